This design comes from an exercise in tuning for a short achievable clock period and few clock cycles on the open sky130 flow, not from production work.
At most, simulation tests tie the RTL to the original design; equivalence was not proved.
Order is by start time. A run may have started before the one above it ended, and the first run may already hold edits.
Not every run is shown, and edits may drop behaviour that the tests do not exercise.
Function not checked in runs 1 to 7, 9 and 10: the RTL went through the layout flow alone.

==> flow/design.v <==
`timescale 1ns / 1ps
module TinyMIPS(clk, rst, data_fromRAM, wrEn, addr_toRAM, data_toRAM);
	input clk, rst;
	output reg wrEn;
	input [15:0] data_fromRAM;
	output reg [15:0] data_toRAM;
	output reg [7:0] addr_toRAM;
	reg [2:0] st, stN;
	reg [7:0] PC, PCN;
	reg [15:0] IW, IWN;
	reg [15:0] T1, T1N, T2, T2N;
	reg [15:0] RF [7:0];
	reg        rfWe;
	reg [2:0]  rfAddr;
	reg [15:0] rfData;
	always @(posedge clk) begin
		st <= stN;
		PC <= PCN;
		IW <= IWN;
		T1 <= T1N;
		T2 <= T2N;
		if (rfWe)
			RF[rfAddr] <= rfData;
	end
	always @ * begin
		wrEn = 1'b0;
		PCN = PC;
		IWN = IW;
		stN = 3'd0;
		addr_toRAM = PC;
		data_toRAM = 16'd0;
		T1N = T1;
		T2N = T2;
		rfWe = 1'b0;
		rfAddr = IW[11:9];
		rfData = 16'd0;
		if (rst) begin
			stN = 3'd0;
			PCN = 8'd0;
		end
		else begin
			case (st)
				3'd0: begin  
					addr_toRAM = PC;
					stN = 3'd1;
				end
				3'd1: begin  
					IWN = data_fromRAM;
					if(data_fromRAM[15:12] == 4'b0000) begin  
						T1N = RF[data_fromRAM[8:6]];
						stN = 3'd2;
					end
					else if(data_fromRAM[15:12] == 4'b0001) begin  
						T1N = RF[data_fromRAM[8:6]];
						stN = 3'd2;
					end
					else if(data_fromRAM[15:12] == 4'b0111) begin  
						rfWe = 1'b1;
						rfAddr = data_fromRAM[11:9];
						rfData = {7'd0,data_fromRAM[8:0]};
						PCN = PC + 8'd1;
						stN = 3'd0;
					end
					else if(data_fromRAM[15:12] == 4'b1001) begin  
						T1N = RF[data_fromRAM[11:9]];
						stN = 3'd2;
					end
					else if(data_fromRAM[15:12] == 4'b0010) begin  
						T1N = RF[data_fromRAM[8:6]];
						stN = 3'd2;
					end
					else if(data_fromRAM[15:12] == 4'b0011) begin  
						T1N = RF[data_fromRAM[8:6]];
						stN = 3'd2;
					end
					else if (data_fromRAM[15:12] == 4'b0100) begin  
						T1N = RF[data_fromRAM[8:6]];
						stN = 3'd2;
					end
					else if (data_fromRAM[15:12] == 4'b0101) begin  
						T1N = RF[data_fromRAM[8:6]];
						stN = 3'd2;
					end
					else if (data_fromRAM[15:12] == 4'b0110) begin  
						T1N = RF[data_fromRAM[8:6]];
						stN = 3'd2;
					end
					else if (data_fromRAM[15:12] == 4'b1000) begin  
						T1N = RF[data_fromRAM[11:9]];
						stN = 3'd2;
					end
					else if (data_fromRAM[15:12] == 4'b1010) begin  
						T1N = RF[data_fromRAM[11:9]];
						stN = 3'd2;
					end
					else begin  
						PCN = PC + 8'd1;
						stN = 3'd0;
					end
				end
				3'd2: begin  
					if (IW[15:12]==4'b0000) begin  
						T2N = RF[IW[5:3]];
						stN = 3'd3;
					end
					else if (IW[15:12]==4'b0001) begin  
						rfWe = 1'b1;
						rfData = T1 + {{10{IW[5]}}, IW[5:0]};
						PCN = PC + 8'd1;
						stN = 3'd0;
					end
					else if(IW[15:12] == 4'b1001) begin  
						T2N = RF[IW[8:6]];
						stN = 3'd3;
					end
					else if (IW[15:12] == 4'b0010) begin  
						T2N = RF[IW[5:3]];
						stN = 3'd3;
					end
					else if (IW[15:12] == 4'b0011) begin  
						T2N = RF[IW[5:3]];
						stN = 3'd3;
					end
					else if (IW[15:12] == 4'b0100) begin  
						T2N = T1 + IW[5:0];
						stN = 3'd3;
					end
					else if (IW[15:12] == 4'b0101) begin  
						T2N = T1 + IW[5:0];
						stN = 3'd3;
					end
					else if (IW[15:12] == 4'b0110) begin  
						rfWe = 1'b1;
						rfData = T1;
						PCN = PC + 8'd1;
						stN = 3'd0;
					end
					else if (IW[15:12] == 4'b1000) begin  
						T2N = RF[IW[8:6]];
						stN = 3'd3;
					end
					else if (IW[15:12] == 4'b1010) begin  
						T2N = RF[IW[8:6]];
						stN = 3'd3;
					end
				end
				3'd3: begin  
					if (IW[15:12]==4'b0000) begin  
						rfWe = 1'b1;
						rfData = T1 + T2;
						PCN = PC + 8'd1;
						stN = 3'd0;
					end
					else if (IW[15:12]==4'b1001) begin  
						PCN = (T1 < T2) ? (PC + {{2{IW[5]}}, IW[5:0]}) : (PC + 8'd1);
						stN = 3'd0;
					end
					else if(IW[15:12] == 4'b0010) begin  
						rfWe = 1'b1;
						rfData = T1 * T2;
						PCN = PC + 8'd1;
						stN = 3'd0;
					end
					else if(IW[15:12] == 4'b0011) begin  
						rfWe = 1'b1;
						rfData = ( T2 < 32 ) ? (T1 >> T2) : (T1 << (T2-32));
						PCN = PC + 8'd1;
						stN = 3'd0;
					end
					else if(IW[15:12] == 4'b0100) begin  
						addr_toRAM = T2[7:0];
						stN = 3'd4;
					end
					else if(IW[15:12] == 4'b0101) begin  
						wrEn = 1'b1;
						data_toRAM = RF[IW[11:9]];
						addr_toRAM = T2[7:0];
						PCN = PC + 8'd1;
						stN = 3'd0;
					end
					else if(IW[15:12] == 4'b1000) begin  
						PCN = (T1 == T2) ? (PC + {{2{IW[5]}}, IW[5:0]}): (PC + 8'd1);
						stN = 3'd0;
					end
					else if(IW[15:12] == 4'b1010) begin  
						PCN = (T1 > T2) ? (PC + {{2{IW[5]}}, IW[5:0]}): (PC + 8'd1);
						stN = 3'd0;
					end
				end
				3'd4: begin  
					rfWe = 1'b1;
					rfData = data_fromRAM;
					PCN = PC + 8'd1;
					stN = 3'd0;
				end
				default: stN = 3'd0;
			endcase
		end
	end
endmodule
==> flow/run.sh <==
#!/bin/bash
# synth_recipe.tcl (not shown) runs the flow's synth.tcl, then flattens the netlist and writes it again
# the make line also repeats each setting of config.mk as NAME=value (left out here)
make -C /OpenROAD-flow-scripts/flow DESIGN_CONFIG=/design/flow/config.mk WORK_HOME=/design/flow/orfs CLKGATE_MAP_FILE= SYNTH_SCRIPT=/design/flow/synth_recipe.tcl finish
==> flow/config.mk <==
export PLATFORM = sky130hd
export DESIGN_NAME = TinyMIPS
export DESIGN_NICKNAME = TinyMIPS
export VERILOG_FILES = /design/flow/design.v
export SDC_FILE = /design/flow/constraint.sdc
export NUM_CORES = 4
export LEC_CHECK = 0
export CAP_MARGIN = 20
export CORE_MARGIN = 2
export CORE_UTILIZATION = 40
export SLEW_MARGIN = 20
==> flow/constraint.sdc <==
create_clock -name core_clock -period 7.0 [get_ports {clk}]
set_input_delay 1.4000 -clock core_clock [delete_from_list [all_inputs] [get_ports {clk}]]
set_output_delay 1.4000 -clock core_clock [all_outputs]
set_load 0.01 [all_outputs]
==> qor.log, run 1 <==
INFO  timing         finalWorstPathRequiredPeriod=6.472ns
INFO  detailed_routing postRouteWirelength=64330µm
INFO  timing         fmax=154.5MHz
INFO  detailed_routing antenna_violating_nets_post_route=0
INFO  logic_synthesis ys_dominant_reg_cell=edfxtp_1
INFO  clock_network  cts.sinks=196
INFO  placed_design  place_area=21190µm²
INFO  worst_hold_path worstHoldPathType=reg2reg
INFO  final_layout   fin_area=21840µm²
INFO  floorplan      die-area=51700µm²
INFO  logic_synthesis synth-edff-count=176
INFO  floorplan      core-area=49050µm²
INFO  run            number_of_maximum_capacitance_violations=0
INFO  placed_design  dpl.hpwl=45720µm
INFO  floorplan      io-pin-count=43
INFO  clock_network  depth_of_the_cts_h_tree=4
INFO  logic_synthesis synth.distinct_cells=85
INFO  final_layout   synthToLayoutAreaGrowth=9.403%
INFO  setup_path     setup.worst_path.end_class=flip-flop
INFO  detailed_routing routed-via-count=15630
INFO  setup_path     crit_path_end=RF[1][15]
INFO  detailed_routing 1st_iter_drt_viols=1706
INFO  clock_network  insertion_delay=0.46ns
INFO  final_layout   final_layout_size_suffix_gt1_frac=0.1738
INFO  timing         clock-skew-final=0.01854ns
INFO  setup_path     critical_path.cell_chain=and2_1 -> fa_1 -> inv_1 -> fa_1 -> fa_1 -> fa_1 -> inv_1 -> fa_1 -> inv_1 -> fa_1 -> inv_1 -> ha_1 -> a21oi_1 -> o21bai_1 -> a41o_1 -> a31oi_1 -> xnor2_1 -> a221oi_1 -> o32ai_1
INFO  logic_synthesis synth.cell_area=19960µm²
INFO  logic_synthesis ys_seq_area_frac=0.2848
INFO  setup_path     reg2reg_to=RF[1][15]
INFO  logic_synthesis synth_nets=2062
INFO  floorplan      fp-row-count=81
INFO  clock_network  cts_max_path_buffers=2
INFO  logic_synthesis ys_ff_latch=196
INFO  timing         drv_slew=0
INFO  timing         setup_repair_after_global_routing_missed_its_margin=no
INFO  final_layout   final_net_count=2061
INFO  setup_path     critical-path-slowest-cell=edfxtp_1
INFO  logic_synthesis cells_after_synth=1858
INFO  timing         final.hold.worst_slack=0.4780ns
INFO  final_layout   layout.filler_cells=4625
INFO  global_route   grt_max_degree=43
INFO  final_layout   highest_count_cells_in_the_layout_ignoring_fill_and_taps=176 x edfxtp_1, 164 x mux4_2, 160 x inv_1
INFO  floorplan      chipHeight=227.4µm
INFO  timing         final_count_of_negative_setup_slack_endpoints=0
INFO  logic_synthesis postSynthAreaPerCell=10.74µm²
INFO  clock_network  cts_made_buffers=17
INFO  detailed_routing drc=0
INFO  setup_path     worst-r2r-cell-count=19
INFO  final_layout   layout_commonest_cell=edfxtp_1
INFO  clock_network  post_cts.repair.setup_buffers=0
INFO  final_layout   final_util=0.4452
INFO  setup_path     crit_top_cell=fa_1
INFO  clock_network  tritoncts=yes
INFO  global_route   grt_pass1_vias=15660
INFO  detailed_routing dr.pass1.iters=7
INFO  timing         min_period_over_period=0.9246
INFO  placed_design  place.gp.congestion=0.9503
INFO  clock_network  cts-root-buf=clkbuf_16
INFO  logic_synthesis ys_async_rst_share=0
INFO  detailed_routing wl_per_cell=25.38µm
INFO  clock_network  holdBufCountCts=0
INFO  setup_path     worst-path-max-fanout=13
INFO  setup_path     critPathKind=reg2reg
INFO  timing         max_slew_margin=0.2459
INFO  detailed_routing routed_via_density=6.164
INFO  timing         tightest_slew=1.123ns
INFO  setup_path     cp_data_arrival_time=6.59ns
INFO  timing         fin_tns_setup=0ns
INFO  setup_path     worst_setup_path_start_kind=flip-flop
INFO  setup_path     worst-r2r-setup-slack=0.53ns
INFO  status         outcome=finished clean
INFO  setup_path     critPathMaxStageDelay=0.62ns
INFO  placed_design  io_buffers=42
INFO  logic_synthesis synth_warnings=1
INFO  global_route   grt_pass1_wl=97550µm
INFO  timing         finalHoldViolCount=0
INFO  global_route   grt.total_usage=0.2543
INFO  setup_path     rr_startpoint=T1[7]
INFO  setup_path     worst_ep_required_time=7.12ns
INFO  clock_network  clk_pin_slew=0.07ns
INFO  global_route   initial_antenna_violation_count=3
INFO  clock_network  post_cts.resized_instances=0
INFO  floorplan      initial_core_util=0.4069
INFO  floorplan      chipWidth=227.4µm
INFO  setup_path     critPathLaunch=T1[7]
INFO  global_route   grt_overflow_total=0
flip-flops by register name (all words and copies together), names as in the netlist, named ones only:
register and flops:
RF 128, IW 16, T1 16, T2 16, st 3, PC 8
metrics by stage:
stage          setup slack [ns]  std cells
2_1_floorplan            0.7626       1858
3_3_place_gp             0.7406       2501
3_5_place_dp             0.5909       2501
4_1_cts                  0.5827       2533
5_1_grt                  0.2248       2534
6_report                 0.5278       2535
per-layer routing:
metal,track usage,part of all wire,vias up
met3,0.04582,0.083,144
met4,0.09129,0.034,2
met1,0.3378,0.41,7822
met5,0,0.00020,-
li1,-,-,6874
met2,0.4178,0.47,783
critical path: cells and delay by family, from the launching register on:
| family | cells | cell delay [ns] |
|---|---|---|
| fa+ha+maj | 7 | 3.38 |
| compound gates | 6 | 1.48 |
| flops | 1 | 0.62 |
| simple gates | 1 | 0.29 |
| buf+inv | 4 | 0.20 |
| xor+xnor | 1 | 0.17 |
final cells by class:
class | instances | area, µm² | share of cell area
Antenna cell | 1 | 2.502 | 0.0001146
Clock buffer | 19 | 432.9 | 0.01982
Clock inverter | 13 | 192.7 | 0.008824
Inverter | 162 | 608.1 | 0.02785
Multi-Input combinational cell | 1375 | 13200 | 0.6043
Sequential cell | 196 | 5689 | 0.2605
Tap cell | 664 | 830.8 | 0.03805
Timing Repair Buffer | 105 | 885.9 | 0.04057
how the worst min path moves through the flow:
stage | endpoint | startpoint | depth (start not counted) | slack (ns)
global placement | flip-flop | IW[6] | 1 | 0.46
detailed placement | flip-flop | IW[6] | 1 | 0.47
CTS | flip-flop | IW[6] | 1 | 0.48
global route | flip-flop | IW[7] | 1 | 0.50
finish | flip-flop | IW[6] | 1 | 0.48
floorplan | flip-flop | IW[8] | 1 | 0.45
synthesized netlist by cell type (all sizes together), types with 11 or more instances:
cell type,number,share of area
mux2,27,0.015
nor2,123,0.023
a22oi,16,0.0060
buf,39,0.010
nand2,151,0.029
mux2i,82,0.041
fa,83,0.083
xor2,25,0.011
a211oi,31,0.012
a21o,18,0.0068
ha,103,0.065
and2,71,0.022
o211ai,11,0.0041
dfxtp,20,0.020
o22ai,16,0.0050
clkbuf,86,0.016
edfxtp,176,0.26
a21oi,109,0.028
inv,162,0.030
mux4,164,0.19
nand2b,17,0.0053
a31oi,15,0.0050
nor2b,11,0.0034
nand3,20,0.0050
nor3,26,0.0065
xnor2,55,0.024
o21ai,74,0.019
cell families after synthesis:
group                    Yosys count  synth area share
AO/OA/AOI/OAI                    359            0.1168
XOR/XNOR                          80           0.03510
adder cells (fa/ha/maj)          186            0.1478
buffers and inverters            287           0.05673
flip-flops                       196            0.2848
multiplexers                     273            0.2416
AND/OR/NAND/NOR                  477            0.1172
Power of run 1 is not shown: the default activity estimate is doubtful for this run.
==> run 2: changes to the inputs <==
==> flow/design.v (replaced) <==
`timescale 1ns / 1ps
module TinyMIPS(clk, rst, data_fromRAM, wrEn, addr_toRAM, data_toRAM);
	input clk, rst;
	output reg wrEn;
	input [15:0] data_fromRAM;
	output reg [15:0] data_toRAM;
	output reg [7:0] addr_toRAM;
	reg [15:0] RF [7:0];
	reg [7:0] fpc;           
	reg       fv;            
	reg [7:0] fa;            
	reg       dv;            
	reg [15:0] dir;
	reg [7:0] dpc;
	reg       ev, eph;
	reg       e_wr, e_mul, e_ld, e_st, e_sh, e_beq, e_blt, e_bgt;
	reg [2:0] ed;
	reg [15:0] eA, eB, eC;
	reg [7:0] e_tgt, e_tgt1;
	wire [15:0] sum = eB + eC;
	wire sh_zero = (|eC[15:6]) | eC[4];
	wire [15:0] sh = sh_zero ? 16'd0 : (eC[5] ? (eB << eC[3:0]) : (eB >> eC[3:0]));
	wire lt = eA < eB;
	wire eq = eA == eB;
	wire gt = eB < eA;
	wire taken = ev & ((e_beq & eq) | (e_blt & lt) | (e_bgt & gt));
	wire e_ph0 = ev & ~eph & (e_mul | e_ld);
	wire e_fin = ~e_ph0;
	wire port_busy = ev & ((e_ld & ~eph) | e_st);
	wire e_wnow = ev & e_wr & e_fin;
	wire [15:0] e_res = e_sh ? sh : ((e_ld & eph) ? data_fromRAM : sum);
	wire [7:0] maddr = sum[7:0];
	reg [15:0] ms, mc;
	integer i;
	reg [15:0] r0, r1, r2, t0, t1;
	always @* begin
		r0 = eC[0] ? eB : 16'd0;
		r1 = eC[1] ? (eB << 1) : 16'd0;
		ms = 16'd0; mc = 16'd0;
		ms = r0 ^ r1;
		mc = (r0 & r1) << 1;
		for (i = 2; i < 16; i = i + 1) begin
			r2 = eC[i] ? (eB << i) : 16'd0;
			t0 = ms ^ mc ^ r2;
			t1 = ((ms & mc) | (ms & r2) | (mc & r2)) << 1;
			ms = t0; mc = t1;
		end
	end
	wire d_has = dv | fv;
	wire [15:0] di = dv ? dir : data_fromRAM;
	wire [7:0] dp = dv ? dpc : fa;
	wire [3:0] op = di[15:12];
	wire [2:0] sA = di[11:9], sB = di[8:6], sC = di[5:3];
	wire [15:0] rA = (e_wnow && ed == sA) ? e_res : RF[sA];
	wire [15:0] rB = (e_wnow && ed == sB) ? e_res : RF[sB];
	wire [15:0] rC = (e_wnow && ed == sC) ? e_res : RF[sC];
	wire st_kill = ev & e_st & d_has & (maddr == dp);
	wire squash = taken | st_kill;
	wire d_adv = d_has & e_fin & ~squash;
	wire fetch = ~port_busy & (~d_has | e_fin);
	wire [7:0] tgt = dp + {{2{di[5]}}, di[5:0]};
	always @* begin
		wrEn = ev & e_st;
		data_toRAM = eA;
		addr_toRAM = port_busy ? maddr : (taken ? e_tgt : fpc);
	end
	always @(posedge clk) begin
		if (e_wnow)
			RF[ed] <= e_res;
		if (rst) begin
			fpc <= 8'd0;
			fv <= 1'b0;
			dv <= 1'b0;
			ev <= 1'b0;
		end
		else begin
			fv <= fetch;
			fa <= taken ? e_tgt : fpc;
			if (st_kill)
				fpc <= dp;
			else if (fetch)
				fpc <= taken ? e_tgt1 : fpc + 8'd1;
			dv <= d_has & ~e_fin;
			if (d_has & ~e_fin) begin
				dir <= di;
				dpc <= dp;
			end
			if (d_adv) begin
				ev <= 1'b1;
				eph <= 1'b0;
				ed <= sA;
				e_wr <= (op <= 4'd4) | (op == 4'd6) | (op == 4'd7);
				e_mul <= op == 4'd2;
				e_ld <= op == 4'd4;
				e_st <= op == 4'd5;
				e_sh <= op == 4'd3;
				e_beq <= op == 4'd8;
				e_blt <= op == 4'd9;
				e_bgt <= op == 4'd10;
				eA <= rA;
				eB <= (op == 4'd7) ? {7'd0, di[8:0]} : rB;
				eC <= (op == 4'd0 || op == 4'd2 || op == 4'd3) ? rC :
				      (op == 4'd1) ? {{10{di[5]}}, di[5:0]} :
				      (op == 4'd4 || op == 4'd5) ? {10'd0, di[5:0]} : 16'd0;
				e_tgt <= tgt;
				e_tgt1 <= tgt + 8'd1;
			end
			else if (e_fin)
				ev <= 1'b0;
			else begin
				eph <= 1'b1;
				if (e_mul) begin
					eB <= ms;
					eC <= mc;
				end
			end
		end
	end
endmodule
==> qor.log, run 2 <==
INFO  placed_design  place.gp.congestion=0.9191 [-3.3%]
INFO  timing         drv_slew=0 [unchanged]
INFO  final_layout   final_layout_size_suffix_gt1_frac=0.1272 [-0.04659]
INFO  final_layout   layout.filler_cells=4451 [-3.8%]
INFO  clock_network  insertion_delay=0.62ns [+0.16 ns]
INFO  logic_synthesis synth.most_common_cell=nand2_1
INFO  detailed_routing wl_per_cell=24.02µm [-5.3%]
INFO  timing         final_count_of_negative_setup_slack_endpoints=3 [+3]
INFO  clock_network  cts-root-buf=clkbuf_16
INFO  detailed_routing drc=0 [unchanged]
INFO  logic_synthesis ys_seq_area_frac=0.3764 [+0.09152]
INFO  detailed_routing dr.pass1.iters=5 [-2]
INFO  final_layout   highest_count_cells_in_the_layout_ignoring_fill_and_taps=565 x nand2_1, 236 x edfxtp_1, 141 x nand3_1
INFO  placed_design  io_buffers=42 [unchanged]
INFO  global_route   initial_antenna_violation_count=0 [-3]
INFO  logic_synthesis synth.distinct_cells=76 [-11%]
INFO  setup_path     timing.critical_path.max_delay_family=adder cells
INFO  final_layout   final_util=0.4588 [+0.01360]
INFO  final_layout   final_cells=2769 [+9.2%]
INFO  logic_synthesis synth_area_leaders=edfxtp_1 37%, nand2_1 11%, fa_1 9.6%
INFO  global_route   grt_max_degree=67 [+56%]
INFO  logic_synthesis ys_ff_latch=247 [+26%]
INFO  setup_path     worst_setup_path_start_kind=flip-flop
INFO  logic_synthesis synth-edff-count=236 [+34%]
INFO  timing         fmax=119.7MHz [-23%]
INFO  final_layout   largest_register_ffs=128 [unchanged]
INFO  setup_path     worst-path-max-fanout=7 [-6]
INFO  timing         setup_repair_after_global_routing_missed_its_margin=yes
INFO  placed_design  dpl.hpwl=46430µm [+1.6%]
INFO  setup_path     worst-r2r-setup-slack=-1.35ns [-1.88 ns]
INFO  placed_design  minimum_setup_slack_after_placement=-1.347ns [-1.937 ns]
INFO  timing         fin_tns_setup=-2.395ns [-2.395 ns]
INFO  clock_network  tritoncts=yes
INFO  floorplan      io-pin-count=43 [unchanged]
INFO  clock_network  clk_pin_slew=0.06ns [about the same]
INFO  floorplan      initial_core_util=0.4058 [-0.001143]
INFO  setup_path     cp_num_buf_inv=5 [+1]
INFO  logic_synthesis ys_dominant_reg_cell=edfxtp_1
INFO  placed_design  dpl.cell_count=2708 [+8.3%]
INFO  final_layout   final_net_count=2298 [+11%]
INFO  timing         finalHoldViolCount=0 [unchanged]
INFO  logic_synthesis synth_top_area_frac=0.3650 [+0.1002]
INFO  floorplan      die-area=50320µm² [-2.7%]
INFO  clock_network  cts.sinks=247 [+26%]
INFO  logic_synthesis synth_warnings=1 [unchanged]
INFO  floorplan      core-area=47850µm² [-2.5%]
INFO  floorplan      fp-row-count=80 [-1.2%]
INFO  logic_synthesis synth.cell_area=19410µm² [-2.7%]
INFO  floorplan      chipHeight=224.3µm [-1.4%]
INFO  global_route   grt_pass1_vias=16060 [+2.5%]
INFO  detailed_routing postRouteWirelength=66520µm [+3.4%]
INFO  setup_path     critPathMaxStageDelay=0.52ns [-0.10 ns]
INFO  setup_path     critical-path-slowest-cell=fa_1
INFO  clock_network  holdBufCountCts=0 [unchanged]
INFO  logic_synthesis synth_nets=2273 [+10%]
INFO  clock_network  depth_of_the_cts_h_tree=1 [-3]
INFO  logic_synthesis leading_cell_types_by_count_after_synthesis=565 x nand2_1, 236 x edfxtp_1, 141 x nand3_1
INFO  global_route   grt_overflow_total=0 [unchanged]
INFO  global_route   grt_pass1_wl=100300µm [+2.9%]
INFO  timing         clock-skew-final=0.04810ns [+0.02956 ns]
INFO  status         outcome=complete, but fails checks
INFO  detailed_routing routed_via_density=6.077 [-1.4%]
INFO  clock_network  cts_max_path_buffers=3 [+1]
INFO  timing         max_slew_margin=0.2413 [-0.004551]
INFO  clock_network  cts_made_buffers=30 [+13]
INFO  final_layout   layout_commonest_cell=nand2_1
INFO  timing         finalWorstPathRequiredPeriod=8.354ns [+1.882 ns]
INFO  floorplan      chipWidth=224.3µm [-1.4%]
INFO  setup_path     worst_ep_required_time=7.37ns [+0.25 ns]
INFO  status           check-failures=negative setup slack
INFO  final_layout   diodes=0 [-1]
INFO  detailed_routing antenna_violating_nets_post_route=0 [unchanged]
INFO  timing         timing.final.ws_setup=-1.354ns [-1.882 ns]
INFO  detailed_routing 1st_iter_drt_viols=1849 [+8.4%]
INFO  timing         tightest_slew=1.133ns [+0.01048 ns]
INFO  setup_path     critPathKind=reg2reg
INFO  run            number_of_maximum_capacitance_violations=0 [unchanged]
INFO  final_layout   synthToLayoutAreaGrowth=13.06%
INFO  timing         min_period_over_period=1.193 [+0.2689]
INFO  setup_path     setup.worst_path.end_class=flip-flop
INFO  logic_synthesis ys_async_rst_share=0 [unchanged]
INFO  detailed_routing routed-via-count=16830 [+7.7%]
INFO  worst_hold_path worstHoldPathType=reg2reg
INFO  logic_synthesis postSynthAreaPerCell=9.219µm² [-14%]
INFO  setup_path     crit_top_cell=fa_1
INFO  global_route   grt.total_usage=0.2625 [+0.008217]
INFO  setup_path     cp_data_arrival_time=8.72ns [+2.13 ns]
INFO  logic_synthesis yosys.area.top_type=edfxtp_1
INFO  logic_synthesis cells_after_synth=2106 [+13%]
-- run 2: final cells by class --
class | count | area (µm²) | share of cell area
Sequential cell | 247 | 7308 | 0.3329
Inverter | 110 | 415.4 | 0.01892
Clock buffer | 38 | 810.8 | 0.03694
Multi-Input combinational cell | 1596 | 11290 | 0.5145
Timing Repair Buffer | 146 | 1242 | 0.05660
Tap cell | 615 | 769.5 | 0.03505
Clock inverter | 17 | 110.1 | 0.005016
-- run 2: layer usage --
layer  global-route usage  wire, µm  vias up  part of all wire
met5                    0         0        -                 0
li1                     -         -     7496                 -
met2               0.4292     30820      842              0.46
met3              0.02626      5207      154             0.078
met4              0.08951      2584        0             0.039
met1               0.3661     27910     8336              0.42
-- run 2: worst paths after layout --
path	to	cells after the start	from
setup / recovery	eB[15]	27	eC[1]
hold / removal	fa[6]	1	e_tgt[6]
setup reg to reg	eB[15]	27	eC[1]
hold reg to reg	fa[6]	1	e_tgt[6]
-- run 2: cells by family (layout without fill, tap and decap cells) --
family,after synthesis,in the layout,share of synthesized area
muxes,112,112,0.07443
buffers and inverters,263,311,0.05516
and+or+nand+nor,931,931,0.2114
AOI/OAI and AO/OA,331,331,0.1162
adders and majority gates,149,149,0.1320
DFF,247,247,0.3764
xor gates and xnor gates,73,73,0.03448
-- run 2: stage by stage --
stage	hold WS, ns	instance area (µm²)
after floorplan	0.5150	19500
after global placement	0.5254	20910
after detailed placement	0.5374	20920
after CTS	0.5504	21860
after global routing	0.5757	21950
final	0.5550	21950
-- run 2: what timing repair did --
item,in CTS,in global routing
resized for setup,4,18
buffers inserted,2,1
setup endpoints to repair,3,4
pin swaps,0,3
Power of run 2 is not shown: the default activity estimate is doubtful for this run.
==> run 3: changes to the inputs <==
==> flow/design.v (replaced) <==
`timescale 1ns / 1ps
module TinyMIPS(clk, rst, data_fromRAM, wrEn, addr_toRAM, data_toRAM);
	input clk, rst;
	output reg wrEn;
	input [15:0] data_fromRAM;
	output reg [15:0] data_toRAM;
	output reg [7:0] addr_toRAM;
	reg [15:0] RF [7:0];
	reg [7:0] ar;            
	reg       afetch;        
	reg       wr;            
	reg [15:0] dr;           
	reg [7:0] pcf;           
	reg       fv;
	reg [7:0] fpc;
	reg [1:0] qn;
	reg [15:0] q0i, q1i;
	reg [7:0] q0p, q1p;
	reg       q0t, q1t;
	reg       ev;
	reg [1:0] e_wc;          
	reg       e_alu, e_mul, e_ld, e_st, e_sh, e_beq, e_blt, e_bgt, e_pred;
	reg [2:0] ed, esA, esB, esC;
	reg       e_pA, e_pB, e_pC;  
	reg [15:0] eA, eB, eC;
	reg [7:0] e_pc1, e_pc2, e_tgt, e_tgt1;
	reg       memv, wbv;
	reg [2:0] memd, wbd;
	reg       m2v;
	reg [2:0] m2d;
	reg       smc_r;
	reg [7:0] smc_pc, smc_pc1;
	always @* begin
		addr_toRAM = ar;
		wrEn = wr;
		data_toRAM = dr;
	end
	wire [15:0] sum = eB + eC;
	wire sh_zero = (|eC[15:6]) | eC[4];
	wire [15:0] sh = sh_zero ? 16'd0 : (eC[5] ? (eB << eC[3:0]) : (eB >> eC[3:0]));
	wire [15:0] alu = e_sh ? sh : sum;
	wire e_wait = e_wc != 2'd0;
	wire ex_go = ev & ~e_wait & ~smc_r;
	wire ex_hold = ev & e_st & wr & (&ar);    
	wire ex_alu = ex_go & e_alu;
	wire ex_st = ex_go & e_st & ~ex_hold;
	wire ex_ld = ex_go & e_ld;
	wire ex_mem = ex_st | ex_ld;
	wire [7:0] sa = sum[7:0];
	wire taken = (e_beq & (eA == eB)) | (e_blt & (eA < eB)) | (e_bgt & (eA > eB));
	wire misp = ex_go & (e_beq | e_blt | e_bgt) & (taken != e_pred);
	wire mw1 = eB[0] & eC[0];
	wire mw2 = eB[1] & eC[0];
	wire mw3 = eB[0] & eC[1];
	wire mw4 = eB[2] & eC[0];
	wire mw5 = eB[1] & eC[1];
	wire mw6 = eB[0] & eC[2];
	wire mw7 = eB[3] & eC[0];
	wire mw8 = eB[2] & eC[1];
	wire mw9 = eB[1] & eC[2];
	wire mw10 = eB[0] & eC[3];
	wire mw11 = eB[4] & eC[0];
	wire mw12 = eB[3] & eC[1];
	wire mw13 = eB[2] & eC[2];
	wire mw14 = eB[1] & eC[3];
	wire mw15 = eB[0] & eC[4];
	wire mw16 = eB[5] & eC[0];
	wire mw17 = eB[4] & eC[1];
	wire mw18 = eB[3] & eC[2];
	wire mw19 = eB[2] & eC[3];
	wire mw20 = eB[1] & eC[4];
	wire mw21 = eB[0] & eC[5];
	wire mw22 = eB[6] & eC[0];
	wire mw23 = eB[5] & eC[1];
	wire mw24 = eB[4] & eC[2];
	wire mw25 = eB[3] & eC[3];
	wire mw26 = eB[2] & eC[4];
	wire mw27 = eB[1] & eC[5];
	wire mw28 = eB[0] & eC[6];
	wire mw29 = eB[7] & eC[0];
	wire mw30 = eB[6] & eC[1];
	wire mw31 = eB[5] & eC[2];
	wire mw32 = eB[4] & eC[3];
	wire mw33 = eB[3] & eC[4];
	wire mw34 = eB[2] & eC[5];
	wire mw35 = eB[1] & eC[6];
	wire mw36 = eB[0] & eC[7];
	wire mw37 = eB[8] & eC[0];
	wire mw38 = eB[7] & eC[1];
	wire mw39 = eB[6] & eC[2];
	wire mw40 = eB[5] & eC[3];
	wire mw41 = eB[4] & eC[4];
	wire mw42 = eB[3] & eC[5];
	wire mw43 = eB[2] & eC[6];
	wire mw44 = eB[1] & eC[7];
	wire mw45 = eB[0] & eC[8];
	wire mw46 = eB[9] & eC[0];
	wire mw47 = eB[8] & eC[1];
	wire mw48 = eB[7] & eC[2];
	wire mw49 = eB[6] & eC[3];
	wire mw50 = eB[5] & eC[4];
	wire mw51 = eB[4] & eC[5];
	wire mw52 = eB[3] & eC[6];
	wire mw53 = eB[2] & eC[7];
	wire mw54 = eB[1] & eC[8];
	wire mw55 = eB[0] & eC[9];
	wire mw56 = eB[10] & eC[0];
	wire mw57 = eB[9] & eC[1];
	wire mw58 = eB[8] & eC[2];
	wire mw59 = eB[7] & eC[3];
	wire mw60 = eB[6] & eC[4];
	wire mw61 = eB[5] & eC[5];
	wire mw62 = eB[4] & eC[6];
	wire mw63 = eB[3] & eC[7];
	wire mw64 = eB[2] & eC[8];
	wire mw65 = eB[1] & eC[9];
	wire mw66 = eB[0] & eC[10];
	wire mw67 = eB[11] & eC[0];
	wire mw68 = eB[10] & eC[1];
	wire mw69 = eB[9] & eC[2];
	wire mw70 = eB[8] & eC[3];
	wire mw71 = eB[7] & eC[4];
	wire mw72 = eB[6] & eC[5];
	wire mw73 = eB[5] & eC[6];
	wire mw74 = eB[4] & eC[7];
	wire mw75 = eB[3] & eC[8];
	wire mw76 = eB[2] & eC[9];
	wire mw77 = eB[1] & eC[10];
	wire mw78 = eB[0] & eC[11];
	wire mw79 = eB[12] & eC[0];
	wire mw80 = eB[11] & eC[1];
	wire mw81 = eB[10] & eC[2];
	wire mw82 = eB[9] & eC[3];
	wire mw83 = eB[8] & eC[4];
	wire mw84 = eB[7] & eC[5];
	wire mw85 = eB[6] & eC[6];
	wire mw86 = eB[5] & eC[7];
	wire mw87 = eB[4] & eC[8];
	wire mw88 = eB[3] & eC[9];
	wire mw89 = eB[2] & eC[10];
	wire mw90 = eB[1] & eC[11];
	wire mw91 = eB[0] & eC[12];
	wire mw92 = eB[13] & eC[0];
	wire mw93 = eB[12] & eC[1];
	wire mw94 = eB[11] & eC[2];
	wire mw95 = eB[10] & eC[3];
	wire mw96 = eB[9] & eC[4];
	wire mw97 = eB[8] & eC[5];
	wire mw98 = eB[7] & eC[6];
	wire mw99 = eB[6] & eC[7];
	wire mw100 = eB[5] & eC[8];
	wire mw101 = eB[4] & eC[9];
	wire mw102 = eB[3] & eC[10];
	wire mw103 = eB[2] & eC[11];
	wire mw104 = eB[1] & eC[12];
	wire mw105 = eB[0] & eC[13];
	wire mw106 = eB[14] & eC[0];
	wire mw107 = eB[13] & eC[1];
	wire mw108 = eB[12] & eC[2];
	wire mw109 = eB[11] & eC[3];
	wire mw110 = eB[10] & eC[4];
	wire mw111 = eB[9] & eC[5];
	wire mw112 = eB[8] & eC[6];
	wire mw113 = eB[7] & eC[7];
	wire mw114 = eB[6] & eC[8];
	wire mw115 = eB[5] & eC[9];
	wire mw116 = eB[4] & eC[10];
	wire mw117 = eB[3] & eC[11];
	wire mw118 = eB[2] & eC[12];
	wire mw119 = eB[1] & eC[13];
	wire mw120 = eB[0] & eC[14];
	wire mw121 = eB[15] & eC[0];
	wire mw122 = eB[14] & eC[1];
	wire mw123 = eB[13] & eC[2];
	wire mw124 = eB[12] & eC[3];
	wire mw125 = eB[11] & eC[4];
	wire mw126 = eB[10] & eC[5];
	wire mw127 = eB[9] & eC[6];
	wire mw128 = eB[8] & eC[7];
	wire mw129 = eB[7] & eC[8];
	wire mw130 = eB[6] & eC[9];
	wire mw131 = eB[5] & eC[10];
	wire mw132 = eB[4] & eC[11];
	wire mw133 = eB[3] & eC[12];
	wire mw134 = eB[2] & eC[13];
	wire mw135 = eB[1] & eC[14];
	wire mw136 = eB[0] & eC[15];
	wire mw137 = mw92 ^ mw93;
	wire mw138 = mw92 & mw93;
	wire mw139 = mw106 ^ mw107 ^ mw108;
	wire mw140 = (mw106 & mw107) | (mw106 & mw108) | (mw107 & mw108);
	wire mw141 = mw109 ^ mw110;
	wire mw142 = mw109 & mw110;
	wire mw143 = mw121 ^ mw122 ^ mw123;
	wire mw144 = (mw121 & mw122) | (mw121 & mw123) | (mw122 & mw123);
	wire mw145 = mw124 ^ mw125 ^ mw126;
	wire mw146 = (mw124 & mw125) | (mw124 & mw126) | (mw125 & mw126);
	wire mw147 = mw127 ^ mw128;
	wire mw148 = mw127 & mw128;
	wire mw149 = mw46 ^ mw47;
	wire mw150 = mw46 & mw47;
	wire mw151 = mw56 ^ mw57 ^ mw58;
	wire mw152 = (mw56 & mw57) | (mw56 & mw58) | (mw57 & mw58);
	wire mw153 = mw59 ^ mw60;
	wire mw154 = mw59 & mw60;
	wire mw155 = mw67 ^ mw68 ^ mw69;
	wire mw156 = (mw67 & mw68) | (mw67 & mw69) | (mw68 & mw69);
	wire mw157 = mw70 ^ mw71 ^ mw72;
	wire mw158 = (mw70 & mw71) | (mw70 & mw72) | (mw71 & mw72);
	wire mw159 = mw73 ^ mw74;
	wire mw160 = mw73 & mw74;
	wire mw161 = mw79 ^ mw80 ^ mw81;
	wire mw162 = (mw79 & mw80) | (mw79 & mw81) | (mw80 & mw81);
	wire mw163 = mw82 ^ mw83 ^ mw84;
	wire mw164 = (mw82 & mw83) | (mw82 & mw84) | (mw83 & mw84);
	wire mw165 = mw85 ^ mw86 ^ mw87;
	wire mw166 = (mw85 & mw86) | (mw85 & mw87) | (mw86 & mw87);
	wire mw167 = mw88 ^ mw89;
	wire mw168 = mw88 & mw89;
	wire mw169 = mw94 ^ mw95 ^ mw96;
	wire mw170 = (mw94 & mw95) | (mw94 & mw96) | (mw95 & mw96);
	wire mw171 = mw97 ^ mw98 ^ mw99;
	wire mw172 = (mw97 & mw98) | (mw97 & mw99) | (mw98 & mw99);
	wire mw173 = mw100 ^ mw101 ^ mw102;
	wire mw174 = (mw100 & mw101) | (mw100 & mw102) | (mw101 & mw102);
	wire mw175 = mw103 ^ mw104 ^ mw105;
	wire mw176 = (mw103 & mw104) | (mw103 & mw105) | (mw104 & mw105);
	wire mw177 = mw111 ^ mw112 ^ mw113;
	wire mw178 = (mw111 & mw112) | (mw111 & mw113) | (mw112 & mw113);
	wire mw179 = mw114 ^ mw115 ^ mw116;
	wire mw180 = (mw114 & mw115) | (mw114 & mw116) | (mw115 & mw116);
	wire mw181 = mw117 ^ mw118 ^ mw119;
	wire mw182 = (mw117 & mw118) | (mw117 & mw119) | (mw118 & mw119);
	wire mw183 = mw120 ^ mw139 ^ mw141;
	wire mw184 = (mw120 & mw139) | (mw120 & mw141) | (mw139 & mw141);
	wire mw185 = mw129 ^ mw130 ^ mw131;
	wire mw186 = (mw129 & mw130) | (mw129 & mw131) | (mw130 & mw131);
	wire mw187 = mw132 ^ mw133 ^ mw134;
	wire mw188 = (mw132 & mw133) | (mw132 & mw134) | (mw133 & mw134);
	wire mw189 = mw135 ^ mw136 ^ mw143;
	wire mw190 = (mw135 & mw136) | (mw135 & mw143) | (mw136 & mw143);
	wire mw191 = mw145 ^ mw147 ^ mw140;
	wire mw192 = (mw145 & mw147) | (mw145 & mw140) | (mw147 & mw140);
	wire mw193 = mw22 ^ mw23;
	wire mw194 = mw22 & mw23;
	wire mw195 = mw29 ^ mw30 ^ mw31;
	wire mw196 = (mw29 & mw30) | (mw29 & mw31) | (mw30 & mw31);
	wire mw197 = mw32 ^ mw33;
	wire mw198 = mw32 & mw33;
	wire mw199 = mw37 ^ mw38 ^ mw39;
	wire mw200 = (mw37 & mw38) | (mw37 & mw39) | (mw38 & mw39);
	wire mw201 = mw40 ^ mw41 ^ mw42;
	wire mw202 = (mw40 & mw41) | (mw40 & mw42) | (mw41 & mw42);
	wire mw203 = mw43 ^ mw44;
	wire mw204 = mw43 & mw44;
	wire mw205 = mw48 ^ mw49 ^ mw50;
	wire mw206 = (mw48 & mw49) | (mw48 & mw50) | (mw49 & mw50);
	wire mw207 = mw51 ^ mw52 ^ mw53;
	wire mw208 = (mw51 & mw52) | (mw51 & mw53) | (mw52 & mw53);
	wire mw209 = mw54 ^ mw55 ^ mw149;
	wire mw210 = (mw54 & mw55) | (mw54 & mw149) | (mw55 & mw149);
	wire mw211 = mw61 ^ mw62 ^ mw63;
	wire mw212 = (mw61 & mw62) | (mw61 & mw63) | (mw62 & mw63);
	wire mw213 = mw64 ^ mw65 ^ mw66;
	wire mw214 = (mw64 & mw65) | (mw64 & mw66) | (mw65 & mw66);
	wire mw215 = mw151 ^ mw153 ^ mw150;
	wire mw216 = (mw151 & mw153) | (mw151 & mw150) | (mw153 & mw150);
	wire mw217 = mw75 ^ mw76 ^ mw77;
	wire mw218 = (mw75 & mw76) | (mw75 & mw77) | (mw76 & mw77);
	wire mw219 = mw78 ^ mw155 ^ mw157;
	wire mw220 = (mw78 & mw155) | (mw78 & mw157) | (mw155 & mw157);
	wire mw221 = mw159 ^ mw152 ^ mw154;
	wire mw222 = (mw159 & mw152) | (mw159 & mw154) | (mw152 & mw154);
	wire mw223 = mw90 ^ mw91 ^ mw161;
	wire mw224 = (mw90 & mw91) | (mw90 & mw161) | (mw91 & mw161);
	wire mw225 = mw163 ^ mw165 ^ mw167;
	wire mw226 = (mw163 & mw165) | (mw163 & mw167) | (mw165 & mw167);
	wire mw227 = mw156 ^ mw158 ^ mw160;
	wire mw228 = (mw156 & mw158) | (mw156 & mw160) | (mw158 & mw160);
	wire mw229 = mw137 ^ mw169 ^ mw171;
	wire mw230 = (mw137 & mw169) | (mw137 & mw171) | (mw169 & mw171);
	wire mw231 = mw173 ^ mw175 ^ mw162;
	wire mw232 = (mw173 & mw175) | (mw173 & mw162) | (mw175 & mw162);
	wire mw233 = mw164 ^ mw166 ^ mw168;
	wire mw234 = (mw164 & mw166) | (mw164 & mw168) | (mw166 & mw168);
	wire mw235 = mw138 ^ mw177 ^ mw179;
	wire mw236 = (mw138 & mw177) | (mw138 & mw179) | (mw177 & mw179);
	wire mw237 = mw181 ^ mw183 ^ mw170;
	wire mw238 = (mw181 & mw183) | (mw181 & mw170) | (mw183 & mw170);
	wire mw239 = mw172 ^ mw174 ^ mw176;
	wire mw240 = (mw172 & mw174) | (mw172 & mw176) | (mw174 & mw176);
	wire mw241 = mw142 ^ mw185 ^ mw187;
	wire mw242 = (mw142 & mw185) | (mw142 & mw187) | (mw185 & mw187);
	wire mw243 = mw189 ^ mw191 ^ mw178;
	wire mw244 = (mw189 & mw191) | (mw189 & mw178) | (mw191 & mw178);
	wire mw245 = mw180 ^ mw182 ^ mw184;
	wire mw246 = (mw180 & mw182) | (mw180 & mw184) | (mw182 & mw184);
	wire mw247 = mw11 ^ mw12;
	wire mw248 = mw11 & mw12;
	wire mw249 = mw16 ^ mw17 ^ mw18;
	wire mw250 = (mw16 & mw17) | (mw16 & mw18) | (mw17 & mw18);
	wire mw251 = mw19 ^ mw20;
	wire mw252 = mw19 & mw20;
	wire mw253 = mw24 ^ mw25 ^ mw26;
	wire mw254 = (mw24 & mw25) | (mw24 & mw26) | (mw25 & mw26);
	wire mw255 = mw27 ^ mw28 ^ mw193;
	wire mw256 = (mw27 & mw28) | (mw27 & mw193) | (mw28 & mw193);
	wire mw257 = mw34 ^ mw35 ^ mw36;
	wire mw258 = (mw34 & mw35) | (mw34 & mw36) | (mw35 & mw36);
	wire mw259 = mw195 ^ mw197 ^ mw194;
	wire mw260 = (mw195 & mw197) | (mw195 & mw194) | (mw197 & mw194);
	wire mw261 = mw45 ^ mw199 ^ mw201;
	wire mw262 = (mw45 & mw199) | (mw45 & mw201) | (mw199 & mw201);
	wire mw263 = mw203 ^ mw196 ^ mw198;
	wire mw264 = (mw203 & mw196) | (mw203 & mw198) | (mw196 & mw198);
	wire mw265 = mw205 ^ mw207 ^ mw209;
	wire mw266 = (mw205 & mw207) | (mw205 & mw209) | (mw207 & mw209);
	wire mw267 = mw200 ^ mw202 ^ mw204;
	wire mw268 = (mw200 & mw202) | (mw200 & mw204) | (mw202 & mw204);
	wire mw269 = mw211 ^ mw213 ^ mw215;
	wire mw270 = (mw211 & mw213) | (mw211 & mw215) | (mw213 & mw215);
	wire mw271 = mw206 ^ mw208 ^ mw210;
	wire mw272 = (mw206 & mw208) | (mw206 & mw210) | (mw208 & mw210);
	wire mw273 = mw217 ^ mw219 ^ mw221;
	wire mw274 = (mw217 & mw219) | (mw217 & mw221) | (mw219 & mw221);
	wire mw275 = mw212 ^ mw214 ^ mw216;
	wire mw276 = (mw212 & mw214) | (mw212 & mw216) | (mw214 & mw216);
	wire mw277 = mw223 ^ mw225 ^ mw227;
	wire mw278 = (mw223 & mw225) | (mw223 & mw227) | (mw225 & mw227);
	wire mw279 = mw218 ^ mw220 ^ mw222;
	wire mw280 = (mw218 & mw220) | (mw218 & mw222) | (mw220 & mw222);
	wire mw281 = mw229 ^ mw231 ^ mw233;
	wire mw282 = (mw229 & mw231) | (mw229 & mw233) | (mw231 & mw233);
	wire mw283 = mw224 ^ mw226 ^ mw228;
	wire mw284 = (mw224 & mw226) | (mw224 & mw228) | (mw226 & mw228);
	wire mw285 = mw235 ^ mw237 ^ mw239;
	wire mw286 = (mw235 & mw237) | (mw235 & mw239) | (mw237 & mw239);
	wire mw287 = mw230 ^ mw232 ^ mw234;
	wire mw288 = (mw230 & mw232) | (mw230 & mw234) | (mw232 & mw234);
	wire mw289 = mw241 ^ mw243 ^ mw245;
	wire mw290 = (mw241 & mw243) | (mw241 & mw245) | (mw243 & mw245);
	wire mw291 = mw236 ^ mw238 ^ mw240;
	wire mw292 = (mw236 & mw238) | (mw236 & mw240) | (mw238 & mw240);
	wire [15:0] mq0 = {mw289, mw285, mw281, mw277, mw273, mw269, mw265, mw261, mw257, mw253, mw21, mw13, mw7, mw4, mw2, mw1};
	wire [15:0] mq1 = {mw291, mw287, mw283, mw279, mw275, mw271, mw267, mw263, mw259, mw255, mw249, mw14, mw8, mw5, mw3, 1'b0};
	wire [15:0] mq2 = {mw286, mw282, mw278, mw274, mw270, mw266, mw262, mw258, mw254, mw250, mw251, mw15, mw9, mw6, 1'b0, 1'b0};
	wire [15:0] mq3 = {mw288, mw284, mw280, mw276, mw272, mw268, mw264, mw260, mw256, mw252, mw248, mw247, mw10, 1'b0, 1'b0, 1'b0};
	reg [15:0] mr0, mr1, mr2, mr3;
	wire [15:0] ms1 = mr0 ^ mr1 ^ mr2;
	wire [15:0] mc1 = ((mr0 & mr1) | (mr0 & mr2) | (mr1 & mr2)) << 1;
	wire [15:0] ms2 = ms1 ^ mc1 ^ mr3;
	wire [15:0] mc2 = ((ms1 & mc1) | (ms1 & mr3) | (mc1 & mr3)) << 1;
	wire [15:0] mres = ms2 + mc2;
	wire [3:0] fop = data_fromRAM[15:12];
	wire f_pred = fv & (fop == 4'd8 || fop == 4'd9 || fop == 4'd10) & data_fromRAM[5];
	wire [7:0] f_tgt = fpc + {{2{data_fromRAM[5]}}, data_fromRAM[5:0]};
	wire [7:0] f_tgt1 = fpc + {{2{data_fromRAM[5]}}, data_fromRAM[5:0]} + 8'd1;
	wire d_valid = (qn != 2'd0) | fv;
	wire [15:0] di = (qn != 2'd0) ? q0i : data_fromRAM;
	wire [7:0] dp = (qn != 2'd0) ? q0p : fpc;
	wire d_pred = (qn != 2'd0) ? q0t : f_pred;
	wire [3:0] op = di[15:12];
	wire [2:0] sA = di[11:9], sB = di[8:6], sC = di[5:3];
	wire is_add = op == 4'd0, is_addi = op == 4'd1, is_mul = op == 4'd2, is_srl = op == 4'd3;
	wire is_ld = op == 4'd4, is_st = op == 4'd5, is_cp = op == 4'd6, is_cpi = op == 4'd7;
	wire is_beq = op == 4'd8, is_blt = op == 4'd9, is_bgt = op == 4'd10;
	wire useA = is_st | is_beq | is_blt | is_bgt;
	wire useB = ~is_cpi & (op <= 4'd10);
	wire useC = is_add | is_mul | is_srl;
	wire [15:0] rA = (ex_alu && ed == sA) ? alu : (m2v && m2d == sA) ? mres : (wbv && wbd == sA) ? data_fromRAM : RF[sA];
	wire [15:0] rB = (ex_alu && ed == sB) ? alu : (m2v && m2d == sB) ? mres : (wbv && wbd == sB) ? data_fromRAM : RF[sB];
	wire [15:0] rC = (ex_alu && ed == sC) ? alu : (m2v && m2d == sC) ? mres : (wbv && wbd == sC) ? data_fromRAM : RF[sC];
	wire lA = ev & e_ld & (ed == sA), lB = ev & e_ld & (ed == sB), lC = ev & e_ld & (ed == sC);
	wire oA = (ev & e_mul & (ed == sA)) | (memv & (memd == sA) & ~(ex_alu & (ed == sA)));
	wire oB = (ev & e_mul & (ed == sB)) | (memv & (memd == sB) & ~(ex_alu & (ed == sB)));
	wire oC = (ev & e_mul & (ed == sC)) | (memv & (memd == sC) & ~(ex_alu & (ed == sC)));
	wire w2 = (useA & lA) | (useB & lB) | (useC & lC);
	wire w1 = (useA & oA) | (useB & oB) | (useC & oC);
	wire smc = ex_st & (((qn != 2'd0) & (q0p == sa)) | ((qn == 2'd2) & (q1p == sa)) |
	                    (fv & (fpc == sa)) | (afetch & (ar == sa)));
	wire misp_k = misp & ~smc_r;
	wire flush = misp_k | smc_r;
	wire ex_free = ~(ev & (e_wait | ex_hold));
	wire cons = d_valid & ex_free;
	wire pred_redir = f_pred & ~flush;
	wire fv_next = afetch & ~flush & ~pred_redir;
	reg [1:0] qn_next;
	always @* begin
		if (flush) qn_next = 2'd0;
		else qn_next = qn + {1'b0, fv} - {1'b0, cons};
	end
	wire fetch = ~ex_mem & ((qn_next == 2'd0) | ((qn_next == 2'd1) & ~fv_next));
	wire [7:0] redir = smc_r ? smc_pc : (taken ? e_tgt : e_pc1);
	wire [7:0] redir1 = smc_r ? smc_pc1 : (taken ? e_tgt1 : e_pc2);
	wire [7:0] fa = flush ? redir : (pred_redir ? f_tgt : pcf);
	wire [7:0] fa1 = flush ? redir1 : (pred_redir ? f_tgt1 : pcf + 8'd1);
	always @(posedge clk) begin
		if (ex_alu) RF[ed] <= alu;
		if (m2v && !(ex_alu && ed == m2d)) RF[m2d] <= mres;
		if (wbv && !(ex_alu && ed == wbd) && !(m2v && m2d == wbd)) RF[wbd] <= data_fromRAM;
		fpc <= ar;
		memd <= ed;
		wbd <= memd;
		m2d <= ed;
		mr0 <= mq0;
		mr1 <= mq1;
		mr2 <= mq2;
		mr3 <= mq3;
		dr <= eA;
		ar <= ex_mem ? sa : fa;
		smc_pc <= e_pc1;
		smc_pc1 <= e_pc2;
		if (qn == 2'd0 || (qn == 2'd1 && cons)) begin
			q0i <= data_fromRAM; q0p <= fpc; q0t <= f_pred;
		end
		else if (qn == 2'd2 && cons) begin
			q0i <= q1i; q0p <= q1p; q0t <= q1t;
		end
		if (!(qn == 2'd2 && !cons)) begin
			q1i <= data_fromRAM; q1p <= fpc; q1t <= f_pred;
		end
		if (ex_free) begin
			e_alu <= is_add | is_addi | is_srl | is_cp | is_cpi;
			e_mul <= is_mul;
			e_ld <= is_ld;
			e_st <= is_st;
			e_sh <= is_srl;
			e_beq <= is_beq;
			e_blt <= is_blt;
			e_bgt <= is_bgt;
			e_pred <= d_pred;
			ed <= sA;
			esA <= sA;
			esB <= sB;
			esC <= sC;
			e_pA <= useA & (lA | oA);
			e_pB <= useB & (lB | oB);
			e_pC <= useC & (lC | oC);
			eA <= rA;
			eB <= is_cpi ? {7'd0, di[8:0]} : rB;
			eC <= useC ? rC : is_addi ? {{10{di[5]}}, di[5:0]} : (is_ld | is_st) ? {10'd0, di[5:0]} : 16'd0;
			e_pc1 <= dp + 8'd1;
			e_pc2 <= dp + 8'd2;
			e_tgt <= dp + {{2{di[5]}}, di[5:0]};
			e_tgt1 <= dp + {{2{di[5]}}, di[5:0]} + 8'd1;
		end
		else if (e_wait) begin
			if (e_pA) begin
				if (m2v && m2d == esA) eA <= mres; else if (wbv && wbd == esA) eA <= data_fromRAM;
			end
			if (e_pB) begin
				if (m2v && m2d == esB) eB <= mres; else if (wbv && wbd == esB) eB <= data_fromRAM;
			end
			if (e_pC) begin
				if (m2v && m2d == esC) eC <= mres; else if (wbv && wbd == esC) eC <= data_fromRAM;
			end
		end
		if (rst) begin
			ar <= 8'd0;
			afetch <= 1'b1;
			wr <= 1'b0;
			pcf <= 8'd1;
			fv <= 1'b0;
			qn <= 2'd0;
			ev <= 1'b0;
			e_wc <= 2'd0;
			memv <= 1'b0;
			wbv <= 1'b0;
			m2v <= 1'b0;
			smc_r <= 1'b0;
		end
		else begin
			wr <= ex_st;
			afetch <= fetch;
			fv <= fv_next;
			qn <= qn_next;
			if (smc) pcf <= e_pc1;
			else if (fetch) pcf <= fa1;
			else pcf <= fa;
			if (ex_free | smc_r) begin
				ev <= cons & ~flush;
				e_wc <= (cons & ~flush) ? (w2 ? 2'd2 : w1 ? 2'd1 : 2'd0) : 2'd0;
			end
			else if (e_wait)
				e_wc <= e_wc - 2'd1;
			memv <= ex_ld;
			wbv <= memv & ~(ex_alu && ed == memd);
			m2v <= ex_go & e_mul;
			smc_r <= smc;
		end
	end
endmodule
==> qor.log, run 3 <==
INFO  status         outcome=finished clean
INFO  timing         fin_tns_setup=0ns [+2.395 ns]
INFO  logic_synthesis synth_top_area_frac=0.2733 [-0.09176]
INFO  final_layout   highest_count_cells_in_the_layout_ignoring_fill_and_taps=759 x nand2_1, 279 x edfxtp_1, 253 x nor2_1
INFO  timing         final_count_of_negative_setup_slack_endpoints=0 [-3]
INFO  setup_path     worst_ep_required_time=7.34ns [-0.03 ns]
INFO  timing         clock-skew-final=0.02053ns [-0.02757 ns]
INFO  logic_synthesis synth_nets=3769 [+66%]
INFO  setup_path     worst_setup_path_start_kind=flip-flop
INFO  clock_network  insertion_delay=0.62ns [about the same]
INFO  detailed_routing dr.pass1.iters=7 [+2]
INFO  detailed_routing 1st_iter_drt_viols=3727 [+100%]
INFO  logic_synthesis synth_area_leaders=edfxtp_1 27%, nand2_1 9.3%, dfxtp_1 8.6%
INFO  timing         finalWorstPathRequiredPeriod=4.971ns [-3.383 ns]
INFO  detailed_routing routed-via-count=27410 [+63%]
INFO  detailed_routing routed_via_density=6.018 [-0.97%]
INFO  setup_path     critPathMaxStageDelay=0.71ns [+0.19 ns]
INFO  timing         max_slew_margin=0.1881 [-0.05321]
INFO  clock_network  cts_max_path_buffers=3 [unchanged]
INFO  worst_hold_path worstHoldPathType=reg2reg
INFO  setup_path     setup.worst_path.end_class=flip-flop
INFO  clock_network  holdBufCountCts=0 [unchanged]
INFO  logic_synthesis ys_async_rst_share=0 [unchanged]
INFO  timing         finalHoldViolCount=0 [unchanged]
INFO  clock_network  depth_of_the_cts_h_tree=2 [+1]
INFO  logic_synthesis yosys.area.top_type=edfxtp_1
INFO  logic_synthesis synth-edff-count=279 [+18%]
INFO  floorplan      die-area=78880µm² [+57%]
INFO  final_layout   final_net_count=3662 [+59%]
INFO  logic_synthesis ys_seq_area_frac=0.3595 [-0.01691]
INFO  final_layout   layout_commonest_cell=nand2_1
INFO  clock_network  cts-root-buf=clkbuf_16
INFO  final_layout   final_layout_size_suffix_gt1_frac=0.08686 [-0.04035]
INFO  floorplan      core-area=75950µm² [+59%]
INFO  clock_network  tritoncts=yes
INFO  global_route   grt.total_usage=0.2861 [+0.02359]
INFO  setup_path     cp_num_buf_inv=1 [-4]
INFO  global_route   initial_antenna_violation_count=0 [unchanged]
INFO  clock_network  cts_made_buffers=49 [+63%]
INFO  final_layout   final_cells=4555 [+64%]
INFO  placed_design  place.gp.congestion=0.9458 [+2.9%]
INFO  final_layout   final_util=0.4444 [-0.01440]
INFO  logic_synthesis synth.distinct_cells=92 [+21%]
INFO  setup_path     timing.critical_path.max_delay_family=simple AND/OR/NAND/NOR gates
INFO  placed_design  dpl.hpwl=78160µm [+68%]
INFO  clock_network  post_cts.repair.setup_buffers=0 [-2]
INFO  floorplan      initial_core_util=0.4037 [-0.002096]
INFO  clock_network  clk_pin_slew=0.06ns [about the same]
INFO  placed_design  dpl.cell_count=4460 [+65%]
INFO  logic_synthesis leading_cell_types_by_count_after_synthesis=759 x nand2_1, 279 x edfxtp_1, 254 x nor2_1
INFO  timing         drv_slew=0 [unchanged]
INFO  run            number_of_maximum_capacitance_violations=0 [unchanged]
INFO  timing         fmax=201.2MHz [+68%]
INFO  detailed_routing postRouteWirelength=114300µm [+72%]
INFO  detailed_routing wl_per_cell=25.10µm [+4.5%]
INFO  logic_synthesis synth.cell_area=30660µm² [+58%]
INFO  clock_network  cts.sinks=411 [+66%]
INFO  timing         tightest_slew=1.218ns [+0.08479 ns]
INFO  logic_synthesis synth.most_common_cell=nand2_1
INFO  logic_synthesis ys_dominant_reg_cell=edfxtp_1
INFO  global_route   grt_overflow_total=0 [unchanged]
INFO  floorplan      chipWidth=280.9µm [+25%]
INFO  global_route   grt_pass1_wl=169200µm [+69%]
INFO  logic_synthesis postSynthAreaPerCell=8.543µm² [-7.3%]
INFO  setup_path     critPathKind=reg2reg
INFO  logic_synthesis ys_ff_latch=411 [+66%]
INFO  placed_design  io_buffers=42 [unchanged]
INFO  logic_synthesis cells_after_synth=3589 [+70%]
INFO  setup_path     critical-path-slowest-cell=nor3_1
INFO  global_route   grt_pass1_vias=25320 [+58%]
INFO  final_layout   largest_register_ffs=128 [unchanged]
INFO  logic_synthesis synth_warnings=1 [unchanged]
INFO  floorplan      io-pin-count=43 [unchanged]
INFO  floorplan      chipHeight=280.9µm [+25%]
INFO  detailed_routing antenna_violating_nets_post_route=0 [unchanged]
INFO  final_layout   synthToLayoutAreaGrowth=10.08%
INFO  setup_path     worst-path-max-fanout=36 [+29]
INFO  clock_network  post_cts.resized_instances=0 [-4]
INFO  floorplan      fp-row-count=101 [+26%]
INFO  timing         min_period_over_period=0.7102 [-0.4833]
INFO  setup_path     critical_path.cell_chain=buf_4 -> ha_1 -> fa_1 -> a211oi_1 -> o21bai_1 -> a2111o_1 -> nand2_1 -> o211ai_1 -> nand4_1 -> nand3_1 -> nor3_1 -> o22ai_1
INFO  setup_path     cp_data_arrival_time=5.31ns [-3.41 ns]
INFO  timing         setup_repair_after_global_routing_missed_its_margin=no
INFO  global_route   grt_max_degree=67 [unchanged]
INFO  detailed_routing drc=0 [unchanged]
[run 3: cell types whose count changed after synthesis, sizes merged, moves of 93 or more]
cell,change
nor2,+200
clkbuf,+119
nand2,+194
dfxtp,+121
o21ai,+162
mux2i,+93
a21oi,+107
[run 3: cell type report]
cell class | instances | area (µm²)
Fill cell | 7342 | 42200
Multi-Input combinational cell | 2753 | 18040
Sequential cell | 411 | 11020
Clock buffer | 58 | 1333
Tap cell | 1030 | 1289
Timing Repair Buffer | 147 | 1216
Inverter | 120 | 451.7
Clock inverter | 34 | 396.6
Antenna cell | 2 | 5.005
[run 3: kinds of logic after synthesis]
family | Yosys count | share of synthesized area
and+or+nand+nor | 1452 | 0.2087
DFF | 411 | 0.3595
buffers and inverters | 425 | 0.05603
adders and majority gates | 163 | 0.08701
AOI/OAI and AO/OA | 764 | 0.1586
muxes | 207 | 0.08048
xor gates and xnor gates | 167 | 0.04975
[run 3: per-layer routing]
metal	vias up	wire length [µm]	global-route usage
li1	12420	-	-
met1	13190	47980	0.4005
met2	1526	49900	0.4372
met3	276	11170	0.04439
met4	0	5303	0.1244
met5	-	0	0
[run 3: worst reg2reg max path, stage by stage, from the launching register on]
cell and delay [ns]:
edfxtp_1 0.39, buf_4 0.30, ha_1 0.31, fa_1 0.45
a211oi_1 0.50, o21bai_1 0.27, a2111o_1 0.50, nand2_1 0.16
o211ai_1 0.17, nand4_1 0.13, nand3_1 0.64, nor3_1 0.71
o22ai_1 0.18
[run 3: final timing paths]
path                               start          to  slack [ns]  depth (start not counted)
worst max-delay path               eC[0]      eA[14]        2.03                         12
worst min-delay path            e_pc2[3]  smc_pc1[3]        0.36                          0
worst max register to register     eC[0]      eA[14]        2.03                         12
worst min register to register  e_pc2[3]  smc_pc1[3]        0.36                          0
[run 3: metrics by stage]
stage	hold slack [ns]	instance area (µm²)	setup WS (ns)
floorplan	0.3290	30660	3.138
global placement	0.3450	31990	1.637
detailed placement	0.3507	32000	1.563
CTS	0.3645	33730	2.119
global route	0.3767	33750	1.766
finish	0.3647	33750	2.029
Power of run 3 is not shown: the default activity estimate is doubtful for this run.
==> run 4: changes to the inputs <==
--- a/flow/design.v
+++ b/flow/design.v
@@ -28,6 +28,11 @@
 	reg [2:0] memd, wbd;
 	reg       m2v;
 	reg [2:0] m2d;
+	reg [3:0] bv;
+	reg [7:0] bpc0, bpc1, bpc2, bpc3, btg0, btg1, btg2, btg3, btp0, btp1, btp2, btp3;
+	reg [1:0] bptr;
+	reg       f_btb, q0b, q1b, e_btb;
+	reg [7:0] e_pc;
 	reg       smc_r;
 	reg [7:0] smc_pc, smc_pc1;
 	always @* begin
@@ -48,7 +53,8 @@
 	wire ex_mem = ex_st | ex_ld;
 	wire [7:0] sa = sum[7:0];
 	wire taken = (e_beq & (eA == eB)) | (e_blt & (eA < eB)) | (e_bgt & (eA > eB));
-	wire misp = ex_go & (e_beq | e_blt | e_bgt) & (taken != e_pred);
+	wire e_br = e_beq | e_blt | e_bgt;
+	wire misp = ex_go & (e_br ? (taken != e_pred) : e_pred);
 	wire mw1 = eB[0] & eC[0];
 	wire mw2 = eB[1] & eC[0];
 	wire mw3 = eB[0] & eC[1];
@@ -352,13 +358,19 @@
 	wire [15:0] mc2 = ((ms1 & mc1) | (ms1 & mr3) | (mc1 & mr3)) << 1;
 	wire [15:0] mres = ms2 + mc2;
 	wire [3:0] fop = data_fromRAM[15:12];
-	wire f_pred = fv & (fop == 4'd8 || fop == 4'd9 || fop == 4'd10) & data_fromRAM[5];
+	wire f_stat = fv & (fop == 4'd8 || fop == 4'd9 || fop == 4'd10) & data_fromRAM[5] & ~f_btb;
+	wire f_pred = f_stat | (fv & f_btb);
+	wire [3:0] bh = {bv[3] & (bpc3 == ar), bv[2] & (bpc2 == ar), bv[1] & (bpc1 == ar), bv[0] & (bpc0 == ar)};
+	wire bhit = afetch & (|bh);
+	wire [7:0] bt = ({8{bh[0]}} & btg0) | ({8{bh[1]}} & btg1) | ({8{bh[2]}} & btg2) | ({8{bh[3]}} & btg3);
+	wire [7:0] bt1 = ({8{bh[0]}} & btp0) | ({8{bh[1]}} & btp1) | ({8{bh[2]}} & btp2) | ({8{bh[3]}} & btp3);
 	wire [7:0] f_tgt = fpc + {{2{data_fromRAM[5]}}, data_fromRAM[5:0]};
 	wire [7:0] f_tgt1 = fpc + {{2{data_fromRAM[5]}}, data_fromRAM[5:0]} + 8'd1;
 	wire d_valid = (qn != 2'd0) | fv;
 	wire [15:0] di = (qn != 2'd0) ? q0i : data_fromRAM;
 	wire [7:0] dp = (qn != 2'd0) ? q0p : fpc;
 	wire d_pred = (qn != 2'd0) ? q0t : f_pred;
+	wire d_btb = (qn != 2'd0) ? q0b : f_btb;
 	wire [3:0] op = di[15:12];
 	wire [2:0] sA = di[11:9], sB = di[8:6], sC = di[5:3];
 	wire is_add = op == 4'd0, is_addi = op == 4'd1, is_mul = op == 4'd2, is_srl = op == 4'd3;
@@ -382,7 +394,7 @@
 	wire flush = misp_k | smc_r;
 	wire ex_free = ~(ev & (e_wait | ex_hold));
 	wire cons = d_valid & ex_free;
-	wire pred_redir = f_pred & ~flush;
+	wire pred_redir = f_stat & ~flush;
 	wire fv_next = afetch & ~flush & ~pred_redir;
 	reg [1:0] qn_next;
 	always @* begin
@@ -392,8 +404,10 @@
 	wire fetch = ~ex_mem & ((qn_next == 2'd0) | ((qn_next == 2'd1) & ~fv_next));
 	wire [7:0] redir = smc_r ? smc_pc : (taken ? e_tgt : e_pc1);
 	wire [7:0] redir1 = smc_r ? smc_pc1 : (taken ? e_tgt1 : e_pc2);
-	wire [7:0] fa = flush ? redir : (pred_redir ? f_tgt : pcf);
-	wire [7:0] fa1 = flush ? redir1 : (pred_redir ? f_tgt1 : pcf + 8'd1);
+	wire [7:0] fa = flush ? redir : (pred_redir ? f_tgt : (bhit ? bt : pcf));
+	wire [7:0] fa1 = flush ? redir1 : (pred_redir ? f_tgt1 : (bhit ? bt1 : pcf + 8'd1));
+	wire b_ins = ex_go & e_br & taken & ~e_btb;
+	wire b_del = ex_go & e_br & ~taken & e_btb;
 	always @(posedge clk) begin
 		if (ex_alu) RF[ed] <= alu;
 		if (m2v && !(ex_alu && ed == m2d)) RF[m2d] <= mres;
@@ -411,13 +425,22 @@
 		smc_pc <= e_pc1;
 		smc_pc1 <= e_pc2;
 		if (qn == 2'd0 || (qn == 2'd1 && cons)) begin
-			q0i <= data_fromRAM; q0p <= fpc; q0t <= f_pred;
+			q0i <= data_fromRAM; q0p <= fpc; q0t <= f_pred; q0b <= f_btb;
 		end
 		else if (qn == 2'd2 && cons) begin
-			q0i <= q1i; q0p <= q1p; q0t <= q1t;
+			q0i <= q1i; q0p <= q1p; q0t <= q1t; q0b <= q1b;
 		end
 		if (!(qn == 2'd2 && !cons)) begin
-			q1i <= data_fromRAM; q1p <= fpc; q1t <= f_pred;
+			q1i <= data_fromRAM; q1p <= fpc; q1t <= f_pred; q1b <= f_btb;
+		end
+		f_btb <= bhit;
+		if (b_ins) begin
+			case (bptr)
+			2'd0: begin bpc0 <= e_pc; btg0 <= e_tgt; btp0 <= e_tgt1; end
+			2'd1: begin bpc1 <= e_pc; btg1 <= e_tgt; btp1 <= e_tgt1; end
+			2'd2: begin bpc2 <= e_pc; btg2 <= e_tgt; btp2 <= e_tgt1; end
+			default: begin bpc3 <= e_pc; btg3 <= e_tgt; btp3 <= e_tgt1; end
+			endcase
 		end
 		if (ex_free) begin
 			e_alu <= is_add | is_addi | is_srl | is_cp | is_cpi;
@@ -429,6 +452,8 @@
 			e_blt <= is_blt;
 			e_bgt <= is_bgt;
 			e_pred <= d_pred;
+			e_btb <= d_btb;
+			e_pc <= dp;
 			ed <= sA;
 			esA <= sA;
 			esB <= sB;
@@ -468,6 +493,8 @@
 			wbv <= 1'b0;
 			m2v <= 1'b0;
 			smc_r <= 1'b0;
+			bv <= 4'd0;
+			bptr <= 2'd0;
 		end
 		else begin
 			wr <= ex_st;
@@ -487,6 +514,22 @@
 			wbv <= memv & ~(ex_alu && ed == memd);
 			m2v <= ex_go & e_mul;
 			smc_r <= smc;
+			if (b_ins) begin
+				bv[bptr] <= 1'b1;
+				bptr <= bptr + 2'd1;
+			end
+			if (b_del) begin
+				if (bpc0 == e_pc) bv[0] <= 1'b0;
+				if (bpc1 == e_pc) bv[1] <= 1'b0;
+				if (bpc2 == e_pc) bv[2] <= 1'b0;
+				if (bpc3 == e_pc) bv[3] <= 1'b0;
+			end
+			if (ex_st) begin
+				if (bpc0 == sa) bv[0] <= 1'b0;
+				if (bpc1 == sa) bv[1] <= 1'b0;
+				if (bpc2 == sa) bv[2] <= 1'b0;
+				if (bpc3 == sa) bv[3] <= 1'b0;
+			end
 		end
 	end
 endmodule
--- a/flow/config.mk
+++ b/flow/config.mk
@@ -8,4 +8,5 @@
 export CAP_MARGIN = 20
 export CORE_MARGIN = 2
 export CORE_UTILIZATION = 40
+export SETUP_SLACK_MARGIN = 4.2
 export SLEW_MARGIN = 20
==> qor.log, run 4 <==
INFO  status         outcome=finished clean
INFO  setup_path     setup.worst_path.end_class=flip-flop
INFO  final_layout   layout_commonest_cell=nand2_1
INFO  global_route   global_route.usage.met2=0.4751 [+0.03792]
INFO  detailed_routing dr.pass1.iters=9 [+2]
INFO  logic_synthesis synth.cell_area=35930µm² [+17%]
INFO  logic_synthesis postSynthAreaPerCell=9.139µm² [+7.0%]
INFO  timing         setup_repair_after_global_routing_missed_its_margin=yes
INFO  logic_synthesis synth.distinct_cells=96 [+4.3%]
INFO  timing         min_period_over_period=0.5559 [-0.1542]
INFO  logic_synthesis cells_after_synth=3932 [+9.6%]
INFO  timing         final_count_of_negative_setup_slack_endpoints=0 [unchanged]
INFO  logic_synthesis synth-edff-count=385 [+38%]
INFO  logic_synthesis synth_nets=4118 [+9.3%]
INFO  clock_network  tritoncts=yes
INFO  logic_synthesis synth-compound-area-share=0.1607 [+0.002103]
INFO  floorplan      chipWidth=303.7µm [+8.1%]
INFO  timing         finalWorstPathRequiredPeriod=3.892ns [-1.080 ns]
INFO  detailed_routing antenna_violating_nets_post_route=0 [unchanged]
INFO  timing         final.hold.worst_slack=0.3638ns [-0.0009770 ns]
INFO  setup_path     worst_ep_required_time=7.36ns [+0.02 ns]
INFO  timing         max_slew_margin=0.2608 [+0.07265]
INFO  logic_synthesis ys_async_rst_share=0 [unchanged]
INFO  detailed_routing 1st_iter_drt_viols=4606 [+24%]
INFO  floorplan      core-area=88650µm² [+17%]
INFO  timing         fmax=257.0MHz [+28%]
INFO  placed_design  dpl.hpwl=89360µm [+14%]
INFO  final_layout   final_layout_size_suffix_gt1_frac=0.2824 [+0.1955]
INFO  placed_design  io_buffers=42 [unchanged]
INFO  final_layout   highest_count_cells_in_the_layout_ignoring_fill_and_taps=606 x nand2_1, 385 x edfxtp_1, 332 x nor2_1
INFO  setup_path     worst-r2r-cell-count=15 [+3]
INFO  logic_synthesis ys_seq_area_frac=0.3992 [+0.03971]
INFO  timing         tightest_slew=1.109ns [-0.1090 ns]
INFO  final_layout   synthToLayoutAreaGrowth=33.49%
INFO  final_layout   largest_register_ffs=128 [unchanged]
INFO  global_route   grt.total_usage=0.3118 [+0.02572]
INFO  detailed_routing drc=0 [unchanged]
INFO  logic_synthesis synth_top_area_frac=0.3217 [+0.04847]
INFO  global_route   initial_antenna_violation_count=2 [+2]
INFO  global_route   met3_usage=0.07819 [+0.03380]
INFO  clock_network  cts-root-buf=clkbuf_16
INFO  worst_hold_path worstHoldPathType=reg2reg
INFO  logic_synthesis ys_dominant_reg_cell=edfxtp_1
INFO  detailed_routing routed-via-count=34110 [+24%]
INFO  logic_synthesis mux_contribution_to_synthesized_area=0.06400 [-0.01648]
INFO  clock_network  insertion_delay=0.68ns [+0.06 ns]
INFO  setup_path     rr_startpoint=mr1[3]
INFO  floorplan      io-pin-count=43 [unchanged]
INFO  timing         finalHoldViolCount=0 [unchanged]
INFO  timing         timing.final.ws_setup=3.108ns [+1.080 ns]
INFO  clock_network  depth_of_the_cts_h_tree=2 [unchanged]
INFO  logic_synthesis leading_cell_types_by_count_after_synthesis=658 x nand2_1, 385 x edfxtp_1, 355 x nor2_1
INFO  timing         drv_slew=0 [unchanged]
INFO  global_route   grt_pass1_wl=217000µm [+28%]
INFO  setup_path     worst-path-max-fanout=7 [-81%]
INFO  clock_network  clk_pin_slew=0.06ns [about the same]
INFO  clock_network  cts_made_buffers=60 [+22%]
INFO  logic_synthesis synth_xor_area_frac=0.06563 [+0.01589]
INFO  setup_path     critPathKind=reg2reg
INFO  final_layout   fin_area=47970µm² [+42%]
INFO  setup_path     crit_path_end=eC[15]
INFO  timing         fin_tns_setup=0ns [unchanged]
INFO  placed_design  place_area=37760µm² [+18%]
INFO  clock_network  cts.sinks=524 [+27%]
INFO  setup_path     worst_setup_path_start_kind=flip-flop
INFO  placed_design  place.gp.congestion=0.9385 [-0.77%]
INFO  logic_synthesis synth_warnings=1 [unchanged]
INFO  logic_synthesis dominant_combinational_cell_family_by_area_after_synthesis=simple AND/OR/NAND/NOR gates
INFO  global_route   grt_overflow_total=0 [unchanged]
INFO  detailed_routing wl_per_cell=27.74µm [+11%]
INFO  logic_synthesis post_synth_and_or_nand_nor_area_fraction=0.1830 [-0.02569]
INFO  run            number_of_maximum_capacitance_violations=0 [unchanged]
INFO  detailed_routing routed_via_density=6.242 [+3.7%]
INFO  global_route   grt_pass1_vias=31960 [+26%]
INFO  setup_path     cp_data_arrival_time=4.25ns [-1.06 ns]
INFO  global_route   grt_max_degree=47 [-30%]
INFO  floorplan      fp-row-count=109 [+7.9%]
INFO  floorplan      chipHeight=303.7µm [+8.1%]
INFO  logic_synthesis ys_ff_latch=524 [+27%]
INFO  floorplan      die-area=92250µm² [+17%]
INFO  logic_synthesis synth_area_leaders=edfxtp_1 32%, dfxtp_1 7.7%, nand2_1 6.9%
INFO  timing         clock-skew-final=0.04170ns [+0.02118 ns]
INFO  setup_path     reg2reg_to=eC[15]
INFO  logic_synthesis post_synth_adder_cell_area=0.07632 [-0.01068]
INFO  final_layout   final_net_count=4433 [+21%]
INFO  setup_path     worst-r2r-setup-slack=3.11ns [+1.08 ns]
INFO  logic_synthesis synth.most_common_cell=nand2_1
INFO  floorplan      initial_core_util=0.4054 [+0.001680]
INFO  setup_path     critPathLaunch=mr1[3]
INFO  clock_network  cts_max_path_buffers=3 [unchanged]
INFO  global_route   global_route.peak_usage_layer=met2
INFO  detailed_routing postRouteWirelength=151600µm [+33%]
INFO  global_route   use_met1=0.4075 [+0.007020]
INFO  logic_synthesis yosys.area.top_type=edfxtp_1
INFO  placed_design  minimum_setup_slack_after_placement=1.576ns [+0.01267 ns]
[run 4: critical path, cell delays in order (launching register included)]
cell and delay, ns:
dfxtp_2 0.32, fa_1 0.50, fa_1 0.54, ha_2 0.20, inv_2 0.04, fa_2 0.34
nor2b_2 0.13, o21ai_2 0.07, a21boi_2 0.17, o211ai_1 0.18, a31oi_2 0.35, xnor2_2 0.18
buf_6 0.20, nor2_2 0.05, a211oi_2 0.19, o32ai_2 0.13
[run 4: timing repair]
action,in CTS,in global routing
gates resized for setup,772,196
cloned,67,8
hold buffers,0,0
setup endpoints to repair,698,485
buffers inserted,292,74
pin swaps,230,128
[run 4: worst min-delay path by stage]
stage / start / to / depth (start not counted)
floorplan: memd[0] / wbd[0] / 0
global placement: e_pc2[6] / smc_pc1[6] / 0
detailed placement: e_pc2[3] / smc_pc1[3] / 0
CTS: e_pc2[3] / smc_pc1[3] / 0
global route: e_pc2[3] / smc_pc1[3] / 0
finish: e_pc2[3] / smc_pc1[3] / 0
[run 4: routing by layer]
metal	wire length, µm	part of all wire
met1	57780	0.38
met5	18	0.00012
met3	17380	0.11
met2	66660	0.44
met4	9769	0.064
[run 4: final cells by class]
class	count	area (µm²)
repair inverters	10	88.84
clock inverters	43	436.7
diodes	1	2.502
well taps	1165	1458
flip-flops and latches	524	14400
inverters	126	589.3
repair buffers	540	6520
clock buffers	71	1604
multi-input cells	2985	22870
fillers	7510	40680
[run 4: through the flow]
stage | util | cells
global route | 0.5411 | 5464
floorplan | - | 3932
global placement | 0.4260 | 4909
detailed placement | 0.4260 | 4909
finish | 0.5411 | 5465
CTS | 0.5233 | 5382
[run 4: cells by family after synthesis]
group / after synthesis
compound gates: 866
buf+inv: 449
xor+xnor: 260
simple gates: 1470
flops: 524
mux: 194
fa+ha+maj: 169
Power of run 4 is not shown: the default activity estimate is doubtful for this run.
==> run 5: changes to the inputs <==
--- a/flow/config.mk
+++ b/flow/config.mk
@@ -8,5 +8,5 @@
 export CAP_MARGIN = 20
 export CORE_MARGIN = 2
 export CORE_UTILIZATION = 40
-export SETUP_SLACK_MARGIN = 4.2
+export SETUP_SLACK_MARGIN = 4.5
 export SLEW_MARGIN = 20
==> qor.log, run 5 <==
INFO  clock_network  tritoncts=yes
INFO  detailed_routing routed_via_density=6.342 [+1.6%]
INFO  floorplan      io-pin-count=43 [unchanged]
INFO  floorplan      initial_core_util=0.4054 [unchanged]
INFO  setup_path     critical_path.cell_chain=fa_1 -> fa_1 -> ha_2 -> inv_2 -> fa_2 -> nor2b_2 -> o21ai_2 -> a21boi_2 -> o211ai_1 -> a31oi_2 -> xnor2_2 -> buf_12 -> nor2_1 -> a211oi_2 -> o32ai_2
INFO  logic_synthesis postSynthAreaPerCell=9.139µm² [unchanged]
INFO  detailed_routing drc=0 [unchanged]
INFO  global_route   grt_overflow_total=0 [unchanged]
INFO  setup_path     cp_data_arrival_time=4.18ns [-0.07 ns]
INFO  setup_path     critPathMaxStageDelay=0.50ns [-0.04 ns]
INFO  timing         setup_repair_after_global_routing_missed_its_margin=yes
INFO  placed_design  dpl.hpwl=90580µm [+1.4%]
INFO  clock_network  insertion_delay=0.65ns [-0.03 ns]
INFO  timing         fin_tns_setup=0ns [unchanged]
INFO  detailed_routing 1st_iter_drt_viols=5368 [+17%]
INFO  logic_synthesis synth.most_common_cell=nand2_1
INFO  setup_path     crit_top_cell=fa_1
INFO  final_layout   final_net_count=4553 [+2.7%]
INFO  worst_hold_path worstHoldPathType=reg2reg
INFO  logic_synthesis ys_ff_latch=524 [unchanged]
INFO  clock_network  cts_max_path_buffers=3 [unchanged]
INFO  global_route   grt.total_usage=0.3253 [+0.01349]
INFO  logic_synthesis synth_nets=4118 [unchanged]
INFO  setup_path     critical-path-slowest-cell=fa_1
INFO  logic_synthesis synth_area_leaders=edfxtp_1 32%, dfxtp_1 7.7%, nand2_1 6.9%
INFO  timing         min_period_over_period=0.5464 [-0.009506]
INFO  detailed_routing antenna_violating_nets_post_route=0 [unchanged]
INFO  timing         tightest_slew=0.9126ns [-0.1962 ns]
INFO  detailed_routing wl_per_cell=28.90µm [+4.2%]
INFO  floorplan      chipWidth=303.7µm [unchanged]
INFO  timing         drv_slew=0 [unchanged]
INFO  clock_network  cts.sinks=524 [unchanged]
INFO  timing         fmax=261.4MHz [+1.7%]
INFO  floorplan      die-area=92250µm² [unchanged]
INFO  clock_network  clk_pin_slew=0.06ns [about the same]
INFO  setup_path     timing.critical_path.max_delay_family=adder cells
INFO  global_route   grt_pass1_wl=224800µm [+3.6%]
INFO  final_layout   largest_register_ffs=128 [unchanged]
INFO  logic_synthesis synth-edff-count=385 [unchanged]
INFO  clock_network  holdBufCountCts=0 [unchanged]
INFO  clock_network  cts_made_buffers=66 [+10%]
INFO  detailed_routing dr.pass1.iters=9 [unchanged]
INFO  setup_path     setup.worst_path.end_class=flip-flop
INFO  logic_synthesis ys_seq_area_frac=0.3992 [unchanged]
INFO  setup_path     worst_ep_required_time=7.36ns [about the same]
INFO  global_route   grt_max_degree=66 [+40%]
INFO  floorplan      fp-row-count=109 [unchanged]
INFO  clock_network  depth_of_the_cts_h_tree=3 [+1]
INFO  placed_design  io_buffers=42 [unchanged]
INFO  final_layout   layout.filler_cells=7128 [-5.1%]
INFO  setup_path     critPathKind=reg2reg
INFO  final_layout   final_layout_size_suffix_gt1_frac=0.3398 [+0.05743]
INFO  timing         finalWorstPathRequiredPeriod=3.825ns [-0.06654 ns]
INFO  logic_synthesis synth.cell_area=35930µm² [unchanged]
INFO  final_layout   highest_count_cells_in_the_layout_ignoring_fill_and_taps=592 x nand2_1, 385 x edfxtp_1, 315 x buf_4
INFO  logic_synthesis yosys.area.top_type=edfxtp_1
INFO  logic_synthesis ys_dominant_reg_cell=edfxtp_1
INFO  logic_synthesis leading_cell_types_by_count_after_synthesis=658 x nand2_1, 385 x edfxtp_1, 355 x nor2_1
INFO  logic_synthesis synth.distinct_cells=96 [unchanged]
INFO  final_layout   layout_commonest_cell=nand2_1
INFO  logic_synthesis synth_warnings=1 [unchanged]
INFO  floorplan      chipHeight=303.7µm [unchanged]
INFO  setup_path     worst_setup_path_start_kind=flip-flop
INFO  logic_synthesis synth_top_area_frac=0.3217 [unchanged]
INFO  timing         finalHoldViolCount=0 [unchanged]
INFO  logic_synthesis ys_async_rst_share=0 [unchanged]
INFO  logic_synthesis cells_after_synth=3932 [unchanged]
INFO  run            number_of_maximum_capacitance_violations=0 [unchanged]
INFO  setup_path     cp_num_buf_inv=2 [unchanged]
INFO  final_layout   synthToLayoutAreaGrowth=40.89%
INFO  status         outcome=finished clean
INFO  floorplan      core-area=88650µm² [unchanged]
INFO  timing         clock-skew-final=0.02692ns [-0.01479 ns]
INFO  setup_path     worst-path-max-fanout=7 [unchanged]
INFO  clock_network  cts-root-buf=clkbuf_16
INFO  detailed_routing routed-via-count=35430 [+3.9%]
INFO  global_route   grt_pass1_vias=32880 [+2.9%]
INFO  detailed_routing postRouteWirelength=161500µm [+6.5%]
INFO  timing         max_slew_margin=0.3864 [+0.1256]
INFO  global_route   initial_antenna_violation_count=2 [unchanged]
INFO  timing         final_count_of_negative_setup_slack_endpoints=0 [unchanged]
INFO  placed_design  place.gp.congestion=0.9485 [+1.1%]
==> run 5: worst paths after layout <==
path | startpoint | to | slack (ns) | depth (start not counted)
setup reg to reg | mr0[3] | eB[15] | 3.18 | 15
hold / removal | e_pc2[4] | smc_pc1[4] | 0.37 | 0
setup / recovery | mr0[3] | eB[15] | 3.18 | 15
hold reg to reg | e_pc2[4] | smc_pc1[4] | 0.37 | 0
==> run 5: cell families after synthesis <==
family,share of synthesized area
DFF,0.3992
and+or+nand+nor,0.1830
xor gates and xnor gates,0.06563
adders and majority gates,0.07632
AOI/OAI and AO/OA,0.1607
buffers and inverters,0.05118
muxes,0.06400
==> run 5: area by class of cell <==
| cell class | instances | area, µm² | share of cell area |
|---|---|---|---|
| diodes | 2 | 5.005 | 0.00009886 |
| clock buffers | 84 | 1782 | 0.03519 |
| clock inverters | 37 | 381.6 | 0.007538 |
| inverters | 126 | 660.6 | 0.01305 |
| multi-input cells | 2986 | 23960 | 0.4733 |
| flip-flops and latches | 524 | 14400 | 0.2845 |
| well taps | 1165 | 1458 | 0.02879 |
| repair buffers | 653 | 7850 | 0.1551 |
| repair inverters | 10 | 128.9 | 0.002546 |
==> run 5: worst reg2reg max path: stages, from the launching register on <==
cell and delay (ns):
dfxtp_2 0.32, fa_1 0.48, fa_1 0.50, ha_2 0.20, inv_2 0.04, fa_2 0.35
nor2b_2 0.14, o21ai_2 0.09, a21boi_2 0.17, o211ai_1 0.15, a31oi_2 0.36, xnor2_2 0.18
buf_12 0.18, nor2_1 0.07, a211oi_2 0.21, o32ai_2 0.10
==> run 5: through the flow <==
stage          cells  utilization  instance area [µm²]  hold slack, ns  worst slack (ns)
2_1_floorplan   3932            -                37170          0.3258             3.363
5_1_grt         5585       0.5711                50620          0.3820             3.025
3_3_place_gp    4914       0.4280                37950          0.3498             1.451
4_1_cts         5444       0.5369                47590          0.3710             3.244
3_5_place_dp    4916       0.4282                37960          0.3574             1.418
6_report        5587       0.5711                50630          0.3693             3.175
==> run 5: layer usage <==
metal	track usage	vias to the layer above	wire length, µm
met2	0.4874	2760	69210
met4	0.2044	2	13100
met3	0.08217	815	20140
met5	0	-	11
li1	-	15000	-
met1	0.4206	16860	59000
==> run 5: repair_timing <==
| action | CTS | global route |
|---|---|---|
| buffers inserted | 343 | 126 |
| pin swaps | 235 | 214 |
| gates resized for setup | 895 | 402 |
| endpoints found under the setup margin | 694 | 536 |
| cloned | 64 | 15 |
Power of run 5 is not shown: the default activity estimate is doubtful for this run.
==> run 6: changes to the inputs <==
--- a/flow/design.v
+++ b/flow/design.v
@@ -11,186 +11,196 @@
 	reg       wr;            
 	reg [15:0] dr;           
 	reg [7:0] pcf;           
-	reg       fv;
+	reg       fv, f_btb;
 	reg [7:0] fpc;
 	reg [1:0] qn;
 	reg [15:0] q0i, q1i;
 	reg [7:0] q0p, q1p;
-	reg       q0t, q1t;
-	reg       ev;
-	reg [1:0] e_wc;          
-	reg       e_alu, e_mul, e_ld, e_st, e_sh, e_beq, e_blt, e_bgt, e_pred;
-	reg [2:0] ed, esA, esB, esC;
-	reg       e_pA, e_pB, e_pC;  
+	reg       q0t, q1t, q0b, q1b;
+	reg       ev, e_ann;
+	reg       e_alu, e_mul, e_ld, e_st, e_sh, e_beq, e_blt, e_bgt, e_pred, e_btb, e_off1, e_off2;
+	reg [2:0] ed;
 	reg [15:0] eA, eB, eC;
-	reg [7:0] e_pc1, e_pc2, e_tgt, e_tgt1;
+	reg [1:0] cA, cB, cC;    
+	reg [1:0] tA, tB, tC;    
+	reg [7:0] e_pc, e_pc1, e_pc2, e_tgt, e_tgt1;
+	reg       skip_pend;
+	reg       rv, mv, lv;
+	reg [2:0] rd_, md, ldd;
+	reg [15:0] res_r, mres_r, ld_r;
 	reg       memv, wbv;
 	reg [2:0] memd, wbd;
 	reg       m2v;
 	reg [2:0] m2d;
+	reg       smc_r;
+	reg [7:0] smc_pc, smc_pc1;
 	reg [3:0] bv;
 	reg [7:0] bpc0, bpc1, bpc2, bpc3, btg0, btg1, btg2, btg3, btp0, btp1, btp2, btp3;
 	reg [1:0] bptr;
-	reg       f_btb, q0b, q1b, e_btb;
-	reg [7:0] e_pc;
-	reg       smc_r;
-	reg [7:0] smc_pc, smc_pc1;
+	reg       bi_r;
+	reg [7:0] bi_pc, bi_tg, bi_tp;
 	always @* begin
 		addr_toRAM = ar;
 		wrEn = wr;
 		data_toRAM = dr;
 	end
-	wire [15:0] sum = eB + eC;
-	wire sh_zero = (|eC[15:6]) | eC[4];
-	wire [15:0] sh = sh_zero ? 16'd0 : (eC[5] ? (eB << eC[3:0]) : (eB >> eC[3:0]));
+	wire [15:0] opA = (cA == 2'd1) ? ((tA == 2'd0) ? res_r : (tA == 2'd1) ? mres_r : ld_r) : eA;
+	wire [15:0] opB = (cB == 2'd1) ? ((tB == 2'd0) ? res_r : (tB == 2'd1) ? mres_r : ld_r) : eB;
+	wire [15:0] opC = (cC == 2'd1) ? ((tC == 2'd0) ? res_r : (tC == 2'd1) ? mres_r : ld_r) : eC;
+	wire e_wait = cA[1] | cB[1] | cC[1];
+	wire evx = ev & ~e_ann;                    
+	wire ex_go = evx & ~e_wait & ~smc_r;
+	wire ex_hold = evx & e_st & wr & (&ar);    
+	wire [15:0] sum = opB + opC;
+	wire sh_zero = (|opC[15:6]) | opC[4];
+	wire [15:0] sh = sh_zero ? 16'd0 : (opC[5] ? (opB << opC[3:0]) : (opB >> opC[3:0]));
 	wire [15:0] alu = e_sh ? sh : sum;
-	wire e_wait = e_wc != 2'd0;
-	wire ex_go = ev & ~e_wait & ~smc_r;
-	wire ex_hold = ev & e_st & wr & (&ar);    
 	wire ex_alu = ex_go & e_alu;
 	wire ex_st = ex_go & e_st & ~ex_hold;
 	wire ex_ld = ex_go & e_ld;
 	wire ex_mem = ex_st | ex_ld;
 	wire [7:0] sa = sum[7:0];
-	wire taken = (e_beq & (eA == eB)) | (e_blt & (eA < eB)) | (e_bgt & (eA > eB));
+	wire tk = (e_beq & (opA == opB)) | (e_blt & (opA < opB)) | (e_bgt & (opA > opB));
 	wire e_br = e_beq | e_blt | e_bgt;
-	wire misp = ex_go & (e_br ? (taken != e_pred) : e_pred);
-	wire mw1 = eB[0] & eC[0];
-	wire mw2 = eB[1] & eC[0];
-	wire mw3 = eB[0] & eC[1];
-	wire mw4 = eB[2] & eC[0];
-	wire mw5 = eB[1] & eC[1];
-	wire mw6 = eB[0] & eC[2];
-	wire mw7 = eB[3] & eC[0];
-	wire mw8 = eB[2] & eC[1];
-	wire mw9 = eB[1] & eC[2];
-	wire mw10 = eB[0] & eC[3];
-	wire mw11 = eB[4] & eC[0];
-	wire mw12 = eB[3] & eC[1];
-	wire mw13 = eB[2] & eC[2];
-	wire mw14 = eB[1] & eC[3];
-	wire mw15 = eB[0] & eC[4];
-	wire mw16 = eB[5] & eC[0];
-	wire mw17 = eB[4] & eC[1];
-	wire mw18 = eB[3] & eC[2];
-	wire mw19 = eB[2] & eC[3];
-	wire mw20 = eB[1] & eC[4];
-	wire mw21 = eB[0] & eC[5];
-	wire mw22 = eB[6] & eC[0];
-	wire mw23 = eB[5] & eC[1];
-	wire mw24 = eB[4] & eC[2];
-	wire mw25 = eB[3] & eC[3];
-	wire mw26 = eB[2] & eC[4];
-	wire mw27 = eB[1] & eC[5];
-	wire mw28 = eB[0] & eC[6];
-	wire mw29 = eB[7] & eC[0];
-	wire mw30 = eB[6] & eC[1];
-	wire mw31 = eB[5] & eC[2];
-	wire mw32 = eB[4] & eC[3];
-	wire mw33 = eB[3] & eC[4];
-	wire mw34 = eB[2] & eC[5];
-	wire mw35 = eB[1] & eC[6];
-	wire mw36 = eB[0] & eC[7];
-	wire mw37 = eB[8] & eC[0];
-	wire mw38 = eB[7] & eC[1];
-	wire mw39 = eB[6] & eC[2];
-	wire mw40 = eB[5] & eC[3];
-	wire mw41 = eB[4] & eC[4];
-	wire mw42 = eB[3] & eC[5];
-	wire mw43 = eB[2] & eC[6];
-	wire mw44 = eB[1] & eC[7];
-	wire mw45 = eB[0] & eC[8];
-	wire mw46 = eB[9] & eC[0];
-	wire mw47 = eB[8] & eC[1];
-	wire mw48 = eB[7] & eC[2];
-	wire mw49 = eB[6] & eC[3];
-	wire mw50 = eB[5] & eC[4];
-	wire mw51 = eB[4] & eC[5];
-	wire mw52 = eB[3] & eC[6];
-	wire mw53 = eB[2] & eC[7];
-	wire mw54 = eB[1] & eC[8];
-	wire mw55 = eB[0] & eC[9];
-	wire mw56 = eB[10] & eC[0];
-	wire mw57 = eB[9] & eC[1];
-	wire mw58 = eB[8] & eC[2];
-	wire mw59 = eB[7] & eC[3];
-	wire mw60 = eB[6] & eC[4];
-	wire mw61 = eB[5] & eC[5];
-	wire mw62 = eB[4] & eC[6];
-	wire mw63 = eB[3] & eC[7];
-	wire mw64 = eB[2] & eC[8];
-	wire mw65 = eB[1] & eC[9];
-	wire mw66 = eB[0] & eC[10];
-	wire mw67 = eB[11] & eC[0];
-	wire mw68 = eB[10] & eC[1];
-	wire mw69 = eB[9] & eC[2];
-	wire mw70 = eB[8] & eC[3];
-	wire mw71 = eB[7] & eC[4];
-	wire mw72 = eB[6] & eC[5];
-	wire mw73 = eB[5] & eC[6];
-	wire mw74 = eB[4] & eC[7];
-	wire mw75 = eB[3] & eC[8];
-	wire mw76 = eB[2] & eC[9];
-	wire mw77 = eB[1] & eC[10];
-	wire mw78 = eB[0] & eC[11];
-	wire mw79 = eB[12] & eC[0];
-	wire mw80 = eB[11] & eC[1];
-	wire mw81 = eB[10] & eC[2];
-	wire mw82 = eB[9] & eC[3];
-	wire mw83 = eB[8] & eC[4];
-	wire mw84 = eB[7] & eC[5];
-	wire mw85 = eB[6] & eC[6];
-	wire mw86 = eB[5] & eC[7];
-	wire mw87 = eB[4] & eC[8];
-	wire mw88 = eB[3] & eC[9];
-	wire mw89 = eB[2] & eC[10];
-	wire mw90 = eB[1] & eC[11];
-	wire mw91 = eB[0] & eC[12];
-	wire mw92 = eB[13] & eC[0];
-	wire mw93 = eB[12] & eC[1];
-	wire mw94 = eB[11] & eC[2];
-	wire mw95 = eB[10] & eC[3];
-	wire mw96 = eB[9] & eC[4];
-	wire mw97 = eB[8] & eC[5];
-	wire mw98 = eB[7] & eC[6];
-	wire mw99 = eB[6] & eC[7];
-	wire mw100 = eB[5] & eC[8];
-	wire mw101 = eB[4] & eC[9];
-	wire mw102 = eB[3] & eC[10];
-	wire mw103 = eB[2] & eC[11];
-	wire mw104 = eB[1] & eC[12];
-	wire mw105 = eB[0] & eC[13];
-	wire mw106 = eB[14] & eC[0];
-	wire mw107 = eB[13] & eC[1];
-	wire mw108 = eB[12] & eC[2];
-	wire mw109 = eB[11] & eC[3];
-	wire mw110 = eB[10] & eC[4];
-	wire mw111 = eB[9] & eC[5];
-	wire mw112 = eB[8] & eC[6];
-	wire mw113 = eB[7] & eC[7];
-	wire mw114 = eB[6] & eC[8];
-	wire mw115 = eB[5] & eC[9];
-	wire mw116 = eB[4] & eC[10];
-	wire mw117 = eB[3] & eC[11];
-	wire mw118 = eB[2] & eC[12];
-	wire mw119 = eB[1] & eC[13];
-	wire mw120 = eB[0] & eC[14];
-	wire mw121 = eB[15] & eC[0];
-	wire mw122 = eB[14] & eC[1];
-	wire mw123 = eB[13] & eC[2];
-	wire mw124 = eB[12] & eC[3];
-	wire mw125 = eB[11] & eC[4];
-	wire mw126 = eB[10] & eC[5];
-	wire mw127 = eB[9] & eC[6];
-	wire mw128 = eB[8] & eC[7];
-	wire mw129 = eB[7] & eC[8];
-	wire mw130 = eB[6] & eC[9];
-	wire mw131 = eB[5] & eC[10];
-	wire mw132 = eB[4] & eC[11];
-	wire mw133 = eB[3] & eC[12];
-	wire mw134 = eB[2] & eC[13];
-	wire mw135 = eB[1] & eC[14];
-	wire mw136 = eB[0] & eC[15];
+	wire taken = tk & ~e_off1 & ~(e_off2 & ~e_pred);
+	wire skip_now = ex_go & e_br & tk & e_off2 & ~e_pred;
+	wire misp = (ex_go & (e_br ? (taken != e_pred) : e_pred)) | (ev & e_ann & e_pred & ~smc_r);
+	wire mw1 = opB[0] & opC[0];
+	wire mw2 = opB[1] & opC[0];
+	wire mw3 = opB[0] & opC[1];
+	wire mw4 = opB[2] & opC[0];
+	wire mw5 = opB[1] & opC[1];
+	wire mw6 = opB[0] & opC[2];
+	wire mw7 = opB[3] & opC[0];
+	wire mw8 = opB[2] & opC[1];
+	wire mw9 = opB[1] & opC[2];
+	wire mw10 = opB[0] & opC[3];
+	wire mw11 = opB[4] & opC[0];
+	wire mw12 = opB[3] & opC[1];
+	wire mw13 = opB[2] & opC[2];
+	wire mw14 = opB[1] & opC[3];
+	wire mw15 = opB[0] & opC[4];
+	wire mw16 = opB[5] & opC[0];
+	wire mw17 = opB[4] & opC[1];
+	wire mw18 = opB[3] & opC[2];
+	wire mw19 = opB[2] & opC[3];
+	wire mw20 = opB[1] & opC[4];
+	wire mw21 = opB[0] & opC[5];
+	wire mw22 = opB[6] & opC[0];
+	wire mw23 = opB[5] & opC[1];
+	wire mw24 = opB[4] & opC[2];
+	wire mw25 = opB[3] & opC[3];
+	wire mw26 = opB[2] & opC[4];
+	wire mw27 = opB[1] & opC[5];
+	wire mw28 = opB[0] & opC[6];
+	wire mw29 = opB[7] & opC[0];
+	wire mw30 = opB[6] & opC[1];
+	wire mw31 = opB[5] & opC[2];
+	wire mw32 = opB[4] & opC[3];
+	wire mw33 = opB[3] & opC[4];
+	wire mw34 = opB[2] & opC[5];
+	wire mw35 = opB[1] & opC[6];
+	wire mw36 = opB[0] & opC[7];
+	wire mw37 = opB[8] & opC[0];
+	wire mw38 = opB[7] & opC[1];
+	wire mw39 = opB[6] & opC[2];
+	wire mw40 = opB[5] & opC[3];
+	wire mw41 = opB[4] & opC[4];
+	wire mw42 = opB[3] & opC[5];
+	wire mw43 = opB[2] & opC[6];
+	wire mw44 = opB[1] & opC[7];
+	wire mw45 = opB[0] & opC[8];
+	wire mw46 = opB[9] & opC[0];
+	wire mw47 = opB[8] & opC[1];
+	wire mw48 = opB[7] & opC[2];
+	wire mw49 = opB[6] & opC[3];
+	wire mw50 = opB[5] & opC[4];
+	wire mw51 = opB[4] & opC[5];
+	wire mw52 = opB[3] & opC[6];
+	wire mw53 = opB[2] & opC[7];
+	wire mw54 = opB[1] & opC[8];
+	wire mw55 = opB[0] & opC[9];
+	wire mw56 = opB[10] & opC[0];
+	wire mw57 = opB[9] & opC[1];
+	wire mw58 = opB[8] & opC[2];
+	wire mw59 = opB[7] & opC[3];
+	wire mw60 = opB[6] & opC[4];
+	wire mw61 = opB[5] & opC[5];
+	wire mw62 = opB[4] & opC[6];
+	wire mw63 = opB[3] & opC[7];
+	wire mw64 = opB[2] & opC[8];
+	wire mw65 = opB[1] & opC[9];
+	wire mw66 = opB[0] & opC[10];
+	wire mw67 = opB[11] & opC[0];
+	wire mw68 = opB[10] & opC[1];
+	wire mw69 = opB[9] & opC[2];
+	wire mw70 = opB[8] & opC[3];
+	wire mw71 = opB[7] & opC[4];
+	wire mw72 = opB[6] & opC[5];
+	wire mw73 = opB[5] & opC[6];
+	wire mw74 = opB[4] & opC[7];
+	wire mw75 = opB[3] & opC[8];
+	wire mw76 = opB[2] & opC[9];
+	wire mw77 = opB[1] & opC[10];
+	wire mw78 = opB[0] & opC[11];
+	wire mw79 = opB[12] & opC[0];
+	wire mw80 = opB[11] & opC[1];
+	wire mw81 = opB[10] & opC[2];
+	wire mw82 = opB[9] & opC[3];
+	wire mw83 = opB[8] & opC[4];
+	wire mw84 = opB[7] & opC[5];
+	wire mw85 = opB[6] & opC[6];
+	wire mw86 = opB[5] & opC[7];
+	wire mw87 = opB[4] & opC[8];
+	wire mw88 = opB[3] & opC[9];
+	wire mw89 = opB[2] & opC[10];
+	wire mw90 = opB[1] & opC[11];
+	wire mw91 = opB[0] & opC[12];
+	wire mw92 = opB[13] & opC[0];
+	wire mw93 = opB[12] & opC[1];
+	wire mw94 = opB[11] & opC[2];
+	wire mw95 = opB[10] & opC[3];
+	wire mw96 = opB[9] & opC[4];
+	wire mw97 = opB[8] & opC[5];
+	wire mw98 = opB[7] & opC[6];
+	wire mw99 = opB[6] & opC[7];
+	wire mw100 = opB[5] & opC[8];
+	wire mw101 = opB[4] & opC[9];
+	wire mw102 = opB[3] & opC[10];
+	wire mw103 = opB[2] & opC[11];
+	wire mw104 = opB[1] & opC[12];
+	wire mw105 = opB[0] & opC[13];
+	wire mw106 = opB[14] & opC[0];
+	wire mw107 = opB[13] & opC[1];
+	wire mw108 = opB[12] & opC[2];
+	wire mw109 = opB[11] & opC[3];
+	wire mw110 = opB[10] & opC[4];
+	wire mw111 = opB[9] & opC[5];
+	wire mw112 = opB[8] & opC[6];
+	wire mw113 = opB[7] & opC[7];
+	wire mw114 = opB[6] & opC[8];
+	wire mw115 = opB[5] & opC[9];
+	wire mw116 = opB[4] & opC[10];
+	wire mw117 = opB[3] & opC[11];
+	wire mw118 = opB[2] & opC[12];
+	wire mw119 = opB[1] & opC[13];
+	wire mw120 = opB[0] & opC[14];
+	wire mw121 = opB[15] & opC[0];
+	wire mw122 = opB[14] & opC[1];
+	wire mw123 = opB[13] & opC[2];
+	wire mw124 = opB[12] & opC[3];
+	wire mw125 = opB[11] & opC[4];
+	wire mw126 = opB[10] & opC[5];
+	wire mw127 = opB[9] & opC[6];
+	wire mw128 = opB[8] & opC[7];
+	wire mw129 = opB[7] & opC[8];
+	wire mw130 = opB[6] & opC[9];
+	wire mw131 = opB[5] & opC[10];
+	wire mw132 = opB[4] & opC[11];
+	wire mw133 = opB[3] & opC[12];
+	wire mw134 = opB[2] & opC[13];
+	wire mw135 = opB[1] & opC[14];
+	wire mw136 = opB[0] & opC[15];
 	wire mw137 = mw92 ^ mw93;
 	wire mw138 = mw92 & mw93;
 	wire mw139 = mw106 ^ mw107 ^ mw108;
@@ -360,12 +370,12 @@
 	wire [3:0] fop = data_fromRAM[15:12];
 	wire f_stat = fv & (fop == 4'd8 || fop == 4'd9 || fop == 4'd10) & data_fromRAM[5] & ~f_btb;
 	wire f_pred = f_stat | (fv & f_btb);
+	wire [7:0] f_tgt = fpc + {{2{data_fromRAM[5]}}, data_fromRAM[5:0]};
+	wire [7:0] f_tgt1 = fpc + {{2{data_fromRAM[5]}}, data_fromRAM[5:0]} + 8'd1;
 	wire [3:0] bh = {bv[3] & (bpc3 == ar), bv[2] & (bpc2 == ar), bv[1] & (bpc1 == ar), bv[0] & (bpc0 == ar)};
 	wire bhit = afetch & (|bh);
 	wire [7:0] bt = ({8{bh[0]}} & btg0) | ({8{bh[1]}} & btg1) | ({8{bh[2]}} & btg2) | ({8{bh[3]}} & btg3);
 	wire [7:0] bt1 = ({8{bh[0]}} & btp0) | ({8{bh[1]}} & btp1) | ({8{bh[2]}} & btp2) | ({8{bh[3]}} & btp3);
-	wire [7:0] f_tgt = fpc + {{2{data_fromRAM[5]}}, data_fromRAM[5:0]};
-	wire [7:0] f_tgt1 = fpc + {{2{data_fromRAM[5]}}, data_fromRAM[5:0]} + 8'd1;
 	wire d_valid = (qn != 2'd0) | fv;
 	wire [15:0] di = (qn != 2'd0) ? q0i : data_fromRAM;
 	wire [7:0] dp = (qn != 2'd0) ? q0p : fpc;
@@ -379,20 +389,21 @@
 	wire useA = is_st | is_beq | is_blt | is_bgt;
 	wire useB = ~is_cpi & (op <= 4'd10);
 	wire useC = is_add | is_mul | is_srl;
-	wire [15:0] rA = (ex_alu && ed == sA) ? alu : (m2v && m2d == sA) ? mres : (wbv && wbd == sA) ? data_fromRAM : RF[sA];
-	wire [15:0] rB = (ex_alu && ed == sB) ? alu : (m2v && m2d == sB) ? mres : (wbv && wbd == sB) ? data_fromRAM : RF[sB];
-	wire [15:0] rC = (ex_alu && ed == sC) ? alu : (m2v && m2d == sC) ? mres : (wbv && wbd == sC) ? data_fromRAM : RF[sC];
-	wire lA = ev & e_ld & (ed == sA), lB = ev & e_ld & (ed == sB), lC = ev & e_ld & (ed == sC);
-	wire oA = (ev & e_mul & (ed == sA)) | (memv & (memd == sA) & ~(ex_alu & (ed == sA)));
-	wire oB = (ev & e_mul & (ed == sB)) | (memv & (memd == sB) & ~(ex_alu & (ed == sB)));
-	wire oC = (ev & e_mul & (ed == sC)) | (memv & (memd == sC) & ~(ex_alu & (ed == sC)));
-	wire w2 = (useA & lA) | (useB & lB) | (useC & lC);
-	wire w1 = (useA & oA) | (useB & oB) | (useC & oC);
+	wire [15:0] rA = (rv && rd_ == sA) ? res_r : (mv && md == sA) ? mres_r : (lv && ldd == sA) ? ld_r : RF[sA];
+	wire [15:0] rB = (rv && rd_ == sB) ? res_r : (mv && md == sB) ? mres_r : (lv && ldd == sB) ? ld_r : RF[sB];
+	wire [15:0] rC = (rv && rd_ == sC) ? res_r : (mv && md == sC) ? mres_r : (lv && ldd == sC) ? ld_r : RF[sC];
+	wire exw = evx & (e_alu | e_mul | e_ld);
+	wire memw = memv & ~(ex_alu & (ed == memd));
+	wire [3:0] fwA = (exw && ed == sA) ? (e_alu ? 4'b0100 : e_mul ? 4'b1001 : 4'b1110) :
+	                 (m2v && m2d == sA) ? 4'b0101 : (memw && memd == sA) ? 4'b1010 : (wbv && wbd == sA) ? 4'b0110 : 4'b0000;
+	wire [3:0] fwB = (exw && ed == sB) ? (e_alu ? 4'b0100 : e_mul ? 4'b1001 : 4'b1110) :
+	                 (m2v && m2d == sB) ? 4'b0101 : (memw && memd == sB) ? 4'b1010 : (wbv && wbd == sB) ? 4'b0110 : 4'b0000;
+	wire [3:0] fwC = (exw && ed == sC) ? (e_alu ? 4'b0100 : e_mul ? 4'b1001 : 4'b1110) :
+	                 (m2v && m2d == sC) ? 4'b0101 : (memw && memd == sC) ? 4'b1010 : (wbv && wbd == sC) ? 4'b0110 : 4'b0000;
 	wire smc = ex_st & (((qn != 2'd0) & (q0p == sa)) | ((qn == 2'd2) & (q1p == sa)) |
 	                    (fv & (fpc == sa)) | (afetch & (ar == sa)));
-	wire misp_k = misp & ~smc_r;
-	wire flush = misp_k | smc_r;
-	wire ex_free = ~(ev & (e_wait | ex_hold));
+	wire flush = misp | smc_r;
+	wire ex_free = ~(evx & (e_wait | ex_hold));
 	wire cons = d_valid & ex_free;
 	wire pred_redir = f_stat & ~flush;
 	wire fv_next = afetch & ~flush & ~pred_redir;
@@ -402,16 +413,24 @@
 		else qn_next = qn + {1'b0, fv} - {1'b0, cons};
 	end
 	wire fetch = ~ex_mem & ((qn_next == 2'd0) | ((qn_next == 2'd1) & ~fv_next));
-	wire [7:0] redir = smc_r ? smc_pc : (taken ? e_tgt : e_pc1);
-	wire [7:0] redir1 = smc_r ? smc_pc1 : (taken ? e_tgt1 : e_pc2);
-	wire [7:0] fa = flush ? redir : (pred_redir ? f_tgt : (bhit ? bt : pcf));
-	wire [7:0] fa1 = flush ? redir1 : (pred_redir ? f_tgt1 : (bhit ? bt1 : pcf + 8'd1));
+	wire [7:0] redir = smc_r ? smc_pc : ((taken & ~e_ann) ? e_tgt : e_pc1);
+	wire [7:0] redir1 = smc_r ? smc_pc1 : ((taken & ~e_ann) ? e_tgt1 : e_pc2);
+	wire [7:0] fa_n = pred_redir ? f_tgt : (bhit ? bt : pcf);
+	wire [7:0] fa1_n = pred_redir ? f_tgt1 : (bhit ? bt1 : pcf + 8'd1);
+	wire [7:0] fa = flush ? redir : fa_n;
+	wire [7:0] fa1 = flush ? redir1 : fa1_n;
 	wire b_ins = ex_go & e_br & taken & ~e_btb;
 	wire b_del = ex_go & e_br & ~taken & e_btb;
 	always @(posedge clk) begin
-		if (ex_alu) RF[ed] <= alu;
-		if (m2v && !(ex_alu && ed == m2d)) RF[m2d] <= mres;
-		if (wbv && !(ex_alu && ed == wbd) && !(m2v && m2d == wbd)) RF[wbd] <= data_fromRAM;
+		if (lv) RF[ldd] <= ld_r;
+		if (mv) RF[md] <= mres_r;
+		if (rv) RF[rd_] <= res_r;
+		res_r <= alu;
+		rd_ <= ed;
+		mres_r <= mres;
+		md <= m2d;
+		ld_r <= data_fromRAM;
+		ldd <= wbd;
 		fpc <= ar;
 		memd <= ed;
 		wbd <= memd;
@@ -420,10 +439,14 @@
 		mr1 <= mq1;
 		mr2 <= mq2;
 		mr3 <= mq3;
-		dr <= eA;
+		dr <= opA;
 		ar <= ex_mem ? sa : fa;
 		smc_pc <= e_pc1;
 		smc_pc1 <= e_pc2;
+		f_btb <= bhit;
+		bi_pc <= e_pc;
+		bi_tg <= e_tgt;
+		bi_tp <= e_tgt1;
 		if (qn == 2'd0 || (qn == 2'd1 && cons)) begin
 			q0i <= data_fromRAM; q0p <= fpc; q0t <= f_pred; q0b <= f_btb;
 		end
@@ -433,13 +456,12 @@
 		if (!(qn == 2'd2 && !cons)) begin
 			q1i <= data_fromRAM; q1p <= fpc; q1t <= f_pred; q1b <= f_btb;
 		end
-		f_btb <= bhit;
-		if (b_ins) begin
+		if (bi_r) begin
 			case (bptr)
-			2'd0: begin bpc0 <= e_pc; btg0 <= e_tgt; btp0 <= e_tgt1; end
-			2'd1: begin bpc1 <= e_pc; btg1 <= e_tgt; btp1 <= e_tgt1; end
-			2'd2: begin bpc2 <= e_pc; btg2 <= e_tgt; btp2 <= e_tgt1; end
-			default: begin bpc3 <= e_pc; btg3 <= e_tgt; btp3 <= e_tgt1; end
+			2'd0: begin bpc0 <= bi_pc; btg0 <= bi_tg; btp0 <= bi_tp; end
+			2'd1: begin bpc1 <= bi_pc; btg1 <= bi_tg; btp1 <= bi_tp; end
+			2'd2: begin bpc2 <= bi_pc; btg2 <= bi_tg; btp2 <= bi_tp; end
+			default: begin bpc3 <= bi_pc; btg3 <= bi_tg; btp3 <= bi_tp; end
 			endcase
 		end
 		if (ex_free) begin
@@ -453,32 +475,32 @@
 			e_bgt <= is_bgt;
 			e_pred <= d_pred;
 			e_btb <= d_btb;
-			e_pc <= dp;
+			e_ann <= skip_now | skip_pend;
+			e_off1 <= di[5:0] == 6'd1;
+			e_off2 <= di[5:0] == 6'd2;
 			ed <= sA;
-			esA <= sA;
-			esB <= sB;
-			esC <= sC;
-			e_pA <= useA & (lA | oA);
-			e_pB <= useB & (lB | oB);
-			e_pC <= useC & (lC | oC);
 			eA <= rA;
 			eB <= is_cpi ? {7'd0, di[8:0]} : rB;
 			eC <= useC ? rC : is_addi ? {{10{di[5]}}, di[5:0]} : (is_ld | is_st) ? {10'd0, di[5:0]} : 16'd0;
+			cA <= useA ? fwA[3:2] : 2'd0;
+			cB <= useB ? fwB[3:2] : 2'd0;
+			cC <= useC ? fwC[3:2] : 2'd0;
+			tA <= fwA[1:0];
+			tB <= fwB[1:0];
+			tC <= fwC[1:0];
+			e_pc <= dp;
 			e_pc1 <= dp + 8'd1;
 			e_pc2 <= dp + 8'd2;
 			e_tgt <= dp + {{2{di[5]}}, di[5:0]};
 			e_tgt1 <= dp + {{2{di[5]}}, di[5:0]} + 8'd1;
 		end
 		else if (e_wait) begin
-			if (e_pA) begin
-				if (m2v && m2d == esA) eA <= mres; else if (wbv && wbd == esA) eA <= data_fromRAM;
-			end
-			if (e_pB) begin
-				if (m2v && m2d == esB) eB <= mres; else if (wbv && wbd == esB) eB <= data_fromRAM;
-			end
-			if (e_pC) begin
-				if (m2v && m2d == esC) eC <= mres; else if (wbv && wbd == esC) eC <= data_fromRAM;
-			end
+			eA <= opA;
+			eB <= opB;
+			eC <= opC;
+			if (cA != 2'd0) cA <= cA - 2'd1;
+			if (cB != 2'd0) cB <= cB - 2'd1;
+			if (cC != 2'd0) cC <= cC - 2'd1;
 		end
 		if (rst) begin
 			ar <= 8'd0;
@@ -488,13 +510,17 @@
 			fv <= 1'b0;
 			qn <= 2'd0;
 			ev <= 1'b0;
-			e_wc <= 2'd0;
+			rv <= 1'b0;
+			mv <= 1'b0;
+			lv <= 1'b0;
 			memv <= 1'b0;
 			wbv <= 1'b0;
 			m2v <= 1'b0;
 			smc_r <= 1'b0;
 			bv <= 4'd0;
 			bptr <= 2'd0;
+			bi_r <= 1'b0;
+			skip_pend <= 1'b0;
 		end
 		else begin
 			wr <= ex_st;
@@ -504,17 +530,18 @@
 			if (smc) pcf <= e_pc1;
 			else if (fetch) pcf <= fa1;
 			else pcf <= fa;
-			if (ex_free | smc_r) begin
+			if (ex_free | smc_r)
 				ev <= cons & ~flush;
-				e_wc <= (cons & ~flush) ? (w2 ? 2'd2 : w1 ? 2'd1 : 2'd0) : 2'd0;
-			end
-			else if (e_wait)
-				e_wc <= e_wc - 2'd1;
+			rv <= ex_alu;
+			mv <= m2v;
+			lv <= wbv;
 			memv <= ex_ld;
-			wbv <= memv & ~(ex_alu && ed == memd);
+			wbv <= memw;
 			m2v <= ex_go & e_mul;
 			smc_r <= smc;
-			if (b_ins) begin
+			skip_pend <= (skip_now | skip_pend) & ~cons & ~flush;
+			bi_r <= b_ins;
+			if (bi_r) begin
 				bv[bptr] <= 1'b1;
 				bptr <= bptr + 2'd1;
 			end
--- a/flow/config.mk
+++ b/flow/config.mk
@@ -8,5 +8,5 @@
 export CAP_MARGIN = 20
 export CORE_MARGIN = 2
 export CORE_UTILIZATION = 40
-export SETUP_SLACK_MARGIN = 4.5
+export SETUP_SLACK_MARGIN = 4.3
 export SLEW_MARGIN = 20
==> qor.log, run 6 <==
INFO  clock_network  tritoncts=yes
INFO  placed_design  dpl.hpwl=87580µm [-3.3%]
INFO  detailed_routing routed-via-count=34100 [-3.7%]
INFO  final_layout   synthToLayoutAreaGrowth=31.28%
INFO  placed_design  place.gp.congestion=0.9218 [-2.8%]
INFO  logic_synthesis postSynthAreaPerCell=9.789µm² [+7.1%]
INFO  global_route   grt_pass1_vias=32520 [-1.1%]
INFO  clock_network  holdBufCountCts=0 [unchanged]
INFO  setup_path     rr_startpoint=tC[0]
INFO  clock_network  cts_max_path_buffers=3 [unchanged]
INFO  setup_path     worst_ep_required_time=7.53ns [+0.17 ns]
INFO  logic_synthesis yosys.area.top_type=edfxtp_1
INFO  floorplan      io-pin-count=43 [unchanged]
INFO  run            number_of_maximum_capacitance_violations=0 [unchanged]
INFO  clock_network  cts_made_buffers=70 [+6.1%]
INFO  logic_synthesis ys_async_rst_share=0 [unchanged]
INFO  floorplan      fp-row-count=113 [+3.7%]
INFO  clock_network  cts-root-buf=clkbuf_16
INFO  placed_design  place_area=40530µm² [+6.8%]
INFO  logic_synthesis synth.most_common_cell=nand2_1
INFO  logic_synthesis synth_area_leaders=edfxtp_1 31%, dfxtp_1 11%, mux2i_1 8.4%
INFO  logic_synthesis synth.distinct_cells=100 [+4.2%]
INFO  final_layout   fin_area=50490µm² [-0.27%]
INFO  final_layout   layout_commonest_cell=nand2_1
INFO  detailed_routing wl_per_cell=27.00µm [-6.6%]
INFO  clock_network  insertion_delay=0.67ns [+0.02 ns]
INFO  timing         clock-skew-final=0.03960ns [+0.01268 ns]
INFO  setup_path     worst_setup_path_start_kind=flip-flop
INFO  detailed_routing drc=0 [unchanged]
INFO  final_layout   layout.filler_cells=8061 [+13%]
INFO  floorplan      chipWidth=314.1µm [+3.4%]
INFO  logic_synthesis synth.cell_area=38460µm² [+7.0%]
INFO  logic_synthesis synth_warnings=1 [unchanged]
INFO  clock_network  depth_of_the_cts_h_tree=3 [unchanged]
INFO  clock_network  clk_pin_slew=0.06ns [about the same]
INFO  floorplan      die-area=98650µm² [+6.9%]
INFO  timing         tightest_slew=1.219ns [+0.3068 ns]
INFO  worst_hold_path worstHoldPathType=reg2reg
INFO  final_layout   final_layout_size_suffix_gt1_frac=0.3008 [-0.03903]
INFO  final_layout   ff_latch_area=16150µm² [+12%]
INFO  global_route   grt_max_degree=55 [-17%]
INFO  setup_path     critPathLaunch=tC[0]
INFO  timing         finalWorstPathRequiredPeriod=4.314ns [+0.4889 ns]
INFO  logic_synthesis leading_cell_types_by_count_after_synthesis=526 x nand2_1, 391 x edfxtp_1, 323 x mux2i_1
INFO  detailed_routing dr.pass1.iters=6 [-3]
INFO  final_layout   diodes=0 [-2]
INFO  global_route   grt_overflow_total=0 [unchanged]
INFO  logic_synthesis ys_seq_area_frac=0.4177 [+0.01855]
INFO  final_layout   multiInputGateArea=23620µm² [-1.4%]
INFO  timing         final_count_of_negative_setup_slack_endpoints=0 [unchanged]
INFO  logic_synthesis ys_ff_latch=607 [+16%]
INFO  status         outcome=finished clean
INFO  clock_network  cts.sinks=607 [+16%]
INFO  global_route   initial_antenna_violation_count=2 [unchanged]
INFO  global_route   grt.total_usage=0.2935 [-0.03178]
INFO  floorplan      initial_core_util=0.4042 [-0.001164]
INFO  setup_path     critPathKind=reg2reg
INFO  timing         min_period_over_period=0.6163 [+0.06984]
INFO  timing         max_slew_margin=0.1855 [-0.2008]
INFO  setup_path     setup.worst_path.end_class=flip-flop
INFO  final_layout   highest_count_cells_in_the_layout_ignoring_fill_and_taps=501 x nand2_1, 391 x edfxtp_1, 286 x buf_4
INFO  timing         drv_slew=0 [unchanged]
INFO  global_route   grt_pass1_wl=216300µm [-3.8%]
INFO  logic_synthesis synth-edff-count=391 [+1.6%]
INFO  logic_synthesis cells_after_synth=3929 [-0.076%]
INFO  setup_path     cp_data_arrival_time=4.84ns [+0.66 ns]
INFO  timing         finalHoldViolCount=0 [unchanged]
INFO  timing         setup_repair_after_global_routing_missed_its_margin=yes
INFO  logic_synthesis synth_nets=4123 [+0.12%]
INFO  detailed_routing routed_via_density=6.137 [-3.2%]
INFO  final_layout   largest_register_ffs=128 [unchanged]
INFO  detailed_routing antenna_violating_nets_post_route=0 [unchanged]
INFO  setup_path     worst-r2r-setup-slack=2.69ns [-0.49 ns]
INFO  final_layout   final_util=0.5306 [-0.04048]
INFO  worst_hold_path holdCritStartpoint=mr0[0]
INFO  logic_synthesis synth_top_area_frac=0.3053 [-0.01645]
INFO  detailed_routing postRouteWirelength=150000µm [-7.1%]
INFO  logic_synthesis ys_dominant_reg_cell=edfxtp_1
INFO  detailed_routing 1st_iter_drt_viols=4493 [-16%]
INFO  floorplan      core-area=95150µm² [+7.3%]
INFO  final_layout   final_net_count=4428 [-2.7%]
INFO  setup_path     worst-path-max-fanout=9 [+2]
INFO  placed_design  io_buffers=42 [unchanged]
INFO  timing         fin_tns_setup=0ns [unchanged]
INFO  floorplan      chipHeight=314.1µm [+3.4%]
INFO  timing         fmax=231.8MHz [-11%]
run 6: cell type report:
class / count / area share
sequential: 607 / 0.3199
timing repair buffer: 530 / 0.1193
inverter: 137 / 0.01259
clock inverter: 34 / 0.009268
tap: 1265 / 0.03135
multi-input combinational: 2882 / 0.4679
timing repair inverter: 6 / 0.001239
clock buffer: 96 / 0.03846
run 6: what timing repair did:
| item | 4_1_cts | 5_1_grt |
|---|---|---|
| gates cloned | 42 | 2 |
| buffers inserted | 247 | 112 |
| resized for setup | 681 | 286 |
| endpoints found under the setup margin | 415 | 340 |
| pin swaps | 173 | 150 |
run 6: kinds of logic after synthesis:
family                     Yosys count  synth area share
AOI/OAI and AO/OA                  827            0.1336
xor gates and xnor gates           252           0.05966
adders and majority gates          177           0.07391
buffers and inverters              451           0.05137
DFF                                607            0.4177
muxes                              424            0.1251
and+or+nand+nor                   1191            0.1386
run 6: worst paths after layout:
kind                             endpoint  depth (start not counted)
worst max-delay path               pcf[3]                         18
worst min register to register  mres_r[0]                          0
worst max register to register     pcf[3]                         18
worst min-delay path            mres_r[0]                          0
run 6: metal layers:
| metal | GRT usage | part of all wire |
|---|---|---|
| met5 | 0 | 0.000087 |
| met4 | 0.1210 | 0.046 |
| met3 | 0.08399 | 0.13 |
| met2 | 0.4378 | 0.43 |
| met1 | 0.3992 | 0.40 |
run 6: worst max-delay path, stage by stage (launching register included):
cell and delay [ns]:
edfxtp_1 0.48, buf_4 0.21, buf_4 0.16, mux2i_1 0.17
o21ai_0 0.10, mux2i_1 0.24, inv_1 0.21, ha_4 0.41
xnor2_1 0.14, a2111oi_2 0.38, o211ai_1 0.21, nor4b_4 0.30
o21ai_1 0.10, o211ai_1 0.21, nand3_1 0.15, nor3b_4 0.21
buf_12 0.16, nor2b_1 0.12, a211o_1 0.22
run 6: through the flow:
step	hold WS (ns)	setup slack, ns	std cells
3_5_place_dp	0.3262	1.617	5024
2_1_floorplan	0.3096	2.602	3929
5_1_grt	0.3388	2.510	5557
6_report	0.3345	2.686	5557
4_1_cts	0.3370	2.789	5443
3_3_place_gp	0.3274	1.610	5024
Power of run 6 is not shown: the default activity estimate is doubtful for this run.
==> run 7: changes to the inputs <==
--- a/flow/config.mk
+++ b/flow/config.mk
@@ -8,5 +8,5 @@
 export CAP_MARGIN = 20
 export CORE_MARGIN = 2
 export CORE_UTILIZATION = 40
-export SETUP_SLACK_MARGIN = 4.3
+export SETUP_SLACK_MARGIN = 4.0
 export SLEW_MARGIN = 20
==> qor.log, run 7 <==
INFO  global_route   initial_antenna_violation_count=3 [+1]
INFO  setup_path     critPathKind=reg2reg
INFO  floorplan      core-area=95150µm² [unchanged]
INFO  detailed_routing routed_via_density=6.109 [-0.46%]
INFO  setup_path     worst_ep_required_time=7.59ns [+0.06 ns]
INFO  global_route   grt_overflow_total=0 [unchanged]
INFO  logic_synthesis ys_seq_area_frac=0.4177 [unchanged]
INFO  worst_hold_path hold-path-endpoint=mres_r[0]
INFO  timing         setup_repair_after_global_routing_missed_its_margin=yes
INFO  timing         clock-skew-final=0.03117ns [-0.008434 ns]
INFO  clock_network  cts-root-buf=clkbuf_16
INFO  logic_synthesis ys_dominant_reg_cell=edfxtp_1
INFO  clock_network  holdBufCountCts=0 [unchanged]
INFO  detailed_routing routed-via-count=33560 [-1.6%]
INFO  timing         tightest_slew=1.151ns [-0.06853 ns]
INFO  logic_synthesis synth.cell_area=38460µm² [unchanged]
INFO  worst_hold_path holdCritStartpoint=mr0[0]
INFO  floorplan      chipWidth=314.1µm [unchanged]
INFO  setup_path     worst-path-max-fanout=8 [-1]
INFO  logic_synthesis synth_nets=4123 [unchanged]
INFO  detailed_routing dr.pass1.iters=7 [+1]
INFO  clock_network  depth_of_the_cts_h_tree=3 [unchanged]
INFO  setup_path     setup.worst_path.end_class=flip-flop
INFO  final_layout   final_net_count=4367 [-1.4%]
INFO  final_layout   layout_commonest_cell=nand2_1
INFO  floorplan      die-area=98650µm² [unchanged]
INFO  final_layout   diodes=0 [unchanged]
INFO  timing         finalHoldViolCount=0 [unchanged]
INFO  setup_path     worst_setup_path_start_kind=flip-flop
INFO  global_route   grt_pass1_wl=209500µm [-3.1%]
INFO  clock_network  tritoncts=yes
INFO  final_layout   layout.filler_cells=8115 [+0.67%]
INFO  final_layout   highest_count_cells_in_the_layout_ignoring_fill_and_taps=505 x nand2_1, 391 x edfxtp_1, 288 x nor2_1
INFO  logic_synthesis leading_cell_types_by_count_after_synthesis=526 x nand2_1, 391 x edfxtp_1, 323 x mux2i_1
INFO  setup_path     rr_startpoint=tC[0]
INFO  worst_hold_path min_path_cells=0 [unchanged]
INFO  global_route   global_route.usage.met2=0.4271 [-0.01076]
INFO  run            number_of_maximum_capacitance_violations=0 [unchanged]
INFO  timing         fmax=232.2MHz [+0.15%]
INFO  global_route   use_met1=0.3935 [-0.005780]
INFO  logic_synthesis postSynthAreaPerCell=9.789µm² [unchanged]
INFO  setup_path     worst-r2r-setup-slack=2.69ns [about the same]
INFO  floorplan      io-pin-count=43 [unchanged]
INFO  detailed_routing 1st_iter_drt_viols=4416 [-1.7%]
INFO  final_layout   final_layout_size_suffix_gt1_frac=0.2823 [-0.01846]
INFO  clock_network  clk_pin_slew=0.06ns [about the same]
INFO  setup_path     cp_data_arrival_time=4.90ns [+0.06 ns]
INFO  logic_synthesis synth.most_common_cell=nand2_1
INFO  global_route   met3_usage=0.05679 [-0.02721]
INFO  logic_synthesis ys_async_rst_share=0 [unchanged]
INFO  timing         final_count_of_negative_setup_slack_endpoints=0 [unchanged]
INFO  floorplan      chipHeight=314.1µm [unchanged]
INFO  timing         max_slew_margin=0.2327 [+0.04718]
INFO  floorplan      fp-row-count=113 [unchanged]
INFO  placed_design  dpl.hpwl=87550µm [about the same]
INFO  worst_hold_path worstHoldPathType=reg2reg
INFO  detailed_routing drc=0 [unchanged]
INFO  final_layout   synthToLayoutAreaGrowth=29.77%
INFO  clock_network  cts.sinks=607 [unchanged]
INFO  setup_path     reg2reg_to=pcf[5]
INFO  global_route   grt_pass1_vias=31510 [-3.1%]
INFO  detailed_routing postRouteWirelength=146500µm [-2.4%]
INFO  logic_synthesis yosys.area.top_type=edfxtp_1
INFO  timing         min_period_over_period=0.6153 [-0.0009486]
INFO  logic_synthesis synth_area_leaders=edfxtp_1 31%, dfxtp_1 11%, mux2i_1 8.4%
INFO  logic_synthesis synth.distinct_cells=100 [unchanged]
INFO  placed_design  place.gp.congestion=0.9205 [-0.14%]
INFO  status         outcome=finished clean
INFO  final_layout   largest_register_ffs=128 [unchanged]
INFO  logic_synthesis synth-edff-count=391 [unchanged]
INFO  clock_network  cts_max_path_buffers=3 [unchanged]
INFO  timing         finalWorstPathRequiredPeriod=4.307ns [-0.006640 ns]
INFO  detailed_routing antenna_violating_nets_post_route=0 [unchanged]
INFO  logic_synthesis cells_after_synth=3929 [unchanged]
INFO  logic_synthesis synth_warnings=1 [unchanged]
INFO  timing         fin_tns_setup=0ns [unchanged]
INFO  global_route   global_route.peak_usage_layer=met2
INFO  timing         drv_slew=0 [unchanged]
INFO  clock_network  insertion_delay=0.67ns [about the same]
INFO  global_route   grt.total_usage=0.2821 [-0.01138]
INFO  logic_synthesis ys_ff_latch=607 [unchanged]
INFO  global_route   grt_max_degree=52 [-5.5%]
INFO  placed_design  io_buffers=42 [unchanged]
INFO  setup_path     worst-r2r-cell-count=18 [unchanged]
INFO  logic_synthesis synth_top_area_frac=0.3053 [unchanged]
INFO  detailed_routing wl_per_cell=26.66µm [-1.3%]
INFO  clock_network  cts_made_buffers=70 [unchanged]
INFO  floorplan      initial_core_util=0.4042 [unchanged]
==> run 7: cell count changes in the layout (fill, tap and decap cells not counted), sizes merged <==
cell           previous run  this run
nor2                    312       311
clkbuf                   99        94
clkdlybuf4s50             5        10
clkinvlp                  9        14
mux2i                   333       331
buf                     489       423
and2                     23        20
nand3                   110       109
clkdlybuf4s15            13         5
nand2                   531       532
inv                     137       138
and4                      2         4
clkinv                   22        24
dlygate4sd2              11        18
==> run 7: area by class of cell <==
cell class	count	area, µm²	area share
Timing Repair inverter	5	43.79	0.0008774
Multi-Input combinational cell	2878	23510	0.4711
Inverter	137	625.6	0.01253
Clock buffer	85	1901	0.03808
Sequential cell	607	16150	0.3236
Timing Repair Buffer	474	5544	0.1111
Tap cell	1265	1583	0.03171
Clock inverter	43	548.0	0.01098
==> run 7: metrics by stage <==
| stage | setup slack, ns | hold slack (ns) | instance area, µm² | utilization | instances |
|---|---|---|---|---|---|
| 6_report | 2.693 | 0.3436 | 49910 | 0.5245 | 5494 |
| 5_1_grt | 2.564 | 0.3523 | 49910 | 0.5245 | 5494 |
| 4_1_cts | 2.712 | 0.3468 | 47080 | 0.4948 | 5368 |
| 3_5_place_dp | 1.657 | 0.3269 | 40410 | 0.4247 | 5028 |
| 3_3_place_gp | 1.714 | 0.3495 | 40400 | 0.4246 | 5027 |
| 2_1_floorplan | 2.602 | 0.3096 | 39220 | - | 3929 |
==> run 7: what timing repair did <==
item                                    in CTS  in global routing
setup buffers                              183                113
pin swaps                                  128                180
gates resized for setup                    495                381
gates cloned                                29                 13
endpoints found under the setup margin     330                198
==> run 7: logic make-up after synthesis <==
family | Yosys count | synth area share
AND/OR/NAND/NOR | 1191 | 0.1386
AO/OA/AOI/OAI | 827 | 0.1336
flip-flops | 607 | 0.4177
buffers and inverters | 451 | 0.05137
multiplexers | 424 | 0.1251
XOR/XNOR | 252 | 0.05966
adder cells (fa/ha/maj) | 177 | 0.07391
==> run 7: worst max-delay path by stage <==
stage                          from   endpoint  depth (start not counted)
global placement    data_fromRAM[3]  e_tgt1[7]                         13
floorplan                     tC[0]     pcf[1]                         22
global route                  tC[0]     pcf[5]                         18
CTS                           tC[0]     pcf[5]                         18
finish                        tC[0]     pcf[5]                         18
detailed placement  data_fromRAM[3]  e_tgt1[7]                         13
==> run 7: worst max-delay path, cell delays in order, from the launching register on <==
cell and delay, ns:
edfxtp_1 0.42, buf_6 0.14, mux2_4 0.28, o211ai_1 0.19, a21boi_4 0.30, inv_8 0.05, ha_4 0.17, fa_2 0.41
a211oi_4 0.31, buf_4 0.18, nor3_4 0.06, nor2_4 0.26, xnor2_1 0.14, a41oi_1 0.23, nand4_1 0.17, nand3_1 0.17
nor3b_4 0.42, nor2b_4 0.23, a211o_1 0.10
==> run 7: layer usage <==
| layer | part of all wire | up-vias |
|---|---|---|
| li1 | - | 14570 |
| met2 | 0.43 | 2286 |
| met1 | 0.40 | 16200 |
| met5 | 0.000082 | - |
| met4 | 0.049 | 2 |
| met3 | 0.12 | 503 |
Power of run 7 is not shown: the default activity estimate is doubtful for this run.
==> run 8: changes to the inputs <==
--- a/flow/design.v
+++ b/flow/design.v
@@ -11,6 +11,14 @@
 	reg       wr;            
 	reg [15:0] dr;           
 	reg [7:0] pcf;           
+	reg [7:0] fr;            
+	reg       cfetch;        
+	reg       csel;          
+	reg       pf;            
+	reg [15:0] cdat;
+	reg [15:0] cd [0:15];
+	reg [3:0] ctg [0:15];
+	reg [15:0] cvl;
 	reg       fv, f_btb;
 	reg [7:0] fpc;
 	reg [1:0] qn;
@@ -23,6 +31,7 @@
 	reg [15:0] eA, eB, eC;
 	reg [1:0] cA, cB, cC;    
 	reg [1:0] tA, tB, tC;    
+	reg       sAr, sAm, sAl, sBr, sBm, sBl, sCr, sCm, sCl;   
 	reg [7:0] e_pc, e_pc1, e_pc2, e_tgt, e_tgt1;
 	reg       skip_pend;
 	reg       rv, mv, lv;
@@ -30,8 +39,8 @@
 	reg [15:0] res_r, mres_r, ld_r;
 	reg       memv, wbv;
 	reg [2:0] memd, wbd;
-	reg       m2v;
-	reg [2:0] m2d;
+	reg       m2v, m3v;
+	reg [2:0] m2d, m3d;
 	reg       smc_r;
 	reg [7:0] smc_pc, smc_pc1;
 	reg [3:0] bv;
@@ -44,9 +53,9 @@
 		wrEn = wr;
 		data_toRAM = dr;
 	end
-	wire [15:0] opA = (cA == 2'd1) ? ((tA == 2'd0) ? res_r : (tA == 2'd1) ? mres_r : ld_r) : eA;
-	wire [15:0] opB = (cB == 2'd1) ? ((tB == 2'd0) ? res_r : (tB == 2'd1) ? mres_r : ld_r) : eB;
-	wire [15:0] opC = (cC == 2'd1) ? ((tC == 2'd0) ? res_r : (tC == 2'd1) ? mres_r : ld_r) : eC;
+	wire [15:0] opA = ({16{sAr}} & res_r) | ({16{sAm}} & mres_r) | ({16{sAl}} & ld_r) | ({16{~(sAr | sAm | sAl)}} & eA);
+	wire [15:0] opB = ({16{sBr}} & res_r) | ({16{sBm}} & mres_r) | ({16{sBl}} & ld_r) | ({16{~(sBr | sBm | sBl)}} & eB);
+	wire [15:0] opC = ({16{sCr}} & res_r) | ({16{sCm}} & mres_r) | ({16{sCl}} & ld_r) | ({16{~(sCr | sCm | sCl)}} & eC);
 	wire e_wait = cA[1] | cB[1] | cC[1];
 	wire evx = ev & ~e_ann;                    
 	wire ex_go = evx & ~e_wait & ~smc_r;
@@ -65,6 +74,7 @@
 	wire taken = tk & ~e_off1 & ~(e_off2 & ~e_pred);
 	wire skip_now = ex_go & e_br & tk & e_off2 & ~e_pred;
 	wire misp = (ex_go & (e_br ? (taken != e_pred) : e_pred)) | (ev & e_ann & e_pred & ~smc_r);
+	reg [15:0] mr0, mr1, mr2, mr3, mr4, mr5, mz0r, mz1r;
 	wire mw1 = opB[0] & opC[0];
 	wire mw2 = opB[1] & opC[0];
 	wire mw3 = opB[0] & opC[1];
@@ -311,73 +321,128 @@
 	wire mw244 = (mw189 & mw191) | (mw189 & mw178) | (mw191 & mw178);
 	wire mw245 = mw180 ^ mw182 ^ mw184;
 	wire mw246 = (mw180 & mw182) | (mw180 & mw184) | (mw182 & mw184);
-	wire mw247 = mw11 ^ mw12;
-	wire mw248 = mw11 & mw12;
-	wire mw249 = mw16 ^ mw17 ^ mw18;
-	wire mw250 = (mw16 & mw17) | (mw16 & mw18) | (mw17 & mw18);
-	wire mw251 = mw19 ^ mw20;
-	wire mw252 = mw19 & mw20;
-	wire mw253 = mw24 ^ mw25 ^ mw26;
-	wire mw254 = (mw24 & mw25) | (mw24 & mw26) | (mw25 & mw26);
-	wire mw255 = mw27 ^ mw28 ^ mw193;
-	wire mw256 = (mw27 & mw28) | (mw27 & mw193) | (mw28 & mw193);
-	wire mw257 = mw34 ^ mw35 ^ mw36;
-	wire mw258 = (mw34 & mw35) | (mw34 & mw36) | (mw35 & mw36);
-	wire mw259 = mw195 ^ mw197 ^ mw194;
-	wire mw260 = (mw195 & mw197) | (mw195 & mw194) | (mw197 & mw194);
-	wire mw261 = mw45 ^ mw199 ^ mw201;
-	wire mw262 = (mw45 & mw199) | (mw45 & mw201) | (mw199 & mw201);
-	wire mw263 = mw203 ^ mw196 ^ mw198;
-	wire mw264 = (mw203 & mw196) | (mw203 & mw198) | (mw196 & mw198);
-	wire mw265 = mw205 ^ mw207 ^ mw209;
-	wire mw266 = (mw205 & mw207) | (mw205 & mw209) | (mw207 & mw209);
-	wire mw267 = mw200 ^ mw202 ^ mw204;
-	wire mw268 = (mw200 & mw202) | (mw200 & mw204) | (mw202 & mw204);
-	wire mw269 = mw211 ^ mw213 ^ mw215;
-	wire mw270 = (mw211 & mw213) | (mw211 & mw215) | (mw213 & mw215);
-	wire mw271 = mw206 ^ mw208 ^ mw210;
-	wire mw272 = (mw206 & mw208) | (mw206 & mw210) | (mw208 & mw210);
-	wire mw273 = mw217 ^ mw219 ^ mw221;
-	wire mw274 = (mw217 & mw219) | (mw217 & mw221) | (mw219 & mw221);
-	wire mw275 = mw212 ^ mw214 ^ mw216;
-	wire mw276 = (mw212 & mw214) | (mw212 & mw216) | (mw214 & mw216);
-	wire mw277 = mw223 ^ mw225 ^ mw227;
-	wire mw278 = (mw223 & mw225) | (mw223 & mw227) | (mw225 & mw227);
-	wire mw279 = mw218 ^ mw220 ^ mw222;
-	wire mw280 = (mw218 & mw220) | (mw218 & mw222) | (mw220 & mw222);
-	wire mw281 = mw229 ^ mw231 ^ mw233;
-	wire mw282 = (mw229 & mw231) | (mw229 & mw233) | (mw231 & mw233);
-	wire mw283 = mw224 ^ mw226 ^ mw228;
-	wire mw284 = (mw224 & mw226) | (mw224 & mw228) | (mw226 & mw228);
-	wire mw285 = mw235 ^ mw237 ^ mw239;
-	wire mw286 = (mw235 & mw237) | (mw235 & mw239) | (mw237 & mw239);
-	wire mw287 = mw230 ^ mw232 ^ mw234;
-	wire mw288 = (mw230 & mw232) | (mw230 & mw234) | (mw232 & mw234);
-	wire mw289 = mw241 ^ mw243 ^ mw245;
-	wire mw290 = (mw241 & mw243) | (mw241 & mw245) | (mw243 & mw245);
-	wire mw291 = mw236 ^ mw238 ^ mw240;
-	wire mw292 = (mw236 & mw238) | (mw236 & mw240) | (mw238 & mw240);
-	wire [15:0] mq0 = {mw289, mw285, mw281, mw277, mw273, mw269, mw265, mw261, mw257, mw253, mw21, mw13, mw7, mw4, mw2, mw1};
-	wire [15:0] mq1 = {mw291, mw287, mw283, mw279, mw275, mw271, mw267, mw263, mw259, mw255, mw249, mw14, mw8, mw5, mw3, 1'b0};
-	wire [15:0] mq2 = {mw286, mw282, mw278, mw274, mw270, mw266, mw262, mw258, mw254, mw250, mw251, mw15, mw9, mw6, 1'b0, 1'b0};
-	wire [15:0] mq3 = {mw288, mw284, mw280, mw276, mw272, mw268, mw264, mw260, mw256, mw252, mw248, mw247, mw10, 1'b0, 1'b0, 1'b0};
-	reg [15:0] mr0, mr1, mr2, mr3;
-	wire [15:0] ms1 = mr0 ^ mr1 ^ mr2;
-	wire [15:0] mc1 = ((mr0 & mr1) | (mr0 & mr2) | (mr1 & mr2)) << 1;
-	wire [15:0] ms2 = ms1 ^ mc1 ^ mr3;
-	wire [15:0] mc2 = ((ms1 & mc1) | (ms1 & mr3) | (mc1 & mr3)) << 1;
-	wire [15:0] mres = ms2 + mc2;
-	wire [3:0] fop = data_fromRAM[15:12];
-	wire f_stat = fv & (fop == 4'd8 || fop == 4'd9 || fop == 4'd10) & data_fromRAM[5] & ~f_btb;
+	wire [15:0] mq0 = {mw241, mw235, mw229, mw223, mw217, mw211, mw205, mw45, mw34, mw24, mw16, mw11, mw7, mw4, mw2, mw1};
+	wire [15:0] mq1 = {mw243, mw237, mw231, mw225, mw219, mw213, mw207, mw199, mw35, mw25, mw17, mw12, mw8, mw5, mw3, 1'b0};
+	wire [15:0] mq2 = {mw245, mw239, mw233, mw227, mw221, mw215, mw209, mw201, mw36, mw26, mw18, mw13, mw9, mw6, 1'b0, 1'b0};
+	wire [15:0] mq3 = {mw236, mw230, mw224, mw218, mw212, mw206, mw200, mw203, mw195, mw27, mw19, mw14, mw10, 1'b0, 1'b0, 1'b0};
+	wire [15:0] mq4 = {mw238, mw232, mw226, mw220, mw214, mw208, mw202, mw196, mw197, mw28, mw20, mw15, 1'b0, 1'b0, 1'b0, 1'b0};
+	wire [15:0] mq5 = {mw240, mw234, mw228, mw222, mw216, mw210, mw204, mw198, mw194, mw193, mw21, 1'b0, 1'b0, 1'b0, 1'b0, 1'b0};
+	wire mw247 = mr0[4] ^ mr1[4];
+	wire mw248 = mr0[4] & mr1[4];
+	wire mw249 = mr0[5] ^ mr1[5] ^ mr2[5];
+	wire mw250 = (mr0[5] & mr1[5]) | (mr0[5] & mr2[5]) | (mr1[5] & mr2[5]);
+	wire mw251 = mr3[5] ^ mr4[5];
+	wire mw252 = mr3[5] & mr4[5];
+	wire mw253 = mr0[6] ^ mr1[6] ^ mr2[6];
+	wire mw254 = (mr0[6] & mr1[6]) | (mr0[6] & mr2[6]) | (mr1[6] & mr2[6]);
+	wire mw255 = mr3[6] ^ mr4[6] ^ mr5[6];
+	wire mw256 = (mr3[6] & mr4[6]) | (mr3[6] & mr5[6]) | (mr4[6] & mr5[6]);
+	wire mw257 = mr0[7] ^ mr1[7] ^ mr2[7];
+	wire mw258 = (mr0[7] & mr1[7]) | (mr0[7] & mr2[7]) | (mr1[7] & mr2[7]);
+	wire mw259 = mr3[7] ^ mr4[7] ^ mr5[7];
+	wire mw260 = (mr3[7] & mr4[7]) | (mr3[7] & mr5[7]) | (mr4[7] & mr5[7]);
+	wire mw261 = mr0[8] ^ mr1[8] ^ mr2[8];
+	wire mw262 = (mr0[8] & mr1[8]) | (mr0[8] & mr2[8]) | (mr1[8] & mr2[8]);
+	wire mw263 = mr3[8] ^ mr4[8] ^ mr5[8];
+	wire mw264 = (mr3[8] & mr4[8]) | (mr3[8] & mr5[8]) | (mr4[8] & mr5[8]);
+	wire mw265 = mr0[9] ^ mr1[9] ^ mr2[9];
+	wire mw266 = (mr0[9] & mr1[9]) | (mr0[9] & mr2[9]) | (mr1[9] & mr2[9]);
+	wire mw267 = mr3[9] ^ mr4[9] ^ mr5[9];
+	wire mw268 = (mr3[9] & mr4[9]) | (mr3[9] & mr5[9]) | (mr4[9] & mr5[9]);
+	wire mw269 = mr0[10] ^ mr1[10] ^ mr2[10];
+	wire mw270 = (mr0[10] & mr1[10]) | (mr0[10] & mr2[10]) | (mr1[10] & mr2[10]);
+	wire mw271 = mr3[10] ^ mr4[10] ^ mr5[10];
+	wire mw272 = (mr3[10] & mr4[10]) | (mr3[10] & mr5[10]) | (mr4[10] & mr5[10]);
+	wire mw273 = mr0[11] ^ mr1[11] ^ mr2[11];
+	wire mw274 = (mr0[11] & mr1[11]) | (mr0[11] & mr2[11]) | (mr1[11] & mr2[11]);
+	wire mw275 = mr3[11] ^ mr4[11] ^ mr5[11];
+	wire mw276 = (mr3[11] & mr4[11]) | (mr3[11] & mr5[11]) | (mr4[11] & mr5[11]);
+	wire mw277 = mr0[12] ^ mr1[12] ^ mr2[12];
+	wire mw278 = (mr0[12] & mr1[12]) | (mr0[12] & mr2[12]) | (mr1[12] & mr2[12]);
+	wire mw279 = mr3[12] ^ mr4[12] ^ mr5[12];
+	wire mw280 = (mr3[12] & mr4[12]) | (mr3[12] & mr5[12]) | (mr4[12] & mr5[12]);
+	wire mw281 = mr0[13] ^ mr1[13] ^ mr2[13];
+	wire mw282 = (mr0[13] & mr1[13]) | (mr0[13] & mr2[13]) | (mr1[13] & mr2[13]);
+	wire mw283 = mr3[13] ^ mr4[13] ^ mr5[13];
+	wire mw284 = (mr3[13] & mr4[13]) | (mr3[13] & mr5[13]) | (mr4[13] & mr5[13]);
+	wire mw285 = mr0[14] ^ mr1[14] ^ mr2[14];
+	wire mw286 = (mr0[14] & mr1[14]) | (mr0[14] & mr2[14]) | (mr1[14] & mr2[14]);
+	wire mw287 = mr3[14] ^ mr4[14] ^ mr5[14];
+	wire mw288 = (mr3[14] & mr4[14]) | (mr3[14] & mr5[14]) | (mr4[14] & mr5[14]);
+	wire mw289 = mr0[15] ^ mr1[15] ^ mr2[15];
+	wire mw290 = (mr0[15] & mr1[15]) | (mr0[15] & mr2[15]) | (mr1[15] & mr2[15]);
+	wire mw291 = mr3[15] ^ mr4[15] ^ mr5[15];
+	wire mw292 = (mr3[15] & mr4[15]) | (mr3[15] & mr5[15]) | (mr4[15] & mr5[15]);
+	wire mw293 = mr0[3] ^ mr1[3];
+	wire mw294 = mr0[3] & mr1[3];
+	wire mw295 = mr2[4] ^ mr3[4] ^ mr4[4];
+	wire mw296 = (mr2[4] & mr3[4]) | (mr2[4] & mr4[4]) | (mr3[4] & mr4[4]);
+	wire mw297 = mr5[5] ^ mw249 ^ mw251;
+	wire mw298 = (mr5[5] & mw249) | (mr5[5] & mw251) | (mw249 & mw251);
+	wire mw299 = mw253 ^ mw255 ^ mw250;
+	wire mw300 = (mw253 & mw255) | (mw253 & mw250) | (mw255 & mw250);
+	wire mw301 = mw257 ^ mw259 ^ mw254;
+	wire mw302 = (mw257 & mw259) | (mw257 & mw254) | (mw259 & mw254);
+	wire mw303 = mw261 ^ mw263 ^ mw258;
+	wire mw304 = (mw261 & mw263) | (mw261 & mw258) | (mw263 & mw258);
+	wire mw305 = mw265 ^ mw267 ^ mw262;
+	wire mw306 = (mw265 & mw267) | (mw265 & mw262) | (mw267 & mw262);
+	wire mw307 = mw269 ^ mw271 ^ mw266;
+	wire mw308 = (mw269 & mw271) | (mw269 & mw266) | (mw271 & mw266);
+	wire mw309 = mw273 ^ mw275 ^ mw270;
+	wire mw310 = (mw273 & mw275) | (mw273 & mw270) | (mw275 & mw270);
+	wire mw311 = mw277 ^ mw279 ^ mw274;
+	wire mw312 = (mw277 & mw279) | (mw277 & mw274) | (mw279 & mw274);
+	wire mw313 = mw281 ^ mw283 ^ mw278;
+	wire mw314 = (mw281 & mw283) | (mw281 & mw278) | (mw283 & mw278);
+	wire mw315 = mw285 ^ mw287 ^ mw282;
+	wire mw316 = (mw285 & mw287) | (mw285 & mw282) | (mw287 & mw282);
+	wire mw317 = mw289 ^ mw291 ^ mw286;
+	wire mw318 = (mw289 & mw291) | (mw289 & mw286) | (mw291 & mw286);
+	wire mw319 = mr0[2] ^ mr1[2];
+	wire mw320 = mr0[2] & mr1[2];
+	wire mw321 = mr2[3] ^ mr3[3] ^ mw293;
+	wire mw322 = (mr2[3] & mr3[3]) | (mr2[3] & mw293) | (mr3[3] & mw293);
+	wire mw323 = mw247 ^ mw295 ^ mw294;
+	wire mw324 = (mw247 & mw295) | (mw247 & mw294) | (mw295 & mw294);
+	wire mw325 = mw248 ^ mw297 ^ mw296;
+	wire mw326 = (mw248 & mw297) | (mw248 & mw296) | (mw297 & mw296);
+	wire mw327 = mw252 ^ mw299 ^ mw298;
+	wire mw328 = (mw252 & mw299) | (mw252 & mw298) | (mw299 & mw298);
+	wire mw329 = mw256 ^ mw301 ^ mw300;
+	wire mw330 = (mw256 & mw301) | (mw256 & mw300) | (mw301 & mw300);
+	wire mw331 = mw260 ^ mw303 ^ mw302;
+	wire mw332 = (mw260 & mw303) | (mw260 & mw302) | (mw303 & mw302);
+	wire mw333 = mw264 ^ mw305 ^ mw304;
+	wire mw334 = (mw264 & mw305) | (mw264 & mw304) | (mw305 & mw304);
+	wire mw335 = mw268 ^ mw307 ^ mw306;
+	wire mw336 = (mw268 & mw307) | (mw268 & mw306) | (mw307 & mw306);
+	wire mw337 = mw272 ^ mw309 ^ mw308;
+	wire mw338 = (mw272 & mw309) | (mw272 & mw308) | (mw309 & mw308);
+	wire mw339 = mw276 ^ mw311 ^ mw310;
+	wire mw340 = (mw276 & mw311) | (mw276 & mw310) | (mw311 & mw310);
+	wire mw341 = mw280 ^ mw313 ^ mw312;
+	wire mw342 = (mw280 & mw313) | (mw280 & mw312) | (mw313 & mw312);
+	wire mw343 = mw284 ^ mw315 ^ mw314;
+	wire mw344 = (mw284 & mw315) | (mw284 & mw314) | (mw315 & mw314);
+	wire mw345 = mw288 ^ mw317 ^ mw316;
+	wire mw346 = (mw288 & mw317) | (mw288 & mw316) | (mw317 & mw316);
+	wire [15:0] mz0 = {mw345, mw343, mw341, mw339, mw337, mw335, mw333, mw331, mw329, mw327, mw325, mw323, mw321, mr2[2], mr0[1], mr0[0]};
+	wire [15:0] mz1 = {mw344, mw342, mw340, mw338, mw336, mw334, mw332, mw330, mw328, mw326, mw324, mw322, mw320, mw319, mr1[1], 1'b0};
+	wire [15:0] mres = mz0r + mz1r;
+	wire [15:0] fdat = csel ? cdat : data_fromRAM;
+	wire [3:0] fop = fdat[15:12];
+	wire f_stat = fv & (fop == 4'd8 || fop == 4'd9 || fop == 4'd10) & fdat[5] & ~f_btb;
 	wire f_pred = f_stat | (fv & f_btb);
-	wire [7:0] f_tgt = fpc + {{2{data_fromRAM[5]}}, data_fromRAM[5:0]};
-	wire [7:0] f_tgt1 = fpc + {{2{data_fromRAM[5]}}, data_fromRAM[5:0]} + 8'd1;
-	wire [3:0] bh = {bv[3] & (bpc3 == ar), bv[2] & (bpc2 == ar), bv[1] & (bpc1 == ar), bv[0] & (bpc0 == ar)};
-	wire bhit = afetch & (|bh);
+	wire [7:0] f_tgt = fpc + {{2{fdat[5]}}, fdat[5:0]};
+	wire [7:0] f_tgt1 = fpc + {{2{fdat[5]}}, fdat[5:0]} + 8'd1;
+	wire anyf = afetch | cfetch;
+	wire [3:0] bh = {bv[3] & (bpc3 == fr), bv[2] & (bpc2 == fr), bv[1] & (bpc1 == fr), bv[0] & (bpc0 == fr)};
+	wire bhit = anyf & (|bh);
 	wire [7:0] bt = ({8{bh[0]}} & btg0) | ({8{bh[1]}} & btg1) | ({8{bh[2]}} & btg2) | ({8{bh[3]}} & btg3);
 	wire [7:0] bt1 = ({8{bh[0]}} & btp0) | ({8{bh[1]}} & btp1) | ({8{bh[2]}} & btp2) | ({8{bh[3]}} & btp3);
 	wire d_valid = (qn != 2'd0) | fv;
-	wire [15:0] di = (qn != 2'd0) ? q0i : data_fromRAM;
+	wire [15:0] di = (qn != 2'd0) ? q0i : fdat;
 	wire [7:0] dp = (qn != 2'd0) ? q0p : fpc;
 	wire d_pred = (qn != 2'd0) ? q0t : f_pred;
 	wire d_btb = (qn != 2'd0) ? q0b : f_btb;
@@ -394,29 +459,36 @@
 	wire [15:0] rC = (rv && rd_ == sC) ? res_r : (mv && md == sC) ? mres_r : (lv && ldd == sC) ? ld_r : RF[sC];
 	wire exw = evx & (e_alu | e_mul | e_ld);
 	wire memw = memv & ~(ex_alu & (ed == memd));
-	wire [3:0] fwA = (exw && ed == sA) ? (e_alu ? 4'b0100 : e_mul ? 4'b1001 : 4'b1110) :
-	                 (m2v && m2d == sA) ? 4'b0101 : (memw && memd == sA) ? 4'b1010 : (wbv && wbd == sA) ? 4'b0110 : 4'b0000;
-	wire [3:0] fwB = (exw && ed == sB) ? (e_alu ? 4'b0100 : e_mul ? 4'b1001 : 4'b1110) :
-	                 (m2v && m2d == sB) ? 4'b0101 : (memw && memd == sB) ? 4'b1010 : (wbv && wbd == sB) ? 4'b0110 : 4'b0000;
-	wire [3:0] fwC = (exw && ed == sC) ? (e_alu ? 4'b0100 : e_mul ? 4'b1001 : 4'b1110) :
-	                 (m2v && m2d == sC) ? 4'b0101 : (memw && memd == sC) ? 4'b1010 : (wbv && wbd == sC) ? 4'b0110 : 4'b0000;
+	wire [3:0] fwA = (exw && ed == sA) ? (e_alu ? 4'b0100 : e_mul ? 4'b1101 : 4'b1110) :
+	                 (m2v && m2d == sA) ? 4'b1001 : (memw && memd == sA) ? 4'b1010 :
+	                 (m3v && m3d == sA) ? 4'b0101 : (wbv && wbd == sA) ? 4'b0110 : 4'b0000;
+	wire [3:0] fwB = (exw && ed == sB) ? (e_alu ? 4'b0100 : e_mul ? 4'b1101 : 4'b1110) :
+	                 (m2v && m2d == sB) ? 4'b1001 : (memw && memd == sB) ? 4'b1010 :
+	                 (m3v && m3d == sB) ? 4'b0101 : (wbv && wbd == sB) ? 4'b0110 : 4'b0000;
+	wire [3:0] fwC = (exw && ed == sC) ? (e_alu ? 4'b0100 : e_mul ? 4'b1101 : 4'b1110) :
+	                 (m2v && m2d == sC) ? 4'b1001 : (memw && memd == sC) ? 4'b1010 :
+	                 (m3v && m3d == sC) ? 4'b0101 : (wbv && wbd == sC) ? 4'b0110 : 4'b0000;
 	wire smc = ex_st & (((qn != 2'd0) & (q0p == sa)) | ((qn == 2'd2) & (q1p == sa)) |
-	                    (fv & (fpc == sa)) | (afetch & (ar == sa)));
+	                    (fv & (fpc == sa)) | (anyf & (fr == sa)));
 	wire flush = misp | smc_r;
 	wire ex_free = ~(evx & (e_wait | ex_hold));
 	wire cons = d_valid & ex_free;
 	wire pred_redir = f_stat & ~flush;
-	wire fv_next = afetch & ~flush & ~pred_redir;
+	wire fv_next = anyf & ~flush & ~pred_redir & ~cmiss;
 	reg [1:0] qn_next;
 	always @* begin
 		if (flush) qn_next = 2'd0;
 		else qn_next = qn + {1'b0, fv} - {1'b0, cons};
 	end
-	wire fetch = ~ex_mem & ((qn_next == 2'd0) | ((qn_next == 2'd1) & ~fv_next));
+	wire room = (qn_next == 2'd0) | ((qn_next == 2'd1) & ~fv_next);
+	wire fetch = ~ex_mem & room;
+	wire fill = pf & ~csel & ~smc_r;
+	wire cfet = ex_mem & room & ~pred_redir;
+	wire cmiss = cfetch & ~(cvl[fr[3:0]] & (ctg[fr[3:0]] == fr[7:4]));
 	wire [7:0] redir = smc_r ? smc_pc : ((taken & ~e_ann) ? e_tgt : e_pc1);
 	wire [7:0] redir1 = smc_r ? smc_pc1 : ((taken & ~e_ann) ? e_tgt1 : e_pc2);
-	wire [7:0] fa_n = pred_redir ? f_tgt : (bhit ? bt : pcf);
-	wire [7:0] fa1_n = pred_redir ? f_tgt1 : (bhit ? bt1 : pcf + 8'd1);
+	wire [7:0] fa_n = pred_redir ? f_tgt : cmiss ? fr : (bhit ? bt : pcf);
+	wire [7:0] fa1_n = pred_redir ? f_tgt1 : cmiss ? fr + 8'd1 : (bhit ? bt1 : pcf + 8'd1);
 	wire [7:0] fa = flush ? redir : fa_n;
 	wire [7:0] fa1 = flush ? redir1 : fa1_n;
 	wire b_ins = ex_go & e_br & taken & ~e_btb;
@@ -428,10 +500,10 @@
 		res_r <= alu;
 		rd_ <= ed;
 		mres_r <= mres;
-		md <= m2d;
+		md <= m3d;
 		ld_r <= data_fromRAM;
 		ldd <= wbd;
-		fpc <= ar;
+		fpc <= fr;
 		memd <= ed;
 		wbd <= memd;
 		m2d <= ed;
@@ -439,8 +511,19 @@
 		mr1 <= mq1;
 		mr2 <= mq2;
 		mr3 <= mq3;
+		mr4 <= mq4;
+		mr5 <= mq5;
+		mz0r <= mz0;
+		mz1r <= mz1;
+		m3d <= m2d;
 		dr <= opA;
 		ar <= ex_mem ? sa : fa;
+		fr <= fa;
+		cdat <= cd[fr[3:0]];
+		if (fill) begin
+			cd[fpc[3:0]] <= data_fromRAM;
+			ctg[fpc[3:0]] <= fpc[7:4];
+		end
 		smc_pc <= e_pc1;
 		smc_pc1 <= e_pc2;
 		f_btb <= bhit;
@@ -448,13 +531,13 @@
 		bi_tg <= e_tgt;
 		bi_tp <= e_tgt1;
 		if (qn == 2'd0 || (qn == 2'd1 && cons)) begin
-			q0i <= data_fromRAM; q0p <= fpc; q0t <= f_pred; q0b <= f_btb;
+			q0i <= fdat; q0p <= fpc; q0t <= f_pred; q0b <= f_btb;
 		end
 		else if (qn == 2'd2 && cons) begin
 			q0i <= q1i; q0p <= q1p; q0t <= q1t; q0b <= q1b;
 		end
 		if (!(qn == 2'd2 && !cons)) begin
-			q1i <= data_fromRAM; q1p <= fpc; q1t <= f_pred; q1b <= f_btb;
+			q1i <= fdat; q1p <= fpc; q1t <= f_pred; q1b <= f_btb;
 		end
 		if (bi_r) begin
 			case (bptr)
@@ -479,9 +562,6 @@
 			e_off1 <= di[5:0] == 6'd1;
 			e_off2 <= di[5:0] == 6'd2;
 			ed <= sA;
-			eA <= rA;
-			eB <= is_cpi ? {7'd0, di[8:0]} : rB;
-			eC <= useC ? rC : is_addi ? {{10{di[5]}}, di[5:0]} : (is_ld | is_st) ? {10'd0, di[5:0]} : 16'd0;
 			cA <= useA ? fwA[3:2] : 2'd0;
 			cB <= useB ? fwB[3:2] : 2'd0;
 			cC <= useC ? fwC[3:2] : 2'd0;
@@ -494,17 +574,31 @@
 			e_tgt <= dp + {{2{di[5]}}, di[5:0]};
 			e_tgt1 <= dp + {{2{di[5]}}, di[5:0]} + 8'd1;
 		end
-		else if (e_wait) begin
-			eA <= opA;
-			eB <= opB;
-			eC <= opC;
+		else begin
 			if (cA != 2'd0) cA <= cA - 2'd1;
 			if (cB != 2'd0) cB <= cB - 2'd1;
 			if (cC != 2'd0) cC <= cC - 2'd1;
 		end
+		eA <= ({16{ex_free}} & rA) | ({16{~ex_free}} & opA);
+		eB <= ({16{ex_free}} & (is_cpi ? {7'd0, di[8:0]} : rB)) | ({16{~ex_free}} & opB);
+		eC <= ({16{ex_free}} & (useC ? rC : is_addi ? {{10{di[5]}}, di[5:0]} : (is_ld | is_st) ? {10'd0, di[5:0]} : 16'd0)) | ({16{~ex_free}} & opC);
+		sAr <= ex_free ? (useA & (fwA == 4'b0100)) : ((cA == 2'd2) & (tA == 2'd0));
+		sAm <= ex_free ? (useA & (fwA == 4'b0101)) : ((cA == 2'd2) & (tA == 2'd1));
+		sAl <= ex_free ? (useA & (fwA == 4'b0110)) : ((cA == 2'd2) & (tA == 2'd2));
+		sBr <= ex_free ? (useB & (fwB == 4'b0100)) : ((cB == 2'd2) & (tB == 2'd0));
+		sBm <= ex_free ? (useB & (fwB == 4'b0101)) : ((cB == 2'd2) & (tB == 2'd1));
+		sBl <= ex_free ? (useB & (fwB == 4'b0110)) : ((cB == 2'd2) & (tB == 2'd2));
+		sCr <= ex_free ? (useC & (fwC == 4'b0100)) : ((cC == 2'd2) & (tC == 2'd0));
+		sCm <= ex_free ? (useC & (fwC == 4'b0101)) : ((cC == 2'd2) & (tC == 2'd1));
+		sCl <= ex_free ? (useC & (fwC == 4'b0110)) : ((cC == 2'd2) & (tC == 2'd2));
 		if (rst) begin
 			ar <= 8'd0;
 			afetch <= 1'b1;
+			cfetch <= 1'b0;
+			csel <= 1'b0;
+			pf <= 1'b0;
+			fr <= 8'd0;
+			cvl <= 16'd0;
 			wr <= 1'b0;
 			pcf <= 8'd1;
 			fv <= 1'b0;
@@ -516,6 +610,7 @@
 			memv <= 1'b0;
 			wbv <= 1'b0;
 			m2v <= 1'b0;
+			m3v <= 1'b0;
 			smc_r <= 1'b0;
 			bv <= 4'd0;
 			bptr <= 2'd0;
@@ -525,15 +620,20 @@
 		else begin
 			wr <= ex_st;
 			afetch <= fetch;
+			cfetch <= cfet;
+			csel <= cfetch;
+			pf <= afetch;
 			fv <= fv_next;
+			if (fill) cvl[fpc[3:0]] <= 1'b1;
+			if (ex_st) cvl[sa[3:0]] <= 1'b0;
 			qn <= qn_next;
-			if (smc) pcf <= e_pc1;
-			else if (fetch) pcf <= fa1;
+			if (fetch | cfet) pcf <= fa1;
 			else pcf <= fa;
 			if (ex_free | smc_r)
 				ev <= cons & ~flush;
 			rv <= ex_alu;
-			mv <= m2v;
+			mv <= m3v;
+			m3v <= m2v & ~(ex_alu && ed == m2d);
 			lv <= wbv;
 			memv <= ex_ld;
 			wbv <= memw;
--- a/flow/config.mk
+++ b/flow/config.mk
@@ -8,5 +8,5 @@
 export CAP_MARGIN = 20
 export CORE_MARGIN = 2
 export CORE_UTILIZATION = 40
-export SETUP_SLACK_MARGIN = 4.0
+export SETUP_SLACK_MARGIN = 4.3
 export SLEW_MARGIN = 20
==> qor.log, run 8 <==
INFO  clock_network  cts-root-buf=clkbuf_16
INFO  clock_network  cts_max_path_buffers=3 [unchanged]
INFO  detailed_routing drc=0 [unchanged]
INFO  logic_synthesis ys_ff_latch=1034 [+70%]
INFO  logic_synthesis synth.distinct_cells=105 [+5.0%]
INFO  timing         fmax=257.4MHz [+11%]
INFO  setup_path     setup.worst_path.end_class=flip-flop
INFO  logic_synthesis synth.cell_area=51070µm² [+33%]
INFO  setup_path     critPathMaxStageDelay=0.77ns [+0.35 ns]
INFO  clock_network  holdBufCountCts=0 [unchanged]
INFO  global_route   grt_overflow_total=0 [unchanged]
INFO  worst_hold_path worstHoldPathType=reg2reg
INFO  timing         final.hold.worst_slack=0.3257ns [-0.01792 ns]
INFO  detailed_routing antenna_violating_nets_post_route=0 [unchanged]
INFO  timing         min_period_over_period=0.5550 [-0.06030]
INFO  global_route   initial_antenna_violation_count=3 [unchanged]
INFO  timing         drv_slew=0 [unchanged]
INFO  final_layout   layout_commonest_cell=edfxtp_1
INFO  floorplan      initial_core_util=0.4015 [-0.002659]
INFO  clock_network  insertion_delay=0.77ns [+0.10 ns]
INFO  detailed_routing dr.pass1.iters=14 [+7]
INFO  logic_synthesis ys_seq_area_frac=0.5352 [+0.1175]
INFO  timing         final_count_of_negative_setup_slack_endpoints=0 [unchanged]
INFO  timing         finalHoldViolCount=0 [unchanged]
INFO  final_layout   synthToLayoutAreaGrowth=31.78%
INFO  global_route   grt_max_degree=68 [+31%]
INFO  final_layout   final_util=0.5292 [+0.004650]
INFO  setup_path     worst-path-max-fanout=7 [-1]
INFO  timing         fin_tns_setup=0ns [unchanged]
INFO  global_route   grt.total_usage=0.2508 [-0.03131]
INFO  setup_path     critical-path-slowest-cell=dfxtp_1
INFO  logic_synthesis yosys.area.top_type=edfxtp_1
INFO  timing         finalWorstPathRequiredPeriod=3.885ns [-0.4221 ns]
INFO  detailed_routing wl_per_cell=26.64µm [about the same]
INFO  logic_synthesis postSynthAreaPerCell=12.29µm² [+26%]
INFO  clock_network  clk_pin_slew=0.06ns [about the same]
INFO  logic_synthesis synth.most_common_cell=edfxtp_1
INFO  clock_network  cts_made_buffers=110 [+57%]
INFO  logic_synthesis cells_after_synth=4156 [+5.8%]
INFO  clock_network  cts.sinks=1034 [+70%]
INFO  final_layout   final_cells=6390 [+16%]
INFO  clock_network  depth_of_the_cts_h_tree=3 [unchanged]
INFO  logic_synthesis ys_async_rst_share=0 [unchanged]
INFO  setup_path     cp_data_arrival_time=4.49ns [-0.41 ns]
INFO  logic_synthesis synth_area_leaders=edfxtp_1 39%, dfxtp_1 15%, mux4_2 8.3%
INFO  placed_design  dpl.cell_count=5702 [+13%]
INFO  logic_synthesis synth_warnings=1 [unchanged]
INFO  detailed_routing postRouteWirelength=170200µm [+16%]
INFO  floorplan      die-area=130600µm² [+32%]
INFO  timing         tightest_slew=1.127ns [-0.02385 ns]
INFO  floorplan      core-area=127200µm² [+34%]
INFO  logic_synthesis leading_cell_types_by_count_after_synthesis=663 x edfxtp_1, 384 x nor2_1, 371 x dfxtp_1
INFO  detailed_routing routed-via-count=38420 [+14%]
INFO  final_layout   largest_register_ffs=256 [+100%]
INFO  setup_path     worst_setup_path_start_kind=flip-flop
INFO  floorplan      fp-row-count=131 [+16%]
INFO  detailed_routing 1st_iter_drt_viols=5396 [+22%]
INFO  floorplan      io-pin-count=43 [unchanged]
INFO  logic_synthesis synth_top_area_frac=0.3898 [+0.08454]
INFO  placed_design  place.gp.congestion=0.9074 [-1.4%]
INFO  setup_path     critical_path.cell_chain=a222oi_1 -> nand2_4 -> clkinvlp_4 -> ha_1 -> nand4_1 -> buf_4 -> nor3_4 -> nor3_1 -> a32o_2 -> or2_4 -> a21oi_4 -> and2_4 -> mux2i_4 -> o32ai_2
INFO  setup_path     critPathKind=reg2reg
INFO  run            number_of_maximum_capacitance_violations=0 [unchanged]
INFO  timing         setup_repair_after_global_routing_missed_its_margin=yes
INFO  timing         clock-skew-final=0.07439ns [+0.04322 ns]
INFO  floorplan      chipHeight=361.3µm [+15%]
INFO  setup_path     worst_ep_required_time=7.60ns [about the same]
INFO  global_route   grt_pass1_wl=245600µm [+17%]
INFO  logic_synthesis ys_dominant_reg_cell=edfxtp_1
INFO  clock_network  tritoncts=yes
INFO  global_route   grt_pass1_vias=37090 [+18%]
INFO  final_layout   final_net_count=4830 [+11%]
INFO  logic_synthesis synth_nets=4356 [+5.7%]
INFO  logic_synthesis synth-edff-count=663 [+70%]
INFO  placed_design  io_buffers=42 [unchanged]
INFO  detailed_routing routed_via_density=6.013 [-1.6%]
INFO  floorplan      chipWidth=361.3µm [+15%]
INFO  final_layout   final_layout_size_suffix_gt1_frac=0.3664 [+0.08407]
INFO  timing         max_slew_margin=0.2271 [-0.005597]
INFO  status         outcome=finished clean
INFO  placed_design  dpl.hpwl=102800µm [+17%]
INFO  final_layout   highest_count_cells_in_the_layout_ignoring_fill_and_taps=663 x edfxtp_1, 327 x nor2_1, 325 x buf_4
-- run 8: cell count changes after synthesis, sizes merged, moves of 31 or more --
| cell | previous run | this run |
|---|---|---|
| mux4 | 33 | 196 |
| and3 | 48 | 17 |
| a222oi | 0 | 47 |
| mux2i | 331 | 138 |
| o21ai | 270 | 117 |
| edfxtp | 391 | 663 |
| dfxtp | 216 | 371 |
| nand2 | 529 | 238 |
| xnor2 | 163 | 196 |
| buf | 123 | 71 |
| nor3 | 42 | 80 |
| nor2 | 311 | 387 |
| a21oi | 221 | 289 |
| inv | 137 | 214 |
-- run 8: what timing repair did --
| action | in CTS | in global routing |
|---|---|---|
| resized for setup | 898 | 296 |
| endpoints found under the setup margin | 400 | 262 |
| pin swaps | 207 | 207 |
| setup buffers | 311 | 133 |
| cloned | 33 | 1 |
-- run 8: through the flow --
stage | area (µm²) | setup slack (ns)
finish | 67310 | 3.115
global route | 67300 | 3.058
CTS | 64900 | 3.257
detailed placement | 54490 | 1.585
global placement | 54490 | 1.620
floorplan | 52600 | 3.193
-- run 8: kinds of logic (layout without fill, tap and decap cells) --
| logic type | count (synthesis) | count (layout) | synth area share |
|---|---|---|---|
| AOI/OAI and AO/OA | 833 | 835 | 0.1090 |
| xor gates and xnor gates | 280 | 280 | 0.04924 |
| buffers and inverters | 483 | 1047 | 0.03792 |
| DFF | 1034 | 1034 | 0.5352 |
| adders and majority gates | 182 | 182 | 0.05664 |
| and+or+nand+nor | 970 | 975 | 0.08724 |
| muxes | 374 | 374 | 0.1247 |
| other | 0 | 1 | 0 |
-- run 8: final timing paths --
| kind | startpoint | end | slack (ns) | cells past startpoint |
|---|---|---|---|---|
| max | ld_r[9] | pcf[7] | 3.11 | 14 |
| min | mr2[2] | mz0r[2] | 0.33 | 0 |
| min reg2reg | mr2[2] | mz0r[2] | 0.33 | 0 |
| max reg2reg | ld_r[9] | pcf[7] | 3.11 | 14 |
-- run 8: area by class of cell --
cell class                 instances  area [µm²]
antenna                            1       2.502
clock buffer                     150        3044
clock inverter                    59       760.7
fill                           10370       59890
inverter                         220       932.1
multi-input combinational       2646       26320
sequential                      1034       27440
tap                             1662        2079
timing repair buffer             617        6716
timing repair inverter             1       8.758
-- run 8: critical path: cells and delay by family (launching register included) --
family,cells,cell delay (ns)
and+or+nand+nor,6,1.18
AOI/OAI and AO/OA,4,0.84
DFF,1,0.77
adders and majority gates,1,0.32
muxes,1,0.32
buffers and inverters,2,0.29
-- run 8: metal layers --
layer	part of all wire	global-route usage	wire, µm	vias up
met5	0.00032	0	55	-
met4	0.051	0.1112	8745	8
met3	0.093	0.04643	15850	565
met2	0.46	0.3985	78550	2249
met1	0.39	0.3357	67030	19160
li1	-	-	-	16440
Testbench counts for the RTL of run 8, summed over its fixed seeds: cycles 41,481.
Power of run 8 is not shown: the default activity estimate is doubtful for this run.
==> run 9: changes to the inputs <==
--- a/flow/design.v
+++ b/flow/design.v
@@ -32,7 +32,8 @@
 	reg [1:0] cA, cB, cC;    
 	reg [1:0] tA, tB, tC;    
 	reg       sAr, sAm, sAl, sBr, sBm, sBl, sCr, sCm, sCl;   
-	reg [7:0] e_pc, e_pc1, e_pc2, e_tgt, e_tgt1;
+	reg [7:0] e_pc;
+	reg [5:0] e_imm;
 	reg       skip_pend;
 	reg       rv, mv, lv;
 	reg [2:0] rd_, md, ldd;
@@ -41,12 +42,11 @@
 	reg [2:0] memd, wbd;
 	reg       m2v, m3v;
 	reg [2:0] m2d, m3d;
-	reg       smc_r;
 	reg [7:0] smc_pc, smc_pc1;
 	reg [3:0] bv;
 	reg [7:0] bpc0, bpc1, bpc2, bpc3, btg0, btg1, btg2, btg3, btp0, btp1, btp2, btp3;
 	reg [1:0] bptr;
-	reg       bi_r;
+	reg       bi_r, bd_r;
 	reg [7:0] bi_pc, bi_tg, bi_tp;
 	always @* begin
 		addr_toRAM = ar;
@@ -56,11 +56,12 @@
 	wire [15:0] opA = ({16{sAr}} & res_r) | ({16{sAm}} & mres_r) | ({16{sAl}} & ld_r) | ({16{~(sAr | sAm | sAl)}} & eA);
 	wire [15:0] opB = ({16{sBr}} & res_r) | ({16{sBm}} & mres_r) | ({16{sBl}} & ld_r) | ({16{~(sBr | sBm | sBl)}} & eB);
 	wire [15:0] opC = ({16{sCr}} & res_r) | ({16{sCm}} & mres_r) | ({16{sCl}} & ld_r) | ({16{~(sCr | sCm | sCl)}} & eC);
-	wire e_wait = cA[1] | cB[1] | cC[1];
+	wire e_wait = cA[1] | cB[1] | cC[1] | (e_mul & (sBr | sBm | sBl | sCr | sCm | sCl));
 	wire evx = ev & ~e_ann;                    
-	wire ex_go = evx & ~e_wait & ~smc_r;
+	wire ex_go = evx & ~e_wait & ~smc;
 	wire ex_hold = evx & e_st & wr & (&ar);    
-	wire [15:0] sum = opB + opC;
+	wire [15:0] sum;
+	TinyMIPS_add16 u_add (.a(opB), .b(opC), .s(sum));
 	wire sh_zero = (|opC[15:6]) | opC[4];
 	wire [15:0] sh = sh_zero ? 16'd0 : (opC[5] ? (opB << opC[3:0]) : (opB >> opC[3:0]));
 	wire [15:0] alu = e_sh ? sh : sum;
@@ -71,146 +72,150 @@
 	wire [7:0] sa = sum[7:0];
 	wire tk = (e_beq & (opA == opB)) | (e_blt & (opA < opB)) | (e_bgt & (opA > opB));
 	wire e_br = e_beq | e_blt | e_bgt;
+	wire [7:0] e_pc1 = e_pc + 8'd1;
+	wire [7:0] e_pc2 = e_pc + 8'd2;
+	wire [7:0] e_tgt = e_pc + {{2{e_imm[5]}}, e_imm};
+	wire [7:0] e_tgt1 = e_pc + {{2{e_imm[5]}}, e_imm} + 8'd1;
 	wire taken = tk & ~e_off1 & ~(e_off2 & ~e_pred);
 	wire skip_now = ex_go & e_br & tk & e_off2 & ~e_pred;
-	wire misp = (ex_go & (e_br ? (taken != e_pred) : e_pred)) | (ev & e_ann & e_pred & ~smc_r);
+	wire misp = (ex_go & (e_br ? (taken != e_pred) : e_pred)) | (ev & e_ann & e_pred & ~smc);
 	reg [15:0] mr0, mr1, mr2, mr3, mr4, mr5, mz0r, mz1r;
-	wire mw1 = opB[0] & opC[0];
-	wire mw2 = opB[1] & opC[0];
-	wire mw3 = opB[0] & opC[1];
-	wire mw4 = opB[2] & opC[0];
-	wire mw5 = opB[1] & opC[1];
-	wire mw6 = opB[0] & opC[2];
-	wire mw7 = opB[3] & opC[0];
-	wire mw8 = opB[2] & opC[1];
-	wire mw9 = opB[1] & opC[2];
-	wire mw10 = opB[0] & opC[3];
-	wire mw11 = opB[4] & opC[0];
-	wire mw12 = opB[3] & opC[1];
-	wire mw13 = opB[2] & opC[2];
-	wire mw14 = opB[1] & opC[3];
-	wire mw15 = opB[0] & opC[4];
-	wire mw16 = opB[5] & opC[0];
-	wire mw17 = opB[4] & opC[1];
-	wire mw18 = opB[3] & opC[2];
-	wire mw19 = opB[2] & opC[3];
-	wire mw20 = opB[1] & opC[4];
-	wire mw21 = opB[0] & opC[5];
-	wire mw22 = opB[6] & opC[0];
-	wire mw23 = opB[5] & opC[1];
-	wire mw24 = opB[4] & opC[2];
-	wire mw25 = opB[3] & opC[3];
-	wire mw26 = opB[2] & opC[4];
-	wire mw27 = opB[1] & opC[5];
-	wire mw28 = opB[0] & opC[6];
-	wire mw29 = opB[7] & opC[0];
-	wire mw30 = opB[6] & opC[1];
-	wire mw31 = opB[5] & opC[2];
-	wire mw32 = opB[4] & opC[3];
-	wire mw33 = opB[3] & opC[4];
-	wire mw34 = opB[2] & opC[5];
-	wire mw35 = opB[1] & opC[6];
-	wire mw36 = opB[0] & opC[7];
-	wire mw37 = opB[8] & opC[0];
-	wire mw38 = opB[7] & opC[1];
-	wire mw39 = opB[6] & opC[2];
-	wire mw40 = opB[5] & opC[3];
-	wire mw41 = opB[4] & opC[4];
-	wire mw42 = opB[3] & opC[5];
-	wire mw43 = opB[2] & opC[6];
-	wire mw44 = opB[1] & opC[7];
-	wire mw45 = opB[0] & opC[8];
-	wire mw46 = opB[9] & opC[0];
-	wire mw47 = opB[8] & opC[1];
-	wire mw48 = opB[7] & opC[2];
-	wire mw49 = opB[6] & opC[3];
-	wire mw50 = opB[5] & opC[4];
-	wire mw51 = opB[4] & opC[5];
-	wire mw52 = opB[3] & opC[6];
-	wire mw53 = opB[2] & opC[7];
-	wire mw54 = opB[1] & opC[8];
-	wire mw55 = opB[0] & opC[9];
-	wire mw56 = opB[10] & opC[0];
-	wire mw57 = opB[9] & opC[1];
-	wire mw58 = opB[8] & opC[2];
-	wire mw59 = opB[7] & opC[3];
-	wire mw60 = opB[6] & opC[4];
-	wire mw61 = opB[5] & opC[5];
-	wire mw62 = opB[4] & opC[6];
-	wire mw63 = opB[3] & opC[7];
-	wire mw64 = opB[2] & opC[8];
-	wire mw65 = opB[1] & opC[9];
-	wire mw66 = opB[0] & opC[10];
-	wire mw67 = opB[11] & opC[0];
-	wire mw68 = opB[10] & opC[1];
-	wire mw69 = opB[9] & opC[2];
-	wire mw70 = opB[8] & opC[3];
-	wire mw71 = opB[7] & opC[4];
-	wire mw72 = opB[6] & opC[5];
-	wire mw73 = opB[5] & opC[6];
-	wire mw74 = opB[4] & opC[7];
-	wire mw75 = opB[3] & opC[8];
-	wire mw76 = opB[2] & opC[9];
-	wire mw77 = opB[1] & opC[10];
-	wire mw78 = opB[0] & opC[11];
-	wire mw79 = opB[12] & opC[0];
-	wire mw80 = opB[11] & opC[1];
-	wire mw81 = opB[10] & opC[2];
-	wire mw82 = opB[9] & opC[3];
-	wire mw83 = opB[8] & opC[4];
-	wire mw84 = opB[7] & opC[5];
-	wire mw85 = opB[6] & opC[6];
-	wire mw86 = opB[5] & opC[7];
-	wire mw87 = opB[4] & opC[8];
-	wire mw88 = opB[3] & opC[9];
-	wire mw89 = opB[2] & opC[10];
-	wire mw90 = opB[1] & opC[11];
-	wire mw91 = opB[0] & opC[12];
-	wire mw92 = opB[13] & opC[0];
-	wire mw93 = opB[12] & opC[1];
-	wire mw94 = opB[11] & opC[2];
-	wire mw95 = opB[10] & opC[3];
-	wire mw96 = opB[9] & opC[4];
-	wire mw97 = opB[8] & opC[5];
-	wire mw98 = opB[7] & opC[6];
-	wire mw99 = opB[6] & opC[7];
-	wire mw100 = opB[5] & opC[8];
-	wire mw101 = opB[4] & opC[9];
-	wire mw102 = opB[3] & opC[10];
-	wire mw103 = opB[2] & opC[11];
-	wire mw104 = opB[1] & opC[12];
-	wire mw105 = opB[0] & opC[13];
-	wire mw106 = opB[14] & opC[0];
-	wire mw107 = opB[13] & opC[1];
-	wire mw108 = opB[12] & opC[2];
-	wire mw109 = opB[11] & opC[3];
-	wire mw110 = opB[10] & opC[4];
-	wire mw111 = opB[9] & opC[5];
-	wire mw112 = opB[8] & opC[6];
-	wire mw113 = opB[7] & opC[7];
-	wire mw114 = opB[6] & opC[8];
-	wire mw115 = opB[5] & opC[9];
-	wire mw116 = opB[4] & opC[10];
-	wire mw117 = opB[3] & opC[11];
-	wire mw118 = opB[2] & opC[12];
-	wire mw119 = opB[1] & opC[13];
-	wire mw120 = opB[0] & opC[14];
-	wire mw121 = opB[15] & opC[0];
-	wire mw122 = opB[14] & opC[1];
-	wire mw123 = opB[13] & opC[2];
-	wire mw124 = opB[12] & opC[3];
-	wire mw125 = opB[11] & opC[4];
-	wire mw126 = opB[10] & opC[5];
-	wire mw127 = opB[9] & opC[6];
-	wire mw128 = opB[8] & opC[7];
-	wire mw129 = opB[7] & opC[8];
-	wire mw130 = opB[6] & opC[9];
-	wire mw131 = opB[5] & opC[10];
-	wire mw132 = opB[4] & opC[11];
-	wire mw133 = opB[3] & opC[12];
-	wire mw134 = opB[2] & opC[13];
-	wire mw135 = opB[1] & opC[14];
-	wire mw136 = opB[0] & opC[15];
+	wire mw1 = eB[0] & eC[0];
+	wire mw2 = eB[1] & eC[0];
+	wire mw3 = eB[0] & eC[1];
+	wire mw4 = eB[2] & eC[0];
+	wire mw5 = eB[1] & eC[1];
+	wire mw6 = eB[0] & eC[2];
+	wire mw7 = eB[3] & eC[0];
+	wire mw8 = eB[2] & eC[1];
+	wire mw9 = eB[1] & eC[2];
+	wire mw10 = eB[0] & eC[3];
+	wire mw11 = eB[4] & eC[0];
+	wire mw12 = eB[3] & eC[1];
+	wire mw13 = eB[2] & eC[2];
+	wire mw14 = eB[1] & eC[3];
+	wire mw15 = eB[0] & eC[4];
+	wire mw16 = eB[5] & eC[0];
+	wire mw17 = eB[4] & eC[1];
+	wire mw18 = eB[3] & eC[2];
+	wire mw19 = eB[2] & eC[3];
+	wire mw20 = eB[1] & eC[4];
+	wire mw21 = eB[0] & eC[5];
+	wire mw22 = eB[6] & eC[0];
+	wire mw23 = eB[5] & eC[1];
+	wire mw24 = eB[4] & eC[2];
+	wire mw25 = eB[3] & eC[3];
+	wire mw26 = eB[2] & eC[4];
+	wire mw27 = eB[1] & eC[5];
+	wire mw28 = eB[0] & eC[6];
+	wire mw29 = eB[7] & eC[0];
+	wire mw30 = eB[6] & eC[1];
+	wire mw31 = eB[5] & eC[2];
+	wire mw32 = eB[4] & eC[3];
+	wire mw33 = eB[3] & eC[4];
+	wire mw34 = eB[2] & eC[5];
+	wire mw35 = eB[1] & eC[6];
+	wire mw36 = eB[0] & eC[7];
+	wire mw37 = eB[8] & eC[0];
+	wire mw38 = eB[7] & eC[1];
+	wire mw39 = eB[6] & eC[2];
+	wire mw40 = eB[5] & eC[3];
+	wire mw41 = eB[4] & eC[4];
+	wire mw42 = eB[3] & eC[5];
+	wire mw43 = eB[2] & eC[6];
+	wire mw44 = eB[1] & eC[7];
+	wire mw45 = eB[0] & eC[8];
+	wire mw46 = eB[9] & eC[0];
+	wire mw47 = eB[8] & eC[1];
+	wire mw48 = eB[7] & eC[2];
+	wire mw49 = eB[6] & eC[3];
+	wire mw50 = eB[5] & eC[4];
+	wire mw51 = eB[4] & eC[5];
+	wire mw52 = eB[3] & eC[6];
+	wire mw53 = eB[2] & eC[7];
+	wire mw54 = eB[1] & eC[8];
+	wire mw55 = eB[0] & eC[9];
+	wire mw56 = eB[10] & eC[0];
+	wire mw57 = eB[9] & eC[1];
+	wire mw58 = eB[8] & eC[2];
+	wire mw59 = eB[7] & eC[3];
+	wire mw60 = eB[6] & eC[4];
+	wire mw61 = eB[5] & eC[5];
+	wire mw62 = eB[4] & eC[6];
+	wire mw63 = eB[3] & eC[7];
+	wire mw64 = eB[2] & eC[8];
+	wire mw65 = eB[1] & eC[9];
+	wire mw66 = eB[0] & eC[10];
+	wire mw67 = eB[11] & eC[0];
+	wire mw68 = eB[10] & eC[1];
+	wire mw69 = eB[9] & eC[2];
+	wire mw70 = eB[8] & eC[3];
+	wire mw71 = eB[7] & eC[4];
+	wire mw72 = eB[6] & eC[5];
+	wire mw73 = eB[5] & eC[6];
+	wire mw74 = eB[4] & eC[7];
+	wire mw75 = eB[3] & eC[8];
+	wire mw76 = eB[2] & eC[9];
+	wire mw77 = eB[1] & eC[10];
+	wire mw78 = eB[0] & eC[11];
+	wire mw79 = eB[12] & eC[0];
+	wire mw80 = eB[11] & eC[1];
+	wire mw81 = eB[10] & eC[2];
+	wire mw82 = eB[9] & eC[3];
+	wire mw83 = eB[8] & eC[4];
+	wire mw84 = eB[7] & eC[5];
+	wire mw85 = eB[6] & eC[6];
+	wire mw86 = eB[5] & eC[7];
+	wire mw87 = eB[4] & eC[8];
+	wire mw88 = eB[3] & eC[9];
+	wire mw89 = eB[2] & eC[10];
+	wire mw90 = eB[1] & eC[11];
+	wire mw91 = eB[0] & eC[12];
+	wire mw92 = eB[13] & eC[0];
+	wire mw93 = eB[12] & eC[1];
+	wire mw94 = eB[11] & eC[2];
+	wire mw95 = eB[10] & eC[3];
+	wire mw96 = eB[9] & eC[4];
+	wire mw97 = eB[8] & eC[5];
+	wire mw98 = eB[7] & eC[6];
+	wire mw99 = eB[6] & eC[7];
+	wire mw100 = eB[5] & eC[8];
+	wire mw101 = eB[4] & eC[9];
+	wire mw102 = eB[3] & eC[10];
+	wire mw103 = eB[2] & eC[11];
+	wire mw104 = eB[1] & eC[12];
+	wire mw105 = eB[0] & eC[13];
+	wire mw106 = eB[14] & eC[0];
+	wire mw107 = eB[13] & eC[1];
+	wire mw108 = eB[12] & eC[2];
+	wire mw109 = eB[11] & eC[3];
+	wire mw110 = eB[10] & eC[4];
+	wire mw111 = eB[9] & eC[5];
+	wire mw112 = eB[8] & eC[6];
+	wire mw113 = eB[7] & eC[7];
+	wire mw114 = eB[6] & eC[8];
+	wire mw115 = eB[5] & eC[9];
+	wire mw116 = eB[4] & eC[10];
+	wire mw117 = eB[3] & eC[11];
+	wire mw118 = eB[2] & eC[12];
+	wire mw119 = eB[1] & eC[13];
+	wire mw120 = eB[0] & eC[14];
+	wire mw121 = eB[15] & eC[0];
+	wire mw122 = eB[14] & eC[1];
+	wire mw123 = eB[13] & eC[2];
+	wire mw124 = eB[12] & eC[3];
+	wire mw125 = eB[11] & eC[4];
+	wire mw126 = eB[10] & eC[5];
+	wire mw127 = eB[9] & eC[6];
+	wire mw128 = eB[8] & eC[7];
+	wire mw129 = eB[7] & eC[8];
+	wire mw130 = eB[6] & eC[9];
+	wire mw131 = eB[5] & eC[10];
+	wire mw132 = eB[4] & eC[11];
+	wire mw133 = eB[3] & eC[12];
+	wire mw134 = eB[2] & eC[13];
+	wire mw135 = eB[1] & eC[14];
+	wire mw136 = eB[0] & eC[15];
 	wire mw137 = mw92 ^ mw93;
 	wire mw138 = mw92 & mw93;
 	wire mw139 = mw106 ^ mw107 ^ mw108;
@@ -429,7 +434,8 @@
 	wire mw346 = (mw288 & mw317) | (mw288 & mw316) | (mw317 & mw316);
 	wire [15:0] mz0 = {mw345, mw343, mw341, mw339, mw337, mw335, mw333, mw331, mw329, mw327, mw325, mw323, mw321, mr2[2], mr0[1], mr0[0]};
 	wire [15:0] mz1 = {mw344, mw342, mw340, mw338, mw336, mw334, mw332, mw330, mw328, mw326, mw324, mw322, mw320, mw319, mr1[1], 1'b0};
-	wire [15:0] mres = mz0r + mz1r;
+	wire [15:0] mres;
+	TinyMIPS_add16 u_madd (.a(mz0r), .b(mz1r), .s(mres));
 	wire [15:0] fdat = csel ? cdat : data_fromRAM;
 	wire [3:0] fop = fdat[15:12];
 	wire f_stat = fv & (fop == 4'd8 || fop == 4'd9 || fop == 4'd10) & fdat[5] & ~f_btb;
@@ -437,6 +443,7 @@
 	wire [7:0] f_tgt = fpc + {{2{fdat[5]}}, fdat[5:0]};
 	wire [7:0] f_tgt1 = fpc + {{2{fdat[5]}}, fdat[5:0]} + 8'd1;
 	wire anyf = afetch | cfetch;
+	wire cmiss = cfetch & (~(cvl[fr[3:0]] & (ctg[fr[3:0]] == fr[7:4])) | (wr & (fr == ar)));
 	wire [3:0] bh = {bv[3] & (bpc3 == fr), bv[2] & (bpc2 == fr), bv[1] & (bpc1 == fr), bv[0] & (bpc0 == fr)};
 	wire bhit = anyf & (|bh);
 	wire [7:0] bt = ({8{bh[0]}} & btg0) | ({8{bh[1]}} & btg1) | ({8{bh[2]}} & btg2) | ({8{bh[3]}} & btg3);
@@ -468,29 +475,22 @@
 	wire [3:0] fwC = (exw && ed == sC) ? (e_alu ? 4'b0100 : e_mul ? 4'b1101 : 4'b1110) :
 	                 (m2v && m2d == sC) ? 4'b1001 : (memw && memd == sC) ? 4'b1010 :
 	                 (m3v && m3d == sC) ? 4'b0101 : (wbv && wbd == sC) ? 4'b0110 : 4'b0000;
-	wire smc = ex_st & (((qn != 2'd0) & (q0p == sa)) | ((qn == 2'd2) & (q1p == sa)) |
-	                    (fv & (fpc == sa)) | (anyf & (fr == sa)));
-	wire flush = misp | smc_r;
+	wire smc = wr & ((ev & (e_pc == ar)) | ((qn != 2'd0) & (q0p == ar)) | ((qn == 2'd2) & (q1p == ar)) |
+	                 (fv & (fpc == ar)));
+	wire flush = misp | smc;
 	wire ex_free = ~(evx & (e_wait | ex_hold));
 	wire cons = d_valid & ex_free;
 	wire pred_redir = f_stat & ~flush;
-	wire fv_next = anyf & ~flush & ~pred_redir & ~cmiss;
-	reg [1:0] qn_next;
-	always @* begin
-		if (flush) qn_next = 2'd0;
-		else qn_next = qn + {1'b0, fv} - {1'b0, cons};
-	end
-	wire room = (qn_next == 2'd0) | ((qn_next == 2'd1) & ~fv_next);
+	wire fv_nf = anyf & ~f_stat & ~cmiss;
+	wire [1:0] qn_nf = qn + {1'b0, fv} - {1'b0, cons};
+	wire room = (qn_nf == 2'd0) | ((qn_nf == 2'd1) & ~fv_nf);
 	wire fetch = ~ex_mem & room;
-	wire fill = pf & ~csel & ~smc_r;
-	wire cfet = ex_mem & room & ~pred_redir;
-	wire cmiss = cfetch & ~(cvl[fr[3:0]] & (ctg[fr[3:0]] == fr[7:4]));
-	wire [7:0] redir = smc_r ? smc_pc : ((taken & ~e_ann) ? e_tgt : e_pc1);
-	wire [7:0] redir1 = smc_r ? smc_pc1 : ((taken & ~e_ann) ? e_tgt1 : e_pc2);
-	wire [7:0] fa_n = pred_redir ? f_tgt : cmiss ? fr : (bhit ? bt : pcf);
-	wire [7:0] fa1_n = pred_redir ? f_tgt1 : cmiss ? fr + 8'd1 : (bhit ? bt1 : pcf + 8'd1);
-	wire [7:0] fa = flush ? redir : fa_n;
-	wire [7:0] fa1 = flush ? redir1 : fa1_n;
+	wire fill = pf & ~csel;
+	wire cfet = ex_mem & room & ~f_stat;
+	wire [7:0] redir = smc ? smc_pc : ((taken & ~e_ann) ? e_tgt : e_pc1);
+	wire [7:0] redir1 = smc ? smc_pc1 : ((taken & ~e_ann) ? e_tgt1 : e_pc2);
+	wire [7:0] fa_n = f_stat ? f_tgt : cmiss ? fr : (bhit ? bt : pcf);
+	wire [7:0] fa1_n = f_stat ? f_tgt1 : cmiss ? fr + 8'd1 : (bhit ? bt1 : pcf + 8'd1);
 	wire b_ins = ex_go & e_br & taken & ~e_btb;
 	wire b_del = ex_go & e_br & ~taken & e_btb;
 	always @(posedge clk) begin
@@ -517,15 +517,17 @@
 		mz1r <= mz1;
 		m3d <= m2d;
 		dr <= opA;
-		ar <= ex_mem ? sa : fa;
-		fr <= fa;
+		ar <= ex_mem ? sa : (flush ? redir : fa_n);
+		fr <= flush ? redir : fa_n;
 		cdat <= cd[fr[3:0]];
 		if (fill) begin
 			cd[fpc[3:0]] <= data_fromRAM;
 			ctg[fpc[3:0]] <= fpc[7:4];
 		end
-		smc_pc <= e_pc1;
-		smc_pc1 <= e_pc2;
+		if (ex_st) begin
+			smc_pc <= e_pc1;
+			smc_pc1 <= e_pc2;
+		end
 		f_btb <= bhit;
 		bi_pc <= e_pc;
 		bi_tg <= e_tgt;
@@ -569,10 +571,7 @@
 			tB <= fwB[1:0];
 			tC <= fwC[1:0];
 			e_pc <= dp;
-			e_pc1 <= dp + 8'd1;
-			e_pc2 <= dp + 8'd2;
-			e_tgt <= dp + {{2{di[5]}}, di[5:0]};
-			e_tgt1 <= dp + {{2{di[5]}}, di[5:0]} + 8'd1;
+			e_imm <= di[5:0];
 		end
 		else begin
 			if (cA != 2'd0) cA <= cA - 2'd1;
@@ -611,25 +610,24 @@
 			wbv <= 1'b0;
 			m2v <= 1'b0;
 			m3v <= 1'b0;
-			smc_r <= 1'b0;
 			bv <= 4'd0;
 			bptr <= 2'd0;
 			bi_r <= 1'b0;
+			bd_r <= 1'b0;
 			skip_pend <= 1'b0;
 		end
 		else begin
 			wr <= ex_st;
-			afetch <= fetch;
-			cfetch <= cfet;
+			afetch <= flush | fetch;
+			cfetch <= ~flush & cfet;
 			csel <= cfetch;
 			pf <= afetch;
-			fv <= fv_next;
+			fv <= ~flush & fv_nf;
 			if (fill) cvl[fpc[3:0]] <= 1'b1;
-			if (ex_st) cvl[sa[3:0]] <= 1'b0;
-			qn <= qn_next;
-			if (fetch | cfet) pcf <= fa1;
-			else pcf <= fa;
-			if (ex_free | smc_r)
+			if (wr) cvl[ar[3:0]] <= 1'b0;
+			qn <= flush ? 2'd0 : qn_nf;
+			pcf <= flush ? redir1 : ((fetch | cfet) ? fa1_n : fa_n);
+			if (ex_free | smc)
 				ev <= cons & ~flush;
 			rv <= ex_alu;
 			mv <= m3v;
@@ -638,25 +636,61 @@
 			memv <= ex_ld;
 			wbv <= memw;
 			m2v <= ex_go & e_mul;
-			smc_r <= smc;
 			skip_pend <= (skip_now | skip_pend) & ~cons & ~flush;
 			bi_r <= b_ins;
+			bd_r <= b_del;
 			if (bi_r) begin
 				bv[bptr] <= 1'b1;
 				bptr <= bptr + 2'd1;
 			end
-			if (b_del) begin
-				if (bpc0 == e_pc) bv[0] <= 1'b0;
-				if (bpc1 == e_pc) bv[1] <= 1'b0;
-				if (bpc2 == e_pc) bv[2] <= 1'b0;
-				if (bpc3 == e_pc) bv[3] <= 1'b0;
+			if (bd_r) begin
+				if (bpc0 == bi_pc) bv[0] <= 1'b0;
+				if (bpc1 == bi_pc) bv[1] <= 1'b0;
+				if (bpc2 == bi_pc) bv[2] <= 1'b0;
+				if (bpc3 == bi_pc) bv[3] <= 1'b0;
 			end
-			if (ex_st) begin
-				if (bpc0 == sa) bv[0] <= 1'b0;
-				if (bpc1 == sa) bv[1] <= 1'b0;
-				if (bpc2 == sa) bv[2] <= 1'b0;
-				if (bpc3 == sa) bv[3] <= 1'b0;
+			if (wr) begin
+				if (bpc0 == ar) bv[0] <= 1'b0;
+				if (bpc1 == ar) bv[1] <= 1'b0;
+				if (bpc2 == ar) bv[2] <= 1'b0;
+				if (bpc3 == ar) bv[3] <= 1'b0;
 			end
 		end
 	end
 endmodule
+module TinyMIPS_add16(a, b, s);
+	input [15:0] a, b;
+	output [15:0] s;
+	wire [15:0] g0 = a & b, p0 = a ^ b;
+	wire [15:0] g1, p1, g2, p2, g3, p3, g4;
+	genvar i;
+	generate for (i = 0; i < 16; i = i + 1) begin : pf
+		if (i >= 1) begin : a1
+			assign g1[i] = g0[i] | (p0[i] & g0[i-1]);
+			assign p1[i] = p0[i] & p0[i-1];
+		end else begin : b1
+			assign g1[i] = g0[i];
+			assign p1[i] = p0[i];
+		end
+		if (i >= 2) begin : a2
+			assign g2[i] = g1[i] | (p1[i] & g1[i-2]);
+			assign p2[i] = p1[i] & p1[i-2];
+		end else begin : b2
+			assign g2[i] = g1[i];
+			assign p2[i] = p1[i];
+		end
+		if (i >= 4) begin : a3
+			assign g3[i] = g2[i] | (p2[i] & g2[i-4]);
+			assign p3[i] = p2[i] & p2[i-4];
+		end else begin : b3
+			assign g3[i] = g2[i];
+			assign p3[i] = p2[i];
+		end
+		if (i >= 8) begin : a4
+			assign g4[i] = g3[i] | (p3[i] & g3[i-8]);
+		end else begin : b4
+			assign g4[i] = g3[i];
+		end
+	end endgenerate
+	assign s = p0 ^ {g4[14:0], 1'b0};
+endmodule
==> qor.log, run 9 <==
INFO  timing         setup_repair_after_global_routing_missed_its_margin=yes
INFO  global_route   grt_pass1_vias=36030 [-2.9%]
INFO  clock_network  cts_max_path_buffers=3 [unchanged]
INFO  global_route   grt_overflow_total=0 [unchanged]
INFO  logic_synthesis synth_warnings=1 [unchanged]
INFO  setup_path     cp_data_arrival_time=4.79ns [+0.30 ns]
INFO  placed_design  place.gp.congestion=0.9230 [+1.7%]
INFO  global_route   grt_pass1_wl=240400µm [-2.1%]
INFO  final_layout   final_net_count=4814 [-0.33%]
INFO  logic_synthesis synth-edff-count=654 [-1.4%]
INFO  logic_synthesis postSynthAreaPerCell=12.00µm² [-2.4%]
INFO  logic_synthesis leading_cell_types_by_count_after_synthesis=654 x edfxtp_1, 356 x dfxtp_1, 336 x nor2_1
INFO  clock_network  clk_pin_slew=0.06ns [about the same]
INFO  global_route   initial_antenna_violation_count=13 [+10]
INFO  floorplan      io-pin-count=43 [unchanged]
INFO  clock_network  holdBufCountCts=0 [unchanged]
INFO  timing         fmax=242.4MHz [-5.8%]
INFO  worst_hold_path holdCritStartpoint=mr2[2]
INFO  clock_network  insertion_delay=0.76ns [about the same]
INFO  floorplan      chipHeight=359.4µm [-0.54%]
INFO  status         outcome=finished clean
INFO  clock_network  cts.sinks=1010 [-2.3%]
INFO  logic_synthesis synth.most_common_cell=edfxtp_1
INFO  logic_synthesis ys_ff_latch=1010 [-2.3%]
INFO  floorplan      initial_core_util=0.4028 [+0.001253]
INFO  global_route   grt_max_degree=59 [-13%]
INFO  clock_network  cts_made_buffers=110 [unchanged]
INFO  detailed_routing postRouteWirelength=164300µm [-3.5%]
INFO  timing         fin_tns_setup=0ns [unchanged]
INFO  setup_path     worst_ep_required_time=7.67ns [+0.07 ns]
INFO  floorplan      fp-row-count=130 [-0.76%]
INFO  logic_synthesis synth-compound-area-share=0.1106 [+0.001529]
INFO  logic_synthesis synth.cell_area=50510µm² [-1.1%]
INFO  final_layout   layout_commonest_cell=edfxtp_1
INFO  final_layout   final_layout_size_suffix_gt1_frac=0.3066 [-0.05984]
INFO  logic_synthesis cells_after_synth=4211 [+1.3%]
INFO  final_layout   synthToLayoutAreaGrowth=27.22%
INFO  global_route   grt.total_usage=0.2471 [-0.003750]
INFO  timing         tightest_slew=1.245ns [+0.1177 ns]
INFO  setup_path     rr_startpoint=sAr
INFO  timing         max_slew_margin=0.1464 [-0.08072]
INFO  placed_design  io_buffers=42 [unchanged]
INFO  timing         min_period_over_period=0.5894 [+0.03438]
INFO  setup_path     setup.worst_path.end_class=flip-flop
INFO  logic_synthesis synth_xor_area_frac=0.04976 [+0.0005204]
INFO  final_layout   highest_count_cells_in_the_layout_ignoring_fill_and_taps=654 x edfxtp_1, 320 x buf_4, 315 x dfxtp_1
INFO  detailed_routing drc=0 [unchanged]
INFO  logic_synthesis ys_async_rst_share=0 [unchanged]
INFO  logic_synthesis ys_dominant_reg_cell=edfxtp_1
INFO  detailed_routing dr.pass1.iters=10 [-4]
INFO  worst_hold_path hold-path-endpoint=mz0r[2]
INFO  detailed_routing wl_per_cell=25.84µm [-3.0%]
INFO  clock_network  cts-root-buf=clkbuf_16
INFO  logic_synthesis ys_seq_area_frac=0.5299 [-0.005369]
INFO  logic_synthesis synth.distinct_cells=96 [-8.6%]
INFO  logic_synthesis synth_area_leaders=edfxtp_1 39%, dfxtp_1 14%, mux4_2 8.4%
INFO  floorplan      die-area=129100µm² [-1.1%]
INFO  placed_design  dpl.hpwl=100300µm [-2.4%]
INFO  logic_synthesis mux_contribution_to_synthesized_area=0.1174 [-0.007239]
INFO  timing         finalHoldViolCount=0 [unchanged]
INFO  setup_path     worst-path-max-fanout=9 [+2]
INFO  detailed_routing antenna_violating_nets_post_route=0 [unchanged]
INFO  clock_network  depth_of_the_cts_h_tree=3 [unchanged]
INFO  logic_synthesis synth_nets=4413 [+1.3%]
INFO  final_layout   largest_register_ffs=256 [unchanged]
INFO  detailed_routing routed-via-count=37310 [-2.9%]
INFO  final_layout   layout.filler_cells=10540 [+1.6%]
INFO  setup_path     worst-r2r-setup-slack=2.87ns [-0.24 ns]
INFO  logic_synthesis synth_top_area_frac=0.3888 [-0.001034]
INFO  logic_synthesis dominant_combinational_cell_family_by_area_after_synthesis=multiplexers
INFO  timing         final_count_of_negative_setup_slack_endpoints=0 [unchanged]
INFO  setup_path     critPathKind=reg2reg
INFO  run            number_of_maximum_capacitance_violations=0 [unchanged]
INFO  logic_synthesis post_synth_and_or_nand_nor_area_fraction=0.09712 [+0.009883]
INFO  setup_path     worst-r2r-cell-count=17 [+3]
INFO  floorplan      core-area=125400µm² [-1.4%]
INFO  detailed_routing routed_via_density=5.866 [-2.4%]
INFO  floorplan      chipWidth=359.4µm [-0.54%]
INFO  timing         drv_slew=0 [unchanged]
INFO  timing         finalWorstPathRequiredPeriod=4.126ns [+0.2407 ns]
INFO  worst_hold_path min_path_cells=0 [unchanged]
INFO  logic_synthesis yosys.area.top_type=edfxtp_1
INFO  clock_network  tritoncts=yes
INFO  logic_synthesis post_synth_adder_cell_area=0.05816 [+0.001519]
INFO  setup_path     reg2reg_to=pcf[2]
INFO  timing         clock-skew-final=0.06374ns [-0.01065 ns]
INFO  detailed_routing 1st_iter_drt_viols=4672 [-13%]
INFO  setup_path     worst_setup_path_start_kind=flip-flop
INFO  worst_hold_path worstHoldPathType=reg2reg
## run 9: what timing repair did
action / in CTS / in global routing
pin swaps: 153 / 112
buffers inserted: 273 / 88
setup endpoints to repair: 366 / 259
gates cloned: 28 / 7
resized for setup: 701 / 178
## run 9: logic make-up (layout without fill, tap and decap cells)
kind of cell / Yosys count / after routing
XOR/XNOR: 287 / 287
buffers and inverters: 468 / 953
multiplexers: 350 / 350
adder cells (fa/ha/maj): 186 / 186
other: 0 / 3
flip-flops: 1010 / 1010
AND/OR/NAND/NOR: 1059 / 1063
AO/OA/AOI/OAI: 851 / 858
## run 9: worst max-delay path by stage
stage                               start     end  slack [ns]  cells after the start
final                                 sAr  pcf[2]        2.87                     17
after floorplan                       sBm   ar[1]        3.02                     18
after detailed placement  data_fromRAM[6]  eB[14]        1.70                     12
after CTS                             sAr  pcf[5]        2.97                     16
after global placement    data_fromRAM[6]  eB[14]        1.73                     12
after global routing            res_r[13]   ar[2]        2.70                     13
## run 9: through the flow
step	instances	util	setup WS, ns	hold WS, ns	cell area [µm²]
finish	6360	0.5124	2.874	0.3351	64260
global route	6357	0.5124	2.704	0.3401	64260
CTS	6261	0.4994	2.967	0.3372	62630
detailed placement	5753	0.4276	1.700	0.3144	53620
global placement	5753	0.4276	1.734	0.3101	53620
floorplan	4211	-	3.018	0.3096	51450
## run 9: cell type report
cell class              instances  area, µm²  share of cell area
flip-flops and latches       1010      26860              0.4180
inverters                     202      789.5             0.01229
well taps                    1650       2064             0.03212
clock buffers                 145       3055             0.04754
multi-input cells            2744      24780              0.3856
clock inverters                62      884.6             0.01377
repair inverters                1      7.507           0.0001168
repair buffers                543       5812             0.09044
diodes                          3      7.507           0.0001168
## run 9: worst max-delay path, cell delays in order (launching register included)
cell and delay (ns):
dfxtp_2 0.32, buf_8 0.14, buf_6 0.14, nor3_4 0.21, buf_12 0.15, nand2_1 0.06
nand2_2 0.12, ha_4 0.22, buf_4 0.13, a21o_1 0.17, a221oi_1 0.43, o21ai_1 0.27
o311a_1 0.44, o41ai_4 0.37, a32o_4 0.30, nor2_4 0.10, a2111o_1 0.39, o31ai_2 0.07
## run 9: metal layers
metal / part of all wire / wire (µm) / vias to the layer above / track usage
li1: - / - / 16370 / -
met1: 0.41 / 67280 / 18500 / 0.3397
met2: 0.45 / 74580 / 1981 / 0.3872
met3: 0.092 / 15140 / 441 / 0.04812
met4: 0.044 / 7230 / 16 / 0.09332
met5: 0.00069 / 114 / - / 0
Power of run 9 is not shown: the default activity estimate is doubtful for this run.
==> run 10: changes to the inputs <==
--- a/flow/design.v
+++ b/flow/design.v
@@ -32,6 +32,7 @@
 	reg [1:0] cA, cB, cC;    
 	reg [1:0] tA, tB, tC;    
 	reg       sAr, sAm, sAl, sBr, sBm, sBl, sCr, sCm, sCl;   
+	reg       sAe, sBe, sCe;                                 
 	reg [7:0] e_pc;
 	reg [5:0] e_imm;
 	reg       skip_pend;
@@ -53,9 +54,9 @@
 		wrEn = wr;
 		data_toRAM = dr;
 	end
-	wire [15:0] opA = ({16{sAr}} & res_r) | ({16{sAm}} & mres_r) | ({16{sAl}} & ld_r) | ({16{~(sAr | sAm | sAl)}} & eA);
-	wire [15:0] opB = ({16{sBr}} & res_r) | ({16{sBm}} & mres_r) | ({16{sBl}} & ld_r) | ({16{~(sBr | sBm | sBl)}} & eB);
-	wire [15:0] opC = ({16{sCr}} & res_r) | ({16{sCm}} & mres_r) | ({16{sCl}} & ld_r) | ({16{~(sCr | sCm | sCl)}} & eC);
+	wire [15:0] opA = ({16{sAr}} & res_r) | ({16{sAm}} & mres_r) | ({16{sAl}} & ld_r) | ({16{sAe}} & eA);
+	wire [15:0] opB = ({16{sBr}} & res_r) | ({16{sBm}} & mres_r) | ({16{sBl}} & ld_r) | ({16{sBe}} & eB);
+	wire [15:0] opC = ({16{sCr}} & res_r) | ({16{sCm}} & mres_r) | ({16{sCl}} & ld_r) | ({16{sCe}} & eC);
 	wire e_wait = cA[1] | cB[1] | cC[1] | (e_mul & (sBr | sBm | sBl | sCr | sCm | sCl));
 	wire evx = ev & ~e_ann;                    
 	wire ex_go = evx & ~e_wait & ~smc;
@@ -590,6 +591,9 @@
 		sCr <= ex_free ? (useC & (fwC == 4'b0100)) : ((cC == 2'd2) & (tC == 2'd0));
 		sCm <= ex_free ? (useC & (fwC == 4'b0101)) : ((cC == 2'd2) & (tC == 2'd1));
 		sCl <= ex_free ? (useC & (fwC == 4'b0110)) : ((cC == 2'd2) & (tC == 2'd2));
+		sAe <= ex_free ? ~(useA & (fwA[3:2] == 2'd1)) : (cA != 2'd2);
+		sBe <= ex_free ? ~(useB & (fwB[3:2] == 2'd1)) : (cB != 2'd2);
+		sCe <= ex_free ? ~(useC & (fwC[3:2] == 2'd1)) : (cC != 2'd2);
 		if (rst) begin
 			ar <= 8'd0;
 			afetch <= 1'b1;
==> qor.log, run 10 <==
INFO  global_route   grt_max_degree=64 [+8.5%]
INFO  clock_network  cts.sinks=1013 [+0.30%]
INFO  setup_path     worst-r2r-setup-slack=3.09ns [+0.21 ns]
INFO  detailed_routing wl_per_cell=25.43µm [-1.6%]
INFO  logic_synthesis synth_xor_area_frac=0.05035 [+0.0005863]
INFO  logic_synthesis dominant_combinational_cell_family_by_area_after_synthesis=multiplexers
INFO  floorplan      chipHeight=360.4µm [+0.27%]
INFO  logic_synthesis cells_after_synth=4250 [+0.93%]
INFO  setup_path     worst-path-max-fanout=8 [-1]
INFO  clock_network  holdBufCountCts=0 [unchanged]
INFO  logic_synthesis post_synth_and_or_nand_nor_area_fraction=0.09331 [-0.003814]
INFO  timing         final_count_of_negative_setup_slack_endpoints=0 [unchanged]
INFO  logic_synthesis synth-compound-area-share=0.1136 [+0.003033]
INFO  logic_synthesis postSynthAreaPerCell=11.95µm² [-0.37%]
INFO  clock_network  tritoncts=yes
INFO  timing         drv_slew=0 [unchanged]
INFO  setup_path     worst-r2r-cell-count=14 [-3]
INFO  setup_path     worst_ep_required_time=7.66ns [about the same]
INFO  timing         tightest_slew=1.157ns [-0.08735 ns]
INFO  placed_design  dpl.cell_count=5762 [+0.16%]
INFO  logic_synthesis synth_warnings=1 [unchanged]
INFO  logic_synthesis yosys.area.top_type=edfxtp_1
INFO  clock_network  depth_of_the_cts_h_tree=3 [unchanged]
INFO  setup_path     setup.worst_path.end_class=flip-flop
INFO  logic_synthesis synth_nets=4452 [+0.88%]
INFO  worst_hold_path hold-path-endpoint=mz0r[0]
INFO  clock_network  cts_max_path_buffers=3 [unchanged]
INFO  global_route   grt_pass1_wl=234600µm [-2.4%]
INFO  final_layout   final_util=0.5061 [-0.006389]
INFO  timing         max_slew_margin=0.2063 [+0.05990]
INFO  final_layout   final_cells=6303 [-0.90%]
INFO  logic_synthesis synth.distinct_cells=96 [unchanged]
INFO  global_route   initial_antenna_violation_count=3 [-10]
INFO  setup_path     reg2reg_to=ar[3]
INFO  floorplan      initial_core_util=0.4035 [+0.0006749]
INFO  timing         finalHoldViolCount=0 [unchanged]
INFO  timing         clock-skew-final=0.07056ns [+0.006824 ns]
INFO  final_layout   final_layout_size_suffix_gt1_frac=0.3031 [-0.003469]
INFO  timing         setup_repair_after_global_routing_missed_its_margin=yes
INFO  logic_synthesis synth_top_area_frac=0.3866 [-0.002155]
INFO  detailed_routing detail_route.wirelength.met1=64840µm [-3.6%]
INFO  logic_synthesis synth.cell_area=50790µm² [+0.56%]
INFO  setup_path     worst_setup_path_start_kind=flip-flop
INFO  logic_synthesis ys_ff_latch=1013 [+0.30%]
INFO  final_layout   synthToLayoutAreaGrowth=25.43%
INFO  worst_hold_path min_path_cells=0 [unchanged]
INFO  setup_path     critPathKind=reg2reg
INFO  detailed_routing 1st_iter_drt_viols=4152 [-11%]
INFO  final_layout   final_net_count=4762 [-1.1%]
INFO  placed_design  io_buffers=42 [unchanged]
INFO  floorplan      chipWidth=360.4µm [+0.27%]
INFO  placed_design  dpl.hpwl=97220µm [-3.0%]
INFO  logic_synthesis synth.most_common_cell=edfxtp_1
INFO  clock_network  clk_pin_slew=0.06ns [about the same]
INFO  logic_synthesis ys_async_rst_share=0 [unchanged]
INFO  detailed_routing dr.pass1.iters=7 [-3]
INFO  floorplan      fp-row-count=130 [unchanged]
INFO  floorplan      die-area=129900µm² [+0.55%]
INFO  clock_network  cts-root-buf=clkbuf_16
INFO  timing         fmax=255.5MHz [+5.4%]
INFO  final_layout   highest_count_cells_in_the_layout_ignoring_fill_and_taps=654 x edfxtp_1, 296 x nor2_1, 291 x nand2_1, 291 x buf_4, 278 x dfxtp_1
INFO  placed_design  place.gp.congestion=0.9294 [+0.69%]
INFO  global_route   grt.total_usage=0.2398 [-0.007324]
INFO  worst_hold_path worstHoldPathType=reg2reg
INFO  logic_synthesis mux_contribution_to_synthesized_area=0.1189 [+0.001443]
INFO  worst_hold_path holdCritStartpoint=mr0[0]
INFO  floorplan      core-area=125900µm² [+0.39%]
INFO  detailed_routing antenna_violating_nets_post_route=0 [unchanged]
INFO  logic_synthesis post_synth_adder_cell_area=0.05784 [-0.0003223]
INFO  global_route   grt_overflow_total=0 [unchanged]
INFO  final_layout   layout.filler_cells=10670 [+1.3%]
INFO  clock_network  cts_made_buffers=106 [-3.6%]
INFO  logic_synthesis synth_area_leaders=edfxtp_1 39%, dfxtp_1 14%, mux4_2 8.4%
INFO  final_layout   layout_commonest_cell=edfxtp_1
INFO  setup_path     rr_startpoint=sBr
INFO  timing         fin_tns_setup=0ns [unchanged]
INFO  logic_synthesis ys_dominant_reg_cell=edfxtp_1
INFO  detailed_routing postRouteWirelength=160300µm [-2.5%]
INFO  final_layout   largest_register_ffs=256 [unchanged]
INFO  logic_synthesis ys_seq_area_frac=0.5281 [-0.001754]
INFO  detailed_routing routed_via_density=5.869 [about the same]
INFO  detailed_routing routed-via-count=36990 [-0.85%]
INFO  detailed_routing met3_length=12480µm [-18%]
INFO  run            number_of_maximum_capacitance_violations=0 [unchanged]
INFO  status         outcome=finished clean
INFO  detailed_routing met2_length=73720µm [-1.2%]
INFO  global_route   grt_pass1_vias=35900 [-0.36%]
INFO  detailed_routing drc=0 [unchanged]
INFO  timing         finalWorstPathRequiredPeriod=3.913ns [-0.2126 ns]
INFO  detailed_routing highest_layer=met5
INFO  timing         min_period_over_period=0.5590 [-0.03038]
INFO  logic_synthesis synth-edff-count=654 [unchanged]
INFO  floorplan      io-pin-count=43 [unchanged]
INFO  logic_synthesis leading_cell_types_by_count_after_synthesis=654 x edfxtp_1, 359 x dfxtp_1, 329 x nor2_1
INFO  setup_path     cp_data_arrival_time=4.57ns [-0.22 ns]
INFO  clock_network  insertion_delay=0.77ns [about the same]
==> run 10: cell count changes after synthesis, moves of 11 or more <==
cell | previous run | this run
a221o_1 | 13 | 2
a222oi_1 | 35 | 0
a22o_1 | 26 | 10
a22oi_1 | 32 | 131
a31oi_1 | 35 | 20
nand3_1 | 50 | 76
nor3_1 | 63 | 46
o21ai_0 | 124 | 102
o21ai_1 | 8 | 35
o31ai_1 | 7 | 22
==> run 10: layout make-up <==
cell class,count,area [µm²],share of cell area
diodes,1,2.502,0.00003928
clock buffers,132,2895,0.04544
clock inverters,68,807.0,0.01267
inverters,201,789.5,0.01239
multi-input cells,2761,24940,0.3915
flip-flops and latches,1013,27000,0.4239
well taps,1650,2064,0.03240
repair buffers,477,5204,0.08168
==> run 10: through the flow <==
stage | hold WS [ns] | area (µm²) | worst slack, ns
floorplan | 0.3096 | 51930 | 3.367
global placement | 0.3107 | 53780 | 1.430
detailed placement | 0.3150 | 53820 | 1.585
CTS | 0.3302 | 62040 | 3.111
global route | 0.3363 | 63710 | 2.970
finish | 0.3281 | 63710 | 3.087
==> run 10: how the worst max path moves through the flow <==
stage                    start     end  slack (ns)  cells past startpoint
4_1_cts                    sBr   ar[3]        3.11                     14
2_1_floorplan  data_fromRAM[0]  pcf[7]        3.37                     14
3_5_place_dp   data_fromRAM[4]   eC[1]        1.58                     11
5_1_grt                    sBr   ar[3]        2.97                     18
6_report                   sBr   ar[3]        3.09                     14
3_3_place_gp   data_fromRAM[3]   eC[3]        1.43                     10
==> run 10: cell families after synthesis <==
group / Yosys count
AO/OA/AOI/OAI: 892
XOR/XNOR: 292
adder cells (fa/ha/maj): 186
buffers and inverters: 483
flip-flops: 1013
multiplexers: 357
AND/OR/NAND/NOR: 1027
==> run 10: worst max-delay path: stages, from the launching register on <==
cell      delay (ns)
dfxtp_4         0.39
buf_8           0.16
a22o_4          0.25
a221oi_4        0.24
ha_4            0.26
and4_4          0.15
a221oi_4        0.40
o311ai_2        0.19
a32oi_2         0.33
nand2_2         0.11
a221o_2         0.39
buf_12          0.14
or4_4           0.43
and3_4          0.19
o21a_1          0.15
==> run 10: layer usage <==
metal	GRT usage	vias up
met2	0.3795	1781
met1	0.3213	18490
met4	0.1258	2
met5	0	-
met3	0.03338	453
li1	-	16270
==> run 10: timing repair <==
action	4_1_cts	5_1_grt
gates cloned	27	5
resized for setup	679	200
endpoints found under the setup margin	372	310
pin swaps	125	120
setup buffers	216	92
Power of run 10 is not shown: the default activity estimate is doubtful for this run.
==> run 11: changes to the inputs <==
--- a/flow/design.v
+++ b/flow/design.v
@@ -36,6 +36,8 @@
 	reg [7:0] e_pc;
 	reg [5:0] e_imm;
 	reg       skip_pend;
+	reg       misp_r;            
+	reg [7:0] redir_r, redir1_r;
 	reg       rv, mv, lv;
 	reg [2:0] rd_, md, ldd;
 	reg [15:0] res_r, mres_r, ld_r;
@@ -59,7 +61,7 @@
 	wire [15:0] opC = ({16{sCr}} & res_r) | ({16{sCm}} & mres_r) | ({16{sCl}} & ld_r) | ({16{sCe}} & eC);
 	wire e_wait = cA[1] | cB[1] | cC[1] | (e_mul & (sBr | sBm | sBl | sCr | sCm | sCl));
 	wire evx = ev & ~e_ann;                    
-	wire ex_go = evx & ~e_wait & ~smc;
+	wire ex_go = evx & ~e_wait & ~smc & ~misp_r;
 	wire ex_hold = evx & e_st & wr & (&ar);    
 	wire [15:0] sum;
 	TinyMIPS_add16 u_add (.a(opB), .b(opC), .s(sum));
@@ -79,7 +81,7 @@
 	wire [7:0] e_tgt1 = e_pc + {{2{e_imm[5]}}, e_imm} + 8'd1;
 	wire taken = tk & ~e_off1 & ~(e_off2 & ~e_pred);
 	wire skip_now = ex_go & e_br & tk & e_off2 & ~e_pred;
-	wire misp = (ex_go & (e_br ? (taken != e_pred) : e_pred)) | (ev & e_ann & e_pred & ~smc);
+	wire misp = (ex_go & (e_br ? (taken != e_pred) : e_pred)) | (ev & e_ann & e_pred & ~smc & ~misp_r);
 	reg [15:0] mr0, mr1, mr2, mr3, mr4, mr5, mz0r, mz1r;
 	wire mw1 = eB[0] & eC[0];
 	wire mw2 = eB[1] & eC[0];
@@ -478,7 +480,7 @@
 	                 (m3v && m3d == sC) ? 4'b0101 : (wbv && wbd == sC) ? 4'b0110 : 4'b0000;
 	wire smc = wr & ((ev & (e_pc == ar)) | ((qn != 2'd0) & (q0p == ar)) | ((qn == 2'd2) & (q1p == ar)) |
 	                 (fv & (fpc == ar)));
-	wire flush = misp | smc;
+	wire flush = misp_r | smc;
 	wire ex_free = ~(evx & (e_wait | ex_hold));
 	wire cons = d_valid & ex_free;
 	wire pred_redir = f_stat & ~flush;
@@ -488,8 +490,8 @@
 	wire fetch = ~ex_mem & room;
 	wire fill = pf & ~csel;
 	wire cfet = ex_mem & room & ~f_stat;
-	wire [7:0] redir = smc ? smc_pc : ((taken & ~e_ann) ? e_tgt : e_pc1);
-	wire [7:0] redir1 = smc ? smc_pc1 : ((taken & ~e_ann) ? e_tgt1 : e_pc2);
+	wire [7:0] redir = smc ? smc_pc : redir_r;
+	wire [7:0] redir1 = smc ? smc_pc1 : redir1_r;
 	wire [7:0] fa_n = f_stat ? f_tgt : cmiss ? fr : (bhit ? bt : pcf);
 	wire [7:0] fa1_n = f_stat ? f_tgt1 : cmiss ? fr + 8'd1 : (bhit ? bt1 : pcf + 8'd1);
 	wire b_ins = ex_go & e_br & taken & ~e_btb;
@@ -525,6 +527,8 @@
 			cd[fpc[3:0]] <= data_fromRAM;
 			ctg[fpc[3:0]] <= fpc[7:4];
 		end
+		redir_r <= (taken & ~e_ann) ? e_tgt : e_pc1;
+		redir1_r <= (taken & ~e_ann) ? e_tgt1 : e_pc2;
 		if (ex_st) begin
 			smc_pc <= e_pc1;
 			smc_pc1 <= e_pc2;
@@ -619,6 +623,7 @@
 			bi_r <= 1'b0;
 			bd_r <= 1'b0;
 			skip_pend <= 1'b0;
+			misp_r <= 1'b0;
 		end
 		else begin
 			wr <= ex_st;
@@ -631,8 +636,9 @@
 			if (wr) cvl[ar[3:0]] <= 1'b0;
 			qn <= flush ? 2'd0 : qn_nf;
 			pcf <= flush ? redir1 : ((fetch | cfet) ? fa1_n : fa_n);
-			if (ex_free | smc)
+			if (ex_free | flush)
 				ev <= cons & ~flush;
+			misp_r <= misp & ~flush;
 			rv <= ex_alu;
 			mv <= m3v;
 			m3v <= m2v & ~(ex_alu && ed == m2d);
==> qor.log, run 11 <==
INFO  logic_synthesis synth_area_leaders=edfxtp_1 38%, dfxtp_1 15%, mux4_2 8.3%
INFO  setup_path     critPathMaxStageDelay=0.56ns [+0.13 ns]
INFO  logic_synthesis synth-edff-count=654 [unchanged]
INFO  detailed_routing detail_route.wirelength.met1=68410µm [+5.5%]
INFO  clock_network  cts_max_path_buffers=3 [unchanged]
INFO  setup_path     setup.worst_path.end_class=flip-flop
INFO  worst_hold_path worstHoldPathType=reg2reg
INFO  clock_network  insertion_delay=0.76ns [about the same]
INFO  clock_network  depth_of_the_cts_h_tree=3 [unchanged]
INFO  floorplan      core-area=127400µm² [+1.2%]
INFO  clock_network  clk_pin_slew=0.06ns [about the same]
INFO  global_route   grt_pass1_vias=37370 [+4.1%]
INFO  timing         min_period_over_period=0.4830 [-0.07606]
INFO  setup_path     critical-path-slowest-cell=dfxtp_2
INFO  setup_path     timing.critical_path.max_delay_family=compound AO/OA/AOI/OAI gates
INFO  final_layout   layout.filler_cells=10400 [-2.6%]
INFO  clock_network  cts-root-buf=clkbuf_16
INFO  timing         final.hold.worst_slack=0.3278ns [-0.0002800 ns]
INFO  placed_design  minimum_setup_slack_after_placement=1.681ns [+0.09623 ns]
INFO  worst_hold_path min_path_cells=0 [unchanged]
INFO  final_layout   highest_count_cells_in_the_layout_ignoring_fill_and_taps=654 x edfxtp_1, 319 x nand2_1, 311 x buf_4
INFO  timing         tightest_slew=1.200ns [+0.04302 ns]
INFO  floorplan      die-area=131000µm² [+0.88%]
INFO  timing         fin_tns_setup=0ns [unchanged]
INFO  logic_synthesis synth.most_common_cell=edfxtp_1
INFO  logic_synthesis synth_warnings=1 [unchanged]
INFO  setup_path     timing.critical_path.depth=14 [unchanged]
INFO  final_layout   diodes=0 [-1]
INFO  setup_path     worst_setup_path_start_kind=flip-flop
INFO  worst_hold_path hold-path-endpoint=mz0r[1]
INFO  clock_network  tritoncts=yes
INFO  global_route   grt_max_degree=77 [+20%]
INFO  global_route   grt_pass1_wl=248000µm [+5.7%]
INFO  logic_synthesis synth.cell_area=51250µm² [+0.89%]
INFO  clock_network  cts.sinks=1030 [+1.7%]
INFO  detailed_routing highest_layer=met4
INFO  setup_path     critPathKind=reg2reg
INFO  detailed_routing routed-via-count=38740 [+4.7%]
INFO  setup_path     critPathLaunch=ld_r[13]
INFO  detailed_routing wl_per_cell=26.54µm [+4.3%]
INFO  setup_path     worst-path-max-fanout=7 [-1]
INFO  detailed_routing routed_via_density=6.003 [+2.3%]
INFO  logic_synthesis yosys.area.top_type=edfxtp_1
INFO  detailed_routing postRouteWirelength=171300µm [+6.8%]
INFO  floorplan      chipHeight=361.9µm [+0.44%]
INFO  logic_synthesis synth.distinct_cells=99 [+3.1%]
INFO  final_layout   final_net_count=4898 [+2.9%]
INFO  timing         final_count_of_negative_setup_slack_endpoints=0 [unchanged]
INFO  timing         clock-skew-final=0.05407ns [-0.01649 ns]
INFO  logic_synthesis ys_seq_area_frac=0.5301 [+0.001999]
INFO  clock_network  cts_made_buffers=108 [+1.9%]
INFO  setup_path     worst-r2r-cell-count=14 [unchanged]
INFO  setup_path     worst-r2r-setup-slack=3.62ns [+0.53 ns]
INFO  run            number_of_maximum_capacitance_violations=0 [unchanged]
INFO  setup_path     cp_num_buf_inv=3 [+1]
INFO  final_layout   final_layout_size_suffix_gt1_frac=0.3299 [+0.02683]
INFO  timing         finalWorstPathRequiredPeriod=3.381ns [-0.5324 ns]
INFO  placed_design  dpl.hpwl=100300µm [+3.1%]
INFO  floorplan      fp-row-count=131 [+0.77%]
INFO  setup_path     worst_ep_required_time=7.64ns [-0.02 ns]
INFO  logic_synthesis cells_after_synth=4268 [+0.42%]
INFO  setup_path     reg2reg_to=redir_r[6]
INFO  setup_path     crit_top_cell=a21o_1
INFO  setup_path     critical_path.cell_chain=a22oi_1 -> nand2_2 -> inv_2 -> ha_1 -> a21o_1 -> a21o_1 -> a21oi_4 -> o2111ai_4 -> a21bo_1 -> a21boi_2 -> nor2b_4 -> buf_6 -> buf_12 -> mux2_4
INFO  final_layout   largest_register_ffs=256 [unchanged]
INFO  detailed_routing met3_length=16800µm [+35%]
INFO  global_route   grt_overflow_total=0 [unchanged]
INFO  timing         drv_slew=0 [unchanged]
INFO  detailed_routing antenna_violating_nets_post_route=0 [unchanged]
INFO  logic_synthesis ys_async_rst_share=0 [unchanged]
INFO  timing         setup_repair_after_global_routing_missed_its_margin=yes
INFO  timing         finalHoldViolCount=0 [unchanged]
INFO  final_layout   synthToLayoutAreaGrowth=29.37%
INFO  global_route   grt.total_usage=0.2520 [+0.01228]
INFO  detailed_routing dr.pass1.iters=6 [-1]
INFO  final_layout   layout_commonest_cell=edfxtp_1
INFO  floorplan      io-pin-count=43 [unchanged]
INFO  logic_synthesis ys_ff_latch=1030 [+1.7%]
INFO  logic_synthesis synth_nets=4470 [+0.40%]
INFO  timing         timing.final.ws_setup=3.619ns [+0.5324 ns]
INFO  worst_hold_path holdCritStartpoint=mr0[1]
INFO  logic_synthesis synth_top_area_frac=0.3832 [-0.003398]
INFO  timing         fmax=295.8MHz [+16%]
INFO  logic_synthesis postSynthAreaPerCell=12.01µm² [+0.46%]
INFO  global_route   initial_antenna_violation_count=5 [+2]
INFO  logic_synthesis ys_dominant_reg_cell=edfxtp_1
INFO  floorplan      chipWidth=361.9µm [+0.44%]
INFO  detailed_routing 1st_iter_drt_viols=4602 [+11%]
INFO  placed_design  place.gp.congestion=0.9533 [+2.6%]
INFO  setup_path     rr_startpoint=ld_r[13]
INFO  timing         max_slew_margin=0.1768 [-0.02950]
INFO  floorplan      initial_core_util=0.4024 [-0.001089]
INFO  detailed_routing drc=0 [unchanged]
INFO  status         outcome=finished clean
INFO  logic_synthesis leading_cell_types_by_count_after_synthesis=654 x edfxtp_1, 376 x dfxtp_1, 362 x nand2_1
INFO  setup_path     cp_data_arrival_time=4.02ns [-0.55 ns]
INFO  placed_design  io_buffers=42 [unchanged]
INFO  detailed_routing met2_length=77110µm [+4.6%]
==> run 11: cell types whose count changed after synthesis, sizes merged, moves of 8 or more <==
cell and change:
mux2i -13, a21oi -11, a211oi +8, a31oi +11, nor2 -36, o21ai -22
dfxtp +17, o211ai +19, nand2 +34, nor3b +8, and2 +12, o31ai -15
buf -11
==> run 11: final cells by class <==
cell class | instances | area (µm²) | share of cell area
sequential | 1030 | 27370 | 0.4128
multi-input combinational | 2778 | 25610 | 0.3863
timing repair buffer | 577 | 6513 | 0.09824
clock buffer | 129 | 2903 | 0.04379
tap | 1662 | 2079 | 0.03137
clock inverter | 77 | 993.5 | 0.01499
inverter | 200 | 819.5 | 0.01236
timing repair inverter | 1 | 7.507 | 0.0001132
==> run 11: per-layer routing <==
layer,vias to the layer above,global-route usage
met4,0,0.1175
met3,524,0.04558
met5,-,0
met2,2234,0.3905
li1,16630,-
met1,19360,0.3438
==> run 11: timing repair <==
item / 4_1_cts / 5_1_grt
pin swaps: 166 / 190
buffers inserted: 272 / 116
gates cloned: 38 / 11
resized for setup: 773 / 290
endpoints found under the setup margin: 356 / 248
hold endpoints to repair: 0 / 0
hold buffers: 0 / 0
==> run 11: worst max path at each step <==
stage | end | slack, ns
2_1_floorplan | pcf[7] | 3.49
3_3_place_gp | e_off1 | 1.77
3_5_place_dp | e_off1 | 1.68
4_1_cts | redir_r[6] | 3.66
5_1_grt | redir_r[5] | 3.52
6_report | redir_r[6] | 3.62
==> run 11: cell families (layout without fill, tap and decap cells) <==
family,after synthesis,in the layout,share of synthesized area
AND/OR/NAND/NOR,1056,1062,0.09627
XOR/XNOR,292,292,0.04991
flip-flops,1030,1030,0.5301
adder cells (fa/ha/maj),188,188,0.05772
AO/OA/AOI/OAI,880,888,0.1124
buffers and inverters,475,984,0.03772
multiplexers,347,348,0.1159
==> run 11: stage by stage <==
step,std cells,area (µm²),utilization
finish,6454,66290,0.5205
global route,6454,66290,0.5205
CTS,6327,63820,0.5011
detailed placement,5811,54320,0.4266
global placement,5811,54320,0.4266
floorplan,4268,52290,-
Testbench counts for the RTL of run 11, summed over its fixed seeds: cycles 42,685.
Power of run 11 is not shown: the default activity estimate is doubtful for this run.
==> run 12: changes to the inputs <==
--- a/flow/design.v
+++ b/flow/design.v
@@ -59,7 +59,7 @@
 	wire [15:0] opA = ({16{sAr}} & res_r) | ({16{sAm}} & mres_r) | ({16{sAl}} & ld_r) | ({16{sAe}} & eA);
 	wire [15:0] opB = ({16{sBr}} & res_r) | ({16{sBm}} & mres_r) | ({16{sBl}} & ld_r) | ({16{sBe}} & eB);
 	wire [15:0] opC = ({16{sCr}} & res_r) | ({16{sCm}} & mres_r) | ({16{sCl}} & ld_r) | ({16{sCe}} & eC);
-	wire e_wait = cA[1] | cB[1] | cC[1] | (e_mul & (sBr | sBm | sBl | sCr | sCm | sCl));
+	reg e_wait;
 	wire evx = ev & ~e_ann;                    
 	wire ex_go = evx & ~e_wait & ~smc & ~misp_r;
 	wire ex_hold = evx & e_st & wr & (&ar);    
@@ -73,7 +73,9 @@
 	wire ex_ld = ex_go & e_ld;
 	wire ex_mem = ex_st | ex_ld;
 	wire [7:0] sa = sum[7:0];
-	wire tk = (e_beq & (opA == opB)) | (e_blt & (opA < opB)) | (e_bgt & (opA > opB));
+	wire c_gt, c_lt, c_eq;
+	TinyMIPS_cmp16 u_cmp (.a(opA), .b(opB), .gt(c_gt), .lt(c_lt), .eq(c_eq));
+	wire tk = (e_beq & c_eq) | (e_blt & c_lt) | (e_bgt & c_gt);
 	wire e_br = e_beq | e_blt | e_bgt;
 	wire [7:0] e_pc1 = e_pc + 8'd1;
 	wire [7:0] e_pc2 = e_pc + 8'd2;
@@ -464,20 +466,26 @@
 	wire useA = is_st | is_beq | is_blt | is_bgt;
 	wire useB = ~is_cpi & (op <= 4'd10);
 	wire useC = is_add | is_mul | is_srl;
-	wire [15:0] rA = (rv && rd_ == sA) ? res_r : (mv && md == sA) ? mres_r : (lv && ldd == sA) ? ld_r : RF[sA];
-	wire [15:0] rB = (rv && rd_ == sB) ? res_r : (mv && md == sB) ? mres_r : (lv && ldd == sB) ? ld_r : RF[sB];
-	wire [15:0] rC = (rv && rd_ == sC) ? res_r : (mv && md == sC) ? mres_r : (lv && ldd == sC) ? ld_r : RF[sC];
 	wire exw = evx & (e_alu | e_mul | e_ld);
 	wire memw = memv & ~(ex_alu & (ed == memd));
-	wire [3:0] fwA = (exw && ed == sA) ? (e_alu ? 4'b0100 : e_mul ? 4'b1101 : 4'b1110) :
-	                 (m2v && m2d == sA) ? 4'b1001 : (memw && memd == sA) ? 4'b1010 :
-	                 (m3v && m3d == sA) ? 4'b0101 : (wbv && wbd == sA) ? 4'b0110 : 4'b0000;
-	wire [3:0] fwB = (exw && ed == sB) ? (e_alu ? 4'b0100 : e_mul ? 4'b1101 : 4'b1110) :
-	                 (m2v && m2d == sB) ? 4'b1001 : (memw && memd == sB) ? 4'b1010 :
-	                 (m3v && m3d == sB) ? 4'b0101 : (wbv && wbd == sB) ? 4'b0110 : 4'b0000;
-	wire [3:0] fwC = (exw && ed == sC) ? (e_alu ? 4'b0100 : e_mul ? 4'b1101 : 4'b1110) :
-	                 (m2v && m2d == sC) ? 4'b1001 : (memw && memd == sC) ? 4'b1010 :
-	                 (m3v && m3d == sC) ? 4'b0101 : (wbv && wbd == sC) ? 4'b0110 : 4'b0000;
+	wire [15:0] RFv [0:7];
+	wire [3:0] fwv [0:7];
+	genvar gr;
+	generate for (gr = 0; gr < 8; gr = gr + 1) begin : rfv
+		assign RFv[gr] = (rv && rd_ == gr) ? res_r : (mv && md == gr) ? mres_r : (lv && ldd == gr) ? ld_r : RF[gr];
+		assign fwv[gr] = (exw && ed == gr) ? (e_alu ? 4'b0100 : e_mul ? 4'b1101 : 4'b1110) :
+		                 (m2v && m2d == gr) ? 4'b1001 : (memw && memd == gr) ? 4'b1010 :
+		                 (m3v && m3d == gr) ? 4'b0101 : (wbv && wbd == gr) ? 4'b0110 : 4'b0000;
+	end endgenerate
+	wire [2:0] qA = q0i[11:9], qB = q0i[8:6], qC = q0i[5:3];
+	wire [2:0] fA = fdat[11:9], fB = fdat[8:6], fC = fdat[5:3];
+	wire qsel = qn != 2'd0;
+	wire [15:0] rA = qsel ? RFv[qA] : RFv[fA];
+	wire [15:0] rB = qsel ? RFv[qB] : RFv[fB];
+	wire [15:0] rC = qsel ? RFv[qC] : RFv[fC];
+	wire [3:0] fwA = qsel ? fwv[qA] : fwv[fA];
+	wire [3:0] fwB = qsel ? fwv[qB] : fwv[fB];
+	wire [3:0] fwC = qsel ? fwv[qC] : fwv[fC];
 	wire smc = wr & ((ev & (e_pc == ar)) | ((qn != 2'd0) & (q0p == ar)) | ((qn == 2'd2) & (q1p == ar)) |
 	                 (fv & (fpc == ar)));
 	wire flush = misp_r | smc;
@@ -497,9 +505,14 @@
 	wire b_ins = ex_go & e_br & taken & ~e_btb;
 	wire b_del = ex_go & e_br & ~taken & e_btb;
 	always @(posedge clk) begin
-		if (lv) RF[ldd] <= ld_r;
-		if (mv) RF[md] <= mres_r;
-		if (rv) RF[rd_] <= res_r;
+		RF[0] <= RFv[0];
+		RF[1] <= RFv[1];
+		RF[2] <= RFv[2];
+		RF[3] <= RFv[3];
+		RF[4] <= RFv[4];
+		RF[5] <= RFv[5];
+		RF[6] <= RFv[6];
+		RF[7] <= RFv[7];
 		res_r <= alu;
 		rd_ <= ed;
 		mres_r <= mres;
@@ -595,6 +608,9 @@
 		sCr <= ex_free ? (useC & (fwC == 4'b0100)) : ((cC == 2'd2) & (tC == 2'd0));
 		sCm <= ex_free ? (useC & (fwC == 4'b0101)) : ((cC == 2'd2) & (tC == 2'd1));
 		sCl <= ex_free ? (useC & (fwC == 4'b0110)) : ((cC == 2'd2) & (tC == 2'd2));
+		e_wait <= ex_free ? ((useA & fwA[3]) | (useB & fwB[3]) | (useC & fwC[3]) |
+		                     (is_mul & ((useB & (fwB[3:2] == 2'd1)) | (useC & (fwC[3:2] == 2'd1))))) :
+		                    ((cA == 2'd3) | (cB == 2'd3) | (cC == 2'd3) | (e_mul & ((cB == 2'd2) | (cC == 2'd2))));
 		sAe <= ex_free ? ~(useA & (fwA[3:2] == 2'd1)) : (cA != 2'd2);
 		sBe <= ex_free ? ~(useB & (fwB[3:2] == 2'd1)) : (cB != 2'd2);
 		sCe <= ex_free ? ~(useC & (fwC[3:2] == 2'd1)) : (cC != 2'd2);
@@ -704,3 +720,30 @@
 	end endgenerate
 	assign s = p0 ^ {g4[14:0], 1'b0};
 endmodule
+module TinyMIPS_cmp16(a, b, gt, lt, eq);
+	input [15:0] a, b;
+	output gt, lt, eq;
+	wire [15:0] g0 = a & ~b, l0 = ~a & b, e0 = ~(a ^ b);
+	wire [7:0] g1, l1, e1;
+	wire [3:0] g2, l2, e2;
+	wire [1:0] g3, l3, e3;
+	genvar i;
+	generate for (i = 0; i < 8; i = i + 1) begin : c1
+		assign g1[i] = g0[2*i+1] | (e0[2*i+1] & g0[2*i]);
+		assign l1[i] = l0[2*i+1] | (e0[2*i+1] & l0[2*i]);
+		assign e1[i] = e0[2*i+1] & e0[2*i];
+	end endgenerate
+	generate for (i = 0; i < 4; i = i + 1) begin : c2
+		assign g2[i] = g1[2*i+1] | (e1[2*i+1] & g1[2*i]);
+		assign l2[i] = l1[2*i+1] | (e1[2*i+1] & l1[2*i]);
+		assign e2[i] = e1[2*i+1] & e1[2*i];
+	end endgenerate
+	generate for (i = 0; i < 2; i = i + 1) begin : c3
+		assign g3[i] = g2[2*i+1] | (e2[2*i+1] & g2[2*i]);
+		assign l3[i] = l2[2*i+1] | (e2[2*i+1] & l2[2*i]);
+		assign e3[i] = e2[2*i+1] & e2[2*i];
+	end endgenerate
+	assign gt = g3[1] | (e3[1] & g3[0]);
+	assign lt = l3[1] | (e3[1] & l3[0]);
+	assign eq = e3[1] & e3[0];
+endmodule
==> qor.log, run 12 <==
INFO  placed_design  io_buffers=42 [unchanged]
INFO  global_route   grt_pass1_vias=50660 [+36%]
INFO  final_layout   ff_latch_area=26110µm² [-4.6%]
INFO  final_layout   synthToLayoutAreaGrowth=33.30%
INFO  logic_synthesis ys_seq_area_frac=0.4551 [-0.07499]
INFO  timing         tightest_slew=1.217ns [+0.01619 ns]
INFO  setup_path     worst-r2r-cell-count=15 [+1]
INFO  global_route   use_met1=0.4718 [+0.1279]
INFO  timing         final_count_of_negative_setup_slack_endpoints=0 [unchanged]
INFO  logic_synthesis synth.distinct_cells=101 [+2.0%]
INFO  global_route   grt_max_degree=64 [-17%]
INFO  detailed_routing postRouteWirelength=271100µm [+58%]
INFO  clock_network  insertion_delay=0.77ns [about the same]
INFO  global_route   grt.total_usage=0.3579 [+0.1059]
INFO  floorplan      core-area=141400µm² [+11%]
INFO  logic_synthesis cells_after_synth=5653 [+32%]
INFO  setup_path     reg2reg_to=pcf[5]
INFO  global_route   met3_usage=0.1068 [+0.06119]
INFO  setup_path     setup.worst_path.end_class=flip-flop
INFO  setup_path     critical-path-slowest-cell=mux4_2
INFO  worst_hold_path holdCritStartpoint=mr0[1]
INFO  status         outcome=finished clean
INFO  setup_path     cp_num_buf_inv=4 [+1]
INFO  timing         finalHoldViolCount=0 [unchanged]
INFO  detailed_routing routed-via-count=53830 [+39%]
INFO  timing         drv_slew=0 [unchanged]
INFO  logic_synthesis synth.most_common_cell=edfxtp_1
INFO  logic_synthesis synth_top_area_frac=0.2775 [-0.1057]
INFO  floorplan      die-area=145300µm² [+11%]
INFO  final_layout   layout.filler_cells=12150 [+17%]
INFO  clock_network  cts.sinks=1031 [+0.097%]
INFO  timing         fmax=260.0MHz [-12%]
INFO  detailed_routing 1st_iter_drt_viols=8306 [+80%]
INFO  global_route   grt_pass1_wl=376300µm [+52%]
INFO  logic_synthesis synth.cell_area=56920µm² [+11%]
INFO  clock_network  depth_of_the_cts_h_tree=3 [unchanged]
INFO  setup_path     worst-path-max-fanout=6 [-1]
INFO  setup_path     timing.critical_path.max_delay_family=compound AO/OA/AOI/OAI gates
INFO  clock_network  clk_pin_slew=0.06ns [about the same]
INFO  setup_path     critPathKind=reg2reg
INFO  clock_network  cts-root-buf=clkbuf_16
INFO  timing         fin_tns_setup=0ns [unchanged]
INFO  logic_synthesis leading_cell_types_by_count_after_synthesis=526 x edfxtp_1, 505 x dfxtp_1, 474 x nor2_1
INFO  setup_path     cp_data_arrival_time=4.53ns [+0.51 ns]
INFO  final_layout   fin_area=75870µm² [+14%]
INFO  final_layout   largest_register_ffs=256 [unchanged]
INFO  logic_synthesis synth-edff-count=526 [-20%]
INFO  setup_path     critPathMaxStageDelay=0.57ns [about the same]
INFO  floorplan      io-pin-count=43 [unchanged]
INFO  placed_design  place.gp.congestion=1.056 [+11%]
INFO  logic_synthesis ys_dominant_reg_cell=edfxtp_1
INFO  logic_synthesis postSynthAreaPerCell=10.07µm² [-16%]
INFO  global_route   grt_overflow_total=0 [unchanged]
INFO  timing         clock-skew-final=0.03976ns [-0.01431 ns]
INFO  placed_design  dpl.hpwl=169300µm [+69%]
INFO  setup_path     worst-r2r-setup-slack=3.15ns [-0.47 ns]
INFO  logic_synthesis yosys.area.top_type=edfxtp_1
INFO  global_route   initial_antenna_violation_count=10 [+5]
INFO  clock_network  cts_max_path_buffers=3 [unchanged]
INFO  floorplan      chipWidth=381.2µm [+5.3%]
INFO  floorplan      fp-row-count=138 [+5.3%]
INFO  timing         setup_repair_after_global_routing_missed_its_margin=yes
INFO  floorplan      initial_core_util=0.4025 [about the same]
INFO  timing         min_period_over_period=0.5495 [+0.06651]
INFO  setup_path     worst_setup_path_start_kind=flip-flop
INFO  final_layout   final_net_count=6436 [+31%]
INFO  detailed_routing drc=0 [unchanged]
INFO  worst_hold_path min_path_cells=0 [unchanged]
INFO  placed_design  place_area=60350µm² [+11%]
INFO  detailed_routing wl_per_cell=33.02µm [+24%]
INFO  clock_network  cts_made_buffers=111 [+2.8%]
INFO  logic_synthesis ys_ff_latch=1031 [+0.097%]
INFO  final_layout   multiInputGateArea=33260µm² [+30%]
INFO  logic_synthesis synth_area_leaders=edfxtp_1 28%, dfxtp_1 18%, mux4_2 5.0%
INFO  final_layout   layout_commonest_cell=buf_4
INFO  logic_synthesis synth_nets=5876 [+31%]
INFO  final_layout   highest_count_cells_in_the_layout_ignoring_fill_and_taps=549 x buf_4, 526 x edfxtp_1, 423 x nor2_1
INFO  worst_hold_path worstHoldPathType=reg2reg
INFO  timing         max_slew_margin=0.1889 [+0.01210]
INFO  run            number_of_maximum_capacitance_violations=0 [unchanged]
INFO  detailed_routing antenna_violating_nets_post_route=0 [unchanged]
INFO  setup_path     rr_startpoint=fr[0]
INFO  logic_synthesis ys_async_rst_share=0 [unchanged]
INFO  timing         finalWorstPathRequiredPeriod=3.846ns [+0.4656 ns]
INFO  setup_path     critical_path.cell_chain=buf_12 -> mux4_2 -> mux4_2 -> xnor2_2 -> o211ai_1 -> nor4_4 -> buf_4 -> nor2b_4 -> buf_12 -> buf_4 -> a311oi_2 -> a21o_1 -> o21ai_2 -> a221oi_1 -> o21a_1
INFO  global_route   global_route.peak_usage_layer=met2
INFO  final_layout   final_layout_size_suffix_gt1_frac=0.3424 [+0.01244]
INFO  floorplan      chipHeight=381.2µm [+5.3%]
INFO  logic_synthesis synth_warnings=2 [+1]
INFO  global_route   global_route.usage.met2=0.5183 [+0.1278]
INFO  setup_path     worst_ep_required_time=7.69ns [+0.05 ns]
INFO  detailed_routing dr.pass1.iters=7 [+1]
INFO  worst_hold_path hold-path-endpoint=mz0r[1]
INFO  clock_network  tritoncts=yes
INFO  detailed_routing routed_via_density=6.558 [+9.2%]
run 12: changes by cell type after synthesis, sizes merged, moves of 84 or more:
| cell | before | now |
|---|---|---|
| nor2 | 294 | 474 |
| clkbuf | 199 | 353 |
| a211oi | 68 | 220 |
| o21ai | 115 | 254 |
| dfxtp | 376 | 505 |
| edfxtp | 654 | 526 |
| inv | 196 | 310 |
| mux2i | 104 | 217 |
| a21oi | 294 | 378 |
run 12: how the worst max path moves through the flow:
stage               startpoint     end  slack (ns)  cells after the start
2_1_floorplan  data_fromRAM[0]  pcf[7]        3.27                     15
3_3_place_gp   data_fromRAM[8]  e_wait        1.48                     12
3_5_place_dp   data_fromRAM[8]  e_wait        1.44                     12
4_1_cts                  fr[0]  pcf[6]        3.19                     14
5_1_grt                  fr[0]  pcf[1]        3.11                     15
6_report                 fr[0]  pcf[5]        3.15                     15
run 12: routing by layer:
layer	part of all wire	routed length (µm)
met1	0.38	103300
met4	0.074	20190
met2	0.42	113000
met3	0.13	34550
met5	0.00011	29
run 12: cells by family after synthesis:
family,synth area share
compound gates,0.1854
xor+xnor,0.03893
fa+ha+maj,0.05606
buf+inv,0.05142
flops,0.4551
mux,0.09441
simple gates,0.1187
run 12: worst reg2reg max path, cell delays in order (launching register included):
cell,delay [ns]
dfxtp_4,0.45
buf_12,0.15
mux4_2,0.49
mux4_2,0.57
xnor2_2,0.15
o211ai_1,0.15
nor4_4,0.27
buf_4,0.19
nor2b_4,0.07
buf_12,0.15
buf_4,0.13
a311oi_2,0.24
a21o_1,0.17
o21ai_2,0.07
a221oi_1,0.37
o21a_1,0.16
run 12: repair_timing:
action                      CTS  global route
setup endpoints to repair   432           222
pin swaps                   280           244
buffers inserted            454           164
resized for setup          1214           394
cloned                       23             9
hold buffers                  0             0
run 12: cell type report:
type                       instances  share of cell area
antenna                            9           0.0002968
clock buffer                     145             0.04078
clock inverter                    64            0.009861
inverter                         313             0.01687
multi-input combinational       3875              0.4384
sequential                      1031              0.3441
tap                             1890             0.03117
timing repair buffer             880              0.1184
timing repair inverter             1          0.00009894
run 12: through the flow:
stage | utilization | instances | hold WS, ns | setup WS, ns
after floorplan | - | 5653 | 0.3096 | 3.271
after global placement | 0.4267 | 7340 | 0.3100 | 1.475
after detailed placement | 0.4268 | 7340 | 0.3128 | 1.441
after CTS | 0.5139 | 8026 | 0.3262 | 3.195
after global routing | 0.5364 | 8200 | 0.3299 | 3.109
final | 0.5365 | 8208 | 0.3263 | 3.154
Testbench counts for the RTL of run 12, summed over its fixed seeds: cycles 42,685.
Power of run 12 is not shown: the default activity estimate is doubtful for this run.
==> run 13: changes to the inputs <==
--- a/flow/design.v
+++ b/flow/design.v
@@ -37,7 +37,7 @@
 	reg [5:0] e_imm;
 	reg       skip_pend;
 	reg       misp_r;            
-	reg [7:0] redir_r, redir1_r;
+	reg [7:0] redir_r, redir1_r, redir2_r;
 	reg       rv, mv, lv;
 	reg [2:0] rd_, md, ldd;
 	reg [15:0] res_r, mres_r, ld_r;
@@ -73,14 +73,14 @@
 	wire ex_ld = ex_go & e_ld;
 	wire ex_mem = ex_st | ex_ld;
 	wire [7:0] sa = sum[7:0];
-	wire c_gt, c_lt, c_eq;
-	TinyMIPS_cmp16 u_cmp (.a(opA), .b(opB), .gt(c_gt), .lt(c_lt), .eq(c_eq));
-	wire tk = (e_beq & c_eq) | (e_blt & c_lt) | (e_bgt & c_gt);
+	wire tk = (e_beq & (opA == opB)) | (e_blt & (opA < opB)) | (e_bgt & (opA > opB));
 	wire e_br = e_beq | e_blt | e_bgt;
 	wire [7:0] e_pc1 = e_pc + 8'd1;
 	wire [7:0] e_pc2 = e_pc + 8'd2;
 	wire [7:0] e_tgt = e_pc + {{2{e_imm[5]}}, e_imm};
 	wire [7:0] e_tgt1 = e_pc + {{2{e_imm[5]}}, e_imm} + 8'd1;
+	wire [7:0] e_tgt2 = e_pc + {{2{e_imm[5]}}, e_imm} + 8'd2;
+	wire [7:0] e_pc3 = e_pc + 8'd3;
 	wire taken = tk & ~e_off1 & ~(e_off2 & ~e_pred);
 	wire skip_now = ex_go & e_br & tk & e_off2 & ~e_pred;
 	wire misp = (ex_go & (e_br ? (taken != e_pred) : e_pred)) | (ev & e_ann & e_pred & ~smc & ~misp_r);
@@ -466,26 +466,20 @@
 	wire useA = is_st | is_beq | is_blt | is_bgt;
 	wire useB = ~is_cpi & (op <= 4'd10);
 	wire useC = is_add | is_mul | is_srl;
+	wire [15:0] rA = (rv && rd_ == sA) ? res_r : (mv && md == sA) ? mres_r : (lv && ldd == sA) ? ld_r : RF[sA];
+	wire [15:0] rB = (rv && rd_ == sB) ? res_r : (mv && md == sB) ? mres_r : (lv && ldd == sB) ? ld_r : RF[sB];
+	wire [15:0] rC = (rv && rd_ == sC) ? res_r : (mv && md == sC) ? mres_r : (lv && ldd == sC) ? ld_r : RF[sC];
 	wire exw = evx & (e_alu | e_mul | e_ld);
 	wire memw = memv & ~(ex_alu & (ed == memd));
-	wire [15:0] RFv [0:7];
-	wire [3:0] fwv [0:7];
-	genvar gr;
-	generate for (gr = 0; gr < 8; gr = gr + 1) begin : rfv
-		assign RFv[gr] = (rv && rd_ == gr) ? res_r : (mv && md == gr) ? mres_r : (lv && ldd == gr) ? ld_r : RF[gr];
-		assign fwv[gr] = (exw && ed == gr) ? (e_alu ? 4'b0100 : e_mul ? 4'b1101 : 4'b1110) :
-		                 (m2v && m2d == gr) ? 4'b1001 : (memw && memd == gr) ? 4'b1010 :
-		                 (m3v && m3d == gr) ? 4'b0101 : (wbv && wbd == gr) ? 4'b0110 : 4'b0000;
-	end endgenerate
-	wire [2:0] qA = q0i[11:9], qB = q0i[8:6], qC = q0i[5:3];
-	wire [2:0] fA = fdat[11:9], fB = fdat[8:6], fC = fdat[5:3];
-	wire qsel = qn != 2'd0;
-	wire [15:0] rA = qsel ? RFv[qA] : RFv[fA];
-	wire [15:0] rB = qsel ? RFv[qB] : RFv[fB];
-	wire [15:0] rC = qsel ? RFv[qC] : RFv[fC];
-	wire [3:0] fwA = qsel ? fwv[qA] : fwv[fA];
-	wire [3:0] fwB = qsel ? fwv[qB] : fwv[fB];
-	wire [3:0] fwC = qsel ? fwv[qC] : fwv[fC];
+	wire [3:0] fwA = (exw && ed == sA) ? (e_alu ? 4'b0100 : e_mul ? 4'b1101 : 4'b1110) :
+	                 (m2v && m2d == sA) ? 4'b1001 : (memw && memd == sA) ? 4'b1010 :
+	                 (m3v && m3d == sA) ? 4'b0101 : (wbv && wbd == sA) ? 4'b0110 : 4'b0000;
+	wire [3:0] fwB = (exw && ed == sB) ? (e_alu ? 4'b0100 : e_mul ? 4'b1101 : 4'b1110) :
+	                 (m2v && m2d == sB) ? 4'b1001 : (memw && memd == sB) ? 4'b1010 :
+	                 (m3v && m3d == sB) ? 4'b0101 : (wbv && wbd == sB) ? 4'b0110 : 4'b0000;
+	wire [3:0] fwC = (exw && ed == sC) ? (e_alu ? 4'b0100 : e_mul ? 4'b1101 : 4'b1110) :
+	                 (m2v && m2d == sC) ? 4'b1001 : (memw && memd == sC) ? 4'b1010 :
+	                 (m3v && m3d == sC) ? 4'b0101 : (wbv && wbd == sC) ? 4'b0110 : 4'b0000;
 	wire smc = wr & ((ev & (e_pc == ar)) | ((qn != 2'd0) & (q0p == ar)) | ((qn == 2'd2) & (q1p == ar)) |
 	                 (fv & (fpc == ar)));
 	wire flush = misp_r | smc;
@@ -498,28 +492,24 @@
 	wire fetch = ~ex_mem & room;
 	wire fill = pf & ~csel;
 	wire cfet = ex_mem & room & ~f_stat;
-	wire [7:0] redir = smc ? smc_pc : redir_r;
-	wire [7:0] redir1 = smc ? smc_pc1 : redir1_r;
+	wire credir = misp_r & ~smc & cvl[redir_r[3:0]] & (ctg[redir_r[3:0]] == redir_r[7:4]);
+	wire [7:0] redir = smc ? smc_pc : credir ? redir1_r : redir_r;
+	wire [7:0] redir1 = smc ? smc_pc1 : credir ? redir2_r : redir1_r;
 	wire [7:0] fa_n = f_stat ? f_tgt : cmiss ? fr : (bhit ? bt : pcf);
 	wire [7:0] fa1_n = f_stat ? f_tgt1 : cmiss ? fr + 8'd1 : (bhit ? bt1 : pcf + 8'd1);
 	wire b_ins = ex_go & e_br & taken & ~e_btb;
 	wire b_del = ex_go & e_br & ~taken & e_btb;
 	always @(posedge clk) begin
-		RF[0] <= RFv[0];
-		RF[1] <= RFv[1];
-		RF[2] <= RFv[2];
-		RF[3] <= RFv[3];
-		RF[4] <= RFv[4];
-		RF[5] <= RFv[5];
-		RF[6] <= RFv[6];
-		RF[7] <= RFv[7];
+		if (lv) RF[ldd] <= ld_r;
+		if (mv) RF[md] <= mres_r;
+		if (rv) RF[rd_] <= res_r;
 		res_r <= alu;
 		rd_ <= ed;
 		mres_r <= mres;
 		md <= m3d;
 		ld_r <= data_fromRAM;
 		ldd <= wbd;
-		fpc <= fr;
+		fpc <= credir ? redir_r : fr;
 		memd <= ed;
 		wbd <= memd;
 		m2d <= ed;
@@ -535,18 +525,19 @@
 		dr <= opA;
 		ar <= ex_mem ? sa : (flush ? redir : fa_n);
 		fr <= flush ? redir : fa_n;
-		cdat <= cd[fr[3:0]];
+		cdat <= cd[credir ? redir_r[3:0] : fr[3:0]];
 		if (fill) begin
 			cd[fpc[3:0]] <= data_fromRAM;
 			ctg[fpc[3:0]] <= fpc[7:4];
 		end
 		redir_r <= (taken & ~e_ann) ? e_tgt : e_pc1;
 		redir1_r <= (taken & ~e_ann) ? e_tgt1 : e_pc2;
+		redir2_r <= (taken & ~e_ann) ? e_tgt2 : e_pc3;
 		if (ex_st) begin
 			smc_pc <= e_pc1;
 			smc_pc1 <= e_pc2;
 		end
-		f_btb <= bhit;
+		f_btb <= bhit & ~credir;
 		bi_pc <= e_pc;
 		bi_tg <= e_tgt;
 		bi_tp <= e_tgt1;
@@ -645,9 +636,9 @@
 			wr <= ex_st;
 			afetch <= flush | fetch;
 			cfetch <= ~flush & cfet;
-			csel <= cfetch;
+			csel <= cfetch | credir;
 			pf <= afetch;
-			fv <= ~flush & fv_nf;
+			fv <= credir | (~flush & fv_nf);
 			if (fill) cvl[fpc[3:0]] <= 1'b1;
 			if (wr) cvl[ar[3:0]] <= 1'b0;
 			qn <= flush ? 2'd0 : qn_nf;
@@ -720,30 +711,3 @@
 	end endgenerate
 	assign s = p0 ^ {g4[14:0], 1'b0};
 endmodule
-module TinyMIPS_cmp16(a, b, gt, lt, eq);
-	input [15:0] a, b;
-	output gt, lt, eq;
-	wire [15:0] g0 = a & ~b, l0 = ~a & b, e0 = ~(a ^ b);
-	wire [7:0] g1, l1, e1;
-	wire [3:0] g2, l2, e2;
-	wire [1:0] g3, l3, e3;
-	genvar i;
-	generate for (i = 0; i < 8; i = i + 1) begin : c1
-		assign g1[i] = g0[2*i+1] | (e0[2*i+1] & g0[2*i]);
-		assign l1[i] = l0[2*i+1] | (e0[2*i+1] & l0[2*i]);
-		assign e1[i] = e0[2*i+1] & e0[2*i];
-	end endgenerate
-	generate for (i = 0; i < 4; i = i + 1) begin : c2
-		assign g2[i] = g1[2*i+1] | (e1[2*i+1] & g1[2*i]);
-		assign l2[i] = l1[2*i+1] | (e1[2*i+1] & l1[2*i]);
-		assign e2[i] = e1[2*i+1] & e1[2*i];
-	end endgenerate
-	generate for (i = 0; i < 2; i = i + 1) begin : c3
-		assign g3[i] = g2[2*i+1] | (e2[2*i+1] & g2[2*i]);
-		assign l3[i] = l2[2*i+1] | (e2[2*i+1] & l2[2*i]);
-		assign e3[i] = e2[2*i+1] & e2[2*i];
-	end endgenerate
-	assign gt = g3[1] | (e3[1] & g3[0]);
-	assign lt = l3[1] | (e3[1] & l3[0]);
-	assign eq = e3[1] & e3[0];
-endmodule
==> qor.log, run 13 <==
INFO  timing         final_count_of_negative_setup_slack_endpoints=0 [unchanged]
INFO  setup_path     timing.critical_path.max_delay_family=multiplexers
INFO  setup_path     worst_ep_required_time=7.63ns [-0.06 ns]
INFO  timing         clock-skew-final=0.09653ns [+0.05676 ns]
INFO  logic_synthesis post_synth_and_or_nand_nor_area_fraction=0.09511 [-0.02359]
INFO  logic_synthesis yosys.area.top_type=edfxtp_1
INFO  timing         min_period_over_period=0.5244 [-0.02506]
INFO  placed_design  io_buffers=42 [unchanged]
INFO  global_route   grt_pass1_vias=38610 [-24%]
INFO  clock_network  cts-root-buf=clkbuf_16
INFO  logic_synthesis ys_seq_area_frac=0.5200 [+0.06485]
INFO  final_layout   final_layout_size_suffix_gt1_frac=0.3216 [-0.02075]
INFO  setup_path     worst-path-max-fanout=6 [unchanged]
INFO  setup_path     worst-r2r-setup-slack=3.33ns [+0.18 ns]
INFO  detailed_routing wl_per_cell=25.34µm [-23%]
INFO  logic_synthesis ys_ff_latch=1038 [+0.68%]
INFO  setup_path     setup.worst_path.end_class=flip-flop
INFO  global_route   grt_pass1_wl=253100µm [-33%]
INFO  logic_synthesis synth_nets=4748 [-19%]
INFO  floorplan      core-area=130000µm² [-8.1%]
INFO  final_layout   final_net_count=5186 [-19%]
INFO  logic_synthesis mux_contribution_to_synthesized_area=0.1163 [+0.02189]
INFO  setup_path     cp_data_arrival_time=4.30ns [-0.23 ns]
INFO  timing         finalHoldViolCount=0 [unchanged]
INFO  logic_synthesis postSynthAreaPerCell=11.58µm² [+15%]
INFO  placed_design  place.gp.congestion=0.9216 [-13%]
INFO  floorplan      initial_core_util=0.4043 [+0.001819]
INFO  logic_synthesis synth_warnings=1 [-1]
INFO  final_layout   layout_commonest_cell=edfxtp_1
INFO  global_route   initial_antenna_violation_count=3 [-7]
INFO  final_layout   synthToLayoutAreaGrowth=29.58%
INFO  logic_synthesis synth_top_area_frac=0.3737 [+0.09619]
INFO  global_route   grt_max_degree=63 [-1.6%]
INFO  clock_network  cts_max_path_buffers=3 [unchanged]
INFO  placed_design  dpl.hpwl=103500µm [-39%]
INFO  setup_path     critPathMaxStageDelay=0.55ns [-0.02 ns]
INFO  final_layout   layout.filler_cells=10750 [-12%]
INFO  detailed_routing routed-via-count=39630 [-26%]
INFO  global_route   grt_overflow_total=0 [unchanged]
INFO  setup_path     crit_top_cell=buf_12
INFO  timing         finalWorstPathRequiredPeriod=3.671ns [-0.1754 ns]
INFO  setup_path     cp_num_buf_inv=6 [+2]
INFO  final_layout   diodes=0 [-9]
INFO  clock_network  insertion_delay=0.80ns [+0.03 ns]
INFO  logic_synthesis synth.distinct_cells=92 [-8.9%]
INFO  final_layout   largest_register_ffs=256 [unchanged]
INFO  final_layout   highest_count_cells_in_the_layout_ignoring_fill_and_taps=654 x edfxtp_1, 337 x buf_4, 324 x nor2_1
INFO  worst_hold_path worstHoldPathType=reg2reg
INFO  clock_network  holdBufCountCts=0 [unchanged]
INFO  global_route   grt.total_usage=0.2480 [-0.1099]
INFO  clock_network  tritoncts=yes
INFO  logic_synthesis synth.most_common_cell=edfxtp_1
INFO  logic_synthesis leading_cell_types_by_count_after_synthesis=654 x edfxtp_1, 384 x dfxtp_1, 363 x nor2_1
INFO  logic_synthesis post_synth_adder_cell_area=0.05762 [+0.001561]
INFO  timing         drv_slew=0 [unchanged]
INFO  logic_synthesis synth_xor_area_frac=0.05000 [+0.01107]
INFO  run            number_of_maximum_capacitance_violations=0 [unchanged]
INFO  clock_network  clk_pin_slew=0.07ns [about the same]
INFO  floorplan      fp-row-count=132 [-4.3%]
INFO  setup_path     critical-path-slowest-cell=mux4_2
INFO  detailed_routing routed_via_density=5.822 [-11%]
INFO  logic_synthesis synth_area_leaders=edfxtp_1 37%, dfxtp_1 15%, mux4_2 5.6%
INFO  status         outcome=finished clean
INFO  detailed_routing dr.pass1.iters=6 [-1]
INFO  detailed_routing antenna_violating_nets_post_route=0 [unchanged]
INFO  setup_path     critical_path.cell_chain=buf_12 -> mux4_2 -> mux4_2 -> nand2b_4 -> o311ai_4 -> a21oi_2 -> o211a_4 -> mux2i_4 -> buf_6 -> buf_16 -> buf_12 -> buf_12 -> buf_16 -> mux2_4 -> a21oi_2 -> o221ai_2
INFO  clock_network  cts.sinks=1038 [+0.68%]
INFO  setup_path     worst_setup_path_start_kind=flip-flop
INFO  detailed_routing 1st_iter_drt_viols=4304 [-48%]
INFO  timing         fin_tns_setup=0ns [unchanged]
INFO  logic_synthesis synth-edff-count=654 [+24%]
INFO  floorplan      chipWidth=366.5µm [-3.9%]
INFO  floorplan      die-area=134300µm² [-7.6%]
INFO  clock_network  cts_made_buffers=109 [-1.8%]
INFO  logic_synthesis synth.cell_area=52550µm² [-7.7%]
INFO  timing         fmax=272.4MHz [+4.8%]
INFO  floorplan      chipHeight=366.5µm [-3.9%]
INFO  setup_path     critPathKind=reg2reg
INFO  logic_synthesis cells_after_synth=4538 [-20%]
INFO  floorplan      io-pin-count=43 [unchanged]
INFO  timing         setup_repair_after_global_routing_missed_its_margin=yes
INFO  clock_network  depth_of_the_cts_h_tree=3 [unchanged]
INFO  logic_synthesis synth-compound-area-share=0.1185 [-0.06681]
INFO  logic_synthesis dominant_combinational_cell_family_by_area_after_synthesis=compound AO/OA/AOI/OAI gates
INFO  logic_synthesis ys_dominant_reg_cell=edfxtp_1
INFO  timing         max_slew_margin=0.1213 [-0.06763]
INFO  timing         tightest_slew=1.281ns [+0.06479 ns]
INFO  detailed_routing postRouteWirelength=172500µm [-36%]
INFO  detailed_routing drc=0 [unchanged]
INFO  logic_synthesis ys_async_rst_share=0 [unchanged]
[run 13: kinds of logic after synthesis]
kind of cell               after synthesis
and+or+nand+nor                       1099
DFF                                   1038
AOI/OAI and AO/OA                      956
buffers and inverters                  519
muxes                                  433
xor gates and xnor gates               300
adders and majority gates              193
[run 13: final cells by class]
class / count / area, µm² / share of cell area
flip-flops and latches: 1038 / 27530 / 0.4043
inverters: 214 / 877.1 / 0.01288
clock buffers: 150 / 3034 / 0.04455
well taps: 1742 / 2180 / 0.03201
multi-input cells: 2989 / 26540 / 0.3897
clock inverters: 50 / 638.1 / 0.009370
repair buffers: 623 / 7297 / 0.1072
repair inverters: 1 / 5.005 / 0.00007349
[run 13: worst reg2reg max path, stage by stage (launching register included)]
cell,delay (ns)
dfxtp_4,0.40
buf_12,0.14
mux4_2,0.55
mux4_2,0.49
nand2b_4,0.16
o311ai_4,0.10
a21oi_2,0.06
o211a_4,0.19
mux2i_4,0.20
buf_6,0.14
buf_16,0.14
buf_12,0.14
buf_12,0.13
buf_16,0.13
mux2_4,0.31
a21oi_2,0.15
o221ai_2,0.10
[run 13: worst paths after layout]
check,from,end,cells past startpoint
worst max-delay path,redir2_r[0],cdat[7],16
worst min-delay path,mr1[1],mz1r[1],0
worst max register to register,redir2_r[0],cdat[7],16
worst min register to register,mr1[1],mz1r[1],0
[run 13: routing by layer]
metal	wire length, µm	global-route usage	up-vias	share of wire
li1	-	-	17450	-
met1	72750	0.3465	19770	0.42
met2	76390	0.3796	1970	0.44
met3	14830	0.04401	435	0.086
met4	8523	0.1040	2	0.049
met5	13	0	-	0.000075
[run 13: repair_timing]
action	in CTS	in global routing
pin swaps	208	164
gates resized for setup	875	239
cloned	59	4
setup endpoints to repair	348	265
buffers inserted	333	89
[run 13: metrics by stage]
| stage | hold WS (ns) | utilization | std cells | area, µm² | worst slack [ns] |
|---|---|---|---|---|---|
| after floorplan | 0.3096 | - | 4538 | 53780 | 3.329 |
| after global placement | 0.3108 | 0.4267 | 6120 | 55460 | 1.782 |
| after detailed placement | 0.3121 | 0.4268 | 6122 | 55480 | 1.630 |
| after CTS | 0.3254 | 0.5088 | 6714 | 66130 | 3.341 |
| after global routing | 0.3369 | 0.5239 | 6807 | 68100 | 3.268 |
| final | 0.3231 | 0.5239 | 6807 | 68100 | 3.329 |
Testbench counts for the RTL of run 13, summed over its fixed seeds: cycles 42,078.
Power of run 13 is not shown: the default activity estimate is doubtful for this run.
==> run 14: changes to the inputs <==
--- a/flow/design.v
+++ b/flow/design.v
@@ -73,7 +73,9 @@
 	wire ex_ld = ex_go & e_ld;
 	wire ex_mem = ex_st | ex_ld;
 	wire [7:0] sa = sum[7:0];
-	wire tk = (e_beq & (opA == opB)) | (e_blt & (opA < opB)) | (e_bgt & (opA > opB));
+	wire c_gt, c_lt, c_eq;
+	TinyMIPS_cmp16 u_cmp (.a(opA), .b(opB), .gt(c_gt), .lt(c_lt), .eq(c_eq));
+	wire tk = (e_beq & c_eq) | (e_blt & c_lt) | (e_bgt & c_gt);
 	wire e_br = e_beq | e_blt | e_bgt;
 	wire [7:0] e_pc1 = e_pc + 8'd1;
 	wire [7:0] e_pc2 = e_pc + 8'd2;
@@ -466,20 +468,26 @@
 	wire useA = is_st | is_beq | is_blt | is_bgt;
 	wire useB = ~is_cpi & (op <= 4'd10);
 	wire useC = is_add | is_mul | is_srl;
-	wire [15:0] rA = (rv && rd_ == sA) ? res_r : (mv && md == sA) ? mres_r : (lv && ldd == sA) ? ld_r : RF[sA];
-	wire [15:0] rB = (rv && rd_ == sB) ? res_r : (mv && md == sB) ? mres_r : (lv && ldd == sB) ? ld_r : RF[sB];
-	wire [15:0] rC = (rv && rd_ == sC) ? res_r : (mv && md == sC) ? mres_r : (lv && ldd == sC) ? ld_r : RF[sC];
 	wire exw = evx & (e_alu | e_mul | e_ld);
 	wire memw = memv & ~(ex_alu & (ed == memd));
-	wire [3:0] fwA = (exw && ed == sA) ? (e_alu ? 4'b0100 : e_mul ? 4'b1101 : 4'b1110) :
-	                 (m2v && m2d == sA) ? 4'b1001 : (memw && memd == sA) ? 4'b1010 :
-	                 (m3v && m3d == sA) ? 4'b0101 : (wbv && wbd == sA) ? 4'b0110 : 4'b0000;
-	wire [3:0] fwB = (exw && ed == sB) ? (e_alu ? 4'b0100 : e_mul ? 4'b1101 : 4'b1110) :
-	                 (m2v && m2d == sB) ? 4'b1001 : (memw && memd == sB) ? 4'b1010 :
-	                 (m3v && m3d == sB) ? 4'b0101 : (wbv && wbd == sB) ? 4'b0110 : 4'b0000;
-	wire [3:0] fwC = (exw && ed == sC) ? (e_alu ? 4'b0100 : e_mul ? 4'b1101 : 4'b1110) :
-	                 (m2v && m2d == sC) ? 4'b1001 : (memw && memd == sC) ? 4'b1010 :
-	                 (m3v && m3d == sC) ? 4'b0101 : (wbv && wbd == sC) ? 4'b0110 : 4'b0000;
+	wire [15:0] RFv [0:7];
+	wire [3:0] fwv [0:7];
+	genvar gr;
+	generate for (gr = 0; gr < 8; gr = gr + 1) begin : rfv
+		assign RFv[gr] = (rv && rd_ == gr) ? res_r : (mv && md == gr) ? mres_r : (lv && ldd == gr) ? ld_r : RF[gr];
+		assign fwv[gr] = (exw && ed == gr) ? (e_alu ? 4'b0100 : e_mul ? 4'b1101 : 4'b1110) :
+		                 (m2v && m2d == gr) ? 4'b1001 : (memw && memd == gr) ? 4'b1010 :
+		                 (m3v && m3d == gr) ? 4'b0101 : (wbv && wbd == gr) ? 4'b0110 : 4'b0000;
+	end endgenerate
+	wire [2:0] qA = q0i[11:9], qB = q0i[8:6], qC = q0i[5:3];
+	wire [2:0] fA = fdat[11:9], fB = fdat[8:6], fC = fdat[5:3];
+	wire qsel = qn != 2'd0;
+	wire [15:0] rA = qsel ? RFv[qA] : RFv[fA];
+	wire [15:0] rB = qsel ? RFv[qB] : RFv[fB];
+	wire [15:0] rC = qsel ? RFv[qC] : RFv[fC];
+	wire [3:0] fwA = qsel ? fwv[qA] : fwv[fA];
+	wire [3:0] fwB = qsel ? fwv[qB] : fwv[fB];
+	wire [3:0] fwC = qsel ? fwv[qC] : fwv[fC];
 	wire smc = wr & ((ev & (e_pc == ar)) | ((qn != 2'd0) & (q0p == ar)) | ((qn == 2'd2) & (q1p == ar)) |
 	                 (fv & (fpc == ar)));
 	wire flush = misp_r | smc;
@@ -500,9 +508,14 @@
 	wire b_ins = ex_go & e_br & taken & ~e_btb;
 	wire b_del = ex_go & e_br & ~taken & e_btb;
 	always @(posedge clk) begin
-		if (lv) RF[ldd] <= ld_r;
-		if (mv) RF[md] <= mres_r;
-		if (rv) RF[rd_] <= res_r;
+		RF[0] <= RFv[0];
+		RF[1] <= RFv[1];
+		RF[2] <= RFv[2];
+		RF[3] <= RFv[3];
+		RF[4] <= RFv[4];
+		RF[5] <= RFv[5];
+		RF[6] <= RFv[6];
+		RF[7] <= RFv[7];
 		res_r <= alu;
 		rd_ <= ed;
 		mres_r <= mres;
@@ -711,3 +724,30 @@
 	end endgenerate
 	assign s = p0 ^ {g4[14:0], 1'b0};
 endmodule
+module TinyMIPS_cmp16(a, b, gt, lt, eq);
+	input [15:0] a, b;
+	output gt, lt, eq;
+	wire [15:0] g0 = a & ~b, l0 = ~a & b, e0 = ~(a ^ b);
+	wire [7:0] g1, l1, e1;
+	wire [3:0] g2, l2, e2;
+	wire [1:0] g3, l3, e3;
+	genvar i;
+	generate for (i = 0; i < 8; i = i + 1) begin : c1
+		assign g1[i] = g0[2*i+1] | (e0[2*i+1] & g0[2*i]);
+		assign l1[i] = l0[2*i+1] | (e0[2*i+1] & l0[2*i]);
+		assign e1[i] = e0[2*i+1] & e0[2*i];
+	end endgenerate
+	generate for (i = 0; i < 4; i = i + 1) begin : c2
+		assign g2[i] = g1[2*i+1] | (e1[2*i+1] & g1[2*i]);
+		assign l2[i] = l1[2*i+1] | (e1[2*i+1] & l1[2*i]);
+		assign e2[i] = e1[2*i+1] & e1[2*i];
+	end endgenerate
+	generate for (i = 0; i < 2; i = i + 1) begin : c3
+		assign g3[i] = g2[2*i+1] | (e2[2*i+1] & g2[2*i]);
+		assign l3[i] = l2[2*i+1] | (e2[2*i+1] & l2[2*i]);
+		assign e3[i] = e2[2*i+1] & e2[2*i];
+	end endgenerate
+	assign gt = g3[1] | (e3[1] & g3[0]);
+	assign lt = l3[1] | (e3[1] & l3[0]);
+	assign eq = e3[1] & e3[0];
+endmodule
==> qor.log, run 14 <==
INFO  detailed_routing routed_via_density=6.571 [+13%]
INFO  floorplan      initial_core_util=0.4033 [-0.0009893]
INFO  logic_synthesis synth_nets=6551 [+38%]
INFO  logic_synthesis mux_contribution_to_synthesized_area=0.06842 [-0.04789]
INFO  setup_path     worst-r2r-cell-count=15 [-1]
INFO  clock_network  cts_max_path_buffers=3 [unchanged]
INFO  logic_synthesis synth.distinct_cells=88 [-4.3%]
INFO  logic_synthesis leading_cell_types_by_count_after_synthesis=790 x nand2_1, 597 x nor2_1, 526 x edfxtp_1
INFO  setup_path     worst_setup_path_start_kind=flip-flop
INFO  timing         clock-skew-final=0.03006ns [-0.06646 ns]
INFO  detailed_routing dr.pass1.iters=8 [+2]
INFO  setup_path     critical_path.cell_chain=buf_6 -> mux4_2 -> mux4_2 -> xnor2_2 -> nand4_1 -> nor3_4 -> buf_4 -> buf_6 -> buf_12 -> buf_12 -> mux2_4 -> mux2_4 -> mux2i_4 -> and2_1 -> a211oi_1
INFO  timing         finalWorstPathRequiredPeriod=3.800ns [+0.1289 ns]
INFO  clock_network  holdBufCountCts=0 [unchanged]
INFO  setup_path     reg2reg_to=ar[3]
INFO  placed_design  dpl.hpwl=177800µm [+72%]
INFO  logic_synthesis ys_dominant_reg_cell=edfxtp_1
INFO  timing         fin_tns_setup=0ns [unchanged]
INFO  logic_synthesis ys_seq_area_frac=0.4426 [-0.07742]
INFO  timing         min_period_over_period=0.5428 [+0.01841]
INFO  floorplan      fp-row-count=140 [+6.1%]
INFO  timing         final_count_of_negative_setup_slack_endpoints=0 [unchanged]
INFO  clock_network  depth_of_the_cts_h_tree=3 [unchanged]
INFO  timing         max_slew_margin=0.2222 [+0.1009]
INFO  clock_network  tritoncts=yes
INFO  final_layout   highest_count_cells_in_the_layout_ignoring_fill_and_taps=733 x nand2_1, 562 x buf_4, 526 x edfxtp_1
INFO  timing         tightest_slew=1.162ns [-0.1190 ns]
INFO  setup_path     worst_ep_required_time=7.60ns [-0.03 ns]
INFO  global_route   initial_antenna_violation_count=11 [+8]
INFO  logic_synthesis dominant_combinational_cell_family_by_area_after_synthesis=compound AO/OA/AOI/OAI gates
INFO  global_route   grt.total_usage=0.3737 [+0.1257]
INFO  logic_synthesis post_synth_adder_cell_area=0.05485 [-0.002765]
INFO  logic_synthesis synth_warnings=2 [+1]
INFO  floorplan      io-pin-count=43 [unchanged]
INFO  setup_path     critPathKind=reg2reg
INFO  detailed_routing drc=0 [unchanged]
INFO  setup_path     worst-path-max-fanout=7 [+1]
INFO  final_layout   layout.filler_cells=12740 [+19%]
INFO  logic_synthesis synth_area_leaders=edfxtp_1 27%, dfxtp_1 17%, nand2_1 5.0%
INFO  worst_hold_path min_path_cells=0 [unchanged]
INFO  logic_synthesis synth_top_area_frac=0.2684 [-0.1053]
INFO  worst_hold_path holdCritStartpoint=mr0[1]
INFO  timing         drv_slew=0 [unchanged]
INFO  status         outcome=finished clean
INFO  setup_path     setup.worst_path.end_class=flip-flop
INFO  detailed_routing routed-via-count=58650 [+48%]
INFO  clock_network  clk_pin_slew=0.06ns [about the same]
INFO  worst_hold_path worstHoldPathType=reg2reg
INFO  setup_path     cp_data_arrival_time=4.40ns [+0.10 ns]
INFO  worst_hold_path hold-path-endpoint=mz0r[1]
INFO  floorplan      core-area=145900µm² [+12%]
INFO  clock_network  cts_made_buffers=114 [+4.6%]
INFO  logic_synthesis synth.cell_area=58850µm² [+12%]
INFO  global_route   grt_pass1_vias=54760 [+42%]
INFO  logic_synthesis cells_after_synth=6325 [+39%]
INFO  clock_network  insertion_delay=0.76ns [-0.04 ns]
INFO  timing         finalHoldViolCount=0 [unchanged]
INFO  detailed_routing wl_per_cell=32.95µm [+30%]
INFO  logic_synthesis synth.most_common_cell=nand2_1
INFO  logic_synthesis yosys.area.top_type=edfxtp_1
INFO  timing         fmax=263.2MHz [-3.4%]
INFO  logic_synthesis postSynthAreaPerCell=9.305µm² [-20%]
INFO  logic_synthesis post_synth_and_or_nand_nor_area_fraction=0.1451 [+0.05001]
INFO  global_route   grt_pass1_wl=407300µm [+61%]
INFO  clock_network  cts.sinks=1038 [unchanged]
INFO  final_layout   final_net_count=7131 [+38%]
INFO  detailed_routing 1st_iter_drt_viols=8671 [+100%]
INFO  setup_path     rr_startpoint=redir2_r[0]
INFO  logic_synthesis synth-compound-area-share=0.1951 [+0.07654]
INFO  clock_network  cts-root-buf=clkbuf_16
INFO  floorplan      chipHeight=387.6µm [+5.8%]
INFO  final_layout   final_layout_size_suffix_gt1_frac=0.3266 [+0.005005]
INFO  setup_path     worst-r2r-setup-slack=3.20ns [-0.13 ns]
INFO  logic_synthesis synth-edff-count=526 [-20%]
INFO  timing         setup_repair_after_global_routing_missed_its_margin=yes
INFO  final_layout   largest_register_ffs=256 [unchanged]
INFO  detailed_routing postRouteWirelength=294100µm [+71%]
INFO  final_layout   layout_commonest_cell=nand2_1
INFO  global_route   grt_max_degree=89 [+41%]
INFO  placed_design  place.gp.congestion=1.060 [+15%]
INFO  setup_path     critPathMaxStageDelay=0.54ns [about the same]
INFO  final_layout   synthToLayoutAreaGrowth=34.55%
INFO  floorplan      chipWidth=387.6µm [+5.8%]
INFO  run            number_of_maximum_capacitance_violations=0 [unchanged]
INFO  floorplan      die-area=150200µm² [+12%]
INFO  setup_path     critical-path-slowest-cell=mux4_2
INFO  placed_design  io_buffers=42 [unchanged]
INFO  logic_synthesis ys_async_rst_share=0 [unchanged]
INFO  global_route   grt_overflow_total=0 [unchanged]
INFO  logic_synthesis synth_xor_area_frac=0.04003 [-0.009964]
INFO  detailed_routing antenna_violating_nets_post_route=0 [unchanged]
INFO  logic_synthesis ys_ff_latch=1038 [unchanged]
run 14: per-layer routing:
metal / up-vias / global-route usage / share of wire
li1: 24160 / - / -
met1: 28590 / 0.4935 / 0.38
met3: 1266 / 0.1295 / 0.14
met4: 8 / 0.2133 / 0.075
met5: - / 0 / 0.00028
met2: 4626 / 0.5295 / 0.40
run 14: how the worst max path moves through the flow:
stage                     depth (start not counted)        to  slack, ns             start
after floorplan                                  18    pcf[6]       3.28   data_fromRAM[3]
after global placement                           10       sAm       1.37  data_fromRAM[11]
after detailed placement                         11       sCr       1.23   data_fromRAM[4]
after CTS                                        16   cdat[8]       3.23       redir2_r[0]
after global routing                             14  cdat[14]       3.06       redir2_r[0]
final                                            15     ar[3]       3.20       redir2_r[0]
run 14: area by class of cell:
| type | instances | area (µm²) | area share |
|---|---|---|---|
| sequential | 1038 | 26230 | 0.3313 |
| timing repair buffer | 944 | 10180 | 0.1286 |
| clock buffer | 153 | 3241 | 0.04092 |
| tap | 1917 | 2399 | 0.03029 |
| timing repair inverter | 4 | 41.29 | 0.0005214 |
| clock inverter | 63 | 643.1 | 0.008122 |
| inverter | 315 | 1304 | 0.01646 |
| multi-input combinational | 4488 | 35130 | 0.4437 |
| antenna | 4 | 10.01 | 0.0001264 |
run 14: timing repair:
action                     4_1_cts  5_1_grt
pin swaps                      305      263
setup buffers                  498      153
resized for setup             1357      503
gates cloned                    41        8
setup endpoints to repair      425      266
run 14: cells by family after synthesis:
| group | count (synthesis) |
|---|---|
| simple gates | 1949 |
| compound gates | 1739 |
| flops | 1038 |
| buf+inv | 804 |
| mux | 317 |
| xor+xnor | 269 |
| fa+ha+maj | 209 |
run 14: worst max-delay path: cells and delay by family, from the launching register on:
| kind | cells | cell delay (ns) |
|---|---|---|
| AOI/OAI and AO/OA | 1 | 0.05 |
| muxes | 5 | 1.78 |
| xor gates and xnor gates | 1 | 0.14 |
| DFF | 1 | 0.46 |
| buffers and inverters | 5 | 0.69 |
| and+or+nand+nor | 3 | 0.49 |
run 14: through the flow:
stage / utilization / worst slack [ns] / cell area [µm²] / hold slack [ns] / std cells
5_1_grt: 0.5426 / 3.059 / 79180 / 0.3341 / 8924
3_5_place_dp: 0.4255 / 1.226 / 62090 / 0.3120 / 8005
3_3_place_gp: 0.4254 / 1.369 / 62070 / 0.3099 / 8003
4_1_cts: 0.5180 / 3.229 / 75580 / 0.3286 / 8760
2_1_floorplan: - / 3.283 / 60060 / 0.3095 / 6325
6_report: 0.5427 / 3.200 / 79180 / 0.3262 / 8926
Testbench counts for the RTL of run 14, summed over its fixed seeds: cycles 42,078.
Power of run 14 is not shown: the default activity estimate is doubtful for this run.
==> run 15: changes to the inputs <==
--- a/flow/design.v
+++ b/flow/design.v
@@ -73,9 +73,7 @@
 	wire ex_ld = ex_go & e_ld;
 	wire ex_mem = ex_st | ex_ld;
 	wire [7:0] sa = sum[7:0];
-	wire c_gt, c_lt, c_eq;
-	TinyMIPS_cmp16 u_cmp (.a(opA), .b(opB), .gt(c_gt), .lt(c_lt), .eq(c_eq));
-	wire tk = (e_beq & c_eq) | (e_blt & c_lt) | (e_bgt & c_gt);
+	wire tk = (e_beq & (opA == opB)) | (e_blt & (opA < opB)) | (e_bgt & (opA > opB));
 	wire e_br = e_beq | e_blt | e_bgt;
 	wire [7:0] e_pc1 = e_pc + 8'd1;
 	wire [7:0] e_pc2 = e_pc + 8'd2;
@@ -468,26 +466,20 @@
 	wire useA = is_st | is_beq | is_blt | is_bgt;
 	wire useB = ~is_cpi & (op <= 4'd10);
 	wire useC = is_add | is_mul | is_srl;
+	wire [15:0] rA = (rv && rd_ == sA) ? res_r : (mv && md == sA) ? mres_r : (lv && ldd == sA) ? ld_r : RF[sA];
+	wire [15:0] rB = (rv && rd_ == sB) ? res_r : (mv && md == sB) ? mres_r : (lv && ldd == sB) ? ld_r : RF[sB];
+	wire [15:0] rC = (rv && rd_ == sC) ? res_r : (mv && md == sC) ? mres_r : (lv && ldd == sC) ? ld_r : RF[sC];
 	wire exw = evx & (e_alu | e_mul | e_ld);
 	wire memw = memv & ~(ex_alu & (ed == memd));
-	wire [15:0] RFv [0:7];
-	wire [3:0] fwv [0:7];
-	genvar gr;
-	generate for (gr = 0; gr < 8; gr = gr + 1) begin : rfv
-		assign RFv[gr] = (rv && rd_ == gr) ? res_r : (mv && md == gr) ? mres_r : (lv && ldd == gr) ? ld_r : RF[gr];
-		assign fwv[gr] = (exw && ed == gr) ? (e_alu ? 4'b0100 : e_mul ? 4'b1101 : 4'b1110) :
-		                 (m2v && m2d == gr) ? 4'b1001 : (memw && memd == gr) ? 4'b1010 :
-		                 (m3v && m3d == gr) ? 4'b0101 : (wbv && wbd == gr) ? 4'b0110 : 4'b0000;
-	end endgenerate
-	wire [2:0] qA = q0i[11:9], qB = q0i[8:6], qC = q0i[5:3];
-	wire [2:0] fA = fdat[11:9], fB = fdat[8:6], fC = fdat[5:3];
-	wire qsel = qn != 2'd0;
-	wire [15:0] rA = qsel ? RFv[qA] : RFv[fA];
-	wire [15:0] rB = qsel ? RFv[qB] : RFv[fB];
-	wire [15:0] rC = qsel ? RFv[qC] : RFv[fC];
-	wire [3:0] fwA = qsel ? fwv[qA] : fwv[fA];
-	wire [3:0] fwB = qsel ? fwv[qB] : fwv[fB];
-	wire [3:0] fwC = qsel ? fwv[qC] : fwv[fC];
+	wire [3:0] fwA = (exw && ed == sA) ? (e_alu ? 4'b0100 : e_mul ? 4'b1101 : 4'b1110) :
+	                 (m2v && m2d == sA) ? 4'b1001 : (memw && memd == sA) ? 4'b1010 :
+	                 (m3v && m3d == sA) ? 4'b0101 : (wbv && wbd == sA) ? 4'b0110 : 4'b0000;
+	wire [3:0] fwB = (exw && ed == sB) ? (e_alu ? 4'b0100 : e_mul ? 4'b1101 : 4'b1110) :
+	                 (m2v && m2d == sB) ? 4'b1001 : (memw && memd == sB) ? 4'b1010 :
+	                 (m3v && m3d == sB) ? 4'b0101 : (wbv && wbd == sB) ? 4'b0110 : 4'b0000;
+	wire [3:0] fwC = (exw && ed == sC) ? (e_alu ? 4'b0100 : e_mul ? 4'b1101 : 4'b1110) :
+	                 (m2v && m2d == sC) ? 4'b1001 : (memw && memd == sC) ? 4'b1010 :
+	                 (m3v && m3d == sC) ? 4'b0101 : (wbv && wbd == sC) ? 4'b0110 : 4'b0000;
 	wire smc = wr & ((ev & (e_pc == ar)) | ((qn != 2'd0) & (q0p == ar)) | ((qn == 2'd2) & (q1p == ar)) |
 	                 (fv & (fpc == ar)));
 	wire flush = misp_r | smc;
@@ -500,7 +492,12 @@
 	wire fetch = ~ex_mem & room;
 	wire fill = pf & ~csel;
 	wire cfet = ex_mem & room & ~f_stat;
-	wire credir = misp_r & ~smc & cvl[redir_r[3:0]] & (ctg[redir_r[3:0]] == redir_r[7:4]);
+	wire hit_t = cvl[e_tgt[3:0]] & (ctg[e_tgt[3:0]] == e_tgt[7:4]) &
+	             ~(fill & (fpc[3:0] == e_tgt[3:0])) & ~(wr & (ar[3:0] == e_tgt[3:0]));
+	wire hit_p = cvl[e_pc1[3:0]] & (ctg[e_pc1[3:0]] == e_pc1[7:4]) &
+	             ~(fill & (fpc[3:0] == e_pc1[3:0])) & ~(wr & (ar[3:0] == e_pc1[3:0]));
+	reg       rhit_r;
+	wire credir = misp_r & ~smc & rhit_r;
 	wire [7:0] redir = smc ? smc_pc : credir ? redir1_r : redir_r;
 	wire [7:0] redir1 = smc ? smc_pc1 : credir ? redir2_r : redir1_r;
 	wire [7:0] fa_n = f_stat ? f_tgt : cmiss ? fr : (bhit ? bt : pcf);
@@ -508,14 +505,9 @@
 	wire b_ins = ex_go & e_br & taken & ~e_btb;
 	wire b_del = ex_go & e_br & ~taken & e_btb;
 	always @(posedge clk) begin
-		RF[0] <= RFv[0];
-		RF[1] <= RFv[1];
-		RF[2] <= RFv[2];
-		RF[3] <= RFv[3];
-		RF[4] <= RFv[4];
-		RF[5] <= RFv[5];
-		RF[6] <= RFv[6];
-		RF[7] <= RFv[7];
+		if (lv) RF[ldd] <= ld_r;
+		if (mv) RF[md] <= mres_r;
+		if (rv) RF[rd_] <= res_r;
 		res_r <= alu;
 		rd_ <= ed;
 		mres_r <= mres;
@@ -546,6 +538,7 @@
 		redir_r <= (taken & ~e_ann) ? e_tgt : e_pc1;
 		redir1_r <= (taken & ~e_ann) ? e_tgt1 : e_pc2;
 		redir2_r <= (taken & ~e_ann) ? e_tgt2 : e_pc3;
+		rhit_r <= (taken & ~e_ann) ? hit_t : hit_p;
 		if (ex_st) begin
 			smc_pc <= e_pc1;
 			smc_pc1 <= e_pc2;
@@ -724,30 +717,3 @@
 	end endgenerate
 	assign s = p0 ^ {g4[14:0], 1'b0};
 endmodule
-module TinyMIPS_cmp16(a, b, gt, lt, eq);
-	input [15:0] a, b;
-	output gt, lt, eq;
-	wire [15:0] g0 = a & ~b, l0 = ~a & b, e0 = ~(a ^ b);
-	wire [7:0] g1, l1, e1;
-	wire [3:0] g2, l2, e2;
-	wire [1:0] g3, l3, e3;
-	genvar i;
-	generate for (i = 0; i < 8; i = i + 1) begin : c1
-		assign g1[i] = g0[2*i+1] | (e0[2*i+1] & g0[2*i]);
-		assign l1[i] = l0[2*i+1] | (e0[2*i+1] & l0[2*i]);
-		assign e1[i] = e0[2*i+1] & e0[2*i];
-	end endgenerate
-	generate for (i = 0; i < 4; i = i + 1) begin : c2
-		assign g2[i] = g1[2*i+1] | (e1[2*i+1] & g1[2*i]);
-		assign l2[i] = l1[2*i+1] | (e1[2*i+1] & l1[2*i]);
-		assign e2[i] = e1[2*i+1] & e1[2*i];
-	end endgenerate
-	generate for (i = 0; i < 2; i = i + 1) begin : c3
-		assign g3[i] = g2[2*i+1] | (e2[2*i+1] & g2[2*i]);
-		assign l3[i] = l2[2*i+1] | (e2[2*i+1] & l2[2*i]);
-		assign e3[i] = e2[2*i+1] & e2[2*i];
-	end endgenerate
-	assign gt = g3[1] | (e3[1] & g3[0]);
-	assign lt = l3[1] | (e3[1] & l3[0]);
-	assign eq = e3[1] & e3[0];
-endmodule
==> qor.log, run 15 <==
INFO  timing         min_period_over_period=0.5176 [-0.02527]
INFO  timing         max_slew_margin=0.1364 [-0.08576]
INFO  final_layout   diodes=0 [-4]
INFO  timing         timing.final.ws_setup=3.377ns [+0.1769 ns]
INFO  setup_path     cp_data_arrival_time=4.30ns [-0.10 ns]
INFO  setup_path     critPathMaxStageDelay=0.36ns [-0.18 ns]
INFO  logic_synthesis synth_warnings=1 [-1]
INFO  setup_path     cp_num_buf_inv=5 [unchanged]
INFO  setup_path     critical_path.cell_chain=buf_8 -> buf_6 -> mux2i_4 -> inv_2 -> ha_4 -> fa_2 -> a21o_1 -> a21oi_2 -> o21bai_1 -> a21oi_2 -> xor2_2 -> buf_6 -> buf_12 -> o221ai_4 -> nor2_1 -> a211o_1 -> a311oi_2
INFO  status         outcome=finished clean
INFO  setup_path     worst_ep_required_time=7.68ns [+0.08 ns]
INFO  timing         fmax=276.0MHz [+4.9%]
INFO  clock_network  insertion_delay=0.78ns [+0.02 ns]
INFO  detailed_routing drc=0 [unchanged]
INFO  final_layout   final_net_count=5394 [-24%]
INFO  placed_design  dpl.hpwl=106600µm [-40%]
INFO  clock_network  holdBufCountCts=0 [unchanged]
INFO  floorplan      chipHeight=369.0µm [-4.8%]
INFO  setup_path     critPathLaunch=data_fromRAM[0]
INFO  floorplan      chipWidth=369.0µm [-4.8%]
INFO  detailed_routing routed_via_density=5.891 [-10%]
INFO  logic_synthesis ys_dominant_reg_cell=edfxtp_1
INFO  clock_network  cts-root-buf=clkbuf_16
INFO  clock_network  cts_max_path_buffers=3 [unchanged]
INFO  detailed_routing postRouteWirelength=181000µm [-38%]
INFO  setup_path     critPathKind=in2reg
INFO  logic_synthesis synth.distinct_cells=77 [-13%]
INFO  setup_path     timing.critical_path.max_delay_family=compound AO/OA/AOI/OAI gates
INFO  timing         final_count_of_negative_setup_slack_endpoints=0 [unchanged]
INFO  final_layout   final_layout_size_suffix_gt1_frac=0.3248 [-0.001808]
INFO  clock_network  clk_pin_slew=0.07ns [about the same]
INFO  setup_path     worst_setup_path_start_kind=primary input
INFO  clock_network  depth_of_the_cts_h_tree=3 [unchanged]
INFO  setup_path     worst-r2r-cell-count=12 [-3]
INFO  setup_path     rr_startpoint=res_r[4]
INFO  detailed_routing wl_per_cell=25.72µm [-22%]
INFO  logic_synthesis ys_async_rst_share=0 [unchanged]
INFO  timing         tightest_slew=1.259ns [+0.09690 ns]
INFO  timing         fin_tns_setup=0ns [unchanged]
INFO  final_layout   highest_count_cells_in_the_layout_ignoring_fill_and_taps=654 x edfxtp_1, 440 x nand2_1, 322 x buf_4
INFO  floorplan      die-area=136200µm² [-9.3%]
INFO  logic_synthesis yosys.area.top_type=edfxtp_1
INFO  logic_synthesis synth_top_area_frac=0.3685 [+0.1001]
INFO  detailed_routing antenna_violating_nets_post_route=0 [unchanged]
INFO  placed_design  io_buffers=42 [unchanged]
INFO  clock_network  cts_made_buffers=111 [-2.6%]
INFO  final_layout   layout.filler_cells=10820 [-15%]
INFO  setup_path     worst-path-max-fanout=5 [-2]
INFO  logic_synthesis ys_seq_area_frac=0.5131 [+0.07050]
INFO  floorplan      core-area=131800µm² [-9.7%]
INFO  logic_synthesis postSynthAreaPerCell=11.26µm² [+21%]
INFO  logic_synthesis ys_ff_latch=1039 [+0.096%]
INFO  logic_synthesis synth.cell_area=53300µm² [-9.4%]
INFO  placed_design  minimum_setup_slack_after_placement=1.575ns [+0.3486 ns]
INFO  global_route   grt_pass1_vias=40510 [-26%]
INFO  floorplan      fp-row-count=133 [-5.0%]
INFO  final_layout   largest_register_ffs=256 [unchanged]
INFO  setup_path     setup.worst_path.end_class=flip-flop
INFO  clock_network  cts.sinks=1039 [+0.096%]
INFO  setup_path     timing.critical_path.depth=17 [+2]
INFO  global_route   grt_overflow_total=0 [unchanged]
INFO  timing         clock-skew-final=0.07913ns [+0.04907 ns]
INFO  logic_synthesis synth-edff-count=654 [+24%]
INFO  detailed_routing routed-via-count=41460 [-29%]
INFO  global_route   grt.total_usage=0.2563 [-0.1174]
INFO  logic_synthesis synth_nets=4944 [-25%]
INFO  timing         finalHoldViolCount=0 [unchanged]
INFO  logic_synthesis leading_cell_types_by_count_after_synthesis=654 x edfxtp_1, 491 x nand2_1, 385 x dfxtp_1
INFO  final_layout   layout_commonest_cell=edfxtp_1
INFO  final_layout   synthToLayoutAreaGrowth=31.27%
INFO  run            number_of_maximum_capacitance_violations=0 [unchanged]
INFO  timing         drv_slew=0 [unchanged]
INFO  global_route   initial_antenna_violation_count=1 [-10]
INFO  floorplan      initial_core_util=0.4044 [+0.001093]
INFO  setup_path     crit_path_end=pcf[6]
INFO  logic_synthesis cells_after_synth=4734 [-25%]
INFO  logic_synthesis synth_area_leaders=edfxtp_1 37%, dfxtp_1 14%, mux4_2 6.6%
INFO  setup_path     critical-path-slowest-cell=fa_2
INFO  global_route   grt_max_degree=58 [-35%]
INFO  timing         finalWorstPathRequiredPeriod=3.623ns [-0.1769 ns]
INFO  placed_design  place.gp.congestion=0.9213 [-13%]
INFO  detailed_routing 1st_iter_drt_viols=4774 [-45%]
INFO  clock_network  tritoncts=yes
INFO  worst_hold_path worstHoldPathType=reg2reg
INFO  detailed_routing dr.pass1.iters=6 [-2]
INFO  setup_path     reg2reg_to=redir_r[3]
INFO  setup_path     worst-r2r-setup-slack=3.51ns [+0.31 ns]
INFO  timing         setup_repair_after_global_routing_missed_its_margin=yes
INFO  logic_synthesis synth.most_common_cell=edfxtp_1
INFO  floorplan      io-pin-count=43 [unchanged]
INFO  global_route   grt_pass1_wl=262900µm [-35%]
==> run 15: layout make-up <==
cell class	instances	area [µm²]	area share
inverters	227	923.4	0.01320
clock buffers	143	3047	0.04354
multi-input cells	3148	27790	0.3972
clock inverters	69	809.5	0.01157
repair buffers	653	7666	0.1096
repair inverters	4	27.53	0.0003934
flip-flops and latches	1039	27510	0.3932
well taps	1755	2196	0.03138
==> run 15: layer usage <==
metal	part of all wire	vias up	wire, µm	track usage
met5	0.000039	-	7	0
met4	0.057	2	10240	0.1301
met3	0.087	542	15680	0.04117
met2	0.46	2181	82670	0.4032
met1	0.40	20610	72400	0.3427
li1	-	18130	-	-
==> run 15: cell families (layout without fill, tap and decap cells) <==
kind of cell	count (synthesis)	after routing	share of synthesized area
adders and majority gates	193	193	0.05681
and+or+nand+nor	1300	1312	0.1105
DFF	1039	1039	0.5131
AOI/OAI and AO/OA	952	953	0.1170
buffers and inverters	560	1096	0.04171
xor gates and xnor gates	324	324	0.05324
muxes	366	366	0.1077
==> run 15: metrics by stage <==
step                      instance area, µm²  utilization  hold slack, ns  cells
after floorplan                        54550            -          0.3096   4734
after global placement                 56500       0.4287          0.3117   6327
after detailed placement               56530       0.4289          0.3132   6328
after CTS                              67700       0.5137          0.3273   6930
after global routing                   69970       0.5309          0.3292   7038
final                                  69970       0.5309          0.3253   7038
==> run 15: how the worst min path moves through the flow <==
stage	to	depth (start not counted)	start	slack (ns)
after global routing	mz0r[0]	0	mr0[0]	0.33
final	mz1r[1]	0	mr1[1]	0.33
after global placement	mz0r[1]	0	mr0[1]	0.31
after CTS	mz0r[1]	0	mr0[1]	0.33
after detailed placement	mz1r[1]	0	mr1[1]	0.31
after floorplan	mres_r[0]	0	mz0r[0]	0.31
==> run 15: repair_timing <==
action                                  4_1_cts  5_1_grt
gates resized for setup                     913      299
setup buffers                               329      103
pin swaps                                   234      185
endpoints found under the setup margin      558      292
cloned                                       61        5
endpoints found under the hold margin         0        0
Testbench counts for the RTL of run 15, summed over its fixed seeds: cycles 42,088.
Power of run 15 is not shown: the default activity estimate is doubtful for this run.
==> run 16: changes to the inputs <==
==> flow/design.v: back to that of run 11 <==
--- a/flow/config.mk
+++ b/flow/config.mk
@@ -8,5 +8,5 @@
 export CAP_MARGIN = 20
 export CORE_MARGIN = 2
 export CORE_UTILIZATION = 40
-export SETUP_SLACK_MARGIN = 4.3
+export SETUP_SLACK_MARGIN = 4.5
 export SLEW_MARGIN = 20
==> qor.log, run 16 <==
INFO  clock_network  holdBufCountCts=0 [unchanged]
INFO  setup_path     rr_startpoint=sAr
INFO  global_route   grt_overflow_total=0 [unchanged]
INFO  logic_synthesis synth_area_leaders=edfxtp_1 38%, dfxtp_1 15%, mux4_2 8.3%
INFO  clock_network  clk_pin_slew=0.06ns [about the same]
INFO  floorplan      die-area=131000µm² [-3.8%]
INFO  clock_network  insertion_delay=0.74ns [-0.04 ns]
INFO  setup_path     critical_path.cell_chain=a22o_1 -> a221oi_4 -> ha_2 -> inv_1 -> a21o_1 -> maj3_2 -> a21oi_4 -> o2111ai_4 -> a21bo_1 -> a21boi_2 -> nor2b_4 -> clkbuf_16 -> mux2_4
INFO  worst_hold_path min_path_cells=0 [unchanged]
INFO  clock_network  cts_made_buffers=106 [-4.5%]
INFO  final_layout   layout.filler_cells=10200 [-5.8%]
INFO  floorplan      initial_core_util=0.4024 [-0.002041]
INFO  placed_design  minimum_setup_slack_after_placement=1.549ns [-0.02584 ns]
INFO  final_layout   highest_count_cells_in_the_layout_ignoring_fill_and_taps=654 x edfxtp_1, 393 x buf_4, 308 x nand2_1
INFO  final_layout   ff_latch_area=27390µm² [-0.43%]
INFO  placed_design  dpl.hpwl=101500µm [-4.7%]
INFO  setup_path     cp_data_arrival_time=4.00ns [-0.30 ns]
INFO  logic_synthesis synth.most_common_cell=edfxtp_1
INFO  logic_synthesis synth.distinct_cells=99 [+29%]
INFO  logic_synthesis ys_dominant_reg_cell=edfxtp_1
INFO  worst_hold_path hold-path-endpoint=mz0r[1]
INFO  final_layout   synthToLayoutAreaGrowth=31.47%
INFO  run            number_of_maximum_capacitance_violations=0 [unchanged]
INFO  logic_synthesis synth_nets=4470 [-9.6%]
INFO  logic_synthesis synth.cell_area=51250µm² [-3.9%]
INFO  detailed_routing routed-via-count=39260 [-5.3%]
INFO  clock_network  depth_of_the_cts_h_tree=3 [unchanged]
INFO  final_layout   largest_register_ffs=256 [unchanged]
INFO  setup_path     worst-r2r-cell-count=13 [+1]
INFO  timing         tightest_slew=1.282ns [+0.02292 ns]
INFO  clock_network  cts_max_path_buffers=3 [unchanged]
INFO  detailed_routing wl_per_cell=27.16µm [+5.6%]
INFO  setup_path     critical-path-slowest-cell=dfxtp_4
INFO  logic_synthesis synth_top_area_frac=0.3832 [+0.01478]
INFO  timing         finalHoldViolCount=0 [unchanged]
INFO  timing         finalWorstPathRequiredPeriod=3.377ns [-0.2461 ns]
INFO  clock_network  cts-root-buf=clkbuf_16
INFO  timing         max_slew_margin=0.1207 [-0.01572]
INFO  setup_path     critPathMaxStageDelay=0.37ns [about the same]
INFO  logic_synthesis ys_ff_latch=1030 [-0.87%]
INFO  timing         setup_repair_after_global_routing_missed_its_margin=yes
INFO  timing         fmax=296.1MHz [+7.3%]
INFO  detailed_routing drc=0 [unchanged]
INFO  final_layout   final_layout_size_suffix_gt1_frac=0.3533 [+0.02850]
INFO  timing         drv_slew=0 [unchanged]
INFO  detailed_routing antenna_violating_nets_post_route=0 [unchanged]
INFO  global_route   grt_max_degree=44 [-24%]
INFO  final_layout   fin_area=67370µm² [-3.7%]
INFO  global_route   grt_pass1_wl=250700µm [-4.6%]
INFO  worst_hold_path holdCritStartpoint=mr0[1]
INFO  logic_synthesis leading_cell_types_by_count_after_synthesis=654 x edfxtp_1, 376 x dfxtp_1, 362 x nand2_1
INFO  worst_hold_path worstHoldPathType=reg2reg
INFO  final_layout   multiInputGateArea=25880µm² [-6.9%]
INFO  setup_path     worst-r2r-setup-slack=3.62ns [+0.11 ns]
INFO  clock_network  cts.sinks=1030 [-0.87%]
INFO  placed_design  dpl.cell_count=5807 [-8.2%]
INFO  timing         fin_tns_setup=0ns [unchanged]
INFO  setup_path     setup.worst_path.end_class=flip-flop
INFO  setup_path     worst_setup_path_start_kind=flip-flop
INFO  timing         clock-skew-final=0.03573ns [-0.04340 ns]
INFO  placed_design  place_area=54460µm² [-3.7%]
INFO  placed_design  place.gp.congestion=0.9446 [+2.5%]
INFO  setup_path     critPathKind=reg2reg
INFO  setup_path     worst-path-max-fanout=7 [+2]
INFO  clock_network  tritoncts=yes
INFO  detailed_routing 1st_iter_drt_viols=5007 [+4.9%]
INFO  timing         final_count_of_negative_setup_slack_endpoints=0 [unchanged]
INFO  logic_synthesis ys_seq_area_frac=0.5301 [+0.01707]
INFO  floorplan      core-area=127400µm² [-3.4%]
INFO  floorplan      chipHeight=361.9µm [-1.9%]
INFO  detailed_routing dr.pass1.iters=6 [unchanged]
INFO  global_route   grt.total_usage=0.2548 [-0.001471]
INFO  logic_synthesis synth-edff-count=654 [unchanged]
INFO  final_layout   final_net_count=4982 [-7.6%]
INFO  placed_design  io_buffers=42 [unchanged]
INFO  timing         min_period_over_period=0.4824 [-0.03516]
INFO  logic_synthesis yosys.area.top_type=edfxtp_1
INFO  logic_synthesis cells_after_synth=4268 [-9.8%]
INFO  setup_path     reg2reg_to=redir1_r[1]
INFO  floorplan      fp-row-count=131 [-1.5%]
INFO  detailed_routing postRouteWirelength=177500µm [-1.9%]
INFO  logic_synthesis ys_async_rst_share=0 [unchanged]
INFO  global_route   grt_pass1_vias=37730 [-6.9%]
INFO  floorplan      io-pin-count=43 [unchanged]
INFO  logic_synthesis synth_warnings=1 [unchanged]
INFO  timing         timing.final.ws_setup=3.623ns [+0.2461 ns]
INFO  final_layout   layout_commonest_cell=edfxtp_1
INFO  logic_synthesis postSynthAreaPerCell=12.01µm² [+6.6%]
INFO  setup_path     worst_ep_required_time=7.62ns [-0.06 ns]
INFO  final_layout   final_cells=6534 [-7.2%]
INFO  global_route   initial_antenna_violation_count=7 [+6]
INFO  floorplan      chipWidth=361.9µm [-1.9%]
INFO  status         outcome=finished clean
INFO  detailed_routing routed_via_density=6.008 [+2.0%]
[run 16: area by class of cell]
class                           instances  share of cell area
Antenna cell                            1          0.00003714
Clock buffer                          147             0.04466
Clock inverter                         52            0.009063
Inverter                              200             0.01252
Multi-Input combinational cell       2776              0.3841
Sequential cell                      1030              0.4066
Tap cell                             1662             0.03087
Timing Repair Buffer                  665              0.1120
Timing Repair inverter                  1           0.0001114
[run 16: per-layer routing]
metal  track usage  routed length [µm]  vias up
li1              -                   -    16770
met1        0.3428               68940    19510
met2        0.4002               80230     2358
met3       0.04656               17630      626
met4        0.1186               10660        2
met5             0                  14        -
[run 16: how the worst max path moves through the flow]
stage               cells after the start           to  slack, ns       startpoint
finish                                 13  redir1_r[1]       3.62              sAr
CTS                                    10       pcf[1]       3.73            fr[1]
floorplan                              13       pcf[7]       3.49  data_fromRAM[0]
detailed placement                      9        eB[8]       1.55  data_fromRAM[7]
global placement                        9        eB[7]       1.72  data_fromRAM[7]
global route                           13   redir_r[4]       3.59              sAr
[run 16: worst max-delay path, delay by kind of cell (launching register included)]
kind / cells / cell delay (ns)
AO/OA/AOI/OAI: 7 / 1.50
adder cells (fa/ha/maj): 2 / 0.56
flip-flops: 1 / 0.37
multiplexers: 1 / 0.29
AND/OR/NAND/NOR: 1 / 0.27
buffers and inverters: 2 / 0.25
[run 16: cell families after synthesis]
logic type               Yosys count  share of synthesized area
adder cells (fa/ha/maj)          188                    0.05772
AO/OA/AOI/OAI                    880                     0.1124
buffers and inverters            475                    0.03772
AND/OR/NAND/NOR                 1056                    0.09627
flip-flops                      1030                     0.5301
XOR/XNOR                         292                    0.04991
multiplexers                     347                     0.1159
[run 16: what timing repair did]
action,in CTS,in global routing
setup buffers,318,147
endpoints found under the setup margin,568,402
pin swaps,169,197
resized for setup,867,271
cloned,48,13
[run 16: stage by stage]
| step | util | hold WS (ns) |
|---|---|---|
| floorplan | - | 0.3096 |
| global placement | 0.4273 | 0.3100 |
| detailed placement | 0.4276 | 0.3121 |
| CTS | 0.5071 | 0.3253 |
| global route | 0.5290 | 0.3292 |
| finish | 0.5290 | 0.3247 |
Testbench counts for the RTL of run 16, summed over its fixed seeds: cycles 42,685.
Power of run 16 is not shown: the default activity estimate is doubtful for this run.
==> run 17: changes to the inputs <==
--- a/flow/config.mk
+++ b/flow/config.mk
@@ -7,6 +7,6 @@
 export LEC_CHECK = 0
 export CAP_MARGIN = 20
 export CORE_MARGIN = 2
-export CORE_UTILIZATION = 40
-export SETUP_SLACK_MARGIN = 4.5
+export CORE_UTILIZATION = 30
+export SETUP_SLACK_MARGIN = 4.3
 export SLEW_MARGIN = 20
==> qor.log, run 17 <==
INFO  status         outcome=finished clean
INFO  setup_path     worst-path-max-fanout=3 [-4]
INFO  clock_network  insertion_delay=0.77ns [+0.03 ns]
INFO  final_layout   final_util=0.3932 [-0.1358]
INFO  detailed_routing routed_via_density=5.442 [-9.4%]
INFO  logic_synthesis mux_contribution_to_synthesized_area=0.1159 [unchanged]
INFO  logic_synthesis synth.cell_area=51250µm² [unchanged]
INFO  global_route   initial_antenna_violation_count=7 [unchanged]
INFO  logic_synthesis dominant_combinational_cell_family_by_area_after_synthesis=multiplexers
INFO  placed_design  place.gp.congestion=0.8954 [-5.2%]
INFO  placed_design  io_buffers=42 [unchanged]
INFO  logic_synthesis yosys.area.top_type=edfxtp_1
INFO  final_layout   layout_commonest_cell=edfxtp_1
INFO  final_layout   layout.filler_cells=15520 [+52%]
INFO  global_route   grt_max_degree=77 [+75%]
INFO  clock_network  cts.sinks=1030 [unchanged]
INFO  timing         clock-skew-final=0.08132ns [+0.04559 ns]
INFO  timing         final_count_of_negative_setup_slack_endpoints=0 [unchanged]
INFO  global_route   grt.total_usage=0.1871 [-0.06777]
INFO  logic_synthesis cells_after_synth=4268 [unchanged]
INFO  detailed_routing 1st_iter_drt_viols=4030 [-20%]
INFO  clock_network  holdBufCountCts=0 [unchanged]
INFO  floorplan      core-area=169500µm² [+33%]
INFO  worst_hold_path worstHoldPathType=reg2reg
INFO  global_route   grt_pass1_vias=37670 [-0.15%]
INFO  logic_synthesis synth_warnings=1 [unchanged]
INFO  floorplan      chipHeight=417.3µm [+15%]
INFO  final_layout   final_net_count=4909 [-1.5%]
INFO  detailed_routing antenna_violating_nets_post_route=0 [unchanged]
INFO  detailed_routing wl_per_cell=24.17µm [-11%]
INFO  final_layout   highest_count_cells_in_the_layout_ignoring_fill_and_taps=654 x edfxtp_1, 328 x buf_4, 302 x nand2_1
INFO  logic_synthesis post_synth_and_or_nand_nor_area_fraction=0.09627 [unchanged]
INFO  clock_network  depth_of_the_cts_h_tree=3 [unchanged]
INFO  floorplan      io-pin-count=43 [unchanged]
INFO  floorplan      chipWidth=417.3µm [+15%]
INFO  logic_synthesis synth_nets=4470 [unchanged]
INFO  logic_synthesis synth.most_common_cell=edfxtp_1
INFO  setup_path     setup.worst_path.end_class=flip-flop
INFO  setup_path     critical-path-slowest-cell=fa_2
INFO  floorplan      die-area=174100µm² [+33%]
INFO  logic_synthesis synth_area_leaders=edfxtp_1 38%, dfxtp_1 15%, mux4_2 8.3%
INFO  final_layout   synthToLayoutAreaGrowth=30.02%
INFO  logic_synthesis post_synth_adder_cell_area=0.05772 [unchanged]
INFO  timing         fmax=299.2MHz [+1.0%]
INFO  clock_network  cts-root-buf=clkbuf_16
INFO  logic_synthesis ys_async_rst_share=0 [unchanged]
INFO  setup_path     worst_ep_required_time=7.70ns [+0.08 ns]
INFO  clock_network  tritoncts=yes
INFO  setup_path     cp_data_arrival_time=4.04ns [+0.04 ns]
INFO  logic_synthesis synth_top_area_frac=0.3832 [unchanged]
INFO  timing         min_period_over_period=0.4775 [-0.004920]
INFO  clock_network  cts_max_path_buffers=3 [unchanged]
INFO  logic_synthesis ys_seq_area_frac=0.5301 [unchanged]
INFO  timing         fin_tns_setup=0ns [unchanged]
INFO  logic_synthesis synth_xor_area_frac=0.04991 [unchanged]
INFO  setup_path     critPathMaxStageDelay=0.37ns [about the same]
INFO  floorplan      fp-row-count=151 [+15%]
INFO  detailed_routing dr.pass1.iters=8 [+2]
INFO  logic_synthesis ys_ff_latch=1030 [unchanged]
INFO  setup_path     worst_setup_path_start_kind=primary input
INFO  final_layout   final_layout_size_suffix_gt1_frac=0.3358 [-0.01748]
INFO  detailed_routing drc=0 [unchanged]
INFO  timing         max_slew_margin=0.2156 [+0.09491]
INFO  clock_network  cts_made_buffers=105 [-0.94%]
INFO  logic_synthesis synth.distinct_cells=99 [unchanged]
INFO  global_route   grt_pass1_wl=246200µm [-1.8%]
INFO  logic_synthesis synth-compound-area-share=0.1124 [unchanged]
INFO  setup_path     critical_path.cell_chain=buf_6 -> buf_6 -> mux2i_4 -> inv_2 -> ha_4 -> fa_2 -> a21o_1 -> a21oi_4 -> o21ai_2 -> a21oi_4 -> xnor2_4 -> xnor2_2 -> nor2_2 -> o32ai_4 -> a21o_1
INFO  global_route   grt_overflow_total=0 [unchanged]
INFO  detailed_routing postRouteWirelength=169600µm [-4.5%]
INFO  run            number_of_maximum_capacitance_violations=0 [unchanged]
INFO  timing         setup_repair_after_global_routing_missed_its_margin=yes
INFO  final_layout   largest_register_ffs=256 [unchanged]
INFO  setup_path     critPathKind=in2reg
INFO  logic_synthesis synth-edff-count=654 [unchanged]
INFO  timing         tightest_slew=1.144ns [-0.1384 ns]
INFO  placed_design  dpl.hpwl=98550µm [-2.9%]
INFO  clock_network  clk_pin_slew=0.07ns [about the same]
INFO  timing         drv_slew=0 [unchanged]
INFO  logic_synthesis postSynthAreaPerCell=12.01µm² [unchanged]
INFO  timing         finalWorstPathRequiredPeriod=3.342ns [-0.03444 ns]
INFO  floorplan      initial_core_util=0.3024 [-0.1000]
INFO  detailed_routing routed-via-count=38180 [-2.7%]
INFO  logic_synthesis ys_dominant_reg_cell=edfxtp_1
INFO  logic_synthesis leading_cell_types_by_count_after_synthesis=654 x edfxtp_1, 376 x dfxtp_1, 362 x nand2_1
INFO  timing         finalHoldViolCount=0 [unchanged]
run 17: routing by layer:
layer	vias to the layer above	track usage	part of all wire
li1	16630	-	-
met1	19060	0.2357	0.39
met2	1934	0.3015	0.47
met3	557	0.03431	0.081
met4	2	0.1067	0.067
met5	-	0	0.000071
run 17: layout make-up:
type / instances / area [µm²] / share of cell area
Antenna cell: 3 / 7.507 / 0.0001127
Clock buffer: 142 / 2831 / 0.04249
Clock inverter: 52 / 581.8 / 0.008732
Inverter: 200 / 800.8 / 0.01202
Multi-Input combinational cell: 2774 / 25690 / 0.3856
Sequential cell: 1030 / 27370 / 0.4108
Tap cell: 2218 / 2775 / 0.04165
Timing Repair Buffer: 595 / 6561 / 0.09847
Timing Repair inverter: 1 / 7.507 / 0.0001127
run 17: through the flow:
| step | std cells | worst slack [ns] | instance area, µm² | hold WS (ns) |
|---|---|---|---|---|
| finish | 7015 | 3.658 | 66630 | 0.3281 |
| global route | 7014 | 3.602 | 66630 | 0.3458 |
| CTS | 6913 | 3.728 | 64390 | 0.3298 |
| detailed placement | 6365 | 1.634 | 55010 | 0.3121 |
| global placement | 6365 | 1.743 | 55010 | 0.3112 |
| floorplan | 4268 | 3.494 | 52290 | 0.3096 |
run 17: kinds of logic (layout without fill, tap and decap cells):
| logic type | count (synthesis) | in the layout |
|---|---|---|
| AND/OR/NAND/NOR | 1056 | 1060 |
| adder cells (fa/ha/maj) | 188 | 188 |
| multiplexers | 347 | 347 |
| flip-flops | 1030 | 1030 |
| XOR/XNOR | 292 | 292 |
| AO/OA/AOI/OAI | 880 | 887 |
| buffers and inverters | 475 | 990 |
| other | 0 | 3 |
run 17: repair_timing:
action | in CTS | in global routing
resized for setup | 796 | 288
setup buffers | 316 | 95
gates cloned | 38 | 4
pin swaps | 187 | 165
setup endpoints to repair | 342 | 260
run 17: worst paths after layout:
| kind | startpoint | end | slack (ns) | depth (start not counted) |
|---|---|---|---|---|
| max | data_fromRAM[0] | pcf[6] | 3.66 | 15 |
| min | mr2[2] | mz0r[2] | 0.33 | 0 |
| max reg2reg | sBl | redir1_r[7] | 3.66 | 17 |
| min reg2reg | mr2[2] | mz0r[2] | 0.33 | 0 |
run 17: critical path: cells and delay by family:
kind            cells  cell delay (ns)
compound gates      6             1.24
xor+xnor            2             0.34
fa+ha+maj           2             0.53
buf+inv             3             0.29
mux                 1             0.16
simple gates        1             0.08
Power of run 17 is not shown: the default activity estimate is doubtful for this run.

## separate check: timing with driven ports
No port has a modelled driver above. Below, the same layouts with a new extraction and two added sets of constraints. Step 1, drivers: a clkbuf_16 drives clk and a buf_2 each remaining input, both assumed. Step 2, shift: input delay + t, output delay - t, t = (earliest + latest rising clock arrival at the registers) / 2. This alone moves slack from input paths to output paths. Slacks: ideal / step 1 / step 2; pairs: ideal / step 1.
| run | t (ns) | slack for setup (ns) | latest minus earliest clock arrival (ns) | worst data-port slew with drivers (ns) | cell pins on the clock port's net |
|---|---|---|---|---|---|
| run 1 | 0.514 | 0.528 / 0.528 / 0.528 | 0.018 / 0.019 | 0.04 | 1 |
| run 2 | 0.658 | -1.354 / -1.354 / -1.354 | 0.048 / 0.048 | 0.04 | 1 |
| run 3 | 0.678 | 2.029 / 2.029 / 1.538 | 0.021 / 0.021 | 0.03 | 1 |
| run 4 | 0.722 | 3.108 / 3.108 / 2.903 | 0.042 / 0.042 | 0.08 | 1 |
| run 5 | 0.706 | 3.175 / 3.175 / 2.819 | 0.027 / 0.027 | 0.05 | 1 |
| run 6 | 0.724 | 2.686 / 2.686 / 2.686 | 0.040 / 0.041 | 0.07 | 1 |
| run 7 | 0.726 | 2.693 / 2.693 / 2.693 | 0.033 / 0.033 | 0.06 | 1 |
| run 8 | 0.808 | 3.115 / 3.115 / 2.604 | 0.075 / 0.076 | 0.07 | 1 |
| run 9 | 0.797 | 2.874 / 2.874 / 2.298 | 0.069 / 0.069 | 0.06 | 1 |
| run 10 | 0.800 | 3.087 / 3.087 / 2.400 | 0.075 / 0.075 | 0.06 | 1 |
| run 11 | 0.812 | 3.619 / 3.619 / 2.920 | 0.055 / 0.055 | 0.04 | 1 |
| run 12 | 0.833 | 3.154 / 3.154 / 2.463 | 0.041 / 0.041 | 0.06 | 1 |
| run 13 | 0.825 | 3.329 / 3.329 / 2.742 | 0.096 / 0.096 | 0.11 | 1 |
| run 14 | 0.833 | 3.200 / 3.200 / 2.594 | 0.032 / 0.033 | 0.06 | 1 |
| run 15 | 0.820 | 3.377 / 3.408 / 2.588 | 0.079 / 0.080 | 0.08 | 1 |
| run 16 | 0.796 | 3.623 / 3.623 / 2.908 | 0.036 / 0.036 | 0.08 | 1 |
| run 17 | 0.803 | 3.658 / 3.661 / 2.901 | 0.086 / 0.086 | 0.10 | 1 |
The setup slack of run 15, which loses most, moves by +0.031 ns with the drivers and by -0.789 ns with both steps.
